From an optimization exercise on the open Yosys and OpenROAD flow, aimed at small area; shortcuts taken in it are not production practice. Where RTL was checked, it was by simulation tests only, not by an equivalence proof against the original. Order is by start time. A run may have started before the one above it ended, and the first run may already hold edits. Not every run is shown, and edits may drop behaviour that the tests do not exercise. Function not checked in runs 2, 4 and 5: the RTL went through the layout flow alone. Power and IR drop assume default switching activity.

==> flow/design.v <==
module adder32bit(
    input [31:0] adder_in0, adder_in1,
    input carry_in,
    output [31:0] adder_out,
    output carry_out
    );
    wire c5;
    wire c6;
    wire c7;
    adder8bit block6(
        .adder_in0(adder_in0[7:0]),
        .adder_in1(adder_in1[7:0]),
        .carry_in(carry_in),
        .adder_out(adder_out[7:0]),
        .carry_out(c5)
        );
    adder8bit block7(
        .adder_in0(adder_in0[15:8]),
        .adder_in1(adder_in1[15:8]),
        .carry_in(c5),
        .adder_out(adder_out[15:8]),
        .carry_out(c6)
        );
    adder8bit block8(
        .adder_in0(adder_in0[23:16]),
        .adder_in1(adder_in1[23:16]),
        .carry_in(c6),
        .adder_out(adder_out[23:16]),
        .carry_out(c7)
        );
    adder8bit block9(
        .adder_in0(adder_in0[31:24]),
        .adder_in1(adder_in1[31:24]),
        .carry_in(c7),
        .adder_out(adder_out[31:24]),
        .carry_out(carry_out)
        );
endmodule
module adder8bit(
    input [7:0] adder_in0, adder_in1,
    input carry_in,
    output [7:0] adder_out,
    output carry_out
    );
    wire c4;
    adder4bit block4(
        .adder_in0(adder_in0[3:0]),
        .adder_in1(adder_in1[3:0]),
        .carry_in(carry_in),
        .adder_out(adder_out[3:0]),
        .carry_out(c4)
        );
    adder4bit block5(
        .adder_in0(adder_in0[7:4]),
        .adder_in1(adder_in1[7:4]),
        .carry_in(c4),
        .adder_out(adder_out[7:4]),
        .carry_out(carry_out)
        );
endmodule
module adder4bit(
    input [3:0] adder_in0, adder_in1,
    input carry_in,
    output [3:0] adder_out,
    output carry_out
    );
    wire c1;
    wire c2;
    wire c3;
    adder1bit block0 (
        .adder_in0(adder_in0[0]),
        .adder_in1(adder_in1[0]),
        .carry_in(carry_in),
        .adder_out(adder_out[0]),
        .carry_out(c1)
        );
    adder1bit block1 (
        .adder_in0(adder_in0[1]),
        .adder_in1(adder_in1[1]),
        .carry_in(c1),
        .adder_out(adder_out[1]),
        .carry_out(c2)
        );
    adder1bit block2 (
        .adder_in0(adder_in0[2]),
        .adder_in1(adder_in1[2]),
        .carry_in(c2),
        .adder_out(adder_out[2]),
        .carry_out(c3)
        );
    adder1bit block3 (
        .adder_in0(adder_in0[3]),
        .adder_in1(adder_in1[3]),
        .carry_in(c3),
        .adder_out(adder_out[3]),
        .carry_out(carry_out)
        );
endmodule
module adder1bit(
    input adder_in0, adder_in1, carry_in,
    output adder_out, carry_out
    );
    assign adder_out = adder_in0 ^ adder_in1 ^ carry_in;
    assign carry_out = (adder_in0 & adder_in1) | (adder_in0 & carry_in) | (adder_in1 & carry_in);
endmodule
module subtractor32bit(
    input [31:0] subtractor_in0, subtractor_in1,
    input borrow_in,
    output [31:0] subtractor_out,
    output borrow_out
    );
    wire c5;
    wire c6;
    wire c7;
    subtractor8bit block6(
        .subtractor_in0(subtractor_in0[7:0]),
        .subtractor_in1(subtractor_in1[7:0]),
        .borrow_in(borrow_in),
        .subtractor_out(subtractor_out[7:0]),
        .borrow_out(c5)
        );
    subtractor8bit block7(
        .subtractor_in0(subtractor_in0[15:8]),
        .subtractor_in1(subtractor_in1[15:8]),
        .borrow_in(c5),
        .subtractor_out(subtractor_out[15:8]),
        .borrow_out(c6)
        );
    subtractor8bit block8(
        .subtractor_in0(subtractor_in0[23:16]),
        .subtractor_in1(subtractor_in1[23:16]),
        .borrow_in(c6),
        .subtractor_out(subtractor_out[23:16]),
        .borrow_out(c7)
        );
    subtractor8bit block9(
        .subtractor_in0(subtractor_in0[31:24]),
        .subtractor_in1(subtractor_in1[31:24]),
        .borrow_in(c7),
        .subtractor_out(subtractor_out[31:24]),
        .borrow_out(borrow_out)
        );
endmodule
module subtractor8bit(
    input [7:0] subtractor_in0, subtractor_in1,
    input borrow_in,
    output [7:0] subtractor_out,
    output borrow_out
    );
    wire c4;
    subtractor4bit block4(
        .subtractor_in0(subtractor_in0[3:0]),
        .subtractor_in1(subtractor_in1[3:0]),
        .borrow_in(borrow_in),
        .subtractor_out(subtractor_out[3:0]),
        .borrow_out(c4)
        );
    subtractor4bit block5(
        .subtractor_in0(subtractor_in0[7:4]),
        .subtractor_in1(subtractor_in1[7:4]),
        .borrow_in(c4),
        .subtractor_out(subtractor_out[7:4]),
        .borrow_out(borrow_out)
        );
endmodule
module subtractor4bit(
    input [3:0] subtractor_in0, subtractor_in1,
    input borrow_in,
    output [3:0] subtractor_out,
    output borrow_out
    );
    wire c1;
    wire c2;
    wire c3;
    subtractor1bit block0 (
        .subtractor_in0(subtractor_in0[0]),
        .subtractor_in1(subtractor_in1[0]),
        .borrow_in(borrow_in),
        .subtractor_out(subtractor_out[0]),
        .borrow_out(c1)
        );
    subtractor1bit block1 (
        .subtractor_in0(subtractor_in0[1]),
        .subtractor_in1(subtractor_in1[1]),
        .borrow_in(c1),
        .subtractor_out(subtractor_out[1]),
        .borrow_out(c2)
        );
    subtractor1bit block2 (
        .subtractor_in0(subtractor_in0[2]),
        .subtractor_in1(subtractor_in1[2]),
        .borrow_in(c2),
        .subtractor_out(subtractor_out[2]),
        .borrow_out(c3)
        );
    subtractor1bit block3 (
        .subtractor_in0(subtractor_in0[3]),
        .subtractor_in1(subtractor_in1[3]),
        .borrow_in(c3),
        .subtractor_out(subtractor_out[3]),
        .borrow_out(borrow_out)
        );
endmodule
module subtractor1bit(
    input subtractor_in0, subtractor_in1, borrow_in,
    output subtractor_out, borrow_out
    );
    assign subtractor_out = subtractor_in0 ^ subtractor_in1 ^ borrow_in;
    assign borrow_out = (~subtractor_in0 & subtractor_in1) | (~subtractor_in0 & borrow_in) | (subtractor_in1 & borrow_in);
endmodule
module gate_and(
    input [31:0]and_in0, and_in1,
    output [31:0]and_out
    );
    assign and_out = and_in0 & and_in1; 
endmodule
module gate_or(
    input [31:0]or_in0, or_in1,
    output [31:0]or_out
    );
    assign or_out = or_in0 | or_in1;
endmodule
module gate_xor(
    input [31:0]xor_in0, xor_in1,
    output [31:0]xor_out
    );
    assign xor_out = xor_in0 ^ xor_in1;
endmodule
module shift_module(
    input [31:0]shift_in0,  
    input [4:0]shift_in1,  
    output [31:0]LSL, LSR, ASR
    );
    assign LSL = shift_in0 << shift_in1; 
    assign LSR = shift_in0 >> shift_in1;
    assign ASR = $signed(shift_in0) >>> shift_in1;
endmodule
module comparator(
    input [31:0]comp_in0, comp_in1,
    output reg SLT,
    output SLTU
    );
    assign SLTU = (comp_in0 < comp_in1)?1'b1:1'b0;
    always @(*)begin
        if (comp_in0[31] == 1'b0 && comp_in1[31] == 1'b0)begin
            SLT = (comp_in0 < comp_in1)?1'b1:1'b0;
        end else if (comp_in0[31] == 1'b1 && comp_in1[31] == 1'b0)begin
            SLT = 1'b1;
        end else if (comp_in0[31] == 1'b0 && comp_in1[31] == 1'b1)begin
            SLT = 1'b0;
        end else begin
            SLT = (comp_in0 < comp_in1)?1'b1:1'b0;
        end
    end
endmodule
module alu_top(
    input clk, clear,
    input [31:0]alu_in0, alu_in1,
    input [3:0]control_signal,
    output reg [31:0]alu_out,
    output zero_flag
    );
    wire [31:0]addition_out;
    wire [31:0]subtraction_out;
    wire [31:0]and_operation_out;
    wire [31:0]or_operation_out;
    wire [31:0]xor_operation_out;
    wire [31:0]LLS_out;
    wire [31:0]LRS_out;
    wire [31:0]ARS_out;
    wire SLTU_out;
    wire SLT_out;
    parameter ADD = 4'b0000;
    parameter SUB = 4'b0001;
    parameter AND = 4'b0010;
    parameter OR = 4'b0011;
    parameter XOR = 4'b0100;
    parameter LOGICAL_LS = 4'b0101;
    parameter LOGICAL_RS = 4'b0110;
    parameter ARITHMETIC_RS = 4'b0111;
    parameter LESS_THAN_UNSIGNED = 4'b1000;
    parameter LESS_THAN_SIGNED = 4'b1001;
    adder32bit ADDITION(
        .adder_in0(alu_in0),
        .adder_in1(alu_in1),
        .carry_in(1'b0),
        .adder_out(addition_out)
        );
    subtractor32bit SUBTRACTION(
        .subtractor_in0(alu_in0),
        .subtractor_in1(alu_in1),
        .borrow_in(1'b0),
        .subtractor_out(subtraction_out)
        );
    gate_and AND_OP(
        .and_in0(alu_in0),
        .and_in1(alu_in1),
        .and_out(and_operation_out)
        );
    gate_or OR_OP(
        .or_in0(alu_in0),
        .or_in1(alu_in1),
        .or_out(or_operation_out)
        );
    gate_xor XOR_OP(
        .xor_in0(alu_in0),
        .xor_in1(alu_in1),
        .xor_out(xor_operation_out)
        );
    shift_module SHIFTING(
        .shift_in0(alu_in0),
        .shift_in1(alu_in1[4:0]),
        .LSL(LLS_out),
        .LSR(LRS_out),
        .ASR(ARS_out)
        );
    comparator COMPARISON(
        .comp_in0(alu_in0),
        .comp_in1(alu_in1),
        .SLTU(SLTU_out),
        .SLT(SLT_out)
        );
    assign zero_flag = (alu_out == 32'b0)?1'b1:1'b0;
    always @(posedge clk or posedge clear)begin
        if (clear)begin
            alu_out = 32'b0;
        end else begin
            case (control_signal)
                ADD: alu_out = addition_out;
                SUB: alu_out = subtraction_out;
                AND: alu_out = and_operation_out;
                OR: alu_out = or_operation_out;
                XOR: alu_out = xor_operation_out;
                LOGICAL_LS: alu_out = LLS_out;
                LOGICAL_RS: alu_out = LRS_out;
                ARITHMETIC_RS: alu_out = ARS_out;
                LESS_THAN_UNSIGNED: alu_out = {31'b0, SLTU_out};
                LESS_THAN_SIGNED: alu_out = {31'b0, SLT_out};
                default: alu_out = 32'b0;
            endcase
        end
    end
endmodule
==> flow/run.sh <==
#!/bin/bash
# synth_recipe.tcl (not shown) runs the flow's synth.tcl, then flattens the netlist and writes it again
# the make line also repeats each setting of config.mk as NAME=value (left out here)
make -C /OpenROAD-flow-scripts/flow DESIGN_CONFIG=/design/flow/config.mk WORK_HOME=/design/flow/orfs CLKGATE_MAP_FILE= SYNTH_SCRIPT=/design/flow/synth_recipe.tcl finish
==> flow/config.mk <==
export PLATFORM = sky130hd
export DESIGN_NAME = alu_top
export DESIGN_NICKNAME = alu_top
export VERILOG_FILES = /design/flow/design.v
export SDC_FILE = /design/flow/constraint.sdc
export NUM_CORES = 4
export LEC_CHECK = 0
export CAP_MARGIN = 20
export CORE_MARGIN = 2
export CORE_UTILIZATION = 40
export SLEW_MARGIN = 20
==> flow/constraint.sdc <==
create_clock -name core_clock -period 4.5 [get_ports {clk}]
set_input_delay 0.9000 -clock core_clock [delete_from_list [all_inputs] [get_ports {clk}]]
set_output_delay 0.9000 -clock core_clock [all_outputs]
set_load 0.01 [all_outputs]
==> impl_metrics.yaml, run 1 <==
outcome:
  status: "timing/DRC/antenna clean"
die:
  die_area_sq_um: 23700
  core_sq_um: 22000
  core.rowCount: 54
  num_io_pins: 103
  die_x_microns: 154
  start_util: 0.409
  die_y_microns: 154
clock_tree:
  tritoncts.num_buffers: 5
  cts.path.max_buffers: 2
  cts_resized: 0
  cts.sink_count: 32
  postCtsHoldBufs: 0
  cts.clk_slew.worst_paths_ns: 0.06
  post_cts_buffers: 0
  cts_root_buf: "clkbuf_16"
  cts_tree: "built"
  h-tree-depth: 2
power_and_ir_drop:
  clkPwrFrac: 0.179
  ir_worst_vdd_mv: 0.125
  p_comb_frac: 0.634
  internal-power_w: 0.00101
  seq_power_share: 0.188
  p_sw_frac: 0.459
  p_per_area_nw_per_um2: 176
  p_switching_w: 0.000859
  leakagePower_nw: 4.70
logic_synthesis:
  synth_edf_count: 0
  synth-async-reset-ratio: 1.00
  ys_ff_latch: 32
  netlist_area_sq_um: 8980
  synth_area_leader_cell: "ha_1"
  synth_top_area_frac: 0.180
  yosysSeqAreaShare: 0.0891
  synth_fp_nets: 1423
  yosysWarnings: 2
  ys_types: 78
  synthTopCellsByArea: "ha_1 (18%), mux2i_1 (9.1%), dfrtp_1 (8.9%), nor2_1 (6.9%), o21ai_0 (6.9%)"
  postSynthCellCount: 1224
  synth_ff_type: "dfrtp_1"
  avgSynthCellArea_sq_um: 7.34
placement:
  port_buffers: 102
  hpwl_mm: 29.3
  globalplace.congestion: 1.01
  post-place-cells: 1592
  pre_cts_slack_ns: 0.137
finish:
  n_fill_cell: 2213
  area_growth_pct: 18.5
  ff_latch_area_sq_um: 801
  n_antenna_cell: 0
  mostFrequentLayoutCells: "nor2_1 (165), ha_1 (129), o21ai_0 (123)"
  final_util: 0.485
  final_common_cell: "nor2_1"
  stdcell_count: 1599
  fin_nets: 1518
  multi_input_area_sq_um: 7580
  largest_reg_flops: 32
  drive_gt1_frac: 0.0933
drt:
  wirelength_mm: 36.7
  via_count: 9978
  ant_nets: 0
  wl_per_cell_microns: 23.0
  drt-initial-drc-count: 1142
  routed_via_density: 6.24
  drc: 0
  drt_first_pass_iters: 7
run:
  cap_viol_max_count: 0
sta:
  setup_violations: 0
  slew_violations: 0
  finalCritPeriodShare: 0.923
  timing.setup.tns_ns: 0
  rsz0062_at_grt: "false"
  setup_slack_ns: 0.345
  relSlewSlack: 0.422
  timing.fmax_mhz: 241
  finalHoldViolCount: 0
  worstMarginPinSlew_ns: 0.862
  period_minus_slack_ns: 4.15
critical_path:
  crit_path_end: "alu_out[31]$_DFF_PP0_"
  worstSetupStartpoint: "alu_in0[0]"
  cp-end-kind: "flop"
  crit_arrival_ns: 4.34
  required_ns: 4.68
  start_kind: "primary input"
  cp_max_fo: 6
  crit_type: "in -> reg"
grt:
  antenna_found_initial: 1
  grt_pass1_wl_mm: 55.9
  grt_max_degree: 58
  grt_usage: 0.305
  grt_overflow: 0
  grt_pass1_vias: 9208
min_path:
  hold_class: "in -> async"
power by group through the flow:
| stage | clock network [W] | registers [W] | logic, W |
|---|---|---|---|
| after floorplan | 0 | 0.000363 | 0.000680 |
| after global placement | 0 | 0.000355 | 0.00116 |
| after detailed placement | 0 | 0.000356 | 0.00116 |
| after CTS | 0.000339 | 0.000351 | 0.00116 |
| after global routing | 0.000353 | 0.000357 | 0.00128 |
| final | 0.000335 | 0.000351 | 0.00119 |
Yosys cell counts, types with 6 or more instances:
library cell,number
a2111oi_0,8
a211o_1,7
a211oi_1,16
a21oi_1,84
a221o_1,7
a221oi_1,18
a22oi_1,10
a31oi_1,11
buf_1,9
buf_2,6
clkbuf_1,54
dfrtp_1,32
ha_1,129
inv_1,82
mux2i_1,82
mux4_2,22
nand2_1,72
nand2b_1,30
nand3_1,12
nor2_1,165
nor3_1,30
nor4_1,14
o211ai_1,20
o21ai_0,123
o21ai_1,10
o21bai_1,10
o22ai_1,9
o31ai_1,7
or3_1,14
xnor2_1,18
xor2_1,10
worst min path at each step:
| stage | from | end |
|---|---|---|
| after floorplan | clear | alu_out[0]$_DFF_PP0_ |
| after global placement | clear | alu_out[15]$_DFF_PP0_ |
| after detailed placement | clear | alu_out[13]$_DFF_PP0_ |
| after CTS | clear | alu_out[15]$_DFF_PP0_ |
| after global routing | clear | alu_out[15]$_DFF_PP0_ |
| final | clear | alu_out[31]$_DFF_PP0_ |
cells by family after synthesis:
kind of cell / count (synthesis) / synth area share
AO/OA/AOI/OAI: 395 / 0.288
AND/OR/NAND/NOR: 373 / 0.194
buffers and inverters: 158 / 0.0689
multiplexers: 109 / 0.153
adder cells (fa/ha/maj): 129 / 0.180
XOR/XNOR: 28 / 0.0273
flip-flops: 32 / 0.0891
through the flow:
| stage | hold slack, ns | power, W | area, sq um |
|---|---|---|---|
| after global routing | 1.06 | 0.00199 | 10600 |
| after CTS | 1.02 | 0.00185 | 10600 |
| after floorplan | 1.02 | 0.00104 | 8980 |
| after detailed placement | 1.33 | 0.00151 | 10500 |
| after global placement | 1.33 | 0.00152 | 10500 |
| final | 1.00 | 0.00187 | 10600 |
critical path: stages:
cell and delay [ns]:
clkdlybuf4s50_1 0.56, inv_1 0.11, ha_1 0.24, or2_2 0.31, a31oi_1 0.34, and4b_4 0.29
nor4_4 0.34, o211ai_2 0.21, o221ai_4 0.26, o311a_1 0.20, o32ai_1 0.08, xor2_1 0.16
a211o_1 0.31
area by class of cell:
| cell class | instances | area share |
|---|---|---|
| Clock buffer | 5 | 0.0117 |
| Timing Repair Buffer | 160 | 0.137 |
| Inverter | 86 | 0.0303 |
| Multi-Input combinational cell | 1034 | 0.712 |
| Sequential cell | 32 | 0.0752 |
| Clock inverter | 2 | 0.00117 |
| Tap cell | 280 | 0.0329 |
metal layers:
metal / wire length [microns] / track usage
met5: 13 / 0
met4: 1130 / 0.0823
met1: 15900 / 0.428
met2: 15600 / 0.463
met3: 4050 / 0.0800
==> inputs of run 2 (changes only) <==
==> flow/design.v (replaced) <==
module alu_top(
    input clk, clear,
    input [31:0]alu_in0, alu_in1,
    input [3:0]control_signal,
    output reg [31:0]alu_out,
    output zero_flag
    );
    wire [31:0] a = alu_in0;
    wire [31:0] b = alu_in1;
    wire sub, k_p, k_c, k_g, k_r, k_l, k_u, k_s, left, leftn, fill;
    alu_dec u_dec(.op(control_signal), .a31(a[31]), .sub(sub), .k_p(k_p),
        .k_c(k_c), .k_g(k_g), .k_r(k_r), .k_l(k_l),
        .k_u(k_u), .k_s(k_s), .left(left), .leftn(leftn), .fill(fill));
    wire [31:0] p, g;
    wire [32:0] c;
    alu_pg u_pg0(.a(a[0]), .b(b[0]), .sub(sub), .p(p[0]), .g(g[0]));
    alu_pg u_pg1(.a(a[1]), .b(b[1]), .sub(sub), .p(p[1]), .g(g[1]));
    alu_pg u_pg2(.a(a[2]), .b(b[2]), .sub(sub), .p(p[2]), .g(g[2]));
    alu_pg u_pg3(.a(a[3]), .b(b[3]), .sub(sub), .p(p[3]), .g(g[3]));
    alu_pg u_pg4(.a(a[4]), .b(b[4]), .sub(sub), .p(p[4]), .g(g[4]));
    alu_pg u_pg5(.a(a[5]), .b(b[5]), .sub(sub), .p(p[5]), .g(g[5]));
    alu_pg u_pg6(.a(a[6]), .b(b[6]), .sub(sub), .p(p[6]), .g(g[6]));
    alu_pg u_pg7(.a(a[7]), .b(b[7]), .sub(sub), .p(p[7]), .g(g[7]));
    alu_pg u_pg8(.a(a[8]), .b(b[8]), .sub(sub), .p(p[8]), .g(g[8]));
    alu_pg u_pg9(.a(a[9]), .b(b[9]), .sub(sub), .p(p[9]), .g(g[9]));
    alu_pg u_pg10(.a(a[10]), .b(b[10]), .sub(sub), .p(p[10]), .g(g[10]));
    alu_pg u_pg11(.a(a[11]), .b(b[11]), .sub(sub), .p(p[11]), .g(g[11]));
    alu_pg u_pg12(.a(a[12]), .b(b[12]), .sub(sub), .p(p[12]), .g(g[12]));
    alu_pg u_pg13(.a(a[13]), .b(b[13]), .sub(sub), .p(p[13]), .g(g[13]));
    alu_pg u_pg14(.a(a[14]), .b(b[14]), .sub(sub), .p(p[14]), .g(g[14]));
    alu_pg u_pg15(.a(a[15]), .b(b[15]), .sub(sub), .p(p[15]), .g(g[15]));
    alu_pg u_pg16(.a(a[16]), .b(b[16]), .sub(sub), .p(p[16]), .g(g[16]));
    alu_pg u_pg17(.a(a[17]), .b(b[17]), .sub(sub), .p(p[17]), .g(g[17]));
    alu_pg u_pg18(.a(a[18]), .b(b[18]), .sub(sub), .p(p[18]), .g(g[18]));
    alu_pg u_pg19(.a(a[19]), .b(b[19]), .sub(sub), .p(p[19]), .g(g[19]));
    alu_pg u_pg20(.a(a[20]), .b(b[20]), .sub(sub), .p(p[20]), .g(g[20]));
    alu_pg u_pg21(.a(a[21]), .b(b[21]), .sub(sub), .p(p[21]), .g(g[21]));
    alu_pg u_pg22(.a(a[22]), .b(b[22]), .sub(sub), .p(p[22]), .g(g[22]));
    alu_pg u_pg23(.a(a[23]), .b(b[23]), .sub(sub), .p(p[23]), .g(g[23]));
    alu_pg u_pg24(.a(a[24]), .b(b[24]), .sub(sub), .p(p[24]), .g(g[24]));
    alu_pg u_pg25(.a(a[25]), .b(b[25]), .sub(sub), .p(p[25]), .g(g[25]));
    alu_pg u_pg26(.a(a[26]), .b(b[26]), .sub(sub), .p(p[26]), .g(g[26]));
    alu_pg u_pg27(.a(a[27]), .b(b[27]), .sub(sub), .p(p[27]), .g(g[27]));
    alu_pg u_pg28(.a(a[28]), .b(b[28]), .sub(sub), .p(p[28]), .g(g[28]));
    alu_pg u_pg29(.a(a[29]), .b(b[29]), .sub(sub), .p(p[29]), .g(g[29]));
    alu_pg u_pg30(.a(a[30]), .b(b[30]), .sub(sub), .p(p[30]), .g(g[30]));
    alu_pg u_pg31(.a(a[31]), .b(b[31]), .sub(sub), .p(p[31]), .g(g[31]));
    assign c[0] = sub;
    wire G0, P0;
    alu_blkgp4 u_gp0(.p(p[3:0]), .g(g[3:0]), .a(a[3:0]), .G(G0), .P(P0));
    alu_ripple4 u_rp0(.p(p[2:0]), .g(g[2:0]), .a(a[2:0]), .cin(c[0]), .c(c[3:1]));
    wire G1, P1;
    alu_blkgp4 u_gp1(.p(p[7:4]), .g(g[7:4]), .a(a[7:4]), .G(G1), .P(P1));
    alu_ripple4 u_rp1(.p(p[6:4]), .g(g[6:4]), .a(a[6:4]), .cin(c[4]), .c(c[7:5]));
    wire G2, P2;
    alu_blkgp4 u_gp2(.p(p[11:8]), .g(g[11:8]), .a(a[11:8]), .G(G2), .P(P2));
    alu_ripple4 u_rp2(.p(p[10:8]), .g(g[10:8]), .a(a[10:8]), .cin(c[8]), .c(c[11:9]));
    wire G3, P3;
    alu_blkgp4 u_gp3(.p(p[15:12]), .g(g[15:12]), .a(a[15:12]), .G(G3), .P(P3));
    alu_ripple4 u_rp3(.p(p[14:12]), .g(g[14:12]), .a(a[14:12]), .cin(c[12]), .c(c[15:13]));
    wire G4, P4;
    alu_blkgp4 u_gp4(.p(p[19:16]), .g(g[19:16]), .a(a[19:16]), .G(G4), .P(P4));
    alu_ripple4 u_rp4(.p(p[18:16]), .g(g[18:16]), .a(a[18:16]), .cin(c[16]), .c(c[19:17]));
    wire G5, P5;
    alu_blkgp4 u_gp5(.p(p[23:20]), .g(g[23:20]), .a(a[23:20]), .G(G5), .P(P5));
    alu_ripple4 u_rp5(.p(p[22:20]), .g(g[22:20]), .a(a[22:20]), .cin(c[20]), .c(c[23:21]));
    wire G6, P6;
    alu_blkgp4 u_gp6(.p(p[27:24]), .g(g[27:24]), .a(a[27:24]), .G(G6), .P(P6));
    alu_ripple4 u_rp6(.p(p[26:24]), .g(g[26:24]), .a(a[26:24]), .cin(c[24]), .c(c[27:25]));
    wire G7, P7;
    alu_blkgp4 u_gp7(.p(p[31:28]), .g(g[31:28]), .a(a[31:28]), .G(G7), .P(P7));
    alu_ripple4 u_rp7(.p(p[30:28]), .g(g[30:28]), .a(a[30:28]), .cin(c[28]), .c(c[31:29]));
    wire BG_1_0;
    alu_cnode u_BG_1_0(.G(G0), .P(P0), .cin(sub), .cout(BG_1_0));
    wire BG_3_2;
    alu_cnode u_BG_3_2(.G(G2), .P(P2), .cin(G1), .cout(BG_3_2));
    wire BP_3_2;
    alu_and2 u_BP_3_2(.a(P2), .b(P1), .y(BP_3_2));
    wire BG_5_4;
    alu_cnode u_BG_5_4(.G(G4), .P(P4), .cin(G3), .cout(BG_5_4));
    wire BP_5_4;
    alu_and2 u_BP_5_4(.a(P4), .b(P3), .y(BP_5_4));
    wire BG_7_6;
    alu_cnode u_BG_7_6(.G(G6), .P(P6), .cin(G5), .cout(BG_7_6));
    wire BP_7_6;
    alu_and2 u_BP_7_6(.a(P6), .b(P5), .y(BP_7_6));
    wire BG_2_0;
    alu_cnode u_BG_2_0(.G(G1), .P(P1), .cin(BG_1_0), .cout(BG_2_0));
    wire BG_3_0;
    alu_cnode u_BG_3_0(.G(BG_3_2), .P(BP_3_2), .cin(BG_1_0), .cout(BG_3_0));
    wire BG_6_4;
    alu_cnode u_BG_6_4(.G(G5), .P(P5), .cin(BG_5_4), .cout(BG_6_4));
    wire BP_6_4;
    alu_and2 u_BP_6_4(.a(P5), .b(BP_5_4), .y(BP_6_4));
    wire BG_7_4;
    alu_cnode u_BG_7_4(.G(BG_7_6), .P(BP_7_6), .cin(BG_5_4), .cout(BG_7_4));
    wire BP_7_4;
    alu_and2 u_BP_7_4(.a(BP_7_6), .b(BP_5_4), .y(BP_7_4));
    wire BG_4_0;
    alu_cnode u_BG_4_0(.G(G3), .P(P3), .cin(BG_3_0), .cout(BG_4_0));
    wire BG_5_0;
    alu_cnode u_BG_5_0(.G(BG_5_4), .P(BP_5_4), .cin(BG_3_0), .cout(BG_5_0));
    wire BG_6_0;
    alu_cnode u_BG_6_0(.G(BG_6_4), .P(BP_6_4), .cin(BG_3_0), .cout(BG_6_0));
    wire BG_7_0;
    alu_cnode u_BG_7_0(.G(BG_7_4), .P(BP_7_4), .cin(BG_3_0), .cout(BG_7_0));
    wire BG_8_0;
    alu_cnode u_BG_8_0(.G(G7), .P(P7), .cin(BG_7_0), .cout(BG_8_0));
    assign c[4] = BG_1_0;
    assign c[8] = BG_2_0;
    assign c[12] = BG_3_0;
    assign c[16] = BG_4_0;
    assign c[20] = BG_5_0;
    assign c[24] = BG_6_0;
    assign c[28] = BG_7_0;
    assign c[32] = BG_8_0;
    wire [31:0] s0;
    alu_muxa u_rv0(.d0(a[0]), .d1(a[31]), .s(left), .sn(leftn), .yn(s0[0]));
    alu_muxa u_rv1(.d0(a[1]), .d1(a[30]), .s(left), .sn(leftn), .yn(s0[1]));
    alu_muxa u_rv2(.d0(a[2]), .d1(a[29]), .s(left), .sn(leftn), .yn(s0[2]));
    alu_muxa u_rv3(.d0(a[3]), .d1(a[28]), .s(left), .sn(leftn), .yn(s0[3]));
    alu_muxa u_rv4(.d0(a[4]), .d1(a[27]), .s(left), .sn(leftn), .yn(s0[4]));
    alu_muxa u_rv5(.d0(a[5]), .d1(a[26]), .s(left), .sn(leftn), .yn(s0[5]));
    alu_muxa u_rv6(.d0(a[6]), .d1(a[25]), .s(left), .sn(leftn), .yn(s0[6]));
    alu_muxa u_rv7(.d0(a[7]), .d1(a[24]), .s(left), .sn(leftn), .yn(s0[7]));
    alu_muxa u_rv8(.d0(a[8]), .d1(a[23]), .s(left), .sn(leftn), .yn(s0[8]));
    alu_muxa u_rv9(.d0(a[9]), .d1(a[22]), .s(left), .sn(leftn), .yn(s0[9]));
    alu_muxa u_rv10(.d0(a[10]), .d1(a[21]), .s(left), .sn(leftn), .yn(s0[10]));
    alu_muxa u_rv11(.d0(a[11]), .d1(a[20]), .s(left), .sn(leftn), .yn(s0[11]));
    alu_muxa u_rv12(.d0(a[12]), .d1(a[19]), .s(left), .sn(leftn), .yn(s0[12]));
    alu_muxa u_rv13(.d0(a[13]), .d1(a[18]), .s(left), .sn(leftn), .yn(s0[13]));
    alu_muxa u_rv14(.d0(a[14]), .d1(a[17]), .s(left), .sn(leftn), .yn(s0[14]));
    alu_muxa u_rv15(.d0(a[15]), .d1(a[16]), .s(left), .sn(leftn), .yn(s0[15]));
    alu_muxa u_rv16(.d0(a[16]), .d1(a[15]), .s(left), .sn(leftn), .yn(s0[16]));
    alu_muxa u_rv17(.d0(a[17]), .d1(a[14]), .s(left), .sn(leftn), .yn(s0[17]));
    alu_muxa u_rv18(.d0(a[18]), .d1(a[13]), .s(left), .sn(leftn), .yn(s0[18]));
    alu_muxa u_rv19(.d0(a[19]), .d1(a[12]), .s(left), .sn(leftn), .yn(s0[19]));
    alu_muxa u_rv20(.d0(a[20]), .d1(a[11]), .s(left), .sn(leftn), .yn(s0[20]));
    alu_muxa u_rv21(.d0(a[21]), .d1(a[10]), .s(left), .sn(leftn), .yn(s0[21]));
    alu_muxa u_rv22(.d0(a[22]), .d1(a[9]), .s(left), .sn(leftn), .yn(s0[22]));
    alu_muxa u_rv23(.d0(a[23]), .d1(a[8]), .s(left), .sn(leftn), .yn(s0[23]));
    alu_muxa u_rv24(.d0(a[24]), .d1(a[7]), .s(left), .sn(leftn), .yn(s0[24]));
    alu_muxa u_rv25(.d0(a[25]), .d1(a[6]), .s(left), .sn(leftn), .yn(s0[25]));
    alu_muxa u_rv26(.d0(a[26]), .d1(a[5]), .s(left), .sn(leftn), .yn(s0[26]));
    alu_muxa u_rv27(.d0(a[27]), .d1(a[4]), .s(left), .sn(leftn), .yn(s0[27]));
    alu_muxa u_rv28(.d0(a[28]), .d1(a[3]), .s(left), .sn(leftn), .yn(s0[28]));
    alu_muxa u_rv29(.d0(a[29]), .d1(a[2]), .s(left), .sn(leftn), .yn(s0[29]));
    alu_muxa u_rv30(.d0(a[30]), .d1(a[1]), .s(left), .sn(leftn), .yn(s0[30]));
    alu_muxa u_rv31(.d0(a[31]), .d1(a[0]), .s(left), .sn(leftn), .yn(s0[31]));
    wire [4:0] sh = b[4:0];
    wire [4:0] shn;
    alu_inv5 u_shn(.a(sh), .y(shn));
    wire filln;
    alu_inv1 u_filln(.a(fill), .y(filln));
    wire [31:0] s1;
    alu_muxo u_s0_0(.d0n(s0[0]), .d1n(s0[1]), .s(sh[0]), .sn(shn[0]), .y(s1[0]));
    alu_muxo u_s0_1(.d0n(s0[1]), .d1n(s0[2]), .s(sh[0]), .sn(shn[0]), .y(s1[1]));
    alu_muxo u_s0_2(.d0n(s0[2]), .d1n(s0[3]), .s(sh[0]), .sn(shn[0]), .y(s1[2]));
    alu_muxo u_s0_3(.d0n(s0[3]), .d1n(s0[4]), .s(sh[0]), .sn(shn[0]), .y(s1[3]));
    alu_muxo u_s0_4(.d0n(s0[4]), .d1n(s0[5]), .s(sh[0]), .sn(shn[0]), .y(s1[4]));
    alu_muxo u_s0_5(.d0n(s0[5]), .d1n(s0[6]), .s(sh[0]), .sn(shn[0]), .y(s1[5]));
    alu_muxo u_s0_6(.d0n(s0[6]), .d1n(s0[7]), .s(sh[0]), .sn(shn[0]), .y(s1[6]));
    alu_muxo u_s0_7(.d0n(s0[7]), .d1n(s0[8]), .s(sh[0]), .sn(shn[0]), .y(s1[7]));
    alu_muxo u_s0_8(.d0n(s0[8]), .d1n(s0[9]), .s(sh[0]), .sn(shn[0]), .y(s1[8]));
    alu_muxo u_s0_9(.d0n(s0[9]), .d1n(s0[10]), .s(sh[0]), .sn(shn[0]), .y(s1[9]));
    alu_muxo u_s0_10(.d0n(s0[10]), .d1n(s0[11]), .s(sh[0]), .sn(shn[0]), .y(s1[10]));
    alu_muxo u_s0_11(.d0n(s0[11]), .d1n(s0[12]), .s(sh[0]), .sn(shn[0]), .y(s1[11]));
    alu_muxo u_s0_12(.d0n(s0[12]), .d1n(s0[13]), .s(sh[0]), .sn(shn[0]), .y(s1[12]));
    alu_muxo u_s0_13(.d0n(s0[13]), .d1n(s0[14]), .s(sh[0]), .sn(shn[0]), .y(s1[13]));
    alu_muxo u_s0_14(.d0n(s0[14]), .d1n(s0[15]), .s(sh[0]), .sn(shn[0]), .y(s1[14]));
    alu_muxo u_s0_15(.d0n(s0[15]), .d1n(s0[16]), .s(sh[0]), .sn(shn[0]), .y(s1[15]));
    alu_muxo u_s0_16(.d0n(s0[16]), .d1n(s0[17]), .s(sh[0]), .sn(shn[0]), .y(s1[16]));
    alu_muxo u_s0_17(.d0n(s0[17]), .d1n(s0[18]), .s(sh[0]), .sn(shn[0]), .y(s1[17]));
    alu_muxo u_s0_18(.d0n(s0[18]), .d1n(s0[19]), .s(sh[0]), .sn(shn[0]), .y(s1[18]));
    alu_muxo u_s0_19(.d0n(s0[19]), .d1n(s0[20]), .s(sh[0]), .sn(shn[0]), .y(s1[19]));
    alu_muxo u_s0_20(.d0n(s0[20]), .d1n(s0[21]), .s(sh[0]), .sn(shn[0]), .y(s1[20]));
    alu_muxo u_s0_21(.d0n(s0[21]), .d1n(s0[22]), .s(sh[0]), .sn(shn[0]), .y(s1[21]));
    alu_muxo u_s0_22(.d0n(s0[22]), .d1n(s0[23]), .s(sh[0]), .sn(shn[0]), .y(s1[22]));
    alu_muxo u_s0_23(.d0n(s0[23]), .d1n(s0[24]), .s(sh[0]), .sn(shn[0]), .y(s1[23]));
    alu_muxo u_s0_24(.d0n(s0[24]), .d1n(s0[25]), .s(sh[0]), .sn(shn[0]), .y(s1[24]));
    alu_muxo u_s0_25(.d0n(s0[25]), .d1n(s0[26]), .s(sh[0]), .sn(shn[0]), .y(s1[25]));
    alu_muxo u_s0_26(.d0n(s0[26]), .d1n(s0[27]), .s(sh[0]), .sn(shn[0]), .y(s1[26]));
    alu_muxo u_s0_27(.d0n(s0[27]), .d1n(s0[28]), .s(sh[0]), .sn(shn[0]), .y(s1[27]));
    alu_muxo u_s0_28(.d0n(s0[28]), .d1n(s0[29]), .s(sh[0]), .sn(shn[0]), .y(s1[28]));
    alu_muxo u_s0_29(.d0n(s0[29]), .d1n(s0[30]), .s(sh[0]), .sn(shn[0]), .y(s1[29]));
    alu_muxo u_s0_30(.d0n(s0[30]), .d1n(s0[31]), .s(sh[0]), .sn(shn[0]), .y(s1[30]));
    alu_muxo u_s0_31(.d0n(s0[31]), .d1n(filln), .s(sh[0]), .sn(shn[0]), .y(s1[31]));
    wire [31:0] s2;
    alu_muxa u_s1_0(.d0(s1[0]), .d1(s1[2]), .s(sh[1]), .sn(shn[1]), .yn(s2[0]));
    alu_muxa u_s1_1(.d0(s1[1]), .d1(s1[3]), .s(sh[1]), .sn(shn[1]), .yn(s2[1]));
    alu_muxa u_s1_2(.d0(s1[2]), .d1(s1[4]), .s(sh[1]), .sn(shn[1]), .yn(s2[2]));
    alu_muxa u_s1_3(.d0(s1[3]), .d1(s1[5]), .s(sh[1]), .sn(shn[1]), .yn(s2[3]));
    alu_muxa u_s1_4(.d0(s1[4]), .d1(s1[6]), .s(sh[1]), .sn(shn[1]), .yn(s2[4]));
    alu_muxa u_s1_5(.d0(s1[5]), .d1(s1[7]), .s(sh[1]), .sn(shn[1]), .yn(s2[5]));
    alu_muxa u_s1_6(.d0(s1[6]), .d1(s1[8]), .s(sh[1]), .sn(shn[1]), .yn(s2[6]));
    alu_muxa u_s1_7(.d0(s1[7]), .d1(s1[9]), .s(sh[1]), .sn(shn[1]), .yn(s2[7]));
    alu_muxa u_s1_8(.d0(s1[8]), .d1(s1[10]), .s(sh[1]), .sn(shn[1]), .yn(s2[8]));
    alu_muxa u_s1_9(.d0(s1[9]), .d1(s1[11]), .s(sh[1]), .sn(shn[1]), .yn(s2[9]));
    alu_muxa u_s1_10(.d0(s1[10]), .d1(s1[12]), .s(sh[1]), .sn(shn[1]), .yn(s2[10]));
    alu_muxa u_s1_11(.d0(s1[11]), .d1(s1[13]), .s(sh[1]), .sn(shn[1]), .yn(s2[11]));
    alu_muxa u_s1_12(.d0(s1[12]), .d1(s1[14]), .s(sh[1]), .sn(shn[1]), .yn(s2[12]));
    alu_muxa u_s1_13(.d0(s1[13]), .d1(s1[15]), .s(sh[1]), .sn(shn[1]), .yn(s2[13]));
    alu_muxa u_s1_14(.d0(s1[14]), .d1(s1[16]), .s(sh[1]), .sn(shn[1]), .yn(s2[14]));
    alu_muxa u_s1_15(.d0(s1[15]), .d1(s1[17]), .s(sh[1]), .sn(shn[1]), .yn(s2[15]));
    alu_muxa u_s1_16(.d0(s1[16]), .d1(s1[18]), .s(sh[1]), .sn(shn[1]), .yn(s2[16]));
    alu_muxa u_s1_17(.d0(s1[17]), .d1(s1[19]), .s(sh[1]), .sn(shn[1]), .yn(s2[17]));
    alu_muxa u_s1_18(.d0(s1[18]), .d1(s1[20]), .s(sh[1]), .sn(shn[1]), .yn(s2[18]));
    alu_muxa u_s1_19(.d0(s1[19]), .d1(s1[21]), .s(sh[1]), .sn(shn[1]), .yn(s2[19]));
    alu_muxa u_s1_20(.d0(s1[20]), .d1(s1[22]), .s(sh[1]), .sn(shn[1]), .yn(s2[20]));
    alu_muxa u_s1_21(.d0(s1[21]), .d1(s1[23]), .s(sh[1]), .sn(shn[1]), .yn(s2[21]));
    alu_muxa u_s1_22(.d0(s1[22]), .d1(s1[24]), .s(sh[1]), .sn(shn[1]), .yn(s2[22]));
    alu_muxa u_s1_23(.d0(s1[23]), .d1(s1[25]), .s(sh[1]), .sn(shn[1]), .yn(s2[23]));
    alu_muxa u_s1_24(.d0(s1[24]), .d1(s1[26]), .s(sh[1]), .sn(shn[1]), .yn(s2[24]));
    alu_muxa u_s1_25(.d0(s1[25]), .d1(s1[27]), .s(sh[1]), .sn(shn[1]), .yn(s2[25]));
    alu_muxa u_s1_26(.d0(s1[26]), .d1(s1[28]), .s(sh[1]), .sn(shn[1]), .yn(s2[26]));
    alu_muxa u_s1_27(.d0(s1[27]), .d1(s1[29]), .s(sh[1]), .sn(shn[1]), .yn(s2[27]));
    alu_muxa u_s1_28(.d0(s1[28]), .d1(s1[30]), .s(sh[1]), .sn(shn[1]), .yn(s2[28]));
    alu_muxa u_s1_29(.d0(s1[29]), .d1(s1[31]), .s(sh[1]), .sn(shn[1]), .yn(s2[29]));
    alu_muxa u_s1_30(.d0(s1[30]), .d1(fill), .s(sh[1]), .sn(shn[1]), .yn(s2[30]));
    alu_muxa u_s1_31(.d0(s1[31]), .d1(fill), .s(sh[1]), .sn(shn[1]), .yn(s2[31]));
    wire [31:0] s3;
    alu_muxo u_s2_0(.d0n(s2[0]), .d1n(s2[4]), .s(sh[2]), .sn(shn[2]), .y(s3[0]));
    alu_muxo u_s2_1(.d0n(s2[1]), .d1n(s2[5]), .s(sh[2]), .sn(shn[2]), .y(s3[1]));
    alu_muxo u_s2_2(.d0n(s2[2]), .d1n(s2[6]), .s(sh[2]), .sn(shn[2]), .y(s3[2]));
    alu_muxo u_s2_3(.d0n(s2[3]), .d1n(s2[7]), .s(sh[2]), .sn(shn[2]), .y(s3[3]));
    alu_muxo u_s2_4(.d0n(s2[4]), .d1n(s2[8]), .s(sh[2]), .sn(shn[2]), .y(s3[4]));
    alu_muxo u_s2_5(.d0n(s2[5]), .d1n(s2[9]), .s(sh[2]), .sn(shn[2]), .y(s3[5]));
    alu_muxo u_s2_6(.d0n(s2[6]), .d1n(s2[10]), .s(sh[2]), .sn(shn[2]), .y(s3[6]));
    alu_muxo u_s2_7(.d0n(s2[7]), .d1n(s2[11]), .s(sh[2]), .sn(shn[2]), .y(s3[7]));
    alu_muxo u_s2_8(.d0n(s2[8]), .d1n(s2[12]), .s(sh[2]), .sn(shn[2]), .y(s3[8]));
    alu_muxo u_s2_9(.d0n(s2[9]), .d1n(s2[13]), .s(sh[2]), .sn(shn[2]), .y(s3[9]));
    alu_muxo u_s2_10(.d0n(s2[10]), .d1n(s2[14]), .s(sh[2]), .sn(shn[2]), .y(s3[10]));
    alu_muxo u_s2_11(.d0n(s2[11]), .d1n(s2[15]), .s(sh[2]), .sn(shn[2]), .y(s3[11]));
    alu_muxo u_s2_12(.d0n(s2[12]), .d1n(s2[16]), .s(sh[2]), .sn(shn[2]), .y(s3[12]));
    alu_muxo u_s2_13(.d0n(s2[13]), .d1n(s2[17]), .s(sh[2]), .sn(shn[2]), .y(s3[13]));
    alu_muxo u_s2_14(.d0n(s2[14]), .d1n(s2[18]), .s(sh[2]), .sn(shn[2]), .y(s3[14]));
    alu_muxo u_s2_15(.d0n(s2[15]), .d1n(s2[19]), .s(sh[2]), .sn(shn[2]), .y(s3[15]));
    alu_muxo u_s2_16(.d0n(s2[16]), .d1n(s2[20]), .s(sh[2]), .sn(shn[2]), .y(s3[16]));
    alu_muxo u_s2_17(.d0n(s2[17]), .d1n(s2[21]), .s(sh[2]), .sn(shn[2]), .y(s3[17]));
    alu_muxo u_s2_18(.d0n(s2[18]), .d1n(s2[22]), .s(sh[2]), .sn(shn[2]), .y(s3[18]));
    alu_muxo u_s2_19(.d0n(s2[19]), .d1n(s2[23]), .s(sh[2]), .sn(shn[2]), .y(s3[19]));
    alu_muxo u_s2_20(.d0n(s2[20]), .d1n(s2[24]), .s(sh[2]), .sn(shn[2]), .y(s3[20]));
    alu_muxo u_s2_21(.d0n(s2[21]), .d1n(s2[25]), .s(sh[2]), .sn(shn[2]), .y(s3[21]));
    alu_muxo u_s2_22(.d0n(s2[22]), .d1n(s2[26]), .s(sh[2]), .sn(shn[2]), .y(s3[22]));
    alu_muxo u_s2_23(.d0n(s2[23]), .d1n(s2[27]), .s(sh[2]), .sn(shn[2]), .y(s3[23]));
    alu_muxo u_s2_24(.d0n(s2[24]), .d1n(s2[28]), .s(sh[2]), .sn(shn[2]), .y(s3[24]));
    alu_muxo u_s2_25(.d0n(s2[25]), .d1n(s2[29]), .s(sh[2]), .sn(shn[2]), .y(s3[25]));
    alu_muxo u_s2_26(.d0n(s2[26]), .d1n(s2[30]), .s(sh[2]), .sn(shn[2]), .y(s3[26]));
    alu_muxo u_s2_27(.d0n(s2[27]), .d1n(s2[31]), .s(sh[2]), .sn(shn[2]), .y(s3[27]));
    alu_muxo u_s2_28(.d0n(s2[28]), .d1n(filln), .s(sh[2]), .sn(shn[2]), .y(s3[28]));
    alu_muxo u_s2_29(.d0n(s2[29]), .d1n(filln), .s(sh[2]), .sn(shn[2]), .y(s3[29]));
    alu_muxo u_s2_30(.d0n(s2[30]), .d1n(filln), .s(sh[2]), .sn(shn[2]), .y(s3[30]));
    alu_muxo u_s2_31(.d0n(s2[31]), .d1n(filln), .s(sh[2]), .sn(shn[2]), .y(s3[31]));
    wire [31:0] s4;
    alu_muxa u_s3_0(.d0(s3[0]), .d1(s3[8]), .s(sh[3]), .sn(shn[3]), .yn(s4[0]));
    alu_muxa u_s3_1(.d0(s3[1]), .d1(s3[9]), .s(sh[3]), .sn(shn[3]), .yn(s4[1]));
    alu_muxa u_s3_2(.d0(s3[2]), .d1(s3[10]), .s(sh[3]), .sn(shn[3]), .yn(s4[2]));
    alu_muxa u_s3_3(.d0(s3[3]), .d1(s3[11]), .s(sh[3]), .sn(shn[3]), .yn(s4[3]));
    alu_muxa u_s3_4(.d0(s3[4]), .d1(s3[12]), .s(sh[3]), .sn(shn[3]), .yn(s4[4]));
    alu_muxa u_s3_5(.d0(s3[5]), .d1(s3[13]), .s(sh[3]), .sn(shn[3]), .yn(s4[5]));
    alu_muxa u_s3_6(.d0(s3[6]), .d1(s3[14]), .s(sh[3]), .sn(shn[3]), .yn(s4[6]));
    alu_muxa u_s3_7(.d0(s3[7]), .d1(s3[15]), .s(sh[3]), .sn(shn[3]), .yn(s4[7]));
    alu_muxa u_s3_8(.d0(s3[8]), .d1(s3[16]), .s(sh[3]), .sn(shn[3]), .yn(s4[8]));
    alu_muxa u_s3_9(.d0(s3[9]), .d1(s3[17]), .s(sh[3]), .sn(shn[3]), .yn(s4[9]));
    alu_muxa u_s3_10(.d0(s3[10]), .d1(s3[18]), .s(sh[3]), .sn(shn[3]), .yn(s4[10]));
    alu_muxa u_s3_11(.d0(s3[11]), .d1(s3[19]), .s(sh[3]), .sn(shn[3]), .yn(s4[11]));
    alu_muxa u_s3_12(.d0(s3[12]), .d1(s3[20]), .s(sh[3]), .sn(shn[3]), .yn(s4[12]));
    alu_muxa u_s3_13(.d0(s3[13]), .d1(s3[21]), .s(sh[3]), .sn(shn[3]), .yn(s4[13]));
    alu_muxa u_s3_14(.d0(s3[14]), .d1(s3[22]), .s(sh[3]), .sn(shn[3]), .yn(s4[14]));
    alu_muxa u_s3_15(.d0(s3[15]), .d1(s3[23]), .s(sh[3]), .sn(shn[3]), .yn(s4[15]));
    alu_muxa u_s3_16(.d0(s3[16]), .d1(s3[24]), .s(sh[3]), .sn(shn[3]), .yn(s4[16]));
    alu_muxa u_s3_17(.d0(s3[17]), .d1(s3[25]), .s(sh[3]), .sn(shn[3]), .yn(s4[17]));
    alu_muxa u_s3_18(.d0(s3[18]), .d1(s3[26]), .s(sh[3]), .sn(shn[3]), .yn(s4[18]));
    alu_muxa u_s3_19(.d0(s3[19]), .d1(s3[27]), .s(sh[3]), .sn(shn[3]), .yn(s4[19]));
    alu_muxa u_s3_20(.d0(s3[20]), .d1(s3[28]), .s(sh[3]), .sn(shn[3]), .yn(s4[20]));
    alu_muxa u_s3_21(.d0(s3[21]), .d1(s3[29]), .s(sh[3]), .sn(shn[3]), .yn(s4[21]));
    alu_muxa u_s3_22(.d0(s3[22]), .d1(s3[30]), .s(sh[3]), .sn(shn[3]), .yn(s4[22]));
    alu_muxa u_s3_23(.d0(s3[23]), .d1(s3[31]), .s(sh[3]), .sn(shn[3]), .yn(s4[23]));
    alu_muxa u_s3_24(.d0(s3[24]), .d1(fill), .s(sh[3]), .sn(shn[3]), .yn(s4[24]));
    alu_muxa u_s3_25(.d0(s3[25]), .d1(fill), .s(sh[3]), .sn(shn[3]), .yn(s4[25]));
    alu_muxa u_s3_26(.d0(s3[26]), .d1(fill), .s(sh[3]), .sn(shn[3]), .yn(s4[26]));
    alu_muxa u_s3_27(.d0(s3[27]), .d1(fill), .s(sh[3]), .sn(shn[3]), .yn(s4[27]));
    alu_muxa u_s3_28(.d0(s3[28]), .d1(fill), .s(sh[3]), .sn(shn[3]), .yn(s4[28]));
    alu_muxa u_s3_29(.d0(s3[29]), .d1(fill), .s(sh[3]), .sn(shn[3]), .yn(s4[29]));
    alu_muxa u_s3_30(.d0(s3[30]), .d1(fill), .s(sh[3]), .sn(shn[3]), .yn(s4[30]));
    alu_muxa u_s3_31(.d0(s3[31]), .d1(fill), .s(sh[3]), .sn(shn[3]), .yn(s4[31]));
    wire [31:0] s5;
    alu_muxo u_s4_0(.d0n(s4[0]), .d1n(s4[16]), .s(sh[4]), .sn(shn[4]), .y(s5[0]));
    alu_muxo u_s4_1(.d0n(s4[1]), .d1n(s4[17]), .s(sh[4]), .sn(shn[4]), .y(s5[1]));
    alu_muxo u_s4_2(.d0n(s4[2]), .d1n(s4[18]), .s(sh[4]), .sn(shn[4]), .y(s5[2]));
    alu_muxo u_s4_3(.d0n(s4[3]), .d1n(s4[19]), .s(sh[4]), .sn(shn[4]), .y(s5[3]));
    alu_muxo u_s4_4(.d0n(s4[4]), .d1n(s4[20]), .s(sh[4]), .sn(shn[4]), .y(s5[4]));
    alu_muxo u_s4_5(.d0n(s4[5]), .d1n(s4[21]), .s(sh[4]), .sn(shn[4]), .y(s5[5]));
    alu_muxo u_s4_6(.d0n(s4[6]), .d1n(s4[22]), .s(sh[4]), .sn(shn[4]), .y(s5[6]));
    alu_muxo u_s4_7(.d0n(s4[7]), .d1n(s4[23]), .s(sh[4]), .sn(shn[4]), .y(s5[7]));
    alu_muxo u_s4_8(.d0n(s4[8]), .d1n(s4[24]), .s(sh[4]), .sn(shn[4]), .y(s5[8]));
    alu_muxo u_s4_9(.d0n(s4[9]), .d1n(s4[25]), .s(sh[4]), .sn(shn[4]), .y(s5[9]));
    alu_muxo u_s4_10(.d0n(s4[10]), .d1n(s4[26]), .s(sh[4]), .sn(shn[4]), .y(s5[10]));
    alu_muxo u_s4_11(.d0n(s4[11]), .d1n(s4[27]), .s(sh[4]), .sn(shn[4]), .y(s5[11]));
    alu_muxo u_s4_12(.d0n(s4[12]), .d1n(s4[28]), .s(sh[4]), .sn(shn[4]), .y(s5[12]));
    alu_muxo u_s4_13(.d0n(s4[13]), .d1n(s4[29]), .s(sh[4]), .sn(shn[4]), .y(s5[13]));
    alu_muxo u_s4_14(.d0n(s4[14]), .d1n(s4[30]), .s(sh[4]), .sn(shn[4]), .y(s5[14]));
    alu_muxo u_s4_15(.d0n(s4[15]), .d1n(s4[31]), .s(sh[4]), .sn(shn[4]), .y(s5[15]));
    alu_muxo u_s4_16(.d0n(s4[16]), .d1n(filln), .s(sh[4]), .sn(shn[4]), .y(s5[16]));
    alu_muxo u_s4_17(.d0n(s4[17]), .d1n(filln), .s(sh[4]), .sn(shn[4]), .y(s5[17]));
    alu_muxo u_s4_18(.d0n(s4[18]), .d1n(filln), .s(sh[4]), .sn(shn[4]), .y(s5[18]));
    alu_muxo u_s4_19(.d0n(s4[19]), .d1n(filln), .s(sh[4]), .sn(shn[4]), .y(s5[19]));
    alu_muxo u_s4_20(.d0n(s4[20]), .d1n(filln), .s(sh[4]), .sn(shn[4]), .y(s5[20]));
    alu_muxo u_s4_21(.d0n(s4[21]), .d1n(filln), .s(sh[4]), .sn(shn[4]), .y(s5[21]));
    alu_muxo u_s4_22(.d0n(s4[22]), .d1n(filln), .s(sh[4]), .sn(shn[4]), .y(s5[22]));
    alu_muxo u_s4_23(.d0n(s4[23]), .d1n(filln), .s(sh[4]), .sn(shn[4]), .y(s5[23]));
    alu_muxo u_s4_24(.d0n(s4[24]), .d1n(filln), .s(sh[4]), .sn(shn[4]), .y(s5[24]));
    alu_muxo u_s4_25(.d0n(s4[25]), .d1n(filln), .s(sh[4]), .sn(shn[4]), .y(s5[25]));
    alu_muxo u_s4_26(.d0n(s4[26]), .d1n(filln), .s(sh[4]), .sn(shn[4]), .y(s5[26]));
    alu_muxo u_s4_27(.d0n(s4[27]), .d1n(filln), .s(sh[4]), .sn(shn[4]), .y(s5[27]));
    alu_muxo u_s4_28(.d0n(s4[28]), .d1n(filln), .s(sh[4]), .sn(shn[4]), .y(s5[28]));
    alu_muxo u_s4_29(.d0n(s4[29]), .d1n(filln), .s(sh[4]), .sn(shn[4]), .y(s5[29]));
    alu_muxo u_s4_30(.d0n(s4[30]), .d1n(filln), .s(sh[4]), .sn(shn[4]), .y(s5[30]));
    alu_muxo u_s4_31(.d0n(s4[31]), .d1n(filln), .s(sh[4]), .sn(shn[4]), .y(s5[31]));
    wire [31:0] res;
    wire f0;
    alu_bit0 u_bit0(.f(f0), .p31(p[31]), .c32(c[32]), .k_u(k_u), .k_s(k_s), .y(res[0]));
    alu_fin u_fin0(.p(p[0]), .c(c[0]), .g(g[0]), .sr(s5[0]), .sl(s5[31]), .k_p(k_p), .k_c(k_c), .k_g(k_g), .k_r(k_r), .k_l(k_l), .y(f0));
    alu_fin u_fin1(.p(p[1]), .c(c[1]), .g(g[1]), .sr(s5[1]), .sl(s5[30]), .k_p(k_p), .k_c(k_c), .k_g(k_g), .k_r(k_r), .k_l(k_l), .y(res[1]));
    alu_fin u_fin2(.p(p[2]), .c(c[2]), .g(g[2]), .sr(s5[2]), .sl(s5[29]), .k_p(k_p), .k_c(k_c), .k_g(k_g), .k_r(k_r), .k_l(k_l), .y(res[2]));
    alu_fin u_fin3(.p(p[3]), .c(c[3]), .g(g[3]), .sr(s5[3]), .sl(s5[28]), .k_p(k_p), .k_c(k_c), .k_g(k_g), .k_r(k_r), .k_l(k_l), .y(res[3]));
    alu_fin u_fin4(.p(p[4]), .c(c[4]), .g(g[4]), .sr(s5[4]), .sl(s5[27]), .k_p(k_p), .k_c(k_c), .k_g(k_g), .k_r(k_r), .k_l(k_l), .y(res[4]));
    alu_fin u_fin5(.p(p[5]), .c(c[5]), .g(g[5]), .sr(s5[5]), .sl(s5[26]), .k_p(k_p), .k_c(k_c), .k_g(k_g), .k_r(k_r), .k_l(k_l), .y(res[5]));
    alu_fin u_fin6(.p(p[6]), .c(c[6]), .g(g[6]), .sr(s5[6]), .sl(s5[25]), .k_p(k_p), .k_c(k_c), .k_g(k_g), .k_r(k_r), .k_l(k_l), .y(res[6]));
    alu_fin u_fin7(.p(p[7]), .c(c[7]), .g(g[7]), .sr(s5[7]), .sl(s5[24]), .k_p(k_p), .k_c(k_c), .k_g(k_g), .k_r(k_r), .k_l(k_l), .y(res[7]));
    alu_fin u_fin8(.p(p[8]), .c(c[8]), .g(g[8]), .sr(s5[8]), .sl(s5[23]), .k_p(k_p), .k_c(k_c), .k_g(k_g), .k_r(k_r), .k_l(k_l), .y(res[8]));
    alu_fin u_fin9(.p(p[9]), .c(c[9]), .g(g[9]), .sr(s5[9]), .sl(s5[22]), .k_p(k_p), .k_c(k_c), .k_g(k_g), .k_r(k_r), .k_l(k_l), .y(res[9]));
    alu_fin u_fin10(.p(p[10]), .c(c[10]), .g(g[10]), .sr(s5[10]), .sl(s5[21]), .k_p(k_p), .k_c(k_c), .k_g(k_g), .k_r(k_r), .k_l(k_l), .y(res[10]));
    alu_fin u_fin11(.p(p[11]), .c(c[11]), .g(g[11]), .sr(s5[11]), .sl(s5[20]), .k_p(k_p), .k_c(k_c), .k_g(k_g), .k_r(k_r), .k_l(k_l), .y(res[11]));
    alu_fin u_fin12(.p(p[12]), .c(c[12]), .g(g[12]), .sr(s5[12]), .sl(s5[19]), .k_p(k_p), .k_c(k_c), .k_g(k_g), .k_r(k_r), .k_l(k_l), .y(res[12]));
    alu_fin u_fin13(.p(p[13]), .c(c[13]), .g(g[13]), .sr(s5[13]), .sl(s5[18]), .k_p(k_p), .k_c(k_c), .k_g(k_g), .k_r(k_r), .k_l(k_l), .y(res[13]));
    alu_fin u_fin14(.p(p[14]), .c(c[14]), .g(g[14]), .sr(s5[14]), .sl(s5[17]), .k_p(k_p), .k_c(k_c), .k_g(k_g), .k_r(k_r), .k_l(k_l), .y(res[14]));
    alu_fin u_fin15(.p(p[15]), .c(c[15]), .g(g[15]), .sr(s5[15]), .sl(s5[16]), .k_p(k_p), .k_c(k_c), .k_g(k_g), .k_r(k_r), .k_l(k_l), .y(res[15]));
    alu_fin u_fin16(.p(p[16]), .c(c[16]), .g(g[16]), .sr(s5[16]), .sl(s5[15]), .k_p(k_p), .k_c(k_c), .k_g(k_g), .k_r(k_r), .k_l(k_l), .y(res[16]));
    alu_fin u_fin17(.p(p[17]), .c(c[17]), .g(g[17]), .sr(s5[17]), .sl(s5[14]), .k_p(k_p), .k_c(k_c), .k_g(k_g), .k_r(k_r), .k_l(k_l), .y(res[17]));
    alu_fin u_fin18(.p(p[18]), .c(c[18]), .g(g[18]), .sr(s5[18]), .sl(s5[13]), .k_p(k_p), .k_c(k_c), .k_g(k_g), .k_r(k_r), .k_l(k_l), .y(res[18]));
    alu_fin u_fin19(.p(p[19]), .c(c[19]), .g(g[19]), .sr(s5[19]), .sl(s5[12]), .k_p(k_p), .k_c(k_c), .k_g(k_g), .k_r(k_r), .k_l(k_l), .y(res[19]));
    alu_fin u_fin20(.p(p[20]), .c(c[20]), .g(g[20]), .sr(s5[20]), .sl(s5[11]), .k_p(k_p), .k_c(k_c), .k_g(k_g), .k_r(k_r), .k_l(k_l), .y(res[20]));
    alu_fin u_fin21(.p(p[21]), .c(c[21]), .g(g[21]), .sr(s5[21]), .sl(s5[10]), .k_p(k_p), .k_c(k_c), .k_g(k_g), .k_r(k_r), .k_l(k_l), .y(res[21]));
    alu_fin u_fin22(.p(p[22]), .c(c[22]), .g(g[22]), .sr(s5[22]), .sl(s5[9]), .k_p(k_p), .k_c(k_c), .k_g(k_g), .k_r(k_r), .k_l(k_l), .y(res[22]));
    alu_fin u_fin23(.p(p[23]), .c(c[23]), .g(g[23]), .sr(s5[23]), .sl(s5[8]), .k_p(k_p), .k_c(k_c), .k_g(k_g), .k_r(k_r), .k_l(k_l), .y(res[23]));
    alu_fin u_fin24(.p(p[24]), .c(c[24]), .g(g[24]), .sr(s5[24]), .sl(s5[7]), .k_p(k_p), .k_c(k_c), .k_g(k_g), .k_r(k_r), .k_l(k_l), .y(res[24]));
    alu_fin u_fin25(.p(p[25]), .c(c[25]), .g(g[25]), .sr(s5[25]), .sl(s5[6]), .k_p(k_p), .k_c(k_c), .k_g(k_g), .k_r(k_r), .k_l(k_l), .y(res[25]));
    alu_fin u_fin26(.p(p[26]), .c(c[26]), .g(g[26]), .sr(s5[26]), .sl(s5[5]), .k_p(k_p), .k_c(k_c), .k_g(k_g), .k_r(k_r), .k_l(k_l), .y(res[26]));
    alu_fin u_fin27(.p(p[27]), .c(c[27]), .g(g[27]), .sr(s5[27]), .sl(s5[4]), .k_p(k_p), .k_c(k_c), .k_g(k_g), .k_r(k_r), .k_l(k_l), .y(res[27]));
    alu_fin u_fin28(.p(p[28]), .c(c[28]), .g(g[28]), .sr(s5[28]), .sl(s5[3]), .k_p(k_p), .k_c(k_c), .k_g(k_g), .k_r(k_r), .k_l(k_l), .y(res[28]));
    alu_fin u_fin29(.p(p[29]), .c(c[29]), .g(g[29]), .sr(s5[29]), .sl(s5[2]), .k_p(k_p), .k_c(k_c), .k_g(k_g), .k_r(k_r), .k_l(k_l), .y(res[29]));
    alu_fin u_fin30(.p(p[30]), .c(c[30]), .g(g[30]), .sr(s5[30]), .sl(s5[1]), .k_p(k_p), .k_c(k_c), .k_g(k_g), .k_r(k_r), .k_l(k_l), .y(res[30]));
    alu_fin u_fin31(.p(p[31]), .c(c[31]), .g(g[31]), .sr(s5[31]), .sl(s5[0]), .k_p(k_p), .k_c(k_c), .k_g(k_g), .k_r(k_r), .k_l(k_l), .y(res[31]));
    alu_zero u_zero(.x(alu_out), .z(zero_flag));
    always @(posedge clk or posedge clear) begin
        if (clear)
            alu_out <= 32'b0;
        else
            alu_out <= res;
    end
endmodule
module alu_dec(input [3:0] op, input a31, output sub, k_p, k_c, k_g,
               output k_r, k_l, k_u, k_s, left, leftn, fill);
    wire lo = ~op[3];
    alu_subdec u_sub(.op(op), .sub(sub));                             
    assign k_c = lo & ~op[2] & ~op[1];                                
    assign k_g = lo & ~op[2] & op[1];                                 
    assign k_p = lo & ((~op[2] & ~op[1]) | (~op[2] & op[0]) | (op[2] & ~op[1] & ~op[0]));  
    assign k_r = lo & op[2] & op[1];                                  
    assign k_l = lo & op[2] & ~op[1] & op[0];                         
    assign k_u = op[3] & ~op[2] & ~op[1] & ~op[0];                    
    assign k_s = op[3] & ~op[2] & ~op[1] & op[0];                     
    assign left = ~op[1];                                             
    assign leftn = op[1];
    assign fill = op[1] & op[0] & a31;                                
endmodule
module alu_subdec(input [3:0] op, output sub);
    assign sub = op[3] | (op[0] & ~op[1]);
endmodule
module alu_pg(input a, b, sub, output p, g);
    wire x;
    alu_xor2 u_x(.a(a), .b(b), .y(x));
    alu_xor2 u_p(.a(x), .b(sub), .y(p));
    alu_nor2b u_g(.a(p), .bn(a), .y(g));
endmodule
module alu_nor2b(input a, bn, output y);
    assign y = ~(a | ~bn);
endmodule
module alu_a22oi(input a1, a2, b1, b2, output y);
    assign y = ~((a1 & a2) | (b1 & b2));
endmodule
module alu_mux2(input a0, a1, s, output y);
    assign y = s ? a1 : a0;
endmodule
module alu_xor2(input a, b, output y);
    assign y = a ^ b;
endmodule
module alu_nand2(input a, b, output y);
    assign y = ~(a & b);
endmodule
module alu_a222oi(input a1, a2, b1, b2, c1, c2, output y);
    assign y = ~((a1 & a2) | (b1 & b2) | (c1 & c2));
endmodule
module alu_a2bb2oi(input a1n, a2n, b1, b2, output y);
    assign y = ~((~a1n & ~a2n) | (b1 & b2));
endmodule
module alu_and2(input a, b, output y);
    assign y = a & b;
endmodule
module alu_cnode(input G, P, cin, output cout);
    assign cout = G | (P & cin);
endmodule
module alu_slt(input p31, c32, k_u, k_s, output y);
    assign y = (k_u & ~c32) | (k_s & (p31 ^ c32));
endmodule
module alu_muxa(input d0, d1, s, sn, output yn);
    assign yn = ~((d0 & sn) | (d1 & s));
endmodule
module alu_muxo(input d0n, d1n, s, sn, output y);
    assign y = ~((d0n | s) & (d1n | sn));
endmodule
module alu_inv5(input [4:0] a, output [4:0] y);
    assign y = ~a;
endmodule
module alu_inv1(input a, output y);
    assign y = ~a;
endmodule
module alu_fin(input p, c, g, sr, sl, k_p, k_c, k_g, k_r, k_l, output y);
    wire ln, rn;
    alu_a222oi u_l(.a1(p), .a2(k_p), .b1(sr), .b2(k_r), .c1(sl), .c2(k_l), .y(ln));
    alu_a22oi u_r(.a1(g), .a2(k_g), .b1(c), .b2(k_c), .y(rn));
    alu_xor2 u_y(.a(ln), .b(rn), .y(y));
endmodule
module alu_bit0(input f, p31, c32, k_u, k_s, output y);
    wire t0, t1;
    assign t1 = f | (k_s & ~p31);
    assign t0 = f | k_u | (k_s & p31);
    alu_mux2 u_m(.a0(t0), .a1(t1), .s(c32), .y(y));
endmodule
module alu_zero(input [31:0] x, output z);
    assign z = ~|x;
endmodule
module alu_blkgp4(input [3:0] p, g, a, output G, P);
    wire [4:0] t;
    assign t[0] = 1'b0;
    genvar i;
    generate for (i = 0; i < 4; i = i + 1) begin : g_c
        assign t[i+1] = g[i] | (p[i] & t[i]);
    end endgenerate
    assign G = t[4];
    assign P = &p;
endmodule
module alu_ripple4(input [2:0] p, g, a, input cin, output [3:1] c);
    wire [3:0] t;
    assign t[0] = cin;
    genvar i;
    generate for (i = 0; i < 3; i = i + 1) begin : g_c
        assign t[i+1] = g[i] | (p[i] & t[i]);
    end endgenerate
    assign c = t[3:1];
endmodule
==> flow/flow/run.sh (new file) <==
#!/bin/bash
# Layout flow: the standard flow, with three changes in how the layout is made:
#  - synthesis maps with an area-oriented ABC script (strash; dch -f; amap -m)
#    and leaves adders to ABC (no separate full/half adder cells),
#  - port buffers use sky130_fd_sc_hd__buf_1,
#  - CTS uses small clock buffers and no dummy loads.
# Each tool's output goes to a log file of its own in this folder.
set -uo pipefail
cp -r "$FLOW_HOME/scripts" scripts_mod
printf 'strash\ndch -f\namap -m\ntopo\n' > scripts_mod/abc_area.script
cp scripts_mod/abc_area.script scripts_mod/abc_speed.script
export BUFFER_PORTS_ARGS="-buffer_cell sky130_fd_sc_hd__buf_1"
export CTS_ARGS="-sink_clustering_enable -repair_clock_nets -dont_use_dummy_load -sink_clustering_size 32 -sink_clustering_max_diameter 300 -buf_list {sky130_fd_sc_hd__clkbuf_4 sky130_fd_sc_hd__clkbuf_8}"
SCRIPTS_DIR="$PWD/scripts_mod" ADDER_MAP_FILE= bash standard.sh synth > synth.log 2>&1 || exit 1
bash standard.sh > layout.log 2>&1
==> flow/standard.sh (new file) <==
#!/bin/bash
# synth_recipe.tcl (not shown) runs the flow's synth.tcl, then flattens the netlist and writes it again
# the make line also repeats each setting of config.mk as NAME=value (left out here)
make -C /OpenROAD-flow-scripts/flow DESIGN_CONFIG=/design/flow/config.mk WORK_HOME=/design/flow/orfs CLKGATE_MAP_FILE= SYNTH_SCRIPT=/design/flow/synth_recipe.tcl "${@:-finish}"
--- a/flow/config.mk
+++ b/flow/config.mk
@@ -5,7 +5,10 @@
 export SDC_FILE = /design/flow/constraint.sdc
 export NUM_CORES = 4
 export LEC_CHECK = 0
+export ABC_AREA = 1
 export CAP_MARGIN = 20
 export CORE_MARGIN = 2
 export CORE_UTILIZATION = 40
+export GPL_TIMING_DRIVEN = 0
 export SLEW_MARGIN = 20
+export SYNTH_HIERARCHICAL = 1
removed: flow/run.sh
==> run 2 against run 1 <==
  * Synthesized area down 50%
  * Largest cell class unchanged
  * Sequential cell count unchanged
  * Die area down 49%
  * Critical path type unchanged
  * Largest power group unchanged
  * Critical path depth up 4
==> impl_metrics.yaml, run 2 <==
run:
  cap_viol_max_count: 0
die:
  die_y_microns: 110
  die_x_microns: 110
  core_sq_um: 10900
  num_io_pins: 103
  start_util: 0.413
  die_area_sq_um: 12100
  core.rowCount: 38
grt:
  grt_max_degree: 36
  grt_overflow: 0
  grt_pass1_vias: 5319
  antenna_found_initial: 0
  grt_pass1_wl_mm: 28.6
  grt_usage: 0.306
clock_tree:
  cts.clk_slew.worst_paths_ns: 0.07
  cts_tree: "built"
  cts.path.max_buffers: 2
  h-tree-depth: 2
  tritoncts.num_buffers: 5
  cts_root_buf: "clkbuf_8"
  postCtsHoldBufs: 0
  cts.sink_count: 32
logic_synthesis:
  synthTopCellsByArea: "a22oi_1 (21%), dfrtp_1 (18%), o22ai_1 (13%), a21oi_1 (11%), nor2_1 (8.3%)"
  synth_ff_type: "dfrtp_1"
  synth.cells.most_frequent: "a22oi_1 (128), nor2_1 (99), a21oi_1 (96), o22ai_1 (96), a21o_1 (37)"
  synth_edf_count: 0
  synth_top_family_by_area: "compound AO/OA/AOI/OAI gates"
  avgSynthCellArea_sq_um: 7.12
  netlist_area_sq_um: 4500
  synth-async-reset-ratio: 1.00
  synth_area_leader_cell: "a22oi_1"
  synth_xor_area_frac: 0
  synth_most_common_cell: "a22oi_1"
  synth_compound_area_frac: 0.623
  synth-simple-area-share: 0.178
  postSynthCellCount: 631
  yosysSeqAreaShare: 0.178
  ys_ff_latch: 32
  synth_adder_area_share: 0
  muxShareOfSynthArea: 0.00250
  ys_types: 20
  synth_top_area_frac: 0.214
  yosysWarnings: 7
  synth_fp_nets: 701
finish:
  multi_input_area_sq_um: 3700
  fin_nets: 825
  n_fill_cell: 1135
  drive_gt1_frac: 0.0598
  largest_reg_flops: 32
  mostFrequentLayoutCells: "a22oi_1 (128), nor2_1 (99), o22ai_1 (96)"
  final_common_cell: "a22oi_1"
  final_util: 0.494
  ff_latch_area_sq_um: 801
  area_growth_pct: 19.6
  n_antenna_cell: 0
critical_path:
  crit_chain: "clkbuf_2, o21bai_4, buf_16, nor2_1, a21oi_1, nor2b_1, a221oi_1, o21bai_1, a21o_1, a21o_1, a21o_1, a21o_1, a21o_1, a21o_1, a22oi_1, nor2_1, a21oi_1"
  cpPeakStageDelay_ns: 0.30
  crit_arrival_ns: 4.40
  slowest_stage: "a21o_1"
  crit_type: "in -> reg"
  start_kind: "primary input"
  cp-end-kind: "flop"
  path_common_cell: "a21o_1"
  required_ns: 4.70
  cp_max_fo: 35
placement:
  pre_cts_slack_ns: -0.576
  hpwl_mm: 14.2
  globalplace.congestion: 0.918
  port_buffers: 102
sta:
  rsz0062_at_grt: "false"
  setup_slack_ns: 0.296
  relSlewSlack: 0.368
  finalCritPeriodShare: 0.934
  timing.fmax_mhz: 238
  setup_violations: 0
  slew_violations: 0
  worstMarginPinSlew_ns: 0.939
  finalHoldViolCount: 0
  period_minus_slack_ns: 4.20
  timing.setup.tns_ns: 0
  final.hold.worst_slack_ns: 0.617
power_and_ir_drop:
  p_total_w: 0.00127
  leakagePower_nw: 1.95
  p_per_area_nw_per_um2: 237
  ir_worst_vdd_mv: 0.146
drt:
  drt_first_pass_iters: 13
  via_count: 6214
  wirelength_mm: 19.1
  ant_nets: 0
  drc: 0
  routed_via_density: 6.96
  drt-initial-drc-count: 740
  wl_per_cell_microns: 21.3
min_path:
  hold_class: "in -> async"
outcome:
  status: "timing/DRC/antenna clean"
-- run 2: routing by layer --
layer | up-vias | global-route usage | part of all wire
li1 | 2941 | - | -
met2 | 355 | 0.472 | 0.44
met1 | 2876 | 0.442 | 0.44
met3 | 42 | 0.0406 | 0.086
met4 | 0 | 0.0949 | 0.027
met5 | - | 0 | 0
-- run 2: Yosys stat by module, one instance, submodules excluded, a selection --
module	flip-flops and latches	cell area (sq um)
alu_nor2b	0	6.26
alu_top	32	805
alu_cnode	0	7.51
alu_mux2	0	11.3
alu_a22oi	0	7.51
alu_and2	0	6.26
alu_a222oi	0	10.0
alu_bit0	0	20.0
-- run 2: where the power goes --
group          switching, W  internal [W]
sequential        0.0000198      0.000325
combinational      0.000473      0.000254
clock              0.000101     0.0000994
-- run 2: final timing paths --
path	slack (ns)	from	endpoint
worst min-delay path	0.62	clear	alu_out[11]$_DFF_PP0_
min in group core_clock	1.12	control_signal[0]	alu_out[0]$_DFF_PP0_
worst max-delay path	0.30	control_signal[1]	alu_out[31]$_DFF_PP0_
max in group asynchronous	3.51	clear	alu_out[6]$_DFF_PP0_
-- run 2: final cells by class --
type	instances	share of cell area
inverters	20	0.0168
plain buffers	1	0.00140
clock buffers	5	0.0128
repair buffers	115	0.0991
multi-input cells	579	0.687
well taps	140	0.0326
flip-flops and latches	32	0.149
repair inverters	1	0.000931
-- run 2: critical path, delay by kind of cell --
kind            cells  cell delay, ns
compound gates     12            2.75
buf+inv             2            0.45
simple gates        3            0.28
-- run 2: logic make-up after synthesis --
logic type,after synthesis
compound gates,409
simple gates,168
flops,32
buf+inv,21
mux,1
-- run 2: metrics by stage --
| stage | std cells | area, sq um |
|---|---|---|
| after floorplan | 631 | 4510 |
| after global placement | 873 | 5060 |
| after detailed placement | 884 | 5220 |
| after CTS | 892 | 5330 |
| after global routing | 893 | 5380 |
| final | 893 | 5380 |
-- run 2: repair_timing --
item                       4_1_cts  5_1_grt
setup buffers                    2        0
gates cloned                     1        1
setup endpoints to repair       11       11
pin swaps                        1        0
hold endpoints to repair         0        0
resized for setup                1       16
==> inputs of run 3 (changes only) <==
--- a/flow/design.v
+++ b/flow/design.v
@@ -7,69 +7,69 @@
     );
     wire [31:0] a = alu_in0;
     wire [31:0] b = alu_in1;
-    wire sub, k_p, k_c, k_g, k_r, k_l, k_u, k_s, left, leftn, fill;
-    alu_dec u_dec(.op(control_signal), .a31(a[31]), .sub(sub), .k_p(k_p),
-        .k_c(k_c), .k_g(k_g), .k_r(k_r), .k_l(k_l),
+    wire sub, k_p, k_pn, k_c, k_cn, k_g, k_gn, k_r, k_l, k_u, k_s, left, leftn, fill;
+    alu_dec u_dec(.op(control_signal), .a31(a[31]), .sub(sub), .k_p(k_p), .k_pn(k_pn),
+        .k_c(k_c), .k_cn(k_cn), .k_g(k_g), .k_gn(k_gn), .k_r(k_r), .k_l(k_l),
         .k_u(k_u), .k_s(k_s), .left(left), .leftn(leftn), .fill(fill));
-    wire [31:0] p, g;
+    wire [31:0] bx, p, gn;
     wire [32:0] c;
-    alu_pg u_pg0(.a(a[0]), .b(b[0]), .sub(sub), .p(p[0]), .g(g[0]));
-    alu_pg u_pg1(.a(a[1]), .b(b[1]), .sub(sub), .p(p[1]), .g(g[1]));
-    alu_pg u_pg2(.a(a[2]), .b(b[2]), .sub(sub), .p(p[2]), .g(g[2]));
-    alu_pg u_pg3(.a(a[3]), .b(b[3]), .sub(sub), .p(p[3]), .g(g[3]));
-    alu_pg u_pg4(.a(a[4]), .b(b[4]), .sub(sub), .p(p[4]), .g(g[4]));
-    alu_pg u_pg5(.a(a[5]), .b(b[5]), .sub(sub), .p(p[5]), .g(g[5]));
-    alu_pg u_pg6(.a(a[6]), .b(b[6]), .sub(sub), .p(p[6]), .g(g[6]));
-    alu_pg u_pg7(.a(a[7]), .b(b[7]), .sub(sub), .p(p[7]), .g(g[7]));
-    alu_pg u_pg8(.a(a[8]), .b(b[8]), .sub(sub), .p(p[8]), .g(g[8]));
-    alu_pg u_pg9(.a(a[9]), .b(b[9]), .sub(sub), .p(p[9]), .g(g[9]));
-    alu_pg u_pg10(.a(a[10]), .b(b[10]), .sub(sub), .p(p[10]), .g(g[10]));
-    alu_pg u_pg11(.a(a[11]), .b(b[11]), .sub(sub), .p(p[11]), .g(g[11]));
-    alu_pg u_pg12(.a(a[12]), .b(b[12]), .sub(sub), .p(p[12]), .g(g[12]));
-    alu_pg u_pg13(.a(a[13]), .b(b[13]), .sub(sub), .p(p[13]), .g(g[13]));
-    alu_pg u_pg14(.a(a[14]), .b(b[14]), .sub(sub), .p(p[14]), .g(g[14]));
-    alu_pg u_pg15(.a(a[15]), .b(b[15]), .sub(sub), .p(p[15]), .g(g[15]));
-    alu_pg u_pg16(.a(a[16]), .b(b[16]), .sub(sub), .p(p[16]), .g(g[16]));
-    alu_pg u_pg17(.a(a[17]), .b(b[17]), .sub(sub), .p(p[17]), .g(g[17]));
-    alu_pg u_pg18(.a(a[18]), .b(b[18]), .sub(sub), .p(p[18]), .g(g[18]));
-    alu_pg u_pg19(.a(a[19]), .b(b[19]), .sub(sub), .p(p[19]), .g(g[19]));
-    alu_pg u_pg20(.a(a[20]), .b(b[20]), .sub(sub), .p(p[20]), .g(g[20]));
-    alu_pg u_pg21(.a(a[21]), .b(b[21]), .sub(sub), .p(p[21]), .g(g[21]));
-    alu_pg u_pg22(.a(a[22]), .b(b[22]), .sub(sub), .p(p[22]), .g(g[22]));
-    alu_pg u_pg23(.a(a[23]), .b(b[23]), .sub(sub), .p(p[23]), .g(g[23]));
-    alu_pg u_pg24(.a(a[24]), .b(b[24]), .sub(sub), .p(p[24]), .g(g[24]));
-    alu_pg u_pg25(.a(a[25]), .b(b[25]), .sub(sub), .p(p[25]), .g(g[25]));
-    alu_pg u_pg26(.a(a[26]), .b(b[26]), .sub(sub), .p(p[26]), .g(g[26]));
-    alu_pg u_pg27(.a(a[27]), .b(b[27]), .sub(sub), .p(p[27]), .g(g[27]));
-    alu_pg u_pg28(.a(a[28]), .b(b[28]), .sub(sub), .p(p[28]), .g(g[28]));
-    alu_pg u_pg29(.a(a[29]), .b(b[29]), .sub(sub), .p(p[29]), .g(g[29]));
-    alu_pg u_pg30(.a(a[30]), .b(b[30]), .sub(sub), .p(p[30]), .g(g[30]));
-    alu_pg u_pg31(.a(a[31]), .b(b[31]), .sub(sub), .p(p[31]), .g(g[31]));
+    alu_pg u_pg0(.a(a[0]), .b(b[0]), .sub(sub), .bx(bx[0]), .p(p[0]), .gn(gn[0]));
+    alu_pg u_pg1(.a(a[1]), .b(b[1]), .sub(sub), .bx(bx[1]), .p(p[1]), .gn(gn[1]));
+    alu_pg u_pg2(.a(a[2]), .b(b[2]), .sub(sub), .bx(bx[2]), .p(p[2]), .gn(gn[2]));
+    alu_pg u_pg3(.a(a[3]), .b(b[3]), .sub(sub), .bx(bx[3]), .p(p[3]), .gn(gn[3]));
+    alu_pg u_pg4(.a(a[4]), .b(b[4]), .sub(sub), .bx(bx[4]), .p(p[4]), .gn(gn[4]));
+    alu_pg u_pg5(.a(a[5]), .b(b[5]), .sub(sub), .bx(bx[5]), .p(p[5]), .gn(gn[5]));
+    alu_pg u_pg6(.a(a[6]), .b(b[6]), .sub(sub), .bx(bx[6]), .p(p[6]), .gn(gn[6]));
+    alu_pg u_pg7(.a(a[7]), .b(b[7]), .sub(sub), .bx(bx[7]), .p(p[7]), .gn(gn[7]));
+    alu_pg u_pg8(.a(a[8]), .b(b[8]), .sub(sub), .bx(bx[8]), .p(p[8]), .gn(gn[8]));
+    alu_pg u_pg9(.a(a[9]), .b(b[9]), .sub(sub), .bx(bx[9]), .p(p[9]), .gn(gn[9]));
+    alu_pg u_pg10(.a(a[10]), .b(b[10]), .sub(sub), .bx(bx[10]), .p(p[10]), .gn(gn[10]));
+    alu_pg u_pg11(.a(a[11]), .b(b[11]), .sub(sub), .bx(bx[11]), .p(p[11]), .gn(gn[11]));
+    alu_pg u_pg12(.a(a[12]), .b(b[12]), .sub(sub), .bx(bx[12]), .p(p[12]), .gn(gn[12]));
+    alu_pg u_pg13(.a(a[13]), .b(b[13]), .sub(sub), .bx(bx[13]), .p(p[13]), .gn(gn[13]));
+    alu_pg u_pg14(.a(a[14]), .b(b[14]), .sub(sub), .bx(bx[14]), .p(p[14]), .gn(gn[14]));
+    alu_pg u_pg15(.a(a[15]), .b(b[15]), .sub(sub), .bx(bx[15]), .p(p[15]), .gn(gn[15]));
+    alu_pg u_pg16(.a(a[16]), .b(b[16]), .sub(sub), .bx(bx[16]), .p(p[16]), .gn(gn[16]));
+    alu_pg u_pg17(.a(a[17]), .b(b[17]), .sub(sub), .bx(bx[17]), .p(p[17]), .gn(gn[17]));
+    alu_pg u_pg18(.a(a[18]), .b(b[18]), .sub(sub), .bx(bx[18]), .p(p[18]), .gn(gn[18]));
+    alu_pg u_pg19(.a(a[19]), .b(b[19]), .sub(sub), .bx(bx[19]), .p(p[19]), .gn(gn[19]));
+    alu_pg u_pg20(.a(a[20]), .b(b[20]), .sub(sub), .bx(bx[20]), .p(p[20]), .gn(gn[20]));
+    alu_pg u_pg21(.a(a[21]), .b(b[21]), .sub(sub), .bx(bx[21]), .p(p[21]), .gn(gn[21]));
+    alu_pg u_pg22(.a(a[22]), .b(b[22]), .sub(sub), .bx(bx[22]), .p(p[22]), .gn(gn[22]));
+    alu_pg u_pg23(.a(a[23]), .b(b[23]), .sub(sub), .bx(bx[23]), .p(p[23]), .gn(gn[23]));
+    alu_pg u_pg24(.a(a[24]), .b(b[24]), .sub(sub), .bx(bx[24]), .p(p[24]), .gn(gn[24]));
+    alu_pg u_pg25(.a(a[25]), .b(b[25]), .sub(sub), .bx(bx[25]), .p(p[25]), .gn(gn[25]));
+    alu_pg u_pg26(.a(a[26]), .b(b[26]), .sub(sub), .bx(bx[26]), .p(p[26]), .gn(gn[26]));
+    alu_pg u_pg27(.a(a[27]), .b(b[27]), .sub(sub), .bx(bx[27]), .p(p[27]), .gn(gn[27]));
+    alu_pg u_pg28(.a(a[28]), .b(b[28]), .sub(sub), .bx(bx[28]), .p(p[28]), .gn(gn[28]));
+    alu_pg u_pg29(.a(a[29]), .b(b[29]), .sub(sub), .bx(bx[29]), .p(p[29]), .gn(gn[29]));
+    alu_pg u_pg30(.a(a[30]), .b(b[30]), .sub(sub), .bx(bx[30]), .p(p[30]), .gn(gn[30]));
+    alu_pg u_pg31(.a(a[31]), .b(b[31]), .sub(sub), .bx(bx[31]), .p(p[31]), .gn(gn[31]));
     assign c[0] = sub;
     wire G0, P0;
-    alu_blkgp4 u_gp0(.p(p[3:0]), .g(g[3:0]), .a(a[3:0]), .G(G0), .P(P0));
-    alu_ripple4 u_rp0(.p(p[2:0]), .g(g[2:0]), .a(a[2:0]), .cin(c[0]), .c(c[3:1]));
+    alu_blkgp4 u_gp0(.p(p[3:0]), .gn(gn[3:0]), .a(a[3:0]), .G(G0), .P(P0));
+    alu_ripple4 u_rp0(.p(p[2:0]), .gn(gn[2:0]), .a(a[2:0]), .cin(c[0]), .c(c[3:1]));
     wire G1, P1;
-    alu_blkgp4 u_gp1(.p(p[7:4]), .g(g[7:4]), .a(a[7:4]), .G(G1), .P(P1));
-    alu_ripple4 u_rp1(.p(p[6:4]), .g(g[6:4]), .a(a[6:4]), .cin(c[4]), .c(c[7:5]));
+    alu_blkgp4 u_gp1(.p(p[7:4]), .gn(gn[7:4]), .a(a[7:4]), .G(G1), .P(P1));
+    alu_ripple4 u_rp1(.p(p[6:4]), .gn(gn[6:4]), .a(a[6:4]), .cin(c[4]), .c(c[7:5]));
     wire G2, P2;
-    alu_blkgp4 u_gp2(.p(p[11:8]), .g(g[11:8]), .a(a[11:8]), .G(G2), .P(P2));
-    alu_ripple4 u_rp2(.p(p[10:8]), .g(g[10:8]), .a(a[10:8]), .cin(c[8]), .c(c[11:9]));
+    alu_blkgp4 u_gp2(.p(p[11:8]), .gn(gn[11:8]), .a(a[11:8]), .G(G2), .P(P2));
+    alu_ripple4 u_rp2(.p(p[10:8]), .gn(gn[10:8]), .a(a[10:8]), .cin(c[8]), .c(c[11:9]));
     wire G3, P3;
-    alu_blkgp4 u_gp3(.p(p[15:12]), .g(g[15:12]), .a(a[15:12]), .G(G3), .P(P3));
-    alu_ripple4 u_rp3(.p(p[14:12]), .g(g[14:12]), .a(a[14:12]), .cin(c[12]), .c(c[15:13]));
+    alu_blkgp4 u_gp3(.p(p[15:12]), .gn(gn[15:12]), .a(a[15:12]), .G(G3), .P(P3));
+    alu_ripple4 u_rp3(.p(p[14:12]), .gn(gn[14:12]), .a(a[14:12]), .cin(c[12]), .c(c[15:13]));
     wire G4, P4;
-    alu_blkgp4 u_gp4(.p(p[19:16]), .g(g[19:16]), .a(a[19:16]), .G(G4), .P(P4));
-    alu_ripple4 u_rp4(.p(p[18:16]), .g(g[18:16]), .a(a[18:16]), .cin(c[16]), .c(c[19:17]));
+    alu_blkgp4 u_gp4(.p(p[19:16]), .gn(gn[19:16]), .a(a[19:16]), .G(G4), .P(P4));
+    alu_ripple4 u_rp4(.p(p[18:16]), .gn(gn[18:16]), .a(a[18:16]), .cin(c[16]), .c(c[19:17]));
     wire G5, P5;
-    alu_blkgp4 u_gp5(.p(p[23:20]), .g(g[23:20]), .a(a[23:20]), .G(G5), .P(P5));
-    alu_ripple4 u_rp5(.p(p[22:20]), .g(g[22:20]), .a(a[22:20]), .cin(c[20]), .c(c[23:21]));
+    alu_blkgp4 u_gp5(.p(p[23:20]), .gn(gn[23:20]), .a(a[23:20]), .G(G5), .P(P5));
+    alu_ripple4 u_rp5(.p(p[22:20]), .gn(gn[22:20]), .a(a[22:20]), .cin(c[20]), .c(c[23:21]));
     wire G6, P6;
-    alu_blkgp4 u_gp6(.p(p[27:24]), .g(g[27:24]), .a(a[27:24]), .G(G6), .P(P6));
-    alu_ripple4 u_rp6(.p(p[26:24]), .g(g[26:24]), .a(a[26:24]), .cin(c[24]), .c(c[27:25]));
+    alu_blkgp4 u_gp6(.p(p[27:24]), .gn(gn[27:24]), .a(a[27:24]), .G(G6), .P(P6));
+    alu_ripple4 u_rp6(.p(p[26:24]), .gn(gn[26:24]), .a(a[26:24]), .cin(c[24]), .c(c[27:25]));
     wire G7, P7;
-    alu_blkgp4 u_gp7(.p(p[31:28]), .g(g[31:28]), .a(a[31:28]), .G(G7), .P(P7));
-    alu_ripple4 u_rp7(.p(p[30:28]), .g(g[30:28]), .a(a[30:28]), .cin(c[28]), .c(c[31:29]));
+    alu_blkgp4 u_gp7(.p(p[31:28]), .gn(gn[31:28]), .a(a[31:28]), .G(G7), .P(P7));
+    alu_ripple4 u_rp7(.p(p[30:28]), .gn(gn[30:28]), .a(a[30:28]), .cin(c[28]), .c(c[31:29]));
     wire BG_1_0;
     alu_cnode u_BG_1_0(.G(G0), .P(P0), .cin(sub), .cout(BG_1_0));
     wire BG_3_2;
@@ -114,6 +114,8 @@
     assign c[24] = BG_6_0;
     assign c[28] = BG_7_0;
     assign c[32] = BG_8_0;
+    wire slt_bit;
+    alu_slt u_slt(.p31(p[31]), .c32(c[32]), .k_u(k_u), .k_s(k_s), .y(slt_bit));
     wire [31:0] s0;
     alu_muxa u_rv0(.d0(a[0]), .d1(a[31]), .s(left), .sn(leftn), .yn(s0[0]));
     alu_muxa u_rv1(.d0(a[1]), .d1(a[30]), .s(left), .sn(leftn), .yn(s0[1]));
@@ -318,40 +320,38 @@
     alu_muxo u_s4_30(.d0n(s4[30]), .d1n(filln), .s(sh[4]), .sn(shn[4]), .y(s5[30]));
     alu_muxo u_s4_31(.d0n(s4[31]), .d1n(filln), .s(sh[4]), .sn(shn[4]), .y(s5[31]));
     wire [31:0] res;
-    wire f0;
-    alu_bit0 u_bit0(.f(f0), .p31(p[31]), .c32(c[32]), .k_u(k_u), .k_s(k_s), .y(res[0]));
-    alu_fin u_fin0(.p(p[0]), .c(c[0]), .g(g[0]), .sr(s5[0]), .sl(s5[31]), .k_p(k_p), .k_c(k_c), .k_g(k_g), .k_r(k_r), .k_l(k_l), .y(f0));
-    alu_fin u_fin1(.p(p[1]), .c(c[1]), .g(g[1]), .sr(s5[1]), .sl(s5[30]), .k_p(k_p), .k_c(k_c), .k_g(k_g), .k_r(k_r), .k_l(k_l), .y(res[1]));
-    alu_fin u_fin2(.p(p[2]), .c(c[2]), .g(g[2]), .sr(s5[2]), .sl(s5[29]), .k_p(k_p), .k_c(k_c), .k_g(k_g), .k_r(k_r), .k_l(k_l), .y(res[2]));
-    alu_fin u_fin3(.p(p[3]), .c(c[3]), .g(g[3]), .sr(s5[3]), .sl(s5[28]), .k_p(k_p), .k_c(k_c), .k_g(k_g), .k_r(k_r), .k_l(k_l), .y(res[3]));
-    alu_fin u_fin4(.p(p[4]), .c(c[4]), .g(g[4]), .sr(s5[4]), .sl(s5[27]), .k_p(k_p), .k_c(k_c), .k_g(k_g), .k_r(k_r), .k_l(k_l), .y(res[4]));
-    alu_fin u_fin5(.p(p[5]), .c(c[5]), .g(g[5]), .sr(s5[5]), .sl(s5[26]), .k_p(k_p), .k_c(k_c), .k_g(k_g), .k_r(k_r), .k_l(k_l), .y(res[5]));
-    alu_fin u_fin6(.p(p[6]), .c(c[6]), .g(g[6]), .sr(s5[6]), .sl(s5[25]), .k_p(k_p), .k_c(k_c), .k_g(k_g), .k_r(k_r), .k_l(k_l), .y(res[6]));
-    alu_fin u_fin7(.p(p[7]), .c(c[7]), .g(g[7]), .sr(s5[7]), .sl(s5[24]), .k_p(k_p), .k_c(k_c), .k_g(k_g), .k_r(k_r), .k_l(k_l), .y(res[7]));
-    alu_fin u_fin8(.p(p[8]), .c(c[8]), .g(g[8]), .sr(s5[8]), .sl(s5[23]), .k_p(k_p), .k_c(k_c), .k_g(k_g), .k_r(k_r), .k_l(k_l), .y(res[8]));
-    alu_fin u_fin9(.p(p[9]), .c(c[9]), .g(g[9]), .sr(s5[9]), .sl(s5[22]), .k_p(k_p), .k_c(k_c), .k_g(k_g), .k_r(k_r), .k_l(k_l), .y(res[9]));
-    alu_fin u_fin10(.p(p[10]), .c(c[10]), .g(g[10]), .sr(s5[10]), .sl(s5[21]), .k_p(k_p), .k_c(k_c), .k_g(k_g), .k_r(k_r), .k_l(k_l), .y(res[10]));
-    alu_fin u_fin11(.p(p[11]), .c(c[11]), .g(g[11]), .sr(s5[11]), .sl(s5[20]), .k_p(k_p), .k_c(k_c), .k_g(k_g), .k_r(k_r), .k_l(k_l), .y(res[11]));
-    alu_fin u_fin12(.p(p[12]), .c(c[12]), .g(g[12]), .sr(s5[12]), .sl(s5[19]), .k_p(k_p), .k_c(k_c), .k_g(k_g), .k_r(k_r), .k_l(k_l), .y(res[12]));
-    alu_fin u_fin13(.p(p[13]), .c(c[13]), .g(g[13]), .sr(s5[13]), .sl(s5[18]), .k_p(k_p), .k_c(k_c), .k_g(k_g), .k_r(k_r), .k_l(k_l), .y(res[13]));
-    alu_fin u_fin14(.p(p[14]), .c(c[14]), .g(g[14]), .sr(s5[14]), .sl(s5[17]), .k_p(k_p), .k_c(k_c), .k_g(k_g), .k_r(k_r), .k_l(k_l), .y(res[14]));
-    alu_fin u_fin15(.p(p[15]), .c(c[15]), .g(g[15]), .sr(s5[15]), .sl(s5[16]), .k_p(k_p), .k_c(k_c), .k_g(k_g), .k_r(k_r), .k_l(k_l), .y(res[15]));
-    alu_fin u_fin16(.p(p[16]), .c(c[16]), .g(g[16]), .sr(s5[16]), .sl(s5[15]), .k_p(k_p), .k_c(k_c), .k_g(k_g), .k_r(k_r), .k_l(k_l), .y(res[16]));
-    alu_fin u_fin17(.p(p[17]), .c(c[17]), .g(g[17]), .sr(s5[17]), .sl(s5[14]), .k_p(k_p), .k_c(k_c), .k_g(k_g), .k_r(k_r), .k_l(k_l), .y(res[17]));
-    alu_fin u_fin18(.p(p[18]), .c(c[18]), .g(g[18]), .sr(s5[18]), .sl(s5[13]), .k_p(k_p), .k_c(k_c), .k_g(k_g), .k_r(k_r), .k_l(k_l), .y(res[18]));
-    alu_fin u_fin19(.p(p[19]), .c(c[19]), .g(g[19]), .sr(s5[19]), .sl(s5[12]), .k_p(k_p), .k_c(k_c), .k_g(k_g), .k_r(k_r), .k_l(k_l), .y(res[19]));
-    alu_fin u_fin20(.p(p[20]), .c(c[20]), .g(g[20]), .sr(s5[20]), .sl(s5[11]), .k_p(k_p), .k_c(k_c), .k_g(k_g), .k_r(k_r), .k_l(k_l), .y(res[20]));
-    alu_fin u_fin21(.p(p[21]), .c(c[21]), .g(g[21]), .sr(s5[21]), .sl(s5[10]), .k_p(k_p), .k_c(k_c), .k_g(k_g), .k_r(k_r), .k_l(k_l), .y(res[21]));
-    alu_fin u_fin22(.p(p[22]), .c(c[22]), .g(g[22]), .sr(s5[22]), .sl(s5[9]), .k_p(k_p), .k_c(k_c), .k_g(k_g), .k_r(k_r), .k_l(k_l), .y(res[22]));
-    alu_fin u_fin23(.p(p[23]), .c(c[23]), .g(g[23]), .sr(s5[23]), .sl(s5[8]), .k_p(k_p), .k_c(k_c), .k_g(k_g), .k_r(k_r), .k_l(k_l), .y(res[23]));
-    alu_fin u_fin24(.p(p[24]), .c(c[24]), .g(g[24]), .sr(s5[24]), .sl(s5[7]), .k_p(k_p), .k_c(k_c), .k_g(k_g), .k_r(k_r), .k_l(k_l), .y(res[24]));
-    alu_fin u_fin25(.p(p[25]), .c(c[25]), .g(g[25]), .sr(s5[25]), .sl(s5[6]), .k_p(k_p), .k_c(k_c), .k_g(k_g), .k_r(k_r), .k_l(k_l), .y(res[25]));
-    alu_fin u_fin26(.p(p[26]), .c(c[26]), .g(g[26]), .sr(s5[26]), .sl(s5[5]), .k_p(k_p), .k_c(k_c), .k_g(k_g), .k_r(k_r), .k_l(k_l), .y(res[26]));
-    alu_fin u_fin27(.p(p[27]), .c(c[27]), .g(g[27]), .sr(s5[27]), .sl(s5[4]), .k_p(k_p), .k_c(k_c), .k_g(k_g), .k_r(k_r), .k_l(k_l), .y(res[27]));
-    alu_fin u_fin28(.p(p[28]), .c(c[28]), .g(g[28]), .sr(s5[28]), .sl(s5[3]), .k_p(k_p), .k_c(k_c), .k_g(k_g), .k_r(k_r), .k_l(k_l), .y(res[28]));
-    alu_fin u_fin29(.p(p[29]), .c(c[29]), .g(g[29]), .sr(s5[29]), .sl(s5[2]), .k_p(k_p), .k_c(k_c), .k_g(k_g), .k_r(k_r), .k_l(k_l), .y(res[29]));
-    alu_fin u_fin30(.p(p[30]), .c(c[30]), .g(g[30]), .sr(s5[30]), .sl(s5[1]), .k_p(k_p), .k_c(k_c), .k_g(k_g), .k_r(k_r), .k_l(k_l), .y(res[30]));
-    alu_fin u_fin31(.p(p[31]), .c(c[31]), .g(g[31]), .sr(s5[31]), .sl(s5[0]), .k_p(k_p), .k_c(k_c), .k_g(k_g), .k_r(k_r), .k_l(k_l), .y(res[31]));
+    alu_fin0 u_fin0(.p(p[0]), .c(c[0]), .gn(gn[0]), .sr(s5[0]), .sl(s5[31]), .k_p(k_p), .k_pn(k_pn), .k_c(k_c), .k_cn(k_cn), .k_g(k_g), .k_gn(k_gn), .k_r(k_r), .k_l(k_l), .x(slt_bit), .y(res[0]));
+    alu_fin u_fin1(.p(p[1]), .c(c[1]), .gn(gn[1]), .sr(s5[1]), .sl(s5[30]), .k_p(k_p), .k_pn(k_pn), .k_c(k_c), .k_cn(k_cn), .k_g(k_g), .k_gn(k_gn), .k_r(k_r), .k_l(k_l), .y(res[1]));
+    alu_fin u_fin2(.p(p[2]), .c(c[2]), .gn(gn[2]), .sr(s5[2]), .sl(s5[29]), .k_p(k_p), .k_pn(k_pn), .k_c(k_c), .k_cn(k_cn), .k_g(k_g), .k_gn(k_gn), .k_r(k_r), .k_l(k_l), .y(res[2]));
+    alu_fin u_fin3(.p(p[3]), .c(c[3]), .gn(gn[3]), .sr(s5[3]), .sl(s5[28]), .k_p(k_p), .k_pn(k_pn), .k_c(k_c), .k_cn(k_cn), .k_g(k_g), .k_gn(k_gn), .k_r(k_r), .k_l(k_l), .y(res[3]));
+    alu_fin u_fin4(.p(p[4]), .c(c[4]), .gn(gn[4]), .sr(s5[4]), .sl(s5[27]), .k_p(k_p), .k_pn(k_pn), .k_c(k_c), .k_cn(k_cn), .k_g(k_g), .k_gn(k_gn), .k_r(k_r), .k_l(k_l), .y(res[4]));
+    alu_fin u_fin5(.p(p[5]), .c(c[5]), .gn(gn[5]), .sr(s5[5]), .sl(s5[26]), .k_p(k_p), .k_pn(k_pn), .k_c(k_c), .k_cn(k_cn), .k_g(k_g), .k_gn(k_gn), .k_r(k_r), .k_l(k_l), .y(res[5]));
+    alu_fin u_fin6(.p(p[6]), .c(c[6]), .gn(gn[6]), .sr(s5[6]), .sl(s5[25]), .k_p(k_p), .k_pn(k_pn), .k_c(k_c), .k_cn(k_cn), .k_g(k_g), .k_gn(k_gn), .k_r(k_r), .k_l(k_l), .y(res[6]));
+    alu_fin u_fin7(.p(p[7]), .c(c[7]), .gn(gn[7]), .sr(s5[7]), .sl(s5[24]), .k_p(k_p), .k_pn(k_pn), .k_c(k_c), .k_cn(k_cn), .k_g(k_g), .k_gn(k_gn), .k_r(k_r), .k_l(k_l), .y(res[7]));
+    alu_fin u_fin8(.p(p[8]), .c(c[8]), .gn(gn[8]), .sr(s5[8]), .sl(s5[23]), .k_p(k_p), .k_pn(k_pn), .k_c(k_c), .k_cn(k_cn), .k_g(k_g), .k_gn(k_gn), .k_r(k_r), .k_l(k_l), .y(res[8]));
+    alu_fin u_fin9(.p(p[9]), .c(c[9]), .gn(gn[9]), .sr(s5[9]), .sl(s5[22]), .k_p(k_p), .k_pn(k_pn), .k_c(k_c), .k_cn(k_cn), .k_g(k_g), .k_gn(k_gn), .k_r(k_r), .k_l(k_l), .y(res[9]));
+    alu_fin u_fin10(.p(p[10]), .c(c[10]), .gn(gn[10]), .sr(s5[10]), .sl(s5[21]), .k_p(k_p), .k_pn(k_pn), .k_c(k_c), .k_cn(k_cn), .k_g(k_g), .k_gn(k_gn), .k_r(k_r), .k_l(k_l), .y(res[10]));
+    alu_fin u_fin11(.p(p[11]), .c(c[11]), .gn(gn[11]), .sr(s5[11]), .sl(s5[20]), .k_p(k_p), .k_pn(k_pn), .k_c(k_c), .k_cn(k_cn), .k_g(k_g), .k_gn(k_gn), .k_r(k_r), .k_l(k_l), .y(res[11]));
+    alu_fin u_fin12(.p(p[12]), .c(c[12]), .gn(gn[12]), .sr(s5[12]), .sl(s5[19]), .k_p(k_p), .k_pn(k_pn), .k_c(k_c), .k_cn(k_cn), .k_g(k_g), .k_gn(k_gn), .k_r(k_r), .k_l(k_l), .y(res[12]));
+    alu_fin u_fin13(.p(p[13]), .c(c[13]), .gn(gn[13]), .sr(s5[13]), .sl(s5[18]), .k_p(k_p), .k_pn(k_pn), .k_c(k_c), .k_cn(k_cn), .k_g(k_g), .k_gn(k_gn), .k_r(k_r), .k_l(k_l), .y(res[13]));
+    alu_fin u_fin14(.p(p[14]), .c(c[14]), .gn(gn[14]), .sr(s5[14]), .sl(s5[17]), .k_p(k_p), .k_pn(k_pn), .k_c(k_c), .k_cn(k_cn), .k_g(k_g), .k_gn(k_gn), .k_r(k_r), .k_l(k_l), .y(res[14]));
+    alu_fin u_fin15(.p(p[15]), .c(c[15]), .gn(gn[15]), .sr(s5[15]), .sl(s5[16]), .k_p(k_p), .k_pn(k_pn), .k_c(k_c), .k_cn(k_cn), .k_g(k_g), .k_gn(k_gn), .k_r(k_r), .k_l(k_l), .y(res[15]));
+    alu_fin u_fin16(.p(p[16]), .c(c[16]), .gn(gn[16]), .sr(s5[16]), .sl(s5[15]), .k_p(k_p), .k_pn(k_pn), .k_c(k_c), .k_cn(k_cn), .k_g(k_g), .k_gn(k_gn), .k_r(k_r), .k_l(k_l), .y(res[16]));
+    alu_fin u_fin17(.p(p[17]), .c(c[17]), .gn(gn[17]), .sr(s5[17]), .sl(s5[14]), .k_p(k_p), .k_pn(k_pn), .k_c(k_c), .k_cn(k_cn), .k_g(k_g), .k_gn(k_gn), .k_r(k_r), .k_l(k_l), .y(res[17]));
+    alu_fin u_fin18(.p(p[18]), .c(c[18]), .gn(gn[18]), .sr(s5[18]), .sl(s5[13]), .k_p(k_p), .k_pn(k_pn), .k_c(k_c), .k_cn(k_cn), .k_g(k_g), .k_gn(k_gn), .k_r(k_r), .k_l(k_l), .y(res[18]));
+    alu_fin u_fin19(.p(p[19]), .c(c[19]), .gn(gn[19]), .sr(s5[19]), .sl(s5[12]), .k_p(k_p), .k_pn(k_pn), .k_c(k_c), .k_cn(k_cn), .k_g(k_g), .k_gn(k_gn), .k_r(k_r), .k_l(k_l), .y(res[19]));
+    alu_fin u_fin20(.p(p[20]), .c(c[20]), .gn(gn[20]), .sr(s5[20]), .sl(s5[11]), .k_p(k_p), .k_pn(k_pn), .k_c(k_c), .k_cn(k_cn), .k_g(k_g), .k_gn(k_gn), .k_r(k_r), .k_l(k_l), .y(res[20]));
+    alu_fin u_fin21(.p(p[21]), .c(c[21]), .gn(gn[21]), .sr(s5[21]), .sl(s5[10]), .k_p(k_p), .k_pn(k_pn), .k_c(k_c), .k_cn(k_cn), .k_g(k_g), .k_gn(k_gn), .k_r(k_r), .k_l(k_l), .y(res[21]));
+    alu_fin u_fin22(.p(p[22]), .c(c[22]), .gn(gn[22]), .sr(s5[22]), .sl(s5[9]), .k_p(k_p), .k_pn(k_pn), .k_c(k_c), .k_cn(k_cn), .k_g(k_g), .k_gn(k_gn), .k_r(k_r), .k_l(k_l), .y(res[22]));
+    alu_fin u_fin23(.p(p[23]), .c(c[23]), .gn(gn[23]), .sr(s5[23]), .sl(s5[8]), .k_p(k_p), .k_pn(k_pn), .k_c(k_c), .k_cn(k_cn), .k_g(k_g), .k_gn(k_gn), .k_r(k_r), .k_l(k_l), .y(res[23]));
+    alu_fin u_fin24(.p(p[24]), .c(c[24]), .gn(gn[24]), .sr(s5[24]), .sl(s5[7]), .k_p(k_p), .k_pn(k_pn), .k_c(k_c), .k_cn(k_cn), .k_g(k_g), .k_gn(k_gn), .k_r(k_r), .k_l(k_l), .y(res[24]));
+    alu_fin u_fin25(.p(p[25]), .c(c[25]), .gn(gn[25]), .sr(s5[25]), .sl(s5[6]), .k_p(k_p), .k_pn(k_pn), .k_c(k_c), .k_cn(k_cn), .k_g(k_g), .k_gn(k_gn), .k_r(k_r), .k_l(k_l), .y(res[25]));
+    alu_fin u_fin26(.p(p[26]), .c(c[26]), .gn(gn[26]), .sr(s5[26]), .sl(s5[5]), .k_p(k_p), .k_pn(k_pn), .k_c(k_c), .k_cn(k_cn), .k_g(k_g), .k_gn(k_gn), .k_r(k_r), .k_l(k_l), .y(res[26]));
+    alu_fin u_fin27(.p(p[27]), .c(c[27]), .gn(gn[27]), .sr(s5[27]), .sl(s5[4]), .k_p(k_p), .k_pn(k_pn), .k_c(k_c), .k_cn(k_cn), .k_g(k_g), .k_gn(k_gn), .k_r(k_r), .k_l(k_l), .y(res[27]));
+    alu_fin u_fin28(.p(p[28]), .c(c[28]), .gn(gn[28]), .sr(s5[28]), .sl(s5[3]), .k_p(k_p), .k_pn(k_pn), .k_c(k_c), .k_cn(k_cn), .k_g(k_g), .k_gn(k_gn), .k_r(k_r), .k_l(k_l), .y(res[28]));
+    alu_fin u_fin29(.p(p[29]), .c(c[29]), .gn(gn[29]), .sr(s5[29]), .sl(s5[2]), .k_p(k_p), .k_pn(k_pn), .k_c(k_c), .k_cn(k_cn), .k_g(k_g), .k_gn(k_gn), .k_r(k_r), .k_l(k_l), .y(res[29]));
+    alu_fin u_fin30(.p(p[30]), .c(c[30]), .gn(gn[30]), .sr(s5[30]), .sl(s5[1]), .k_p(k_p), .k_pn(k_pn), .k_c(k_c), .k_cn(k_cn), .k_g(k_g), .k_gn(k_gn), .k_r(k_r), .k_l(k_l), .y(res[30]));
+    alu_fin u_fin31(.p(p[31]), .c(c[31]), .gn(gn[31]), .sr(s5[31]), .sl(s5[0]), .k_p(k_p), .k_pn(k_pn), .k_c(k_c), .k_cn(k_cn), .k_g(k_g), .k_gn(k_gn), .k_r(k_r), .k_l(k_l), .y(res[31]));
     alu_zero u_zero(.x(alu_out), .z(zero_flag));
     always @(posedge clk or posedge clear) begin
         if (clear)
@@ -360,13 +360,16 @@
             alu_out <= res;
     end
 endmodule
-module alu_dec(input [3:0] op, input a31, output sub, k_p, k_c, k_g,
+module alu_dec(input [3:0] op, input a31, output sub, k_p, k_pn, k_c, k_cn, k_g, k_gn,
                output k_r, k_l, k_u, k_s, left, leftn, fill);
     wire lo = ~op[3];
-    alu_subdec u_sub(.op(op), .sub(sub));                             
+    assign sub = op[3] | (op[0] & ~op[1] & ~op[2]);                   
     assign k_c = lo & ~op[2] & ~op[1];                                
     assign k_g = lo & ~op[2] & op[1];                                 
     assign k_p = lo & ((~op[2] & ~op[1]) | (~op[2] & op[0]) | (op[2] & ~op[1] & ~op[0]));  
+    assign k_cn = ~k_c;
+    assign k_gn = ~k_g;
+    assign k_pn = ~k_p;
     assign k_r = lo & op[2] & op[1];                                  
     assign k_l = lo & op[2] & ~op[1] & op[0];                         
     assign k_u = op[3] & ~op[2] & ~op[1] & ~op[0];                    
@@ -375,23 +378,10 @@
     assign leftn = op[1];
     assign fill = op[1] & op[0] & a31;                                
 endmodule
-module alu_subdec(input [3:0] op, output sub);
-    assign sub = op[3] | (op[0] & ~op[1]);
-endmodule
-module alu_pg(input a, b, sub, output p, g);
-    wire x;
-    alu_xor2 u_x(.a(a), .b(b), .y(x));
-    alu_xor2 u_p(.a(x), .b(sub), .y(p));
-    alu_nor2b u_g(.a(p), .bn(a), .y(g));
-endmodule
-module alu_nor2b(input a, bn, output y);
-    assign y = ~(a | ~bn);
-endmodule
-module alu_a22oi(input a1, a2, b1, b2, output y);
-    assign y = ~((a1 & a2) | (b1 & b2));
-endmodule
-module alu_mux2(input a0, a1, s, output y);
-    assign y = s ? a1 : a0;
+module alu_pg(input a, b, sub, output bx, p, gn);
+    alu_xor2 u_bx(.a(b), .b(sub), .y(bx));
+    alu_xor2 u_p(.a(a), .b(bx), .y(p));
+    alu_nand2 u_gn(.a(a), .b(bx), .y(gn));
 endmodule
 module alu_xor2(input a, b, output y);
     assign y = a ^ b;
@@ -426,22 +416,20 @@
 module alu_inv1(input a, output y);
     assign y = ~a;
 endmodule
-module alu_fin(input p, c, g, sr, sl, k_p, k_c, k_g, k_r, k_l, output y);
+module alu_fin(input p, c, gn, sr, sl, k_p, k_pn, k_c, k_cn, k_g, k_gn, k_r, k_l, output y);
     wire ln, rn;
     alu_a222oi u_l(.a1(p), .a2(k_p), .b1(sr), .b2(k_r), .c1(sl), .c2(k_l), .y(ln));
-    alu_a22oi u_r(.a1(g), .a2(k_g), .b1(c), .b2(k_c), .y(rn));
+    alu_a2bb2oi u_r(.a1n(gn), .a2n(k_gn), .b1(c), .b2(k_c), .y(rn));
     alu_xor2 u_y(.a(ln), .b(rn), .y(y));
 endmodule
-module alu_bit0(input f, p31, c32, k_u, k_s, output y);
-    wire t0, t1;
-    assign t1 = f | (k_s & ~p31);
-    assign t0 = f | k_u | (k_s & p31);
-    alu_mux2 u_m(.a0(t0), .a1(t1), .s(c32), .y(y));
+module alu_fin0(input p, c, gn, sr, sl, k_p, k_pn, k_c, k_cn, k_g, k_gn, k_r, k_l, x, output y);
+    assign y = ((p & k_p) | (sr & k_r) | (sl & k_l)) ^ ((c & k_c) | (~gn & k_g) | x);
 endmodule
 module alu_zero(input [31:0] x, output z);
     assign z = ~|x;
 endmodule
-module alu_blkgp4(input [3:0] p, g, a, output G, P);
+module alu_blkgp4(input [3:0] p, gn, a, output G, P);
+    wire [3:0] g = ~gn;
     wire [4:0] t;
     assign t[0] = 1'b0;
     genvar i;
@@ -451,12 +439,12 @@
     assign G = t[4];
     assign P = &p;
 endmodule
-module alu_ripple4(input [2:0] p, g, a, input cin, output [3:1] c);
+module alu_ripple4(input [2:0] p, gn, a, input cin, output [3:1] c);
     wire [3:0] t;
     assign t[0] = cin;
     genvar i;
     generate for (i = 0; i < 3; i = i + 1) begin : g_c
-        assign t[i+1] = g[i] | (p[i] & t[i]);
+        assign t[i+1] = ~gn[i] | (p[i] & t[i]);
     end endgenerate
     assign c = t[3:1];
 endmodule
--- a/flow/flow/run.sh
+++ b/flow/flow/run.sh
@@ -10,6 +10,6 @@
 printf 'strash\ndch -f\namap -m\ntopo\n' > scripts_mod/abc_area.script
 cp scripts_mod/abc_area.script scripts_mod/abc_speed.script
 export BUFFER_PORTS_ARGS="-buffer_cell sky130_fd_sc_hd__buf_1"
-export CTS_ARGS="-sink_clustering_enable -repair_clock_nets -dont_use_dummy_load -sink_clustering_size 32 -sink_clustering_max_diameter 300 -buf_list {sky130_fd_sc_hd__clkbuf_4 sky130_fd_sc_hd__clkbuf_8}"
+export CTS_ARGS="-sink_clustering_enable -repair_clock_nets -dont_use_dummy_load -buf_list {sky130_fd_sc_hd__clkbuf_4 sky130_fd_sc_hd__clkbuf_8}"
 SCRIPTS_DIR="$PWD/scripts_mod" ADDER_MAP_FILE= bash standard.sh synth > synth.log 2>&1 || exit 1
 bash standard.sh > layout.log 2>&1
==> run 3 against run 2 <==
  * Largest cell class unchanged
  * Non-clock buffer count is 3 lower
  * Global-route usage is 1.5 points higher
  * Total power is 0.12% lower
  * Worst hold slack worse by 0.040 ns
  * Critical path type unchanged
  * Setup slack worse by 0.15 ns
  * Combinational power is 0.8% lower
  * Fmax is 3.4% lower
  * Sequential cell count stayed put
  * Die area is 0.62% lower
  * Wire length is 3.4% higher
  * Synthesized area is 0.64% lower
==> impl_metrics.yaml, run 3 <==
clock_tree:
  cts_root_buf: "clkbuf_8"
  postCtsHoldBufs: 0
  tritoncts.num_buffers: 5
  h-tree-depth: 2
  cts.path.max_buffers: 2
  cts_tree: "built"
  cts.sink_count: 32
  cts.clk_slew.worst_paths_ns: 0.08
logic_synthesis:
  netlist_area_sq_um: 4470
  synth_fp_nets: 785
  postSynthCellCount: 715
  yosysWarnings: 7
  avgSynthCellArea_sq_um: 6.25
grt:
  grt_pass1_vias: 5624
  grt_usage: 0.322
  grt_pass1_wl_mm: 29.6
  grt_max_degree: 36
  grt_overflow: 0
  antenna_found_initial: 0
drt:
  drt_first_pass_iters: 10
  drc: 0
  wl_per_cell_microns: 20.2
  via_count: 6380
  wirelength_mm: 19.7
  drt-initial-drc-count: 970
  routed_via_density: 6.56
  ant_nets: 0
finish:
  largest_reg_flops: 32
  n_fill_cell: 1189
  stdcell_count: 973
  mostFrequentLayoutCells: "nor2_1 (136), a21oi_1 (121), nand2_1 (98)"
  fin_nets: 905
  area_growth_pct: 20.2
  n_antenna_cell: 0
  ff_latch_area_sq_um: 801
  final_common_cell: "nor2_1"
  drive_gt1_frac: 0.0564
  multi_input_area_sq_um: 3640
placement:
  globalplace.congestion: 0.966
  hpwl_mm: 14.8
  post-place-cells: 965
  port_buffers: 102
die:
  die_x_microns: 110
  core.rowCount: 38
  num_io_pins: 103
  core_sq_um: 10900
  die_area_sq_um: 12000
  die_y_microns: 110
  start_util: 0.410
sta:
  finalCritPeriodShare: 0.967
  slew_violations: 0
  setup_violations: 0
  finalHoldViolCount: 0
  relSlewSlack: 0.259
  final.hold.worst_slack_ns: 0.577
  rsz0062_at_grt: "true"
  period_minus_slack_ns: 4.35
  worstMarginPinSlew_ns: 1.11
  timing.fmax_mhz: 230
run:
  cap_viol_max_count: 0
outcome:
  status: "timing/DRC/antenna clean"
min_path:
  hold_class: "in -> async"
critical_path:
  worstSetupStartpoint: "control_signal[1]"
  crit_type: "in -> reg"
  cp-end-kind: "flop"
  crit_arrival_ns: 4.55
  cp_max_fo: 26
  start_kind: "primary input"
  required_ns: 4.70
power_and_ir_drop:
  leakagePower_nw: 1.94
  ir_worst_vdd_mv: 0.164
  p_per_area_nw_per_um2: 237
-- run 3: cell types whose count changed in the layout (fill, tap and decap cells not counted), moves of 8 or more --
cell	change
nand2_1	+98
nor2_1	+37
a22oi_1	-32
nor2b_1	-32
a21oi_1	+29
a21o_1	-26
clkinv_1	+16
o21ai_0	+15
a21oi_2	+10
o21bai_1	-9
a221oi_1	-8
and2_0	-8
and3_1	-8
-- run 3: worst max-delay path by stage --
stage                                end  cells after the start
global placement    alu_out[0]$_DFF_PP0_                     22
CTS                 alu_out[0]$_DFF_PP0_                     23
detailed placement  alu_out[0]$_DFF_PP0_                     23
global route        alu_out[0]$_DFF_PP0_                     24
finish              alu_out[0]$_DFF_PP0_                     24
floorplan           alu_out[0]$_DFF_PP0_                     21
-- run 3: worst max-delay path, stage by stage --
cell	delay (ns)
buf_2	0.16
clkinv_4	0.16
nand2_2	0.14
o21ai_4	0.26
buf_4	0.18
buf_16	0.16
nor2_1	0.06
a21oi_1	0.23
nor2_1	0.10
a21oi_2	0.16
nand2_1	0.09
o21ai_0	0.16
a21oi_1	0.06
o21ai_0	0.23
a21o_1	0.15
a21o_2	0.18
a21o_4	0.19
a21o_1	0.17
nand2_1	0.05
o21ai_0	0.08
o22ai_1	0.11
a221oi_2	0.27
nor2_1	0.11
a21oi_2	0.17
-- run 3: stage by stage --
step / instance area [sq um] / worst slack, ns / util / TNS [ns] / power (W)
2_1_floorplan: 4480 / 0.0939 / - / 0 / 0.000783
3_3_place_gp: 5040 / -1.36 / 0.463 / -28.55 / 0.00102
3_5_place_dp: 5200 / -0.871 / 0.478 / -4.55 / 0.00104
4_1_cts: 5310 / 0.0849 / 0.488 / 0 / 0.00125
5_1_grt: 5370 / -0.0807 / 0.493 / -0.0807 / 0.00137
6_report: 5370 / 0.148 / 0.493 / 0 / 0.00127
-- run 3: layout make-up --
class	instances	area share
multi-input combinational	650	0.677
sequential	32	0.149
timing repair buffer	112	0.102
tap	140	0.0326
inverter	32	0.0240
clock buffer	5	0.0128
buffer	1	0.00140
timing repair inverter	1	0.000932
-- run 3: timing repair --
action                                  CTS  global route
pin swaps                                 1             1
endpoints found under the setup margin    6             8
buffers inserted                          2             0
gates cloned                              1             0
resized for setup                         5            17
-- run 3: metal layers --
metal / GRT usage / vias to the layer above / wire, microns
li1: - / 3088 / -
met5: 0 / - / 0
met1: 0.419 / 2896 / 8350
met3: 0.0640 / 47 / 1800
met2: 0.521 / 349 / 8870
met4: 0.126 / 0 / 683
-- run 3: power by group --
group          internal [W]  total (W)  leakage, nW  switching, W
Sequential         0.000325   0.000345        0.411     0.0000201
Clock             0.0000998   0.000206       0.0359      0.000106
Combinational      0.000238   0.000721         1.50      0.000483
Total              0.000662    0.00127         1.94      0.000609
==> inputs of run 4 (changes only) <==
--- a/flow/design.v
+++ b/flow/design.v
@@ -7,69 +7,118 @@
     );
     wire [31:0] a = alu_in0;
     wire [31:0] b = alu_in1;
-    wire sub, k_p, k_pn, k_c, k_cn, k_g, k_gn, k_r, k_l, k_u, k_s, left, leftn, fill;
-    alu_dec u_dec(.op(control_signal), .a31(a[31]), .sub(sub), .k_p(k_p), .k_pn(k_pn),
-        .k_c(k_c), .k_cn(k_cn), .k_g(k_g), .k_gn(k_gn), .k_r(k_r), .k_l(k_l),
-        .k_u(k_u), .k_s(k_s), .left(left), .leftn(leftn), .fill(fill));
-    wire [31:0] bx, p, gn;
+    wire sub, k_p, k_c, k_g, k_r, k_l, k_u, k_s, left, leftn, fill;
+    alu_dec u_dec(.op(control_signal), .a31(a[31]), .sub(sub), .k_p(k_p),
+        .k_c(k_c), .k_g(k_g), .k_r(k_r), .k_l(k_l),
+        .k_u(k_u), .k_s(k_s), .left(left), .fill(fill));
+    assign leftn = control_signal[1];
+    wire [31:0] p, g;
     wire [32:0] c;
-    alu_pg u_pg0(.a(a[0]), .b(b[0]), .sub(sub), .bx(bx[0]), .p(p[0]), .gn(gn[0]));
-    alu_pg u_pg1(.a(a[1]), .b(b[1]), .sub(sub), .bx(bx[1]), .p(p[1]), .gn(gn[1]));
-    alu_pg u_pg2(.a(a[2]), .b(b[2]), .sub(sub), .bx(bx[2]), .p(p[2]), .gn(gn[2]));
-    alu_pg u_pg3(.a(a[3]), .b(b[3]), .sub(sub), .bx(bx[3]), .p(p[3]), .gn(gn[3]));
-    alu_pg u_pg4(.a(a[4]), .b(b[4]), .sub(sub), .bx(bx[4]), .p(p[4]), .gn(gn[4]));
-    alu_pg u_pg5(.a(a[5]), .b(b[5]), .sub(sub), .bx(bx[5]), .p(p[5]), .gn(gn[5]));
-    alu_pg u_pg6(.a(a[6]), .b(b[6]), .sub(sub), .bx(bx[6]), .p(p[6]), .gn(gn[6]));
-    alu_pg u_pg7(.a(a[7]), .b(b[7]), .sub(sub), .bx(bx[7]), .p(p[7]), .gn(gn[7]));
-    alu_pg u_pg8(.a(a[8]), .b(b[8]), .sub(sub), .bx(bx[8]), .p(p[8]), .gn(gn[8]));
-    alu_pg u_pg9(.a(a[9]), .b(b[9]), .sub(sub), .bx(bx[9]), .p(p[9]), .gn(gn[9]));
-    alu_pg u_pg10(.a(a[10]), .b(b[10]), .sub(sub), .bx(bx[10]), .p(p[10]), .gn(gn[10]));
-    alu_pg u_pg11(.a(a[11]), .b(b[11]), .sub(sub), .bx(bx[11]), .p(p[11]), .gn(gn[11]));
-    alu_pg u_pg12(.a(a[12]), .b(b[12]), .sub(sub), .bx(bx[12]), .p(p[12]), .gn(gn[12]));
-    alu_pg u_pg13(.a(a[13]), .b(b[13]), .sub(sub), .bx(bx[13]), .p(p[13]), .gn(gn[13]));
-    alu_pg u_pg14(.a(a[14]), .b(b[14]), .sub(sub), .bx(bx[14]), .p(p[14]), .gn(gn[14]));
-    alu_pg u_pg15(.a(a[15]), .b(b[15]), .sub(sub), .bx(bx[15]), .p(p[15]), .gn(gn[15]));
-    alu_pg u_pg16(.a(a[16]), .b(b[16]), .sub(sub), .bx(bx[16]), .p(p[16]), .gn(gn[16]));
-    alu_pg u_pg17(.a(a[17]), .b(b[17]), .sub(sub), .bx(bx[17]), .p(p[17]), .gn(gn[17]));
-    alu_pg u_pg18(.a(a[18]), .b(b[18]), .sub(sub), .bx(bx[18]), .p(p[18]), .gn(gn[18]));
-    alu_pg u_pg19(.a(a[19]), .b(b[19]), .sub(sub), .bx(bx[19]), .p(p[19]), .gn(gn[19]));
-    alu_pg u_pg20(.a(a[20]), .b(b[20]), .sub(sub), .bx(bx[20]), .p(p[20]), .gn(gn[20]));
-    alu_pg u_pg21(.a(a[21]), .b(b[21]), .sub(sub), .bx(bx[21]), .p(p[21]), .gn(gn[21]));
-    alu_pg u_pg22(.a(a[22]), .b(b[22]), .sub(sub), .bx(bx[22]), .p(p[22]), .gn(gn[22]));
-    alu_pg u_pg23(.a(a[23]), .b(b[23]), .sub(sub), .bx(bx[23]), .p(p[23]), .gn(gn[23]));
-    alu_pg u_pg24(.a(a[24]), .b(b[24]), .sub(sub), .bx(bx[24]), .p(p[24]), .gn(gn[24]));
-    alu_pg u_pg25(.a(a[25]), .b(b[25]), .sub(sub), .bx(bx[25]), .p(p[25]), .gn(gn[25]));
-    alu_pg u_pg26(.a(a[26]), .b(b[26]), .sub(sub), .bx(bx[26]), .p(p[26]), .gn(gn[26]));
-    alu_pg u_pg27(.a(a[27]), .b(b[27]), .sub(sub), .bx(bx[27]), .p(p[27]), .gn(gn[27]));
-    alu_pg u_pg28(.a(a[28]), .b(b[28]), .sub(sub), .bx(bx[28]), .p(p[28]), .gn(gn[28]));
-    alu_pg u_pg29(.a(a[29]), .b(b[29]), .sub(sub), .bx(bx[29]), .p(p[29]), .gn(gn[29]));
-    alu_pg u_pg30(.a(a[30]), .b(b[30]), .sub(sub), .bx(bx[30]), .p(p[30]), .gn(gn[30]));
-    alu_pg u_pg31(.a(a[31]), .b(b[31]), .sub(sub), .bx(bx[31]), .p(p[31]), .gn(gn[31]));
+    alu_pg u_pg0(.a(a[0]), .b(b[0]), .sub(sub), .p(p[0]), .g(g[0]));
+    alu_pg u_pg1(.a(a[1]), .b(b[1]), .sub(sub), .p(p[1]), .g(g[1]));
+    alu_pg u_pg2(.a(a[2]), .b(b[2]), .sub(sub), .p(p[2]), .g(g[2]));
+    alu_pg u_pg3(.a(a[3]), .b(b[3]), .sub(sub), .p(p[3]), .g(g[3]));
+    alu_pg u_pg4(.a(a[4]), .b(b[4]), .sub(sub), .p(p[4]), .g(g[4]));
+    alu_pg u_pg5(.a(a[5]), .b(b[5]), .sub(sub), .p(p[5]), .g(g[5]));
+    alu_pg u_pg6(.a(a[6]), .b(b[6]), .sub(sub), .p(p[6]), .g(g[6]));
+    alu_pg u_pg7(.a(a[7]), .b(b[7]), .sub(sub), .p(p[7]), .g(g[7]));
+    alu_pg u_pg8(.a(a[8]), .b(b[8]), .sub(sub), .p(p[8]), .g(g[8]));
+    alu_pg u_pg9(.a(a[9]), .b(b[9]), .sub(sub), .p(p[9]), .g(g[9]));
+    alu_pg u_pg10(.a(a[10]), .b(b[10]), .sub(sub), .p(p[10]), .g(g[10]));
+    alu_pg u_pg11(.a(a[11]), .b(b[11]), .sub(sub), .p(p[11]), .g(g[11]));
+    alu_pg u_pg12(.a(a[12]), .b(b[12]), .sub(sub), .p(p[12]), .g(g[12]));
+    alu_pg u_pg13(.a(a[13]), .b(b[13]), .sub(sub), .p(p[13]), .g(g[13]));
+    alu_pg u_pg14(.a(a[14]), .b(b[14]), .sub(sub), .p(p[14]), .g(g[14]));
+    alu_pg u_pg15(.a(a[15]), .b(b[15]), .sub(sub), .p(p[15]), .g(g[15]));
+    alu_pg u_pg16(.a(a[16]), .b(b[16]), .sub(sub), .p(p[16]), .g(g[16]));
+    alu_pg u_pg17(.a(a[17]), .b(b[17]), .sub(sub), .p(p[17]), .g(g[17]));
+    alu_pg u_pg18(.a(a[18]), .b(b[18]), .sub(sub), .p(p[18]), .g(g[18]));
+    alu_pg u_pg19(.a(a[19]), .b(b[19]), .sub(sub), .p(p[19]), .g(g[19]));
+    alu_pg u_pg20(.a(a[20]), .b(b[20]), .sub(sub), .p(p[20]), .g(g[20]));
+    alu_pg u_pg21(.a(a[21]), .b(b[21]), .sub(sub), .p(p[21]), .g(g[21]));
+    alu_pg u_pg22(.a(a[22]), .b(b[22]), .sub(sub), .p(p[22]), .g(g[22]));
+    alu_pg u_pg23(.a(a[23]), .b(b[23]), .sub(sub), .p(p[23]), .g(g[23]));
+    alu_pg u_pg24(.a(a[24]), .b(b[24]), .sub(sub), .p(p[24]), .g(g[24]));
+    alu_pg u_pg25(.a(a[25]), .b(b[25]), .sub(sub), .p(p[25]), .g(g[25]));
+    alu_pg u_pg26(.a(a[26]), .b(b[26]), .sub(sub), .p(p[26]), .g(g[26]));
+    alu_pg u_pg27(.a(a[27]), .b(b[27]), .sub(sub), .p(p[27]), .g(g[27]));
+    alu_pg u_pg28(.a(a[28]), .b(b[28]), .sub(sub), .p(p[28]), .g(g[28]));
+    alu_pg u_pg29(.a(a[29]), .b(b[29]), .sub(sub), .p(p[29]), .g(g[29]));
+    alu_pg u_pg30(.a(a[30]), .b(b[30]), .sub(sub), .p(p[30]), .g(g[30]));
+    alu_pg u_pg31(.a(a[31]), .b(b[31]), .sub(sub), .p(p[31]), .g(g[31]));
     assign c[0] = sub;
-    wire G0, P0;
-    alu_blkgp4 u_gp0(.p(p[3:0]), .gn(gn[3:0]), .a(a[3:0]), .G(G0), .P(P0));
-    alu_ripple4 u_rp0(.p(p[2:0]), .gn(gn[2:0]), .a(a[2:0]), .cin(c[0]), .c(c[3:1]));
-    wire G1, P1;
-    alu_blkgp4 u_gp1(.p(p[7:4]), .gn(gn[7:4]), .a(a[7:4]), .G(G1), .P(P1));
-    alu_ripple4 u_rp1(.p(p[6:4]), .gn(gn[6:4]), .a(a[6:4]), .cin(c[4]), .c(c[7:5]));
-    wire G2, P2;
-    alu_blkgp4 u_gp2(.p(p[11:8]), .gn(gn[11:8]), .a(a[11:8]), .G(G2), .P(P2));
-    alu_ripple4 u_rp2(.p(p[10:8]), .gn(gn[10:8]), .a(a[10:8]), .cin(c[8]), .c(c[11:9]));
-    wire G3, P3;
-    alu_blkgp4 u_gp3(.p(p[15:12]), .gn(gn[15:12]), .a(a[15:12]), .G(G3), .P(P3));
-    alu_ripple4 u_rp3(.p(p[14:12]), .gn(gn[14:12]), .a(a[14:12]), .cin(c[12]), .c(c[15:13]));
-    wire G4, P4;
-    alu_blkgp4 u_gp4(.p(p[19:16]), .gn(gn[19:16]), .a(a[19:16]), .G(G4), .P(P4));
-    alu_ripple4 u_rp4(.p(p[18:16]), .gn(gn[18:16]), .a(a[18:16]), .cin(c[16]), .c(c[19:17]));
-    wire G5, P5;
-    alu_blkgp4 u_gp5(.p(p[23:20]), .gn(gn[23:20]), .a(a[23:20]), .G(G5), .P(P5));
-    alu_ripple4 u_rp5(.p(p[22:20]), .gn(gn[22:20]), .a(a[22:20]), .cin(c[20]), .c(c[23:21]));
-    wire G6, P6;
-    alu_blkgp4 u_gp6(.p(p[27:24]), .gn(gn[27:24]), .a(a[27:24]), .G(G6), .P(P6));
-    alu_ripple4 u_rp6(.p(p[26:24]), .gn(gn[26:24]), .a(a[26:24]), .cin(c[24]), .c(c[27:25]));
-    wire G7, P7;
-    alu_blkgp4 u_gp7(.p(p[31:28]), .gn(gn[31:28]), .a(a[31:28]), .G(G7), .P(P7));
-    alu_ripple4 u_rp7(.p(p[30:28]), .gn(gn[30:28]), .a(a[30:28]), .cin(c[28]), .c(c[31:29]));
+    wire [3:0] GG0, PP0;
+    assign GG0[0] = g[0];
+    assign PP0[0] = p[0];
+    alu_blkpre4 u_gp0(.p(p[3:0]), .g(g[3:0]), .G(GG0[3:1]), .P(PP0[3:1]));
+    wire G0 = GG0[3];
+    wire P0 = PP0[3];
+    alu_cnode u_ci0_0(.G(GG0[0]), .P(PP0[0]), .cin(c[0]), .cout(c[1]));
+    alu_cnode u_ci0_1(.G(GG0[1]), .P(PP0[1]), .cin(c[0]), .cout(c[2]));
+    alu_cnode u_ci0_2(.G(GG0[2]), .P(PP0[2]), .cin(c[0]), .cout(c[3]));
+    wire [3:0] GG1, PP1;
+    assign GG1[0] = g[4];
+    assign PP1[0] = p[4];
+    alu_blkpre4 u_gp1(.p(p[7:4]), .g(g[7:4]), .G(GG1[3:1]), .P(PP1[3:1]));
+    wire G1 = GG1[3];
+    wire P1 = PP1[3];
+    alu_cnode u_ci1_0(.G(GG1[0]), .P(PP1[0]), .cin(c[4]), .cout(c[5]));
+    alu_cnode u_ci1_1(.G(GG1[1]), .P(PP1[1]), .cin(c[4]), .cout(c[6]));
+    alu_cnode u_ci1_2(.G(GG1[2]), .P(PP1[2]), .cin(c[4]), .cout(c[7]));
+    wire [3:0] GG2, PP2;
+    assign GG2[0] = g[8];
+    assign PP2[0] = p[8];
+    alu_blkpre4 u_gp2(.p(p[11:8]), .g(g[11:8]), .G(GG2[3:1]), .P(PP2[3:1]));
+    wire G2 = GG2[3];
+    wire P2 = PP2[3];
+    alu_cnode u_ci2_0(.G(GG2[0]), .P(PP2[0]), .cin(c[8]), .cout(c[9]));
+    alu_cnode u_ci2_1(.G(GG2[1]), .P(PP2[1]), .cin(c[8]), .cout(c[10]));
+    alu_cnode u_ci2_2(.G(GG2[2]), .P(PP2[2]), .cin(c[8]), .cout(c[11]));
+    wire [3:0] GG3, PP3;
+    assign GG3[0] = g[12];
+    assign PP3[0] = p[12];
+    alu_blkpre4 u_gp3(.p(p[15:12]), .g(g[15:12]), .G(GG3[3:1]), .P(PP3[3:1]));
+    wire G3 = GG3[3];
+    wire P3 = PP3[3];
+    alu_cnode u_ci3_0(.G(GG3[0]), .P(PP3[0]), .cin(c[12]), .cout(c[13]));
+    alu_cnode u_ci3_1(.G(GG3[1]), .P(PP3[1]), .cin(c[12]), .cout(c[14]));
+    alu_cnode u_ci3_2(.G(GG3[2]), .P(PP3[2]), .cin(c[12]), .cout(c[15]));
+    wire [3:0] GG4, PP4;
+    assign GG4[0] = g[16];
+    assign PP4[0] = p[16];
+    alu_blkpre4 u_gp4(.p(p[19:16]), .g(g[19:16]), .G(GG4[3:1]), .P(PP4[3:1]));
+    wire G4 = GG4[3];
+    wire P4 = PP4[3];
+    alu_cnode u_ci4_0(.G(GG4[0]), .P(PP4[0]), .cin(c[16]), .cout(c[17]));
+    alu_cnode u_ci4_1(.G(GG4[1]), .P(PP4[1]), .cin(c[16]), .cout(c[18]));
+    alu_cnode u_ci4_2(.G(GG4[2]), .P(PP4[2]), .cin(c[16]), .cout(c[19]));
+    wire [3:0] GG5, PP5;
+    assign GG5[0] = g[20];
+    assign PP5[0] = p[20];
+    alu_blkpre4 u_gp5(.p(p[23:20]), .g(g[23:20]), .G(GG5[3:1]), .P(PP5[3:1]));
+    wire G5 = GG5[3];
+    wire P5 = PP5[3];
+    alu_cnode u_ci5_0(.G(GG5[0]), .P(PP5[0]), .cin(c[20]), .cout(c[21]));
+    alu_cnode u_ci5_1(.G(GG5[1]), .P(PP5[1]), .cin(c[20]), .cout(c[22]));
+    alu_cnode u_ci5_2(.G(GG5[2]), .P(PP5[2]), .cin(c[20]), .cout(c[23]));
+    wire [3:0] GG6, PP6;
+    assign GG6[0] = g[24];
+    assign PP6[0] = p[24];
+    alu_blkpre4 u_gp6(.p(p[27:24]), .g(g[27:24]), .G(GG6[3:1]), .P(PP6[3:1]));
+    wire G6 = GG6[3];
+    wire P6 = PP6[3];
+    alu_cnode u_ci6_0(.G(GG6[0]), .P(PP6[0]), .cin(c[24]), .cout(c[25]));
+    alu_cnode u_ci6_1(.G(GG6[1]), .P(PP6[1]), .cin(c[24]), .cout(c[26]));
+    alu_cnode u_ci6_2(.G(GG6[2]), .P(PP6[2]), .cin(c[24]), .cout(c[27]));
+    wire [3:0] GG7, PP7;
+    assign GG7[0] = g[28];
+    assign PP7[0] = p[28];
+    alu_blkpre4 u_gp7(.p(p[31:28]), .g(g[31:28]), .G(GG7[3:1]), .P(PP7[3:1]));
+    wire G7 = GG7[3];
+    wire P7 = PP7[3];
+    alu_cnode u_ci7_0(.G(GG7[0]), .P(PP7[0]), .cin(c[28]), .cout(c[29]));
+    alu_cnode u_ci7_1(.G(GG7[1]), .P(PP7[1]), .cin(c[28]), .cout(c[30]));
+    alu_cnode u_ci7_2(.G(GG7[2]), .P(PP7[2]), .cin(c[28]), .cout(c[31]));
     wire BG_1_0;
     alu_cnode u_BG_1_0(.G(G0), .P(P0), .cin(sub), .cout(BG_1_0));
     wire BG_3_2;
@@ -114,8 +163,6 @@
     assign c[24] = BG_6_0;
     assign c[28] = BG_7_0;
     assign c[32] = BG_8_0;
-    wire slt_bit;
-    alu_slt u_slt(.p31(p[31]), .c32(c[32]), .k_u(k_u), .k_s(k_s), .y(slt_bit));
     wire [31:0] s0;
     alu_muxa u_rv0(.d0(a[0]), .d1(a[31]), .s(left), .sn(leftn), .yn(s0[0]));
     alu_muxa u_rv1(.d0(a[1]), .d1(a[30]), .s(left), .sn(leftn), .yn(s0[1]));
@@ -320,38 +367,40 @@
     alu_muxo u_s4_30(.d0n(s4[30]), .d1n(filln), .s(sh[4]), .sn(shn[4]), .y(s5[30]));
     alu_muxo u_s4_31(.d0n(s4[31]), .d1n(filln), .s(sh[4]), .sn(shn[4]), .y(s5[31]));
     wire [31:0] res;
-    alu_fin0 u_fin0(.p(p[0]), .c(c[0]), .gn(gn[0]), .sr(s5[0]), .sl(s5[31]), .k_p(k_p), .k_pn(k_pn), .k_c(k_c), .k_cn(k_cn), .k_g(k_g), .k_gn(k_gn), .k_r(k_r), .k_l(k_l), .x(slt_bit), .y(res[0]));
-    alu_fin u_fin1(.p(p[1]), .c(c[1]), .gn(gn[1]), .sr(s5[1]), .sl(s5[30]), .k_p(k_p), .k_pn(k_pn), .k_c(k_c), .k_cn(k_cn), .k_g(k_g), .k_gn(k_gn), .k_r(k_r), .k_l(k_l), .y(res[1]));
-    alu_fin u_fin2(.p(p[2]), .c(c[2]), .gn(gn[2]), .sr(s5[2]), .sl(s5[29]), .k_p(k_p), .k_pn(k_pn), .k_c(k_c), .k_cn(k_cn), .k_g(k_g), .k_gn(k_gn), .k_r(k_r), .k_l(k_l), .y(res[2]));
-    alu_fin u_fin3(.p(p[3]), .c(c[3]), .gn(gn[3]), .sr(s5[3]), .sl(s5[28]), .k_p(k_p), .k_pn(k_pn), .k_c(k_c), .k_cn(k_cn), .k_g(k_g), .k_gn(k_gn), .k_r(k_r), .k_l(k_l), .y(res[3]));
-    alu_fin u_fin4(.p(p[4]), .c(c[4]), .gn(gn[4]), .sr(s5[4]), .sl(s5[27]), .k_p(k_p), .k_pn(k_pn), .k_c(k_c), .k_cn(k_cn), .k_g(k_g), .k_gn(k_gn), .k_r(k_r), .k_l(k_l), .y(res[4]));
-    alu_fin u_fin5(.p(p[5]), .c(c[5]), .gn(gn[5]), .sr(s5[5]), .sl(s5[26]), .k_p(k_p), .k_pn(k_pn), .k_c(k_c), .k_cn(k_cn), .k_g(k_g), .k_gn(k_gn), .k_r(k_r), .k_l(k_l), .y(res[5]));
-    alu_fin u_fin6(.p(p[6]), .c(c[6]), .gn(gn[6]), .sr(s5[6]), .sl(s5[25]), .k_p(k_p), .k_pn(k_pn), .k_c(k_c), .k_cn(k_cn), .k_g(k_g), .k_gn(k_gn), .k_r(k_r), .k_l(k_l), .y(res[6]));
-    alu_fin u_fin7(.p(p[7]), .c(c[7]), .gn(gn[7]), .sr(s5[7]), .sl(s5[24]), .k_p(k_p), .k_pn(k_pn), .k_c(k_c), .k_cn(k_cn), .k_g(k_g), .k_gn(k_gn), .k_r(k_r), .k_l(k_l), .y(res[7]));
-    alu_fin u_fin8(.p(p[8]), .c(c[8]), .gn(gn[8]), .sr(s5[8]), .sl(s5[23]), .k_p(k_p), .k_pn(k_pn), .k_c(k_c), .k_cn(k_cn), .k_g(k_g), .k_gn(k_gn), .k_r(k_r), .k_l(k_l), .y(res[8]));
-    alu_fin u_fin9(.p(p[9]), .c(c[9]), .gn(gn[9]), .sr(s5[9]), .sl(s5[22]), .k_p(k_p), .k_pn(k_pn), .k_c(k_c), .k_cn(k_cn), .k_g(k_g), .k_gn(k_gn), .k_r(k_r), .k_l(k_l), .y(res[9]));
-    alu_fin u_fin10(.p(p[10]), .c(c[10]), .gn(gn[10]), .sr(s5[10]), .sl(s5[21]), .k_p(k_p), .k_pn(k_pn), .k_c(k_c), .k_cn(k_cn), .k_g(k_g), .k_gn(k_gn), .k_r(k_r), .k_l(k_l), .y(res[10]));
-    alu_fin u_fin11(.p(p[11]), .c(c[11]), .gn(gn[11]), .sr(s5[11]), .sl(s5[20]), .k_p(k_p), .k_pn(k_pn), .k_c(k_c), .k_cn(k_cn), .k_g(k_g), .k_gn(k_gn), .k_r(k_r), .k_l(k_l), .y(res[11]));
-    alu_fin u_fin12(.p(p[12]), .c(c[12]), .gn(gn[12]), .sr(s5[12]), .sl(s5[19]), .k_p(k_p), .k_pn(k_pn), .k_c(k_c), .k_cn(k_cn), .k_g(k_g), .k_gn(k_gn), .k_r(k_r), .k_l(k_l), .y(res[12]));
-    alu_fin u_fin13(.p(p[13]), .c(c[13]), .gn(gn[13]), .sr(s5[13]), .sl(s5[18]), .k_p(k_p), .k_pn(k_pn), .k_c(k_c), .k_cn(k_cn), .k_g(k_g), .k_gn(k_gn), .k_r(k_r), .k_l(k_l), .y(res[13]));
-    alu_fin u_fin14(.p(p[14]), .c(c[14]), .gn(gn[14]), .sr(s5[14]), .sl(s5[17]), .k_p(k_p), .k_pn(k_pn), .k_c(k_c), .k_cn(k_cn), .k_g(k_g), .k_gn(k_gn), .k_r(k_r), .k_l(k_l), .y(res[14]));
-    alu_fin u_fin15(.p(p[15]), .c(c[15]), .gn(gn[15]), .sr(s5[15]), .sl(s5[16]), .k_p(k_p), .k_pn(k_pn), .k_c(k_c), .k_cn(k_cn), .k_g(k_g), .k_gn(k_gn), .k_r(k_r), .k_l(k_l), .y(res[15]));
-    alu_fin u_fin16(.p(p[16]), .c(c[16]), .gn(gn[16]), .sr(s5[16]), .sl(s5[15]), .k_p(k_p), .k_pn(k_pn), .k_c(k_c), .k_cn(k_cn), .k_g(k_g), .k_gn(k_gn), .k_r(k_r), .k_l(k_l), .y(res[16]));
-    alu_fin u_fin17(.p(p[17]), .c(c[17]), .gn(gn[17]), .sr(s5[17]), .sl(s5[14]), .k_p(k_p), .k_pn(k_pn), .k_c(k_c), .k_cn(k_cn), .k_g(k_g), .k_gn(k_gn), .k_r(k_r), .k_l(k_l), .y(res[17]));
-    alu_fin u_fin18(.p(p[18]), .c(c[18]), .gn(gn[18]), .sr(s5[18]), .sl(s5[13]), .k_p(k_p), .k_pn(k_pn), .k_c(k_c), .k_cn(k_cn), .k_g(k_g), .k_gn(k_gn), .k_r(k_r), .k_l(k_l), .y(res[18]));
-    alu_fin u_fin19(.p(p[19]), .c(c[19]), .gn(gn[19]), .sr(s5[19]), .sl(s5[12]), .k_p(k_p), .k_pn(k_pn), .k_c(k_c), .k_cn(k_cn), .k_g(k_g), .k_gn(k_gn), .k_r(k_r), .k_l(k_l), .y(res[19]));
-    alu_fin u_fin20(.p(p[20]), .c(c[20]), .gn(gn[20]), .sr(s5[20]), .sl(s5[11]), .k_p(k_p), .k_pn(k_pn), .k_c(k_c), .k_cn(k_cn), .k_g(k_g), .k_gn(k_gn), .k_r(k_r), .k_l(k_l), .y(res[20]));
-    alu_fin u_fin21(.p(p[21]), .c(c[21]), .gn(gn[21]), .sr(s5[21]), .sl(s5[10]), .k_p(k_p), .k_pn(k_pn), .k_c(k_c), .k_cn(k_cn), .k_g(k_g), .k_gn(k_gn), .k_r(k_r), .k_l(k_l), .y(res[21]));
-    alu_fin u_fin22(.p(p[22]), .c(c[22]), .gn(gn[22]), .sr(s5[22]), .sl(s5[9]), .k_p(k_p), .k_pn(k_pn), .k_c(k_c), .k_cn(k_cn), .k_g(k_g), .k_gn(k_gn), .k_r(k_r), .k_l(k_l), .y(res[22]));
-    alu_fin u_fin23(.p(p[23]), .c(c[23]), .gn(gn[23]), .sr(s5[23]), .sl(s5[8]), .k_p(k_p), .k_pn(k_pn), .k_c(k_c), .k_cn(k_cn), .k_g(k_g), .k_gn(k_gn), .k_r(k_r), .k_l(k_l), .y(res[23]));
-    alu_fin u_fin24(.p(p[24]), .c(c[24]), .gn(gn[24]), .sr(s5[24]), .sl(s5[7]), .k_p(k_p), .k_pn(k_pn), .k_c(k_c), .k_cn(k_cn), .k_g(k_g), .k_gn(k_gn), .k_r(k_r), .k_l(k_l), .y(res[24]));
-    alu_fin u_fin25(.p(p[25]), .c(c[25]), .gn(gn[25]), .sr(s5[25]), .sl(s5[6]), .k_p(k_p), .k_pn(k_pn), .k_c(k_c), .k_cn(k_cn), .k_g(k_g), .k_gn(k_gn), .k_r(k_r), .k_l(k_l), .y(res[25]));
-    alu_fin u_fin26(.p(p[26]), .c(c[26]), .gn(gn[26]), .sr(s5[26]), .sl(s5[5]), .k_p(k_p), .k_pn(k_pn), .k_c(k_c), .k_cn(k_cn), .k_g(k_g), .k_gn(k_gn), .k_r(k_r), .k_l(k_l), .y(res[26]));
-    alu_fin u_fin27(.p(p[27]), .c(c[27]), .gn(gn[27]), .sr(s5[27]), .sl(s5[4]), .k_p(k_p), .k_pn(k_pn), .k_c(k_c), .k_cn(k_cn), .k_g(k_g), .k_gn(k_gn), .k_r(k_r), .k_l(k_l), .y(res[27]));
-    alu_fin u_fin28(.p(p[28]), .c(c[28]), .gn(gn[28]), .sr(s5[28]), .sl(s5[3]), .k_p(k_p), .k_pn(k_pn), .k_c(k_c), .k_cn(k_cn), .k_g(k_g), .k_gn(k_gn), .k_r(k_r), .k_l(k_l), .y(res[28]));
-    alu_fin u_fin29(.p(p[29]), .c(c[29]), .gn(gn[29]), .sr(s5[29]), .sl(s5[2]), .k_p(k_p), .k_pn(k_pn), .k_c(k_c), .k_cn(k_cn), .k_g(k_g), .k_gn(k_gn), .k_r(k_r), .k_l(k_l), .y(res[29]));
-    alu_fin u_fin30(.p(p[30]), .c(c[30]), .gn(gn[30]), .sr(s5[30]), .sl(s5[1]), .k_p(k_p), .k_pn(k_pn), .k_c(k_c), .k_cn(k_cn), .k_g(k_g), .k_gn(k_gn), .k_r(k_r), .k_l(k_l), .y(res[30]));
-    alu_fin u_fin31(.p(p[31]), .c(c[31]), .gn(gn[31]), .sr(s5[31]), .sl(s5[0]), .k_p(k_p), .k_pn(k_pn), .k_c(k_c), .k_cn(k_cn), .k_g(k_g), .k_gn(k_gn), .k_r(k_r), .k_l(k_l), .y(res[31]));
+    wire f0;
+    alu_bit0 u_bit0(.f(f0), .p31(p[31]), .c32(c[32]), .k_u(k_u), .k_s(k_s), .y(res[0]));
+    alu_fin u_fin0(.p(p[0]), .c(c[0]), .g(g[0]), .sr(s5[0]), .sl(s5[31]), .k_p(k_p), .k_c(k_c), .k_g(k_g), .k_r(k_r), .k_l(k_l), .y(f0));
+    alu_fin u_fin1(.p(p[1]), .c(c[1]), .g(g[1]), .sr(s5[1]), .sl(s5[30]), .k_p(k_p), .k_c(k_c), .k_g(k_g), .k_r(k_r), .k_l(k_l), .y(res[1]));
+    alu_fin u_fin2(.p(p[2]), .c(c[2]), .g(g[2]), .sr(s5[2]), .sl(s5[29]), .k_p(k_p), .k_c(k_c), .k_g(k_g), .k_r(k_r), .k_l(k_l), .y(res[2]));
+    alu_fin u_fin3(.p(p[3]), .c(c[3]), .g(g[3]), .sr(s5[3]), .sl(s5[28]), .k_p(k_p), .k_c(k_c), .k_g(k_g), .k_r(k_r), .k_l(k_l), .y(res[3]));
+    alu_fin u_fin4(.p(p[4]), .c(c[4]), .g(g[4]), .sr(s5[4]), .sl(s5[27]), .k_p(k_p), .k_c(k_c), .k_g(k_g), .k_r(k_r), .k_l(k_l), .y(res[4]));
+    alu_fin u_fin5(.p(p[5]), .c(c[5]), .g(g[5]), .sr(s5[5]), .sl(s5[26]), .k_p(k_p), .k_c(k_c), .k_g(k_g), .k_r(k_r), .k_l(k_l), .y(res[5]));
+    alu_fin u_fin6(.p(p[6]), .c(c[6]), .g(g[6]), .sr(s5[6]), .sl(s5[25]), .k_p(k_p), .k_c(k_c), .k_g(k_g), .k_r(k_r), .k_l(k_l), .y(res[6]));
+    alu_fin u_fin7(.p(p[7]), .c(c[7]), .g(g[7]), .sr(s5[7]), .sl(s5[24]), .k_p(k_p), .k_c(k_c), .k_g(k_g), .k_r(k_r), .k_l(k_l), .y(res[7]));
+    alu_fin u_fin8(.p(p[8]), .c(c[8]), .g(g[8]), .sr(s5[8]), .sl(s5[23]), .k_p(k_p), .k_c(k_c), .k_g(k_g), .k_r(k_r), .k_l(k_l), .y(res[8]));
+    alu_fin u_fin9(.p(p[9]), .c(c[9]), .g(g[9]), .sr(s5[9]), .sl(s5[22]), .k_p(k_p), .k_c(k_c), .k_g(k_g), .k_r(k_r), .k_l(k_l), .y(res[9]));
+    alu_fin u_fin10(.p(p[10]), .c(c[10]), .g(g[10]), .sr(s5[10]), .sl(s5[21]), .k_p(k_p), .k_c(k_c), .k_g(k_g), .k_r(k_r), .k_l(k_l), .y(res[10]));
+    alu_fin u_fin11(.p(p[11]), .c(c[11]), .g(g[11]), .sr(s5[11]), .sl(s5[20]), .k_p(k_p), .k_c(k_c), .k_g(k_g), .k_r(k_r), .k_l(k_l), .y(res[11]));
+    alu_fin u_fin12(.p(p[12]), .c(c[12]), .g(g[12]), .sr(s5[12]), .sl(s5[19]), .k_p(k_p), .k_c(k_c), .k_g(k_g), .k_r(k_r), .k_l(k_l), .y(res[12]));
+    alu_fin u_fin13(.p(p[13]), .c(c[13]), .g(g[13]), .sr(s5[13]), .sl(s5[18]), .k_p(k_p), .k_c(k_c), .k_g(k_g), .k_r(k_r), .k_l(k_l), .y(res[13]));
+    alu_fin u_fin14(.p(p[14]), .c(c[14]), .g(g[14]), .sr(s5[14]), .sl(s5[17]), .k_p(k_p), .k_c(k_c), .k_g(k_g), .k_r(k_r), .k_l(k_l), .y(res[14]));
+    alu_fin u_fin15(.p(p[15]), .c(c[15]), .g(g[15]), .sr(s5[15]), .sl(s5[16]), .k_p(k_p), .k_c(k_c), .k_g(k_g), .k_r(k_r), .k_l(k_l), .y(res[15]));
+    alu_fin u_fin16(.p(p[16]), .c(c[16]), .g(g[16]), .sr(s5[16]), .sl(s5[15]), .k_p(k_p), .k_c(k_c), .k_g(k_g), .k_r(k_r), .k_l(k_l), .y(res[16]));
+    alu_fin u_fin17(.p(p[17]), .c(c[17]), .g(g[17]), .sr(s5[17]), .sl(s5[14]), .k_p(k_p), .k_c(k_c), .k_g(k_g), .k_r(k_r), .k_l(k_l), .y(res[17]));
+    alu_fin u_fin18(.p(p[18]), .c(c[18]), .g(g[18]), .sr(s5[18]), .sl(s5[13]), .k_p(k_p), .k_c(k_c), .k_g(k_g), .k_r(k_r), .k_l(k_l), .y(res[18]));
+    alu_fin u_fin19(.p(p[19]), .c(c[19]), .g(g[19]), .sr(s5[19]), .sl(s5[12]), .k_p(k_p), .k_c(k_c), .k_g(k_g), .k_r(k_r), .k_l(k_l), .y(res[19]));
+    alu_fin u_fin20(.p(p[20]), .c(c[20]), .g(g[20]), .sr(s5[20]), .sl(s5[11]), .k_p(k_p), .k_c(k_c), .k_g(k_g), .k_r(k_r), .k_l(k_l), .y(res[20]));
+    alu_fin u_fin21(.p(p[21]), .c(c[21]), .g(g[21]), .sr(s5[21]), .sl(s5[10]), .k_p(k_p), .k_c(k_c), .k_g(k_g), .k_r(k_r), .k_l(k_l), .y(res[21]));
+    alu_fin u_fin22(.p(p[22]), .c(c[22]), .g(g[22]), .sr(s5[22]), .sl(s5[9]), .k_p(k_p), .k_c(k_c), .k_g(k_g), .k_r(k_r), .k_l(k_l), .y(res[22]));
+    alu_fin u_fin23(.p(p[23]), .c(c[23]), .g(g[23]), .sr(s5[23]), .sl(s5[8]), .k_p(k_p), .k_c(k_c), .k_g(k_g), .k_r(k_r), .k_l(k_l), .y(res[23]));
+    alu_fin u_fin24(.p(p[24]), .c(c[24]), .g(g[24]), .sr(s5[24]), .sl(s5[7]), .k_p(k_p), .k_c(k_c), .k_g(k_g), .k_r(k_r), .k_l(k_l), .y(res[24]));
+    alu_fin u_fin25(.p(p[25]), .c(c[25]), .g(g[25]), .sr(s5[25]), .sl(s5[6]), .k_p(k_p), .k_c(k_c), .k_g(k_g), .k_r(k_r), .k_l(k_l), .y(res[25]));
+    alu_fin u_fin26(.p(p[26]), .c(c[26]), .g(g[26]), .sr(s5[26]), .sl(s5[5]), .k_p(k_p), .k_c(k_c), .k_g(k_g), .k_r(k_r), .k_l(k_l), .y(res[26]));
+    alu_fin u_fin27(.p(p[27]), .c(c[27]), .g(g[27]), .sr(s5[27]), .sl(s5[4]), .k_p(k_p), .k_c(k_c), .k_g(k_g), .k_r(k_r), .k_l(k_l), .y(res[27]));
+    alu_fin u_fin28(.p(p[28]), .c(c[28]), .g(g[28]), .sr(s5[28]), .sl(s5[3]), .k_p(k_p), .k_c(k_c), .k_g(k_g), .k_r(k_r), .k_l(k_l), .y(res[28]));
+    alu_fin u_fin29(.p(p[29]), .c(c[29]), .g(g[29]), .sr(s5[29]), .sl(s5[2]), .k_p(k_p), .k_c(k_c), .k_g(k_g), .k_r(k_r), .k_l(k_l), .y(res[29]));
+    alu_fin u_fin30(.p(p[30]), .c(c[30]), .g(g[30]), .sr(s5[30]), .sl(s5[1]), .k_p(k_p), .k_c(k_c), .k_g(k_g), .k_r(k_r), .k_l(k_l), .y(res[30]));
+    alu_fin u_fin31(.p(p[31]), .c(c[31]), .g(g[31]), .sr(s5[31]), .sl(s5[0]), .k_p(k_p), .k_c(k_c), .k_g(k_g), .k_r(k_r), .k_l(k_l), .y(res[31]));
     alu_zero u_zero(.x(alu_out), .z(zero_flag));
     always @(posedge clk or posedge clear) begin
         if (clear)
@@ -360,28 +409,37 @@
             alu_out <= res;
     end
 endmodule
-module alu_dec(input [3:0] op, input a31, output sub, k_p, k_pn, k_c, k_cn, k_g, k_gn,
-               output k_r, k_l, k_u, k_s, left, leftn, fill);
+module alu_dec(input [3:0] op, input a31, output sub, k_p, k_c, k_g,
+               output k_r, k_l, k_u, k_s, left, fill);
     wire lo = ~op[3];
-    assign sub = op[3] | (op[0] & ~op[1] & ~op[2]);                   
+    alu_subdec u_sub(.op(op), .sub(sub));                             
     assign k_c = lo & ~op[2] & ~op[1];                                
     assign k_g = lo & ~op[2] & op[1];                                 
     assign k_p = lo & ((~op[2] & ~op[1]) | (~op[2] & op[0]) | (op[2] & ~op[1] & ~op[0]));  
-    assign k_cn = ~k_c;
-    assign k_gn = ~k_g;
-    assign k_pn = ~k_p;
     assign k_r = lo & op[2] & op[1];                                  
     assign k_l = lo & op[2] & ~op[1] & op[0];                         
     assign k_u = op[3] & ~op[2] & ~op[1] & ~op[0];                    
     assign k_s = op[3] & ~op[2] & ~op[1] & op[0];                     
     assign left = ~op[1];                                             
-    assign leftn = op[1];
     assign fill = op[1] & op[0] & a31;                                
 endmodule
-module alu_pg(input a, b, sub, output bx, p, gn);
-    alu_xor2 u_bx(.a(b), .b(sub), .y(bx));
-    alu_xor2 u_p(.a(a), .b(bx), .y(p));
-    alu_nand2 u_gn(.a(a), .b(bx), .y(gn));
+module alu_subdec(input [3:0] op, output sub);
+    assign sub = op[3] | (op[0] & ~op[1]);
+endmodule
+module alu_pg(input a, b, sub, output p, g);
+    wire x;
+    alu_xor2 u_x(.a(a), .b(b), .y(x));
+    alu_xor2 u_p(.a(x), .b(sub), .y(p));
+    alu_nor2b u_g(.a(p), .bn(a), .y(g));
+endmodule
+module alu_nor2b(input a, bn, output y);
+    assign y = ~(a | ~bn);
+endmodule
+module alu_a22oi(input a1, a2, b1, b2, output y);
+    assign y = ~((a1 & a2) | (b1 & b2));
+endmodule
+module alu_mux2(input a0, a1, s, output y);
+    assign y = s ? a1 : a0;
 endmodule
 module alu_xor2(input a, b, output y);
     assign y = a ^ b;
@@ -416,35 +474,30 @@
 module alu_inv1(input a, output y);
     assign y = ~a;
 endmodule
-module alu_fin(input p, c, gn, sr, sl, k_p, k_pn, k_c, k_cn, k_g, k_gn, k_r, k_l, output y);
+module alu_fin(input p, c, g, sr, sl, k_p, k_c, k_g, k_r, k_l, output y);
     wire ln, rn;
     alu_a222oi u_l(.a1(p), .a2(k_p), .b1(sr), .b2(k_r), .c1(sl), .c2(k_l), .y(ln));
-    alu_a2bb2oi u_r(.a1n(gn), .a2n(k_gn), .b1(c), .b2(k_c), .y(rn));
+    alu_a22oi u_r(.a1(g), .a2(k_g), .b1(c), .b2(k_c), .y(rn));
     alu_xor2 u_y(.a(ln), .b(rn), .y(y));
 endmodule
-module alu_fin0(input p, c, gn, sr, sl, k_p, k_pn, k_c, k_cn, k_g, k_gn, k_r, k_l, x, output y);
-    assign y = ((p & k_p) | (sr & k_r) | (sl & k_l)) ^ ((c & k_c) | (~gn & k_g) | x);
+module alu_bit0(input f, p31, c32, k_u, k_s, output y);
+    wire t0, t1;
+    assign t1 = f | (k_s & ~p31);
+    assign t0 = f | k_u | (k_s & p31);
+    alu_mux2 u_m(.a0(t0), .a1(t1), .s(c32), .y(y));
 endmodule
 module alu_zero(input [31:0] x, output z);
     assign z = ~|x;
 endmodule
-module alu_blkgp4(input [3:0] p, gn, a, output G, P);
-    wire [3:0] g = ~gn;
-    wire [4:0] t;
-    assign t[0] = 1'b0;
-    genvar i;
-    generate for (i = 0; i < 4; i = i + 1) begin : g_c
-        assign t[i+1] = g[i] | (p[i] & t[i]);
-    end endgenerate
-    assign G = t[4];
-    assign P = &p;
-endmodule
-module alu_ripple4(input [2:0] p, gn, a, input cin, output [3:1] c);
-    wire [3:0] t;
-    assign t[0] = cin;
+module alu_blkpre4(input [3:0] p, g, output [3:1] G, P);
+    wire [3:0] gg, pp;
+    assign gg[0] = g[0];
+    assign pp[0] = p[0];
     genvar i;
-    generate for (i = 0; i < 3; i = i + 1) begin : g_c
-        assign t[i+1] = ~gn[i] | (p[i] & t[i]);
+    generate for (i = 1; i < 4; i = i + 1) begin : g_c
+        alu_cnode u_g(.G(g[i]), .P(p[i]), .cin(gg[i-1]), .cout(gg[i]));
+        alu_and2 u_p(.a(p[i]), .b(pp[i-1]), .y(pp[i]));
     end endgenerate
-    assign c = t[3:1];
+    assign G = gg[3:1];
+    assign P = pp[3:1];
 endmodule
--- a/flow/flow/run.sh
+++ b/flow/flow/run.sh
@@ -10,6 +10,6 @@
 printf 'strash\ndch -f\namap -m\ntopo\n' > scripts_mod/abc_area.script
 cp scripts_mod/abc_area.script scripts_mod/abc_speed.script
 export BUFFER_PORTS_ARGS="-buffer_cell sky130_fd_sc_hd__buf_1"
-export CTS_ARGS="-sink_clustering_enable -repair_clock_nets -dont_use_dummy_load -buf_list {sky130_fd_sc_hd__clkbuf_4 sky130_fd_sc_hd__clkbuf_8}"
+export CTS_ARGS="-sink_clustering_enable -repair_clock_nets -dont_use_dummy_load -sink_clustering_size 32 -sink_clustering_max_diameter 300 -buf_list {sky130_fd_sc_hd__clkbuf_4}"
 SCRIPTS_DIR="$PWD/scripts_mod" ADDER_MAP_FILE= bash standard.sh synth > synth.log 2>&1 || exit 1
 bash standard.sh > layout.log 2>&1
--- a/flow/config.mk
+++ b/flow/config.mk
@@ -6,9 +6,9 @@
 export NUM_CORES = 4
 export LEC_CHECK = 0
 export ABC_AREA = 1
-export CAP_MARGIN = 20
+export CAP_MARGIN = 10
 export CORE_MARGIN = 2
 export CORE_UTILIZATION = 40
 export GPL_TIMING_DRIVEN = 0
-export SLEW_MARGIN = 20
+export SLEW_MARGIN = 10
 export SYNTH_HIERARCHICAL = 1
==> run 4 against run 3 <==
  * Still clean on timing, DRC and antenna
  * Setup slack better by 0.069 ns
  * Global-route usage decreased by 1.8 points
  * Core utilization is 0.38 points lower
  * Fmax increased by 1.6%
  * Critical path depth down 12
  * Synthesized area increased by 2.0%
==> impl_metrics.yaml, run 4 <==
outcome:
  status: "timing/DRC/antenna clean"
critical_path:
  cp_max_fo: 35
  start_kind: "primary input"
  crit_path_end: "alu_out[0]$_DFF_PP0_"
  required_ns: 4.71
  cp-end-kind: "flop"
  crit_type: "in -> reg"
  worstSetupStartpoint: "alu_in1[0]"
  crit_arrival_ns: 4.49
logic_synthesis:
  synth_ff_type: "dfrtp_1"
  synth_edf_count: 0
  netlist_area_sq_um: 4560
  synth_top_area_frac: 0.211
  synth_area_leader_cell: "a22oi_1"
  ys_types: 19
  synth_most_common_cell: "a22oi_1"
  synth.cells.most_frequent: "a22oi_1 (128), nor2_1 (99), a21oi_1 (96), o22ai_1 (96), a21o_1 (61)"
  synth_fp_nets: 708
  yosysSeqAreaShare: 0.176
  ys_ff_latch: 32
  postSynthCellCount: 638
  synthTopCellsByArea: "a22oi_1 (21%), dfrtp_1 (18%), o22ai_1 (13%), a21oi_1 (11%), a21o_1 (10%)"
  avgSynthCellArea_sq_um: 7.14
  synth-async-reset-ratio: 1.00
  yosysWarnings: 7
finish:
  largest_reg_flops: 32
  final_cell_area_sq_um: 5370
  drive_gt1_frac: 0.0501
  fin_nets: 830
  final_common_cell: "a22oi_1"
  mostFrequentLayoutCells: "a22oi_1 (128), nor2_1 (99), o22ai_1 (96), buf_1 (96), a21oi_1 (95)"
  area_growth_pct: 17.9
  n_antenna_cell: 0
drt:
  wl_per_cell_microns: 21.6
  ant_nets: 0
  via_count: 6241
  wirelength_mm: 19.4
  drc: 0
  routed_via_density: 6.95
  drt_first_pass_iters: 6
  drt-initial-drc-count: 828
run:
  cap_viol_max_count: 0
clock_tree:
  cts.clk_slew.worst_paths_ns: 0.11
  tritoncts.num_buffers: 5
  cts.path.max_buffers: 2
  cts.sink_count: 32
  h-tree-depth: 2
  cts_root_buf: "clkbuf_4"
  cts_tree: "built"
  postCtsHoldBufs: 0
power_and_ir_drop:
  p_switching_w: 0.000589
  p_sw_frac: 0.480
  clkPwrFrac: 0.117
  internal-power_w: 0.000637
  seq_power_share: 0.282
  ir_worst_vdd_mv: 0.141
  p_per_area_nw_per_um2: 228
  p_comb_frac: 0.602
  leakagePower_nw: 2.05
sta:
  slew_violations: 0
  setup_violations: 0
  finalCritPeriodShare: 0.952
  finalHoldViolCount: 0
  timing.setup.tns_ns: 0
  relSlewSlack: 0.418
  period_minus_slack_ns: 4.28
  worstMarginPinSlew_ns: 0.867
  timing.fmax_mhz: 233
  rsz0062_at_grt: "false"
grt:
  antenna_found_initial: 0
  grt_overflow: 0
  grt_usage: 0.304
  grt_pass1_wl_mm: 30.2
  grt_max_degree: 41
  grt_pass1_vias: 5528
die:
  core_sq_um: 11000
  die_area_sq_um: 12300
  die_y_microns: 111
  die_x_microns: 111
  core.rowCount: 38
  start_util: 0.415
  num_io_pins: 103
placement:
  port_buffers: 102
  hpwl_mm: 14.7
  dpl_cell_area_sq_um: 5300
  globalplace.congestion: 0.917
min_path:
  hold_class: "in -> async"
## run 4: kinds of logic (layout without fill, tap and decap cells)
logic type | count (synthesis) | in the layout | synth area share
AND/OR/NAND/NOR | 176 | 176 | 0.186
buffers and inverters | 12 | 131 | 0.00988
AO/OA/AOI/OAI | 417 | 418 | 0.626
flip-flops | 32 | 32 | 0.176
multiplexers | 1 | 1 | 0.00247
## run 4: final cells by class
class | count | area, sq um
Clock buffer | 5 | 37.5
Fill cell | 1150 | 5610
Inverter | 12 | 58.8
Multi-Input combinational cell | 595 | 3780
Sequential cell | 32 | 801
Tap cell | 140 | 175
Timing Repair Buffer | 114 | 523
## run 4: per-module statistics from Yosys (local to each module, per instance), a selection
module / flops+latches / copies in the design
alu_subdec: 0 / 1
alu_inv5: 0 / 1
alu_xor2: 0 / 96
alu_a222oi: 0 / 32
alu_muxo: 0 / 96
alu_a22oi: 0 / 32
alu_dec: 0 / 1
alu_mux2: 0 / 1
alu_top: 32 / 1
alu_and2: 0 / 29
alu_zero: 0 / 1
alu_bit0: 0 / 1
alu_inv1: 0 / 1
alu_nor2b: 0 / 32
alu_cnode: 0 / 61
## run 4: routing by layer
layer | wire, microns | up-vias | global-route usage
li1 | - | 2954 | -
met1 | 8540 | 2908 | 0.425
met2 | 8820 | 336 | 0.486
met3 | 1540 | 43 | 0.0437
met4 | 525 | 0 | 0.0892
met5 | 0 | - | 0
## run 4: timing repair
item | CTS | global route
buffers inserted | 1 | 0
cloned | 1 | 0
resized for setup | 3 | 6
pin swaps | 1 | 0
endpoints found under the setup margin | 29 | 3
## run 4: worst min path at each step
stage / from / to
3_3_place_gp: clear / alu_out[29]$_DFF_PP0_
4_1_cts: clear / alu_out[29]$_DFF_PP0_
5_1_grt: clear / alu_out[29]$_DFF_PP0_
3_5_place_dp: clear / alu_out[29]$_DFF_PP0_
2_1_floorplan: clear / alu_out[0]$_DFF_PP0_
6_report: clear / alu_out[6]$_DFF_PP0_
## run 4: per-stage QoR
stage,std cells,total power [W],utilization,setup slack [ns],hold WS (ns)
2_1_floorplan,638,0.000803,-,0.0425,0.879
3_5_place_dp,891,0.00106,0.482,-0.924,1.08
6_report,898,0.00123,0.489,0.216,0.612
4_1_cts,898,0.00121,0.488,0.0676,0.684
3_3_place_gp,880,0.00104,0.466,-3.34,1.06
5_1_grt,898,0.00132,0.489,0.0456,0.661
## run 4: worst max-delay path, stage by stage
cell and delay (ns):
buf_2 0.51, clkinvlp_4 0.66, o22ai_1 0.49, a22oi_1 0.15, o22ai_1 0.31, a22oi_1 0.15, o22ai_1 0.33, a222oi_1 0.20
nor2_1 0.14, a21oi_1 0.07, a211o_1 0.26, mux2_1 0.30
## run 4: power by group through the flow
stage | Combinational, W | Clock [W] | Sequential, W
2_1_floorplan | 0.000435 | 0 | 0.000368
3_3_place_gp | 0.000689 | 0 | 0.000350
3_5_place_dp | 0.000710 | 0 | 0.000351
4_1_cts | 0.000718 | 0.000151 | 0.000345
5_1_grt | 0.000800 | 0.000167 | 0.000350
6_report | 0.000738 | 0.000143 | 0.000346
==> inputs of run 5 (changes only) <==
--- a/flow/design.v
+++ b/flow/design.v
@@ -202,6 +202,8 @@
     wire filln;
     alu_inv1 u_filln(.a(fill), .y(filln));
     wire [31:0] s1;
+    wire q0;
+    alu_nor2 u_q0(.a(shn[0]), .b(fill), .y(q0));
     alu_muxo u_s0_0(.d0n(s0[0]), .d1n(s0[1]), .s(sh[0]), .sn(shn[0]), .y(s1[0]));
     alu_muxo u_s0_1(.d0n(s0[1]), .d1n(s0[2]), .s(sh[0]), .sn(shn[0]), .y(s1[1]));
     alu_muxo u_s0_2(.d0n(s0[2]), .d1n(s0[3]), .s(sh[0]), .sn(shn[0]), .y(s1[2]));
@@ -233,74 +235,80 @@
     alu_muxo u_s0_28(.d0n(s0[28]), .d1n(s0[29]), .s(sh[0]), .sn(shn[0]), .y(s1[28]));
     alu_muxo u_s0_29(.d0n(s0[29]), .d1n(s0[30]), .s(sh[0]), .sn(shn[0]), .y(s1[29]));
     alu_muxo u_s0_30(.d0n(s0[30]), .d1n(s0[31]), .s(sh[0]), .sn(shn[0]), .y(s1[30]));
-    alu_muxo u_s0_31(.d0n(s0[31]), .d1n(filln), .s(sh[0]), .sn(shn[0]), .y(s1[31]));
+    alu_a21oi u_s0_31(.a1(shn[0]), .a2(s0[31]), .b1(q0), .y(s1[31]));
     wire [31:0] s2;
-    alu_muxa u_s1_0(.d0(s1[0]), .d1(s1[2]), .s(sh[1]), .sn(shn[1]), .yn(s2[0]));
-    alu_muxa u_s1_1(.d0(s1[1]), .d1(s1[3]), .s(sh[1]), .sn(shn[1]), .yn(s2[1]));
-    alu_muxa u_s1_2(.d0(s1[2]), .d1(s1[4]), .s(sh[1]), .sn(shn[1]), .yn(s2[2]));
-    alu_muxa u_s1_3(.d0(s1[3]), .d1(s1[5]), .s(sh[1]), .sn(shn[1]), .yn(s2[3]));
-    alu_muxa u_s1_4(.d0(s1[4]), .d1(s1[6]), .s(sh[1]), .sn(shn[1]), .yn(s2[4]));
-    alu_muxa u_s1_5(.d0(s1[5]), .d1(s1[7]), .s(sh[1]), .sn(shn[1]), .yn(s2[5]));
-    alu_muxa u_s1_6(.d0(s1[6]), .d1(s1[8]), .s(sh[1]), .sn(shn[1]), .yn(s2[6]));
-    alu_muxa u_s1_7(.d0(s1[7]), .d1(s1[9]), .s(sh[1]), .sn(shn[1]), .yn(s2[7]));
-    alu_muxa u_s1_8(.d0(s1[8]), .d1(s1[10]), .s(sh[1]), .sn(shn[1]), .yn(s2[8]));
-    alu_muxa u_s1_9(.d0(s1[9]), .d1(s1[11]), .s(sh[1]), .sn(shn[1]), .yn(s2[9]));
-    alu_muxa u_s1_10(.d0(s1[10]), .d1(s1[12]), .s(sh[1]), .sn(shn[1]), .yn(s2[10]));
-    alu_muxa u_s1_11(.d0(s1[11]), .d1(s1[13]), .s(sh[1]), .sn(shn[1]), .yn(s2[11]));
-    alu_muxa u_s1_12(.d0(s1[12]), .d1(s1[14]), .s(sh[1]), .sn(shn[1]), .yn(s2[12]));
-    alu_muxa u_s1_13(.d0(s1[13]), .d1(s1[15]), .s(sh[1]), .sn(shn[1]), .yn(s2[13]));
-    alu_muxa u_s1_14(.d0(s1[14]), .d1(s1[16]), .s(sh[1]), .sn(shn[1]), .yn(s2[14]));
-    alu_muxa u_s1_15(.d0(s1[15]), .d1(s1[17]), .s(sh[1]), .sn(shn[1]), .yn(s2[15]));
-    alu_muxa u_s1_16(.d0(s1[16]), .d1(s1[18]), .s(sh[1]), .sn(shn[1]), .yn(s2[16]));
-    alu_muxa u_s1_17(.d0(s1[17]), .d1(s1[19]), .s(sh[1]), .sn(shn[1]), .yn(s2[17]));
-    alu_muxa u_s1_18(.d0(s1[18]), .d1(s1[20]), .s(sh[1]), .sn(shn[1]), .yn(s2[18]));
-    alu_muxa u_s1_19(.d0(s1[19]), .d1(s1[21]), .s(sh[1]), .sn(shn[1]), .yn(s2[19]));
-    alu_muxa u_s1_20(.d0(s1[20]), .d1(s1[22]), .s(sh[1]), .sn(shn[1]), .yn(s2[20]));
-    alu_muxa u_s1_21(.d0(s1[21]), .d1(s1[23]), .s(sh[1]), .sn(shn[1]), .yn(s2[21]));
-    alu_muxa u_s1_22(.d0(s1[22]), .d1(s1[24]), .s(sh[1]), .sn(shn[1]), .yn(s2[22]));
-    alu_muxa u_s1_23(.d0(s1[23]), .d1(s1[25]), .s(sh[1]), .sn(shn[1]), .yn(s2[23]));
-    alu_muxa u_s1_24(.d0(s1[24]), .d1(s1[26]), .s(sh[1]), .sn(shn[1]), .yn(s2[24]));
-    alu_muxa u_s1_25(.d0(s1[25]), .d1(s1[27]), .s(sh[1]), .sn(shn[1]), .yn(s2[25]));
-    alu_muxa u_s1_26(.d0(s1[26]), .d1(s1[28]), .s(sh[1]), .sn(shn[1]), .yn(s2[26]));
-    alu_muxa u_s1_27(.d0(s1[27]), .d1(s1[29]), .s(sh[1]), .sn(shn[1]), .yn(s2[27]));
-    alu_muxa u_s1_28(.d0(s1[28]), .d1(s1[30]), .s(sh[1]), .sn(shn[1]), .yn(s2[28]));
-    alu_muxa u_s1_29(.d0(s1[29]), .d1(s1[31]), .s(sh[1]), .sn(shn[1]), .yn(s2[29]));
-    alu_muxa u_s1_30(.d0(s1[30]), .d1(fill), .s(sh[1]), .sn(shn[1]), .yn(s2[30]));
-    alu_muxa u_s1_31(.d0(s1[31]), .d1(fill), .s(sh[1]), .sn(shn[1]), .yn(s2[31]));
+    wire q1;
+    alu_nor2 u_q1(.a(shn[4]), .b(filln), .y(q1));
+    alu_muxa u_s1_0(.d0(s1[0]), .d1(s1[16]), .s(sh[4]), .sn(shn[4]), .yn(s2[0]));
+    alu_muxa u_s1_1(.d0(s1[1]), .d1(s1[17]), .s(sh[4]), .sn(shn[4]), .yn(s2[1]));
+    alu_muxa u_s1_2(.d0(s1[2]), .d1(s1[18]), .s(sh[4]), .sn(shn[4]), .yn(s2[2]));
+    alu_muxa u_s1_3(.d0(s1[3]), .d1(s1[19]), .s(sh[4]), .sn(shn[4]), .yn(s2[3]));
+    alu_muxa u_s1_4(.d0(s1[4]), .d1(s1[20]), .s(sh[4]), .sn(shn[4]), .yn(s2[4]));
+    alu_muxa u_s1_5(.d0(s1[5]), .d1(s1[21]), .s(sh[4]), .sn(shn[4]), .yn(s2[5]));
+    alu_muxa u_s1_6(.d0(s1[6]), .d1(s1[22]), .s(sh[4]), .sn(shn[4]), .yn(s2[6]));
+    alu_muxa u_s1_7(.d0(s1[7]), .d1(s1[23]), .s(sh[4]), .sn(shn[4]), .yn(s2[7]));
+    alu_muxa u_s1_8(.d0(s1[8]), .d1(s1[24]), .s(sh[4]), .sn(shn[4]), .yn(s2[8]));
+    alu_muxa u_s1_9(.d0(s1[9]), .d1(s1[25]), .s(sh[4]), .sn(shn[4]), .yn(s2[9]));
+    alu_muxa u_s1_10(.d0(s1[10]), .d1(s1[26]), .s(sh[4]), .sn(shn[4]), .yn(s2[10]));
+    alu_muxa u_s1_11(.d0(s1[11]), .d1(s1[27]), .s(sh[4]), .sn(shn[4]), .yn(s2[11]));
+    alu_muxa u_s1_12(.d0(s1[12]), .d1(s1[28]), .s(sh[4]), .sn(shn[4]), .yn(s2[12]));
+    alu_muxa u_s1_13(.d0(s1[13]), .d1(s1[29]), .s(sh[4]), .sn(shn[4]), .yn(s2[13]));
+    alu_muxa u_s1_14(.d0(s1[14]), .d1(s1[30]), .s(sh[4]), .sn(shn[4]), .yn(s2[14]));
+    alu_muxa u_s1_15(.d0(s1[15]), .d1(s1[31]), .s(sh[4]), .sn(shn[4]), .yn(s2[15]));
+    alu_a21oi u_s1_16(.a1(shn[4]), .a2(s1[16]), .b1(q1), .y(s2[16]));
+    alu_a21oi u_s1_17(.a1(shn[4]), .a2(s1[17]), .b1(q1), .y(s2[17]));
+    alu_a21oi u_s1_18(.a1(shn[4]), .a2(s1[18]), .b1(q1), .y(s2[18]));
+    alu_a21oi u_s1_19(.a1(shn[4]), .a2(s1[19]), .b1(q1), .y(s2[19]));
+    alu_a21oi u_s1_20(.a1(shn[4]), .a2(s1[20]), .b1(q1), .y(s2[20]));
+    alu_a21oi u_s1_21(.a1(shn[4]), .a2(s1[21]), .b1(q1), .y(s2[21]));
+    alu_a21oi u_s1_22(.a1(shn[4]), .a2(s1[22]), .b1(q1), .y(s2[22]));
+    alu_a21oi u_s1_23(.a1(shn[4]), .a2(s1[23]), .b1(q1), .y(s2[23]));
+    alu_a21oi u_s1_24(.a1(shn[4]), .a2(s1[24]), .b1(q1), .y(s2[24]));
+    alu_a21oi u_s1_25(.a1(shn[4]), .a2(s1[25]), .b1(q1), .y(s2[25]));
+    alu_a21oi u_s1_26(.a1(shn[4]), .a2(s1[26]), .b1(q1), .y(s2[26]));
+    alu_a21oi u_s1_27(.a1(shn[4]), .a2(s1[27]), .b1(q1), .y(s2[27]));
+    alu_a21oi u_s1_28(.a1(shn[4]), .a2(s1[28]), .b1(q1), .y(s2[28]));
+    alu_a21oi u_s1_29(.a1(shn[4]), .a2(s1[29]), .b1(q1), .y(s2[29]));
+    alu_a21oi u_s1_30(.a1(shn[4]), .a2(s1[30]), .b1(q1), .y(s2[30]));
+    alu_a21oi u_s1_31(.a1(shn[4]), .a2(s1[31]), .b1(q1), .y(s2[31]));
     wire [31:0] s3;
-    alu_muxo u_s2_0(.d0n(s2[0]), .d1n(s2[4]), .s(sh[2]), .sn(shn[2]), .y(s3[0]));
-    alu_muxo u_s2_1(.d0n(s2[1]), .d1n(s2[5]), .s(sh[2]), .sn(shn[2]), .y(s3[1]));
-    alu_muxo u_s2_2(.d0n(s2[2]), .d1n(s2[6]), .s(sh[2]), .sn(shn[2]), .y(s3[2]));
-    alu_muxo u_s2_3(.d0n(s2[3]), .d1n(s2[7]), .s(sh[2]), .sn(shn[2]), .y(s3[3]));
-    alu_muxo u_s2_4(.d0n(s2[4]), .d1n(s2[8]), .s(sh[2]), .sn(shn[2]), .y(s3[4]));
-    alu_muxo u_s2_5(.d0n(s2[5]), .d1n(s2[9]), .s(sh[2]), .sn(shn[2]), .y(s3[5]));
-    alu_muxo u_s2_6(.d0n(s2[6]), .d1n(s2[10]), .s(sh[2]), .sn(shn[2]), .y(s3[6]));
-    alu_muxo u_s2_7(.d0n(s2[7]), .d1n(s2[11]), .s(sh[2]), .sn(shn[2]), .y(s3[7]));
-    alu_muxo u_s2_8(.d0n(s2[8]), .d1n(s2[12]), .s(sh[2]), .sn(shn[2]), .y(s3[8]));
-    alu_muxo u_s2_9(.d0n(s2[9]), .d1n(s2[13]), .s(sh[2]), .sn(shn[2]), .y(s3[9]));
-    alu_muxo u_s2_10(.d0n(s2[10]), .d1n(s2[14]), .s(sh[2]), .sn(shn[2]), .y(s3[10]));
-    alu_muxo u_s2_11(.d0n(s2[11]), .d1n(s2[15]), .s(sh[2]), .sn(shn[2]), .y(s3[11]));
-    alu_muxo u_s2_12(.d0n(s2[12]), .d1n(s2[16]), .s(sh[2]), .sn(shn[2]), .y(s3[12]));
-    alu_muxo u_s2_13(.d0n(s2[13]), .d1n(s2[17]), .s(sh[2]), .sn(shn[2]), .y(s3[13]));
-    alu_muxo u_s2_14(.d0n(s2[14]), .d1n(s2[18]), .s(sh[2]), .sn(shn[2]), .y(s3[14]));
-    alu_muxo u_s2_15(.d0n(s2[15]), .d1n(s2[19]), .s(sh[2]), .sn(shn[2]), .y(s3[15]));
-    alu_muxo u_s2_16(.d0n(s2[16]), .d1n(s2[20]), .s(sh[2]), .sn(shn[2]), .y(s3[16]));
-    alu_muxo u_s2_17(.d0n(s2[17]), .d1n(s2[21]), .s(sh[2]), .sn(shn[2]), .y(s3[17]));
-    alu_muxo u_s2_18(.d0n(s2[18]), .d1n(s2[22]), .s(sh[2]), .sn(shn[2]), .y(s3[18]));
-    alu_muxo u_s2_19(.d0n(s2[19]), .d1n(s2[23]), .s(sh[2]), .sn(shn[2]), .y(s3[19]));
-    alu_muxo u_s2_20(.d0n(s2[20]), .d1n(s2[24]), .s(sh[2]), .sn(shn[2]), .y(s3[20]));
-    alu_muxo u_s2_21(.d0n(s2[21]), .d1n(s2[25]), .s(sh[2]), .sn(shn[2]), .y(s3[21]));
-    alu_muxo u_s2_22(.d0n(s2[22]), .d1n(s2[26]), .s(sh[2]), .sn(shn[2]), .y(s3[22]));
-    alu_muxo u_s2_23(.d0n(s2[23]), .d1n(s2[27]), .s(sh[2]), .sn(shn[2]), .y(s3[23]));
-    alu_muxo u_s2_24(.d0n(s2[24]), .d1n(s2[28]), .s(sh[2]), .sn(shn[2]), .y(s3[24]));
-    alu_muxo u_s2_25(.d0n(s2[25]), .d1n(s2[29]), .s(sh[2]), .sn(shn[2]), .y(s3[25]));
-    alu_muxo u_s2_26(.d0n(s2[26]), .d1n(s2[30]), .s(sh[2]), .sn(shn[2]), .y(s3[26]));
-    alu_muxo u_s2_27(.d0n(s2[27]), .d1n(s2[31]), .s(sh[2]), .sn(shn[2]), .y(s3[27]));
-    alu_muxo u_s2_28(.d0n(s2[28]), .d1n(filln), .s(sh[2]), .sn(shn[2]), .y(s3[28]));
-    alu_muxo u_s2_29(.d0n(s2[29]), .d1n(filln), .s(sh[2]), .sn(shn[2]), .y(s3[29]));
-    alu_muxo u_s2_30(.d0n(s2[30]), .d1n(filln), .s(sh[2]), .sn(shn[2]), .y(s3[30]));
-    alu_muxo u_s2_31(.d0n(s2[31]), .d1n(filln), .s(sh[2]), .sn(shn[2]), .y(s3[31]));
+    wire q2;
+    alu_nor2 u_q2(.a(shn[1]), .b(fill), .y(q2));
+    alu_muxo u_s2_0(.d0n(s2[0]), .d1n(s2[2]), .s(sh[1]), .sn(shn[1]), .y(s3[0]));
+    alu_muxo u_s2_1(.d0n(s2[1]), .d1n(s2[3]), .s(sh[1]), .sn(shn[1]), .y(s3[1]));
+    alu_muxo u_s2_2(.d0n(s2[2]), .d1n(s2[4]), .s(sh[1]), .sn(shn[1]), .y(s3[2]));
+    alu_muxo u_s2_3(.d0n(s2[3]), .d1n(s2[5]), .s(sh[1]), .sn(shn[1]), .y(s3[3]));
+    alu_muxo u_s2_4(.d0n(s2[4]), .d1n(s2[6]), .s(sh[1]), .sn(shn[1]), .y(s3[4]));
+    alu_muxo u_s2_5(.d0n(s2[5]), .d1n(s2[7]), .s(sh[1]), .sn(shn[1]), .y(s3[5]));
+    alu_muxo u_s2_6(.d0n(s2[6]), .d1n(s2[8]), .s(sh[1]), .sn(shn[1]), .y(s3[6]));
+    alu_muxo u_s2_7(.d0n(s2[7]), .d1n(s2[9]), .s(sh[1]), .sn(shn[1]), .y(s3[7]));
+    alu_muxo u_s2_8(.d0n(s2[8]), .d1n(s2[10]), .s(sh[1]), .sn(shn[1]), .y(s3[8]));
+    alu_muxo u_s2_9(.d0n(s2[9]), .d1n(s2[11]), .s(sh[1]), .sn(shn[1]), .y(s3[9]));
+    alu_muxo u_s2_10(.d0n(s2[10]), .d1n(s2[12]), .s(sh[1]), .sn(shn[1]), .y(s3[10]));
+    alu_muxo u_s2_11(.d0n(s2[11]), .d1n(s2[13]), .s(sh[1]), .sn(shn[1]), .y(s3[11]));
+    alu_muxo u_s2_12(.d0n(s2[12]), .d1n(s2[14]), .s(sh[1]), .sn(shn[1]), .y(s3[12]));
+    alu_muxo u_s2_13(.d0n(s2[13]), .d1n(s2[15]), .s(sh[1]), .sn(shn[1]), .y(s3[13]));
+    alu_muxo u_s2_14(.d0n(s2[14]), .d1n(s2[16]), .s(sh[1]), .sn(shn[1]), .y(s3[14]));
+    alu_muxo u_s2_15(.d0n(s2[15]), .d1n(s2[17]), .s(sh[1]), .sn(shn[1]), .y(s3[15]));
+    alu_muxo u_s2_16(.d0n(s2[16]), .d1n(s2[18]), .s(sh[1]), .sn(shn[1]), .y(s3[16]));
+    alu_muxo u_s2_17(.d0n(s2[17]), .d1n(s2[19]), .s(sh[1]), .sn(shn[1]), .y(s3[17]));
+    alu_muxo u_s2_18(.d0n(s2[18]), .d1n(s2[20]), .s(sh[1]), .sn(shn[1]), .y(s3[18]));
+    alu_muxo u_s2_19(.d0n(s2[19]), .d1n(s2[21]), .s(sh[1]), .sn(shn[1]), .y(s3[19]));
+    alu_muxo u_s2_20(.d0n(s2[20]), .d1n(s2[22]), .s(sh[1]), .sn(shn[1]), .y(s3[20]));
+    alu_muxo u_s2_21(.d0n(s2[21]), .d1n(s2[23]), .s(sh[1]), .sn(shn[1]), .y(s3[21]));
+    alu_muxo u_s2_22(.d0n(s2[22]), .d1n(s2[24]), .s(sh[1]), .sn(shn[1]), .y(s3[22]));
+    alu_muxo u_s2_23(.d0n(s2[23]), .d1n(s2[25]), .s(sh[1]), .sn(shn[1]), .y(s3[23]));
+    alu_muxo u_s2_24(.d0n(s2[24]), .d1n(s2[26]), .s(sh[1]), .sn(shn[1]), .y(s3[24]));
+    alu_muxo u_s2_25(.d0n(s2[25]), .d1n(s2[27]), .s(sh[1]), .sn(shn[1]), .y(s3[25]));
+    alu_muxo u_s2_26(.d0n(s2[26]), .d1n(s2[28]), .s(sh[1]), .sn(shn[1]), .y(s3[26]));
+    alu_muxo u_s2_27(.d0n(s2[27]), .d1n(s2[29]), .s(sh[1]), .sn(shn[1]), .y(s3[27]));
+    alu_muxo u_s2_28(.d0n(s2[28]), .d1n(s2[30]), .s(sh[1]), .sn(shn[1]), .y(s3[28]));
+    alu_muxo u_s2_29(.d0n(s2[29]), .d1n(s2[31]), .s(sh[1]), .sn(shn[1]), .y(s3[29]));
+    alu_a21oi u_s2_30(.a1(shn[1]), .a2(s2[30]), .b1(q2), .y(s3[30]));
+    alu_a21oi u_s2_31(.a1(shn[1]), .a2(s2[31]), .b1(q2), .y(s3[31]));
     wire [31:0] s4;
+    wire q3;
+    alu_nor2 u_q3(.a(shn[3]), .b(filln), .y(q3));
     alu_muxa u_s3_0(.d0(s3[0]), .d1(s3[8]), .s(sh[3]), .sn(shn[3]), .yn(s4[0]));
     alu_muxa u_s3_1(.d0(s3[1]), .d1(s3[9]), .s(sh[3]), .sn(shn[3]), .yn(s4[1]));
     alu_muxa u_s3_2(.d0(s3[2]), .d1(s3[10]), .s(sh[3]), .sn(shn[3]), .yn(s4[2]));
@@ -325,47 +333,49 @@
     alu_muxa u_s3_21(.d0(s3[21]), .d1(s3[29]), .s(sh[3]), .sn(shn[3]), .yn(s4[21]));
     alu_muxa u_s3_22(.d0(s3[22]), .d1(s3[30]), .s(sh[3]), .sn(shn[3]), .yn(s4[22]));
     alu_muxa u_s3_23(.d0(s3[23]), .d1(s3[31]), .s(sh[3]), .sn(shn[3]), .yn(s4[23]));
-    alu_muxa u_s3_24(.d0(s3[24]), .d1(fill), .s(sh[3]), .sn(shn[3]), .yn(s4[24]));
-    alu_muxa u_s3_25(.d0(s3[25]), .d1(fill), .s(sh[3]), .sn(shn[3]), .yn(s4[25]));
-    alu_muxa u_s3_26(.d0(s3[26]), .d1(fill), .s(sh[3]), .sn(shn[3]), .yn(s4[26]));
-    alu_muxa u_s3_27(.d0(s3[27]), .d1(fill), .s(sh[3]), .sn(shn[3]), .yn(s4[27]));
-    alu_muxa u_s3_28(.d0(s3[28]), .d1(fill), .s(sh[3]), .sn(shn[3]), .yn(s4[28]));
-    alu_muxa u_s3_29(.d0(s3[29]), .d1(fill), .s(sh[3]), .sn(shn[3]), .yn(s4[29]));
-    alu_muxa u_s3_30(.d0(s3[30]), .d1(fill), .s(sh[3]), .sn(shn[3]), .yn(s4[30]));
-    alu_muxa u_s3_31(.d0(s3[31]), .d1(fill), .s(sh[3]), .sn(shn[3]), .yn(s4[31]));
+    alu_a21oi u_s3_24(.a1(shn[3]), .a2(s3[24]), .b1(q3), .y(s4[24]));
+    alu_a21oi u_s3_25(.a1(shn[3]), .a2(s3[25]), .b1(q3), .y(s4[25]));
+    alu_a21oi u_s3_26(.a1(shn[3]), .a2(s3[26]), .b1(q3), .y(s4[26]));
+    alu_a21oi u_s3_27(.a1(shn[3]), .a2(s3[27]), .b1(q3), .y(s4[27]));
+    alu_a21oi u_s3_28(.a1(shn[3]), .a2(s3[28]), .b1(q3), .y(s4[28]));
+    alu_a21oi u_s3_29(.a1(shn[3]), .a2(s3[29]), .b1(q3), .y(s4[29]));
+    alu_a21oi u_s3_30(.a1(shn[3]), .a2(s3[30]), .b1(q3), .y(s4[30]));
+    alu_a21oi u_s3_31(.a1(shn[3]), .a2(s3[31]), .b1(q3), .y(s4[31]));
     wire [31:0] s5;
-    alu_muxo u_s4_0(.d0n(s4[0]), .d1n(s4[16]), .s(sh[4]), .sn(shn[4]), .y(s5[0]));
-    alu_muxo u_s4_1(.d0n(s4[1]), .d1n(s4[17]), .s(sh[4]), .sn(shn[4]), .y(s5[1]));
-    alu_muxo u_s4_2(.d0n(s4[2]), .d1n(s4[18]), .s(sh[4]), .sn(shn[4]), .y(s5[2]));
-    alu_muxo u_s4_3(.d0n(s4[3]), .d1n(s4[19]), .s(sh[4]), .sn(shn[4]), .y(s5[3]));
-    alu_muxo u_s4_4(.d0n(s4[4]), .d1n(s4[20]), .s(sh[4]), .sn(shn[4]), .y(s5[4]));
-    alu_muxo u_s4_5(.d0n(s4[5]), .d1n(s4[21]), .s(sh[4]), .sn(shn[4]), .y(s5[5]));
-    alu_muxo u_s4_6(.d0n(s4[6]), .d1n(s4[22]), .s(sh[4]), .sn(shn[4]), .y(s5[6]));
-    alu_muxo u_s4_7(.d0n(s4[7]), .d1n(s4[23]), .s(sh[4]), .sn(shn[4]), .y(s5[7]));
-    alu_muxo u_s4_8(.d0n(s4[8]), .d1n(s4[24]), .s(sh[4]), .sn(shn[4]), .y(s5[8]));
-    alu_muxo u_s4_9(.d0n(s4[9]), .d1n(s4[25]), .s(sh[4]), .sn(shn[4]), .y(s5[9]));
-    alu_muxo u_s4_10(.d0n(s4[10]), .d1n(s4[26]), .s(sh[4]), .sn(shn[4]), .y(s5[10]));
-    alu_muxo u_s4_11(.d0n(s4[11]), .d1n(s4[27]), .s(sh[4]), .sn(shn[4]), .y(s5[11]));
-    alu_muxo u_s4_12(.d0n(s4[12]), .d1n(s4[28]), .s(sh[4]), .sn(shn[4]), .y(s5[12]));
-    alu_muxo u_s4_13(.d0n(s4[13]), .d1n(s4[29]), .s(sh[4]), .sn(shn[4]), .y(s5[13]));
-    alu_muxo u_s4_14(.d0n(s4[14]), .d1n(s4[30]), .s(sh[4]), .sn(shn[4]), .y(s5[14]));
-    alu_muxo u_s4_15(.d0n(s4[15]), .d1n(s4[31]), .s(sh[4]), .sn(shn[4]), .y(s5[15]));
-    alu_muxo u_s4_16(.d0n(s4[16]), .d1n(filln), .s(sh[4]), .sn(shn[4]), .y(s5[16]));
-    alu_muxo u_s4_17(.d0n(s4[17]), .d1n(filln), .s(sh[4]), .sn(shn[4]), .y(s5[17]));
-    alu_muxo u_s4_18(.d0n(s4[18]), .d1n(filln), .s(sh[4]), .sn(shn[4]), .y(s5[18]));
-    alu_muxo u_s4_19(.d0n(s4[19]), .d1n(filln), .s(sh[4]), .sn(shn[4]), .y(s5[19]));
-    alu_muxo u_s4_20(.d0n(s4[20]), .d1n(filln), .s(sh[4]), .sn(shn[4]), .y(s5[20]));
-    alu_muxo u_s4_21(.d0n(s4[21]), .d1n(filln), .s(sh[4]), .sn(shn[4]), .y(s5[21]));
-    alu_muxo u_s4_22(.d0n(s4[22]), .d1n(filln), .s(sh[4]), .sn(shn[4]), .y(s5[22]));
-    alu_muxo u_s4_23(.d0n(s4[23]), .d1n(filln), .s(sh[4]), .sn(shn[4]), .y(s5[23]));
-    alu_muxo u_s4_24(.d0n(s4[24]), .d1n(filln), .s(sh[4]), .sn(shn[4]), .y(s5[24]));
-    alu_muxo u_s4_25(.d0n(s4[25]), .d1n(filln), .s(sh[4]), .sn(shn[4]), .y(s5[25]));
-    alu_muxo u_s4_26(.d0n(s4[26]), .d1n(filln), .s(sh[4]), .sn(shn[4]), .y(s5[26]));
-    alu_muxo u_s4_27(.d0n(s4[27]), .d1n(filln), .s(sh[4]), .sn(shn[4]), .y(s5[27]));
-    alu_muxo u_s4_28(.d0n(s4[28]), .d1n(filln), .s(sh[4]), .sn(shn[4]), .y(s5[28]));
-    alu_muxo u_s4_29(.d0n(s4[29]), .d1n(filln), .s(sh[4]), .sn(shn[4]), .y(s5[29]));
-    alu_muxo u_s4_30(.d0n(s4[30]), .d1n(filln), .s(sh[4]), .sn(shn[4]), .y(s5[30]));
-    alu_muxo u_s4_31(.d0n(s4[31]), .d1n(filln), .s(sh[4]), .sn(shn[4]), .y(s5[31]));
+    wire q4;
+    alu_nor2 u_q4(.a(shn[2]), .b(fill), .y(q4));
+    alu_muxo u_s4_0(.d0n(s4[0]), .d1n(s4[4]), .s(sh[2]), .sn(shn[2]), .y(s5[0]));
+    alu_muxo u_s4_1(.d0n(s4[1]), .d1n(s4[5]), .s(sh[2]), .sn(shn[2]), .y(s5[1]));
+    alu_muxo u_s4_2(.d0n(s4[2]), .d1n(s4[6]), .s(sh[2]), .sn(shn[2]), .y(s5[2]));
+    alu_muxo u_s4_3(.d0n(s4[3]), .d1n(s4[7]), .s(sh[2]), .sn(shn[2]), .y(s5[3]));
+    alu_muxo u_s4_4(.d0n(s4[4]), .d1n(s4[8]), .s(sh[2]), .sn(shn[2]), .y(s5[4]));
+    alu_muxo u_s4_5(.d0n(s4[5]), .d1n(s4[9]), .s(sh[2]), .sn(shn[2]), .y(s5[5]));
+    alu_muxo u_s4_6(.d0n(s4[6]), .d1n(s4[10]), .s(sh[2]), .sn(shn[2]), .y(s5[6]));
+    alu_muxo u_s4_7(.d0n(s4[7]), .d1n(s4[11]), .s(sh[2]), .sn(shn[2]), .y(s5[7]));
+    alu_muxo u_s4_8(.d0n(s4[8]), .d1n(s4[12]), .s(sh[2]), .sn(shn[2]), .y(s5[8]));
+    alu_muxo u_s4_9(.d0n(s4[9]), .d1n(s4[13]), .s(sh[2]), .sn(shn[2]), .y(s5[9]));
+    alu_muxo u_s4_10(.d0n(s4[10]), .d1n(s4[14]), .s(sh[2]), .sn(shn[2]), .y(s5[10]));
+    alu_muxo u_s4_11(.d0n(s4[11]), .d1n(s4[15]), .s(sh[2]), .sn(shn[2]), .y(s5[11]));
+    alu_muxo u_s4_12(.d0n(s4[12]), .d1n(s4[16]), .s(sh[2]), .sn(shn[2]), .y(s5[12]));
+    alu_muxo u_s4_13(.d0n(s4[13]), .d1n(s4[17]), .s(sh[2]), .sn(shn[2]), .y(s5[13]));
+    alu_muxo u_s4_14(.d0n(s4[14]), .d1n(s4[18]), .s(sh[2]), .sn(shn[2]), .y(s5[14]));
+    alu_muxo u_s4_15(.d0n(s4[15]), .d1n(s4[19]), .s(sh[2]), .sn(shn[2]), .y(s5[15]));
+    alu_muxo u_s4_16(.d0n(s4[16]), .d1n(s4[20]), .s(sh[2]), .sn(shn[2]), .y(s5[16]));
+    alu_muxo u_s4_17(.d0n(s4[17]), .d1n(s4[21]), .s(sh[2]), .sn(shn[2]), .y(s5[17]));
+    alu_muxo u_s4_18(.d0n(s4[18]), .d1n(s4[22]), .s(sh[2]), .sn(shn[2]), .y(s5[18]));
+    alu_muxo u_s4_19(.d0n(s4[19]), .d1n(s4[23]), .s(sh[2]), .sn(shn[2]), .y(s5[19]));
+    alu_muxo u_s4_20(.d0n(s4[20]), .d1n(s4[24]), .s(sh[2]), .sn(shn[2]), .y(s5[20]));
+    alu_muxo u_s4_21(.d0n(s4[21]), .d1n(s4[25]), .s(sh[2]), .sn(shn[2]), .y(s5[21]));
+    alu_muxo u_s4_22(.d0n(s4[22]), .d1n(s4[26]), .s(sh[2]), .sn(shn[2]), .y(s5[22]));
+    alu_muxo u_s4_23(.d0n(s4[23]), .d1n(s4[27]), .s(sh[2]), .sn(shn[2]), .y(s5[23]));
+    alu_muxo u_s4_24(.d0n(s4[24]), .d1n(s4[28]), .s(sh[2]), .sn(shn[2]), .y(s5[24]));
+    alu_muxo u_s4_25(.d0n(s4[25]), .d1n(s4[29]), .s(sh[2]), .sn(shn[2]), .y(s5[25]));
+    alu_muxo u_s4_26(.d0n(s4[26]), .d1n(s4[30]), .s(sh[2]), .sn(shn[2]), .y(s5[26]));
+    alu_muxo u_s4_27(.d0n(s4[27]), .d1n(s4[31]), .s(sh[2]), .sn(shn[2]), .y(s5[27]));
+    alu_a21oi u_s4_28(.a1(shn[2]), .a2(s4[28]), .b1(q4), .y(s5[28]));
+    alu_a21oi u_s4_29(.a1(shn[2]), .a2(s4[29]), .b1(q4), .y(s5[29]));
+    alu_a21oi u_s4_30(.a1(shn[2]), .a2(s4[30]), .b1(q4), .y(s5[30]));
+    alu_a21oi u_s4_31(.a1(shn[2]), .a2(s4[31]), .b1(q4), .y(s5[31]));
     wire [31:0] res;
     wire f0;
     alu_bit0 u_bit0(.f(f0), .p31(p[31]), .c32(c[32]), .k_u(k_u), .k_s(k_s), .y(res[0]));
@@ -432,6 +442,12 @@
     alu_xor2 u_p(.a(x), .b(sub), .y(p));
     alu_nor2b u_g(.a(p), .bn(a), .y(g));
 endmodule
+module alu_nor2(input a, b, output y);
+    assign y = ~(a | b);
+endmodule
+module alu_a21oi(input a1, a2, b1, output y);
+    assign y = ~((a1 & a2) | b1);
+endmodule
 module alu_nor2b(input a, bn, output y);
     assign y = ~(a | ~bn);
 endmodule
==> flow/flow/run.sh (replaced) <==
#!/bin/bash
# Layout flow: the standard flow, with these changes in how the layout is made:
#  - synthesis maps with an area-oriented ABC script (strash; dch -f; amap -m)
#    and leaves adders to ABC (no separate full/half adder cells),
#  - port buffers use sky130_fd_sc_hd__buf_1,
#  - CTS uses small clock buffers and no dummy loads,
#  - floorplan removes synthesis buffers instead of sizing gates before placement.
# Each tool's output goes to a log file of its own in this folder.
set -uo pipefail
cp -r "$FLOW_HOME/scripts" scripts_mod
printf 'strash\ndch -f\namap -m\ntopo\n' > scripts_mod/abc_area.script
cp scripts_mod/abc_area.script scripts_mod/abc_speed.script
export REMOVE_ABC_BUFFERS=1
export BUFFER_PORTS_ARGS="-buffer_cell sky130_fd_sc_hd__buf_1"
export CTS_ARGS="-sink_clustering_enable -repair_clock_nets -dont_use_dummy_load -sink_clustering_size 32 -sink_clustering_max_diameter 300 -buf_list {sky130_fd_sc_hd__clkbuf_4}"
SCRIPTS_DIR="$PWD/scripts_mod" ADDER_MAP_FILE= bash standard.sh synth > synth.log 2>&1 || exit 1
bash standard.sh > layout.log 2>&1
==> run 5 against run 4 <==
  * Synthesized area down 1.1%
  * Wire length down 0.37%
  * Non-clock buffer count up 5
  * Cell count up 1.1%
  * Sequential share of layout area up 0.059 points
  * Critical path depth unchanged
  * Sequential cell count unchanged
  * Highest routed layer unchanged
==> impl_metrics.yaml, run 5 <==
finish:
  drive_gt1_frac: 0.0521
  area_growth_pct: 18.7
  final_common_cell: "a21oi_1"
  n_antenna_cell: 0
  largest_reg_flops: 32
  mostFrequentLayoutCells: "a21oi_1 (127), a22oi_1 (104), nor2_1 (103)"
  fin_nets: 840
placement:
  globalplace.congestion: 0.919
  port_buffers: 102
  pre_cts_slack_ns: -1.24
  hpwl_mm: 14.9
die:
  num_io_pins: 103
  core_sq_um: 10900
  core.rowCount: 38
  die_area_sq_um: 12100
  start_util: 0.412
  die_y_microns: 110
  die_x_microns: 110
drt:
  via_count: 6143
  wirelength_mm: 19.4
  highest_layer: "met4"
  drt-initial-drc-count: 668
  wl_met3_mm: 1.52
  drc: 0
  wl_per_cell_microns: 21.3
  wl_met2_mm: 9.24
  ant_nets: 0
  routed_via_density: 6.77
  drt-met1-wl_mm: 8.35
  drt_first_pass_iters: 9
logic_synthesis:
  synth_top_area_frac: 0.178
  netlist_area_sq_um: 4510
  synth.cells.most_frequent: "a21oi_1 (127), a22oi_1 (104), nor2_1 (104)"
  yosysWarnings: 7
  synth_edf_count: 0
  synth-simple-area-share: 0.192
  synthTopCellsByArea: "dfrtp_1 (18%), a22oi_1 (17%), a21oi_1 (14%), o22ai_1 (12%), a21o_1 (10%)"
  synth_top_family_by_area: "compound AO/OA/AOI/OAI gates"
  ys_ff_latch: 32
  synth_adder_area_share: 0
  postSynthCellCount: 643
  synth_xor_area_frac: 0
  synth_compound_area_frac: 0.618
  muxShareOfSynthArea: 0.00250
  synth_ff_type: "dfrtp_1"
  yosysSeqAreaShare: 0.178
  synth_area_leader_cell: "dfrtp_1"
  ys_types: 19
  avgSynthCellArea_sq_um: 7.01
  synth_most_common_cell: "a21oi_1"
  synth-async-reset-ratio: 1.00
clock_tree:
  cts.sink_count: 32
  h-tree-depth: 2
  cts.path.max_buffers: 2
  cts_tree: "built"
  cts_root_buf: "clkbuf_4"
  cts.clk_slew.worst_paths_ns: 0.11
  tritoncts.num_buffers: 5
sta:
  slew_violations: 0
  finalHoldViolCount: 0
  finalCritPeriodShare: 0.952
  period_minus_slack_ns: 4.28
  timing.fmax_mhz: 233
  rsz0062_at_grt: "false"
  setup_slack_ns: 0.215
  setup_violations: 0
  relSlewSlack: 0.316
  worstMarginPinSlew_ns: 1.03
critical_path:
  cp-end-kind: "flop"
  cp_max_fo: 34
  required_ns: 4.71
  crit_type: "in -> reg"
  start_kind: "primary input"
  crit_arrival_ns: 4.49
power_and_ir_drop:
  leakagePower_nw: 2.07
  ir_worst_vdd_mv: 0.151
  p_total_w: 0.00122
  p_per_area_nw_per_um2: 228
outcome:
  status: "timing/DRC/antenna clean"
grt:
  grt_usage: 0.308
  grt_pass1_vias: 5407
  grt_overflow: 0
  grt_max_degree: 39
  antenna_found_initial: 0
  grt_pass1_wl_mm: 28.5
run:
  cap_viol_max_count: 0
min_path:
  hold_class: "in -> async"
[run 5: cell types whose count changed in the layout (fill, tap and decap cells not counted), sizes merged, moves of 2 or more]
cell,delta
a22oi,-24
clkinvlp,-2
o22ai,-7
clkinv,+2
a21oi,+31
buf,+3
nor2,+5
[run 5: how the worst max path moves through the flow]
stage | depth (start not counted) | startpoint | end | slack (ns)
2_1_floorplan | 15 | control_signal[0] | alu_out[29]$_DFF_PP0_ | -1.02
3_3_place_gp | 14 | control_signal[1] | alu_out[31]$_DFF_PP0_ | -3.59
3_5_place_dp | 12 | alu_in1[0] | alu_out[0]$_DFF_PP0_ | -1.24
4_1_cts | 12 | control_signal[1] | alu_out[0]$_DFF_PP0_ | 0.06
5_1_grt | 12 | alu_in1[0] | alu_out[0]$_DFF_PP0_ | 0.02
6_report | 12 | alu_in1[0] | alu_out[0]$_DFF_PP0_ | 0.22
[run 5: Yosys stat by module (local to each module, per instance), excerpt]
module	cells	flops+latches
alu_top	33	32
alu_zero	11	0
alu_dec	12	0
alu_subdec	2	0
alu_xor2	2	0
alu_cnode	1	0
alu_nor2b	1	0
alu_a21oi	1	0
alu_nor2	1	0
alu_inv1	1	0
[run 5: cell type report]
type,count,area (sq um)
tap,140,175
sequential,32,801
multi-input combinational,600,3730
inverter,12,56.3
timing repair buffer,119,552
clock buffer,5,37.5
fill,1153,5580
[run 5: report_power, final]
part / internal, W / switching, W / total (W)
sequential: 0.000326 / 0.0000215 / 0.000347
combinational: 0.000258 / 0.000470 / 0.000727
clock: 0.0000521 / 0.0000950 / 0.000147
[run 5: per-layer routing]
layer | track usage | up-vias
met5 | 0 | -
met4 | 0.0786 | 0
met3 | 0.0453 | 20
met2 | 0.527 | 296
met1 | 0.406 | 2877
li1 | - | 2950
[run 5: kinds of logic (layout without fill, tap and decap cells)]
group / after synthesis / in the layout
buffers and inverters: 12 / 136
and+or+nand+nor: 181 / 181
DFF: 32 / 32
AOI/OAI and AO/OA: 417 / 418
muxes: 1 / 1
[run 5: what timing repair did]
item	in CTS	in global routing
setup endpoints to repair	32	14
cloned	0	1
buffers inserted	0	5
hold buffers	0	0
pin swaps	0	1
resized for setup	9	3
[run 5: critical path, cell delays in order]
cell and delay (ns):
clkdlybuf4s15_2 0.61, clkinv_2 0.56, o22ai_1 0.40, a22oi_1 0.18, o22ai_1 0.30, a22oi_1 0.14
o22ai_1 0.40, a222oi_1 0.21, nor2_1 0.15, a21oi_1 0.07, a211o_1 0.24, mux2_1 0.31
[run 5: metrics by stage]
step	TNS [ns]	hold WS [ns]	utilization	instances	cell area, sq um
4_1_cts	0	0.681	0.483	901	5280
5_1_grt	0	0.677	0.489	908	5350
2_1_floorplan	-25.27	0.879	-	643	4510
3_3_place_gp	-104.44	1.07	0.463	885	5070
6_report	0	0.620	0.489	908	5350
3_5_place_dp	-23.13	1.08	0.478	896	5230
==> inputs of run 6 (changes only) <==
--- a/flow/design.v
+++ b/flow/design.v
@@ -7,9 +7,9 @@
     );
     wire [31:0] a = alu_in0;
     wire [31:0] b = alu_in1;
-    wire sub, k_p, k_c, k_g, k_r, k_l, k_u, k_s, left, leftn, fill;
+    wire sub, k_p, k_c, k_cn, k_g, k_r, k_l, k_u, k_s, left, leftn, fill;
     alu_dec u_dec(.op(control_signal), .a31(a[31]), .sub(sub), .k_p(k_p),
-        .k_c(k_c), .k_g(k_g), .k_r(k_r), .k_l(k_l),
+        .k_c(k_c), .k_cn(k_cn), .k_g(k_g), .k_r(k_r), .k_l(k_l),
         .k_u(k_u), .k_s(k_s), .left(left), .fill(fill));
     assign leftn = control_signal[1];
     wire [31:0] p, g;
@@ -47,122 +47,222 @@
     alu_pg u_pg30(.a(a[30]), .b(b[30]), .sub(sub), .p(p[30]), .g(g[30]));
     alu_pg u_pg31(.a(a[31]), .b(b[31]), .sub(sub), .p(p[31]), .g(g[31]));
     assign c[0] = sub;
-    wire [3:0] GG0, PP0;
-    assign GG0[0] = g[0];
-    assign PP0[0] = p[0];
-    alu_blkpre4 u_gp0(.p(p[3:0]), .g(g[3:0]), .G(GG0[3:1]), .P(PP0[3:1]));
-    wire G0 = GG0[3];
-    wire P0 = PP0[3];
-    alu_cnode u_ci0_0(.G(GG0[0]), .P(PP0[0]), .cin(c[0]), .cout(c[1]));
-    alu_cnode u_ci0_1(.G(GG0[1]), .P(PP0[1]), .cin(c[0]), .cout(c[2]));
-    alu_cnode u_ci0_2(.G(GG0[2]), .P(PP0[2]), .cin(c[0]), .cout(c[3]));
-    wire [3:0] GG1, PP1;
-    assign GG1[0] = g[4];
-    assign PP1[0] = p[4];
-    alu_blkpre4 u_gp1(.p(p[7:4]), .g(g[7:4]), .G(GG1[3:1]), .P(PP1[3:1]));
-    wire G1 = GG1[3];
-    wire P1 = PP1[3];
-    alu_cnode u_ci1_0(.G(GG1[0]), .P(PP1[0]), .cin(c[4]), .cout(c[5]));
-    alu_cnode u_ci1_1(.G(GG1[1]), .P(PP1[1]), .cin(c[4]), .cout(c[6]));
-    alu_cnode u_ci1_2(.G(GG1[2]), .P(PP1[2]), .cin(c[4]), .cout(c[7]));
-    wire [3:0] GG2, PP2;
-    assign GG2[0] = g[8];
-    assign PP2[0] = p[8];
-    alu_blkpre4 u_gp2(.p(p[11:8]), .g(g[11:8]), .G(GG2[3:1]), .P(PP2[3:1]));
-    wire G2 = GG2[3];
-    wire P2 = PP2[3];
-    alu_cnode u_ci2_0(.G(GG2[0]), .P(PP2[0]), .cin(c[8]), .cout(c[9]));
-    alu_cnode u_ci2_1(.G(GG2[1]), .P(PP2[1]), .cin(c[8]), .cout(c[10]));
-    alu_cnode u_ci2_2(.G(GG2[2]), .P(PP2[2]), .cin(c[8]), .cout(c[11]));
-    wire [3:0] GG3, PP3;
-    assign GG3[0] = g[12];
-    assign PP3[0] = p[12];
-    alu_blkpre4 u_gp3(.p(p[15:12]), .g(g[15:12]), .G(GG3[3:1]), .P(PP3[3:1]));
-    wire G3 = GG3[3];
-    wire P3 = PP3[3];
-    alu_cnode u_ci3_0(.G(GG3[0]), .P(PP3[0]), .cin(c[12]), .cout(c[13]));
-    alu_cnode u_ci3_1(.G(GG3[1]), .P(PP3[1]), .cin(c[12]), .cout(c[14]));
-    alu_cnode u_ci3_2(.G(GG3[2]), .P(PP3[2]), .cin(c[12]), .cout(c[15]));
-    wire [3:0] GG4, PP4;
-    assign GG4[0] = g[16];
-    assign PP4[0] = p[16];
-    alu_blkpre4 u_gp4(.p(p[19:16]), .g(g[19:16]), .G(GG4[3:1]), .P(PP4[3:1]));
-    wire G4 = GG4[3];
-    wire P4 = PP4[3];
-    alu_cnode u_ci4_0(.G(GG4[0]), .P(PP4[0]), .cin(c[16]), .cout(c[17]));
-    alu_cnode u_ci4_1(.G(GG4[1]), .P(PP4[1]), .cin(c[16]), .cout(c[18]));
-    alu_cnode u_ci4_2(.G(GG4[2]), .P(PP4[2]), .cin(c[16]), .cout(c[19]));
-    wire [3:0] GG5, PP5;
-    assign GG5[0] = g[20];
-    assign PP5[0] = p[20];
-    alu_blkpre4 u_gp5(.p(p[23:20]), .g(g[23:20]), .G(GG5[3:1]), .P(PP5[3:1]));
-    wire G5 = GG5[3];
-    wire P5 = PP5[3];
-    alu_cnode u_ci5_0(.G(GG5[0]), .P(PP5[0]), .cin(c[20]), .cout(c[21]));
-    alu_cnode u_ci5_1(.G(GG5[1]), .P(PP5[1]), .cin(c[20]), .cout(c[22]));
-    alu_cnode u_ci5_2(.G(GG5[2]), .P(PP5[2]), .cin(c[20]), .cout(c[23]));
-    wire [3:0] GG6, PP6;
-    assign GG6[0] = g[24];
-    assign PP6[0] = p[24];
-    alu_blkpre4 u_gp6(.p(p[27:24]), .g(g[27:24]), .G(GG6[3:1]), .P(PP6[3:1]));
-    wire G6 = GG6[3];
-    wire P6 = PP6[3];
-    alu_cnode u_ci6_0(.G(GG6[0]), .P(PP6[0]), .cin(c[24]), .cout(c[25]));
-    alu_cnode u_ci6_1(.G(GG6[1]), .P(PP6[1]), .cin(c[24]), .cout(c[26]));
-    alu_cnode u_ci6_2(.G(GG6[2]), .P(PP6[2]), .cin(c[24]), .cout(c[27]));
-    wire [3:0] GG7, PP7;
-    assign GG7[0] = g[28];
-    assign PP7[0] = p[28];
-    alu_blkpre4 u_gp7(.p(p[31:28]), .g(g[31:28]), .G(GG7[3:1]), .P(PP7[3:1]));
-    wire G7 = GG7[3];
-    wire P7 = PP7[3];
-    alu_cnode u_ci7_0(.G(GG7[0]), .P(PP7[0]), .cin(c[28]), .cout(c[29]));
-    alu_cnode u_ci7_1(.G(GG7[1]), .P(PP7[1]), .cin(c[28]), .cout(c[30]));
-    alu_cnode u_ci7_2(.G(GG7[2]), .P(PP7[2]), .cin(c[28]), .cout(c[31]));
-    wire BG_1_0;
-    alu_cnode u_BG_1_0(.G(G0), .P(P0), .cin(sub), .cout(BG_1_0));
-    wire BG_3_2;
-    alu_cnode u_BG_3_2(.G(G2), .P(P2), .cin(G1), .cout(BG_3_2));
-    wire BP_3_2;
-    alu_and2 u_BP_3_2(.a(P2), .b(P1), .y(BP_3_2));
-    wire BG_5_4;
-    alu_cnode u_BG_5_4(.G(G4), .P(P4), .cin(G3), .cout(BG_5_4));
-    wire BP_5_4;
-    alu_and2 u_BP_5_4(.a(P4), .b(P3), .y(BP_5_4));
-    wire BG_7_6;
-    alu_cnode u_BG_7_6(.G(G6), .P(P6), .cin(G5), .cout(BG_7_6));
-    wire BP_7_6;
-    alu_and2 u_BP_7_6(.a(P6), .b(P5), .y(BP_7_6));
-    wire BG_2_0;
-    alu_cnode u_BG_2_0(.G(G1), .P(P1), .cin(BG_1_0), .cout(BG_2_0));
-    wire BG_3_0;
-    alu_cnode u_BG_3_0(.G(BG_3_2), .P(BP_3_2), .cin(BG_1_0), .cout(BG_3_0));
-    wire BG_6_4;
-    alu_cnode u_BG_6_4(.G(G5), .P(P5), .cin(BG_5_4), .cout(BG_6_4));
-    wire BP_6_4;
-    alu_and2 u_BP_6_4(.a(P5), .b(BP_5_4), .y(BP_6_4));
-    wire BG_7_4;
-    alu_cnode u_BG_7_4(.G(BG_7_6), .P(BP_7_6), .cin(BG_5_4), .cout(BG_7_4));
-    wire BP_7_4;
-    alu_and2 u_BP_7_4(.a(BP_7_6), .b(BP_5_4), .y(BP_7_4));
-    wire BG_4_0;
-    alu_cnode u_BG_4_0(.G(G3), .P(P3), .cin(BG_3_0), .cout(BG_4_0));
-    wire BG_5_0;
-    alu_cnode u_BG_5_0(.G(BG_5_4), .P(BP_5_4), .cin(BG_3_0), .cout(BG_5_0));
-    wire BG_6_0;
-    alu_cnode u_BG_6_0(.G(BG_6_4), .P(BP_6_4), .cin(BG_3_0), .cout(BG_6_0));
-    wire BG_7_0;
-    alu_cnode u_BG_7_0(.G(BG_7_4), .P(BP_7_4), .cin(BG_3_0), .cout(BG_7_0));
-    wire BG_8_0;
-    alu_cnode u_BG_8_0(.G(G7), .P(P7), .cin(BG_7_0), .cout(BG_8_0));
-    assign c[4] = BG_1_0;
-    assign c[8] = BG_2_0;
-    assign c[12] = BG_3_0;
-    assign c[16] = BG_4_0;
-    assign c[20] = BG_5_0;
-    assign c[24] = BG_6_0;
-    assign c[28] = BG_7_0;
-    assign c[32] = BG_8_0;
+    wire c1_0;
+    alu_c1 u_c1(.a(a[0]), .b(b[0]), .sub(sub), .c(c1_0));
+    wire G1;
+    alu_a21oi u_G1(.a1(p[1]), .a2(c1_0), .b1(g[1]), .y(G1));
+    wire G2;
+    alu_a21oi u_G2(.a1(p[3]), .a2(g[2]), .b1(g[3]), .y(G2));
+    wire P3;
+    alu_nand2 u_P3(.a(p[3]), .b(p[2]), .y(P3));
+    wire G4;
+    alu_a21oi u_G4(.a1(p[5]), .a2(g[4]), .b1(g[5]), .y(G4));
+    wire P5;
+    alu_nand2 u_P5(.a(p[5]), .b(p[4]), .y(P5));
+    wire G6;
+    alu_a21oi u_G6(.a1(p[7]), .a2(g[6]), .b1(g[7]), .y(G6));
+    wire P7;
+    alu_nand2 u_P7(.a(p[7]), .b(p[6]), .y(P7));
+    wire G8;
+    alu_a21oi u_G8(.a1(p[9]), .a2(g[8]), .b1(g[9]), .y(G8));
+    wire P9;
+    alu_nand2 u_P9(.a(p[9]), .b(p[8]), .y(P9));
+    wire G10;
+    alu_a21oi u_G10(.a1(p[11]), .a2(g[10]), .b1(g[11]), .y(G10));
+    wire P11;
+    alu_nand2 u_P11(.a(p[11]), .b(p[10]), .y(P11));
+    wire G12;
+    alu_a21oi u_G12(.a1(p[13]), .a2(g[12]), .b1(g[13]), .y(G12));
+    wire P13;
+    alu_nand2 u_P13(.a(p[13]), .b(p[12]), .y(P13));
+    wire G14;
+    alu_a21oi u_G14(.a1(p[15]), .a2(g[14]), .b1(g[15]), .y(G14));
+    wire P15;
+    alu_nand2 u_P15(.a(p[15]), .b(p[14]), .y(P15));
+    wire G16;
+    alu_a21oi u_G16(.a1(p[17]), .a2(g[16]), .b1(g[17]), .y(G16));
+    wire P17;
+    alu_nand2 u_P17(.a(p[17]), .b(p[16]), .y(P17));
+    wire G18;
+    alu_a21oi u_G18(.a1(p[19]), .a2(g[18]), .b1(g[19]), .y(G18));
+    wire P19;
+    alu_nand2 u_P19(.a(p[19]), .b(p[18]), .y(P19));
+    wire G20;
+    alu_a21oi u_G20(.a1(p[21]), .a2(g[20]), .b1(g[21]), .y(G20));
+    wire P21;
+    alu_nand2 u_P21(.a(p[21]), .b(p[20]), .y(P21));
+    wire G22;
+    alu_a21oi u_G22(.a1(p[23]), .a2(g[22]), .b1(g[23]), .y(G22));
+    wire P23;
+    alu_nand2 u_P23(.a(p[23]), .b(p[22]), .y(P23));
+    wire G24;
+    alu_a21oi u_G24(.a1(p[25]), .a2(g[24]), .b1(g[25]), .y(G24));
+    wire P25;
+    alu_nand2 u_P25(.a(p[25]), .b(p[24]), .y(P25));
+    wire G26;
+    alu_a21oi u_G26(.a1(p[27]), .a2(g[26]), .b1(g[27]), .y(G26));
+    wire P27;
+    alu_nand2 u_P27(.a(p[27]), .b(p[26]), .y(P27));
+    wire G28;
+    alu_a21oi u_G28(.a1(p[29]), .a2(g[28]), .b1(g[29]), .y(G28));
+    wire P29;
+    alu_nand2 u_P29(.a(p[29]), .b(p[28]), .y(P29));
+    wire G30;
+    alu_a21oi u_G30(.a1(p[31]), .a2(g[30]), .b1(g[31]), .y(G30));
+    wire P31;
+    alu_nand2 u_P31(.a(p[31]), .b(p[30]), .y(P31));
+    wire G32;
+    alu_o21ai u_G32(.a1(P3), .a2(G1), .b1(G2), .y(G32));
+    wire G33;
+    alu_o21ai u_G33(.a1(P7), .a2(G4), .b1(G6), .y(G33));
+    wire P34;
+    alu_nor2 u_P34(.a(P7), .b(P5), .y(P34));
+    wire G35;
+    alu_o21ai u_G35(.a1(P11), .a2(G8), .b1(G10), .y(G35));
+    wire P36;
+    alu_nor2 u_P36(.a(P11), .b(P9), .y(P36));
+    wire G37;
+    alu_o21ai u_G37(.a1(P15), .a2(G12), .b1(G14), .y(G37));
+    wire P38;
+    alu_nor2 u_P38(.a(P15), .b(P13), .y(P38));
+    wire G39;
+    alu_o21ai u_G39(.a1(P19), .a2(G16), .b1(G18), .y(G39));
+    wire P40;
+    alu_nor2 u_P40(.a(P19), .b(P17), .y(P40));
+    wire G41;
+    alu_o21ai u_G41(.a1(P23), .a2(G20), .b1(G22), .y(G41));
+    wire P42;
+    alu_nor2 u_P42(.a(P23), .b(P21), .y(P42));
+    wire G43;
+    alu_o21ai u_G43(.a1(P27), .a2(G24), .b1(G26), .y(G43));
+    wire P44;
+    alu_nor2 u_P44(.a(P27), .b(P25), .y(P44));
+    wire G45;
+    alu_o21ai u_G45(.a1(P31), .a2(G28), .b1(G30), .y(G45));
+    wire P46;
+    alu_nor2 u_P46(.a(P31), .b(P29), .y(P46));
+    wire G47;
+    alu_a21oi u_G47(.a1(P34), .a2(G32), .b1(G33), .y(G47));
+    wire G48;
+    alu_a21oi u_G48(.a1(P38), .a2(G35), .b1(G37), .y(G48));
+    wire P49;
+    alu_nand2 u_P49(.a(P38), .b(P36), .y(P49));
+    wire G50;
+    alu_a21oi u_G50(.a1(P42), .a2(G39), .b1(G41), .y(G50));
+    wire P51;
+    alu_nand2 u_P51(.a(P42), .b(P40), .y(P51));
+    wire G52;
+    alu_a21oi u_G52(.a1(P46), .a2(G43), .b1(G45), .y(G52));
+    wire P53;
+    alu_nand2 u_P53(.a(P46), .b(P44), .y(P53));
+    wire G54;
+    alu_o21ai u_G54(.a1(P49), .a2(G47), .b1(G48), .y(G54));
+    wire G55;
+    alu_o21ai u_G55(.a1(P53), .a2(G50), .b1(G52), .y(G55));
+    wire P56;
+    alu_nor2 u_P56(.a(P53), .b(P51), .y(P56));
+    wire G57;
+    alu_a21oi u_G57(.a1(P56), .a2(G54), .b1(G55), .y(G57));
+    wire ni58;
+    alu_inv1 u_ni58(.a(G54), .y(ni58));
+    wire G59;
+    alu_o21ai u_G59(.a1(P51), .a2(ni58), .b1(G50), .y(G59));
+    wire ni60;
+    alu_inv1 u_ni60(.a(G47), .y(ni60));
+    wire G61;
+    alu_a21oi u_G61(.a1(P36), .a2(ni60), .b1(G35), .y(G61));
+    wire G62;
+    alu_a21oi u_G62(.a1(P40), .a2(G54), .b1(G39), .y(G62));
+    wire G63;
+    alu_a21oi u_G63(.a1(P44), .a2(G59), .b1(G43), .y(G63));
+    wire ni64;
+    alu_inv1 u_ni64(.a(G32), .y(ni64));
+    wire G65;
+    alu_o21ai u_G65(.a1(P5), .a2(ni64), .b1(G4), .y(G65));
+    wire G66;
+    alu_o21ai u_G66(.a1(P9), .a2(G47), .b1(G8), .y(G66));
+    wire G67;
+    alu_o21ai u_G67(.a1(P13), .a2(G61), .b1(G12), .y(G67));
+    wire G68;
+    alu_o21ai u_G68(.a1(P17), .a2(ni58), .b1(G16), .y(G68));
+    wire G69;
+    alu_o21ai u_G69(.a1(P21), .a2(G62), .b1(G20), .y(G69));
+    wire ni70;
+    alu_inv1 u_ni70(.a(G59), .y(ni70));
+    wire G71;
+    alu_o21ai u_G71(.a1(P25), .a2(ni70), .b1(G24), .y(G71));
+    wire G72;
+    alu_o21ai u_G72(.a1(P29), .a2(G63), .b1(G28), .y(G72));
+    wire ni73;
+    alu_inv1 u_ni73(.a(G1), .y(ni73));
+    wire G74;
+    alu_a21oi u_G74(.a1(p[2]), .a2(ni73), .b1(g[2]), .y(G74));
+    wire G75;
+    alu_a21oi u_G75(.a1(p[4]), .a2(G32), .b1(g[4]), .y(G75));
+    wire G76;
+    alu_a21oi u_G76(.a1(p[6]), .a2(G65), .b1(g[6]), .y(G76));
+    wire G77;
+    alu_a21oi u_G77(.a1(p[8]), .a2(ni60), .b1(g[8]), .y(G77));
+    wire G78;
+    alu_a21oi u_G78(.a1(p[10]), .a2(G66), .b1(g[10]), .y(G78));
+    wire ni79;
+    alu_inv1 u_ni79(.a(G61), .y(ni79));
+    wire G80;
+    alu_a21oi u_G80(.a1(p[12]), .a2(ni79), .b1(g[12]), .y(G80));
+    wire G81;
+    alu_a21oi u_G81(.a1(p[14]), .a2(G67), .b1(g[14]), .y(G81));
+    wire G82;
+    alu_a21oi u_G82(.a1(p[16]), .a2(G54), .b1(g[16]), .y(G82));
+    wire G83;
+    alu_a21oi u_G83(.a1(p[18]), .a2(G68), .b1(g[18]), .y(G83));
+    wire ni84;
+    alu_inv1 u_ni84(.a(G62), .y(ni84));
+    wire G85;
+    alu_a21oi u_G85(.a1(p[20]), .a2(ni84), .b1(g[20]), .y(G85));
+    wire G86;
+    alu_a21oi u_G86(.a1(p[22]), .a2(G69), .b1(g[22]), .y(G86));
+    wire G87;
+    alu_a21oi u_G87(.a1(p[24]), .a2(G59), .b1(g[24]), .y(G87));
+    wire G88;
+    alu_a21oi u_G88(.a1(p[26]), .a2(G71), .b1(g[26]), .y(G88));
+    wire ni89;
+    alu_inv1 u_ni89(.a(G63), .y(ni89));
+    wire G90;
+    alu_a21oi u_G90(.a1(p[28]), .a2(ni89), .b1(g[28]), .y(G90));
+    wire G91;
+    alu_a21oi u_G91(.a1(p[30]), .a2(G72), .b1(g[30]), .y(G91));
+    assign c[1] = c1_0;
+    assign c[2] = G1;
+    assign c[3] = G74;
+    assign c[4] = G32;
+    assign c[5] = G75;
+    assign c[6] = G65;
+    assign c[7] = G76;
+    assign c[8] = G47;
+    assign c[9] = G77;
+    assign c[10] = G66;
+    assign c[11] = G78;
+    assign c[12] = G61;
+    assign c[13] = G80;
+    assign c[14] = G67;
+    assign c[15] = G81;
+    assign c[16] = G54;
+    assign c[17] = G82;
+    assign c[18] = G68;
+    assign c[19] = G83;
+    assign c[20] = G62;
+    assign c[21] = G85;
+    assign c[22] = G69;
+    assign c[23] = G86;
+    assign c[24] = G59;
+    assign c[25] = G87;
+    assign c[26] = G71;
+    assign c[27] = G88;
+    assign c[28] = G63;
+    assign c[29] = G90;
+    assign c[30] = G72;
+    assign c[31] = G91;
+    assign c[32] = G57;
     wire [31:0] s0;
     alu_muxa u_rv0(.d0(a[0]), .d1(a[31]), .s(left), .sn(leftn), .yn(s0[0]));
     alu_muxa u_rv1(.d0(a[1]), .d1(a[30]), .s(left), .sn(leftn), .yn(s0[1]));
@@ -378,39 +478,39 @@
     alu_a21oi u_s4_31(.a1(shn[2]), .a2(s4[31]), .b1(q4), .y(s5[31]));
     wire [31:0] res;
     wire f0;
-    alu_bit0 u_bit0(.f(f0), .p31(p[31]), .c32(c[32]), .k_u(k_u), .k_s(k_s), .y(res[0]));
+    alu_bit0n u_bit0(.f(f0), .p31(p[31]), .c32n(c[32]), .k_u(k_u), .k_s(k_s), .y(res[0]));
     alu_fin u_fin0(.p(p[0]), .c(c[0]), .g(g[0]), .sr(s5[0]), .sl(s5[31]), .k_p(k_p), .k_c(k_c), .k_g(k_g), .k_r(k_r), .k_l(k_l), .y(f0));
     alu_fin u_fin1(.p(p[1]), .c(c[1]), .g(g[1]), .sr(s5[1]), .sl(s5[30]), .k_p(k_p), .k_c(k_c), .k_g(k_g), .k_r(k_r), .k_l(k_l), .y(res[1]));
-    alu_fin u_fin2(.p(p[2]), .c(c[2]), .g(g[2]), .sr(s5[2]), .sl(s5[29]), .k_p(k_p), .k_c(k_c), .k_g(k_g), .k_r(k_r), .k_l(k_l), .y(res[2]));
-    alu_fin u_fin3(.p(p[3]), .c(c[3]), .g(g[3]), .sr(s5[3]), .sl(s5[28]), .k_p(k_p), .k_c(k_c), .k_g(k_g), .k_r(k_r), .k_l(k_l), .y(res[3]));
+    alu_finn u_fin2(.p(p[2]), .cn(c[2]), .g(g[2]), .sr(s5[2]), .sl(s5[29]), .k_p(k_p), .k_cn(k_cn), .k_g(k_g), .k_r(k_r), .k_l(k_l), .y(res[2]));
+    alu_finn u_fin3(.p(p[3]), .cn(c[3]), .g(g[3]), .sr(s5[3]), .sl(s5[28]), .k_p(k_p), .k_cn(k_cn), .k_g(k_g), .k_r(k_r), .k_l(k_l), .y(res[3]));
     alu_fin u_fin4(.p(p[4]), .c(c[4]), .g(g[4]), .sr(s5[4]), .sl(s5[27]), .k_p(k_p), .k_c(k_c), .k_g(k_g), .k_r(k_r), .k_l(k_l), .y(res[4]));
-    alu_fin u_fin5(.p(p[5]), .c(c[5]), .g(g[5]), .sr(s5[5]), .sl(s5[26]), .k_p(k_p), .k_c(k_c), .k_g(k_g), .k_r(k_r), .k_l(k_l), .y(res[5]));
+    alu_finn u_fin5(.p(p[5]), .cn(c[5]), .g(g[5]), .sr(s5[5]), .sl(s5[26]), .k_p(k_p), .k_cn(k_cn), .k_g(k_g), .k_r(k_r), .k_l(k_l), .y(res[5]));
     alu_fin u_fin6(.p(p[6]), .c(c[6]), .g(g[6]), .sr(s5[6]), .sl(s5[25]), .k_p(k_p), .k_c(k_c), .k_g(k_g), .k_r(k_r), .k_l(k_l), .y(res[6]));
-    alu_fin u_fin7(.p(p[7]), .c(c[7]), .g(g[7]), .sr(s5[7]), .sl(s5[24]), .k_p(k_p), .k_c(k_c), .k_g(k_g), .k_r(k_r), .k_l(k_l), .y(res[7]));
-    alu_fin u_fin8(.p(p[8]), .c(c[8]), .g(g[8]), .sr(s5[8]), .sl(s5[23]), .k_p(k_p), .k_c(k_c), .k_g(k_g), .k_r(k_r), .k_l(k_l), .y(res[8]));
-    alu_fin u_fin9(.p(p[9]), .c(c[9]), .g(g[9]), .sr(s5[9]), .sl(s5[22]), .k_p(k_p), .k_c(k_c), .k_g(k_g), .k_r(k_r), .k_l(k_l), .y(res[9]));
+    alu_finn u_fin7(.p(p[7]), .cn(c[7]), .g(g[7]), .sr(s5[7]), .sl(s5[24]), .k_p(k_p), .k_cn(k_cn), .k_g(k_g), .k_r(k_r), .k_l(k_l), .y(res[7]));
+    alu_finn u_fin8(.p(p[8]), .cn(c[8]), .g(g[8]), .sr(s5[8]), .sl(s5[23]), .k_p(k_p), .k_cn(k_cn), .k_g(k_g), .k_r(k_r), .k_l(k_l), .y(res[8]));
+    alu_finn u_fin9(.p(p[9]), .cn(c[9]), .g(g[9]), .sr(s5[9]), .sl(s5[22]), .k_p(k_p), .k_cn(k_cn), .k_g(k_g), .k_r(k_r), .k_l(k_l), .y(res[9]));
     alu_fin u_fin10(.p(p[10]), .c(c[10]), .g(g[10]), .sr(s5[10]), .sl(s5[21]), .k_p(k_p), .k_c(k_c), .k_g(k_g), .k_r(k_r), .k_l(k_l), .y(res[10]));
-    alu_fin u_fin11(.p(p[11]), .c(c[11]), .g(g[11]), .sr(s5[11]), .sl(s5[20]), .k_p(k_p), .k_c(k_c), .k_g(k_g), .k_r(k_r), .k_l(k_l), .y(res[11]));
-    alu_fin u_fin12(.p(p[12]), .c(c[12]), .g(g[12]), .sr(s5[12]), .sl(s5[19]), .k_p(k_p), .k_c(k_c), .k_g(k_g), .k_r(k_r), .k_l(k_l), .y(res[12]));
-    alu_fin u_fin13(.p(p[13]), .c(c[13]), .g(g[13]), .sr(s5[13]), .sl(s5[18]), .k_p(k_p), .k_c(k_c), .k_g(k_g), .k_r(k_r), .k_l(k_l), .y(res[13]));
+    alu_finn u_fin11(.p(p[11]), .cn(c[11]), .g(g[11]), .sr(s5[11]), .sl(s5[20]), .k_p(k_p), .k_cn(k_cn), .k_g(k_g), .k_r(k_r), .k_l(k_l), .y(res[11]));
+    alu_finn u_fin12(.p(p[12]), .cn(c[12]), .g(g[12]), .sr(s5[12]), .sl(s5[19]), .k_p(k_p), .k_cn(k_cn), .k_g(k_g), .k_r(k_r), .k_l(k_l), .y(res[12]));
+    alu_finn u_fin13(.p(p[13]), .cn(c[13]), .g(g[13]), .sr(s5[13]), .sl(s5[18]), .k_p(k_p), .k_cn(k_cn), .k_g(k_g), .k_r(k_r), .k_l(k_l), .y(res[13]));
     alu_fin u_fin14(.p(p[14]), .c(c[14]), .g(g[14]), .sr(s5[14]), .sl(s5[17]), .k_p(k_p), .k_c(k_c), .k_g(k_g), .k_r(k_r), .k_l(k_l), .y(res[14]));
-    alu_fin u_fin15(.p(p[15]), .c(c[15]), .g(g[15]), .sr(s5[15]), .sl(s5[16]), .k_p(k_p), .k_c(k_c), .k_g(k_g), .k_r(k_r), .k_l(k_l), .y(res[15]));
+    alu_finn u_fin15(.p(p[15]), .cn(c[15]), .g(g[15]), .sr(s5[15]), .sl(s5[16]), .k_p(k_p), .k_cn(k_cn), .k_g(k_g), .k_r(k_r), .k_l(k_l), .y(res[15]));
     alu_fin u_fin16(.p(p[16]), .c(c[16]), .g(g[16]), .sr(s5[16]), .sl(s5[15]), .k_p(k_p), .k_c(k_c), .k_g(k_g), .k_r(k_r), .k_l(k_l), .y(res[16]));
-    alu_fin u_fin17(.p(p[17]), .c(c[17]), .g(g[17]), .sr(s5[17]), .sl(s5[14]), .k_p(k_p), .k_c(k_c), .k_g(k_g), .k_r(k_r), .k_l(k_l), .y(res[17]));
+    alu_finn u_fin17(.p(p[17]), .cn(c[17]), .g(g[17]), .sr(s5[17]), .sl(s5[14]), .k_p(k_p), .k_cn(k_cn), .k_g(k_g), .k_r(k_r), .k_l(k_l), .y(res[17]));
     alu_fin u_fin18(.p(p[18]), .c(c[18]), .g(g[18]), .sr(s5[18]), .sl(s5[13]), .k_p(k_p), .k_c(k_c), .k_g(k_g), .k_r(k_r), .k_l(k_l), .y(res[18]));
-    alu_fin u_fin19(.p(p[19]), .c(c[19]), .g(g[19]), .sr(s5[19]), .sl(s5[12]), .k_p(k_p), .k_c(k_c), .k_g(k_g), .k_r(k_r), .k_l(k_l), .y(res[19]));
-    alu_fin u_fin20(.p(p[20]), .c(c[20]), .g(g[20]), .sr(s5[20]), .sl(s5[11]), .k_p(k_p), .k_c(k_c), .k_g(k_g), .k_r(k_r), .k_l(k_l), .y(res[20]));
-    alu_fin u_fin21(.p(p[21]), .c(c[21]), .g(g[21]), .sr(s5[21]), .sl(s5[10]), .k_p(k_p), .k_c(k_c), .k_g(k_g), .k_r(k_r), .k_l(k_l), .y(res[21]));
+    alu_finn u_fin19(.p(p[19]), .cn(c[19]), .g(g[19]), .sr(s5[19]), .sl(s5[12]), .k_p(k_p), .k_cn(k_cn), .k_g(k_g), .k_r(k_r), .k_l(k_l), .y(res[19]));
+    alu_finn u_fin20(.p(p[20]), .cn(c[20]), .g(g[20]), .sr(s5[20]), .sl(s5[11]), .k_p(k_p), .k_cn(k_cn), .k_g(k_g), .k_r(k_r), .k_l(k_l), .y(res[20]));
+    alu_finn u_fin21(.p(p[21]), .cn(c[21]), .g(g[21]), .sr(s5[21]), .sl(s5[10]), .k_p(k_p), .k_cn(k_cn), .k_g(k_g), .k_r(k_r), .k_l(k_l), .y(res[21]));
     alu_fin u_fin22(.p(p[22]), .c(c[22]), .g(g[22]), .sr(s5[22]), .sl(s5[9]), .k_p(k_p), .k_c(k_c), .k_g(k_g), .k_r(k_r), .k_l(k_l), .y(res[22]));
-    alu_fin u_fin23(.p(p[23]), .c(c[23]), .g(g[23]), .sr(s5[23]), .sl(s5[8]), .k_p(k_p), .k_c(k_c), .k_g(k_g), .k_r(k_r), .k_l(k_l), .y(res[23]));
+    alu_finn u_fin23(.p(p[23]), .cn(c[23]), .g(g[23]), .sr(s5[23]), .sl(s5[8]), .k_p(k_p), .k_cn(k_cn), .k_g(k_g), .k_r(k_r), .k_l(k_l), .y(res[23]));
     alu_fin u_fin24(.p(p[24]), .c(c[24]), .g(g[24]), .sr(s5[24]), .sl(s5[7]), .k_p(k_p), .k_c(k_c), .k_g(k_g), .k_r(k_r), .k_l(k_l), .y(res[24]));
-    alu_fin u_fin25(.p(p[25]), .c(c[25]), .g(g[25]), .sr(s5[25]), .sl(s5[6]), .k_p(k_p), .k_c(k_c), .k_g(k_g), .k_r(k_r), .k_l(k_l), .y(res[25]));
+    alu_finn u_fin25(.p(p[25]), .cn(c[25]), .g(g[25]), .sr(s5[25]), .sl(s5[6]), .k_p(k_p), .k_cn(k_cn), .k_g(k_g), .k_r(k_r), .k_l(k_l), .y(res[25]));
     alu_fin u_fin26(.p(p[26]), .c(c[26]), .g(g[26]), .sr(s5[26]), .sl(s5[5]), .k_p(k_p), .k_c(k_c), .k_g(k_g), .k_r(k_r), .k_l(k_l), .y(res[26]));
-    alu_fin u_fin27(.p(p[27]), .c(c[27]), .g(g[27]), .sr(s5[27]), .sl(s5[4]), .k_p(k_p), .k_c(k_c), .k_g(k_g), .k_r(k_r), .k_l(k_l), .y(res[27]));
-    alu_fin u_fin28(.p(p[28]), .c(c[28]), .g(g[28]), .sr(s5[28]), .sl(s5[3]), .k_p(k_p), .k_c(k_c), .k_g(k_g), .k_r(k_r), .k_l(k_l), .y(res[28]));
-    alu_fin u_fin29(.p(p[29]), .c(c[29]), .g(g[29]), .sr(s5[29]), .sl(s5[2]), .k_p(k_p), .k_c(k_c), .k_g(k_g), .k_r(k_r), .k_l(k_l), .y(res[29]));
+    alu_finn u_fin27(.p(p[27]), .cn(c[27]), .g(g[27]), .sr(s5[27]), .sl(s5[4]), .k_p(k_p), .k_cn(k_cn), .k_g(k_g), .k_r(k_r), .k_l(k_l), .y(res[27]));
+    alu_finn u_fin28(.p(p[28]), .cn(c[28]), .g(g[28]), .sr(s5[28]), .sl(s5[3]), .k_p(k_p), .k_cn(k_cn), .k_g(k_g), .k_r(k_r), .k_l(k_l), .y(res[28]));
+    alu_finn u_fin29(.p(p[29]), .cn(c[29]), .g(g[29]), .sr(s5[29]), .sl(s5[2]), .k_p(k_p), .k_cn(k_cn), .k_g(k_g), .k_r(k_r), .k_l(k_l), .y(res[29]));
     alu_fin u_fin30(.p(p[30]), .c(c[30]), .g(g[30]), .sr(s5[30]), .sl(s5[1]), .k_p(k_p), .k_c(k_c), .k_g(k_g), .k_r(k_r), .k_l(k_l), .y(res[30]));
-    alu_fin u_fin31(.p(p[31]), .c(c[31]), .g(g[31]), .sr(s5[31]), .sl(s5[0]), .k_p(k_p), .k_c(k_c), .k_g(k_g), .k_r(k_r), .k_l(k_l), .y(res[31]));
+    alu_finn u_fin31(.p(p[31]), .cn(c[31]), .g(g[31]), .sr(s5[31]), .sl(s5[0]), .k_p(k_p), .k_cn(k_cn), .k_g(k_g), .k_r(k_r), .k_l(k_l), .y(res[31]));
     alu_zero u_zero(.x(alu_out), .z(zero_flag));
     always @(posedge clk or posedge clear) begin
         if (clear)
@@ -419,11 +519,12 @@
             alu_out <= res;
     end
 endmodule
-module alu_dec(input [3:0] op, input a31, output sub, k_p, k_c, k_g,
+module alu_dec(input [3:0] op, input a31, output sub, k_p, k_c, k_cn, k_g,
                output k_r, k_l, k_u, k_s, left, fill);
     wire lo = ~op[3];
     alu_subdec u_sub(.op(op), .sub(sub));                             
     assign k_c = lo & ~op[2] & ~op[1];                                
+    assign k_cn = ~k_c;
     assign k_g = lo & ~op[2] & op[1];                                 
     assign k_p = lo & ((~op[2] & ~op[1]) | (~op[2] & op[0]) | (op[2] & ~op[1] & ~op[0]));  
     assign k_r = lo & op[2] & op[1];                                  
@@ -496,6 +597,24 @@
     alu_a22oi u_r(.a1(g), .a2(k_g), .b1(c), .b2(k_c), .y(rn));
     alu_xor2 u_y(.a(ln), .b(rn), .y(y));
 endmodule
+module alu_bit0n(input f, p31, c32n, k_u, k_s, output y);
+    wire t0, t1;
+    assign t1 = f | (k_s & ~p31);
+    assign t0 = f | k_u | (k_s & p31);
+    alu_mux2 u_m(.a0(t1), .a1(t0), .s(c32n), .y(y));
+endmodule
+module alu_c1(input a, b, sub, output c);
+    assign c = sub ? (a | ~b) : (a & b);
+endmodule
+module alu_o21ai(input a1, a2, b1, output y);
+    assign y = ~((a1 | a2) & b1);
+endmodule
+module alu_finn(input p, cn, g, sr, sl, k_p, k_cn, k_g, k_r, k_l, output y);
+    wire ln, rn;
+    alu_a222oi u_l(.a1(p), .a2(k_p), .b1(sr), .b2(k_r), .c1(sl), .c2(k_l), .y(ln));
+    alu_a2bb2oi u_r(.a1n(cn), .a2n(k_cn), .b1(g), .b2(k_g), .y(rn));
+    alu_xor2 u_y(.a(ln), .b(rn), .y(y));
+endmodule
 module alu_bit0(input f, p31, c32, k_u, k_s, output y);
     wire t0, t1;
     assign t1 = f | (k_s & ~p31);
@@ -505,15 +624,3 @@
 module alu_zero(input [31:0] x, output z);
     assign z = ~|x;
 endmodule
-module alu_blkpre4(input [3:0] p, g, output [3:1] G, P);
-    wire [3:0] gg, pp;
-    assign gg[0] = g[0];
-    assign pp[0] = p[0];
-    genvar i;
-    generate for (i = 1; i < 4; i = i + 1) begin : g_c
-        alu_cnode u_g(.G(g[i]), .P(p[i]), .cin(gg[i-1]), .cout(gg[i]));
-        alu_and2 u_p(.a(p[i]), .b(pp[i-1]), .y(pp[i]));
-    end endgenerate
-    assign G = gg[3:1];
-    assign P = pp[3:1];
-endmodule
==> run 6 against run 5 <==
  * Still clean
  * Sequential power about the same
  * Clock power about the same
  * Die area down 4.0%
  * Core utilization up 0.54 points
  * Sequential share of layout area up 0.57 points
  * Synthesized area down 4.1%
==> impl_metrics.yaml, run 6 <==
outcome:
  status: "timing/DRC/antenna clean"
finish:
  largest_reg_flops: 32
  drive_gt1_frac: 0.0496
  final_util: 0.495
  ff_latch_area_sq_um: 801
  n_antenna_cell: 0
  area_growth_pct: 19.3
  final_common_cell: "a21oi_1"
  mostFrequentLayoutCells: "a21oi_1 (185), nor2_1 (131), buf_1 (97)"
  multi_input_area_sq_um: 3530
  fin_nets: 858
  n_fill_cell: 1118
  final_cell_area_sq_um: 5150
min_path:
  hold_class: "in -> async"
grt:
  grt_pass1_wl_mm: 29.0
  grt_overflow: 0
  antenna_found_initial: 0
  grt_usage: 0.320
  grt_max_degree: 40
  grt_pass1_vias: 5582
run:
  cap_viol_max_count: 0
drt:
  drc: 0
  drt_first_pass_iters: 7
  drt-initial-drc-count: 894
  wl_per_cell_microns: 20.8
  ant_nets: 0
  wirelength_mm: 19.2
  routed_via_density: 6.76
  via_count: 6232
placement:
  port_buffers: 102
  dpl_cell_area_sq_um: 5030
  hpwl_mm: 14.5
  pre_cts_slack_ns: -1.80
  globalplace.congestion: 0.963
die:
  num_io_pins: 103
  die_x_microns: 108
  die_area_sq_um: 11700
  core.rowCount: 37
  die_y_microns: 108
  start_util: 0.415
  core_sq_um: 10400
logic_synthesis:
  synth_most_common_cell: "a21oi_1"
  yosysWarnings: 7
  postSynthCellCount: 666
  synth_top_family_by_area: "compound AO/OA/AOI/OAI gates"
  synth-async-reset-ratio: 1.00
  synth_compound_area_frac: 0.593
  ys_ff_latch: 32
  synth_adder_area_share: 0
  synth.cells.most_frequent: "a21oi_1 (186), nor2_1 (132), o22ai_1 (89)"
  netlist_area_sq_um: 4320
  yosysSeqAreaShare: 0.185
  avgSynthCellArea_sq_um: 6.49
  synth_ff_type: "dfrtp_1"
  synth-simple-area-share: 0.199
  ys_types: 19
  synth_top_area_frac: 0.215
  synth_edf_count: 0
  synthTopCellsByArea: "a21oi_1 (22%), dfrtp_1 (19%), a22oi_1 (15%), o22ai_1 (13%), nor2_1 (11%)"
  synth_xor_area_frac: 0
  synth_area_leader_cell: "a21oi_1"
  muxShareOfSynthArea: 0.00521
critical_path:
  crit_arrival_ns: 4.47
  cpPeakStageDelay_ns: 0.34
  cp-end-kind: "flop"
  start_kind: "primary input"
  cp_max_fo: 36
  crit_path_end: "alu_out[31]$_DFF_PP0_"
  path_common_cell: "a21oi_1"
  slowest_stage: "o21ai_2"
  crit_chain: "buf_1, clkinv_1, o21bai_4, buf_12, nor2_1, a21oi_1, nand2_1, o21ai_2, a21oi_2, o21ai_2, clkinv_1, o21ai_2, a21oi_1, o21ai_0, a21oi_1, nor2_1, a21oi_1, nor2_1, a21oi_1"
  required_ns: 4.70
  crit_type: "in -> reg"
  worstSetupStartpoint: "control_signal[0]"
sta:
  final.hold.worst_slack_ns: 0.643
  setup_slack_ns: 0.224
  timing.setup.tns_ns: 0
  finalHoldViolCount: 0
  worstMarginPinSlew_ns: 0.957
  period_minus_slack_ns: 4.28
  slew_violations: 0
  rsz0062_at_grt: "false"
  setup_violations: 0
  relSlewSlack: 0.362
  finalCritPeriodShare: 0.950
  timing.fmax_mhz: 234
power_and_ir_drop:
  leakagePower_nw: 1.67
  p_per_area_nw_per_um2: 232
  ir_worst_vdd_mv: 0.134
clock_tree:
  cts.path.max_buffers: 2
  h-tree-depth: 2
  postCtsHoldBufs: 0
  cts.clk_slew.worst_paths_ns: 0.11
  tritoncts.num_buffers: 5
  cts_tree: "built"
  cts_root_buf: "clkbuf_4"
  cts.sink_count: 32
run 6: cell count changes after synthesis, sizes merged:
cell,delta
a21o,-61
a21oi,+59
a22oi,-20
and2,-29
clkinv,+9
mux2,+1
nand2,+18
nor2,+28
o21ai,+18
run 6: repair_timing:
item	CTS	global route
gates resized for setup	14	7
pin swaps	2	0
gates cloned	1	0
setup buffers	2	0
endpoints found under the setup margin	32	10
run 6: worst min path at each step:
stage,start,end,slack (ns),cells after the start
after floorplan,clear,alu_out[0]$_DFF_PP0_,0.88,1
after global placement,clear,alu_out[25]$_DFF_PP0_,1.07,2
after detailed placement,clear,alu_out[24]$_DFF_PP0_,1.09,2
after CTS,clear,alu_out[24]$_DFF_PP0_,0.72,2
after global routing,clear,alu_out[24]$_DFF_PP0_,0.71,2
final,clear,alu_out[25]$_DFF_PP0_,0.64,2
run 6: through the flow:
stage / total power, W / std cells
final: 0.00119 / 922
after global placement: 0.00100 / 904
after global routing: 0.00128 / 922
after CTS: 0.00118 / 922
after detailed placement: 0.00101 / 914
after floorplan: 0.000769 / 666
run 6: per-layer routing:
layer / global-route usage / vias up / routed length [microns]
met5: 0 / - / 0
met4: 0.143 / 0 / 894
met3: 0.0555 / 60 / 1710
met2: 0.525 / 332 / 8810
met1: 0.411 / 2870 / 7780
li1: - / 2970 / -
run 6: critical path, delay by kind of cell:
| family | cells | cell delay (ns) |
|---|---|---|
| buffers and inverters | 4 | 1.00 |
| AO/OA/AOI/OAI | 11 | 2.13 |
| AND/OR/NAND/NOR | 4 | 0.42 |
run 6: cells by family (layout without fill, tap and decap cells):
group,after synthesis,count (layout)
and+or+nand+nor,198,198
muxes,2,2
DFF,32,32
AOI/OAI and AO/OA,413,414
buffers and inverters,21,140
run 6: Yosys stat by module, one instance, submodules excluded, excerpt:
| module | flip-flops and latches | copies in the design |
|---|---|---|
| alu_a21oi | 0 | 70 |
| alu_a222oi | 0 | 32 |
| alu_a22oi | 0 | 12 |
| alu_a2bb2oi | 0 | 20 |
| alu_c1 | 0 | 1 |
| alu_dec | 0 | 1 |
| alu_inv1 | 0 | 9 |
| alu_inv5 | 0 | 1 |
| alu_muxa | 0 | 72 |
| alu_subdec | 0 | 1 |
| alu_top | 32 | 1 |
| alu_xor2 | 0 | 96 |
run 6: cell type report:
type	count	share of cell area
repair buffers	114	0.101
clock buffers	5	0.00728
inverters	21	0.0177
multi-input cells	614	0.685
well taps	136	0.0330
flip-flops and latches	32	0.155
run 6: power breakdown:
part           internal (W)  switching [W]  leakage, nW  total (W)
registers          0.000326      0.0000210        0.412   0.000347
logic              0.000226       0.000473         1.23   0.000699
clock network     0.0000523      0.0000961       0.0230   0.000148
==> inputs of run 7 (changes only) <==
--- a/flow/config.mk
+++ b/flow/config.mk
@@ -6,9 +6,9 @@
 export NUM_CORES = 4
 export LEC_CHECK = 0
 export ABC_AREA = 1
-export CAP_MARGIN = 10
+export CAP_MARGIN = 0
 export CORE_MARGIN = 2
 export CORE_UTILIZATION = 40
 export GPL_TIMING_DRIVEN = 0
-export SLEW_MARGIN = 10
+export SLEW_MARGIN = 0
 export SYNTH_HIERARCHICAL = 1
==> run 7 against run 6 <==
  * Still clean
  * Wire length decreased by 0.29%
  * Via count barely moved
  * Synthesized cell count did not move
  * Clock-buffer cell count did not move
  * Global-route usage shrank 0.14 points
  * Design area rose by 0.63%
  * Largest power group unchanged
  * Highest routed layer unchanged
==> impl_metrics.yaml, run 7 <==
drt:
  drt-met1-wl_mm: 7.91
  via_count: 6226
  wirelength_mm: 19.1
  highest_layer: "met4"
  drc: 0
  ant_nets: 0
  drt_first_pass_iters: 7
  wl_met3_mm: 1.56
  wl_per_cell_microns: 20.7
  drt-initial-drc-count: 780
  routed_via_density: 6.73
  wl_met2_mm: 9.15
logic_synthesis:
  yosysWarnings: 7
  synth_top_area_frac: 0.215
  ys_types: 19
  yosysSeqAreaShare: 0.185
  synth_area_leader_cell: "a21oi_1"
  synth.cells.most_frequent: "a21oi_1 (186), nor2_1 (132), o22ai_1 (89)"
  synth_most_common_cell: "a21oi_1"
  postSynthCellCount: 666
  synth_ff_type: "dfrtp_1"
  ys_ff_latch: 32
  synth_edf_count: 0
  synth-async-reset-ratio: 1.00
  avgSynthCellArea_sq_um: 6.49
  synthTopCellsByArea: "a21oi_1 (22%), dfrtp_1 (19%), a22oi_1 (15%), o22ai_1 (13%), nor2_1 (11%)"
  netlist_area_sq_um: 4320
critical_path:
  cp_max_fo: 19
  start_kind: "primary input"
  required_ns: 4.70
  cp-end-kind: "flop"
  crit_type: "in -> reg"
  crit_arrival_ns: 4.43
power_and_ir_drop:
  leakagePower_nw: 1.69
  p_total_w: 0.00120
  ir_worst_vdd_mv: 0.138
  p_per_area_nw_per_um2: 230
die:
  core_sq_um: 10400
  num_io_pins: 103
  start_util: 0.415
  die_area_sq_um: 11700
  core.rowCount: 37
  die_x_microns: 108
  die_y_microns: 108
min_path:
  hold_class: "in -> async"
sta:
  slew_violations: 0
  worstMarginPinSlew_ns: 0.960
  setup_violations: 0
  timing.fmax_mhz: 237
  relSlewSlack: 0.360
  rsz0062_at_grt: "false"
  finalCritPeriodShare: 0.938
  finalHoldViolCount: 0
  period_minus_slack_ns: 4.22
finish:
  mostFrequentLayoutCells: "a21oi_1 (185), nor2_1 (131), buf_1 (96)"
  area_growth_pct: 20.0
  final_common_cell: "a21oi_1"
  drive_gt1_frac: 0.0532
  n_antenna_cell: 0
  final_util: 0.498
  fin_nets: 861
  largest_reg_flops: 32
grt:
  grt_usage: 0.319
  antenna_found_initial: 0
  grt_pass1_vias: 5537
  grt_max_degree: 40
  grt_overflow: 0
  grt_pass1_wl_mm: 28.9
clock_tree:
  cts.path.max_buffers: 2
  h-tree-depth: 2
  cts.clk_slew.worst_paths_ns: 0.10
  tritoncts.num_buffers: 5
  postCtsHoldBufs: 0
  cts_tree: "built"
  cts.sink_count: 32
  cts_root_buf: "clkbuf_4"
placement:
  globalplace.congestion: 0.963
  hpwl_mm: 14.5
  port_buffers: 102
outcome:
  status: "timing/DRC/antenna clean"
run:
  cap_viol_max_count: 0
-- run 7: worst paths after layout --
path | depth (start not counted) | start | slack, ns | endpoint
hold / removal | 2 | clear | 0.64 | alu_out[25]$_DFF_PP0_
setup / recovery | 18 | alu_in1[4] | 0.28 | alu_out[31]$_DFF_PP0_
max in group asynchronous | 2 | clear | 3.39 | alu_out[19]$_DFF_PP0_
min in group core_clock | 4 | alu_in0[23] | 1.14 | alu_out[23]$_DFF_PP0_
-- run 7: where the power goes --
group	total (W)	internal (W)	switching [W]
Clock	0.000147	0.0000522	0.0000950
Combinational	0.000701	0.000227	0.000474
Sequential	0.000347	0.000326	0.0000212
-- run 7: cell families (layout without fill, tap and decap cells) --
kind of cell           count (synthesis)  in the layout  synth area share
AND/OR/NAND/NOR                      198            198             0.199
flip-flops                            32             32             0.185
multiplexers                           2              2           0.00521
buffers and inverters                 21            143            0.0182
AO/OA/AOI/OAI                        413            414             0.593
-- run 7: layout make-up --
type,count,area [sq um]
Timing Repair Buffer,116,552
Multi-Input combinational cell,614,3530
Tap cell,136,170
Inverter,21,90.1
Clock buffer,5,37.5
Sequential cell,32,801
Fill cell,1087,5230
Timing Repair inverter,1,3.75
-- run 7: worst max-delay path: stages --
cell	delay [ns]
buf_1	0.69
nor2_1	0.11
a21oi_1	0.19
a21oi_1	0.15
nor2b_1	0.21
a21oi_1	0.12
o21ai_0	0.22
a21oi_2	0.12
o21ai_4	0.27
clkinv_1	0.22
o21ai_2	0.33
a21oi_1	0.16
o21ai_0	0.24
a21oi_1	0.11
nor2_1	0.10
a21oi_1	0.08
nor2_1	0.13
a21oi_1	0.06
-- run 7: what timing repair did --
item                                    CTS  global route
endpoints found under the hold margin     0             0
cloned                                    2             0
setup buffers                             1             3
resized for setup                        19             9
pin swaps                                 2             0
endpoints found under the setup margin   32            10
-- run 7: modules after synthesis (local to each module, per instance), a selection --
| module | copies in the design | flip-flops and latches | cells |
|---|---|---|---|
| alu_muxo | 89 | 0 | 1 |
| alu_a22oi | 12 | 0 | 1 |
| alu_nor2b | 32 | 0 | 1 |
| alu_a222oi | 32 | 0 | 1 |
| alu_muxa | 72 | 0 | 1 |
| alu_subdec | 1 | 0 | 2 |
| alu_xor2 | 96 | 0 | 2 |
| alu_o21ai | 18 | 0 | 1 |
| alu_nand2 | 18 | 0 | 1 |
| alu_bit0n | 1 | 0 | 3 |
| alu_c1 | 1 | 0 | 1 |
| alu_a21oi | 70 | 0 | 1 |
| alu_a2bb2oi | 20 | 0 | 2 |
| alu_nor2 | 13 | 0 | 1 |
-- run 7: stage by stage --
step,instances,setup WS [ns],TNS (ns),area (sq um),hold slack [ns]
3_3_place_gp,904,-5.22,-123.14,4870,1.07
5_1_grt,925,0.0278,0,5190,0.709
2_1_floorplan,666,-1.62,-25.70,4320,0.879
4_1_cts,922,0.0816,0,5150,0.719
6_report,925,0.278,0,5190,0.644
3_5_place_dp,914,-1.80,-30.95,5040,1.09
-- run 7: metal layers --
| layer | global-route usage | up-vias |
|---|---|---|
| met5 | 0 | - |
| met2 | 0.555 | 337 |
| met1 | 0.414 | 2884 |
| met4 | 0.0971 | 0 |
| li1 | - | 2972 |
| met3 | 0.0356 | 33 |
==> inputs of run 8 (changes only) <==
--- a/flow/design.v
+++ b/flow/design.v
@@ -7,231 +7,229 @@
     );
     wire [31:0] a = alu_in0;
     wire [31:0] b = alu_in1;
-    wire sub, k_p, k_c, k_cn, k_g, k_r, k_l, k_u, k_s, left, leftn, fill;
+    wire sub, k_p, k_c, k_cn, k_g, k_gn, k_r, k_l, k_u, k_s, left, leftn, fill;
     alu_dec u_dec(.op(control_signal), .a31(a[31]), .sub(sub), .k_p(k_p),
-        .k_c(k_c), .k_cn(k_cn), .k_g(k_g), .k_r(k_r), .k_l(k_l),
+        .k_c(k_c), .k_cn(k_cn), .k_g(k_g), .k_gn(k_gn), .k_r(k_r), .k_l(k_l),
         .k_u(k_u), .k_s(k_s), .left(left), .fill(fill));
     assign leftn = control_signal[1];
-    wire [31:0] p, g;
+    wire [31:0] x, pn, gn;
     wire [32:0] c;
-    alu_pg u_pg0(.a(a[0]), .b(b[0]), .sub(sub), .p(p[0]), .g(g[0]));
-    alu_pg u_pg1(.a(a[1]), .b(b[1]), .sub(sub), .p(p[1]), .g(g[1]));
-    alu_pg u_pg2(.a(a[2]), .b(b[2]), .sub(sub), .p(p[2]), .g(g[2]));
-    alu_pg u_pg3(.a(a[3]), .b(b[3]), .sub(sub), .p(p[3]), .g(g[3]));
-    alu_pg u_pg4(.a(a[4]), .b(b[4]), .sub(sub), .p(p[4]), .g(g[4]));
-    alu_pg u_pg5(.a(a[5]), .b(b[5]), .sub(sub), .p(p[5]), .g(g[5]));
-    alu_pg u_pg6(.a(a[6]), .b(b[6]), .sub(sub), .p(p[6]), .g(g[6]));
-    alu_pg u_pg7(.a(a[7]), .b(b[7]), .sub(sub), .p(p[7]), .g(g[7]));
-    alu_pg u_pg8(.a(a[8]), .b(b[8]), .sub(sub), .p(p[8]), .g(g[8]));
-    alu_pg u_pg9(.a(a[9]), .b(b[9]), .sub(sub), .p(p[9]), .g(g[9]));
-    alu_pg u_pg10(.a(a[10]), .b(b[10]), .sub(sub), .p(p[10]), .g(g[10]));
-    alu_pg u_pg11(.a(a[11]), .b(b[11]), .sub(sub), .p(p[11]), .g(g[11]));
-    alu_pg u_pg12(.a(a[12]), .b(b[12]), .sub(sub), .p(p[12]), .g(g[12]));
-    alu_pg u_pg13(.a(a[13]), .b(b[13]), .sub(sub), .p(p[13]), .g(g[13]));
-    alu_pg u_pg14(.a(a[14]), .b(b[14]), .sub(sub), .p(p[14]), .g(g[14]));
-    alu_pg u_pg15(.a(a[15]), .b(b[15]), .sub(sub), .p(p[15]), .g(g[15]));
-    alu_pg u_pg16(.a(a[16]), .b(b[16]), .sub(sub), .p(p[16]), .g(g[16]));
-    alu_pg u_pg17(.a(a[17]), .b(b[17]), .sub(sub), .p(p[17]), .g(g[17]));
-    alu_pg u_pg18(.a(a[18]), .b(b[18]), .sub(sub), .p(p[18]), .g(g[18]));
-    alu_pg u_pg19(.a(a[19]), .b(b[19]), .sub(sub), .p(p[19]), .g(g[19]));
-    alu_pg u_pg20(.a(a[20]), .b(b[20]), .sub(sub), .p(p[20]), .g(g[20]));
-    alu_pg u_pg21(.a(a[21]), .b(b[21]), .sub(sub), .p(p[21]), .g(g[21]));
-    alu_pg u_pg22(.a(a[22]), .b(b[22]), .sub(sub), .p(p[22]), .g(g[22]));
-    alu_pg u_pg23(.a(a[23]), .b(b[23]), .sub(sub), .p(p[23]), .g(g[23]));
-    alu_pg u_pg24(.a(a[24]), .b(b[24]), .sub(sub), .p(p[24]), .g(g[24]));
-    alu_pg u_pg25(.a(a[25]), .b(b[25]), .sub(sub), .p(p[25]), .g(g[25]));
-    alu_pg u_pg26(.a(a[26]), .b(b[26]), .sub(sub), .p(p[26]), .g(g[26]));
-    alu_pg u_pg27(.a(a[27]), .b(b[27]), .sub(sub), .p(p[27]), .g(g[27]));
-    alu_pg u_pg28(.a(a[28]), .b(b[28]), .sub(sub), .p(p[28]), .g(g[28]));
-    alu_pg u_pg29(.a(a[29]), .b(b[29]), .sub(sub), .p(p[29]), .g(g[29]));
-    alu_pg u_pg30(.a(a[30]), .b(b[30]), .sub(sub), .p(p[30]), .g(g[30]));
-    alu_pg u_pg31(.a(a[31]), .b(b[31]), .sub(sub), .p(p[31]), .g(g[31]));
-    assign c[0] = sub;
-    wire c1_0;
-    alu_c1 u_c1(.a(a[0]), .b(b[0]), .sub(sub), .c(c1_0));
+    alu_pg u_pg0(.a(a[0]), .b(b[0]), .sub(sub), .x(x[0]), .pn(pn[0]), .gn(gn[0]));
+    alu_pg u_pg1(.a(a[1]), .b(b[1]), .sub(sub), .x(x[1]), .pn(pn[1]), .gn(gn[1]));
+    alu_pg u_pg2(.a(a[2]), .b(b[2]), .sub(sub), .x(x[2]), .pn(pn[2]), .gn(gn[2]));
+    alu_pg u_pg3(.a(a[3]), .b(b[3]), .sub(sub), .x(x[3]), .pn(pn[3]), .gn(gn[3]));
+    alu_pg u_pg4(.a(a[4]), .b(b[4]), .sub(sub), .x(x[4]), .pn(pn[4]), .gn(gn[4]));
+    alu_pg u_pg5(.a(a[5]), .b(b[5]), .sub(sub), .x(x[5]), .pn(pn[5]), .gn(gn[5]));
+    alu_pg u_pg6(.a(a[6]), .b(b[6]), .sub(sub), .x(x[6]), .pn(pn[6]), .gn(gn[6]));
+    alu_pg u_pg7(.a(a[7]), .b(b[7]), .sub(sub), .x(x[7]), .pn(pn[7]), .gn(gn[7]));
+    alu_pg u_pg8(.a(a[8]), .b(b[8]), .sub(sub), .x(x[8]), .pn(pn[8]), .gn(gn[8]));
+    alu_pg u_pg9(.a(a[9]), .b(b[9]), .sub(sub), .x(x[9]), .pn(pn[9]), .gn(gn[9]));
+    alu_pg u_pg10(.a(a[10]), .b(b[10]), .sub(sub), .x(x[10]), .pn(pn[10]), .gn(gn[10]));
+    alu_pg u_pg11(.a(a[11]), .b(b[11]), .sub(sub), .x(x[11]), .pn(pn[11]), .gn(gn[11]));
+    alu_pg u_pg12(.a(a[12]), .b(b[12]), .sub(sub), .x(x[12]), .pn(pn[12]), .gn(gn[12]));
+    alu_pg u_pg13(.a(a[13]), .b(b[13]), .sub(sub), .x(x[13]), .pn(pn[13]), .gn(gn[13]));
+    alu_pg u_pg14(.a(a[14]), .b(b[14]), .sub(sub), .x(x[14]), .pn(pn[14]), .gn(gn[14]));
+    alu_pg u_pg15(.a(a[15]), .b(b[15]), .sub(sub), .x(x[15]), .pn(pn[15]), .gn(gn[15]));
+    alu_pg u_pg16(.a(a[16]), .b(b[16]), .sub(sub), .x(x[16]), .pn(pn[16]), .gn(gn[16]));
+    alu_pg u_pg17(.a(a[17]), .b(b[17]), .sub(sub), .x(x[17]), .pn(pn[17]), .gn(gn[17]));
+    alu_pg u_pg18(.a(a[18]), .b(b[18]), .sub(sub), .x(x[18]), .pn(pn[18]), .gn(gn[18]));
+    alu_pg u_pg19(.a(a[19]), .b(b[19]), .sub(sub), .x(x[19]), .pn(pn[19]), .gn(gn[19]));
+    alu_pg u_pg20(.a(a[20]), .b(b[20]), .sub(sub), .x(x[20]), .pn(pn[20]), .gn(gn[20]));
+    alu_pg u_pg21(.a(a[21]), .b(b[21]), .sub(sub), .x(x[21]), .pn(pn[21]), .gn(gn[21]));
+    alu_pg u_pg22(.a(a[22]), .b(b[22]), .sub(sub), .x(x[22]), .pn(pn[22]), .gn(gn[22]));
+    alu_pg u_pg23(.a(a[23]), .b(b[23]), .sub(sub), .x(x[23]), .pn(pn[23]), .gn(gn[23]));
+    alu_pg u_pg24(.a(a[24]), .b(b[24]), .sub(sub), .x(x[24]), .pn(pn[24]), .gn(gn[24]));
+    alu_pg u_pg25(.a(a[25]), .b(b[25]), .sub(sub), .x(x[25]), .pn(pn[25]), .gn(gn[25]));
+    alu_pg u_pg26(.a(a[26]), .b(b[26]), .sub(sub), .x(x[26]), .pn(pn[26]), .gn(gn[26]));
+    alu_pg u_pg27(.a(a[27]), .b(b[27]), .sub(sub), .x(x[27]), .pn(pn[27]), .gn(gn[27]));
+    alu_pg u_pg28(.a(a[28]), .b(b[28]), .sub(sub), .x(x[28]), .pn(pn[28]), .gn(gn[28]));
+    alu_pg u_pg29(.a(a[29]), .b(b[29]), .sub(sub), .x(x[29]), .pn(pn[29]), .gn(gn[29]));
+    alu_pg u_pg30(.a(a[30]), .b(b[30]), .sub(sub), .x(x[30]), .pn(pn[30]), .gn(gn[30]));
+    alu_pg u_pg31(.a(a[31]), .b(b[31]), .sub(sub), .x(x[31]), .pn(pn[31]), .gn(gn[31]));
+    assign c[0] = 1'b0;
     wire G1;
-    alu_a21oi u_G1(.a1(p[1]), .a2(c1_0), .b1(g[1]), .y(G1));
+    alu_o21ai u_G1(.a1(pn[1]), .a2(gn[0]), .b1(gn[1]), .y(G1));
     wire G2;
-    alu_a21oi u_G2(.a1(p[3]), .a2(g[2]), .b1(g[3]), .y(G2));
+    alu_o21ai u_G2(.a1(pn[3]), .a2(gn[2]), .b1(gn[3]), .y(G2));
     wire P3;
-    alu_nand2 u_P3(.a(p[3]), .b(p[2]), .y(P3));
+    alu_nor2 u_P3(.a(pn[3]), .b(pn[2]), .y(P3));
     wire G4;
-    alu_a21oi u_G4(.a1(p[5]), .a2(g[4]), .b1(g[5]), .y(G4));
+    alu_o21ai u_G4(.a1(pn[5]), .a2(gn[4]), .b1(gn[5]), .y(G4));
     wire P5;
-    alu_nand2 u_P5(.a(p[5]), .b(p[4]), .y(P5));
+    alu_nor2 u_P5(.a(pn[5]), .b(pn[4]), .y(P5));
     wire G6;
-    alu_a21oi u_G6(.a1(p[7]), .a2(g[6]), .b1(g[7]), .y(G6));
+    alu_o21ai u_G6(.a1(pn[7]), .a2(gn[6]), .b1(gn[7]), .y(G6));
     wire P7;
-    alu_nand2 u_P7(.a(p[7]), .b(p[6]), .y(P7));
+    alu_nor2 u_P7(.a(pn[7]), .b(pn[6]), .y(P7));
     wire G8;
-    alu_a21oi u_G8(.a1(p[9]), .a2(g[8]), .b1(g[9]), .y(G8));
+    alu_o21ai u_G8(.a1(pn[9]), .a2(gn[8]), .b1(gn[9]), .y(G8));
     wire P9;
-    alu_nand2 u_P9(.a(p[9]), .b(p[8]), .y(P9));
+    alu_nor2 u_P9(.a(pn[9]), .b(pn[8]), .y(P9));
     wire G10;
-    alu_a21oi u_G10(.a1(p[11]), .a2(g[10]), .b1(g[11]), .y(G10));
+    alu_o21ai u_G10(.a1(pn[11]), .a2(gn[10]), .b1(gn[11]), .y(G10));
     wire P11;
-    alu_nand2 u_P11(.a(p[11]), .b(p[10]), .y(P11));
+    alu_nor2 u_P11(.a(pn[11]), .b(pn[10]), .y(P11));
     wire G12;
-    alu_a21oi u_G12(.a1(p[13]), .a2(g[12]), .b1(g[13]), .y(G12));
+    alu_o21ai u_G12(.a1(pn[13]), .a2(gn[12]), .b1(gn[13]), .y(G12));
     wire P13;
-    alu_nand2 u_P13(.a(p[13]), .b(p[12]), .y(P13));
+    alu_nor2 u_P13(.a(pn[13]), .b(pn[12]), .y(P13));
     wire G14;
-    alu_a21oi u_G14(.a1(p[15]), .a2(g[14]), .b1(g[15]), .y(G14));
+    alu_o21ai u_G14(.a1(pn[15]), .a2(gn[14]), .b1(gn[15]), .y(G14));
     wire P15;
-    alu_nand2 u_P15(.a(p[15]), .b(p[14]), .y(P15));
+    alu_nor2 u_P15(.a(pn[15]), .b(pn[14]), .y(P15));
     wire G16;
-    alu_a21oi u_G16(.a1(p[17]), .a2(g[16]), .b1(g[17]), .y(G16));
+    alu_o21ai u_G16(.a1(pn[17]), .a2(gn[16]), .b1(gn[17]), .y(G16));
     wire P17;
-    alu_nand2 u_P17(.a(p[17]), .b(p[16]), .y(P17));
+    alu_nor2 u_P17(.a(pn[17]), .b(pn[16]), .y(P17));
     wire G18;
-    alu_a21oi u_G18(.a1(p[19]), .a2(g[18]), .b1(g[19]), .y(G18));
+    alu_o21ai u_G18(.a1(pn[19]), .a2(gn[18]), .b1(gn[19]), .y(G18));
     wire P19;
-    alu_nand2 u_P19(.a(p[19]), .b(p[18]), .y(P19));
+    alu_nor2 u_P19(.a(pn[19]), .b(pn[18]), .y(P19));
     wire G20;
-    alu_a21oi u_G20(.a1(p[21]), .a2(g[20]), .b1(g[21]), .y(G20));
+    alu_o21ai u_G20(.a1(pn[21]), .a2(gn[20]), .b1(gn[21]), .y(G20));
     wire P21;
-    alu_nand2 u_P21(.a(p[21]), .b(p[20]), .y(P21));
+    alu_nor2 u_P21(.a(pn[21]), .b(pn[20]), .y(P21));
     wire G22;
-    alu_a21oi u_G22(.a1(p[23]), .a2(g[22]), .b1(g[23]), .y(G22));
+    alu_o21ai u_G22(.a1(pn[23]), .a2(gn[22]), .b1(gn[23]), .y(G22));
     wire P23;
-    alu_nand2 u_P23(.a(p[23]), .b(p[22]), .y(P23));
+    alu_nor2 u_P23(.a(pn[23]), .b(pn[22]), .y(P23));
     wire G24;
-    alu_a21oi u_G24(.a1(p[25]), .a2(g[24]), .b1(g[25]), .y(G24));
+    alu_o21ai u_G24(.a1(pn[25]), .a2(gn[24]), .b1(gn[25]), .y(G24));
     wire P25;
-    alu_nand2 u_P25(.a(p[25]), .b(p[24]), .y(P25));
+    alu_nor2 u_P25(.a(pn[25]), .b(pn[24]), .y(P25));
     wire G26;
-    alu_a21oi u_G26(.a1(p[27]), .a2(g[26]), .b1(g[27]), .y(G26));
+    alu_o21ai u_G26(.a1(pn[27]), .a2(gn[26]), .b1(gn[27]), .y(G26));
     wire P27;
-    alu_nand2 u_P27(.a(p[27]), .b(p[26]), .y(P27));
+    alu_nor2 u_P27(.a(pn[27]), .b(pn[26]), .y(P27));
     wire G28;
-    alu_a21oi u_G28(.a1(p[29]), .a2(g[28]), .b1(g[29]), .y(G28));
+    alu_o21ai u_G28(.a1(pn[29]), .a2(gn[28]), .b1(gn[29]), .y(G28));
     wire P29;
-    alu_nand2 u_P29(.a(p[29]), .b(p[28]), .y(P29));
+    alu_nor2 u_P29(.a(pn[29]), .b(pn[28]), .y(P29));
     wire G30;
-    alu_a21oi u_G30(.a1(p[31]), .a2(g[30]), .b1(g[31]), .y(G30));
+    alu_o21ai u_G30(.a1(pn[31]), .a2(gn[30]), .b1(gn[31]), .y(G30));
     wire P31;
-    alu_nand2 u_P31(.a(p[31]), .b(p[30]), .y(P31));
+    alu_nor2 u_P31(.a(pn[31]), .b(pn[30]), .y(P31));
     wire G32;
-    alu_o21ai u_G32(.a1(P3), .a2(G1), .b1(G2), .y(G32));
+    alu_a21oi u_G32(.a1(P3), .a2(G1), .b1(G2), .y(G32));
     wire G33;
-    alu_o21ai u_G33(.a1(P7), .a2(G4), .b1(G6), .y(G33));
+    alu_a21oi u_G33(.a1(P7), .a2(G4), .b1(G6), .y(G33));
     wire P34;
-    alu_nor2 u_P34(.a(P7), .b(P5), .y(P34));
+    alu_nand2 u_P34(.a(P7), .b(P5), .y(P34));
     wire G35;
-    alu_o21ai u_G35(.a1(P11), .a2(G8), .b1(G10), .y(G35));
+    alu_a21oi u_G35(.a1(P11), .a2(G8), .b1(G10), .y(G35));
     wire P36;
-    alu_nor2 u_P36(.a(P11), .b(P9), .y(P36));
+    alu_nand2 u_P36(.a(P11), .b(P9), .y(P36));
     wire G37;
-    alu_o21ai u_G37(.a1(P15), .a2(G12), .b1(G14), .y(G37));
+    alu_a21oi u_G37(.a1(P15), .a2(G12), .b1(G14), .y(G37));
     wire P38;
-    alu_nor2 u_P38(.a(P15), .b(P13), .y(P38));
+    alu_nand2 u_P38(.a(P15), .b(P13), .y(P38));
     wire G39;
-    alu_o21ai u_G39(.a1(P19), .a2(G16), .b1(G18), .y(G39));
+    alu_a21oi u_G39(.a1(P19), .a2(G16), .b1(G18), .y(G39));
     wire P40;
-    alu_nor2 u_P40(.a(P19), .b(P17), .y(P40));
+    alu_nand2 u_P40(.a(P19), .b(P17), .y(P40));
     wire G41;
-    alu_o21ai u_G41(.a1(P23), .a2(G20), .b1(G22), .y(G41));
+    alu_a21oi u_G41(.a1(P23), .a2(G20), .b1(G22), .y(G41));
     wire P42;
-    alu_nor2 u_P42(.a(P23), .b(P21), .y(P42));
+    alu_nand2 u_P42(.a(P23), .b(P21), .y(P42));
     wire G43;
-    alu_o21ai u_G43(.a1(P27), .a2(G24), .b1(G26), .y(G43));
+    alu_a21oi u_G43(.a1(P27), .a2(G24), .b1(G26), .y(G43));
     wire P44;
-    alu_nor2 u_P44(.a(P27), .b(P25), .y(P44));
+    alu_nand2 u_P44(.a(P27), .b(P25), .y(P44));
     wire G45;
-    alu_o21ai u_G45(.a1(P31), .a2(G28), .b1(G30), .y(G45));
+    alu_a21oi u_G45(.a1(P31), .a2(G28), .b1(G30), .y(G45));
     wire P46;
-    alu_nor2 u_P46(.a(P31), .b(P29), .y(P46));
+    alu_nand2 u_P46(.a(P31), .b(P29), .y(P46));
     wire G47;
-    alu_a21oi u_G47(.a1(P34), .a2(G32), .b1(G33), .y(G47));
+    alu_o21ai u_G47(.a1(P34), .a2(G32), .b1(G33), .y(G47));
     wire G48;
-    alu_a21oi u_G48(.a1(P38), .a2(G35), .b1(G37), .y(G48));
+    alu_o21ai u_G48(.a1(P38), .a2(G35), .b1(G37), .y(G48));
     wire P49;
-    alu_nand2 u_P49(.a(P38), .b(P36), .y(P49));
+    alu_nor2 u_P49(.a(P38), .b(P36), .y(P49));
     wire G50;
-    alu_a21oi u_G50(.a1(P42), .a2(G39), .b1(G41), .y(G50));
+    alu_o21ai u_G50(.a1(P42), .a2(G39), .b1(G41), .y(G50));
     wire P51;
-    alu_nand2 u_P51(.a(P42), .b(P40), .y(P51));
+    alu_nor2 u_P51(.a(P42), .b(P40), .y(P51));
     wire G52;
-    alu_a21oi u_G52(.a1(P46), .a2(G43), .b1(G45), .y(G52));
+    alu_o21ai u_G52(.a1(P46), .a2(G43), .b1(G45), .y(G52));
     wire P53;
-    alu_nand2 u_P53(.a(P46), .b(P44), .y(P53));
+    alu_nor2 u_P53(.a(P46), .b(P44), .y(P53));
     wire G54;
-    alu_o21ai u_G54(.a1(P49), .a2(G47), .b1(G48), .y(G54));
+    alu_a21oi u_G54(.a1(P49), .a2(G47), .b1(G48), .y(G54));
     wire G55;
-    alu_o21ai u_G55(.a1(P53), .a2(G50), .b1(G52), .y(G55));
+    alu_a21oi u_G55(.a1(P53), .a2(G50), .b1(G52), .y(G55));
     wire P56;
-    alu_nor2 u_P56(.a(P53), .b(P51), .y(P56));
+    alu_nand2 u_P56(.a(P53), .b(P51), .y(P56));
     wire G57;
-    alu_a21oi u_G57(.a1(P56), .a2(G54), .b1(G55), .y(G57));
+    alu_o21ai u_G57(.a1(P56), .a2(G54), .b1(G55), .y(G57));
     wire ni58;
     alu_inv1 u_ni58(.a(G54), .y(ni58));
     wire G59;
-    alu_o21ai u_G59(.a1(P51), .a2(ni58), .b1(G50), .y(G59));
+    alu_a21oi u_G59(.a1(P51), .a2(ni58), .b1(G50), .y(G59));
     wire ni60;
     alu_inv1 u_ni60(.a(G47), .y(ni60));
     wire G61;
-    alu_a21oi u_G61(.a1(P36), .a2(ni60), .b1(G35), .y(G61));
+    alu_o21ai u_G61(.a1(P36), .a2(ni60), .b1(G35), .y(G61));
     wire G62;
-    alu_a21oi u_G62(.a1(P40), .a2(G54), .b1(G39), .y(G62));
+    alu_o21ai u_G62(.a1(P40), .a2(G54), .b1(G39), .y(G62));
     wire G63;
-    alu_a21oi u_G63(.a1(P44), .a2(G59), .b1(G43), .y(G63));
+    alu_o21ai u_G63(.a1(P44), .a2(G59), .b1(G43), .y(G63));
     wire ni64;
     alu_inv1 u_ni64(.a(G32), .y(ni64));
     wire G65;
-    alu_o21ai u_G65(.a1(P5), .a2(ni64), .b1(G4), .y(G65));
+    alu_a21oi u_G65(.a1(P5), .a2(ni64), .b1(G4), .y(G65));
     wire G66;
-    alu_o21ai u_G66(.a1(P9), .a2(G47), .b1(G8), .y(G66));
+    alu_a21oi u_G66(.a1(P9), .a2(G47), .b1(G8), .y(G66));
     wire G67;
-    alu_o21ai u_G67(.a1(P13), .a2(G61), .b1(G12), .y(G67));
+    alu_a21oi u_G67(.a1(P13), .a2(G61), .b1(G12), .y(G67));
     wire G68;
-    alu_o21ai u_G68(.a1(P17), .a2(ni58), .b1(G16), .y(G68));
+    alu_a21oi u_G68(.a1(P17), .a2(ni58), .b1(G16), .y(G68));
     wire G69;
-    alu_o21ai u_G69(.a1(P21), .a2(G62), .b1(G20), .y(G69));
+    alu_a21oi u_G69(.a1(P21), .a2(G62), .b1(G20), .y(G69));
     wire ni70;
     alu_inv1 u_ni70(.a(G59), .y(ni70));
     wire G71;
-    alu_o21ai u_G71(.a1(P25), .a2(ni70), .b1(G24), .y(G71));
+    alu_a21oi u_G71(.a1(P25), .a2(ni70), .b1(G24), .y(G71));
     wire G72;
-    alu_o21ai u_G72(.a1(P29), .a2(G63), .b1(G28), .y(G72));
+    alu_a21oi u_G72(.a1(P29), .a2(G63), .b1(G28), .y(G72));
     wire ni73;
     alu_inv1 u_ni73(.a(G1), .y(ni73));
     wire G74;
-    alu_a21oi u_G74(.a1(p[2]), .a2(ni73), .b1(g[2]), .y(G74));
+    alu_o21ai u_G74(.a1(pn[2]), .a2(ni73), .b1(gn[2]), .y(G74));
     wire G75;
-    alu_a21oi u_G75(.a1(p[4]), .a2(G32), .b1(g[4]), .y(G75));
+    alu_o21ai u_G75(.a1(pn[4]), .a2(G32), .b1(gn[4]), .y(G75));
     wire G76;
-    alu_a21oi u_G76(.a1(p[6]), .a2(G65), .b1(g[6]), .y(G76));
+    alu_o21ai u_G76(.a1(pn[6]), .a2(G65), .b1(gn[6]), .y(G76));
     wire G77;
-    alu_a21oi u_G77(.a1(p[8]), .a2(ni60), .b1(g[8]), .y(G77));
+    alu_o21ai u_G77(.a1(pn[8]), .a2(ni60), .b1(gn[8]), .y(G77));
     wire G78;
-    alu_a21oi u_G78(.a1(p[10]), .a2(G66), .b1(g[10]), .y(G78));
+    alu_o21ai u_G78(.a1(pn[10]), .a2(G66), .b1(gn[10]), .y(G78));
     wire ni79;
     alu_inv1 u_ni79(.a(G61), .y(ni79));
     wire G80;
-    alu_a21oi u_G80(.a1(p[12]), .a2(ni79), .b1(g[12]), .y(G80));
+    alu_o21ai u_G80(.a1(pn[12]), .a2(ni79), .b1(gn[12]), .y(G80));
     wire G81;
-    alu_a21oi u_G81(.a1(p[14]), .a2(G67), .b1(g[14]), .y(G81));
+    alu_o21ai u_G81(.a1(pn[14]), .a2(G67), .b1(gn[14]), .y(G81));
     wire G82;
-    alu_a21oi u_G82(.a1(p[16]), .a2(G54), .b1(g[16]), .y(G82));
+    alu_o21ai u_G82(.a1(pn[16]), .a2(G54), .b1(gn[16]), .y(G82));
     wire G83;
-    alu_a21oi u_G83(.a1(p[18]), .a2(G68), .b1(g[18]), .y(G83));
+    alu_o21ai u_G83(.a1(pn[18]), .a2(G68), .b1(gn[18]), .y(G83));
     wire ni84;
     alu_inv1 u_ni84(.a(G62), .y(ni84));
     wire G85;
-    alu_a21oi u_G85(.a1(p[20]), .a2(ni84), .b1(g[20]), .y(G85));
+    alu_o21ai u_G85(.a1(pn[20]), .a2(ni84), .b1(gn[20]), .y(G85));
     wire G86;
-    alu_a21oi u_G86(.a1(p[22]), .a2(G69), .b1(g[22]), .y(G86));
+    alu_o21ai u_G86(.a1(pn[22]), .a2(G69), .b1(gn[22]), .y(G86));
     wire G87;
-    alu_a21oi u_G87(.a1(p[24]), .a2(G59), .b1(g[24]), .y(G87));
+    alu_o21ai u_G87(.a1(pn[24]), .a2(G59), .b1(gn[24]), .y(G87));
     wire G88;
-    alu_a21oi u_G88(.a1(p[26]), .a2(G71), .b1(g[26]), .y(G88));
+    alu_o21ai u_G88(.a1(pn[26]), .a2(G71), .b1(gn[26]), .y(G88));
     wire ni89;
     alu_inv1 u_ni89(.a(G63), .y(ni89));
     wire G90;
-    alu_a21oi u_G90(.a1(p[28]), .a2(ni89), .b1(g[28]), .y(G90));
+    alu_o21ai u_G90(.a1(pn[28]), .a2(ni89), .b1(gn[28]), .y(G90));
     wire G91;
-    alu_a21oi u_G91(.a1(p[30]), .a2(G72), .b1(g[30]), .y(G91));
-    assign c[1] = c1_0;
+    alu_o21ai u_G91(.a1(pn[30]), .a2(G72), .b1(gn[30]), .y(G91));
+    assign c[1] = gn[0];
     assign c[2] = G1;
     assign c[3] = G74;
     assign c[4] = G32;
@@ -478,39 +476,39 @@
     alu_a21oi u_s4_31(.a1(shn[2]), .a2(s4[31]), .b1(q4), .y(s5[31]));
     wire [31:0] res;
     wire f0;
-    alu_bit0n u_bit0(.f(f0), .p31(p[31]), .c32n(c[32]), .k_u(k_u), .k_s(k_s), .y(res[0]));
-    alu_fin u_fin0(.p(p[0]), .c(c[0]), .g(g[0]), .sr(s5[0]), .sl(s5[31]), .k_p(k_p), .k_c(k_c), .k_g(k_g), .k_r(k_r), .k_l(k_l), .y(f0));
-    alu_fin u_fin1(.p(p[1]), .c(c[1]), .g(g[1]), .sr(s5[1]), .sl(s5[30]), .k_p(k_p), .k_c(k_c), .k_g(k_g), .k_r(k_r), .k_l(k_l), .y(res[1]));
-    alu_finn u_fin2(.p(p[2]), .cn(c[2]), .g(g[2]), .sr(s5[2]), .sl(s5[29]), .k_p(k_p), .k_cn(k_cn), .k_g(k_g), .k_r(k_r), .k_l(k_l), .y(res[2]));
-    alu_finn u_fin3(.p(p[3]), .cn(c[3]), .g(g[3]), .sr(s5[3]), .sl(s5[28]), .k_p(k_p), .k_cn(k_cn), .k_g(k_g), .k_r(k_r), .k_l(k_l), .y(res[3]));
-    alu_fin u_fin4(.p(p[4]), .c(c[4]), .g(g[4]), .sr(s5[4]), .sl(s5[27]), .k_p(k_p), .k_c(k_c), .k_g(k_g), .k_r(k_r), .k_l(k_l), .y(res[4]));
-    alu_finn u_fin5(.p(p[5]), .cn(c[5]), .g(g[5]), .sr(s5[5]), .sl(s5[26]), .k_p(k_p), .k_cn(k_cn), .k_g(k_g), .k_r(k_r), .k_l(k_l), .y(res[5]));
-    alu_fin u_fin6(.p(p[6]), .c(c[6]), .g(g[6]), .sr(s5[6]), .sl(s5[25]), .k_p(k_p), .k_c(k_c), .k_g(k_g), .k_r(k_r), .k_l(k_l), .y(res[6]));
-    alu_finn u_fin7(.p(p[7]), .cn(c[7]), .g(g[7]), .sr(s5[7]), .sl(s5[24]), .k_p(k_p), .k_cn(k_cn), .k_g(k_g), .k_r(k_r), .k_l(k_l), .y(res[7]));
-    alu_finn u_fin8(.p(p[8]), .cn(c[8]), .g(g[8]), .sr(s5[8]), .sl(s5[23]), .k_p(k_p), .k_cn(k_cn), .k_g(k_g), .k_r(k_r), .k_l(k_l), .y(res[8]));
-    alu_finn u_fin9(.p(p[9]), .cn(c[9]), .g(g[9]), .sr(s5[9]), .sl(s5[22]), .k_p(k_p), .k_cn(k_cn), .k_g(k_g), .k_r(k_r), .k_l(k_l), .y(res[9]));
-    alu_fin u_fin10(.p(p[10]), .c(c[10]), .g(g[10]), .sr(s5[10]), .sl(s5[21]), .k_p(k_p), .k_c(k_c), .k_g(k_g), .k_r(k_r), .k_l(k_l), .y(res[10]));
-    alu_finn u_fin11(.p(p[11]), .cn(c[11]), .g(g[11]), .sr(s5[11]), .sl(s5[20]), .k_p(k_p), .k_cn(k_cn), .k_g(k_g), .k_r(k_r), .k_l(k_l), .y(res[11]));
-    alu_finn u_fin12(.p(p[12]), .cn(c[12]), .g(g[12]), .sr(s5[12]), .sl(s5[19]), .k_p(k_p), .k_cn(k_cn), .k_g(k_g), .k_r(k_r), .k_l(k_l), .y(res[12]));
-    alu_finn u_fin13(.p(p[13]), .cn(c[13]), .g(g[13]), .sr(s5[13]), .sl(s5[18]), .k_p(k_p), .k_cn(k_cn), .k_g(k_g), .k_r(k_r), .k_l(k_l), .y(res[13]));
-    alu_fin u_fin14(.p(p[14]), .c(c[14]), .g(g[14]), .sr(s5[14]), .sl(s5[17]), .k_p(k_p), .k_c(k_c), .k_g(k_g), .k_r(k_r), .k_l(k_l), .y(res[14]));
-    alu_finn u_fin15(.p(p[15]), .cn(c[15]), .g(g[15]), .sr(s5[15]), .sl(s5[16]), .k_p(k_p), .k_cn(k_cn), .k_g(k_g), .k_r(k_r), .k_l(k_l), .y(res[15]));
-    alu_fin u_fin16(.p(p[16]), .c(c[16]), .g(g[16]), .sr(s5[16]), .sl(s5[15]), .k_p(k_p), .k_c(k_c), .k_g(k_g), .k_r(k_r), .k_l(k_l), .y(res[16]));
-    alu_finn u_fin17(.p(p[17]), .cn(c[17]), .g(g[17]), .sr(s5[17]), .sl(s5[14]), .k_p(k_p), .k_cn(k_cn), .k_g(k_g), .k_r(k_r), .k_l(k_l), .y(res[17]));
-    alu_fin u_fin18(.p(p[18]), .c(c[18]), .g(g[18]), .sr(s5[18]), .sl(s5[13]), .k_p(k_p), .k_c(k_c), .k_g(k_g), .k_r(k_r), .k_l(k_l), .y(res[18]));
-    alu_finn u_fin19(.p(p[19]), .cn(c[19]), .g(g[19]), .sr(s5[19]), .sl(s5[12]), .k_p(k_p), .k_cn(k_cn), .k_g(k_g), .k_r(k_r), .k_l(k_l), .y(res[19]));
-    alu_finn u_fin20(.p(p[20]), .cn(c[20]), .g(g[20]), .sr(s5[20]), .sl(s5[11]), .k_p(k_p), .k_cn(k_cn), .k_g(k_g), .k_r(k_r), .k_l(k_l), .y(res[20]));
-    alu_finn u_fin21(.p(p[21]), .cn(c[21]), .g(g[21]), .sr(s5[21]), .sl(s5[10]), .k_p(k_p), .k_cn(k_cn), .k_g(k_g), .k_r(k_r), .k_l(k_l), .y(res[21]));
-    alu_fin u_fin22(.p(p[22]), .c(c[22]), .g(g[22]), .sr(s5[22]), .sl(s5[9]), .k_p(k_p), .k_c(k_c), .k_g(k_g), .k_r(k_r), .k_l(k_l), .y(res[22]));
-    alu_finn u_fin23(.p(p[23]), .cn(c[23]), .g(g[23]), .sr(s5[23]), .sl(s5[8]), .k_p(k_p), .k_cn(k_cn), .k_g(k_g), .k_r(k_r), .k_l(k_l), .y(res[23]));
-    alu_fin u_fin24(.p(p[24]), .c(c[24]), .g(g[24]), .sr(s5[24]), .sl(s5[7]), .k_p(k_p), .k_c(k_c), .k_g(k_g), .k_r(k_r), .k_l(k_l), .y(res[24]));
-    alu_finn u_fin25(.p(p[25]), .cn(c[25]), .g(g[25]), .sr(s5[25]), .sl(s5[6]), .k_p(k_p), .k_cn(k_cn), .k_g(k_g), .k_r(k_r), .k_l(k_l), .y(res[25]));
-    alu_fin u_fin26(.p(p[26]), .c(c[26]), .g(g[26]), .sr(s5[26]), .sl(s5[5]), .k_p(k_p), .k_c(k_c), .k_g(k_g), .k_r(k_r), .k_l(k_l), .y(res[26]));
-    alu_finn u_fin27(.p(p[27]), .cn(c[27]), .g(g[27]), .sr(s5[27]), .sl(s5[4]), .k_p(k_p), .k_cn(k_cn), .k_g(k_g), .k_r(k_r), .k_l(k_l), .y(res[27]));
-    alu_finn u_fin28(.p(p[28]), .cn(c[28]), .g(g[28]), .sr(s5[28]), .sl(s5[3]), .k_p(k_p), .k_cn(k_cn), .k_g(k_g), .k_r(k_r), .k_l(k_l), .y(res[28]));
-    alu_finn u_fin29(.p(p[29]), .cn(c[29]), .g(g[29]), .sr(s5[29]), .sl(s5[2]), .k_p(k_p), .k_cn(k_cn), .k_g(k_g), .k_r(k_r), .k_l(k_l), .y(res[29]));
-    alu_fin u_fin30(.p(p[30]), .c(c[30]), .g(g[30]), .sr(s5[30]), .sl(s5[1]), .k_p(k_p), .k_c(k_c), .k_g(k_g), .k_r(k_r), .k_l(k_l), .y(res[30]));
-    alu_finn u_fin31(.p(p[31]), .cn(c[31]), .g(g[31]), .sr(s5[31]), .sl(s5[0]), .k_p(k_p), .k_cn(k_cn), .k_g(k_g), .k_r(k_r), .k_l(k_l), .y(res[31]));
+    alu_bit0 u_bit0(.f(f0), .x31(x[31]), .c32(c[32]), .k_u(k_u), .k_s(k_s), .y(res[0]));
+    alu_fin0 u_fin0(.x(x[0]), .gn(gn[0]), .sr(s5[0]), .sl(s5[31]), .k_p(k_p), .k_g(k_g), .k_r(k_r), .k_l(k_l), .y(f0));
+    alu_finn u_fin1(.x(x[1]), .cn(c[1]), .gn(gn[1]), .sr(s5[1]), .sl(s5[30]), .k_p(k_p), .k_cn(k_cn), .k_gn(k_gn), .k_r(k_r), .k_l(k_l), .y(res[1]));
+    alu_fin u_fin2(.x(x[2]), .c(c[2]), .gn(gn[2]), .sr(s5[2]), .sl(s5[29]), .k_p(k_p), .k_c(k_c), .k_gn(k_gn), .k_r(k_r), .k_l(k_l), .y(res[2]));
+    alu_fin u_fin3(.x(x[3]), .c(c[3]), .gn(gn[3]), .sr(s5[3]), .sl(s5[28]), .k_p(k_p), .k_c(k_c), .k_gn(k_gn), .k_r(k_r), .k_l(k_l), .y(res[3]));
+    alu_finn u_fin4(.x(x[4]), .cn(c[4]), .gn(gn[4]), .sr(s5[4]), .sl(s5[27]), .k_p(k_p), .k_cn(k_cn), .k_gn(k_gn), .k_r(k_r), .k_l(k_l), .y(res[4]));
+    alu_fin u_fin5(.x(x[5]), .c(c[5]), .gn(gn[5]), .sr(s5[5]), .sl(s5[26]), .k_p(k_p), .k_c(k_c), .k_gn(k_gn), .k_r(k_r), .k_l(k_l), .y(res[5]));
+    alu_finn u_fin6(.x(x[6]), .cn(c[6]), .gn(gn[6]), .sr(s5[6]), .sl(s5[25]), .k_p(k_p), .k_cn(k_cn), .k_gn(k_gn), .k_r(k_r), .k_l(k_l), .y(res[6]));
+    alu_fin u_fin7(.x(x[7]), .c(c[7]), .gn(gn[7]), .sr(s5[7]), .sl(s5[24]), .k_p(k_p), .k_c(k_c), .k_gn(k_gn), .k_r(k_r), .k_l(k_l), .y(res[7]));
+    alu_fin u_fin8(.x(x[8]), .c(c[8]), .gn(gn[8]), .sr(s5[8]), .sl(s5[23]), .k_p(k_p), .k_c(k_c), .k_gn(k_gn), .k_r(k_r), .k_l(k_l), .y(res[8]));
+    alu_fin u_fin9(.x(x[9]), .c(c[9]), .gn(gn[9]), .sr(s5[9]), .sl(s5[22]), .k_p(k_p), .k_c(k_c), .k_gn(k_gn), .k_r(k_r), .k_l(k_l), .y(res[9]));
+    alu_finn u_fin10(.x(x[10]), .cn(c[10]), .gn(gn[10]), .sr(s5[10]), .sl(s5[21]), .k_p(k_p), .k_cn(k_cn), .k_gn(k_gn), .k_r(k_r), .k_l(k_l), .y(res[10]));
+    alu_fin u_fin11(.x(x[11]), .c(c[11]), .gn(gn[11]), .sr(s5[11]), .sl(s5[20]), .k_p(k_p), .k_c(k_c), .k_gn(k_gn), .k_r(k_r), .k_l(k_l), .y(res[11]));
+    alu_fin u_fin12(.x(x[12]), .c(c[12]), .gn(gn[12]), .sr(s5[12]), .sl(s5[19]), .k_p(k_p), .k_c(k_c), .k_gn(k_gn), .k_r(k_r), .k_l(k_l), .y(res[12]));
+    alu_fin u_fin13(.x(x[13]), .c(c[13]), .gn(gn[13]), .sr(s5[13]), .sl(s5[18]), .k_p(k_p), .k_c(k_c), .k_gn(k_gn), .k_r(k_r), .k_l(k_l), .y(res[13]));
+    alu_finn u_fin14(.x(x[14]), .cn(c[14]), .gn(gn[14]), .sr(s5[14]), .sl(s5[17]), .k_p(k_p), .k_cn(k_cn), .k_gn(k_gn), .k_r(k_r), .k_l(k_l), .y(res[14]));
+    alu_fin u_fin15(.x(x[15]), .c(c[15]), .gn(gn[15]), .sr(s5[15]), .sl(s5[16]), .k_p(k_p), .k_c(k_c), .k_gn(k_gn), .k_r(k_r), .k_l(k_l), .y(res[15]));
+    alu_finn u_fin16(.x(x[16]), .cn(c[16]), .gn(gn[16]), .sr(s5[16]), .sl(s5[15]), .k_p(k_p), .k_cn(k_cn), .k_gn(k_gn), .k_r(k_r), .k_l(k_l), .y(res[16]));
+    alu_fin u_fin17(.x(x[17]), .c(c[17]), .gn(gn[17]), .sr(s5[17]), .sl(s5[14]), .k_p(k_p), .k_c(k_c), .k_gn(k_gn), .k_r(k_r), .k_l(k_l), .y(res[17]));
+    alu_finn u_fin18(.x(x[18]), .cn(c[18]), .gn(gn[18]), .sr(s5[18]), .sl(s5[13]), .k_p(k_p), .k_cn(k_cn), .k_gn(k_gn), .k_r(k_r), .k_l(k_l), .y(res[18]));
+    alu_fin u_fin19(.x(x[19]), .c(c[19]), .gn(gn[19]), .sr(s5[19]), .sl(s5[12]), .k_p(k_p), .k_c(k_c), .k_gn(k_gn), .k_r(k_r), .k_l(k_l), .y(res[19]));
+    alu_fin u_fin20(.x(x[20]), .c(c[20]), .gn(gn[20]), .sr(s5[20]), .sl(s5[11]), .k_p(k_p), .k_c(k_c), .k_gn(k_gn), .k_r(k_r), .k_l(k_l), .y(res[20]));
+    alu_fin u_fin21(.x(x[21]), .c(c[21]), .gn(gn[21]), .sr(s5[21]), .sl(s5[10]), .k_p(k_p), .k_c(k_c), .k_gn(k_gn), .k_r(k_r), .k_l(k_l), .y(res[21]));
+    alu_finn u_fin22(.x(x[22]), .cn(c[22]), .gn(gn[22]), .sr(s5[22]), .sl(s5[9]), .k_p(k_p), .k_cn(k_cn), .k_gn(k_gn), .k_r(k_r), .k_l(k_l), .y(res[22]));
+    alu_fin u_fin23(.x(x[23]), .c(c[23]), .gn(gn[23]), .sr(s5[23]), .sl(s5[8]), .k_p(k_p), .k_c(k_c), .k_gn(k_gn), .k_r(k_r), .k_l(k_l), .y(res[23]));
+    alu_finn u_fin24(.x(x[24]), .cn(c[24]), .gn(gn[24]), .sr(s5[24]), .sl(s5[7]), .k_p(k_p), .k_cn(k_cn), .k_gn(k_gn), .k_r(k_r), .k_l(k_l), .y(res[24]));
+    alu_fin u_fin25(.x(x[25]), .c(c[25]), .gn(gn[25]), .sr(s5[25]), .sl(s5[6]), .k_p(k_p), .k_c(k_c), .k_gn(k_gn), .k_r(k_r), .k_l(k_l), .y(res[25]));
+    alu_finn u_fin26(.x(x[26]), .cn(c[26]), .gn(gn[26]), .sr(s5[26]), .sl(s5[5]), .k_p(k_p), .k_cn(k_cn), .k_gn(k_gn), .k_r(k_r), .k_l(k_l), .y(res[26]));
+    alu_fin u_fin27(.x(x[27]), .c(c[27]), .gn(gn[27]), .sr(s5[27]), .sl(s5[4]), .k_p(k_p), .k_c(k_c), .k_gn(k_gn), .k_r(k_r), .k_l(k_l), .y(res[27]));
+    alu_fin u_fin28(.x(x[28]), .c(c[28]), .gn(gn[28]), .sr(s5[28]), .sl(s5[3]), .k_p(k_p), .k_c(k_c), .k_gn(k_gn), .k_r(k_r), .k_l(k_l), .y(res[28]));
+    alu_fin u_fin29(.x(x[29]), .c(c[29]), .gn(gn[29]), .sr(s5[29]), .sl(s5[2]), .k_p(k_p), .k_c(k_c), .k_gn(k_gn), .k_r(k_r), .k_l(k_l), .y(res[29]));
+    alu_finn u_fin30(.x(x[30]), .cn(c[30]), .gn(gn[30]), .sr(s5[30]), .sl(s5[1]), .k_p(k_p), .k_cn(k_cn), .k_gn(k_gn), .k_r(k_r), .k_l(k_l), .y(res[30]));
+    alu_fin u_fin31(.x(x[31]), .c(c[31]), .gn(gn[31]), .sr(s5[31]), .sl(s5[0]), .k_p(k_p), .k_c(k_c), .k_gn(k_gn), .k_r(k_r), .k_l(k_l), .y(res[31]));
     alu_zero u_zero(.x(alu_out), .z(zero_flag));
     always @(posedge clk or posedge clear) begin
         if (clear)
@@ -519,12 +517,13 @@
             alu_out <= res;
     end
 endmodule
-module alu_dec(input [3:0] op, input a31, output sub, k_p, k_c, k_cn, k_g,
+module alu_dec(input [3:0] op, input a31, output sub, k_p, k_c, k_cn, k_g, k_gn,
                output k_r, k_l, k_u, k_s, left, fill);
     wire lo = ~op[3];
     alu_subdec u_sub(.op(op), .sub(sub));                             
     assign k_c = lo & ~op[2] & ~op[1];                                
     assign k_cn = ~k_c;
+    assign k_gn = ~k_g;
     assign k_g = lo & ~op[2] & op[1];                                 
     assign k_p = lo & ((~op[2] & ~op[1]) | (~op[2] & op[0]) | (op[2] & ~op[1] & ~op[0]));  
     assign k_r = lo & op[2] & op[1];                                  
@@ -537,11 +536,16 @@
 module alu_subdec(input [3:0] op, output sub);
     assign sub = op[3] | (op[0] & ~op[1]);
 endmodule
-module alu_pg(input a, b, sub, output p, g);
-    wire x;
+module alu_pg(input a, b, sub, output x, pn, gn);
     alu_xor2 u_x(.a(a), .b(b), .y(x));
-    alu_xor2 u_p(.a(x), .b(sub), .y(p));
-    alu_nor2b u_g(.a(p), .bn(a), .y(g));
+    alu_xnor2 u_p(.a(x), .b(sub), .y(pn));
+    alu_nand2 u_g(.a(b), .b(pn), .y(gn));
+endmodule
+module alu_xnor2(input a, b, output y);
+    assign y = ~(a ^ b);
+endmodule
+module alu_o22ai(input a1, a2, b1, b2, output y);
+    assign y = ~((a1 | a2) & (b1 | b2));
 endmodule
 module alu_nor2(input a, b, output y);
     assign y = ~(a | b);
@@ -549,12 +553,6 @@
 module alu_a21oi(input a1, a2, b1, output y);
     assign y = ~((a1 & a2) | b1);
 endmodule
-module alu_nor2b(input a, bn, output y);
-    assign y = ~(a | ~bn);
-endmodule
-module alu_a22oi(input a1, a2, b1, b2, output y);
-    assign y = ~((a1 & a2) | (b1 & b2));
-endmodule
 module alu_mux2(input a0, a1, s, output y);
     assign y = s ? a1 : a0;
 endmodule
@@ -570,15 +568,6 @@
 module alu_a2bb2oi(input a1n, a2n, b1, b2, output y);
     assign y = ~((~a1n & ~a2n) | (b1 & b2));
 endmodule
-module alu_and2(input a, b, output y);
-    assign y = a & b;
-endmodule
-module alu_cnode(input G, P, cin, output cout);
-    assign cout = G | (P & cin);
-endmodule
-module alu_slt(input p31, c32, k_u, k_s, output y);
-    assign y = (k_u & ~c32) | (k_s & (p31 ^ c32));
-endmodule
 module alu_muxa(input d0, d1, s, sn, output yn);
     assign yn = ~((d0 & sn) | (d1 & s));
 endmodule
@@ -591,34 +580,30 @@
 module alu_inv1(input a, output y);
     assign y = ~a;
 endmodule
-module alu_fin(input p, c, g, sr, sl, k_p, k_c, k_g, k_r, k_l, output y);
+module alu_fin(input x, c, gn, sr, sl, k_p, k_c, k_gn, k_r, k_l, output y);
     wire ln, rn;
-    alu_a222oi u_l(.a1(p), .a2(k_p), .b1(sr), .b2(k_r), .c1(sl), .c2(k_l), .y(ln));
-    alu_a22oi u_r(.a1(g), .a2(k_g), .b1(c), .b2(k_c), .y(rn));
+    alu_a222oi u_l(.a1(x), .a2(k_p), .b1(sr), .b2(k_r), .c1(sl), .c2(k_l), .y(ln));
+    alu_a2bb2oi u_r(.a1n(gn), .a2n(k_gn), .b1(c), .b2(k_c), .y(rn));
     alu_xor2 u_y(.a(ln), .b(rn), .y(y));
 endmodule
-module alu_bit0n(input f, p31, c32n, k_u, k_s, output y);
-    wire t0, t1;
-    assign t1 = f | (k_s & ~p31);
-    assign t0 = f | k_u | (k_s & p31);
-    alu_mux2 u_m(.a0(t1), .a1(t0), .s(c32n), .y(y));
-endmodule
-module alu_c1(input a, b, sub, output c);
-    assign c = sub ? (a | ~b) : (a & b);
+module alu_fin0(input x, gn, sr, sl, k_p, k_g, k_r, k_l, output y);
+    wire ln;
+    alu_a222oi u_l(.a1(x), .a2(k_p), .b1(sr), .b2(k_r), .c1(sl), .c2(k_l), .y(ln));
+    assign y = ~ln ^ (~gn & k_g);
 endmodule
 module alu_o21ai(input a1, a2, b1, output y);
     assign y = ~((a1 | a2) & b1);
 endmodule
-module alu_finn(input p, cn, g, sr, sl, k_p, k_cn, k_g, k_r, k_l, output y);
-    wire ln, rn;
-    alu_a222oi u_l(.a1(p), .a2(k_p), .b1(sr), .b2(k_r), .c1(sl), .c2(k_l), .y(ln));
-    alu_a2bb2oi u_r(.a1n(cn), .a2n(k_cn), .b1(g), .b2(k_g), .y(rn));
-    alu_xor2 u_y(.a(ln), .b(rn), .y(y));
+module alu_finn(input x, cn, gn, sr, sl, k_p, k_cn, k_gn, k_r, k_l, output y);
+    wire ln, r;
+    alu_a222oi u_l(.a1(x), .a2(k_p), .b1(sr), .b2(k_r), .c1(sl), .c2(k_l), .y(ln));
+    alu_o22ai u_r(.a1(cn), .a2(k_cn), .b1(gn), .b2(k_gn), .y(r));
+    alu_xnor2 u_y(.a(ln), .b(r), .y(y));
 endmodule
-module alu_bit0(input f, p31, c32, k_u, k_s, output y);
+module alu_bit0(input f, x31, c32, k_u, k_s, output y);
     wire t0, t1;
-    assign t1 = f | (k_s & ~p31);
-    assign t0 = f | k_u | (k_s & p31);
+    assign t1 = f | k_u | (k_s & ~x31);
+    assign t0 = f | (k_s & x31);
     alu_mux2 u_m(.a0(t0), .a1(t1), .s(c32), .y(y));
 endmodule
 module alu_zero(input [31:0] x, output z);
--- a/flow/flow/run.sh
+++ b/flow/flow/run.sh
@@ -4,13 +4,15 @@
 #    and leaves adders to ABC (no separate full/half adder cells),
 #  - port buffers use sky130_fd_sc_hd__buf_1,
 #  - CTS uses small clock buffers and no dummy loads,
-#  - floorplan removes synthesis buffers instead of sizing gates before placement.
+#  - floorplan removes synthesis buffers instead of sizing gates before placement,
+#  - after global routing, gates with timing slack are sized down (RECOVER_POWER).
 # Each tool's output goes to a log file of its own in this folder.
 set -uo pipefail
 cp -r "$FLOW_HOME/scripts" scripts_mod
 printf 'strash\ndch -f\namap -m\ntopo\n' > scripts_mod/abc_area.script
 cp scripts_mod/abc_area.script scripts_mod/abc_speed.script
 export REMOVE_ABC_BUFFERS=1
+export RECOVER_POWER=100
 export BUFFER_PORTS_ARGS="-buffer_cell sky130_fd_sc_hd__buf_1"
 export CTS_ARGS="-sink_clustering_enable -repair_clock_nets -dont_use_dummy_load -sink_clustering_size 32 -sink_clustering_max_diameter 300 -buf_list {sky130_fd_sc_hd__clkbuf_4}"
 SCRIPTS_DIR="$PWD/scripts_mod" ADDER_MAP_FILE= bash standard.sh synth > synth.log 2>&1 || exit 1
--- a/flow/config.mk
+++ b/flow/config.mk
@@ -6,9 +6,9 @@
 export NUM_CORES = 4
 export LEC_CHECK = 0
 export ABC_AREA = 1
-export CAP_MARGIN = 0
+export CAP_MARGIN = 10
 export CORE_MARGIN = 2
 export CORE_UTILIZATION = 40
 export GPL_TIMING_DRIVEN = 0
-export SLEW_MARGIN = 0
+export SLEW_MARGIN = 10
 export SYNTH_HIERARCHICAL = 1
==> run 8 against run 7 <==
  * Design area is 2.7% lower
  * Via count is 1.1% lower
  * Wire length is 4.0% lower
  * Setup slack worse by 0.027 ns
  * Critical path depth is 7 lower
  * Total power is 3.1% lower
  * Combinational power is 5.1% lower
  * Die area is 2.3% lower
  * Worst hold slack better by 0.19 ns
  * Global-route usage is 0.69 points lower
  * Sequential cell count stayed put
  * Fmax is 0.63% lower
  * Critical path type unchanged
  * Largest power group unchanged
==> impl_metrics.yaml, run 8 <==
finish:
  mostFrequentLayoutCells: "a21oi_1 (118), o22ai_1 (100), nor2_1 (98)"
  area_growth_pct: 19.6
  drive_gt1_frac: 0.0445
  largest_reg_flops: 32
  stdcell_count: 924
  final_cell_area_sq_um: 5050
  final_common_cell: "a21oi_1"
  fin_nets: 859
clock_tree:
  cts.path.max_buffers: 2
  tritoncts.num_buffers: 5
  cts.clk_slew.worst_paths_ns: 0.11
  cts_tree: "built"
  cts.sink_count: 32
  cts_root_buf: "clkbuf_4"
  h-tree-depth: 2
sta:
  slew_violations: 0
  final.hold.worst_slack_ns: 0.832
  setup_violations: 0
  finalHoldViolCount: 0
  finalCritPeriodShare: 0.944
  timing.fmax_mhz: 235
  worstMarginPinSlew_ns: 1.23
  relSlewSlack: 0.177
  rsz0062_at_grt: "false"
  period_minus_slack_ns: 4.25
grt:
  grt_usage: 0.312
  grt_overflow: 0
  antenna_found_initial: 1
  grt_pass1_vias: 5147
  grt_pass1_wl_mm: 27.8
  grt_max_degree: 40
drt:
  wirelength_mm: 18.4
  via_count: 6155
  drt-initial-drc-count: 848
  wl_per_cell_microns: 19.9
  ant_nets: 0
  routed_via_density: 6.66
  drt_first_pass_iters: 19
  drc: 0
critical_path:
  crit_chain: "clkdlybuf4s15_2, clkinv_1, nor2_1, a21oi_1, a21oi_1, a222oi_1, nand2_1, o21ai_0, nor2_1, o21ai_0, mux2_1"
  crit_family: "buffers and inverters"
  crit_type: "in -> reg"
  cpPeakStageDelay_ns: 0.88
  slowest_stage: "clkinv_1"
  cp_max_fo: 33
  worstSetupStartpoint: "alu_in1[3]"
  crit_buf_inv: 2
  crit_arrival_ns: 4.47
  cp-end-kind: "flop"
  start_kind: "primary input"
  required_ns: 4.72
placement:
  dpl_cell_area_sq_um: 4930
  hpwl_mm: 14.0
  globalplace.congestion: 0.991
  post-place-cells: 915
  port_buffers: 102
logic_synthesis:
  synth_xor_area_frac: 0
  ys_ff_latch: 32
  synth_top_family_by_area: "compound AO/OA/AOI/OAI gates"
  synth-async-reset-ratio: 1.00
  synth_most_common_cell: "a21oi_1"
  ys_types: 19
  avgSynthCellArea_sq_um: 6.33
  postSynthCellCount: 667
  synth_compound_area_frac: 0.601
  yosysWarnings: 7
  synth_ff_type: "dfrtp_1"
  synth_edf_count: 0
  synth.cells.most_frequent: "a21oi_1 (121), o22ai_1 (100), nor2_1 (99)"
  yosysSeqAreaShare: 0.190
  muxShareOfSynthArea: 0.00267
  synthTopCellsByArea: "dfrtp_1 (19%), o22ai_1 (15%), a21oi_1 (14%), a22oi_1 (13%), o21ai_0 (10%)"
  synth-simple-area-share: 0.187
  synth_adder_area_share: 0
  netlist_area_sq_um: 4220
  synth_area_leader_cell: "dfrtp_1"
  synth_top_area_frac: 0.190
die:
  die_x_microns: 107
  core.rowCount: 37
  num_io_pins: 103
  die_area_sq_um: 11400
  die_y_microns: 107
  core_sq_um: 10300
  start_util: 0.411
power_and_ir_drop:
  p_per_area_nw_per_um2: 230
  leakagePower_nw: 1.68
  ir_worst_vdd_mv: 0.0993
run:
  cap_viol_max_count: 0
outcome:
  status: "timing/DRC/antenna clean"
min_path:
  hold_class: "in -> async"
## run 8: cell types whose count changed in the layout (fill, tap and decap cells not counted), moves of 3 or more
cell / change
nand2_1: +66
o22ai_1: +11
a21oi_1: -67
nor2b_1: -31
buf_6: -3
o21ai_0: +66
nor2_1: -33
a22oi_1: -12
## run 8: cell families after synthesis
kind of cell | after synthesis
AND/OR/NAND/NOR | 200
AO/OA/AOI/OAI | 412
buffers and inverters | 22
flip-flops | 32
multiplexers | 1
## run 8: timing repair
item                       4_1_cts  5_1_grt
pin swaps                        1        0
gates resized for setup         12        9
setup endpoints to repair       32        9
cloned                           1        0
buffers inserted                 2        0
hold buffers                     0        0
## run 8: power breakdown
group          leakage [nW]  switching (W)  internal, W
registers             0.413      0.0000187     0.000323
logic                  1.25       0.000454     0.000211
clock network        0.0230      0.0000996    0.0000521
total                  1.68       0.000572     0.000586
## run 8: final timing paths
path | slack, ns | cells after the start | end
worst max-delay path | 0.25 | 11 | alu_out[0]$_DFF_PP0_
worst min-delay path | 0.83 | 2 | alu_out[5]$_DFF_PP0_
max in group asynchronous | 2.91 | 2 | alu_out[15]$_DFF_PP0_
min in group core_clock | 1.00 | 5 | alu_out[6]$_DFF_PP0_
## run 8: final cells by class
cell class	instances	area [sq um]
Clock buffer	5	37.5
Fill cell	1111	5230
Inverter	22	87.6
Antenna cell	1	2.50
Sequential cell	32	801
Timing Repair Buffer	114	526
Multi-Input combinational cell	614	3420
Tap cell	136	170
## run 8: modules after synthesis, one instance, submodules excluded, excerpt
module	area (sq um)	flops+latches
alu_a222oi	10.0	0
alu_bit0	20.0	0
alu_fin0	15.0	0
alu_inv1	3.75	0
alu_muxo	6.26	0
alu_nand2	3.75	0
alu_o21ai	5.00	0
alu_o22ai	6.26	0
alu_subdec	11.3	0
alu_top	805	32
alu_xnor2	8.76	0
alu_xor2	8.76	0
alu_zero	66.3	0
## run 8: per-stage QoR
stage / setup WS (ns) / power (W) / setup TNS, ns / utilization
2_1_floorplan: -0.944 / 0.000740 / -12.44 / -
3_3_place_gp: -3.95 / 0.000963 / -99.37 / 0.464
3_5_place_dp: -1.18 / 0.000977 / -20.51 / 0.479
4_1_cts: -0.0120 / 0.00114 / -0.0120 / 0.489
5_1_grt: 0.00597 / 0.00124 / 0 / 0.491
6_report: 0.251 / 0.00116 / 0 / 0.491
## run 8: layer usage
| metal | vias to the layer above | track usage | wire length, microns |
|---|---|---|---|
| li1 | 2970 | - | - |
| met1 | 2773 | 0.465 | 8010 |
| met2 | 385 | 0.480 | 8070 |
| met3 | 27 | 0.0267 | 1870 |
| met4 | 0 | 0.0835 | 414 |
| met5 | - | 0 | 0 |
==> inputs of run 9 (changes only) <==
==> flow/flow/run.sh (replaced) <==
#!/bin/bash
# Layout flow: the standard flow, with these changes in how the layout is made:
#  - synthesis maps with an area-oriented ABC script (strash; dch -f; amap -m)
#    and leaves adders to ABC (no separate full/half adder cells),
#  - port buffers use sky130_fd_sc_hd__buf_1,
#  - CTS uses small clock buffers and no dummy loads,
#  - floorplan removes synthesis buffers instead of sizing gates before placement.
# Each tool's output goes to a log file of its own in this folder.
set -uo pipefail
cp -r "$FLOW_HOME/scripts" scripts_mod
printf 'strash\ndch -f\namap -m\ntopo\n' > scripts_mod/abc_area.script
cp scripts_mod/abc_area.script scripts_mod/abc_speed.script
export REMOVE_ABC_BUFFERS=1
export BUFFER_PORTS_ARGS="-buffer_cell sky130_fd_sc_hd__buf_1"
export CTS_ARGS="-sink_clustering_enable -repair_clock_nets -dont_use_dummy_load -sink_clustering_size 32 -sink_clustering_max_diameter 300 -buf_list {sky130_fd_sc_hd__clkbuf_4}"
SCRIPTS_DIR="$PWD/scripts_mod" ADDER_MAP_FILE= bash standard.sh synth > synth.log 2>&1 || exit 1
bash standard.sh > layout.log 2>&1
==> run 9 against run 8 <==
  * Total power up 0.22%
  * Synthesized area unchanged
  * Design area up 0.12%
  * Setup slack worse by 0.032 ns
  * Non-clock buffer count unchanged
  * Worst hold slack worse by 0.23 ns
  * Wire length up 0.13%
  * First-iteration DRC count down 0.35%
  * Critical path type unchanged
  * Still clean
  * Global-route usage unchanged
  * Sequential cell count unchanged
  * Fmax down 0.74%
  * Combinational power about the same
==> impl_metrics.yaml, run 9 <==
outcome:
  status: "timing/DRC/antenna clean"
sta:
  worstMarginPinSlew_ns: 1.01
  rsz0062_at_grt: "false"
  timing.setup.tns_ns: 0
  period_minus_slack_ns: 4.28
  finalHoldViolCount: 0
  slew_violations: 0
  finalCritPeriodShare: 0.951
  timing.fmax_mhz: 234
  setup_violations: 0
  relSlewSlack: 0.320
  final.hold.worst_slack_ns: 0.603
drt:
  drt-initial-drc-count: 845
  drc: 0
  wirelength_mm: 18.4
  wl_per_cell_microns: 19.9
  ant_nets: 0
  via_count: 6158
  routed_via_density: 6.66
  drt_first_pass_iters: 10
die:
  core_sq_um: 10300
  core.rowCount: 37
  start_util: 0.411
  die_x_microns: 107
  die_area_sq_um: 11400
  die_y_microns: 107
  num_io_pins: 103
finish:
  mostFrequentLayoutCells: "a21oi_1 (118), o22ai_1 (100), nor2_1 (98)"
  ff_latch_area_sq_um: 801
  largest_reg_flops: 32
  area_growth_pct: 19.8
  stdcell_count: 924
  final_cell_area_sq_um: 5050
  final_common_cell: "a21oi_1"
  n_fill_cell: 1110
  multi_input_area_sq_um: 3420
  fin_nets: 859
  drive_gt1_frac: 0.0457
placement:
  globalplace.congestion: 0.991
  port_buffers: 102
  hpwl_mm: 14.0
  post-place-cells: 915
  dpl_cell_area_sq_um: 4930
logic_synthesis:
  synthTopCellsByArea: "dfrtp_1 (19%), o22ai_1 (15%), a21oi_1 (14%), a22oi_1 (13%), o21ai_0 (10%)"
  netlist_area_sq_um: 4220
  synth_edf_count: 0
  ys_ff_latch: 32
  synth-async-reset-ratio: 1.00
  synth_most_common_cell: "a21oi_1"
  yosysWarnings: 7
  synth_ff_type: "dfrtp_1"
  synth.cells.most_frequent: "a21oi_1 (121), o22ai_1 (100), nor2_1 (99)"
  synth_top_area_frac: 0.190
  postSynthCellCount: 667
  synth_area_leader_cell: "dfrtp_1"
  ys_types: 19
  yosysSeqAreaShare: 0.190
  avgSynthCellArea_sq_um: 6.33
grt:
  grt_usage: 0.312
  grt_pass1_wl_mm: 27.8
  grt_pass1_vias: 5147
  grt_max_degree: 40
  grt_overflow: 0
  antenna_found_initial: 1
clock_tree:
  cts_tree: "built"
  cts_root_buf: "clkbuf_4"
  tritoncts.num_buffers: 5
  cts.clk_slew.worst_paths_ns: 0.11
  cts.sink_count: 32
  cts.path.max_buffers: 2
  h-tree-depth: 2
critical_path:
  cp_max_fo: 33
  crit_type: "in -> reg"
  crit_arrival_ns: 4.51
  cp-end-kind: "flop"
  required_ns: 4.73
  start_kind: "primary input"
power_and_ir_drop:
  leakagePower_nw: 1.69
  ir_worst_vdd_mv: 0.101
  p_per_area_nw_per_um2: 230
  p_total_w: 0.00116
min_path:
  hold_class: "in -> async"
run:
  cap_viol_max_count: 0
-- run 9: cell counts after synthesis --
No cell type changed its count.
-- run 9: logic make-up after synthesis --
logic type | count (synthesis) | share of synthesized area
compound gates | 412 | 0.601
buf+inv | 22 | 0.0196
flops | 32 | 0.190
mux | 1 | 0.00267
simple gates | 200 | 0.187
-- run 9: how the worst max path moves through the flow --
stage / from / to / slack [ns] / depth (start not counted)
6_report: alu_in1[3] / alu_out[0]$_DFF_PP0_ / 0.22 / 11
4_1_cts: control_signal[0] / alu_out[31]$_DFF_PP0_ / -0.01 / 18
5_1_grt: alu_in1[3] / alu_out[0]$_DFF_PP0_ / 0.006 / 11
3_3_place_gp: control_signal[1] / alu_out[31]$_DFF_PP0_ / -3.95 / 16
2_1_floorplan: control_signal[0] / alu_out[31]$_DFF_PP0_ / -0.94 / 16
3_5_place_dp: control_signal[1] / alu_out[31]$_DFF_PP0_ / -1.18 / 17
-- run 9: repair_timing --
| action | in CTS | in global routing |
|---|---|---|
| gates resized for setup | 12 | 9 |
| gates cloned | 1 | 0 |
| endpoints found under the hold margin | 0 | 0 |
| hold buffers | 0 | 0 |
| setup endpoints to repair | 32 | 9 |
| buffers inserted | 2 | 0 |
| pin swaps | 1 | 0 |
-- run 9: power by group --
| part | total [W] | leakage (nW) | internal, W | switching [W] |
|---|---|---|---|---|
| Sequential | 0.000342 | 0.413 | 0.000323 | 0.0000187 |
| Combinational | 0.000666 | 1.25 | 0.000211 | 0.000455 |
| Clock | 0.000153 | 0.0230 | 0.0000521 | 0.000101 |
| Total | 0.00116 | 1.69 | 0.000587 | 0.000574 |
-- run 9: critical path: stages --
cell and delay, ns:
clkdlybuf4s15_2 0.57, clkinv_1 0.90, nor2_1 0.77, a21oi_1 0.13, a21oi_1 0.29, a222oi_1 0.14
nand2_1 0.11, o21ai_0 0.13, nor2_1 0.12, o21ai_0 0.08, mux2_1 0.35
-- run 9: per-module statistics from Yosys (local to each module, per instance), excerpt --
module / times used / flip-flops and latches / cell area [sq um] / cells
alu_muxo: 89 / 0 / 6.26 / 1
alu_xor2: 52 / 0 / 8.76 / 2
alu_o21ai: 39 / 0 / 5.00 / 1
alu_inv5: 1 / 0 / 18.8 / 5
alu_zero: 1 / 0 / 66.3 / 11
alu_a222oi: 32 / 0 / 10.0 / 1
alu_a2bb2oi: 20 / 0 / 8.76 / 2
alu_inv1: 9 / 0 / 3.75 / 1
-- run 9: per-stage QoR --
| stage | setup WS, ns | utilization |
|---|---|---|
| finish | 0.219 | 0.492 |
| global route | 0.00597 | 0.492 |
| CTS | -0.0120 | 0.489 |
| detailed placement | -1.18 | 0.479 |
| global placement | -3.95 | 0.464 |
| floorplan | -0.944 | - |
-- run 9: cell type report --
| cell class | count | area share |
|---|---|---|
| diodes | 1 | 0.000495 |
| multi-input cells | 614 | 0.677 |
| inverters | 22 | 0.0173 |
| well taps | 136 | 0.0337 |
| clock buffers | 5 | 0.00743 |
| flip-flops and latches | 32 | 0.158 |
| repair buffers | 114 | 0.105 |
-- run 9: metal layers --
metal / GRT usage / wire length (microns)
met1: 0.465 / 8100
met2: 0.480 / 8120
met3: 0.0267 / 1770
met4: 0.0835 / 403
met5: 0 / 0
==> inputs of run 10 (changes only) <==
==> flow/flow/run.sh (replaced) <==
#!/bin/bash
# Layout flow: the standard flow, with these changes in how the layout is made:
#  - synthesis maps with an area-oriented ABC script (strash; dch -f; amap -m)
#    and leaves adders to ABC (no separate full/half adder cells),
#  - port buffers use sky130_fd_sc_hd__buf_1,
#  - CTS uses small clock buffers and no dummy loads.
# Each tool's output goes to a log file of its own in this folder.
set -uo pipefail
cp -r "$FLOW_HOME/scripts" scripts_mod
printf 'strash\ndch -f\namap -m\ntopo\n' > scripts_mod/abc_area.script
cp scripts_mod/abc_area.script scripts_mod/abc_speed.script
export BUFFER_PORTS_ARGS="-buffer_cell sky130_fd_sc_hd__buf_1"
export CTS_ARGS="-sink_clustering_enable -repair_clock_nets -dont_use_dummy_load -sink_clustering_size 32 -sink_clustering_max_diameter 300 -buf_list {sky130_fd_sc_hd__clkbuf_4}"
SCRIPTS_DIR="$PWD/scripts_mod" ADDER_MAP_FILE= bash standard.sh synth > synth.log 2>&1 || exit 1
bash standard.sh > layout.log 2>&1
==> run 10 against run 9 <==
  * Still clean on timing, DRC and antenna
  * Critical path depth increased by 2
  * Via count down 0.55%
  * First-iteration DRC count is 23% higher
  * Combinational power is essentially flat
  * Sequential cell count did not move
  * Wire length fell by 0.85%
  * Critical path type unchanged
==> impl_metrics.yaml, run 10 <==
die:
  num_io_pins: 103
  die_y_microns: 107
  core.rowCount: 37
  start_util: 0.411
  die_x_microns: 107
  die_area_sq_um: 11400
  core_sq_um: 10300
sta:
  rsz0062_at_grt: "false"
  setup_violations: 0
  timing.fmax_mhz: 234
  period_minus_slack_ns: 4.27
  finalHoldViolCount: 0
  final.hold.worst_slack_ns: 0.675
  relSlewSlack: 0.314
  worstMarginPinSlew_ns: 1.02
  timing.setup.tns_ns: 0
  finalCritPeriodShare: 0.950
  slew_violations: 0
  setup_slack_ns: 0.225
drt:
  drc: 0
  drt-initial-drc-count: 1043
  routed_via_density: 6.64
  via_count: 6124
  drt_first_pass_iters: 10
  wl_per_cell_microns: 19.8
  ant_nets: 0
  wirelength_mm: 18.2
finish:
  n_fill_cell: 1113
  n_antenna_cell: 0
  fin_nets: 858
  final_common_cell: "a21oi_1"
  drive_gt1_frac: 0.0445
  largest_reg_flops: 32
  mostFrequentLayoutCells: "a21oi_1 (118), o22ai_1 (100), nor2_1 (98)"
  area_growth_pct: 19.1
  multi_input_area_sq_um: 3440
  ff_latch_area_sq_um: 801
critical_path:
  crit_type: "in -> reg"
  cp-end-kind: "flop"
  crit_arrival_ns: 4.45
  cp_max_fo: 40
  required_ns: 4.68
  start_kind: "primary input"
logic_synthesis:
  synth_fp_nets: 737
  avgSynthCellArea_sq_um: 6.33
  synth_ff_type: "dfrtp_1"
  netlist_area_sq_um: 4220
  ys_ff_latch: 32
  synth_top_area_frac: 0.190
  synth-async-reset-ratio: 1.00
  yosysWarnings: 7
  synthTopCellsByArea: "dfrtp_1 (19%), o22ai_1 (15%), a21oi_1 (14%), a22oi_1 (13%), o21ai_0 (10%)"
  synth_most_common_cell: "a21oi_1"
  synth_edf_count: 0
  synth_area_leader_cell: "dfrtp_1"
  yosysSeqAreaShare: 0.190
  postSynthCellCount: 667
  synth.cells.most_frequent: "a21oi_1 (121), o22ai_1 (100), nor2_1 (99)"
  ys_types: 19
placement:
  pre_cts_slack_ns: -1.19
  port_buffers: 102
  hpwl_mm: 13.9
  globalplace.congestion: 0.953
power_and_ir_drop:
  p_per_area_nw_per_um2: 226
  p_total_w: 0.00113
  leakagePower_nw: 1.67
  ir_worst_vdd_mv: 0.110
clock_tree:
  cts.path.max_buffers: 2
  postCtsHoldBufs: 0
  cts.sink_count: 32
  cts.clk_slew.worst_paths_ns: 0.08
  cts_tree: "built"
  h-tree-depth: 2
  tritoncts.num_buffers: 5
  cts_root_buf: "clkbuf_4"
outcome:
  status: "timing/DRC/antenna clean"
min_path:
  hold_class: "in -> async"
grt:
  grt_pass1_vias: 5046
  grt_overflow: 0
  grt_max_degree: 41
  antenna_found_initial: 0
  grt_pass1_wl_mm: 27.4
  grt_usage: 0.307
run:
  cap_viol_max_count: 0
==> run 10: cell counts after synthesis <==
No cell type changed its count.
==> run 10: how the worst max path moves through the flow <==
| stage | start | end | slack, ns | cells after the start |
|---|---|---|---|---|
| finish | control_signal[1] | alu_out[0]$_DFF_PP0_ | 0.23 | 13 |
| global route | control_signal[1] | alu_out[0]$_DFF_PP0_ | 0.05 | 13 |
| CTS | alu_in1[0] | alu_out[0]$_DFF_PP0_ | 0.03 | 13 |
| detailed placement | control_signal[0] | alu_out[31]$_DFF_PP0_ | -1.19 | 17 |
| global placement | control_signal[1] | alu_out[0]$_DFF_PP0_ | -2.63 | 9 |
| floorplan | control_signal[2] | alu_out[0]$_DFF_PP0_ | 0.13 | 8 |
==> run 10: timing repair <==
item / in CTS / in global routing
gates resized for setup: 19 / 12
setup endpoints to repair: 32 / 10
hold endpoints to repair: 0 / 0
setup buffers: 0 / 3
gates cloned: 2 / 0
pin swaps: 1 / 2
==> run 10: layer usage <==
layer	routed length, microns	up-vias	GRT usage
met2	8060	410	0.491
met1	7560	2714	0.435
met4	563	0	0.0946
met5	0	-	0
li1	-	2966	-
met3	2050	34	0.0316
==> run 10: through the flow <==
step,util,instances,cell area [sq um]
2_1_floorplan,-,667,4230
3_3_place_gp,0.465,905,4780
3_5_place_dp,0.474,912,4870
4_1_cts,0.486,919,4990
5_1_grt,0.489,922,5030
6_report,0.489,922,5030
==> run 10: cells by family after synthesis <==
kind of cell	after synthesis	synth area share
buffers and inverters	22	0.0196
AOI/OAI and AO/OA	412	0.601
muxes	1	0.00267
and+or+nand+nor	200	0.187
DFF	32	0.190
==> run 10: cell type report <==
cell class,instances,area share
inverters,22,0.0189
repair buffers,112,0.0966
flip-flops and latches,32,0.159
multi-input cells,615,0.684
clock buffers,5,0.00747
well taps,136,0.0339
==> run 10: where the power goes <==
group          internal, W  switching (W)  total (W)  leakage, nW
Sequential        0.000323      0.0000180   0.000341        0.413
Clock            0.0000521      0.0000757   0.000128       0.0230
Combinational     0.000210       0.000454   0.000664         1.23
==> run 10: critical path: stages <==
cell	delay (ns)
buf_4	0.43
clkinv_4	0.35
a22oi_1	0.35
o22ai_1	0.20
a22oi_1	0.32
o22ai_1	0.15
a22oi_1	0.29
o22ai_1	0.20
a222oi_1	0.52
o21ai_0	0.21
nor2_1	0.11
o21ai_0	0.09
mux2_1	0.32
==> run 10: per-module statistics from Yosys, one instance, submodules excluded, excerpt <==
module      cells  flip-flops and latches  copies in the design
alu_a222oi      1                       0                    32
alu_bit0        4                       0                     1
alu_fin0        3                       0                     1
alu_inv1        1                       0                     9
alu_mux2        1                       0                     1
alu_muxa        1                       0                    72
alu_nand2       1                       0                    40
alu_o22ai       1                       0                    11
alu_subdec      2                       0                     1
alu_top        33                      32                     1
alu_xor2        2                       0                    52
alu_zero       11                       0                     1
==> inputs of run 11 (changes only) <==
--- a/flow/design.v
+++ b/flow/design.v
@@ -8,9 +8,16 @@
     wire [31:0] a = alu_in0;
     wire [31:0] b = alu_in1;
     wire sub, k_p, k_c, k_cn, k_g, k_gn, k_r, k_l, k_u, k_s, left, leftn, fill;
-    alu_dec u_dec(.op(control_signal), .a31(a[31]), .sub(sub), .k_p(k_p),
-        .k_c(k_c), .k_cn(k_cn), .k_g(k_g), .k_gn(k_gn), .k_r(k_r), .k_l(k_l),
+    wire subn, k_pn, k_rn, k_ln;
+    alu_dec u_dec(.op(control_signal), .a31(a[31]), .subn(subn), .k_pn(k_pn),
+        .k_cn(k_cn), .k_g(k_g), .k_rn(k_rn), .k_ln(k_ln),
         .k_u(k_u), .k_s(k_s), .left(left), .fill(fill));
+    alu_inv1 u_drv_sub(.a(subn), .y(sub));
+    alu_inv1 u_drv_p(.a(k_pn), .y(k_p));
+    alu_inv1 u_drv_c(.a(k_cn), .y(k_c));
+    alu_inv1 u_drv_g(.a(k_g), .y(k_gn));
+    alu_inv1 u_drv_r(.a(k_rn), .y(k_r));
+    alu_inv1 u_drv_l(.a(k_ln), .y(k_l));
     assign leftn = control_signal[1];
     wire [31:0] x, pn, gn;
     wire [32:0] c;
@@ -517,24 +524,22 @@
             alu_out <= res;
     end
 endmodule
-module alu_dec(input [3:0] op, input a31, output sub, k_p, k_c, k_cn, k_g, k_gn,
-               output k_r, k_l, k_u, k_s, left, fill);
+module alu_dec(input [3:0] op, input a31, output subn, k_pn, k_cn, k_g,
+               output k_rn, k_ln, k_u, k_s, left, fill);
     wire lo = ~op[3];
-    alu_subdec u_sub(.op(op), .sub(sub));                             
-    assign k_c = lo & ~op[2] & ~op[1];                                
-    assign k_cn = ~k_c;
-    assign k_gn = ~k_g;
+    alu_subdec u_sub(.op(op), .subn(subn));                           
+    assign k_cn = ~(lo & ~op[2] & ~op[1]);                            
     assign k_g = lo & ~op[2] & op[1];                                 
-    assign k_p = lo & ((~op[2] & ~op[1]) | (~op[2] & op[0]) | (op[2] & ~op[1] & ~op[0]));  
-    assign k_r = lo & op[2] & op[1];                                  
-    assign k_l = lo & op[2] & ~op[1] & op[0];                         
+    assign k_pn = ~(lo & ((~op[2] & ~op[1]) | (~op[2] & op[0]) | (op[2] & ~op[1] & ~op[0])));  
+    assign k_rn = ~(lo & op[2] & op[1]);                              
+    assign k_ln = ~(lo & op[2] & ~op[1] & op[0]);                     
     assign k_u = op[3] & ~op[2] & ~op[1] & ~op[0];                    
     assign k_s = op[3] & ~op[2] & ~op[1] & op[0];                     
     assign left = ~op[1];                                             
     assign fill = op[1] & op[0] & a31;                                
 endmodule
-module alu_subdec(input [3:0] op, output sub);
-    assign sub = op[3] | (op[0] & ~op[1]);
+module alu_subdec(input [3:0] op, output subn);
+    assign subn = ~(op[3] | (op[0] & ~op[1]));
 endmodule
 module alu_pg(input a, b, sub, output x, pn, gn);
     alu_xor2 u_x(.a(a), .b(b), .y(x));
==> run 11 against run 10 <==
  * Synthesized area rose by 0.42%
  * Critical path depth is 4 higher
  * Synthesized cell count up 0.75%
  * Sequential cell count unchanged
  * Sequential share of layout area up 0.37 points
  * Non-clock buffer count fell by 9
  * First-iteration DRC count is 0.38% lower
  * Cell count shrank 0.43%
  * Setup slack worse by 0.015 ns
  * Combinational power shrank 1%
  * Critical endpoint is now alu_out[23]$_DFF_PP0_
==> impl_metrics.yaml, run 11 <==
logic_synthesis:
  synth_area_leader_cell: "dfrtp_1"
  yosysWarnings: 7
  synthTopCellsByArea: "dfrtp_1 (19%), o22ai_1 (15%), a21oi_1 (15%), a22oi_1 (13%), o21ai_0 (10%)"
  netlist_area_sq_um: 4240
  yosysSeqAreaShare: 0.189
  synth_fp_nets: 742
  ys_ff_latch: 32
  postSynthCellCount: 672
  synth.cells.most_frequent: "a21oi_1 (123), o22ai_1 (100), nor2_1 (99)"
  ys_types: 19
  synth_most_common_cell: "a21oi_1"
  synth_top_area_frac: 0.189
  synth-async-reset-ratio: 1.00
  synth_ff_type: "dfrtp_1"
  avgSynthCellArea_sq_um: 6.30
  synth_edf_count: 0
sta:
  slew_violations: 0
  rsz0062_at_grt: "false"
  finalCritPeriodShare: 0.953
  setup_violations: 0
  relSlewSlack: 0.276
  period_minus_slack_ns: 4.29
  worstMarginPinSlew_ns: 1.08
  timing.fmax_mhz: 233
  timing.setup.tns_ns: 0
  finalHoldViolCount: 0
critical_path:
  cp-end-kind: "flop"
  crit_family: "compound AO/OA/AOI/OAI gates"
  worstSetupStartpoint: "control_signal[1]"
  crit_chain: "buf_6, clkinv_1, a21oi_4, clkinv_4, o21ai_0, nand2_1, o21ai_1, a21oi_2, o21ai_2, a21oi_2, buf_4, o21ai_0, a21oi_1, o21ai_0, a21oi_1, nor2_1, a21oi_1"
  cp_max_fo: 37
  required_ns: 4.74
  slowest_stage: "o21ai_0"
  start_kind: "primary input"
  crit_buf_inv: 4
  crit_arrival_ns: 4.53
  cpPeakStageDelay_ns: 0.43
  crit_type: "in -> reg"
die:
  die_y_microns: 107
  start_util: 0.410
  die_x_microns: 107
  core.rowCount: 37
  core_sq_um: 10300
  die_area_sq_um: 11400
  num_io_pins: 103
finish:
  drive_gt1_frac: 0.0320
  fin_nets: 854
  n_antenna_cell: 0
  area_growth_pct: 16.0
  n_fill_cell: 1090
  mostFrequentLayoutCells: "a21oi_1 (119), o22ai_1 (100), nor2_1 (98)"
  stdcell_count: 918
  final_common_cell: "a21oi_1"
  largest_reg_flops: 32
outcome:
  status: "timing/DRC/antenna clean"
grt:
  grt_pass1_wl_mm: 28.9
  grt_overflow: 0
  grt_max_degree: 38
  grt_pass1_vias: 5280
  antenna_found_initial: 0
  grt_usage: 0.324
power_and_ir_drop:
  leakagePower_nw: 1.62
  p_per_area_nw_per_um2: 236
  ir_worst_vdd_mv: 0.137
clock_tree:
  cts.path.max_buffers: 2
  cts.clk_slew.worst_paths_ns: 0.12
  tritoncts.num_buffers: 5
  cts.sink_count: 32
  cts_tree: "built"
  h-tree-depth: 2
  postCtsHoldBufs: 0
  cts_root_buf: "clkbuf_4"
placement:
  globalplace.congestion: 0.893
  port_buffers: 102
  post-place-cells: 910
  hpwl_mm: 13.7
drt:
  wirelength_mm: 19.0
  ant_nets: 0
  drc: 0
  drt-initial-drc-count: 1039
  via_count: 6167
  drt_first_pass_iters: 9
  wl_per_cell_microns: 20.7
  routed_via_density: 6.72
run:
  cap_viol_max_count: 0
min_path:
  hold_class: "in -> async"
[run 11: changes by cell type after synthesis, sizes merged]
| cell | previous run | this run |
|---|---|---|
| o21ai | 84 | 85 |
| a21oi | 121 | 123 |
| nor3 | 3 | 1 |
| nor4 | 9 | 8 |
| a221oi | 1 | 0 |
| clkinv | 22 | 26 |
| or4 | 0 | 1 |
| or3 | 0 | 2 |
| o21bai | 1 | 0 |
[run 11: repair_timing]
item                       4_1_cts  5_1_grt
cloned                           1        1
setup endpoints to repair       32       15
buffers inserted                 1        0
pin swaps                        1        0
resized for setup               14       14
[run 11: final timing paths]
check	end	slack [ns]	depth (start not counted)
max	alu_out[23]$_DFF_PP0_	0.21	17
min	alu_out[24]$_DFF_PP0_	0.63	2
max in group asynchronous	alu_out[12]$_DFF_PP0_	3.37	2
min in group core_clock	alu_out[6]$_DFF_PP0_	1.00	5
[run 11: area by class of cell]
class | instances | area (sq um) | share of cell area
multi-input combinational | 614 | 3370 | 0.686
sequential | 32 | 801 | 0.163
timing repair buffer | 103 | 409 | 0.0833
tap | 136 | 170 | 0.0346
inverter | 26 | 113 | 0.0229
clock buffer | 5 | 37.5 | 0.00764
timing repair inverter | 2 | 11.3 | 0.00229
[run 11: metal layers]
metal	share of wire	GRT usage
met1	0.44	0.478
met2	0.43	0.488
met3	0.098	0.0444
met4	0.023	0.100
met5	0	0
[run 11: per-module statistics from Yosys, one instance, submodules excluded, excerpt]
module / times used / cells inside / flops+latches
alu_zero: 1 / 11 / 0
alu_dec: 1 / 13 / 0
alu_bit0: 1 / 4 / 0
alu_inv5: 1 / 5 / 0
alu_fin0: 1 / 3 / 0
alu_xnor2: 43 / 2 / 0
alu_xor2: 52 / 2 / 0
alu_a2bb2oi: 20 / 2 / 0
alu_muxa: 72 / 1 / 0
alu_muxo: 89 / 1 / 0
alu_o21ai: 39 / 1 / 0
alu_nand2: 40 / 1 / 0
[run 11: cells by family after synthesis]
kind of cell           Yosys count  share of synthesized area
AND/OR/NAND/NOR                200                      0.187
buffers and inverters           26                     0.0230
flip-flops                      32                      0.189
AO/OA/AOI/OAI                  413                      0.598
multiplexers                     1                    0.00266
[run 11: per-stage QoR]
stage                     worst slack, ns  total power [W]  cell area, sq um  hold WS, ns  utilization
after floorplan                     0.121         0.000739              4240        0.879            -
after global placement              -2.93         0.000968              4790         1.08        0.464
after detailed placement            -1.61         0.000969              4790         1.11        0.464
after CTS                          0.0667          0.00114              4880        0.713        0.473
after global routing               0.0224          0.00124              4910        0.688        0.476
final                               0.210          0.00116              4910        0.631        0.476
[run 11: where the power goes]
group | internal, W | switching (W) | total, W
combinational | 0.000201 | 0.000456 | 0.000657
sequential | 0.000323 | 0.0000205 | 0.000344
clock | 0.0000522 | 0.000107 | 0.000159
total | 0.000577 | 0.000583 | 0.00116
==> inputs of run 12 (changes only) <==
--- a/flow/config.mk
+++ b/flow/config.mk
@@ -8,7 +8,8 @@
 export ABC_AREA = 1
 export CAP_MARGIN = 10
 export CORE_MARGIN = 2
-export CORE_UTILIZATION = 40
+export CORE_UTILIZATION = 50
 export GPL_TIMING_DRIVEN = 0
+export PLACE_DENSITY = 0.65
 export SLEW_MARGIN = 10
 export SYNTH_HIERARCHICAL = 1
==> run 12 against run 11 <==
  * Still clean
  * Combinational power is 0.6% lower
  * Worst hold slack better by 0.028 ns
  * Clock-buffer cell count stayed put
  * Largest cell class unchanged
  * Highest routed layer unchanged
==> impl_metrics.yaml, run 12 <==
run:
  cap_viol_max_count: 0
sta:
  finalCritPeriodShare: 0.916
  timing.fmax_mhz: 243
  relSlewSlack: 0.264
  setup_violations: 0
  setup_slack_ns: 0.377
  rsz0062_at_grt: "false"
  final.hold.worst_slack_ns: 0.659
  worstMarginPinSlew_ns: 1.10
  period_minus_slack_ns: 4.12
  finalHoldViolCount: 0
  slew_violations: 0
clock_tree:
  cts.path.max_buffers: 2
  cts_root_buf: "clkbuf_4"
  tritoncts.num_buffers: 5
  cts.clk_slew.worst_paths_ns: 0.10
  cts_tree: "built"
  cts.sink_count: 32
  h-tree-depth: 2
  postCtsHoldBufs: 0
drt:
  wirelength_mm: 17.6
  wl_per_cell_microns: 19.8
  via_count: 6287
  drc: 0
  ant_nets: 0
  routed_via_density: 7.10
  drt-initial-drc-count: 935
  drt_first_pass_iters: 13
finish:
  ff_latch_area_sq_um: 801
  mostFrequentLayoutCells: "a21oi_1 (119), o22ai_1 (100), nor2_1 (98)"
  n_fill_cell: 856
  stdcell_count: 886
  multi_input_area_sq_um: 3380
  area_growth_pct: 15.4
  final_util: 0.595
  final_cell_area_sq_um: 4890
  n_antenna_cell: 0
  final_common_cell: "a21oi_1"
  fin_nets: 853
  drive_gt1_frac: 0.0307
  largest_reg_flops: 32
logic_synthesis:
  synth_top_area_frac: 0.189
  synth-async-reset-ratio: 1.00
  synth_edf_count: 0
  ys_ff_latch: 32
  netlist_area_sq_um: 4240
  yosysSeqAreaShare: 0.189
  synth_most_common_cell: "a21oi_1"
  synth_ff_type: "dfrtp_1"
  avgSynthCellArea_sq_um: 6.30
  yosysWarnings: 7
  synth_area_leader_cell: "dfrtp_1"
  synth_fp_nets: 742
  ys_types: 19
  synth.cells.most_frequent: "a21oi_1 (123), o22ai_1 (100), nor2_1 (99)"
  synthTopCellsByArea: "dfrtp_1 (19%), o22ai_1 (15%), a21oi_1 (15%), a22oi_1 (13%), o21ai_0 (10%)"
  postSynthCellCount: 672
critical_path:
  crit_arrival_ns: 4.38
  start_kind: "primary input"
  cp-end-kind: "flop"
  crit_path_end: "alu_out[31]$_DFF_PP0_"
  crit_chain: "buf_6, clkinv_1, a21oi_4, inv_8, nand2_1, o21ai_0, nand2_1, o21ai_0, a21oi_2, o21ai_2, a21oi_4, clkinv_1, a21oi_2, o21ai_1, a21oi_1, o21ai_0, a21oi_1, nor2_1, a21oi_1"
  slowest_stage: "a21oi_4"
  cp_max_fo: 37
  worstSetupStartpoint: "control_signal[1]"
  crit_type: "in -> reg"
  cpPeakStageDelay_ns: 0.30
  required_ns: 4.76
die:
  die_area_sq_um: 9230
  die_y_microns: 96.1
  num_io_pins: 103
  die_x_microns: 96.1
  start_util: 0.516
  core_sq_um: 8220
  core.rowCount: 33
placement:
  hpwl_mm: 12.9
  port_buffers: 102
  pre_cts_slack_ns: -1.52
  globalplace.congestion: 1.02
  post-place-cells: 880
  dpl_cell_area_sq_um: 4770
power_and_ir_drop:
  p_comb_frac: 0.570
  p_switching_w: 0.000568
  ir_worst_vdd_mv: 0.147
  seq_power_share: 0.299
  leakagePower_nw: 1.63
  clkPwrFrac: 0.131
  internal-power_w: 0.000577
  p_sw_frac: 0.496
  p_per_area_nw_per_um2: 234
grt:
  grt_pass1_vias: 5298
  antenna_found_initial: 0
  grt_overflow: 0
  grt_max_degree: 38
  grt_pass1_wl_mm: 26.6
  grt_usage: 0.375
outcome:
  status: "timing/DRC/antenna clean"
min_path:
  hold_class: "in -> async"
-- run 12: worst min path at each step --
stage,from,end,cells past startpoint,slack [ns]
after global placement,clear,alu_out[26]$_DFF_PP0_,2,1.06
after floorplan,clear,alu_out[0]$_DFF_PP0_,1,0.88
final,clear,alu_out[26]$_DFF_PP0_,2,0.66
after detailed placement,clear,alu_out[26]$_DFF_PP0_,2,1.10
after global routing,clear,alu_out[26]$_DFF_PP0_,2,0.72
after CTS,clear,alu_out[26]$_DFF_PP0_,2,0.74
-- run 12: repair_timing --
item	in CTS	in global routing
cloned	1	0
endpoints found under the setup margin	31	10
pin swaps	0	1
gates resized for setup	15	13
setup buffers	0	0
-- run 12: area by class of cell --
cell class | count | share of cell area
inverters | 26 | 0.0230
well taps | 105 | 0.0269
flip-flops and latches | 32 | 0.164
clock buffers | 5 | 0.00768
repair buffers | 103 | 0.0858
repair inverters | 1 | 0.00128
multi-input cells | 614 | 0.691
-- run 12: cells by family (layout without fill, tap and decap cells) --
logic type	after synthesis	after routing	synth area share
buffers and inverters	26	135	0.0230
multiplexers	1	1	0.00266
AND/OR/NAND/NOR	200	200	0.187
flip-flops	32	32	0.189
AO/OA/AOI/OAI	413	413	0.598
-- run 12: through the flow --
step                setup TNS, ns  total power, W
finish                          0         0.00115
global route                    0         0.00122
CTS                             0         0.00112
detailed placement         -25.97        0.000959
global placement           -59.03        0.000948
floorplan                       0        0.000739
-- run 12: power groups by stage --
stage	registers [W]	clock network, W	logic (W)
global route	0.000348	0.000160	0.000711
finish	0.000343	0.000150	0.000653
floorplan	0.000365	0	0.000374
detailed placement	0.000349	0	0.000610
CTS	0.000343	0.000152	0.000621
global placement	0.000347	0	0.000601
-- run 12: Yosys stat by module (local to each module, per instance), a selection --
module,copies in the design,flip-flops and latches
alu_a222oi,32,0
alu_zero,1,0
alu_xor2,52,0
alu_nor2,23,0
alu_fin0,1,0
alu_inv1,15,0
alu_bit0,1,0
alu_a21oi,49,0
-- run 12: metal layers --
metal,vias to the layer above,track usage,part of all wire
li1,2949,-,-
met1,2786,0.515,0.40
met2,492,0.573,0.43
met3,60,0.0689,0.13
met4,0,0.158,0.038
met5,-,0,0
-- run 12: critical path, delay by kind of cell --
family                 cells  cell delay [ns]
AO/OA/AOI/OAI             12             2.43
buffers and inverters      4             0.76
AND/OR/NAND/NOR            3             0.30

[separate check: timing with driven ports]
In the flow no input, the clock included, has a driving cell. The finished layouts below were timed again as built, in two steps. Step 1: set_driving_cell puts a clkbuf_16 on clk and a buf_2 on each other input, an assumption about the parent block. Step 2 also shifts input and output timing later by t, the mid clock arrival at the registers, as if the neighbouring blocks saw the same clock. a / b / c = no drivers / after step 1 / after step 2; a / b = the first two.
run | t, ns | setup WS [ns] | clock arrival spread, ns | worst register clock-pin slew, ns
run 1 | 0.328 | 0.345 / 0.362 / 0.034 | 0.015 / 0.014 | 0.06 / 0.06
run 2 | 0.322 | 0.296 / 0.307 / -0.015 | 0.012 / 0.012 | 0.07 / 0.07
run 3 | 0.313 | 0.148 / 0.161 / -0.152 | 0.016 / 0.016 | 0.08 / 0.08
run 4 | 0.366 | 0.216 / 0.223 / -0.143 | 0.025 / 0.024 | 0.11 / 0.11
run 5 | 0.369 | 0.215 / 0.224 / -0.145 | 0.023 / 0.024 | 0.11 / 0.11
run 6 | 0.356 | 0.224 / 0.234 / -0.122 | 0.015 / 0.016 | 0.11 / 0.11
run 7 | 0.357 | 0.278 / 0.282 / -0.075 | 0.011 / 0.010 | 0.10 / 0.10
run 8 | 0.382 | 0.251 / 0.262 / -0.120 | 0.021 / 0.020 | 0.11 / 0.11
run 9 | 0.388 | 0.219 / 0.229 / -0.159 | 0.021 / 0.020 | 0.11 / 0.11
run 10 | 0.326 | 0.225 / 0.228 / -0.098 | 0.012 / 0.012 | 0.09 / 0.09
run 11 | 0.380 | 0.210 / 0.202 / -0.178 | 0.018 / 0.017 | 0.12 / 0.12
run 12 | 0.353 | 0.377 / 0.367 / 0.014 | 0.013 / 0.012 | 0.10 / 0.10
With both steps, setup timing fails in 10 of these runs, where it was met with ideal ports. For run 11, which loses most, drivers alone change the setup slack by -0.008 ns; drivers and shift together by -0.388 ns.
